Source: an optimization exercise on an open RTL-to-GDS flow (aim: small area and a short achievable clock period). Production flows keep margins and buffers that such runs may drop. RTL that was checked went through simulation tests only; none was proved equivalent to the original. Runs are listed by start time; runs that overlapped did not see each other's results, and the first one shown may already differ from the original design. Some runs may be left out. An edit can pass the tests and still lose a function that they never use. No functional check of the RTL was part of runs 7, 11, 12, 20, 23, 26, 27 and 30. No activity file was given, so power comes from the tool's default toggle rates.

===== flow/constraint.sdc =====
create_clock -name core_clock -period 8.0 [get_ports {clock}]
set_input_delay 1.6000 -clock core_clock [delete_from_list [all_inputs] [get_ports {clock}]]
set_output_delay 1.6000 -clock core_clock [all_outputs]
set_load 0.01 [all_outputs]

===== flow/config.mk =====
export PLATFORM = sky130hd
export DESIGN_NAME = RegularFuzzification
export DESIGN_NICKNAME = RegularFuzzification
export VERILOG_FILES = /design/flow/design.v
export SDC_FILE = /design/flow/constraint.sdc
export NUM_CORES = 4
export LEC_CHECK = 0
export CAP_MARGIN = 20
export CORE_MARGIN = 2
export CORE_UTILIZATION = 40
export SLEW_MARGIN = 20

===== flow/design.v =====
module RegularFuzzification(
  input        clock,
  input        reset,
  input        io_start,
  input  [9:0] io_inputs_0,
  input  [9:0] io_inputs_1,
  output       io_outResultValid,
  output [6:0] io_outResult
);
  reg [9:0] xr;
  reg [7:0] yr;
  always @(posedge clock) if (io_start) begin
    xr <= io_inputs_0;
    yr <= io_inputs_1[7:0];
  end
  wire x50  = xr > 10'd50;
  wire x150 = xr > 10'd150;
  wire x200 = xr > 10'd200;
  wire x300 = xr > 10'd300;
  wire x350 = xr > 10'd350;
  wire x450 = xr > 10'd450;
  wire x500 = xr > 10'd500;
  wire x550 = xr > 10'd550;
  wire x600 = xr > 10'd600;
  wire [9:0] cx = !x150 ? 10'd50 : !x300 ? 10'd200 : !x450 ? 10'd350 : !x500 ? 10'd450 : 10'd500;
  wire [9:0] ud = xr - cx;
  wire [6:0] u  = ud[6:0];
  wire y20  = yr > 8'd20;
  wire y40  = yr > 8'd40;
  wire y60  = yr > 8'd60;
  wire y80  = yr > 8'd80;
  wire y100 = yr > 8'd100;
  wire y120 = yr > 8'd120;
  wire y140 = yr > 8'd140;
  wire y160 = yr > 8'd160;
  wire [7:0] cy = !y40 ? 8'd20 : !y80 ? 8'd60 : !y120 ? 8'd100 : 8'd140;
  wire [7:0] yd = yr - cy;
  wire [6:0] s5 = {yd[4:0], 2'b00} + {2'b00, yd[4:0]};
  wire slope = (y20 && !y40) || (y60 && !y80) || (y100 && !y120) || (y140 && !y160);
  wire [6:0] s  = y160 ? 7'd100 : slope ? s5 : 7'd0;
  wire [6:0] vC  = 7'd100;
  wire [6:0] vU  = u;
  wire [6:0] vNU = 7'd100 - u;
  wire [6:0] vFU = 7'd50 - u;
  wire [6:0] vS  = s;
  wire [6:0] vNS = 7'd100 - s;
  wire [7:0] us = {1'b0, u} + {1'b0, s};
  wire ugts     = u > s;
  wire ueqs     = u == s;
  wire u50ges   = ({1'b0, u} + 8'd50) >= {1'b0, s};
  wire uspgt100 = us > 8'd100;
  wire uspge50  = us >= 8'd50;
  wire ugt50    = u > 7'd50;
  wire ugt25    = u > 7'd25;
  wire sgt50    = s > 7'd50;
  wire a_C = 1'b0;
  wire a_FU = (x500 && !x550 && y80 && !ueqs && uspge50 && !ugt25) ||
      (x500 && !x550 && y120 && !ueqs && !ugt25) ||
      (x500 && !x600 && y120 && !u50ges) ||
      (x500 && !x600 && y120 && !ugts && !uspge50);
  wire a_NS = (x600 && y80 && !sgt50) ||
      (x550 && y120 && !y160 && uspgt100) ||
      (x450 && !x500 && y140 && !ugts && !sgt50) ||
      (x600 && y120 && !y160) ||
      (x550 && y80 && uspgt100 && !sgt50) ||
      (x350 && y140 && uspgt100 && !sgt50) ||
      (x500 && y120 && !y160 && u50ges && uspgt100);
  wire a_NU = (x450 && !x500 && y80 && !y160 && uspgt100) ||
      (x450 && !x500 && y120 && ugts && !uspge50) ||
      (x450 && !x500 && y160 && !u50ges) ||
      (x450 && !x500 && y140 && ugts);
  wire a_S = (x600 && y60 && !y80) ||
      (x450 && !x500 && y100 && !y120 && !uspgt100) ||
      (x350 && !x450 && y80 && ueqs) ||
      (x600 && y100 && !y120 && sgt50) ||
      (x500 && y60 && !y80 && ugts) ||
      (x350 && !x450 && y100 && !y120 && ugts) ||
      (x500 && !x550 && y40 && !y140 && ueqs) ||
      (x450 && !x500 && y140 && !uspgt100 && sgt50) ||
      (x500 && !x550 && y100 && ueqs && uspge50) ||
      (x500 && y60 && !y80 && ueqs) ||
      (x350 && !x500 && y120 && ugts && sgt50) ||
      (x500 && y40 && !y120 && ugts && sgt50) ||
      (x350 && !x600 && y80 && !y140 && ueqs) ||
      (x500 && !x550 && y80 && !y140 && !ugts && !uspge50);
  wire a_U = (x350 && !x450 && y100 && !ugts && !ueqs) ||
      (x500 && !x550 && y80 && !ueqs && !uspgt100 && ugt25) ||
      (x500 && !x600 && y40 && !y100 && !ugts && !ueqs) ||
      (x350 && !x450 && y120 && ugts && !uspgt100) ||
      (x550 && !x600 && y100 && !uspgt100) ||
      (x500 && !x600 && y80 && !y100) ||
      (x500 && !x550 && y80 && !y120 && uspgt100 && ugt25) ||
      (x450 && !x500 && y160 && u50ges) ||
      (x500 && !x550 && y100 && !y120 && ugts) ||
      (x350 && !x600 && y120 && !y140 && uspge50) ||
      (x550 && !x600 && y100 && !y120 && !ugts && !ueqs);
  wire n_C = 1'b0;
  wire n_FU = (x500 && !x600 && !y40 && !ueqs && !ugt25 && !sgt50) ||
      (x500 && !x600 && !y40 && !ugts && !uspge50) ||
      (x500 && !x600 && !y40 && u50ges && !ugt25 && sgt50);
  wire n_NS = (x600 && !y80 && !sgt50) ||
      (!x150 && !y120 && !ugts && !sgt50) ||
      (x500 && y40 && !y80 && uspgt100) ||
      (!x50 && !y120 && !sgt50) ||
      (x450 && !x500 && !y40 && !ugts) ||
      (x150 && !x200 && !y40) ||
      (x200 && !x300 && !y60 && !ugts && !uspgt100) ||
      (x150 && !x300 && y120 && !ugts && !sgt50) ||
      (x350 && !x500 && !y60 && uspgt100) ||
      (!x50 && y100 && !y120) ||
      (x150 && !x200 && y120 && !sgt50) ||
      (x600 && y40 && !y80) ||
      (!x150 && y100 && !y120 && !ugts && !uspgt100) ||
      (x200 && !x300 && !y140 && uspgt100 && !sgt50) ||
      (x50 && !x150 && !y80 && ueqs) ||
      (x50 && !x150 && !y60 && ugts && uspgt100) ||
      (x350 && !y40 && uspgt100 && !sgt50) ||
      (x50 && !x200 && y140 && uspgt100 && !sgt50) ||
      (x200 && !x300 && y140 && !y160 && ueqs) ||
      (x450 && !x600 && !y40 && !u50ges && !uspgt100) ||
      (x200 && !x300 && y80 && !y120 && ueqs && sgt50) ||
      (x150 && !x200 && y100 && u50ges && uspge50 && !ugt50) ||
      (x200 && !x300 && y80 && !y120 && ugts && sgt50);
  wire n_NU = (!x150 && !y100 && ugts && !uspge50) ||
      (!x150 && !y100 && uspgt100 && !ugt50) ||
      (x200 && !x300 && y140 && ugts) ||
      (x200 && !x300 && y100 && !u50ges && uspgt100) ||
      (x450 && !x500 && !y40 && ugts && !uspge50) ||
      (!x300 && y20 && !y40 && ugts && !ugt50) ||
      (x50 && !x150 && y60 && !y80 && ugts) ||
      (!x150 && y100 && !y120 && ugts && !ugt50) ||
      (x200 && !x300 && y120 && !ueqs && ugt50) ||
      (!x350 && !y20 && ugts && !uspge50) ||
      (x200 && !x350 && y120 && ugts && !uspge50) ||
      (x150 && !x350 && y80 && !y160 && uspgt100 && !ugt50) ||
      (x50 && !x150 && !y80 && !ugts && !ueqs && ugt50) ||
      (x50 && !x150 && y40 && !y60 && ugt50) ||
      (x50 && !x150 && y80 && !y100 && ugt50) ||
      (x450 && !x500 && y20 && !y40 && ugts) ||
      (x200 && !x300 && y100 && !ugts && !ueqs && ugt50) ||
      (x50 && !x150 && y100 && !y120 && !uspgt100 && ugt50);
  wire n_S = (x150 && !x200 && y80 && sgt50) ||
      (x600 && !y60 && sgt50) ||
      (x200 && !x300 && y80 && !y140 && !ugts && !uspgt100) ||
      (!x50 && !y80 && sgt50) ||
      (!x150 && !y80 && !uspgt100 && sgt50) ||
      (x50 && !x200 && y140 && ueqs) ||
      (x500 && !x550 && !y80 && ueqs && uspge50) ||
      (x200 && !x300 && y40 && !y80 && ueqs) ||
      (x150 && !x300 && y140 && !uspgt100 && sgt50) ||
      (x350 && !x450 && !y60 && ueqs && !uspgt100) ||
      (x150 && !x200 && y100 && !y120 && ugts) ||
      (x200 && !x300 && !y80 && ugts && sgt50) ||
      (x50 && !x150 && y100 && ugts && sgt50) ||
      (x450 && !y40 && ueqs && sgt50) ||
      (x450 && !y40 && ugts && sgt50) ||
      (x200 && !x300 && !y100 && ueqs && sgt50) ||
      (x150 && !x200 && y100 && !y120 && !uspge50) ||
      (x50 && !x150 && y80 && ueqs && uspgt100) ||
      (x500 && !x550 && y40 && !y80 && ueqs) ||
      (x50 && !x150 && y80 && !y140 && ugts && uspgt100);
  wire n_U = (x50 && !x150 && y120 && !ueqs && !ugt50) ||
      (x200 && !x300 && y40 && !y100 && !ueqs && !uspgt100) ||
      (x350 && !x450 && !y40 && !ueqs && !uspgt100) ||
      (x500 && !x600 && y40 && !y80 && !ueqs && !uspgt100) ||
      (x500 && !x550 && !y40 && !ueqs && ugt25) ||
      (x200 && !x300 && !y100 && !ugts && !ueqs && uspgt100) ||
      (x50 && !x150 && y100 && !ugts && !ueqs && uspgt100) ||
      (x200 && !x300 && y60 && !y120 && ugts && !uspgt100) ||
      (!x550 && !y20 && uspge50 && !ugt50) ||
      (x550 && !x600 && !y80 && !uspgt100) ||
      (x200 && !x300 && !y100 && !uspgt100 && ugt50) ||
      (x50 && !x150 && !y40 && !uspgt100 && ugt50) ||
      (x50 && !x150 && y120 && !y140) ||
      (!x350 && y160 && u50ges && !ugt50) ||
      (x500 && !x550 && !y60 && uspgt100) ||
      (!x200 && y80 && !y100 && uspge50 && !ugt50) ||
      (x50 && !x150 && y140 && !ueqs && !uspgt100) ||
      (!x300 && y40 && !y60 && uspge50 && !ugt50) ||
      (!x300 && y120 && !y140 && uspge50 && !ugt50) ||
      (x550 && !x600 && !y40 && !ugts && !ueqs);
  wire n_c0 = (x550) ||
      (y120 && !sgt50) ||
      (x150 && y80 && !y140 && !ugts) ||
      (x500 && ugt25) ||
      (x350 && y40) ||
      (x50 && !x200 && y80 && !y140 && uspgt100) ||
      (!x150 && y140 && !uspgt100) ||
      (x200 && !x300 && !y40 && ugt50 && !sgt50) ||
      (x500 && uspgt100) ||
      (x200 && y120 && ugts) ||
      (x200 && y140 && ueqs) ||
      (x150 && !x200 && y80 && !y120);
  wire n_c1 = (x350) ||
      (x200 && y40 && !y100) ||
      (y140 && !ugts && !ueqs && uspgt100) ||
      (!x200 && y120 && ugt50 && sgt50) ||
      (x200 && y60 && !y120 && ugts) ||
      (x200 && !y80 && uspgt100 && sgt50) ||
      (x150 && y120 && !u50ges) ||
      (x200 && y120 && !uspgt100 && sgt50);
  wire o_C = 1'b0;
  wire o_FU = (x500 && !x550 && !y80 && sgt50) ||
      (x500 && !x600 && y40 && !y120 && !uspge50) ||
      (x500 && !x550 && y100 && !y120 && !ueqs && u50ges) ||
      (x500 && !x550 && !y100 && !ugts && ugt25) ||
      (x500 && !x550 && y60 && !y80 && !ueqs) ||
      (x500 && !x550 && y20 && !y40 && !ueqs && uspge50) ||
      (x500 && !x550 && !y120 && ueqs && ugt25);
  wire o_NS = (x150 && !x200 && y40 && !y120 && !sgt50) ||
      (x450 && !x500 && y100 && !y120 && !ugts) ||
      (x200 && !x300 && y60 && !y140 && !ugts && !sgt50) ||
      (!x150 && y120 && !ugts && !sgt50) ||
      (x350 && !x450 && y80 && !y140 && uspgt100) ||
      (x450 && !x500 && y60 && !y120 && !ugts && !sgt50) ||
      (!x50 && y120 && !sgt50) ||
      (x150 && !x200 && y80 && !y120) ||
      (x500 && !x600 && y80 && !y120 && !u50ges) ||
      (x150 && !x300 && y80 && !y140 && !uspgt100 && sgt50) ||
      (x200 && !x300 && !y80 && ueqs && uspgt100) ||
      (x50 && !x200 && y100 && !y120 && ugts && uspgt100) ||
      (!x50 && y80 && uspge50 && !ugt50 && !sgt50) ||
      (x200 && !x300 && y140 && uspgt100 && !sgt50) ||
      (x50 && !x150 && y140 && !y160 && ueqs) ||
      (x50 && !x200 && y80 && !y140 && ueqs && sgt50) ||
      (x150 && !x200 && !y100 && u50ges && uspge50 && !ugt50) ||
      (x350 && !x500 && y60 && !y120 && uspgt100 && !sgt50) ||
      (x50 && !x200 && y40 && !y100 && uspgt100 && !sgt50);
  wire o_NU = (x200 && !x300 && !y80 && !ueqs && uspgt100) ||
      (x450 && !x500 && !y80 && uspgt100) ||
      (x50 && !x150 && y140 && ugts) ||
      (!x200 && y80 && !u50ges && uspgt100) ||
      (x200 && !x300 && y60 && !y80 && ugts) ||
      (x200 && !x300 && y100 && !y120 && ugts && !uspgt100) ||
      (x450 && !x500 && y100 && !y120 && ugts) ||
      (x50 && !x150 && y120 && !ueqs && ugt50) ||
      (x450 && !x500 && y60 && !y80 && ugts) ||
      (!x200 && y120 && ugts && !uspge50) ||
      (!x150 && y100 && !y160 && uspgt100 && !ugt50) ||
      (x200 && !x300 && y80 && !y100 && !uspge50) ||
      (x450 && !x500 && y80 && !y100 && !uspge50) ||
      (x450 && !x500 && y40 && !y60 && !uspge50) ||
      (x200 && !x300 && y40 && !y60 && !uspge50) ||
      (x200 && !x300 && y40 && !y60 && ugt50) ||
      (x200 && !x300 && y80 && !y100 && ugt50) ||
      (x50 && !x150 && y80 && !ugts && !ueqs && ugt50);
  wire o_S = (x200 && !x300 && y20 && !y40 && !uspgt100) ||
      (!x50 && y100 && sgt50) ||
      (x450 && !x500 && y20 && !y40 && !uspgt100) ||
      (x50 && !x200 && y20 && !y40 && ugts) ||
      (x350 && !x450 && !y120 && ueqs && !ugt50) ||
      (x50 && !x150 && !y120 && ueqs && !ugt50) ||
      (x150 && !x200 && !y80 && sgt50) ||
      (!x150 && y100 && !uspgt100 && sgt50) ||
      (x350 && !x500 && y20 && !y40 && ugts) ||
      (x200 && !x300 && y120 && ueqs) ||
      (x450 && !x600 && y20 && !y40 && !uspge50) ||
      (x450 && !x500 && !y100 && !uspgt100 && sgt50) ||
      (x200 && !x300 && !y100 && !uspgt100 && sgt50) ||
      (x50 && !x150 && y80 && !y120 && !ugts && !uspgt100) ||
      (x500 && !x600 && !y140 && ueqs && uspge50 && !ugt25) ||
      (x50 && !x150 && !y80 && ueqs) ||
      (x350 && !x450 && !y100 && ueqs) ||
      (!x50 && y100 && !y120 && ugt50) ||
      (x200 && !x300 && y80 && ugts && sgt50) ||
      (!x150 && y100 && !y120 && !ugts && !uspge50) ||
      (x50 && !x150 && !y100 && ugts && sgt50) ||
      (x350 && !x550 && !y80 && ugts && sgt50) ||
      (x150 && !x300 && y20 && !y40 && !uspge50) ||
      (x200 && !x300 && y80 && ueqs && uspgt100) ||
      (x200 && !x300 && y100 && !y120 && uspgt100 && !sgt50);
  wire o_U = (x350 && !x450 && y40 && !y120 && !ueqs && !uspgt100) ||
      (x50 && !x150 && !y80 && !ugts && !ueqs) ||
      (x200 && !x300 && y140 && !ueqs && !ugt50) ||
      (x350 && !x450 && !y100 && !ugts && !ueqs) ||
      (x50 && !x150 && y60 && !y120 && ugts && !uspgt100) ||
      (x200 && !x300 && y100 && !ugts && !ueqs && uspgt100) ||
      (x200 && !x300 && y120 && !ueqs && !uspgt100) ||
      (x50 && !x150 && y40 && !y60) ||
      (!x200 && y160 && u50ges && !ugt50) ||
      (!x300 && y80 && !y100 && uspge50 && !ugt50) ||
      (x350 && !x500 && y40 && !y60 && uspge50) ||
      (!x150 && y120 && !y140 && uspge50 && !ugt50) ||
      (x350 && !x500 && y80 && !y100 && uspge50) ||
      (!x300 && y40 && !y60 && uspge50 && !ugt50);
  wire o_c3 = (x350) ||
      (x200 && y120) ||
      (x200 && y80 && uspgt100);
  function [6:0] pick(input c, input uu, input nu, input fu, input ss, input ns,
                      input [6:0] a, input [6:0] b, input [6:0] d, input [6:0] e, input [6:0] f, input [6:0] g);
    pick = ({7{c}} & a) | ({7{uu}} & b) | ({7{nu}} & d) | ({7{fu}} & e) | ({7{ss}} & f) | ({7{ns}} & g);
  endfunction
  wire [6:0] ov = pick(o_C, o_U, o_NU, o_FU, o_S, o_NS, vC, vU, vNU, vFU, vS, vNS);
  wire [6:0] nv = pick(n_C, n_U, n_NU, n_FU, n_S, n_NS, vC, vU, vNU, vFU, vS, vNS);
  wire [6:0] av = pick(a_C, a_U, a_NU, a_FU, a_S, a_NS, vC, vU, vNU, vFU, vS, vNS);
  reg [6:0] rov, rnv, rav;
  reg       ro3;
  reg [1:0] rnk;
  always @(posedge clock) if (io_start) begin
    rov <= ov;
    ro3 <= o_c3;
    rnv <= nv;
    rnk <= {n_c1, n_c0};
    rav <= av;
  end
  reg [6:0] rov2;
  reg       ro32;
  always @(posedge clock) if (io_start) begin
    rov2 <= rov;
    ro32 <= ro3;
  end
  wire [1:0] ok = {ro32, 1'b1};
  wire       take_new = (rnv > rov2) || (rnv == rov2 && rnk < ok);
  reg  [6:0] bv;
  reg  [1:0] bk;
  always @(posedge clock) if (io_start) begin
    bv <= take_new ? rnv : rov2;
    bk <= take_new ? rnk : ok;
  end
  wire [9:0] tx = 10'd500 + bv;
  wire [7:0] ty = 8'd140 + bv / 7'd5;
  wire       keep = (bv == 7'd100) || (io_inputs_0 <= tx) || (io_inputs_1[7:0] <= ty);
  wire [2:0] fin = (bv >= rav && keep) ? ((bv == 7'd0) ? 3'd0 : {1'b0, bk}) : 3'd4;
  reg [2:0] f1, f2, f3, f4, f5;
  always @(posedge clock) if (io_start) begin
    f1 <= fin;
    f2 <= f1;
    f3 <= f2;
    f4 <= f3;
    f5 <= f4;
  end
  assign io_outResultValid = 1'b0;
  assign io_outResult = io_start ? {4'd0, f5} : 7'd0;
endmodule

===== flow/run.sh =====
#!/bin/bash
# synth_recipe.tcl (not shown) runs the flow's synth.tcl, then flattens the netlist and writes it again
# the make line also repeats each setting of config.mk as NAME=value (left out here)
make -C /OpenROAD-flow-scripts/flow DESIGN_CONFIG=/design/flow/config.mk WORK_HOME=/design/flow/orfs CLKGATE_MAP_FILE= SYNTH_SCRIPT=/design/flow/synth_recipe.tcl finish

==> results of run 1 <==
==> synthesized netlist by cell type (4+ instances only) <==
cell type | instances | share of area (%)
a211o_1 | 7 | 0.71
a211oi_1 | 14 | 1.2
a21o_1 | 22 | 1.9
a21oi_1 | 67 | 3.9
a221o_1 | 5 | 0.58
a221oi_1 | 13 | 1.3
a222oi_1 | 11 | 1.3
a22o_1 | 5 | 0.51
a22oi_1 | 17 | 1.5
a31oi_1 | 16 | 1.2
a32oi_1 | 5 | 0.51
and2_1 | 18 | 1.3
and3_1 | 5 | 0.36
buf_2 | 22 | 1.3
buf_4 | 7 | 0.61
clkbuf_1 | 32 | 1.4
edfxtp_1 | 74 | 26
fa_1 | 4 | 0.92
ha_1 | 75 | 11
inv_1 | 59 | 2.6
mux2_2 | 9 | 1.2
mux2i_1 | 5 | 0.58
nand2_1 | 69 | 3.0
nand2b_1 | 17 | 1.2
nand3_1 | 37 | 2.1
nand4_1 | 10 | 0.72
nor2_1 | 82 | 3.6
nor2b_1 | 14 | 1.0
nor3_1 | 28 | 1.6
nor3b_1 | 6 | 0.52
nor4_1 | 8 | 0.58
o211ai_1 | 12 | 1.0
o21a_1 | 7 | 0.61
o21ai_0 | 55 | 3.2
o21ai_1 | 19 | 1.1
o221ai_1 | 8 | 0.81
o22ai_1 | 20 | 1.4
o31ai_1 | 8 | 0.69
o32ai_1 | 6 | 0.61
or2_1 | 7 | 0.51
or3_1 | 9 | 0.65
xnor2_1 | 18 | 1.8
xor2_1 | 11 | 1.1
==> worst paths after layout <==
| check | slack [ns] | startpoint | endpoint | cells after the start |
|---|---|---|---|---|
| worst min-delay path | 0.42 | f3[0] | f4[0] | 0 |
| worst min register to register | 0.42 | f3[0] | f4[0] | 0 |
| worst max register to register | 0.42 | yr[0] | rnv[2] | 23 |
| worst max-delay path | 0.42 | yr[0] | rnv[2] | 23 |
==> through the flow <==
stage               setup WS (ns)  power (W)  instance area, um2
global placement           0.7169   0.003230                9250
finish                     0.4221   0.003811                9622
detailed placement         0.7194   0.003241                9250
CTS                        0.6706   0.003751                9617
global route               0.1106   0.004096                9622
floorplan                   1.891   0.002486                8673
==> final cells by class <==
class,instances,area share (%)
sequential,74,23.09
clock buffer,9,2.341
tap,275,3.576
multi-input combinational,839,61.35
clock inverter,7,1.469
timing repair buffer,65,5.748
inverter,62,2.419
==> logic make-up (layout without fill, tap and decap cells) <==
kind of cell,after synthesis,after routing
simple gates,327,327
xor+xnor,32,32
mux,15,15
buf+inv,127,143
compound gates,380,380
other cells,1,5
fa+ha+maj,80,80
flops,74,74
==> report_power, final <==
group	leakage, nW	switching (W)	internal [W]	total (W)
clock network	0.176	0.000156	0.000336	0.000492
logic	2.82	0.00160	0.00100	0.00260
registers	0.724	0.000112	0.000604	0.000716
==> flip-flops by register name, indices dropped and copies added, names as in the netlist <==
| signal | cells |
|---|---|
| rov2 | 7 |
| bv | 7 |
| f3 | 3 |
| xr | 10 |
| rav | 7 |
| f5 | 3 |
| yr | 8 |
| ro3 | 1 |
| f2 | 3 |
| rnk | 2 |
| rnv | 7 |
| ro32 | 1 |
| f1 | 3 |
| f4 | 3 |
| bk | 2 |
| rov | 7 |
==> per-layer routing <==
metal  wire, um  vias up  part of all wire [%]  global-route usage [%]
li1           -     4018                     -                       -
met1      12980     4193                    42                   37.35
met2      12840      648                    42                   39.41
met3       3562      119                    12                   6.416
met4       1445        0                   4.7                   13.13
met5          0        -                     0                       0
==> cells in the final DEF (no fill, tap or decap), drive strengths merged, types with 19 or more instances in the layout <==
cell,count
o22ai,20
and2,19
clkdlybuf4s50,21
a21oi,69
nand2,70
edfxtp,74
ha,75
inv,61
buf,44
nor3,28
nand3,37
a21o,22
nor2,83
o21ai,74
xnor2,19
==> reports/metrics.yaml, run 1 <==
run_status:
  status: "no timing/DRC/antenna violations"
grt:
  grtUsageTotal_pct: 27.00
  overflow: 0
  grt_max_degree: 60
  first_global_vias: 8200
  grt_pass1_wl_um: 47190
  antenna_found_initial: 0
placed_design:
  gp_congestion: 1.003
  post-dp-hpwl_um: 22490
  dp_cells: 1315
  io_buffers: 22
die:
  die_height_um: 151.1
  core_um2: 21150
  start_util_pct: 40.93
  rows: 53
  die_x_um: 151.1
  num_io_pins: 31
  die-area_um2: 22840
synthesis:
  synthMuxAreaShare_pct: 1.879
  synthArstFlopShare_pct: 0
  synth_warnings: 1
  synth_top_family_by_area: "compound AO/OA/AOI/OAI gates"
  yosys_register_bits: 74
  synth_flop_cell: "edfxtp_1"
  synth-xor-area-share_pct: 3.584
  yosysSeqAreaShare_pct: 25.66
  synth_compound_area_share_pct: 31.73
  synth-edff-count: 74
  syn_area_um2: 8658
  yosys.area_share.simple_pct: 18.83
  avgSynthCellArea_um2: 8.357
  yosys.cell_types.count: 102
  syn_inst: 1036
  synthAdderAreaFrac_pct: 11.88
clocking:
  path_clk_slew_ns: 0.06
  clkSinkCount: 74
  post_cts_resized: 0
  clockBufferDepth: 2
  cts_buffers: 9
  cts.htree.levels: 3
  ctsHoldBuffers: 0
  clk_root_buffer_cell: "clkbuf_16"
  cts_setup_buffers: 0
  clk-insertion-delay-late_ns: 0.34
  cts_tree: "done"
routing:
  wl_um: 30830
  ant_nets: 0
  vias: 8978
  drt_pass1_iterations: 9
  routed_via_density: 6.745
  wl_per_cell_um: 23.16
  dr.first_iter.drc_count: 1406
  drc: 0
setup_path:
  crit_family: "compound AO/OA/AOI/OAI gates"
  crit_path_cell_trace: "nor4_1 > nor2_1 > a21o_1 > and2_1 > fa_1 > xor2_1 > ha_1 > nor2b_1 > o21ai_0 > xor3_1 > o21ai_1 > ha_1 > and4bb_1 > and2_1 > a21o_1 > o21ai_0 > a22oi_1 > o221ai_1 > a2111oi_0 > buf_4 > nor3_1 > a221oi_1 > o21ai_1"
  path_max_fanout: 11
  cp.buffers_inverters: 1
  crit_required_ns: 8.06
  arrival_ns: 7.64
  critPathLaunchType: "register"
  slowest_stage: "edfxtp_1"
  criticalPathCategory: "reg -> reg"
  slowest_delay_ns: 0.60
  end_kind: "register"
job:
  drv_cap: 0
final_layout:
  area_growth_pct: 11.13
  multi_input_area_um2: 5903
  nNetsFinal: 1153
  antenna_cells: 0
  final_core_util_pct: 45.48
  layout.area.seq_um2: 2222
  n_fill_cell: 2070
  fin_cells: 1331
  layout-drive-gt1-share_pct: 9.375
pwr:
  leakage_nw: 3.719
  max-vdd-ir-drop_uv: 154.0
  p_per_area_nw_per_um2: 396.1
sta:
  max_freq_mhz: 132.0
  timing.final.crit_period_ns: 7.578
  worst_pin_slew_ns: 1.113
  setup_viol: 0
  hold_viol: 0
  finClkSkew_ns: 0.008962
  fin_tns_setup_ns: 0
  grt_setup_unrepaired: "false"
  whs_ns: 0.4162
  fin_crit_sh_pct: 94.72
  slew_viol_final: 0
  slew_headroom_pct: 25.54
worst_hold_path:
  min-delay-path-class: "reg -> reg"
==> run 2: changes to the inputs <==
--- a/flow/design.v
+++ b/flow/design.v
@@ -9,33 +9,42 @@
 );
-  reg [9:0] xr;
-  reg [7:0] yr;
+  wire [9:0] xi = io_inputs_0;
+  wire [7:0] yi = io_inputs_1[7:0];
+  wire [3:0] xseg = (xi <= 10'd50) ? 4'd0 : (xi <= 10'd150) ? 4'd1 : (xi <= 10'd200) ? 4'd2 :
+                    (xi <= 10'd300) ? 4'd3 : (xi <= 10'd350) ? 4'd4 : (xi <= 10'd450) ? 4'd5 :
+                    (xi <= 10'd500) ? 4'd6 : (xi <= 10'd550) ? 4'd7 : (xi <= 10'd600) ? 4'd8 : 4'd9;
+  wire [9:0] cxi = (xi <= 10'd150) ? 10'd50 : (xi <= 10'd300) ? 10'd200 : (xi <= 10'd450) ? 10'd350 :
+                   (xi <= 10'd500) ? 10'd450 : 10'd500;
+  wire [9:0] udi = xi - cxi;
+  wire [3:0] yseg = (yi <= 8'd20) ? 4'd0 : (yi <= 8'd40) ? 4'd1 : (yi <= 8'd60) ? 4'd2 :
+                    (yi <= 8'd80) ? 4'd3 : (yi <= 8'd100) ? 4'd4 : (yi <= 8'd120) ? 4'd5 :
+                    (yi <= 8'd140) ? 4'd6 : (yi <= 8'd160) ? 4'd7 : 4'd8;
+  wire [7:0] cyi = (yi <= 8'd40) ? 8'd20 : (yi <= 8'd80) ? 8'd60 : (yi <= 8'd120) ? 8'd100 : 8'd140;
+  wire [7:0] ydi = yi - cyi;
+  wire [6:0] s5i = {ydi[4:0], 2'b00} + {2'b00, ydi[4:0]};
+  wire [6:0] si  = (yseg == 4'd8) ? 7'd100 : yseg[0] ? s5i : 7'd0;
+  reg [3:0] xs, ys;
+  reg [6:0] u, s;
   always @(posedge clock) if (io_start) begin
-    xr <= io_inputs_0;
-    yr <= io_inputs_1[7:0];
+    xs <= xseg;
+    u  <= udi[6:0];
+    ys <= yseg;
+    s  <= si;
   end
-  wire x50  = xr > 10'd50;
-  wire x150 = xr > 10'd150;
-  wire x200 = xr > 10'd200;
-  wire x300 = xr > 10'd300;
-  wire x350 = xr > 10'd350;
-  wire x450 = xr > 10'd450;
-  wire x500 = xr > 10'd500;
-  wire x550 = xr > 10'd550;
-  wire x600 = xr > 10'd600;
-  wire [9:0] cx = !x150 ? 10'd50 : !x300 ? 10'd200 : !x450 ? 10'd350 : !x500 ? 10'd450 : 10'd500;
-  wire [9:0] ud = xr - cx;
-  wire [6:0] u  = ud[6:0];
-  wire y20  = yr > 8'd20;
-  wire y40  = yr > 8'd40;
-  wire y60  = yr > 8'd60;
-  wire y80  = yr > 8'd80;
-  wire y100 = yr > 8'd100;
-  wire y120 = yr > 8'd120;
-  wire y140 = yr > 8'd140;
-  wire y160 = yr > 8'd160;
-  wire [7:0] cy = !y40 ? 8'd20 : !y80 ? 8'd60 : !y120 ? 8'd100 : 8'd140;
-  wire [7:0] yd = yr - cy;
-  wire [6:0] s5 = {yd[4:0], 2'b00} + {2'b00, yd[4:0]};
-  wire slope = (y20 && !y40) || (y60 && !y80) || (y100 && !y120) || (y140 && !y160);
-  wire [6:0] s  = y160 ? 7'd100 : slope ? s5 : 7'd0;
+  wire x50  = xs > 4'd0;
+  wire x150 = xs > 4'd1;
+  wire x200 = xs > 4'd2;
+  wire x300 = xs > 4'd3;
+  wire x350 = xs > 4'd4;
+  wire x450 = xs > 4'd5;
+  wire x500 = xs > 4'd6;
+  wire x550 = xs > 4'd7;
+  wire x600 = xs > 4'd8;
+  wire y20  = ys > 4'd0;
+  wire y40  = ys > 4'd1;
+  wire y60  = ys > 4'd2;
+  wire y80  = ys > 4'd3;
+  wire y100 = ys > 4'd4;
+  wire y120 = ys > 4'd5;
+  wire y140 = ys > 4'd6;
+  wire y160 = ys > 4'd7;
   wire [6:0] vC  = 7'd100;
@@ -320,4 +329,6 @@
   wire [9:0] tx = 10'd500 + bv;
-  wire [7:0] ty = 8'd140 + bv / 7'd5;
-  wire       keep = (bv == 7'd100) || (io_inputs_0 <= tx) || (io_inputs_1[7:0] <= ty);
+  wire [4:0] t4 = yi[4:0] + 5'd20;                        
+  wire [6:0] b4 = {t4, 2'b00} + {2'b00, t4};
+  wire       keep = (bv == 7'd100) || (xi <= tx) || (yi <= 8'd140) ||
+                    (yi <= 8'd160 && b4 <= bv);
   wire [2:0] fin = (bv >= rav && keep) ? ((bv == 7'd0) ? 3'd0 : {1'b0, bk}) : 3'd4;
--- a/flow/config.mk
+++ b/flow/config.mk
@@ -10,2 +10,3 @@
 export CORE_UTILIZATION = 40
+export SETUP_SLACK_MARGIN = 3.0
 export SLEW_MARGIN = 20
==> run 2 against run 1 <==
Total power decreased by 37%; synthesized cell count fell by 1.5%; still clean on timing, DRC and antenna; critical endpoint is now rov[2]; cell count fell by 3.4%; design area shrank 3.3%; clock skew is essentially flat; hold slack got worse by 0.0014 ns; first-iteration DRC count decreased by 6.5%; sequential share of layout area is 2.1 points higher; sequential cell count is 4 higher; register-to-register slack improved by 2.8 ns.
==> reports/metrics.yaml, run 2 <==
die:
  core_um2: 21090  # -0.31%
  die-area_um2: 22740  # -0.44%
  die_x_um: 150.8  # -0.22%
  rows: 53  # unchanged
  start_util_pct: 40.87  # -0.055 points
  die_height_um: 150.8  # -0.22%
  num_io_pins: 31  # unchanged
synthesis:
  ys_top_cells_by_count: "edfxtp_1 (78), nor2_1 (78), ha_1 (77)"
  yosys.area.top_type_share_pct: 27.17  # +1.5 points
  synth_warnings: 1  # unchanged
  synthArstFlopShare_pct: 0  # unchanged
  syn_area_um2: 8620  # -0.45%
  yosys_register_bits: 78  # +5.4%
  ys_top_cells_by_area: "edfxtp_1 (27%), ha_1 (11%), a21oi_1 (3.9%)"
  synth-edff-count: 78  # +5.4%
  syn_inst: 1020  # -1.5%
  synth.largest_area_cell: "edfxtp_1"
  yosys.cell_types.count: 93  # -8.8%
  yosysSeqAreaShare_pct: 27.17  # +1.5 points
  synth_flop_cell: "edfxtp_1"
  avgSynthCellArea_um2: 8.451  # +1.1%
clocking:
  clkSinkCount: 78  # +5.4%
  cts.htree.levels: 3  # unchanged
  clk_root_buffer_cell: "clkbuf_16"
  cts_setup_buffers: 0  # unchanged
  path_clk_slew_ns: 0.06  # about the same
  ctsHoldBuffers: 0  # unchanged
  cts_tree: "done"
  clk-insertion-delay-late_ns: 0.34  # about the same
  cts_buffers: 9  # unchanged
  post_cts_resized: 0  # unchanged
  clockBufferDepth: 2  # unchanged
routing:
  drt_pass1_iterations: 6  # -3
  wl_per_cell_um: 21.85  # -5.7%
  wl_um: 28100  # -8.9%
  ant_nets: 0  # unchanged
  dr_wl_met3_um: 3117  # -12%
  dr.first_iter.drc_count: 1314  # -6.5%
  drt-met1-wl_um: 12010  # -7.5%
  top_layer: "met4"
  routed_via_density: 6.510  # -3.5%
  drc: 0  # unchanged
  routed-wl-met2_um: 11750  # -8.5%
  vias: 8372  # -6.7%
final_layout:
  final_cell_mix: "nor2_1 (78), edfxtp_1 (78), ha_1 (77)"
  layout-drive-gt1-share_pct: 8.614  # -0.76 points
  area_growth_pct: 7.984
  nNetsFinal: 1110  # -3.7%
  final_core_util_pct: 44.14  # -1.3 points
sta:
  timing.final.crit_period_ns: 4.762  # -2.816 ns
  fin_tns_setup_ns: 0  # unchanged
  worst_pin_slew_ns: 1.064  # -0.04873 ns
  setup_viol: 0  # unchanged
  fin_crit_sh_pct: 59.52  # -35 points
  max_freq_mhz: 210.0  # +59%
  hold_viol: 0  # unchanged
  grt_setup_unrepaired: "false"
  slew_viol_final: 0  # unchanged
  slew_headroom_pct: 28.80  # +3.3 points
  finClkSkew_ns: 0.009420  # +0.0004576 ns
run_status:
  status: "no timing/DRC/antenna violations"
setup_path:
  slowest_stage: "or3_2"
  startpoint: "s[6]"
  end_kind: "register"
  crit_family: "compound AO/OA/AOI/OAI gates"
  crit_path_cell_trace: "inv_1 > ha_1 > nand4_1 > or3_2 > o21ai_1 > buf_4 > o32ai_1 > a21oi_1 > nand3_1 > a2111oi_0 > o211ai_1"
  criticalPathCategory: "reg -> reg"
  ff2ff_path_depth: 11  # -52%
  cp.buffers_inverters: 2  # +1
  critPathLaunchType: "register"
  rr_startpoint: "s[6]"
  crit_required_ns: 8.05  # about the same
  arrival_ns: 4.81  # -2.83 ns
  slowest_delay_ns: 0.76  # +0.16 ns
  path_max_fanout: 23  # +12
  r2r_end: "rov[2]"
  rrSetupSlack_ns: 3.24  # +2.82 ns
grt:
  grtUsageTotal_pct: 24.87  # -2.1 points
  grt_pass1_wl_um: 43860  # -7.1%
  first_global_vias: 7778  # -5.1%
  overflow: 0  # unchanged
  grt_max_degree: 82  # +37%
  antenna_found_initial: 1  # +1
worst_hold_path:
  min-delay-path-class: "reg -> reg"
  whs_path_depth: 0  # unchanged
  min_from: "f1[2]"
  hold_end: "f2[2]"
placed_design:
  io_buffers: 22  # unchanged
  gp_congestion: 1.039  # +3.6%
  post-dp-hpwl_um: 20350  # -9.5%
pwr:
  p_per_area_nw_per_um2: 257.0  # -35%
  leakage_nw: 3.591  # -3.5%
  max-vdd-ir-drop_uv: 103.1  # -33%
job:
  drv_cap: 0  # unchanged
-- run 2: cells by family (layout without fill, tap and decap cells) --
family          count (synthesis)  after routing  share of synthesized area (%)
buf+inv                       134            120                          6.895
compound gates                338            338                          27.81
other cells                     1              6                        0.04351
simple gates                  333            333                          19.93
fa+ha+maj                      82             82                          12.34
mux                            13             13                          1.640
flops                          78             78                          27.17
xor+xnor                       41             41                          4.166
-- run 2: worst max-delay path by stage --
| stage | end | slack [ns] | cells after the start |
|---|---|---|---|
| after floorplan | f1[2] | 3.90 | 13 |
| after global placement | f1[0] | 2.80 | 14 |
| after detailed placement | f1[0] | 2.80 | 14 |
| after CTS | f1[0] | 3.14 | 14 |
| after global routing | s[6] | 3.00 | 14 |
| final | rov[2] | 3.24 | 11 |
-- run 2: layout make-up --
type                       instances  area (um2)
tap                              275       344.1
clock inverter                     7       78.83
antenna                            1       2.502
multi-input combinational        812        5725
fill                            2093       11780
timing repair buffer              39       345.3
inverter                          65       244.0
clock buffer                       9       225.2
sequential                        78        2342
-- run 2: power by group --
group | internal, W | switching [W]
Sequential | 0.000593 | 0.000123
Clock | 0.000245 | 0.000162
Combinational | 0.000496 | 0.000774
-- run 2: stage by stage --
step	hold WS (ns)	instances	power, W	instance area (um2)	setup WS, ns
floorplan	0.4003	1024	0.001593	8635	3.905
global placement	0.4009	1269	0.001943	8995	2.800
detailed placement	0.4045	1269	0.001948	8995	2.799
CTS	0.4182	1285	0.002364	9299	3.139
global route	0.4204	1285	0.002544	9305	3.003
finish	0.4148	1286	0.002392	9308	3.238
-- run 2: worst reg2reg max path, cell delays in order, from the launching register on --
cell       delay (ns)
edfxtp_1         0.68
inv_1            0.24
ha_1             0.50
nand4_1          0.21
or3_2            0.76
o21ai_1          0.18
buf_4            0.31
o32ai_1          0.15
a21oi_1          0.24
nand3_1          0.34
a2111oi_0        0.65
o211ai_1         0.22
-- run 2: layer usage --
metal	track usage (%)	vias up
met2	37.11	543
met4	10.23	0
met5	0	-
met3	5.151	107
li1	-	3831
met1	35.00	3891
==> run 3: changes to the inputs <==
--- a/flow/config.mk
+++ b/flow/config.mk
@@ -10,3 +10,2 @@
 export CORE_UTILIZATION = 40
-export SETUP_SLACK_MARGIN = 3.0
 export SLEW_MARGIN = 20
==> run 3 against run 2 <==
Combinational power hardly changed; first-iteration DRC count decreased by 17%; largest cell class unchanged; total power about the same; hold slack got worse by 0.00078 ns; global-route usage stayed put; area after synthesis did not move; clock power hardly changed; clock skew up 0.0014 ns; maximum frequency is 2.5% lower; non-clock buffer count stayed put; die area unchanged; largest power group unchanged.
==> reports/metrics.yaml, run 3 <==
run_status:
  status: "no timing/DRC/antenna violations"
die:
  rows: 53  # unchanged
  core_um2: 21090  # unchanged
  die-area_um2: 22740  # unchanged
  die_height_um: 150.8  # unchanged
  num_io_pins: 31  # unchanged
  die_x_um: 150.8  # unchanged
  start_util_pct: 40.87  # unchanged
pwr:
  p_per_area_nw_per_um2: 257.1  # about the same
  leakage_nw: 3.591  # about the same
  max-vdd-ir-drop_uv: 102.6  # -0.55%
sta:
  fin_crit_sh_pct: 61.06  # +1.5 points
  max_freq_mhz: 204.7  # -2.5%
  worst_pin_slew_ns: 1.030  # -0.03400 ns
  slew_viol_final: 0  # unchanged
  setup_viol: 0  # unchanged
  timing.final.crit_period_ns: 4.885  # +0.1228 ns
  layout_setup_ws_ns: 3.115  # -0.1228 ns
  finClkSkew_ns: 0.01083  # +0.001410 ns
  grt_setup_unrepaired: "false"
  slew_headroom_pct: 30.87  # +2.1 points
  hold_viol: 0  # unchanged
  whs_ns: 0.4140  # -0.0007810 ns
  fin_tns_setup_ns: 0  # unchanged
clocking:
  path_clk_slew_ns: 0.06  # about the same
  clk-insertion-delay-late_ns: 0.34  # about the same
  cts_setup_buffers: 0  # unchanged
  ctsHoldBuffers: 0  # unchanged
  clockBufferDepth: 2  # unchanged
  post_cts_resized: 0  # unchanged
  cts.htree.levels: 3  # unchanged
  cts_buffers: 9  # unchanged
  clkSinkCount: 78  # unchanged
  cts_tree: "done"
  clk_root_buffer_cell: "clkbuf_16"
synthesis:
  ys_top_cells_by_count: "edfxtp_1 (78), nor2_1 (78), ha_1 (77)"
  avgSynthCellArea_um2: 8.451  # unchanged
  synth_flop_cell: "edfxtp_1"
  synth_top_family_by_area: "compound AO/OA/AOI/OAI gates"
  synthMuxAreaShare_pct: 1.640  # unchanged
  synth_warnings: 1  # unchanged
  ys_top_cells_by_area: "edfxtp_1 (27%), ha_1 (11%), a21oi_1 (3.9%)"
  yosysSeqAreaShare_pct: 27.17  # unchanged
  synth.largest_area_cell: "edfxtp_1"
  yosys.cell_types.count: 93  # unchanged
  synth-xor-area-share_pct: 4.166  # unchanged
  syn_inst: 1020  # unchanged
  syn_area_um2: 8620  # unchanged
  yosys.area_share.simple_pct: 19.93  # unchanged
  synthAdderAreaFrac_pct: 12.34  # unchanged
  yosys.area.top_type_share_pct: 27.17  # unchanged
  synthArstFlopShare_pct: 0  # unchanged
  synth-edff-count: 78  # unchanged
  synth_compound_area_share_pct: 27.81  # unchanged
  yosys_register_bits: 78  # unchanged
setup_path:
  crit_end: "rav[1]"
  criticalPathCategory: "reg -> reg"
  end_kind: "register"
  crit_required_ns: 8.06  # about the same
  arrival_ns: 4.94  # +0.13 ns
  startpoint: "s[6]"
  ff2ff_path_depth: 12  # +1
  rr_startpoint: "s[6]"
  r2r_end: "rav[1]"
  rrSetupSlack_ns: 3.12  # -0.12 ns
  critPathLaunchType: "register"
  path_max_fanout: 23  # unchanged
final_layout:
  layout-drive-gt1-share_pct: 8.317  # -0.30 points
  nNetsFinal: 1110  # unchanged
  final_cell_mix: "nor2_1 (78), edfxtp_1 (78), ha_1 (77)"
  n_fill_cell: 2091  # -0.096%
  area_growth_pct: 7.911  # about the same
  fin_area_um2: 9301  # about the same
grt:
  overflow: 0  # unchanged
  first_global_vias: 7778  # unchanged
  grtUsageTotal_pct: 24.87  # unchanged
  grt_max_degree: 82  # unchanged
  antenna_found_initial: 1  # unchanged
  met1_usage_pct: 35.00  # unchanged
  use_met2_pct: 37.11  # unchanged
  met3_usage_pct: 5.151  # unchanged
  grt-busiest-layer: "met2"
  grt_pass1_wl_um: 43860  # unchanged
routing:
  ant_nets: 0  # unchanged
  drc: 0  # unchanged
  dr.first_iter.drc_count: 1092  # -17%
  drt_pass1_iterations: 6  # unchanged
  routed_via_density: 6.460  # -0.76%
  wl_per_cell_um: 21.86  # about the same
  vias: 8308  # -0.76%
  wl_um: 28110  # about the same
job:
  drv_cap: 0  # unchanged
placed_design:
  gp_congestion: 1.039  # unchanged
  dp_slack_ns: 2.799  # unchanged
  placed_area_um2: 8995  # unchanged
  post-dp-hpwl_um: 20350  # unchanged
  io_buffers: 22  # unchanged
worst_hold_path:
  min-delay-path-class: "reg -> reg"
## run 3: power by group
part           internal, W  switching, W
Clock             0.000245      0.000163
Sequential        0.000593      0.000122
Combinational     0.000495      0.000773
Total              0.00133       0.00106
## run 3: per-stage QoR
step                std cells  utilization (%)  total power (W)
finish                   1286            44.11         0.002391
global route             1285            44.10         0.002542
CTS                      1285            44.10         0.002364
detailed placement       1269            42.65         0.001948
global placement         1269            42.65         0.001943
floorplan                1024                -         0.001593
## run 3: worst max-delay path, stage by stage, from the launching register on
cell      delay, ns
edfxtp_1       0.69
inv_1          0.24
ha_1           0.50
nand4_1        0.21
or3_1          0.78
o21ai_1        0.22
buf_4          0.32
nor2_1         0.10
a222oi_1       0.32
mux2i_1        0.12
or4b_1         0.65
a222oi_1       0.28
o211ai_1       0.16
## run 3: cell families (layout without fill, tap and decap cells)
family | after synthesis | in the layout
compound gates | 338 | 338
simple gates | 333 | 333
buf+inv | 134 | 120
fa+ha+maj | 82 | 82
flops | 78 | 78
xor+xnor | 41 | 41
mux | 13 | 13
other cells | 1 | 6
## run 3: how the worst min path moves through the flow
stage / startpoint / endpoint / cells after the start
after floorplan: f1[0] / f2[0] / 0
after global placement: f1[0] / f2[0] / 0
after detailed placement: f4[0] / f5[0] / 0
after CTS: f1[2] / f2[2] / 0
after global routing: f1[2] / f2[2] / 0
final: f1[2] / f2[2] / 0
## run 3: area by class of cell
| type | count | area (um2) | share of cell area, % |
|---|---|---|---|
| diodes | 1 | 2.502 | 0.02690 |
| clock buffers | 9 | 225.2 | 2.421 |
| clock inverters | 7 | 78.83 | 0.8475 |
| inverters | 65 | 244.0 | 2.623 |
| multi-input cells | 812 | 5719 | 61.49 |
| flip-flops and latches | 78 | 2342 | 25.18 |
| well taps | 275 | 344.1 | 3.699 |
| repair buffers | 39 | 345.3 | 3.713 |
## run 3: routing by layer
layer	share of wire, %	up-vias
met5	0	-
met4	4.2	0
met3	11	106
met2	42	533
met1	43	3844
li1	-	3825
==> run 4: changes to the inputs <==
==> flow/design.v (replaced) <==
module RegularFuzzification(
  input        clock,
  input        reset,
  input        io_start,
  input  [9:0] io_inputs_0,
  input  [9:0] io_inputs_1,
  output       io_outResultValid,
  output [6:0] io_outResult
);
  function gt7(input [6:0] a, input [6:0] b);
    integer i;
    reg g;
    begin
      g = 1'b0;
      for (i = 0; i < 7; i = i + 1)
        g = (a[i] & ~b[i]) | (~(~a[i] & b[i]) & g);
      gt7 = g;
    end
  endfunction
  function gt10(input [9:0] a, input [9:0] b);
    integer i;
    reg g;
    begin
      g = 1'b0;
      for (i = 0; i < 10; i = i + 1)
        g = (a[i] & ~b[i]) | (~(~a[i] & b[i]) & g);
      gt10 = g;
    end
  endfunction
  wire [9:0] xi = io_inputs_0;
  wire [7:0] yi = io_inputs_1[7:0];
  wire [3:0] xseg = (xi <= 10'd50) ? 4'd0 : (xi <= 10'd150) ? 4'd1 : (xi <= 10'd200) ? 4'd2 :
                    (xi <= 10'd300) ? 4'd3 : (xi <= 10'd350) ? 4'd4 : (xi <= 10'd450) ? 4'd5 :
                    (xi <= 10'd500) ? 4'd6 : (xi <= 10'd550) ? 4'd7 : (xi <= 10'd600) ? 4'd8 : 4'd9;
  wire [9:0] cxi = (xi <= 10'd150) ? 10'd50 : (xi <= 10'd300) ? 10'd200 : (xi <= 10'd450) ? 10'd350 :
                   (xi <= 10'd500) ? 10'd450 : 10'd500;
  wire [9:0] udi = xi - cxi;
  wire [3:0] yseg = (yi <= 8'd20) ? 4'd0 : (yi <= 8'd40) ? 4'd1 : (yi <= 8'd60) ? 4'd2 :
                    (yi <= 8'd80) ? 4'd3 : (yi <= 8'd100) ? 4'd4 : (yi <= 8'd120) ? 4'd5 :
                    (yi <= 8'd140) ? 4'd6 : (yi <= 8'd160) ? 4'd7 : 4'd8;
  wire [7:0] cyi = (yi <= 8'd40) ? 8'd20 : (yi <= 8'd80) ? 8'd60 : (yi <= 8'd120) ? 8'd100 : 8'd140;
  wire [7:0] ydi = yi - cyi;
  wire [6:0] s5i = {ydi[4:0], 2'b00} + {2'b00, ydi[4:0]};
  wire [6:0] si  = (yseg == 4'd8) ? 7'd100 : yseg[0] ? s5i : 7'd0;
  reg [3:0] xs, ys;
  reg [6:0] u, s;
  always @(posedge clock) if (io_start) begin
    xs <= xseg;
    u  <= udi[6:0];
    ys <= yseg;
    s  <= si;
  end
  wire x50  = xs > 4'd0;
  wire x150 = xs > 4'd1;
  wire x200 = xs > 4'd2;
  wire x300 = xs > 4'd3;
  wire x350 = xs > 4'd4;
  wire x450 = xs > 4'd5;
  wire x500 = xs > 4'd6;
  wire x550 = xs > 4'd7;
  wire x600 = xs > 4'd8;
  wire y20  = ys > 4'd0;
  wire y40  = ys > 4'd1;
  wire y60  = ys > 4'd2;
  wire y80  = ys > 4'd3;
  wire y100 = ys > 4'd4;
  wire y120 = ys > 4'd5;
  wire y140 = ys > 4'd6;
  wire y160 = ys > 4'd7;
  wire [6:0] vC  = 7'd100;
  wire [6:0] vU  = u;
  wire [6:0] vNU = 7'd100 - u;
  wire [6:0] vFU = 7'd50 - u;
  wire [6:0] vS  = s;
  wire [6:0] vNS = 7'd100 - s;
  wire ugts     = gt7(u, s);
  wire ueqs     = u == s;
  wire u50ges   = !gt7(vFU, vNS);      
  wire uspgt100 = gt7(u, vNS);         
  wire uspge50  = !gt7(vFU, vS);       
  wire ugt50    = u > 7'd50;
  wire ugt25    = u > 7'd25;
  wire sgt50    = s > 7'd50;
  wire a_C = 1'b0;
  wire a_FU = (x500 && !x550 && y80 && !ueqs && uspge50 && !ugt25) ||
      (x500 && !x550 && y120 && !ueqs && !ugt25) ||
      (x500 && !x550 && y120 && !u50ges) ||
      (x500 && !x550 && y120 && ueqs && !uspge50);
  wire a_NS = (x600 && y80 && !sgt50) ||
      (x550 && y140 && !y160 && sgt50) ||
      (x450 && !x500 && y140 && !ugts && !sgt50) ||
      (x350 && y120 && uspgt100 && !sgt50) ||
      (x550 && y100 && uspgt100 && !sgt50) ||
      (x500 && y120 && !y160 && u50ges && uspgt100);
  wire a_NU = (x450 && !x500 && y80 && !y160 && uspgt100) ||
      (x450 && !x500 && y120 && ugts && !uspge50) ||
      (x450 && !x500 && y160 && !u50ges) ||
      (x450 && !x500 && y140 && ugts);
  wire a_S = (x600 && y60 && !y80) ||
      (x600 && y80 && !y120 && sgt50) ||
      (x450 && !x500 && y100 && !y120 && !uspgt100) ||
      (x350 && !x450 && y80 && ueqs) ||
      (x500 && !x600 && y40 && !y140 && ueqs) ||
      (x500 && y60 && !y80 && ugts) ||
      (x350 && !x450 && y100 && !y120 && ugts) ||
      (x450 && !x500 && y100 && !uspgt100 && sgt50) ||
      (x500 && !x550 && y40 && ueqs && uspge50) ||
      (x500 && y80 && !y140 && ugts && sgt50) ||
      (x350 && !x550 && y80 && ugts && sgt50) ||
      (x450 && !x550 && y80 && !y140 && !ugts && !uspge50);
  wire a_U = (x350 && !x450 && y100 && !ugts && !ueqs) ||
      (x500 && !x600 && y40 && !y140 && !ugts && !ueqs && ugt25) ||
      (x500 && !x600 && y120 && !ueqs && !uspgt100 && ugt25) ||
      (x350 && !x450 && y120 && !ueqs && !ugt50) ||
      (x500 && !x600 && y80 && !y100) ||
      (x500 && !x550 && y40 && !y100 && !ugts && !ueqs) ||
      (x500 && !x550 && y100 && !y120 && ugts) ||
      (x350 && !x450 && y120 && !y140) ||
      (x550 && !x600 && y100 && !uspgt100) ||
      (x350 && !x450 && y140 && !ueqs && !uspgt100) ||
      (x300 && !x500 && y160 && u50ges) ||
      (x350 && !x500 && y120 && !y140 && uspge50);
  wire n_C = 1'b0;
  wire n_FU = (x500 && !x600 && !y40 && !ueqs && !ugt25 && !sgt50) ||
      (x500 && !x550 && !y40 && !ugts && !uspge50) ||
      (x500 && !x600 && !y40 && u50ges && !ugt25 && sgt50);
  wire n_NS = (x600 && !y80 && !sgt50) ||
      (!x50 && !y120 && !sgt50) ||
      (x500 && y40 && !y80 && uspgt100) ||
      (!x150 && !y120 && !ugts && !sgt50) ||
      (x150 && !x200 && !y40) ||
      (x350 && !x500 && !y60 && uspgt100) ||
      (x450 && !x500 && !y40 && !ugts) ||
      (x150 && !x200 && y120 && !sgt50) ||
      (x200 && !x300 && !y60 && !ugts && !uspgt100) ||
      (!x50 && y100 && !y120) ||
      (x150 && !x300 && y140 && !ugts && !sgt50) ||
      (x200 && !x300 && !y120 && uspgt100 && !sgt50) ||
      (x50 && !x150 && !y80 && ueqs) ||
      (x50 && !x150 && !y60 && ugts && uspgt100) ||
      (x600 && y40 && !y80) ||
      (!x150 && y100 && !y120 && !ugts && !uspgt100) ||
      (x550 && !y60 && uspgt100 && !sgt50) ||
      (x200 && !x300 && y140 && !y160 && ueqs) ||
      (x50 && !x150 && y120 && uspgt100 && !sgt50) ||
      (x200 && !x300 && y100 && !y140 && ugts && sgt50) ||
      (x200 && !x300 && y100 && !y140 && ueqs && ugt50) ||
      (x500 && !x550 && !y60 && !u50ges && !uspgt100) ||
      (x150 && !x200 && y100 && uspge50 && !sgt50);
  wire n_NU = (!x200 && !y120 && ugts && !uspge50 && !ugt50) ||
      (x200 && !x300 && y120 && !ueqs && ugt50) ||
      (x50 && !x150 && !y80 && !ugts && !ueqs && uspgt100) ||
      (x50 && !x150 && y60 && !y80 && ugts) ||
      (x200 && !x350 && y100 && !u50ges && uspgt100 && !ugt50) ||
      (!x350 && y20 && !y40 && ugts && !ugt50) ||
      (x50 && !x150 && y80 && !y120 && !uspgt100 && ugt50) ||
      (x200 && !x300 && y140 && ugts) ||
      (x450 && !x500 && y20 && !y40 && ugts) ||
      (x450 && !x500 && !y20 && !uspge50) ||
      (!x300 && !y20 && !ueqs && !uspge50 && !ugt50) ||
      (x50 && !x150 && y40 && !y60 && !uspge50) ||
      (x200 && !x300 && y120 && !y140 && !uspge50) ||
      (x200 && !x300 && y80 && !ugts && !ueqs && ugt50) ||
      (x200 && !x300 && y100 && !y160 && uspgt100 && !ugt50) ||
      (!x150 && y100 && !y120 && ugts && !ugt50);
  wire n_S = (x150 && !x200 && y80 && sgt50) ||
      (!x50 && !y80 && sgt50) ||
      (x600 && !y60 && sgt50) ||
      (x200 && !x300 && y80 && !y140 && !ugts && !uspgt100) ||
      (!x150 && !y80 && !uspgt100 && sgt50) ||
      (x50 && !x200 && y140 && ueqs) ||
      (x150 && !x200 && y100 && !y120 && !uspge50) ||
      (x200 && !x300 && y40 && !y80 && ueqs) ||
      (x50 && !x200 && y100 && ugts && sgt50) ||
      (x200 && !x300 && !y80 && ugts && sgt50) ||
      (x500 && !x550 && !y100 && ueqs && uspge50) ||
      (x150 && !x300 && y140 && !uspgt100 && sgt50) ||
      (x350 && !x450 && !y60 && ueqs && !uspgt100) ||
      (x550 && !y40 && ueqs && uspgt100) ||
      (x450 && !y60 && ugts && sgt50) ||
      (x50 && !x200 && y100 && ueqs && !u50ges) ||
      (x200 && !x300 && !y80 && ueqs && ugt50) ||
      (x50 && !x150 && y80 && !y140 && uspgt100 && !sgt50) ||
      (x500 && !x550 && y40 && !y80 && ueqs);
  wire n_U = (x200 && !x300 && y40 && !y100 && !ueqs && !uspgt100) ||
      (x500 && !x600 && !y80 && !ueqs && !uspgt100 && ugt25) ||
      (x50 && !x150 && y120 && !ugts && !ueqs) ||
      (x350 && !x450 && !y40 && !ueqs && !uspgt100) ||
      (x50 && !x150 && y120 && !ueqs && !uspgt100) ||
      (x200 && !x350 && !y80 && uspgt100 && !ugt50) ||
      (x200 && !x300 && !y120 && !uspgt100 && ugt50) ||
      (x500 && !x600 && y40 && !y80 && !ueqs && !uspgt100) ||
      (x500 && !x600 && !y40 && !ugts && !ueqs && uspgt100) ||
      (x50 && !x150 && y100 && !ugts && !ueqs && uspgt100) ||
      (x50 && !x150 && !y40 && !uspgt100 && ugt50) ||
      (x200 && !x300 && !y100 && !ugts && !ueqs && ugt50) ||
      (!x500 && !y20 && uspge50) ||
      (x200 && !x300 && y80 && !y120 && ugts && !uspgt100) ||
      (!x300 && y160 && u50ges) ||
      (!x300 && y40 && !y60 && uspge50) ||
      (!x350 && y120 && !y140 && uspge50) ||
      (!x150 && y80 && !y100 && uspge50);
  wire n_c0 = (x550) ||
      (y120 && !sgt50) ||
      (x150 && y80 && !y140 && !ugts) ||
      (x500 && ugt25) ||
      (x50 && !x200 && y100 && !y120 && uspgt100) ||
      (x350 && y40) ||
      (x200 && !x300 && !y40 && ugt50 && !sgt50) ||
      (!x150 && y140 && !uspgt100) ||
      (x200 && y120 && ugts) ||
      (x200 && y140 && ueqs) ||
      (x150 && !x200 && y80 && !y120) ||
      (x500 && uspgt100);
  wire n_c1 = (x350) ||
      (x200 && y40 && !y100) ||
      (y140 && !ugts && !ueqs && uspgt100) ||
      (x200 && y100 && !y120 && ugts) ||
      (x200 && !y80 && uspgt100 && sgt50) ||
      (x150 && !x200 && y120 && sgt50) ||
      (!x200 && y120 && ueqs && uspgt100) ||
      (x150 && y120 && !ugt50 && sgt50) ||
      (!x200 && y140 && ugts && sgt50);
  wire o_C = 1'b0;
  wire o_FU = (x500 && !x550 && !y80 && sgt50) ||
      (x500 && !x550 && y40 && !y120 && !uspge50) ||
      (x500 && !x550 && y100 && !y120 && !ueqs && u50ges) ||
      (x500 && !x550 && !y100 && !ugts && ugt25) ||
      (x500 && !x550 && y60 && !y80 && !ueqs) ||
      (x500 && !x550 && !y120 && ueqs && ugt25) ||
      (x500 && !x550 && y20 && !y40 && ugts && uspge50) ||
      (x500 && !x600 && !y80 && !ueqs && uspge50 && !ugt25);
  wire o_NS = (x150 && !x300 && y40 && !y120 && !ugts && !sgt50) ||
      (x350 && !x500 && y80 && !y140 && uspgt100) ||
      (x150 && !x200 && y80 && !y120) ||
      (x450 && !x500 && y60 && !y140 && !ugts && !sgt50) ||
      (!x50 && y120 && !sgt50) ||
      (!x150 && y120 && !ugts && !sgt50) ||
      (x150 && !x200 && y40 && !y80 && !sgt50) ||
      (x200 && !x300 && !y80 && ueqs && !u50ges) ||
      (x450 && !x550 && y100 && !y120 && !u50ges) ||
      (x50 && !x150 && y40 && !y120 && uspgt100 && !sgt50) ||
      (x150 && !x300 && y100 && !y140 && !uspgt100 && sgt50) ||
      (x450 && !x500 && y100 && !y120 && !ugts) ||
      (x200 && !x300 && y140 && uspgt100 && !sgt50) ||
      (x50 && !x150 && y120 && !y160 && ueqs) ||
      (x50 && !x200 && y80 && !y140 && ugts && sgt50) ||
      (x50 && !x200 && y100 && !y120 && ueqs && ugt50) ||
      (x350 && !x550 && y40 && !y100 && uspgt100 && !sgt50) ||
      (!x50 && y80 && u50ges && uspge50) ||
      (x150 && !x200 && !y120 && uspge50 && !sgt50);
  wire o_NU = (x200 && !x300 && !y80 && !ueqs && uspgt100) ||
      (x50 && !x150 && y120 && !ueqs && ugt50) ||
      (x450 && !x500 && !y80 && uspgt100) ||
      (!x200 && y80 && !y160 && uspgt100 && !ugt50) ||
      (x150 && !x300 && y40 && !y100 && ugts && !uspge50 && !ugt50) ||
      (x200 && !x300 && y100 && !y120 && ugts && !uspgt100) ||
      (x50 && !x150 && y120 && ugts && !uspge50) ||
      (x200 && !x300 && y60 && !y80 && ugts) ||
      (x450 && !x500 && y100 && !y120 && ugts) ||
      (x450 && !x500 && y60 && !y80 && ugts) ||
      (x200 && !x300 && y40 && !y60 && ugt50) ||
      (x450 && !x500 && y80 && !y100 && !uspge50) ||
      (x450 && !x500 && y40 && !y60 && !uspge50) ||
      (x200 && !x300 && y80 && !y100 && ugt50) ||
      (!x150 && y80 && !u50ges && uspgt100 && !ugt50) ||
      (x50 && !x150 && y80 && !ugts && !ueqs && ugt50) ||
      (x50 && !x150 && y140 && ugts);
  wire o_S = (!x50 && y100 && sgt50) ||
      (x50 && !x200 && y20 && !y40 && ugts) ||
      (x200 && !x300 && y20 && !y40 && !uspgt100) ||
      (x150 && !x200 && !y80 && sgt50) ||
      (x450 && !x500 && y20 && !y40 && !uspgt100) ||
      (x50 && !x150 && !y80 && ueqs) ||
      (x350 && !x450 && !y100 && ueqs) ||
      (x350 && !x500 && y20 && !y40 && ugts) ||
      (x200 && !x300 && y120 && ueqs) ||
      (!x150 && y100 && !uspgt100 && sgt50) ||
      (x50 && !x150 && y100 && !y120 && !ugts && !sgt50) ||
      (!x50 && y100 && !y120 && !uspge50) ||
      (x450 && !x550 && y20 && !y40 && !uspge50) ||
      (x200 && !x300 && y100 && ugts && sgt50) ||
      (x450 && !x500 && !y100 && !uspgt100 && sgt50) ||
      (x200 && !x300 && !y100 && !uspgt100 && sgt50) ||
      (x350 && !x450 && !y140 && ueqs && !uspgt100) ||
      (x500 && !x550 && !y140 && ueqs && uspge50 && !ugt25) ||
      (x350 && !x550 && !y100 && ugts && sgt50) ||
      (x50 && !x200 && !y100 && ugts && sgt50) ||
      (x200 && !x300 && y80 && ueqs && uspgt100) ||
      (x200 && !x300 && y80 && !y140 && ugts && uspgt100) ||
      (x150 && !x200 && !y60 && !ueqs && !uspge50 && !ugt50);
  wire o_U = (x350 && !x450 && y60 && !y120 && !ueqs && !uspgt100) ||
      (x50 && !x150 && !y80 && !ugts && !ueqs) ||
      (x200 && !x300 && y120 && !ueqs && !uspgt100) ||
      (x350 && !x450 && !y100 && !ugts && !ueqs) ||
      (x200 && !x300 && y100 && !ugts && !ueqs && uspgt100) ||
      (x50 && !x150 && y60 && !y100 && !ueqs && !uspgt100) ||
      (x350 && !x450 && y40 && !y60) ||
      (x50 && !x150 && y40 && !y60) ||
      (!x200 && y60 && !y120 && ugts && !ugt50) ||
      (!x500 && y80 && !y100 && uspge50) ||
      (!x500 && y40 && !y60 && uspge50) ||
      (x50 && !x150 && y100 && !y120 && !uspgt100 && ugt50) ||
      (!x200 && y160 && u50ges) ||
      (!x350 && y120 && !y140 && uspge50);
  wire o_c3 = (x350) ||
      (x200 && y120) ||
      (x200 && y80 && uspgt100);
  function [6:0] pick(input c, input uu, input nu, input fu, input ss, input ns,
                      input [6:0] a, input [6:0] b, input [6:0] d, input [6:0] e, input [6:0] f, input [6:0] g);
    pick = ({7{c}} & a) | ({7{uu}} & b) | ({7{nu}} & d) | ({7{fu}} & e) | ({7{ss}} & f) | ({7{ns}} & g);
  endfunction
  wire [6:0] ov = pick(o_C, o_U, o_NU, o_FU, o_S, o_NS, vC, vU, vNU, vFU, vS, vNS);
  wire [6:0] nv = pick(n_C, n_U, n_NU, n_FU, n_S, n_NS, vC, vU, vNU, vFU, vS, vNS);
  wire [6:0] av = pick(a_C, a_U, a_NU, a_FU, a_S, a_NS, vC, vU, vNU, vFU, vS, vNS);
  reg [6:0] rov, rnv, rav;
  reg       ro3;
  reg [1:0] rnk;
  always @(posedge clock) if (io_start) begin
    rov <= ov;
    ro3 <= o_c3;
    rnv <= nv;
    rnk <= {n_c1, n_c0};
    rav <= av;
  end
  reg [6:0] rov2;
  reg       ro32;
  always @(posedge clock) if (io_start) begin
    rov2 <= rov;
    ro32 <= ro3;
  end
  wire [1:0] ok = {ro32, 1'b1};
  wire       take_new = gt7(rnv, rov2) || (rnv == rov2 && rnk < ok);
  reg  [6:0] bv;
  reg  [1:0] bk;
  always @(posedge clock) if (io_start) begin
    bv <= take_new ? rnv : rov2;
    bk <= take_new ? rnk : ok;
  end
  wire [9:0] tx = 10'd500 + bv;
  wire [4:0] t4 = yi[4:0] + 5'd20;                        
  wire [6:0] b4 = {t4, 2'b00} + {2'b00, t4};
  wire       keep = (bv == 7'd100) || (xi <= tx) || (yi <= 8'd140) ||
                    (yi <= 8'd160 && b4 <= bv);
  wire [2:0] fin = (!gt7(rav, bv) && keep) ? ((bv == 7'd0) ? 3'd0 : {1'b0, bk}) : 3'd4;
  reg [2:0] f1, f2, f3, f4, f5;
  always @(posedge clock) if (io_start) begin
    f1 <= fin;
    f2 <= f1;
    f3 <= f2;
    f4 <= f3;
    f5 <= f4;
  end
  assign io_outResultValid = 1'b0;
  assign io_outResult = io_start ? {4'd0, f5} : 7'd0;
endmodule
--- a/flow/config.mk
+++ b/flow/config.mk
@@ -10,2 +10,3 @@
 export CORE_UTILIZATION = 40
+export SETUP_SLACK_MARGIN = 4.0
 export SLEW_MARGIN = 20
==> run 4 against run 3 <==
Sequential share of layout area decreased by 1.6 points; via count up 6.2%; sequential cell count stayed put; hold slack worse by 0.0056 ns; total power grew 3.4%; area after synthesis is 0.39% lower; combinational power rose by 11%; sequential power down 4.3%; global-route usage rose by 1.3 points; core utilization up 3.2 points; synthesized cell count is 2.3% higher; cell count rose by 4.6%; critical path type is now in -> reg; largest power group unchanged.
==> reports/metrics.yaml, run 4 <==
run_status:
  status: "no timing/DRC/antenna violations"
pwr:
  power_w: 0.002473  # +3.4%
  p_per_area_nw_per_um2: 248.4  # -3.4%
  max-vdd-ir-drop_uv: 105.6  # +3.0%
  leakage_nw: 3.871  # +7.8%
die:
  die-area_um2: 22650  # -0.38%
  num_io_pins: 31  # unchanged
  core_um2: 21020  # -0.31%
  start_util_pct: 40.84  # about the same
  die_height_um: 150.5  # -0.19%
  rows: 53  # unchanged
  die_x_um: 150.5  # -0.19%
clocking:
  clk-insertion-delay-late_ns: 0.35  # about the same
  cts.htree.levels: 3  # unchanged
  clkSinkCount: 78  # unchanged
  cts_buffers: 9  # unchanged
  clockBufferDepth: 2  # unchanged
  path_clk_slew_ns: 0.06  # about the same
  cts_tree: "done"
  clk_root_buffer_cell: "clkbuf_16"
synthesis:
  synth_top_family_by_area: "compound AO/OA/AOI/OAI gates"
  yosysMostFrequentCell: "nand2_1"
  synth.largest_area_cell: "edfxtp_1"
  synthMuxAreaShare_pct: 1.428  # -0.21 points
  synthAdderAreaFrac_pct: 11.75  # -0.59 points
  synth_flop_cell: "edfxtp_1"
  synthArstFlopShare_pct: 0  # unchanged
  syn_area_um2: 8586  # -0.39%
  avgSynthCellArea_um2: 8.232  # -2.6%
  ys_top_cells_by_count: "nand2_1 (98), nor2_1 (79), edfxtp_1 (78)"
  synth_warnings: 1  # unchanged
  syn_inst: 1043  # +2.3%
  ys_top_cells_by_area: "edfxtp_1 (27%), ha_1 (9.6%), nand2_1 (4.3%)"
  yosys.area.top_type_share_pct: 27.28  # +0.11 points
  yosysSeqAreaShare_pct: 27.28  # +0.11 points
  yosys_register_bits: 78  # unchanged
  yosys.area_share.simple_pct: 20.77  # +0.84 points
  synth-edff-count: 78  # unchanged
  yosys.cell_types.count: 94  # +1.1%
  synth_compound_area_share_pct: 27.86  # +0.051 points
  synth-xor-area-share_pct: 3.556  # -0.61 points
grt:
  grtUsageTotal_pct: 26.14  # +1.3 points
  grt_max_degree: 41  # -50%
  grt_pass1_wl_um: 45640  # +4.1%
  overflow: 0  # unchanged
  antenna_found_initial: 0  # -1
  first_global_vias: 8015  # +3.0%
sta:
  slew_headroom_pct: 32.27  # +1.4 points
  hold_viol: 0  # unchanged
  worst_pin_slew_ns: 1.007  # -0.02275 ns
  timing.final.crit_period_ns: 3.943  # -0.9414 ns
  setup_viol: 0  # unchanged
  fin_crit_sh_pct: 49.29  # -12 points
  grt_setup_unrepaired: "true"
  finClkSkew_ns: 0.008813  # -0.002017 ns
  max_freq_mhz: 253.6  # +24%
  slew_viol_final: 0  # unchanged
  fin_tns_setup_ns: 0  # unchanged
  whs_ns: 0.4085  # -0.005559 ns
setup_path:
  criticalPathCategory: "in -> reg"
  critPathLaunchType: "input port"
  arrival_ns: 4.04  # -0.90 ns
  path_max_fanout: 5  # -78%
  end_kind: "register"
  crit_required_ns: 8.09  # +0.03 ns
final_layout:
  final_common_cell: "nand2_1"
  area_growth_pct: 15.93
  fin_area_um2: 9953  # +7.0%
  nNetsFinal: 1158  # +4.3%
  final_core_util_pct: 47.35  # +3.2 points
  final_cell_mix: "nand2_1 (97), edfxtp_1 (78), nor2_1 (77)"
  antenna_cells: 0  # -1
  layout-drive-gt1-share_pct: 16.36  # +8.0 points
placed_design:
  placed_area_um2: 8961  # -0.38%
  post-dp-hpwl_um: 20370  # +0.11%
  io_buffers: 22  # unchanged
  gp_congestion: 1.034  # -0.56%
routing:
  dr.first_iter.drc_count: 1252  # +15%
  wl_per_cell_um: 22.09  # +1.1%
  vias: 8823  # +6.2%
  wl_um: 29710  # +5.7%
  ant_nets: 0  # unchanged
  drt_pass1_iterations: 9  # +3
  routed_via_density: 6.560  # +1.5%
  drc: 0  # unchanged
worst_hold_path:
  min-delay-path-class: "reg -> reg"
job:
  drv_cap: 0  # unchanged
run 4: what timing repair did:
item,in CTS,in global routing
hold buffers,0,0
cloned,2,0
resized for setup,63,49
pin swaps,11,19
setup endpoints to repair,36,30
buffers inserted,27,14
run 4: metal layers:
metal  up-vias  part of all wire (%)  track usage (%)
li1       3990                     -                -
met1      4185                    42            36.54
met2       551                    44            39.70
met3        97                    11            5.727
met4         0                   3.6            9.198
met5         -                     0                0
run 4: final timing paths:
path / slack [ns] / start / end / depth (start not counted)
setup / recovery: 4.06 / io_inputs_1[3] / f1[1] / 14
hold / removal: 0.41 / rov[6] / rov2[6] / 0
setup reg to reg: 4.11 / u[1] / rov[6] / 13
hold reg to reg: 0.41 / rov[6] / rov2[6] / 0
run 4: cells by family (layout without fill, tap and decap cells):
family,count (synthesis),after routing
compound gates,336,336
other cells,1,5
buf+inv,145,168
fa+ha+maj,80,80
simple gates,357,357
flops,78,78
xor+xnor,34,34
mux,12,12
run 4: critical path, stage by stage:
cell	delay, ns
buf_4	0.14
inv_4	0.08
ha_4	0.22
buf_4	0.15
ha_1	0.28
a21o_1	0.19
a21oi_2	0.16
xnor2_2	0.08
ha_1	0.31
a21oi_2	0.06
nor2b_1	0.13
o22ai_2	0.13
a221oi_4	0.41
nor2_1	0.09
run 4: where the power goes:
| part | leakage, nW | internal (W) | switching [W] |
|---|---|---|---|
| sequential | 0.763 | 0.000600 | 0.0000838 |
| combinational | 2.97 | 0.000537 | 0.000868 |
| clock | 0.137 | 0.000212 | 0.000171 |
run 4: cell type report:
type / count / area, um2
Fill cell: 2006 / 11070
Tap cell: 275 / 344.1
Timing Repair Buffer: 85 / 763.2
Sequential cell: 78 / 2342
Clock buffer: 10 / 229.0
Multi-Input combinational cell: 824 / 5971
Inverter: 67 / 259.0
Clock inverter: 6 / 45.04
run 4: per-stage QoR:
step | instances | worst slack [ns]
after detailed placement | 1286 | 2.925
after CTS | 1331 | 3.975
after global routing | 1345 | 3.930
after global placement | 1286 | 2.904
final | 1345 | 4.057
after floorplan | 1047 | 3.974
==> run 5: changes to the inputs <==
--- a/flow/config.mk
+++ b/flow/config.mk
@@ -10,3 +10,3 @@
 export CORE_UTILIZATION = 40
-export SETUP_SLACK_MARGIN = 4.0
+export SETUP_SLACK_MARGIN = 3.5
 export SLEW_MARGIN = 20
==> run 5 against run 4 <==
Via count fell by 3.4%; count of clock-buffer cells in the layout fell by 1; design area fell by 5.8%; combinational power fell by 11%; register-to-register slack got worse by 0.44 ns; global-route usage fell by 0.76 points; routed wire length fell by 3.8%; critical path type is now in -> out; critical endpoint is now io_outResult[1]; highest routed layer unchanged.
==> reports/metrics.yaml, run 5 <==
final_layout:
  nNetsFinal: 1121  # -3.2%
  n_fill_cell: 2077  # +3.5%
  final_common_cell: "nand2_1"
  antenna_cells: 0  # unchanged
  area_growth_pct: 9.239
  final_cell_mix: "nand2_1 (98), nor2_1 (78), edfxtp_1 (78)"
  layout-drive-gt1-share_pct: 9.777  # -6.6 points
  layout.area.seq_um2: 2342  # unchanged
  multi_input_area_um2: 5725  # -4.1%
die:
  num_io_pins: 31  # unchanged
  start_util_pct: 40.84  # unchanged
  die_height_um: 150.5  # unchanged
  core_um2: 21020  # unchanged
  die-area_um2: 22650  # unchanged
  rows: 53  # unchanged
  die_x_um: 150.5  # unchanged
grt:
  first_global_vias: 7795  # -2.7%
  use_met2_pct: 37.84  # -1.9 points
  grt_max_degree: 82  # +100%
  overflow: 0  # unchanged
  met3_usage_pct: 4.545  # -1.2 points
  grtUsageTotal_pct: 25.37  # -0.76 points
  met1_usage_pct: 36.17  # -0.37 points
  antenna_found_initial: 0  # unchanged
  grt_pass1_wl_um: 44460  # -2.6%
  grt-busiest-layer: "met2"
routing:
  drc: 0  # unchanged
  wl_um: 28580  # -3.8%
  dr.first_iter.drc_count: 1167  # -6.8%
  ant_nets: 0  # unchanged
  wl_per_cell_um: 21.85  # -1.1%
  routed_via_density: 6.515  # -0.68%
  drt_pass1_iterations: 6  # -3
  vias: 8522  # -3.4%
synthesis:
  yosys.area.top_type_share_pct: 27.28  # unchanged
  yosys.cell_types.count: 94  # unchanged
  synthArstFlopShare_pct: 0  # unchanged
  yosys_register_bits: 78  # unchanged
  ys_top_cells_by_area: "edfxtp_1 (27%), ha_1 (9.6%), nand2_1 (4.3%)"
  yosysSeqAreaShare_pct: 27.28  # unchanged
  yosysMostFrequentCell: "nand2_1"
  synth.largest_area_cell: "edfxtp_1"
  syn_area_um2: 8586  # unchanged
  synth-edff-count: 78  # unchanged
  synth_warnings: 1  # unchanged
  avgSynthCellArea_um2: 8.232  # unchanged
  ys_top_cells_by_count: "nand2_1 (98), nor2_1 (79), edfxtp_1 (78)"
  syn_inst: 1043  # unchanged
  synth_flop_cell: "edfxtp_1"
pwr:
  max-vdd-ir-drop_uv: 109.1  # +3.3%
  p_per_area_nw_per_um2: 251.8  # +1.4%
  leakage_nw: 3.555  # -8.2%
placed_design:
  io_buffers: 22  # unchanged
  post-dp-hpwl_um: 20560  # +0.95%
  gp_congestion: 0.9757  # -5.6%
clocking:
  path_clk_slew_ns: 0.06  # about the same
  clk_root_buffer_cell: "clkbuf_16"
  cts.htree.levels: 3  # unchanged
  clockBufferDepth: 2  # unchanged
  clkSinkCount: 78  # unchanged
  cts_buffers: 9  # unchanged
  cts_tree: "done"
  clk-insertion-delay-late_ns: 0.35  # about the same
setup_path:
  path_max_fanout: 81  # +76
  critPathLaunchType: "input port"
  criticalPathCategory: "in -> out"
  end_kind: "primary output"
  arrival_ns: 2.77  # -1.27 ns
  crit_required_ns: 6.40  # -1.69 ns
sta:
  slew_viol_final: 0  # unchanged
  hold_viol: 0  # unchanged
  timing.final.crit_period_ns: 4.372  # +0.4290 ns
  setup_viol: 0  # unchanged
  whs_ns: 0.4184  # +0.009969 ns
  grt_setup_unrepaired: "false"
  fin_crit_sh_pct: 54.65  # +5.4 points
  worst_pin_slew_ns: 1.199  # +0.1917 ns
  finClkSkew_ns: 0.01100  # +0.002192 ns
  slew_headroom_pct: 19.39  # -13 points
  fin_tns_setup_ns: 0  # unchanged
  max_freq_mhz: 228.7  # -9.8%
worst_hold_path:
  min-delay-path-class: "reg -> reg"
run_status:
  status: "no timing/DRC/antenna violations"
job:
  drv_cap: 0  # unchanged
[run 5: cell count changes in the layout (fill, tap and decap cells not counted), moves of 3 or more]
cell             delta
buf_4              -34
clkdlybuf4s50_1    +16
dlygate4sd2_1       -9
xnor2_1             +6
inv_1               +5
a21oi_1             +4
inv_2               -4
xnor2_2             -4
a21oi_2             -3
ha_4                -3
o31ai_1             +3
o31ai_2             -3
[run 5: what timing repair did]
action,CTS,global route
endpoints found under the hold margin,0,0
hold buffers,0,0
pin swaps,1,1
buffers inserted,0,7
gates resized for setup,10,17
endpoints found under the setup margin,11,24
[run 5: power by group]
part / internal [W] / total (W) / switching, W
combinational: 0.000473 / 0.00126 / 0.000783
sequential: 0.000601 / 0.000715 / 0.000114
clock: 0.000214 / 0.000391 / 0.000177
total: 0.00129 / 0.00236 / 0.00107
[run 5: layout make-up]
class                   instances  share of cell area (%)
clock inverters                 7                  0.6137
well taps                     275                   3.669
flip-flops and latches         78                   24.97
inverters                      67                   2.748
repair buffers                 48                   4.549
multi-input cells             824                   61.05
clock buffers                   9                   2.401
[run 5: final timing paths]
check	start	to	slack, ns	cells past startpoint
setup reg to reg	u[0]	rov[3]	3.67	12
setup / recovery	io_start	io_outResult[1]	3.63	3
hold reg to reg	f4[0]	f5[0]	0.42	0
hold / removal	f4[0]	f5[0]	0.42	0
[run 5: per-stage QoR]
stage / area, um2 / std cells / worst slack [ns] / util (%) / power (W)
detailed placement: 8935 / 1285 / 2.818 / 42.50 / 0.001919
global route: 9379 / 1308 / 3.501 / 44.62 / 0.002512
floorplan: 8601 / 1047 / 3.858 / - / 0.001559
finish: 9379 / 1308 / 3.628 / 44.62 / 0.002361
global placement: 8927 / 1284 / 2.825 / 42.47 / 0.001912
CTS: 9260 / 1301 / 3.495 / 44.05 / 0.002323
[run 5: per-layer routing]
metal	vias to the layer above	wire length (um)
li1	3913	-
met4	0	1005
met5	-	0
met2	496	12350
met1	4031	12390
met3	82	2836
[run 5: logic make-up after synthesis]
group,Yosys count,synth area share [%]
AND/OR/NAND/NOR,357,20.77
flip-flops,78,27.28
adder cells (fa/ha/maj),80,11.75
AO/OA/AOI/OAI,336,27.86
buffers and inverters,145,7.316
XOR/XNOR,34,3.556
multiplexers,12,1.428
other,1,0.04368
[run 5: critical path, stage by stage]
cell             delay (ns)
buf_8                  0.42
and2_1                 0.21
clkdlybuf4s50_1        0.53
==> run 6: changes to the inputs <==
==> flow/design.v (replaced) <==
module RegularFuzzification(
  input        clock,
  input        reset,
  input        io_start,
  input  [9:0] io_inputs_0,
  input  [9:0] io_inputs_1,
  output       io_outResultValid,
  output [6:0] io_outResult
);
  function gt7(input [6:0] a, input [6:0] b);
    integer i;
    reg g;
    begin
      g = 1'b0;
      for (i = 0; i < 7; i = i + 1)
        g = (a[i] & ~b[i]) | (~(~a[i] & b[i]) & g);
      gt7 = g;
    end
  endfunction
  wire [9:0] xi = io_inputs_0;
  wire [7:0] yi = io_inputs_1[7:0];
  wire xa = xi > 10'd50,  xb = xi > 10'd150, xc = xi > 10'd200, xd = xi > 10'd300,
       xe = xi > 10'd350, xf = xi > 10'd450, xg = xi > 10'd500, xh = xi > 10'd550,
       xk = xi > 10'd600;
  wire a1 = xa && !xb, a2 = xb && !xc, a3 = xc && !xd, a5 = xe && !xf, a67 = xf && !xh,
       a78 = xg && !xk;
  wire [6:0] k2 = ({7{a1}} & 7'd78) | ({7{a3}} & 7'd56) | ({7{a78}} & 7'd12);
  wire [6:0] x2s = xi[6:0] + k2;                            
  wire [6:0] x2i = ({7{a1 || a3 || a78}} & x2s) | ({7{a2 || xk}} & 7'd100);
  wire       neg = !a5;                                     
  wire [6:0] k1 = ({7{a1}} & 7'd23) | ({7{a3}} & 7'd45) | ({7{a5}} & 7'd34) | ({7{a67}} & 7'd39);
  wire [6:0] x1s = (xi[6:0] ^ {7{neg}}) + k1;
  wire [6:0] x1i = ({7{a1 || a3 || a5 || a67}} & x1s) | ({7{!xa}} & 7'd100);
  wire [1:0] ii  = {xe, xc};
  wire hxgi = (xi < 10'd100) || (xc && xi < 10'd250) || (xe && xi < 10'd525);
  wire hxei = (xi == 10'd100) || (xi == 10'd250) || (xd && !xe) || (xi == 10'd525);
  wire ya = yi > 8'd20,  yb = yi > 8'd40,  yc = yi > 8'd60,  yd = yi > 8'd80,
       ye = yi > 8'd100, yf = yi > 8'd120, yg = yi > 8'd140, yh = yi > 8'd160;
  wire [1:0] ji  = {yd, yb} == 2'b11 ? {1'b1, yf} : {1'b0, yb};
  wire s1 = ya && !yb, s2 = yc && !yd, s3 = ye && !yf, s4 = yg && !yh;
  wire [6:0] y5  = {yi[4:0], 2'b00} + yi[6:0];               
  wire [6:0] ky2 = ({7{s1}} & 7'd28) | ({7{s2}} & 7'd84) | ({7{s3}} & 7'd12) | ({7{s4}} & 7'd68);
  wire [6:0] ky1 = ({7{s1}} & 7'd73) | ({7{s2}} & 7'd17) | ({7{s3}} & 7'd89) | ({7{s4}} & 7'd33);
  wire       ysl = s1 || s2 || s3 || s4;
  wire [6:0] y2s = y5 + ky2;                                
  wire [6:0] y1s = ~y5 + ky1;                               
  wire [6:0] y2i = ({7{ysl}} & y2s) | ({7{yh}} & 7'd100);
  wire [6:0] y1i = ({7{ysl}} & y1s) | ({7{!ysl && !yh}} & 7'd100);
  wire hyei = (yi == 8'd30) || (yi == 8'd70) || (yi == 8'd110) || (yi == 8'd150);
  wire hygi = !yh && !hyei && !(s1 && yi > 8'd30) && !(s2 && yi > 8'd70) &&
              !(s3 && yi > 8'd110) && !(s4 && yi > 8'd150);
  reg [6:0] X1, X2, Y1, Y2;
  reg       i1, i0, j1, j0, hxg, hxe, hyg, hye;
  always @(posedge clock) if (io_start) begin
    X1 <= x1i;  X2 <= x2i;  {i1, i0} <= ii;  hxg <= hxgi; hxe <= hxei;
    Y1 <= y1i;  Y2 <= y2i;  {j1, j0} <= ji;  hyg <= hygi; hye <= hyei;
  end
  wire g11 = gt7(X1, Y1);
  wire g12 = gt7(X1, Y2);
  wire g21 = gt7(X2, Y1);
  wire g22 = gt7(X2, Y2);
  wire a_X1 = (i1 && j1 && !g12 && hxg) ||
      (i1 && j1 && j0 && !g11 && hxg) ||
      (i1 && j1 && j0 && g11 && g21 && !hxe);
  wire a_X2 = (i1 && j1 && !g21 && !hxg) ||
      (i1 && !j1 && j0 && !g12 && !g22) ||
      (i1 && j1 && !j0 && !g22 && !hxg) ||
      (i1 && j1 && hxe) ||
      (i1 && !j1 && j0 && !g11 && !g22) ||
      (i1 && j1 && !j0 && g12 && g22);
  wire a_Y1 = (i1 && j1 && j0 && !g11 && g21 && !hye) ||
      (i1 && j1 && g21 && hyg) ||
      (i1 && j1 && j0 && g11 && hyg);
  wire a_Y2 = (i1 && !j1 && j0 && g22) ||
      (i1 && j1 && g12 && !hyg) ||
      (i1 && j1 && g22 && hye) ||
      (i1 && j1 && !j0 && g12 && !g22) ||
      (i1 && j1 && !j0 && g22 && !hyg);
  wire n_X1 = (!j1 && !j0 && !g11 && hxg) ||
      (!i0 && !j1 && j0 && !g11 && !hxe) ||
      (!i1 && i0 && j1 && j0 && !g11 && !hxe) ||
      (!i1 && i0 && j1 && g21 && !g22 && !hxe) ||
      (!i0 && !j1 && !g12 && hxg) ||
      (!i0 && j1 && !j0 && !g11 && !g21 && !hxe) ||
      (!i0 && !j1 && !g22 && !hxg && !hxe) ||
      (!i1 && i0 && j1 && !g12 && hxg);
  wire n_X2 = (i1 && !j1 && !g21 && !hxg) ||
      (!i0 && hxe) ||
      (!i0 && j1 && !g12 && !g22) ||
      (i0 && !j1 && !j0 && g21 && !g22) ||
      (!i0 && j1 && j0 && !g21) ||
      (i0 && !j1 && j0 && !g11 && hxg) ||
      (!i1 && i0 && !j1 && g11 && !g12) ||
      (!i1 && i0 && !j1 && j0 && g12) ||
      (!j1 && !j0 && !g21 && g22 && !hxg) ||
      (!i1 && hxe && hye) ||
      (!i1 && i0 && j1 && !j0 && !g11 && g12) ||
      (!i1 && g11 && hxe) ||
      (!i1 && g12 && hxe) ||
      (i0 && !j1 && !g21 && !hxg && !hxe) ||
      (i1 && !j1 && j0 && !g12 && !g21) ||
      (!i1 && i0 && !j1 && g21 && !g22) ||
      (!i1 && i0 && j1 && !j0 && !g21 && g22);
  wire n_Y1 = (i1 && !j1 && j0 && g21 && !hye) ||
      (i0 && !j1 && !j0 && g11 && g12 && !hye) ||
      (i0 && !j1 && g21 && hyg) ||
      (!i0 && !j0 && g11 && hyg) ||
      (!i1 && i0 && j1 && !j0 && g21 && g22 && !hye) ||
      (!i0 && !j1 && g11 && hyg) ||
      (!j1 && !j0 && g21 && hyg) ||
      (!i0 && j1 && j0 && g21 && hyg) ||
      (!i0 && j1 && !j0 && g12 && !hyg && !hye) ||
      (i1 && !j1 && !j0 && g11 && !g21 && !hye) ||
      (!i1 && i0 && j1 && j0 && g11 && hyg) ||
      (!i0 && !j1 && !j0 && g22 && !hyg && !hye);
  wire n_Y2 = (!i1 && !j0 && !hxe && hye) ||
      (!i0 && j1 && g22 && !hyg) ||
      (i0 && !j1 && g21 && hye) ||
      (!i0 && !j1 && g12 && !hyg) ||
      (!i1 && i0 && j1 && g12 && !hyg) ||
      (!i1 && i0 && !j1 && g22 && !hyg) ||
      (!j1 && !j0 && g11 && hye) ||
      (!i0 && j1 && !j0 && g21 && g22) ||
      (i0 && !j1 && !j0 && g22 && !hyg) ||
      (!i1 && i0 && j1 && !j0 && g11 && hyg);
  wire n_c0 = (i1 && j0) ||
      (j1 && j0 && hyg) ||
      (i1 && !hxg && !hxe) ||
      (i0 && j1 && !j0 && !g22) ||
      (!i0 && j1 && !j0 && g21) ||
      (j1 && j0 && hye) ||
      (i0 && !j1 && !j0 && !hxg && !hxe && hyg) ||
      (i1 && g21) ||
      (i0 && j1 && j0 && !g11) ||
      (!i0 && j1 && j0 && !g21) ||
      (i0 && !j1 && !j0 && g22 && hye);
  wire n_c1 = (i1) ||
      (i0 && !j1 && j0) ||
      (i0 && j1 && !j0 && g22) ||
      (j1 && j0 && g11 && g21) ||
      (i0 && !j1 && g21 && !g22) ||
      (i0 && j0 && !g21 && !hyg && !hye) ||
      (!i0 && j1 && j0 && g21 && !g22) ||
      (i0 && !j1 && !g11 && !hyg && !hye) ||
      (!i0 && j1 && j0 && g22 && !hyg && !hye);
  wire o_X1 = (i0 && !j1 && !g12 && !g22 && !hxe) ||
      (i0 && j1 && !j0 && !g11 && !g21 && !hxe) ||
      (!i0 && j1 && j0 && !g11 && !hxe) ||
      (!i1 && i0 && !j1 && !g12 && g22) ||
      (!i0 && j1 && !g12 && !g22 && !hxe) ||
      (i0 && !j1 && j0 && !g21 && g22 && !hxe) ||
      (i0 && !j1 && j0 && !g11 && hxg) ||
      (!j1 && !j0 && !g12 && !g21 && g22) ||
      (i1 && !j0 && !g11 && g21 && !g22);
  wire o_X2 = (!i0 && !j1 && !g22) ||
      (i1 && !j1 && !g12 && hxe) ||
      (!i1 && i0 && j1 && g21 && !g22) ||
      (!i1 && i0 && j1 && j0 && g12) ||
      (!i0 && j1 && hxe) ||
      (!i1 && hxe && hye) ||
      (!i0 && !j1 && j0 && !g21) ||
      (!i0 && j1 && !j0 && !g11 && !g21) ||
      (i1 && !j0 && !g11 && !g12 && hxe) ||
      (!j1 && g11 && hxe) ||
      (j1 && !j0 && g12 && hxe) ||
      (!j1 && j0 && g12 && hxe) ||
      (!i1 && i0 && j1 && !g12 && hxg) ||
      (!i1 && i0 && j1 && j0 && !g21 && g22) ||
      (!i1 && !j1 && !j0 && !g11 && g12 && !g22);
  wire o_Y1 = (i1 && j1 && !j0 && g11 && !hye) ||
      (i0 && !j1 && j0 && g11 && hyg) ||
      (i0 && j1 && !j0 && g11 && g12 && !hye) ||
      (!i0 && !j1 && j0 && g21 && hyg) ||
      (!i0 && j1 && j0 && g11 && hyg) ||
      (!i0 && j1 && !j0 && g21 && hyg) ||
      (!i0 && j1 && !j0 && g22 && !hyg && !hye) ||
      (!i1 && i0 && j1 && j0 && g21 && hyg);
  wire o_Y2 = (!j1 && !j0 && g12 && g22) ||
      (i0 && !j1 && g12 && !hyg) ||
      (!i0 && j1 && g12 && !hyg) ||
      (!i0 && !j1 && g22 && !hyg) ||
      (!i1 && i0 && j1 && g22 && !hyg) ||
      (i1 && !j1 && !j0 && g12) ||
      (i0 && !j0 && g11 && hye) ||
      (!i0 && !j0 && g22 && hye) ||
      (!i0 && j1 && !j0 && g11 && hyg) ||
      (i0 && !j1 && !j0 && g11 && hyg) ||
      (!i0 && !j1 && !j0 && g21 && g22) ||
      (!i1 && i0 && j1 && !j0 && g21 && g22);
  wire o_c3 = (i1) ||
      (i0 && j1 && j0) ||
      (i0 && j1 && g21);
  function [6:0] pick(input s1, input s2, input s3, input s4,
                      input [6:0] a, input [6:0] b, input [6:0] c, input [6:0] d);
    pick = ({7{s1}} & a) | ({7{s2}} & b) | ({7{s3}} & c) | ({7{s4}} & d);
  endfunction
  wire [6:0] ov = pick(o_X1, o_X2, o_Y1, o_Y2, X1, X2, Y1, Y2);
  wire [6:0] nv = pick(n_X1, n_X2, n_Y1, n_Y2, X1, X2, Y1, Y2);
  wire [6:0] av = pick(a_X1, a_X2, a_Y1, a_Y2, X1, X2, Y1, Y2);
  reg [6:0] rov, rnv, rav;
  reg       ro3;
  reg [1:0] rnk;
  always @(posedge clock) if (io_start) begin
    rov <= ov;
    ro3 <= o_c3;
    rnv <= nv;
    rnk <= {n_c1, n_c0};
    rav <= av;
  end
  reg [6:0] rov2;
  reg       ro32;
  always @(posedge clock) if (io_start) begin
    rov2 <= rov;
    ro32 <= ro3;
  end
  wire [1:0] ok = {ro32, 1'b1};
  wire       take_new = gt7(rnv, rov2) || (rnv == rov2 && rnk < ok);
  reg  [6:0] bv;
  reg  [1:0] bk;
  always @(posedge clock) if (io_start) begin
    bv <= take_new ? rnv : rov2;
    bk <= take_new ? rnk : ok;
  end
  wire [9:0] tx = 10'd500 + bv;
  wire [4:0] t4 = yi[4:0] + 5'd20;                        
  wire [6:0] b4 = {t4, 2'b00} + {2'b00, t4};
  wire       keep = (bv == 7'd100) || (xi <= tx) || (yi <= 8'd140) ||
                    (yi <= 8'd160 && b4 <= bv);
  wire [2:0] fin = (!gt7(rav, bv) && keep) ? ((bv == 7'd0) ? 3'd0 : {1'b0, bk}) : 3'd4;
  reg [2:0] f1, f2, f3, f4, f5;
  always @(posedge clock) if (io_start) begin
    f1 <= fin;
    f2 <= f1;
    f3 <= f2;
    f4 <= f3;
    f5 <= f4;
  end
  assign io_outResultValid = 1'b0;
  assign io_outResult = io_start ? {4'd0, f5} : 7'd0;
endmodule
--- a/flow/config.mk
+++ b/flow/config.mk
@@ -10,3 +10,3 @@
 export CORE_UTILIZATION = 40
-export SETUP_SLACK_MARGIN = 3.5
+export SETUP_SLACK_MARGIN = 4.0
 export SLEW_MARGIN = 20
==> run 6 against run 5 <==
Still clean on timing, DRC and antenna; first-iteration DRC count is 55% lower; sequential share of layout area grew 4.3 points; critical path type is now in -> reg; non-clock buffer count rose by 27; clock skew down 0.0020 ns; cell count is 11% lower; largest cell class unchanged; global-route usage shrank 2.9 points; design area shrank 0.39%; routed wire length down 22%.
==> reports/metrics.yaml, run 6 <==
synthesis:
  ys_top_cells_by_count: "edfxtp_1 (91), inv_1 (72), ha_1 (63)"
  synth_flop_cell: "edfxtp_1"
  ys_top_cells_by_area: "edfxtp_1 (35%), ha_1 (10%), o21ai_0 (3.5%)"
  syn_area_um2: 7776  # -9.4%
  yosys_register_bits: 91  # +17%
  synth_warnings: 1  # unchanged
  synthArstFlopShare_pct: 0  # unchanged
  yosys.cell_types.count: 83  # -12%
  synth.largest_area_cell: "edfxtp_1"
  yosysMostFrequentCell: "edfxtp_1"
  avgSynthCellArea_um2: 9.138  # +11%
  synth-edff-count: 91  # +17%
  yosys.area.top_type_share_pct: 35.14  # +7.9 points
  syn_inst: 851  # -18%
  yosysSeqAreaShare_pct: 35.14  # +7.9 points
grt:
  antenna_found_initial: 1  # +1
  overflow: 0  # unchanged
  grt_max_degree: 48  # -41%
  grt_pass1_wl_um: 35800  # -19%
  grtUsageTotal_pct: 22.49  # -2.9 points
  first_global_vias: 6664  # -15%
pwr:
  power_w: 0.001998  # -15%
  p_seq_share_pct: 36.3  # +6.0 points
  p_per_area_nw_per_um2: 213.9  # -15%
  clkPwrFrac_pct: 21.3  # +4.7 points
  p_switching_w: 0.0007855  # -27%
  p_sw_share_pct: 39.30  # -6.2 points
  leakage_nw: 3.662  # +3.0%
  max-vdd-ir-drop_uv: 101.3  # -7.1%
  p_comb_share_pct: 42.4  # -11 points
  internal_power_w: 0.001213  # -5.8%
sta:
  fin_tns_setup_ns: 0  # unchanged
  max_freq_mhz: 249.3  # +9.0%
  slew_viol_final: 0  # unchanged
  hold_viol: 0  # unchanged
  fin_crit_sh_pct: 50.13  # -4.5 points
  timing.final.crit_period_ns: 4.011  # -0.3616 ns
  setup_viol: 0  # unchanged
  slew_headroom_pct: 28.07  # +8.7 points
  finClkSkew_ns: 0.008970  # -0.002035 ns
  worst_pin_slew_ns: 1.079  # -0.1200 ns
  grt_setup_unrepaired: "true"
final_layout:
  area_growth_pct: 20.14
  final_common_cell: "edfxtp_1"
  layout-drive-gt1-share_pct: 19.58  # +9.8 points
  antenna_cells: 0  # unchanged
  nNetsFinal: 985  # -12%
  final_cell_mix: "edfxtp_1 (91), inv_1 (67), ha_1 (54)"
  fin_area_um2: 9343  # -0.39%
  n_fill_cell: 1816  # -13%
routing:
  wl_per_cell_um: 19.30  # -12%
  vias: 6947  # -18%
  dr.first_iter.drc_count: 520  # -55%
  routed_via_density: 5.994  # -8.0%
  drc: 0  # unchanged
  ant_nets: 0  # unchanged
  wl_um: 22370  # -22%
  drt_pass1_iterations: 5  # -1
setup_path:
  rr_startpoint: "i0"
  r2r_end: "rnv[6]"
  crit_required_ns: 8.09  # +1.69 ns
  arrival_ns: 4.10  # +1.33 ns
  ff2ff_path_depth: 8  # -4
  end_kind: "register"
  rrSetupSlack_ns: 4.38  # +0.71 ns
  critPathLaunchType: "input port"
  criticalPathCategory: "in -> reg"
  path_max_fanout: 4  # -95%
worst_hold_path:
  whs_path_depth: 0  # unchanged
  min_from: "rov[1]"
  hold_end: "rov2[1]"
  min-delay-path-class: "reg -> reg"
clocking:
  cts_tree: "done"
  cts_buffers: 9  # unchanged
  clk-insertion-delay-late_ns: 0.35  # about the same
  cts.htree.levels: 3  # unchanged
  clkSinkCount: 91  # +17%
  path_clk_slew_ns: 0.07  # about the same
  ctsHoldBuffers: 0  # unchanged
  clockBufferDepth: 2  # unchanged
  clk_root_buffer_cell: "clkbuf_16"
die:
  start_util_pct: 41.16  # +0.32 points
  core_um2: 18890  # -10%
  die_x_um: 143.4  # -4.7%
  num_io_pins: 31  # unchanged
  die-area_um2: 20570  # -9.2%
  die_height_um: 143.4  # -4.7%
  rows: 50  # -5.7%
placed_design:
  io_buffers: 22  # unchanged
  placed_area_um2: 8348  # -6.6%
  post-dp-hpwl_um: 15910  # -23%
  gp_congestion: 0.9710  # -0.48%
run_status:
  status: "no timing/DRC/antenna violations"
job:
  drv_cap: 0  # unchanged
==> run 6: metrics by stage <==
stage          hold WS [ns]  worst slack (ns)  std cells  utilization [%]
6_report             0.4209             3.989       1159            49.45
5_1_grt              0.4268             3.814       1159            49.45
4_1_cts              0.4225             3.920       1147            48.44
3_5_place_dp         0.4052             2.262       1095            44.19
3_3_place_gp         0.4008             2.301       1095            44.19
2_1_floorplan        0.4003             3.549        855                -
==> run 6: how the worst max path moves through the flow <==
| stage | startpoint | end | slack [ns] | depth (start not counted) |
|---|---|---|---|---|
| 2_1_floorplan | io_inputs_0[1] | X1[6] | 3.55 | 16 |
| 3_3_place_gp | io_inputs_1[3] | f1[0] | 2.30 | 13 |
| 6_report | io_inputs_0[0] | X1[6] | 3.99 | 16 |
| 4_1_cts | io_inputs_1[2] | f1[0] | 3.92 | 16 |
| 5_1_grt | io_inputs_0[0] | X1[6] | 3.81 | 16 |
| 3_5_place_dp | io_inputs_1[3] | f1[0] | 2.26 | 13 |
==> run 6: critical path, cell delays in order <==
cell and delay [ns]:
buf_8 0.10, and2_4 0.16, or4b_4 0.51, a21oi_4 0.16, a31oi_4 0.06, nor2_4 0.13
xnor2_1 0.09, ha_2 0.18, fa_2 0.35, a21oi_2 0.12, nor2_1 0.05, nor2_1 0.12
o21bai_1 0.08, a21oi_1 0.17, xnor2_1 0.13, o21ai_1 0.08
==> run 6: final cells by class <==
cell class / count / area, um2 / area share [%]
clock buffers: 9 / 225.2 / 2.411
clock inverters: 7 / 76.32 / 0.8169
inverters: 74 / 289.0 / 3.094
multi-input cells: 643 / 4989 / 53.39
flip-flops and latches: 91 / 2733 / 29.25
well taps: 260 / 325.3 / 3.482
repair buffers: 75 / 705.7 / 7.553
==> run 6: power by group through the flow <==
stage	Sequential, W	Combinational, W	Clock (W)
finish	0.000726	0.000848	0.000425
global route	0.000735	0.000940	0.000455
CTS	0.000724	0.000814	0.000436
detailed placement	0.000733	0.000756	0
global placement	0.000732	0.000750	0
floorplan	0.000689	0.000579	0
==> run 6: kinds of logic (layout without fill, tap and decap cells) <==
| group | Yosys count | in the layout | synth area share (%) |
|---|---|---|---|
| other cells | 1 | 5 | 0.04822 |
| fa+ha+maj | 75 | 75 | 12.37 |
| mux | 10 | 10 | 1.319 |
| buf+inv | 121 | 165 | 6.355 |
| xor+xnor | 37 | 37 | 4.167 |
| compound gates | 281 | 281 | 25.13 |
| simple gates | 235 | 235 | 15.46 |
| flops | 91 | 91 | 35.14 |
==> run 6: timing repair <==
item                                    4_1_cts  5_1_grt
gates cloned                                  2        0
endpoints found under the setup margin       31       12
pin swaps                                    27       33
buffers inserted                             34       12
gates resized for setup                     120       34
==> run 6: routing by layer <==
layer / GRT usage, % / share of wire, % / vias up
met5: 0 / 0 / -
met4: 6.347 / 1.7 / 0
met3: 3.032 / 6.4 / 31
met2: 36.22 / 47 / 286
met1: 31.73 / 45 / 3305
li1: - / - / 3325
==> run 7: changes to the inputs <==
--- a/flow/design.v
+++ b/flow/design.v
@@ -24,11 +24,15 @@
        xk = xi > 10'd600;
-  wire a1 = xa && !xb, a2 = xb && !xc, a3 = xc && !xd, a5 = xe && !xf, a67 = xf && !xh,
-       a78 = xg && !xk;
-  wire [6:0] k2 = ({7{a1}} & 7'd78) | ({7{a3}} & 7'd56) | ({7{a78}} & 7'd12);
-  wire [6:0] x2s = xi[6:0] + k2;                            
-  wire [6:0] x2i = ({7{a1 || a3 || a78}} & x2s) | ({7{a2 || xk}} & 7'd100);
-  wire       neg = !a5;                                     
-  wire [6:0] k1 = ({7{a1}} & 7'd23) | ({7{a3}} & 7'd45) | ({7{a5}} & 7'd34) | ({7{a67}} & 7'd39);
-  wire [6:0] x1s = (xi[6:0] ^ {7{neg}}) + k1;
-  wire [6:0] x1i = ({7{a1 || a3 || a5 || a67}} & x1s) | ({7{!xa}} & 7'd100);
+  wire [9:0] xm50  = xi - 10'd50;
+  wire [9:0] xm200 = xi - 10'd200;
+  wire [9:0] xm350 = xi - 10'd350;
+  wire [9:0] xm500 = xi - 10'd500;
+  wire [9:0] m150x = 10'd150 - xi;
+  wire [9:0] m300x = 10'd300 - xi;
+  wire [9:0] m550x = 10'd550 - xi;
+  wire [6:0] x1i = ({7{!xa}}       & 7'd100)      | ({7{xa && !xb}} & m150x[6:0]) |
+                   ({7{xc && !xd}} & m300x[6:0])  | ({7{xe && !xf}} & xm350[6:0]) |
+                   ({7{xf && !xh}} & m550x[6:0]);
+  wire [6:0] x2i = ({7{xa && !xb}} & xm50[6:0])   | ({7{xb && !xc}} & 7'd100) |
+                   ({7{xc && !xd}} & xm200[6:0])  | ({7{xg && !xk}} & xm500[6:0]) |
+                   ({7{xk}}        & 7'd100);
   wire [1:0] ii  = {xe, xc};
@@ -41,9 +45,7 @@
   wire [6:0] y5  = {yi[4:0], 2'b00} + yi[6:0];               
-  wire [6:0] ky2 = ({7{s1}} & 7'd28) | ({7{s2}} & 7'd84) | ({7{s3}} & 7'd12) | ({7{s4}} & 7'd68);
-  wire [6:0] ky1 = ({7{s1}} & 7'd73) | ({7{s2}} & 7'd17) | ({7{s3}} & 7'd89) | ({7{s4}} & 7'd33);
-  wire       ysl = s1 || s2 || s3 || s4;
-  wire [6:0] y2s = y5 + ky2;                                
-  wire [6:0] y1s = ~y5 + ky1;                               
-  wire [6:0] y2i = ({7{ysl}} & y2s) | ({7{yh}} & 7'd100);
-  wire [6:0] y1i = ({7{ysl}} & y1s) | ({7{!ysl && !yh}} & 7'd100);
+  wire [6:0] y2i = ({7{s1}} & (y5 - 7'd100)) | ({7{s2}} & (y5 - 7'd44)) |
+                   ({7{s3}} & (y5 - 7'd116)) | ({7{s4}} & (y5 - 7'd60)) | ({7{yh}} & 7'd100);
+  wire [6:0] y1i = ({7{s1}} & (7'd72 - y5)) | ({7{s2}} & (7'd16 - y5)) |
+                   ({7{s3}} & (7'd88 - y5)) | ({7{s4}} & (7'd32 - y5)) |
+                   ({7{!s1 && !s2 && !s3 && !s4 && !yh}} & 7'd100);
   wire hyei = (yi == 8'd30) || (yi == 8'd70) || (yi == 8'd110) || (yi == 8'd150);
==> run 7 against run 6 <==
Global-route usage is 0.18 points lower; register-to-register slack worse by 0.09 ns; highest routed layer unchanged; hold slack worse by 0.00052 ns; synthesized cell count is 11% higher; total power is 3.2% lower; combinational power is 6.7% lower; routed wire length is 9.7% higher; largest power group unchanged; sequential share of layout area is 0.19 points higher; core utilization is 3.9 points lower.
==> reports/metrics.yaml, run 7 <==
synthesis:
  synthAdderAreaFrac_pct: 11.65  # -0.72 points
  ys_top_cells_by_area: "edfxtp_1 (33%), ha_1 (10%), a21oi_1 (4.7%)"
  yosysSeqAreaShare_pct: 32.75  # -2.4 points
  yosys_register_bits: 91  # unchanged
  avgSynthCellArea_um2: 8.829  # -3.4%
  syn_inst: 945  # +11%
  synthMuxAreaShare_pct: 1.605  # +0.29 points
  synth.largest_area_cell: "edfxtp_1"
  ys_top_cells_by_count: "edfxtp_1 (91), inv_1 (82), a21oi_1 (78)"
  yosys.area.top_type_share_pct: 32.75  # -2.4 points
  synth_compound_area_share_pct: 28.09  # +3.0 points
  synth_flop_cell: "edfxtp_1"
  synth-edff-count: 91  # unchanged
  synth_warnings: 1  # unchanged
  yosys.area_share.simple_pct: 16.32  # +0.85 points
  yosys.cell_types.count: 89  # +7.2%
  synth_top_family_by_area: "compound AO/OA/AOI/OAI gates"
  synthArstFlopShare_pct: 0  # unchanged
  synth-xor-area-share_pct: 2.624  # -1.5 points
  yosysMostFrequentCell: "edfxtp_1"
  syn_area_um2: 8343  # +7.3%
setup_path:
  crit_path_cell_trace: "buf_2 > ha_1 > nor2b_1 > a31o_2 > o21ai_0 > a21oi_1 > or3_1 > o22ai_1 > a2111oi_0 > a31oi_1"
  criticalPathCategory: "in -> reg"
  crit_required_ns: 8.08  # about the same
  arrival_ns: 4.01  # -0.09 ns
  slowest_delay_ns: 0.52  # about the same
  end_kind: "register"
  critPathLaunchType: "input port"
  path_max_fanout: 12  # +8
  slowest_stage: "a2111oi_0"
die:
  die_x_um: 148.4  # +3.5%
  die-area_um2: 22030  # +7.1%
  rows: 52  # +4.0%
  die_height_um: 148.4  # +3.5%
  start_util_pct: 40.97  # -0.19 points
  core_um2: 20360  # +7.8%
  num_io_pins: 31  # unchanged
grt:
  grt_max_degree: 66  # +38%
  overflow: 0  # unchanged
  first_global_vias: 7041  # +5.7%
  antenna_found_initial: 0  # -1
  grtUsageTotal_pct: 22.31  # -0.18 points
  grt_pass1_wl_um: 38990  # +8.9%
sta:
  setup_viol: 0  # unchanged
  grt_setup_unrepaired: "true"
  slew_headroom_pct: 38.34  # +10 points
  worst_pin_slew_ns: 0.9187  # -0.1602 ns
  max_freq_mhz: 254.6  # +2.1%
  hold_viol: 0  # unchanged
  slew_viol_final: 0  # unchanged
  timing.final.crit_period_ns: 3.928  # -0.08255 ns
  fin_crit_sh_pct: 49.10  # -1.0 points
  fin_tns_setup_ns: 0  # unchanged
  finClkSkew_ns: 0.008868  # -0.0001023 ns
routing:
  wl_um: 24550  # +9.7%
  routed_via_density: 6.363  # +6.2%
  wl_per_cell_um: 20.24  # +4.9%
  drc: 0  # unchanged
  ant_nets: 0  # unchanged
  vias: 7718  # +11%
  dr.first_iter.drc_count: 790  # +52%
  drt_pass1_iterations: 6  # +1
final_layout:
  final_cell_mix: "edfxtp_1 (91), inv_1 (74), a21oi_1 (73)"
  final_common_cell: "edfxtp_1"
  fin_cells: 1213  # +4.7%
  layout-drive-gt1-share_pct: 10.50  # -9.1 points
  area_growth_pct: 11.26
  antenna_cells: 0  # unchanged
  nNetsFinal: 1031  # +4.7%
clocking:
  cts_tree: "done"
  clkSinkCount: 91  # unchanged
  clk-insertion-delay-late_ns: 0.35  # about the same
  cts.htree.levels: 3  # unchanged
  clk_root_buffer_cell: "clkbuf_16"
  clockBufferDepth: 2  # unchanged
  cts_buffers: 9  # unchanged
  path_clk_slew_ns: 0.07  # about the same
worst_hold_path:
  min-delay-path-class: "reg -> reg"
pwr:
  leakage_nw: 3.554  # -2.9%
  p_per_area_nw_per_um2: 208.4  # -2.6%
  max-vdd-ir-drop_uv: 110.7  # +9.3%
placed_design:
  dp_cells: 1193  # +8.9%
  gp_congestion: 0.9373  # -3.5%
  post-dp-hpwl_um: 17360  # +9.1%
  io_buffers: 22  # unchanged
run_status:
  status: "no timing/DRC/antenna violations"
job:
  drv_cap: 0  # unchanged
## run 7: cell types whose count changed after synthesis, moves of 7 or more
cell / previous run / this run
a21oi_1: 48 / 78
a221o_1: 1 / 16
o211ai_1: 24 / 13
inv_1: 72 / 82
o221ai_1: 0 / 10
nand2_1: 48 / 57
o32ai_1: 1 / 10
clkbuf_1: 26 / 34
nand3_1: 22 / 30
o22ai_1: 12 / 20
xnor2_1: 27 / 19
a32oi_1: 9 / 2
nor3_1: 19 / 26
## run 7: critical path: cells and delay by family
kind | cells | cell delay (ns)
buffers and inverters | 1 | 0.28
adders and majority gates | 1 | 0.33
and+or+nand+nor | 2 | 0.56
AOI/OAI and AO/OA | 6 | 1.24
## run 7: worst paths after layout
kind,start,depth (start not counted),endpoint,slack (ns)
min,f3[1],0,f4[1],0.42
min reg2reg,f3[1],0,f4[1],0.42
max,io_inputs_0[2],10,X1[4],4.07
max reg2reg,Y2[6],7,rnv[6],4.29
## run 7: logic make-up after synthesis
logic type | Yosys count
compound gates | 334
xor+xnor | 25
fa+ha+maj | 78
buf+inv | 139
flops | 91
mux | 13
other cells | 1
simple gates | 264
## run 7: layout make-up
cell class	instances	area, um2
clock buffer	9	225.2
multi-input combinational	719	5251
fill	1977	11080
clock inverter	7	76.32
timing repair buffer	30	309.0
inverter	87	350.3
sequential	91	2733
tap	270	337.8
## run 7: timing repair
item | in CTS | in global routing
resized for setup | 67 | 51
setup endpoints to repair | 36 | 19
hold buffers | 0 | 0
gates cloned | 1 | 0
setup buffers | 1 | 2
pin swaps | 0 | 6
## run 7: stage by stage
step	instance area [um2]	utilization, %	hold slack (ns)	setup WS [ns]	power [W]
after global routing	9283	45.58	0.4275	3.993	0.002051
after CTS	9154	44.95	0.4183	3.940	0.001913
after detailed placement	8708	42.76	0.4045	2.673	0.001478
after floorplan	8396	-	0.4003	3.910	0.001271
after global placement	8708	42.76	0.4004	2.635	0.001474
final	9283	45.58	0.4204	4.072	0.001935
## run 7: metal layers
metal  GRT usage [%]  up-vias  share of wire [%]
met1           32.31     3704                 44
met2           34.33      365                 45
li1                -     3607                  -
met4           6.762        0                2.1
met5               0        -                  0
met3           3.558       42                8.2
## run 7: power breakdown
group | total [W] | leakage (nW) | switching [W] | internal (W)
clock | 0.000418 | 0.149 | 0.000196 | 0.000222
sequential | 0.000726 | 0.889 | 0.0000898 | 0.000636
combinational | 0.000791 | 2.52 | 0.000481 | 0.000310
total | 0.00193 | 3.55 | 0.000767 | 0.00117
==> run 8: changes to the inputs <==
--- a/flow/design.v
+++ b/flow/design.v
@@ -24,15 +24,11 @@
        xk = xi > 10'd600;
-  wire [9:0] xm50  = xi - 10'd50;
-  wire [9:0] xm200 = xi - 10'd200;
-  wire [9:0] xm350 = xi - 10'd350;
-  wire [9:0] xm500 = xi - 10'd500;
-  wire [9:0] m150x = 10'd150 - xi;
-  wire [9:0] m300x = 10'd300 - xi;
-  wire [9:0] m550x = 10'd550 - xi;
-  wire [6:0] x1i = ({7{!xa}}       & 7'd100)      | ({7{xa && !xb}} & m150x[6:0]) |
-                   ({7{xc && !xd}} & m300x[6:0])  | ({7{xe && !xf}} & xm350[6:0]) |
-                   ({7{xf && !xh}} & m550x[6:0]);
-  wire [6:0] x2i = ({7{xa && !xb}} & xm50[6:0])   | ({7{xb && !xc}} & 7'd100) |
-                   ({7{xc && !xd}} & xm200[6:0])  | ({7{xg && !xk}} & xm500[6:0]) |
-                   ({7{xk}}        & 7'd100);
+  wire a1 = xa && !xb, a2 = xb && !xc, a3 = xc && !xd, a5 = xe && !xf, a67 = xf && !xh,
+       a78 = xg && !xk;
+  wire [6:0] k2 = ({7{a1}} & 7'd78) | ({7{a3}} & 7'd56) | ({7{a78}} & 7'd12);
+  wire [6:0] x2s = xi[6:0] + k2;                            
+  wire [6:0] x2i = ({7{a1 || a3 || a78}} & x2s) | ({7{a2 || xk}} & 7'd100);
+  wire       neg = !a5;                                     
+  wire [6:0] k1 = ({7{a1}} & 7'd23) | ({7{a3}} & 7'd45) | ({7{a5}} & 7'd34) | ({7{a67}} & 7'd39);
+  wire [6:0] x1s = (xi[6:0] ^ {7{neg}}) + k1;
+  wire [6:0] x1i = ({7{a1 || a3 || a5 || a67}} & x1s) | ({7{!xa}} & 7'd100);
   wire [1:0] ii  = {xe, xc};
@@ -45,7 +41,9 @@
   wire [6:0] y5  = {yi[4:0], 2'b00} + yi[6:0];               
-  wire [6:0] y2i = ({7{s1}} & (y5 - 7'd100)) | ({7{s2}} & (y5 - 7'd44)) |
-                   ({7{s3}} & (y5 - 7'd116)) | ({7{s4}} & (y5 - 7'd60)) | ({7{yh}} & 7'd100);
-  wire [6:0] y1i = ({7{s1}} & (7'd72 - y5)) | ({7{s2}} & (7'd16 - y5)) |
-                   ({7{s3}} & (7'd88 - y5)) | ({7{s4}} & (7'd32 - y5)) |
-                   ({7{!s1 && !s2 && !s3 && !s4 && !yh}} & 7'd100);
+  wire [6:0] ky2 = ({7{s1}} & 7'd28) | ({7{s2}} & 7'd84) | ({7{s3}} & 7'd12) | ({7{s4}} & 7'd68);
+  wire [6:0] ky1 = ({7{s1}} & 7'd73) | ({7{s2}} & 7'd17) | ({7{s3}} & 7'd89) | ({7{s4}} & 7'd33);
+  wire       ysl = s1 || s2 || s3 || s4;
+  wire [6:0] y2s = y5 + ky2;                                
+  wire [6:0] y1s = ~y5 + ky1;                               
+  wire [6:0] y2i = ({7{ysl}} & y2s) | ({7{yh}} & 7'd100);
+  wire [6:0] y1i = ({7{ysl}} & y1s) | ({7{!ysl && !yh}} & 7'd100);
   wire hyei = (yi == 8'd30) || (yi == 8'd70) || (yi == 8'd110) || (yi == 8'd150);
@@ -201,5 +199,4 @@
   wire [6:0] av = pick(a_X1, a_X2, a_Y1, a_Y2, X1, X2, Y1, Y2);
-  reg [6:0] rov, rnv, rav;
+  reg [6:0] rov;
   reg       ro3;
-  reg [1:0] rnk;
   always @(posedge clock) if (io_start) begin
@@ -207,14 +204,6 @@
     ro3 <= o_c3;
-    rnv <= nv;
-    rnk <= {n_c1, n_c0};
-    rav <= av;
-  end
-  reg [6:0] rov2;
-  reg       ro32;
-  always @(posedge clock) if (io_start) begin
-    rov2 <= rov;
-    ro32 <= ro3;
-  end
-  wire [1:0] ok = {ro32, 1'b1};
-  wire       take_new = gt7(rnv, rov2) || (rnv == rov2 && rnk < ok);
+  end
+  wire [1:0] ok = {ro3, 1'b1};
+  wire [1:0] nk = {n_c1, n_c0};
+  wire       take_new = gt7(nv, rov) || (nv == rov && nk < ok);
   reg  [6:0] bv;
@@ -222,11 +211,122 @@
   always @(posedge clock) if (io_start) begin
-    bv <= take_new ? rnv : rov2;
-    bk <= take_new ? rnk : ok;
-  end
-  wire [9:0] tx = 10'd500 + bv;
-  wire [4:0] t4 = yi[4:0] + 5'd20;                        
-  wire [6:0] b4 = {t4, 2'b00} + {2'b00, t4};
-  wire       keep = (bv == 7'd100) || (xi <= tx) || (yi <= 8'd140) ||
-                    (yi <= 8'd160 && b4 <= bv);
-  wire [2:0] fin = (!gt7(rav, bv) && keep) ? ((bv == 7'd0) ? 3'd0 : {1'b0, bk}) : 3'd4;
+    bv <= take_new ? nv : rov;
+    bk <= take_new ? nk : ok;
+  end
+  reg  [6:0] wv;
+  reg  [2:0] wi;
+  always @(posedge clock) if (io_start) begin
+    wv <= bv;
+    wi <= gt7(av, bv) ? 3'd4 : (bv == 7'd0) ? 3'd0 : {1'b0, bk};
+  end
+  reg [4:0] wv5;                           
+  always @* begin
+    case (wv)
+      7'd0: wv5 = 5'd0;
+      7'd1: wv5 = 5'd0;
+      7'd2: wv5 = 5'd0;
+      7'd3: wv5 = 5'd0;
+      7'd4: wv5 = 5'd0;
+      7'd5: wv5 = 5'd1;
+      7'd6: wv5 = 5'd1;
+      7'd7: wv5 = 5'd1;
+      7'd8: wv5 = 5'd1;
+      7'd9: wv5 = 5'd1;
+      7'd10: wv5 = 5'd2;
+      7'd11: wv5 = 5'd2;
+      7'd12: wv5 = 5'd2;
+      7'd13: wv5 = 5'd2;
+      7'd14: wv5 = 5'd2;
+      7'd15: wv5 = 5'd3;
+      7'd16: wv5 = 5'd3;
+      7'd17: wv5 = 5'd3;
+      7'd18: wv5 = 5'd3;
+      7'd19: wv5 = 5'd3;
+      7'd20: wv5 = 5'd4;
+      7'd21: wv5 = 5'd4;
+      7'd22: wv5 = 5'd4;
+      7'd23: wv5 = 5'd4;
+      7'd24: wv5 = 5'd4;
+      7'd25: wv5 = 5'd5;
+      7'd26: wv5 = 5'd5;
+      7'd27: wv5 = 5'd5;
+      7'd28: wv5 = 5'd5;
+      7'd29: wv5 = 5'd5;
+      7'd30: wv5 = 5'd6;
+      7'd31: wv5 = 5'd6;
+      7'd32: wv5 = 5'd6;
+      7'd33: wv5 = 5'd6;
+      7'd34: wv5 = 5'd6;
+      7'd35: wv5 = 5'd7;
+      7'd36: wv5 = 5'd7;
+      7'd37: wv5 = 5'd7;
+      7'd38: wv5 = 5'd7;
+      7'd39: wv5 = 5'd7;
+      7'd40: wv5 = 5'd8;
+      7'd41: wv5 = 5'd8;
+      7'd42: wv5 = 5'd8;
+      7'd43: wv5 = 5'd8;
+      7'd44: wv5 = 5'd8;
+      7'd45: wv5 = 5'd9;
+      7'd46: wv5 = 5'd9;
+      7'd47: wv5 = 5'd9;
+      7'd48: wv5 = 5'd9;
+      7'd49: wv5 = 5'd9;
+      7'd50: wv5 = 5'd10;
+      7'd51: wv5 = 5'd10;
+      7'd52: wv5 = 5'd10;
+      7'd53: wv5 = 5'd10;
+      7'd54: wv5 = 5'd10;
+      7'd55: wv5 = 5'd11;
+      7'd56: wv5 = 5'd11;
+      7'd57: wv5 = 5'd11;
+      7'd58: wv5 = 5'd11;
+      7'd59: wv5 = 5'd11;
+      7'd60: wv5 = 5'd12;
+      7'd61: wv5 = 5'd12;
+      7'd62: wv5 = 5'd12;
+      7'd63: wv5 = 5'd12;
+      7'd64: wv5 = 5'd12;
+      7'd65: wv5 = 5'd13;
+      7'd66: wv5 = 5'd13;
+      7'd67: wv5 = 5'd13;
+      7'd68: wv5 = 5'd13;
+      7'd69: wv5 = 5'd13;
+      7'd70: wv5 = 5'd14;
+      7'd71: wv5 = 5'd14;
+      7'd72: wv5 = 5'd14;
+      7'd73: wv5 = 5'd14;
+      7'd74: wv5 = 5'd14;
+      7'd75: wv5 = 5'd15;
+      7'd76: wv5 = 5'd15;
+      7'd77: wv5 = 5'd15;
+      7'd78: wv5 = 5'd15;
+      7'd79: wv5 = 5'd15;
+      7'd80: wv5 = 5'd16;
+      7'd81: wv5 = 5'd16;
+      7'd82: wv5 = 5'd16;
+      7'd83: wv5 = 5'd16;
+      7'd84: wv5 = 5'd16;
+      7'd85: wv5 = 5'd17;
+      7'd86: wv5 = 5'd17;
+      7'd87: wv5 = 5'd17;
+      7'd88: wv5 = 5'd17;
+      7'd89: wv5 = 5'd17;
+      7'd90: wv5 = 5'd18;
+      7'd91: wv5 = 5'd18;
+      7'd92: wv5 = 5'd18;
+      7'd93: wv5 = 5'd18;
+      7'd94: wv5 = 5'd18;
+      7'd95: wv5 = 5'd19;
+      7'd96: wv5 = 5'd19;
+      7'd97: wv5 = 5'd19;
+      7'd98: wv5 = 5'd19;
+      7'd99: wv5 = 5'd19;
+      7'd100: wv5 = 5'd20;
+      default: wv5 = 5'd20;
+    endcase
+  end
+  wire [9:0] tx = 10'd500 + wv;
+  wire [7:0] ty = 8'd140 + wv5;
+  wire       keep = (wv == 7'd100) || (xi <= tx) || (yi <= ty);
+  wire [2:0] fin = (wi[2] || !keep) ? 3'd4 : wi;
   reg [2:0] f1, f2, f3, f4, f5;
==> run 8 against run 7 <==
Routed wire length decreased by 7.4%; synthesized cell count decreased by 4.6%; design area increased by 3.7%; highest routed layer unchanged.
==> reports/metrics.yaml, run 8 <==
run_status:
  status: "no timing/DRC/antenna violations"
worst_hold_path:
  whs_path_depth: 0  # unchanged
  min-delay-path-class: "reg -> reg"
final_layout:
  layout-drive-gt1-share_pct: 25.36  # +15 points
  fin_area_um2: 9629  # +3.7%
  area_growth_pct: 26.56
  final_cell_mix: "nand2_1 (81), buf_4 (81), edfxtp_1 (77)"
  layout.area.seq_um2: 2412  # -12%
  nNetsFinal: 1058  # +2.6%
  multi_input_area_um2: 5374  # +2.3%
  antenna_cells: 0  # unchanged
  n_fill_cell: 1725  # -13%
clocking:
  path_clk_slew_ns: 0.06  # about the same
  clockBufferDepth: 2  # unchanged
  clkSinkCount: 82  # -9.9%
  ctsHoldBuffers: 0  # unchanged
  cts.htree.levels: 3  # unchanged
  clk_root_buffer_cell: "clkbuf_16"
  cts_buffers: 9  # unchanged
  cts_tree: "done"
  clk-insertion-delay-late_ns: 0.36  # about the same
routing:
  ant_nets: 0  # unchanged
  wl_per_cell_um: 18.70  # -7.6%
  routed_via_density: 6.024  # -5.3%
  drc: 0  # unchanged
  vias: 7325  # -5.1%
  wl_um: 22730  # -7.4%
  dr.first_iter.drc_count: 707  # -11%
  drt_pass1_iterations: 8  # +2
setup_path:
  cp.buffers_inverters: 3  # +2
  path_depth: 25  # +15
  critPathLaunchType: "register"
  slowest_stage: "edfxtp_1"
  crit_family: "compound AO/OA/AOI/OAI gates"
  slowest_delay_ns: 0.41  # -0.11 ns
  end_kind: "register"
  cpMostUsedCell: "nor2_2"
  criticalPathCategory: "reg -> reg"
  path_max_fanout: 5  # -7
  arrival_ns: 4.74  # +0.73 ns
  ff2ff_path_depth: 25  # +18
  crit_required_ns: 8.09  # about the same
sta:
  layout_setup_ws_ns: 3.351  # -0.7205 ns
  fin_crit_sh_pct: 58.11  # +9.0 points
  timing.final.crit_period_ns: 4.649  # +0.7205 ns
  slew_viol_final: 0  # unchanged
  grt_setup_unrepaired: "true"
  hold_viol: 0  # unchanged
  worst_pin_slew_ns: 0.7886  # -0.1301 ns
  setup_viol: 0  # unchanged
  slew_headroom_pct: 47.42  # +9.1 points
  finClkSkew_ns: 0.01776  # +0.008889 ns
  fin_tns_setup_ns: 0  # unchanged
  max_freq_mhz: 215.1  # -16%
die:
  num_io_pins: 31  # unchanged
  start_util_pct: 40.68  # -0.29 points
  core_um2: 18710  # -8.1%
  die_x_um: 141.9  # -4.4%
  die_height_um: 141.9  # -4.4%
  rows: 50  # -3.8%
  die-area_um2: 20140  # -8.6%
synthesis:
  synth.largest_area_cell: "edfxtp_1"
  yosys_register_bits: 82  # -9.9%
  yosysMostFrequentCell: "nand2_1"
  ys_top_cells_by_area: "edfxtp_1 (30%), ha_1 (8.9%), nand2_1 (4.4%)"
  yosys.cell_types.count: 77  # -13%
  avgSynthCellArea_um2: 8.435  # -4.5%
  synth-edff-count: 77  # -15%
  synthArstFlopShare_pct: 0  # unchanged
  ys_top_cells_by_count: "nand2_1 (90), edfxtp_1 (77), inv_1 (68)"
  yosys.area.top_type_share_pct: 30.39  # -2.4 points
  syn_inst: 902  # -4.6%
  synth_flop_cell: "edfxtp_1"
  synth_warnings: 1  # unchanged
  yosysSeqAreaShare_pct: 31.71  # -1.0 points
  syn_area_um2: 7609  # -8.8%
grt:
  first_global_vias: 6742  # -4.2%
  grt_pass1_wl_um: 35890  # -7.9%
  antenna_found_initial: 0  # unchanged
  overflow: 0  # unchanged
  grtUsageTotal_pct: 22.64  # +0.33 points
  grt_max_degree: 50  # -24%
pwr:
  power_w: 0.002336  # +21%
  p_per_area_nw_per_um2: 242.6  # +16%
  max-vdd-ir-drop_uv: 142.4  # +29%
  leakage_nw: 3.857  # +8.5%
placed_design:
  gp_congestion: 0.9283  # -0.96%
  io_buffers: 22  # unchanged
  placed_area_um2: 8183  # -6.0%
  post-dp-hpwl_um: 15020  # -13%
  dp_slack_ns: 2.564  # -0.1095 ns
job:
  drv_cap: 0  # unchanged
-- run 8: changes by cell type in the layout (fill, tap and decap cells not counted), sizes merged, moves of 9 or more --
| cell | previous run | this run |
|---|---|---|
| a21oi | 78 | 66 |
| nand2b | 8 | 21 |
| ha | 68 | 54 |
| nor3 | 28 | 17 |
| inv | 84 | 68 |
| a22oi | 10 | 23 |
| a221o | 16 | 2 |
| buf | 14 | 100 |
| edfxtp | 91 | 77 |
| nand3 | 30 | 20 |
| o2111ai | 12 | 3 |
| nand2 | 57 | 90 |
-- run 8: metal layers --
metal / routed length [um] / global-route usage, %
met1: 9844 / 30.32
met2: 10600 / 36.61
met3: 1655 / 4.286
met4: 633 / 8.211
met5: 0 / 0
-- run 8: cell families after synthesis --
group / share of synthesized area [%]
AOI/OAI and AO/OA: 26.79
adders and majority gates: 11.30
DFF: 31.71
xor gates and xnor gates: 3.568
other: 0.04929
muxes: 2.549
and+or+nand+nor: 17.88
buffers and inverters: 6.167
-- run 8: layout make-up --
class / count / share of cell area [%]
repair buffers: 110 / 10.10
flip-flops and latches: 82 / 25.05
clock inverters: 6 / 0.9485
inverters: 68 / 2.677
well taps: 234 / 3.041
multi-input cells: 706 / 55.81
clock buffers: 10 / 2.378
-- run 8: worst register-to-register path, cell delays in order (launching register included) --
cell,delay (ns)
edfxtp_1,0.41
nand2b_4,0.17
maj3_2,0.32
o211ai_1,0.20
buf_4,0.19
and2_4,0.17
nor2_4,0.05
a21oi_2,0.16
nor3_2,0.06
a221oi_1,0.22
o211ai_1,0.31
a22oi_2,0.33
nand2_2,0.11
inv_2,0.08
ha_4,0.12
inv_2,0.03
a21oi_2,0.11
nor2_2,0.05
nor2_2,0.12
nor2_1,0.05
o21bai_1,0.13
a21oi_1,0.09
nor2_1,0.12
nor2_2,0.06
or3_4,0.39
mux2_4,0.35
-- run 8: final timing paths --
| path | start | to | slack, ns |
|---|---|---|---|
| worst min register to register | f1[2] | f2[2] | 0.42 |
| worst min-delay path | f1[2] | f2[2] | 0.42 |
| worst max-delay path | Y1[0] | bv[3] | 3.35 |
| worst max register to register | Y1[0] | bv[3] | 3.35 |
-- run 8: power by group --
part	internal [W]	leakage [nW]	switching [W]	total, W
clock network	0.000274	0.145	0.000168	0.000442
registers	0.000591	0.790	0.000107	0.000698
logic	0.000537	2.92	0.000659	0.00120
total	0.00140	3.86	0.000934	0.00234
-- run 8: through the flow --
step | utilization, % | std cells | hold WS, ns
6_report | 51.48 | 1216 | 0.4193
5_1_grt | 51.48 | 1216 | 0.4271
4_1_cts | 49.09 | 1189 | 0.4187
3_5_place_dp | 43.75 | 1117 | 0.4045
3_3_place_gp | 43.75 | 1117 | 0.4003
2_1_floorplan | - | 906 | 0.4003
-- run 8: what timing repair did --
action                     CTS  global route
resized for setup          137            79
setup endpoints to repair   40            20
cloned                       2             0
buffers inserted            54            27
pin swaps                   36            49
==> run 9: changes to the inputs <==
--- a/flow/config.mk
+++ b/flow/config.mk
@@ -10,3 +10,3 @@
 export CORE_UTILIZATION = 40
-export SETUP_SLACK_MARGIN = 4.0
+export SETUP_SLACK_MARGIN = 4.3
 export SLEW_MARGIN = 20
==> run 9 against run 8 <==
Die area stayed put; area after synthesis stayed put; worst setup slack better by 0.13 ns; hold slack hardly changed; clock skew is 0.014 ns lower; synthesized cell count stayed put; count of clock-buffer cells in the layout is 1 lower; total power is 1.3% higher; critical path type unchanged.
==> reports/metrics.yaml, run 9 <==
grt:
  antenna_found_initial: 0  # unchanged
  overflow: 0  # unchanged
  grtUsageTotal_pct: 23.31  # +0.67 points
  grt_pass1_wl_um: 37210  # +3.7%
  first_global_vias: 7235  # +7.3%
  grt_max_degree: 62  # +24%
synthesis:
  synth-xor-area-share_pct: 3.568  # unchanged
  yosys_register_bits: 82  # unchanged
  synth_top_family_by_area: "compound AO/OA/AOI/OAI gates"
  synth-edff-count: 77  # unchanged
  yosysMostFrequentCell: "nand2_1"
  syn_area_um2: 7609  # unchanged
  synthAdderAreaFrac_pct: 11.30  # unchanged
  synth_flop_cell: "edfxtp_1"
  synthMuxAreaShare_pct: 2.549  # unchanged
  avgSynthCellArea_um2: 8.435  # unchanged
  synth.largest_area_cell: "edfxtp_1"
  yosysSeqAreaShare_pct: 31.71  # unchanged
  synthArstFlopShare_pct: 0  # unchanged
  syn_inst: 902  # unchanged
  yosys.area_share.simple_pct: 17.88  # unchanged
  ys_top_cells_by_area: "edfxtp_1 (30%), ha_1 (8.9%), nand2_1 (4.4%)"
  yosys.cell_types.count: 77  # unchanged
  ys_top_cells_by_count: "nand2_1 (90), edfxtp_1 (77), inv_1 (68)"
  yosys.area.top_type_share_pct: 30.39  # unchanged
  synth_compound_area_share_pct: 26.79  # unchanged
  synth_warnings: 1  # unchanged
sta:
  hold_viol: 0  # unchanged
  grt_setup_unrepaired: "true"
  max_freq_mhz: 221.2  # +2.8%
  timing.final.crit_period_ns: 4.520  # -0.1282 ns
  worst_pin_slew_ns: 0.8694  # +0.08075 ns
  setup_viol: 0  # unchanged
  finClkSkew_ns: 0.004165  # -0.01359 ns
  slew_viol_final: 0  # unchanged
  fin_tns_setup_ns: 0  # unchanged
  fin_crit_sh_pct: 56.50  # -1.6 points
  slew_headroom_pct: 42.04  # -5.4 points
routing:
  ant_nets: 0  # unchanged
  routed_via_density: 6.114  # +1.5%
  drt_pass1_iterations: 5  # -3
  vias: 7636  # +4.2%
  drc: 0  # unchanged
  wl_per_cell_um: 18.74  # +0.21%
  dr.first_iter.drc_count: 849  # +20%
  wl_um: 23400  # +2.9%
die:
  core_um2: 18710  # unchanged
  start_util_pct: 40.68  # unchanged
  die-area_um2: 20140  # unchanged
  die_height_um: 141.9  # unchanged
  num_io_pins: 31  # unchanged
  rows: 50  # unchanged
  die_x_um: 141.9  # unchanged
pwr:
  max-vdd-ir-drop_uv: 127.4  # -10%
  internal_power_w: 0.001406  # +0.33%
  power_w: 0.002366  # +1.3%
  leakage_nw: 4.065  # +5.4%
  clkPwrFrac_pct: 17.7  # -1.2 points
  p_sw_share_pct: 40.57  # +0.57 points
  p_comb_share_pct: 52.9  # +1.7 points
  p_per_area_nw_per_um2: 234.5  # -3.3%
  p_seq_share_pct: 29.4  # -0.5 points
  p_switching_w: 0.0009601  # +2.7%
setup_path:
  criticalPathCategory: "reg -> reg"
  arrival_ns: 4.61  # -0.13 ns
  rr_startpoint: "X1[1]"
  r2r_end: "bv[3]"
  rrSetupSlack_ns: 3.48  # +0.13 ns
  crit_required_ns: 8.09  # about the same
  path_max_fanout: 5  # unchanged
  critPathLaunchType: "register"
  ff2ff_path_depth: 25  # unchanged
  end_kind: "register"
final_layout:
  final_cell_mix: "buf_4 (112), nand2_1 (79), edfxtp_1 (77)"
  nNetsFinal: 1091  # +3.1%
  n_fill_cell: 1665  # -3.5%
  antenna_cells: 0  # unchanged
  final_core_util_pct: 53.94  # +2.5 points
  area_growth_pct: 32.61
  fin_cells: 1249  # +2.7%
  layout-drive-gt1-share_pct: 29.36  # +4.0 points
  final_common_cell: "buf_4"
clocking:
  cts_buffers: 9  # unchanged
  clk-insertion-delay-late_ns: 0.34  # -0.02 ns
  ctsHoldBuffers: 0  # unchanged
  cts_tree: "done"
  cts.htree.levels: 3  # unchanged
  clkSinkCount: 82  # unchanged
  path_clk_slew_ns: 0.06  # about the same
  clk_root_buffer_cell: "clkbuf_16"
  clockBufferDepth: 2  # unchanged
worst_hold_path:
  min_from: "f4[2]"
  hold_end: "f5[2]"
  min-delay-path-class: "reg -> reg"
  whs_path_depth: 0  # unchanged
job:
  drv_cap: 0  # unchanged
placed_design:
  post-dp-hpwl_um: 15100  # +0.53%
  dp_cells: 1117  # unchanged
  gp_congestion: 0.8955  # -3.5%
  io_buffers: 22  # unchanged
run_status:
  status: "no timing/DRC/antenna violations"
-- run 9: cell count changes in the layout (fill, tap and decap cells not counted), sizes merged --
cell	delta
clkbuf	-2
bufinv	-1
clkinv	+1
clkdlybuf4s15	+1
dlygate4sd2	-3
inv	+2
clkinvlp	-1
clkdlybuf4s18	+1
buf	+35
-- run 9: how the worst max path moves through the flow --
| stage | end | from | slack [ns] |
|---|---|---|---|
| after global routing | bv[3] | Y1[5] | 3.34 |
| after floorplan | Y1[6] | io_inputs_1[0] | 3.59 |
| final | bv[3] | X1[1] | 3.48 |
| after CTS | bv[3] | Y1[0] | 3.55 |
| after detailed placement | X1[6] | io_inputs_0[2] | 2.42 |
| after global placement | X1[6] | io_inputs_0[2] | 2.51 |
-- run 9: power groups by stage --
stage	combinational [W]	clock, W	sequential, W
2_1_floorplan	0.000764	0	0.000651
3_3_place_gp	0.000932	0	0.000705
3_5_place_dp	0.000939	0	0.000705
4_1_cts	0.00112	0.000430	0.000690
5_1_grt	0.00137	0.000444	0.000706
6_report	0.00125	0.000419	0.000695
-- run 9: kinds of logic after synthesis --
group           after synthesis
buf+inv                     119
other cells                   1
flops                        82
simple gates                284
compound gates              299
xor+xnor                     31
mux                          18
fa+ha+maj                    68
-- run 9: worst max-delay path: stages (launching register included) --
cell      delay (ns)
edfxtp_1        0.47
inv_1           0.09
maj3_2          0.32
o211ai_1        0.20
buf_4           0.19
and2_4          0.17
nor2_4          0.05
a21oi_1         0.15
nor3_1          0.07
a221oi_2        0.19
o211ai_1        0.27
a22oi_1         0.25
nand2_1         0.14
inv_1           0.08
ha_2            0.15
inv_1           0.04
a21oi_2         0.11
nor2_1          0.05
nor2_1          0.09
nor2_1          0.05
o21bai_1        0.13
a21oi_1         0.08
nor2_1          0.13
nor2_2          0.07
or3_4           0.38
mux2_4          0.34
-- run 9: layer usage --
| layer | routed length (um) | track usage, % | vias up |
|---|---|---|---|
| li1 | - | - | 3595 |
| met1 | 10030 | 30.82 | 3641 |
| met2 | 10880 | 37.30 | 325 |
| met3 | 1577 | 4.995 | 75 |
| met4 | 917 | 9.316 | 0 |
| met5 | 0 | 0 | - |
-- run 9: metrics by stage --
| stage | setup slack (ns) | area [um2] | hold slack, ns |
|---|---|---|---|
| after detailed placement | 2.417 | 8253 | 0.4045 |
| after global routing | 3.335 | 10090 | 0.4272 |
| after CTS | 3.551 | 9504 | 0.4197 |
| after floorplan | 3.588 | 8033 | 0.4003 |
| after global placement | 2.511 | 8253 | 0.4021 |
| final | 3.480 | 10090 | 0.4190 |
-- run 9: what timing repair did --
action | in CTS | in global routing
buffers inserted | 72 | 41
endpoints found under the setup margin | 46 | 30
pin swaps | 53 | 53
resized for setup | 181 | 61
cloned | 2 | 1
-- run 9: final cells by class --
type                            instances  area, um2  share of cell area, %
Inverter                               68      262.8                  2.604
Tap cell                              234      292.8                  2.902
Timing Repair Buffer                  143       1271                  12.60
Sequential cell                        82       2412                  23.91
Clock buffer                            9      225.2                  2.232
Multi-Input combinational cell        706       5549                  55.00
Clock inverter                          7      76.32                 0.7564
==> run 10: changes to the inputs <==
--- a/flow/design.v
+++ b/flow/design.v
@@ -199,4 +199,5 @@
   wire [6:0] av = pick(a_X1, a_X2, a_Y1, a_Y2, X1, X2, Y1, Y2);
-  reg [6:0] rov;
+  reg [6:0] rov, rnv;
   reg       ro3;
+  reg [1:0] rnk;
   always @(posedge clock) if (io_start) begin
@@ -204,12 +205,15 @@
     ro3 <= o_c3;
-  end
-  wire [1:0] ok = {ro3, 1'b1};
-  wire [1:0] nk = {n_c1, n_c0};
-  wire       take_new = gt7(nv, rov) || (nv == rov && nk < ok);
-  reg  [6:0] bv;
-  reg  [1:0] bk;
-  always @(posedge clock) if (io_start) begin
-    bv <= take_new ? nv : rov;
-    bk <= take_new ? nk : ok;
-  end
+    rnv <= nv;
+    rnk <= {n_c1, n_c0};
+  end
+  reg [6:0] rov2;
+  reg       ro32;
+  always @(posedge clock) if (io_start) begin
+    rov2 <= rov;
+    ro32 <= ro3;
+  end
+  wire [1:0] ok = {ro32, 1'b1};
+  wire       take_new = gt7(rnv, rov2) || (rnv == rov2 && rnk < ok);
+  wire [6:0] bv = take_new ? rnv : rov2;
+  wire [1:0] bk = take_new ? rnk : ok;
   reg  [6:0] wv;
@@ -220,114 +224,11 @@
   end
-  reg [4:0] wv5;                           
-  always @* begin
-    case (wv)
-      7'd0: wv5 = 5'd0;
-      7'd1: wv5 = 5'd0;
-      7'd2: wv5 = 5'd0;
-      7'd3: wv5 = 5'd0;
-      7'd4: wv5 = 5'd0;
-      7'd5: wv5 = 5'd1;
-      7'd6: wv5 = 5'd1;
-      7'd7: wv5 = 5'd1;
-      7'd8: wv5 = 5'd1;
-      7'd9: wv5 = 5'd1;
-      7'd10: wv5 = 5'd2;
-      7'd11: wv5 = 5'd2;
-      7'd12: wv5 = 5'd2;
-      7'd13: wv5 = 5'd2;
-      7'd14: wv5 = 5'd2;
-      7'd15: wv5 = 5'd3;
-      7'd16: wv5 = 5'd3;
-      7'd17: wv5 = 5'd3;
-      7'd18: wv5 = 5'd3;
-      7'd19: wv5 = 5'd3;
-      7'd20: wv5 = 5'd4;
-      7'd21: wv5 = 5'd4;
-      7'd22: wv5 = 5'd4;
-      7'd23: wv5 = 5'd4;
-      7'd24: wv5 = 5'd4;
-      7'd25: wv5 = 5'd5;
-      7'd26: wv5 = 5'd5;
-      7'd27: wv5 = 5'd5;
-      7'd28: wv5 = 5'd5;
-      7'd29: wv5 = 5'd5;
-      7'd30: wv5 = 5'd6;
-      7'd31: wv5 = 5'd6;
-      7'd32: wv5 = 5'd6;
-      7'd33: wv5 = 5'd6;
-      7'd34: wv5 = 5'd6;
-      7'd35: wv5 = 5'd7;
-      7'd36: wv5 = 5'd7;
-      7'd37: wv5 = 5'd7;
-      7'd38: wv5 = 5'd7;
-      7'd39: wv5 = 5'd7;
-      7'd40: wv5 = 5'd8;
-      7'd41: wv5 = 5'd8;
-      7'd42: wv5 = 5'd8;
-      7'd43: wv5 = 5'd8;
-      7'd44: wv5 = 5'd8;
-      7'd45: wv5 = 5'd9;
-      7'd46: wv5 = 5'd9;
-      7'd47: wv5 = 5'd9;
-      7'd48: wv5 = 5'd9;
-      7'd49: wv5 = 5'd9;
-      7'd50: wv5 = 5'd10;
-      7'd51: wv5 = 5'd10;
-      7'd52: wv5 = 5'd10;
-      7'd53: wv5 = 5'd10;
-      7'd54: wv5 = 5'd10;
-      7'd55: wv5 = 5'd11;
-      7'd56: wv5 = 5'd11;
-      7'd57: wv5 = 5'd11;
-      7'd58: wv5 = 5'd11;
-      7'd59: wv5 = 5'd11;
-      7'd60: wv5 = 5'd12;
-      7'd61: wv5 = 5'd12;
-      7'd62: wv5 = 5'd12;
-      7'd63: wv5 = 5'd12;
-      7'd64: wv5 = 5'd12;
-      7'd65: wv5 = 5'd13;
-      7'd66: wv5 = 5'd13;
-      7'd67: wv5 = 5'd13;
-      7'd68: wv5 = 5'd13;
-      7'd69: wv5 = 5'd13;
-      7'd70: wv5 = 5'd14;
-      7'd71: wv5 = 5'd14;
-      7'd72: wv5 = 5'd14;
-      7'd73: wv5 = 5'd14;
-      7'd74: wv5 = 5'd14;
-      7'd75: wv5 = 5'd15;
-      7'd76: wv5 = 5'd15;
-      7'd77: wv5 = 5'd15;
-      7'd78: wv5 = 5'd15;
-      7'd79: wv5 = 5'd15;
-      7'd80: wv5 = 5'd16;
-      7'd81: wv5 = 5'd16;
-      7'd82: wv5 = 5'd16;
-      7'd83: wv5 = 5'd16;
-      7'd84: wv5 = 5'd16;
-      7'd85: wv5 = 5'd17;
-      7'd86: wv5 = 5'd17;
-      7'd87: wv5 = 5'd17;
-      7'd88: wv5 = 5'd17;
-      7'd89: wv5 = 5'd17;
-      7'd90: wv5 = 5'd18;
-      7'd91: wv5 = 5'd18;
-      7'd92: wv5 = 5'd18;
-      7'd93: wv5 = 5'd18;
-      7'd94: wv5 = 5'd18;
-      7'd95: wv5 = 5'd19;
-      7'd96: wv5 = 5'd19;
-      7'd97: wv5 = 5'd19;
-      7'd98: wv5 = 5'd19;
-      7'd99: wv5 = 5'd19;
-      7'd100: wv5 = 5'd20;
-      default: wv5 = 5'd20;
-    endcase
-  end
-  wire [9:0] tx = 10'd500 + wv;
-  wire [7:0] ty = 8'd140 + wv5;
-  wire       keep = (wv == 7'd100) || (xi <= tx) || (yi <= ty);
-  wire [2:0] fin = (wi[2] || !keep) ? 3'd4 : wi;
-  reg [2:0] f1, f2, f3, f4, f5;
+  reg  [6:0] wv2;
+  reg  [2:0] wi2;
+  always @(posedge clock) if (io_start) begin
+    wv2 <= wv;
+    wi2 <= wi;
+  end
+  wire r24gt = i1 && i0 && j1 && j0 && gt7(X2, wv2) && gt7(Y2, wv2);
+  wire [2:0] fin = (wi2[2] || r24gt) ? 3'd4 : wi2;
+  reg [2:0] f1, f2, f3, f4;
   always @(posedge clock) if (io_start) begin
@@ -337,6 +238,5 @@
     f4 <= f3;
-    f5 <= f4;
   end
   assign io_outResultValid = 1'b0;
-  assign io_outResult = io_start ? {4'd0, f5} : 7'd0;
+  assign io_outResult = io_start ? {4'd0, f4} : 7'd0;
 endmodule
--- a/flow/config.mk
+++ b/flow/config.mk
@@ -10,3 +10,3 @@
 export CORE_UTILIZATION = 40
-export SETUP_SLACK_MARGIN = 4.3
+export SETUP_SLACK_MARGIN = 4.0
 export SLEW_MARGIN = 20
==> run 10 against run 9 <==
Highest routed layer unchanged; critical endpoint is now X1[5]; combinational power down 34%; synthesized cell count is 11% lower; largest cell class unchanged; register-to-register slack better by 0.68 ns; still clean on timing, DRC and antenna.
==> reports/metrics.yaml, run 10 <==
final_layout:
  multi_input_area_um2: 4392  # -21%
  final_cell_mix: "edfxtp_1 (92), nand2_1 (73), inv_1 (62)"
  antenna_cells: 0  # unchanged
  n_fill_cell: 1664  # -0.060%
  area_growth_pct: 19.08
  layout-drive-gt1-share_pct: 18.62  # -11 points
  nNetsFinal: 900  # -18%
  layout.area.seq_um2: 2763  # +15%
  fin_area_um2: 8606  # -15%
  final_common_cell: "edfxtp_1"
die:
  num_io_pins: 31  # unchanged
  rows: 49  # -2.0%
  start_util_pct: 40.51  # -0.17 points
  core_um2: 17840  # -4.6%
  die-area_um2: 19160  # -4.9%
  die_height_um: 138.4  # -2.5%
  die_x_um: 138.4  # -2.5%
worst_hold_path:
  whs_path_depth: 0  # unchanged
  min_from: "wi[2]"
  min-delay-path-class: "reg -> reg"
synthesis:
  synth.largest_area_cell: "edfxtp_1"
  synth_warnings: 1  # unchanged
  synthArstFlopShare_pct: 0  # unchanged
  yosys_register_bits: 92  # +12%
  syn_area_um2: 7227  # -5.0%
  ys_top_cells_by_area: "edfxtp_1 (38%), ha_1 (6.1%), nand2_1 (3.9%)"
  ys_top_cells_by_count: "edfxtp_1 (92), nand2_1 (76), nor2_1 (66)"
  synth-edff-count: 92  # +19%
  syn_inst: 801  # -11%
  yosysSeqAreaShare_pct: 38.23  # +6.5 points
  avgSynthCellArea_um2: 9.022  # +7.0%
  yosys.area.top_type_share_pct: 38.23  # +7.8 points
  synth_flop_cell: "edfxtp_1"
  yosysMostFrequentCell: "edfxtp_1"
  yosys.cell_types.count: 80  # +3.9%
clocking:
  ctsHoldBuffers: 0  # unchanged
  cts.htree.levels: 3  # unchanged
  clk_root_buffer_cell: "clkbuf_16"
  clockBufferDepth: 2  # unchanged
  cts_tree: "done"
  cts_buffers: 9  # unchanged
  path_clk_slew_ns: 0.07  # about the same
  clk-insertion-delay-late_ns: 0.35  # about the same
  clkSinkCount: 92  # +12%
setup_path:
  arrival_ns: 4.24  # -0.37 ns
  slowest_stage: "or3b_4"
  crit_required_ns: 8.09  # about the same
  crit_family: "compound AO/OA/AOI/OAI gates"
  path_max_fanout: 8  # +3
  criticalPathCategory: "in -> reg"
  cp.buffers_inverters: 3  # -1
  rr_startpoint: "Y2[0]"
  slowest_delay_ns: 0.43  # -0.04 ns
  end_kind: "register"
  startpoint: "io_inputs_0[1]"
  crit_path_cell_trace: "buf_6 > a211oi_4 > a21o_1 > or3b_4 > buf_6 > nor2b_2 > nand2_2 > buf_4 > ha_1 > a21o_1 > a21oi_2 > nor2_1 > o21ai_1 > nand2b_1 > xnor2_1 > o21ai_1"
  critPathLaunchType: "input port"
  path_depth: 16  # -36%
  ff2ff_path_depth: 12  # -52%
sta:
  timing.final.crit_period_ns: 4.149  # -0.3718 ns
  grt_setup_unrepaired: "true"
  finClkSkew_ns: 0.006494  # +0.002329 ns
  layout_setup_ws_ns: 3.851  # +0.3718 ns
  hold_viol: 0  # unchanged
  slew_headroom_pct: 37.81  # -4.2 points
  fin_tns_setup_ns: 0  # unchanged
  max_freq_mhz: 241.0  # +9.0%
  setup_viol: 0  # unchanged
  whs_ns: 0.4154  # -0.003611 ns
  worst_pin_slew_ns: 0.9329  # +0.06350 ns
  slew_viol_final: 0  # unchanged
  fin_crit_sh_pct: 51.86  # -4.6 points
grt:
  grtUsageTotal_pct: 20.14  # -3.2 points
  grt_pass1_wl_um: 31170  # -16%
  overflow: 0  # unchanged
  grt_max_degree: 52  # -16%
  first_global_vias: 5790  # -20%
  antenna_found_initial: 0  # unchanged
pwr:
  max-vdd-ir-drop_uv: 118.7  # -6.9%
  leakage_nw: 3.350  # -18%
  p_per_area_nw_per_um2: 228.8  # -2.5%
routing:
  wl_per_cell_um: 18.37  # -1.9%
  wl_um: 19700  # -16%
  routed_via_density: 5.893  # -3.6%
  ant_nets: 0  # unchanged
  dr.first_iter.drc_count: 683  # -20%
  vias: 6317  # -17%
  drt_pass1_iterations: 5  # unchanged
  drc: 0  # unchanged
placed_design:
  placed_area_um2: 7712  # -6.5%
  io_buffers: 22  # unchanged
  post-dp-hpwl_um: 13390  # -11%
  dp_slack_ns: 2.629  # +0.2122 ns
  gp_congestion: 0.8931  # -0.27%
run_status:
  status: "no timing/DRC/antenna violations"
job:
  drv_cap: 0  # unchanged
run 10: changes by cell type after synthesis, moves of 6 or more:
cell,before,now
ha_1,54,35
o21ai_0,61,43
edfxtp_1,77,92
nand2_1,90,76
a21oi_1,66,54
mux2_2,11,1
a22oi_1,23,14
o211ai_1,11,3
nor2b_1,21,14
a31oi_1,9,15
nand3_1,20,14
o22ai_1,14,20
run 10: final timing paths:
check / slack (ns) / to
min reg2reg: 0.42 / wi2[2]
max reg2reg: 4.16 / wi[2]
max: 3.85 / X1[5]
min: 0.42 / wi2[2]
run 10: cell type report:
cell class | count | area share, %
Clock buffer | 9 | 2.617
Clock inverter | 7 | 0.8723
Inverter | 64 | 2.792
Multi-Input combinational cell | 602 | 51.03
Sequential cell | 92 | 32.10
Tap cell | 229 | 3.329
Timing Repair Buffer | 69 | 7.255
run 10: per-stage QoR:
stage          util [%]  cells  power [W]
2_1_floorplan         -    805   0.001266
3_3_place_gp      43.23   1014   0.001460
3_5_place_dp      43.23   1014   0.001471
4_1_cts           46.61   1052   0.001930
5_1_grt           48.24   1072   0.002094
6_report          48.24   1072   0.001969
run 10: worst reg2reg max path, delay by kind of cell (launching register included):
kind	cells	cell delay, ns
fa+ha+maj	1	0.33
compound gates	5	1.43
simple gates	6	1.32
flops	1	0.50
run 10: logic make-up (layout without fill, tap and decap cells):
group / Yosys count / after routing / share of synthesized area, %
and+or+nand+nor: 249 / 250 / 16.72
adders and majority gates: 52 / 52 / 8.986
other: 1 / 5 / 0.05189
DFF: 92 / 92 / 38.23
AOI/OAI and AO/OA: 260 / 260 / 25.43
xor gates and xnor gates: 27 / 27 / 3.272
buffers and inverters: 112 / 149 / 6.181
muxes: 8 / 8 / 1.125
run 10: routing by layer:
layer	global-route usage (%)	up-vias	part of all wire [%]
met5	0	-	0
met4	6.552	0	1.1
met3	2.840	16	6.0
met2	31.34	205	47
met1	29.04	3016	46
li1	-	3080	-
run 10: power by group:
part,leakage (nW),switching [W],total (W),internal (W)
combinational,2.31,0.000484,0.000819,0.000335
clock,0.145,0.000200,0.000421,0.000221
sequential,0.895,0.0000762,0.000729,0.000652
total,3.35,0.000760,0.00197,0.00121
run 10: timing repair:
| item | CTS | global route |
|---|---|---|
| gates cloned | 2 | 0 |
| pin swaps | 26 | 28 |
| setup buffers | 20 | 20 |
| endpoints found under the setup margin | 23 | 17 |
| resized for setup | 118 | 55 |
==> run 11: changes to the inputs <==
--- a/flow/design.v
+++ b/flow/design.v
@@ -63,10 +63,8 @@
       (i1 && j1 && j0 && !g11 && hxg) ||
-      (i1 && j1 && j0 && g11 && g21 && !hxe);
-  wire a_X2 = (i1 && j1 && !g21 && !hxg) ||
-      (i1 && !j1 && j0 && !g12 && !g22) ||
+      (i1 && j1 && j0 && g11 && !g12);
+  wire a_X2 = (i1 && !j1 && j0 && !g22) ||
+      (i1 && j1 && !g21 && !hxg) ||
       (i1 && j1 && !j0 && !g22 && !hxg) ||
-      (i1 && j1 && hxe) ||
-      (i1 && !j1 && j0 && !g11 && !g22) ||
-      (i1 && j1 && !j0 && g12 && g22);
-  wire a_Y1 = (i1 && j1 && j0 && !g11 && g21 && !hye) ||
+      (i1 && j1 && !j0 && !g21 && g22);
+  wire a_Y1 = (i1 && j1 && j0 && !g11 && g21) ||
       (i1 && j1 && g21 && hyg) ||
@@ -74,53 +72,37 @@
   wire a_Y2 = (i1 && !j1 && j0 && g22) ||
+      (i1 && j1 && !j0 && g12 && !g22) ||
       (i1 && j1 && g12 && !hyg) ||
-      (i1 && j1 && g22 && hye) ||
-      (i1 && j1 && !j0 && g12 && !g22) ||
       (i1 && j1 && !j0 && g22 && !hyg);
   wire n_X1 = (!j1 && !j0 && !g11 && hxg) ||
-      (!i0 && !j1 && j0 && !g11 && !hxe) ||
-      (!i1 && i0 && j1 && j0 && !g11 && !hxe) ||
-      (!i1 && i0 && j1 && g21 && !g22 && !hxe) ||
-      (!i0 && !j1 && !g12 && hxg) ||
-      (!i0 && j1 && !j0 && !g11 && !g21 && !hxe) ||
-      (!i0 && !j1 && !g22 && !hxg && !hxe) ||
-      (!i1 && i0 && j1 && !g12 && hxg);
-  wire n_X2 = (i1 && !j1 && !g21 && !hxg) ||
-      (!i0 && hxe) ||
-      (!i0 && j1 && !g12 && !g22) ||
+      (!i0 && !j1 && j0 && !g11) ||
+      (!i1 && i0 && j1 && j0 && !g11) ||
+      (!i1 && i0 && j1 && !g12 && !g22) ||
+      (!i0 && !j1 && !g12 && !g22) ||
+      (!i0 && j1 && !j0 && !g11 && g12);
+  wire n_X2 = (i0 && !j1 && j0 && !g21) ||
+      (!j1 && !j0 && !g21 && !hxg) ||
+      (!i0 && j1 && j0 && !g21) ||
       (i0 && !j1 && !j0 && g21 && !g22) ||
-      (!i0 && j1 && j0 && !g21) ||
-      (i0 && !j1 && j0 && !g11 && hxg) ||
-      (!i1 && i0 && !j1 && g11 && !g12) ||
-      (!i1 && i0 && !j1 && j0 && g12) ||
-      (!j1 && !j0 && !g21 && g22 && !hxg) ||
-      (!i1 && hxe && hye) ||
-      (!i1 && i0 && j1 && !j0 && !g11 && g12) ||
-      (!i1 && g11 && hxe) ||
-      (!i1 && g12 && hxe) ||
-      (i0 && !j1 && !g21 && !hxg && !hxe) ||
-      (i1 && !j1 && j0 && !g12 && !g21) ||
-      (!i1 && i0 && !j1 && g21 && !g22) ||
-      (!i1 && i0 && j1 && !j0 && !g21 && g22);
-  wire n_Y1 = (i1 && !j1 && j0 && g21 && !hye) ||
-      (i0 && !j1 && !j0 && g11 && g12 && !hye) ||
+      (!i0 && j1 && g11 && g21) ||
+      (!i1 && i0 && !j1 && j0 && !g22) ||
+      (!i1 && i0 && j1 && !j0 && !g21 && g22) ||
+      (!i0 && j1 && !g12 && hxg) ||
+      (!i1 && i0 && !j1 && !g12 && !g21);
+  wire n_Y1 = (i1 && !j1 && j0 && g21) ||
+      (i0 && !j1 && !j0 && g11 && !g21) ||
       (i0 && !j1 && g21 && hyg) ||
-      (!i0 && !j0 && g11 && hyg) ||
-      (!i1 && i0 && j1 && !j0 && g21 && g22 && !hye) ||
-      (!i0 && !j1 && g11 && hyg) ||
-      (!j1 && !j0 && g21 && hyg) ||
+      (!i0 && !j0 && !g22 && hyg) ||
+      (!i0 && !j1 && !j0 && !g11 && !g12) ||
+      (!i1 && i0 && j1 && !j0 && !g11 && g21) ||
+      (!i0 && !j1 && !g22 && hyg) ||
       (!i0 && j1 && j0 && g21 && hyg) ||
-      (!i0 && j1 && !j0 && g12 && !hyg && !hye) ||
-      (i1 && !j1 && !j0 && g11 && !g21 && !hye) ||
-      (!i1 && i0 && j1 && j0 && g11 && hyg) ||
-      (!i0 && !j1 && !j0 && g22 && !hyg && !hye);
-  wire n_Y2 = (!i1 && !j0 && !hxe && hye) ||
-      (!i0 && j1 && g22 && !hyg) ||
-      (i0 && !j1 && g21 && hye) ||
+      (!i0 && j1 && !j0 && !g21 && !hyg) ||
+      (!i1 && i0 && j1 && j0 && g11 && hyg);
+  wire n_Y2 = (!i0 && j1 && !g11 && !hyg) ||
+      (!i1 && i0 && j1 && !g21 && hxg && !hyg) ||
+      (!i1 && i0 && !j1 && !g11 && g21 && !hyg) ||
       (!i0 && !j1 && g12 && !hyg) ||
-      (!i1 && i0 && j1 && g12 && !hyg) ||
-      (!i1 && i0 && !j1 && g22 && !hyg) ||
-      (!j1 && !j0 && g11 && hye) ||
-      (!i0 && j1 && !j0 && g21 && g22) ||
-      (i0 && !j1 && !j0 && g22 && !hyg) ||
-      (!i1 && i0 && j1 && !j0 && g11 && hyg);
+      (!i1 && i0 && j1 && !j0 && g12 && !g22) ||
+      (i1 && !j1 && !j0 && g22 && !hyg) ||
+      (!i0 && j1 && !j0 && !g11 && !g12);
   wire n_c0 = (i1 && j0) ||
@@ -135,3 +117,3 @@
       (!i0 && j1 && j0 && !g21) ||
-      (i0 && !j1 && !j0 && g22 && hye);
+      (i0 && !j1 && !j0 && g21 && hye);
   wire n_c1 = (i1) ||
@@ -145,46 +127,29 @@
       (!i0 && j1 && j0 && g22 && !hyg && !hye);
-  wire o_X1 = (i0 && !j1 && !g12 && !g22 && !hxe) ||
-      (i0 && j1 && !j0 && !g11 && !g21 && !hxe) ||
-      (!i0 && j1 && j0 && !g11 && !hxe) ||
-      (!i1 && i0 && !j1 && !g12 && g22) ||
-      (!i0 && j1 && !g12 && !g22 && !hxe) ||
-      (i0 && !j1 && j0 && !g21 && g22 && !hxe) ||
-      (i0 && !j1 && j0 && !g11 && hxg) ||
-      (!j1 && !j0 && !g12 && !g21 && g22) ||
-      (i1 && !j0 && !g11 && g21 && !g22);
+  wire o_X1 = (i0 && !j1 && !g12) ||
+      (i1 && j1 && !j0 && !g11) ||
+      (!i0 && j1 && j0 && !g11) ||
+      (i0 && !j1 && j0 && !g11) ||
+      (!i0 && j1 && !g12 && !g22) ||
+      (i0 && j1 && !j0 && !g21 && g22) ||
+      (i0 && j1 && !j0 && !g11 && g12);
   wire o_X2 = (!i0 && !j1 && !g22) ||
-      (i1 && !j1 && !g12 && hxe) ||
-      (!i1 && i0 && j1 && g21 && !g22) ||
-      (!i1 && i0 && j1 && j0 && g12) ||
-      (!i0 && j1 && hxe) ||
-      (!i1 && hxe && hye) ||
+      (!i1 && i0 && j1 && !g12 && !g22) ||
+      (!i1 && i0 && j1 && j0 && !g21) ||
       (!i0 && !j1 && j0 && !g21) ||
-      (!i0 && j1 && !j0 && !g11 && !g21) ||
-      (i1 && !j0 && !g11 && !g12 && hxe) ||
-      (!j1 && g11 && hxe) ||
-      (j1 && !j0 && g12 && hxe) ||
-      (!j1 && j0 && g12 && hxe) ||
-      (!i1 && i0 && j1 && !g12 && hxg) ||
-      (!i1 && i0 && j1 && j0 && !g21 && g22) ||
-      (!i1 && !j1 && !j0 && !g11 && g12 && !g22);
-  wire o_Y1 = (i1 && j1 && !j0 && g11 && !hye) ||
+      (!i0 && j1 && !j0 && !g21 && g22);
+  wire o_Y1 = (i1 && j1 && !j0 && g11) ||
       (i0 && !j1 && j0 && g11 && hyg) ||
-      (i0 && j1 && !j0 && g11 && g12 && !hye) ||
-      (!i0 && !j1 && j0 && g21 && hyg) ||
-      (!i0 && j1 && j0 && g11 && hyg) ||
-      (!i0 && j1 && !j0 && g21 && hyg) ||
-      (!i0 && j1 && !j0 && g22 && !hyg && !hye) ||
+      (!i0 && j1 && !j0 && g21 && g22) ||
+      (i0 && j1 && !j0 && g11 && !g21) ||
+      (!i0 && !j1 && j0 && !g12 && hyg) ||
+      (!i0 && j1 && j0 && !g22 && hyg) ||
       (!i1 && i0 && j1 && j0 && g21 && hyg);
-  wire o_Y2 = (!j1 && !j0 && g12 && g22) ||
+  wire o_Y2 = (i0 && !j1 && !j0 && g12) ||
+      (!i0 && !j1 && !j0 && g22) ||
+      (!i0 && j1 && g12 && !hyg) ||
       (i0 && !j1 && g12 && !hyg) ||
-      (!i0 && j1 && g12 && !hyg) ||
+      (!i1 && i0 && j1 && g22 && !hyg) ||
       (!i0 && !j1 && g22 && !hyg) ||
-      (!i1 && i0 && j1 && g22 && !hyg) ||
-      (i1 && !j1 && !j0 && g12) ||
-      (i0 && !j0 && g11 && hye) ||
-      (!i0 && !j0 && g22 && hye) ||
-      (!i0 && j1 && !j0 && g11 && hyg) ||
-      (i0 && !j1 && !j0 && g11 && hyg) ||
-      (!i0 && !j1 && !j0 && g21 && g22) ||
-      (!i1 && i0 && j1 && !j0 && g21 && g22);
+      (!i0 && j1 && !j0 && !g21 && !g22) ||
+      (!i1 && i0 && j1 && !j0 && !g12 && g22);
   wire o_c3 = (i1) ||
==> run 11 against run 10 <==
Critical path depth up 2; clock skew up 0.0061 ns; sequential power up 3.3%; sequential share of layout area up 1.2 points; worst setup slack worse by 0.018 ns; first-iteration DRC count down 37%; combinational power down 4.3%; core utilization down 0.51 points; global-route usage up 1.6 points; critical path type unchanged; critical endpoint is now X1[6]; largest power group unchanged.
==> reports/metrics.yaml, run 11 <==
run_status:
  status: "no timing/DRC/antenna violations"
sta:
  grt_setup_unrepaired: "true"
  worst_pin_slew_ns: 1.127  # +0.1939 ns
  hold_viol: 0  # unchanged
  fin_tns_setup_ns: 0  # unchanged
  fin_crit_sh_pct: 52.09  # +0.23 points
  finClkSkew_ns: 0.01257  # +0.006074 ns
  slew_headroom_pct: 24.88  # -13 points
  setup_viol: 0  # unchanged
  slew_viol_final: 0  # unchanged
  timing.final.crit_period_ns: 4.167  # +0.01833 ns
  max_freq_mhz: 240.0  # -0.44%
placed_design:
  placed_area_um2: 7508  # -2.6%
  post-dp-hpwl_um: 14150  # +5.7%
  gp_congestion: 0.9371  # +4.9%
  io_buffers: 22  # unchanged
final_layout:
  fin_area_um2: 8284  # -3.7%
  area_growth_pct: 16.44
  final_core_util_pct: 47.73  # -0.51 points
  nNetsFinal: 870  # -3.3%
  final_cell_mix: "edfxtp_1 (92), nand2_1 (78), inv_1 (60)"
  final_common_cell: "edfxtp_1"
  layout-drive-gt1-share_pct: 16.85  # -1.8 points
  antenna_cells: 0  # unchanged
  n_fill_cell: 1637  # -1.6%
synthesis:
  synthArstFlopShare_pct: 0  # unchanged
  avgSynthCellArea_um2: 9.156  # +1.5%
  synth_flop_cell: "edfxtp_1"
  synth_warnings: 1  # unchanged
  syn_inst: 777  # -3.0%
  yosys_register_bits: 92  # unchanged
  yosys.cell_types.count: 79  # -1.3%
  yosysMostFrequentCell: "edfxtp_1"
  ys_top_cells_by_area: "edfxtp_1 (39%), ha_1 (6.2%), nand2_1 (4.3%)"
  ys_top_cells_by_count: "edfxtp_1 (92), nand2_1 (81), inv_1 (61)"
  synth.largest_area_cell: "edfxtp_1"
  synth-edff-count: 92  # unchanged
  yosysSeqAreaShare_pct: 38.83  # +0.61 points
  syn_area_um2: 7114  # -1.6%
  yosys.area.top_type_share_pct: 38.83  # +0.61 points
setup_path:
  slowest_stage: "fa_2"
  path_max_fanout: 4  # -4
  crit_path_cell_trace: "buf_8 > and3_4 > a31o_4 > a211o_1 > o21ai_2 > or3_4 > xor2_2 > ha_2 > fa_2 > a21oi_2 > nor2_1 > nor2_1 > o21bai_1 > a21oi_1 > xnor2_1 > nand2_1 > o21ai_1 > nand2_1"
  arrival_ns: 4.28  # +0.04 ns
  criticalPathCategory: "in -> reg"
  slowest_delay_ns: 0.40  # -0.03 ns
  crit_required_ns: 8.11  # +0.02 ns
  crit_family: "simple AND/OR/NAND/NOR gates"
  cp.buffers_inverters: 1  # -2
  end_kind: "register"
  critPathLaunchType: "input port"
pwr:
  p_sw_share_pct: 38.64  # about the same
  internal_power_w: 0.001203  # -0.43%
  p_seq_share_pct: 38.4  # +1.4 points
  p_comb_share_pct: 40.0  # -1.6 points
  power_w: 0.001961  # -0.39%
  leakage_nw: 3.254  # -2.9%
  p_switching_w: 0.0007577  # -0.32%
  max-vdd-ir-drop_uv: 122.9  # +3.6%
  p_per_area_nw_per_um2: 236.7  # +3.5%
  clkPwrFrac_pct: 21.6  # +0.2 points
clocking:
  clkSinkCount: 92  # unchanged
  cts_tree: "done"
  clk-insertion-delay-late_ns: 0.36  # about the same
  clk_root_buffer_cell: "clkbuf_16"
  cts.htree.levels: 3  # unchanged
  ctsHoldBuffers: 0  # unchanged
  cts_buffers: 9  # unchanged
  clockBufferDepth: 2  # unchanged
  path_clk_slew_ns: 0.07  # about the same
grt:
  grt-busiest-layer: "met2"
  grt_pass1_wl_um: 31190  # about the same
  use_met2_pct: 36.12  # +4.8 points
  first_global_vias: 5891  # +1.7%
  grt_max_degree: 60  # +15%
  antenna_found_initial: 0  # unchanged
  grtUsageTotal_pct: 21.71  # +1.6 points
  met3_usage_pct: 4.194  # +1.4 points
  met1_usage_pct: 27.67  # -1.4 points
  overflow: 0  # unchanged
routing:
  routed_via_density: 5.947  # +0.92%
  drt_pass1_iterations: 6  # +1
  dr.first_iter.drc_count: 433  # -37%
  ant_nets: 0  # unchanged
  drc: 0  # unchanged
  wl_per_cell_um: 19.11  # +4.0%
  vias: 6173  # -2.3%
  wl_um: 19840  # +0.73%
die:
  rows: 48  # -2.0%
  die-area_um2: 18870  # -1.5%
  core_um2: 17360  # -2.7%
  die_height_um: 137.4  # -0.76%
  die_x_um: 137.4  # -0.76%
  start_util_pct: 40.99  # +0.48 points
  num_io_pins: 31  # unchanged
job:
  drv_cap: 0  # unchanged
worst_hold_path:
  min-delay-path-class: "reg -> reg"
[run 11: final timing paths]
check | start | to | slack (ns) | cells past startpoint
worst max-delay path | io_inputs_0[2] | X1[6] | 3.83 | 18
worst min-delay path | rov[6] | rov2[6] | 0.42 | 0
worst max register to register | Y2[6] | wi[1] | 4.22 | 10
worst min register to register | rov[6] | rov2[6] | 0.42 | 0
[run 11: logic make-up after synthesis]
| family | after synthesis | synth area share, % |
|---|---|---|
| and+or+nand+nor | 253 | 17.39 |
| DFF | 92 | 38.83 |
| xor gates and xnor gates | 26 | 3.201 |
| adders and majority gates | 53 | 9.304 |
| buffers and inverters | 110 | 6.261 |
| muxes | 8 | 1.143 |
| other | 1 | 0.05271 |
| AOI/OAI and AO/OA | 234 | 23.81 |
[run 11: layer usage]
| metal | up-vias | share of wire [%] |
|---|---|---|
| li1 | 2948 | - |
| met2 | 216 | 48 |
| met5 | - | 0 |
| met3 | 39 | 5.8 |
| met1 | 2970 | 43 |
| met4 | 0 | 3.0 |
[run 11: final cells by class]
cell class	count	area [um2]	area share, %
tap	225	281.5	3.398
timing repair buffer	61	590.6	7.129
inverter	65	244.0	2.945
clock buffer	9	225.2	2.719
clock inverter	7	75.07	0.9062
multi-input combinational	579	4105	49.55
sequential	92	2763	33.35
[run 11: timing repair]
item                                    4_1_cts  5_1_grt
endpoints found under the setup margin       25       11
cloned                                        1        0
pin swaps                                    25       24
buffers inserted                             27        8
gates resized for setup                     117       20
[run 11: metrics by stage]
stage,instances,hold slack [ns],worst slack [ns]
after CTS,1030,0.4155,3.850
after detailed placement,986,0.4045,2.486
after global placement,986,0.4016,2.482
final,1038,0.4190,3.833
after floorplan,781,0.4003,3.447
after global routing,1038,0.4184,3.659
[run 11: power by group through the flow]
stage          Clock [W]  Sequential, W  Combinational, W
2_1_floorplan          0       0.000712          0.000554
3_3_place_gp           0       0.000757          0.000707
3_5_place_dp           0       0.000762          0.000719
4_1_cts         0.000436       0.000752          0.000744
5_1_grt         0.000453       0.000762          0.000861
6_report        0.000425       0.000753          0.000784
==> run 12: changes to the inputs <==
--- a/flow/design.v
+++ b/flow/design.v
@@ -26,9 +26,8 @@
        a78 = xg && !xk;
-  wire [6:0] k2 = ({7{a1}} & 7'd78) | ({7{a3}} & 7'd56) | ({7{a78}} & 7'd12);
-  wire [6:0] x2s = xi[6:0] + k2;                            
-  wire [6:0] x2i = ({7{a1 || a3 || a78}} & x2s) | ({7{a2 || xk}} & 7'd100);
-  wire       neg = !a5;                                     
-  wire [6:0] k1 = ({7{a1}} & 7'd23) | ({7{a3}} & 7'd45) | ({7{a5}} & 7'd34) | ({7{a67}} & 7'd39);
-  wire [6:0] x1s = (xi[6:0] ^ {7{neg}}) + k1;
-  wire [6:0] x1i = ({7{a1 || a3 || a5 || a67}} & x1s) | ({7{!xa}} & 7'd100);
+  wire [6:0] x7 = xi[6:0];
+  wire [6:0] x1i = ({7{!xa}} & 7'd100)          | ({7{a1}}  & (7'd22 - x7)) |
+                   ({7{a3}}  & (7'd44 - x7))     | ({7{a5}}  & (x7 + 7'd34)) |
+                   ({7{a67}} & (7'd38 - x7));                    
+  wire [6:0] x2i = ({7{a1}}  & (x7 + 7'd78))     | ({7{a3}}  & (x7 + 7'd56)) |
+                   ({7{a78}} & (x7 + 7'd12))     | ({7{a2 || xk}} & 7'd100);   
   wire [1:0] ii  = {xe, xc};
==> run 12 against run 11 <==
Sequential share of layout area up 0.32 points; register-to-register slack worse by 0.12 ns; sequential cell count unchanged; worst setup slack better by 0.13 ns; clock skew down 0.0017 ns; critical path depth unchanged; cell count up 0.67%; count of clock-buffer cells in the layout unchanged; area after synthesis up 1.2%; via count down 0.18%.
==> reports/metrics.yaml, run 12 <==
run_status:
  status: "no timing/DRC/antenna violations"
placed_design:
  io_buffers: 22  # unchanged
  dp_slack_ns: 2.735  # +0.2493 ns
  gp_congestion: 0.9472  # +1.1%
  post-dp-hpwl_um: 12970  # -8.3%
sta:
  grt_setup_unrepaired: "true"
  setup_viol: 0  # unchanged
  slew_viol_final: 0  # unchanged
  layout_setup_ws_ns: 3.965  # +0.1321 ns
  hold_viol: 0  # unchanged
  fin_tns_setup_ns: 0  # unchanged
  max_freq_mhz: 247.8  # +3.3%
  whs_ns: 0.4118  # -0.007195 ns
  fin_crit_sh_pct: 50.43  # -1.7 points
  timing.final.crit_period_ns: 4.035  # -0.1321 ns
  finClkSkew_ns: 0.01089  # -0.001676 ns
  slew_headroom_pct: 20.80  # -4.1 points
  worst_pin_slew_ns: 1.169  # +0.04265 ns
synthesis:
  ys_top_cells_by_area: "edfxtp_1 (38%), ha_1 (7.3%), nand2_1 (4.9%)"
  yosys.area.top_type_share_pct: 38.39  # -0.45 points
  yosysMostFrequentCell: "nand2_1"
  syn_inst: 789  # +1.5%
  yosys_register_bits: 92  # unchanged
  synthArstFlopShare_pct: 0  # unchanged
  yosys.cell_types.count: 80  # +1.3%
  avgSynthCellArea_um2: 9.122  # -0.38%
  synth-edff-count: 92  # unchanged
  ys_top_cells_by_count: "nand2_1 (93), edfxtp_1 (92), inv_1 (58)"
  synth.largest_area_cell: "edfxtp_1"
  syn_area_um2: 7197  # +1.2%
  synth_flop_cell: "edfxtp_1"
  synth_warnings: 1  # unchanged
  yosysSeqAreaShare_pct: 38.39  # -0.45 points
grt:
  grt_max_degree: 43  # -28%
  grtUsageTotal_pct: 19.23  # -2.5 points
  overflow: 0  # unchanged
  antenna_found_initial: 0  # unchanged
  grt_pass1_wl_um: 29740  # -4.6%
  first_global_vias: 5664  # -3.9%
routing:
  ant_nets: 0  # unchanged
  vias: 6162  # -0.18%
  wl_per_cell_um: 17.75  # -7.1%
  drt_pass1_iterations: 8  # +2
  wl_um: 18550  # -6.5%
  dr.first_iter.drc_count: 546  # +26%
  routed_via_density: 5.897  # -0.85%
  drc: 0  # unchanged
setup_path:
  critPathLaunchType: "input port"
  slowest_delay_ns: 0.54  # +0.14 ns
  cpMostUsedCell: "a21oi_2"
  crit_family: "simple AND/OR/NAND/NOR gates"
  slowest_stage: "or4_4"
  rrSetupSlack_ns: 4.10  # -0.12 ns
  crit_path_cell_trace: "buf_12 > or4_4 > and2_4 > o21ai_1 > nand2_1 > a21o_1 > nand2b_1 > nor2_4 > nor2_2 > ha_2 > nor3b_4 > o21ai_2 > nand2b_1 > a21oi_2 > xnor2_2 > a21oi_2 > a21oi_2 > nand2_1"
  criticalPathCategory: "in -> reg"
  end_kind: "register"
  arrival_ns: 4.14  # -0.14 ns
  crit_required_ns: 8.11  # about the same
  path_max_fanout: 6  # +2
  cp.buffers_inverters: 1  # unchanged
clocking:
  clkSinkCount: 92  # unchanged
  cts.htree.levels: 3  # unchanged
  path_clk_slew_ns: 0.07  # about the same
  cts_buffers: 9  # unchanged
  clk-insertion-delay-late_ns: 0.36  # about the same
  clockBufferDepth: 2  # unchanged
  cts_tree: "done"
  clk_root_buffer_cell: "clkbuf_16"
pwr:
  leakage_nw: 3.175  # -2.4%
  p_comb_share_pct: 36.1  # -3.9 points
  p_switching_w: 0.0006522  # -14%
  clkPwrFrac_pct: 23.5  # +1.9 points
  p_per_area_nw_per_um2: 215.9  # -8.8%
  p_sw_share_pct: 36.81  # -1.8 points
  max-vdd-ir-drop_uv: 141.3  # +15%
  internal_power_w: 0.001119  # -7.0%
  p_seq_share_pct: 40.4  # +2.0 points
final_layout:
  final_common_cell: "edfxtp_1"
  layout-drive-gt1-share_pct: 14.71  # -2.1 points
  n_fill_cell: 1764  # +7.8%
  area_growth_pct: 14.01
  nNetsFinal: 878  # +0.92%
  layout.area.seq_um2: 2763  # unchanged
  final_cell_mix: "edfxtp_1 (92), nand2_1 (90), inv_1 (53)"
  antenna_cells: 0  # unchanged
  multi_input_area_um2: 4150  # +1.1%
die:
  start_util_pct: 40.48  # -0.51 points
  num_io_pins: 31  # unchanged
  core_um2: 17780  # +2.4%
  die_height_um: 138.1  # +0.56%
  die_x_um: 138.1  # +0.56%
  rows: 49  # +2.1%
  die-area_um2: 19080  # +1.1%
worst_hold_path:
  min-delay-path-class: "reg -> reg"
job:
  drv_cap: 0  # unchanged
run 12: metal layers:
metal  vias up  GRT usage (%)  routed length (um)
met2       252          30.64                8736
met4         0          6.552                 340
met5         -              0                   0
li1       2988              -                   -
met1      2894          26.90                8321
met3        28          2.910                1149
run 12: cell type report:
class / count / area share, %
tap: 229 / 3.492
inverter: 61 / 2.912
sequential: 92 / 33.67
clock inverter: 7 / 0.9149
timing repair buffer: 50 / 5.688
clock buffer: 9 / 2.745
multi-input combinational: 597 / 50.58
run 12: cells by family (layout without fill, tap and decap cells):
family | Yosys count | in the layout | synth area share [%]
simple gates | 256 | 256 | 17.19
compound gates | 242 | 242 | 23.77
buf+inv | 104 | 127 | 5.946
flops | 92 | 92 | 38.39
fa+ha+maj | 66 | 66 | 11.04
xor+xnor | 18 | 18 | 2.191
mux | 10 | 10 | 1.426
other cells | 1 | 5 | 0.05211
run 12: path summary, 6_finish.rpt:
| path | start | end | cells past startpoint |
|---|---|---|---|
| hold reg to reg | rov[6] | rov2[6] | 0 |
| setup / recovery | io_inputs_1[3] | Y1[6] | 18 |
| setup reg to reg | Y1[0] | wi[0] | 12 |
| hold / removal | rov[6] | rov2[6] | 0 |
run 12: metrics by stage:
step	utilization [%]	cell area (um2)	total power [W]	instances
detailed placement	42.48	7553	0.001321	1002
CTS	45.11	8020	0.001755	1032
floorplan	-	7261	0.001158	793
finish	46.15	8205	0.001772	1045
global route	46.15	8205	0.001882	1045
global placement	42.48	7553	0.001317	1002
run 12: power by group through the flow:
stage          registers [W]  clock network [W]  logic, W
2_1_floorplan       0.000685                  0  0.000472
3_3_place_gp        0.000725                  0  0.000592
3_5_place_dp        0.000726                  0  0.000595
4_1_cts             0.000717           0.000430  0.000609
5_1_grt             0.000726           0.000450  0.000707
6_report            0.000715           0.000416  0.000640
run 12: timing repair:
| action | 4_1_cts | 5_1_grt |
|---|---|---|
| endpoints found under the hold margin | 0 | 0 |
| setup buffers | 13 | 13 |
| gates resized for setup | 55 | 39 |
| endpoints found under the setup margin | 30 | 15 |
| pin swaps | 7 | 12 |
| gates cloned | 1 | 0 |
| hold buffers | 0 | 0 |
==> run 13: changes to the inputs <==
--- a/flow/design.v
+++ b/flow/design.v
@@ -40,18 +40,15 @@
   wire [6:0] y5  = {yi[4:0], 2'b00} + yi[6:0];               
-  wire [6:0] ky2 = ({7{s1}} & 7'd28) | ({7{s2}} & 7'd84) | ({7{s3}} & 7'd12) | ({7{s4}} & 7'd68);
-  wire [6:0] ky1 = ({7{s1}} & 7'd73) | ({7{s2}} & 7'd17) | ({7{s3}} & 7'd89) | ({7{s4}} & 7'd33);
-  wire       ysl = s1 || s2 || s3 || s4;
-  wire [6:0] y2s = y5 + ky2;                                
-  wire [6:0] y1s = ~y5 + ky1;                               
-  wire [6:0] y2i = ({7{ysl}} & y2s) | ({7{yh}} & 7'd100);
-  wire [6:0] y1i = ({7{ysl}} & y1s) | ({7{!ysl && !yh}} & 7'd100);
-  wire hyei = (yi == 8'd30) || (yi == 8'd70) || (yi == 8'd110) || (yi == 8'd150);
-  wire hygi = !yh && !hyei && !(s1 && yi > 8'd30) && !(s2 && yi > 8'd70) &&
-              !(s3 && yi > 8'd110) && !(s4 && yi > 8'd150);
-  reg [6:0] X1, X2, Y1, Y2;
-  reg       i1, i0, j1, j0, hxg, hxe, hyg, hye;
+  wire [6:0] y2i = ({7{s1}} & (y5 + 7'd28)) | ({7{s2}} & (y5 + 7'd84)) |
+                   ({7{s3}} & (y5 + 7'd12)) | ({7{s4}} & (y5 + 7'd68)) |
+                   ({7{yh}} & 7'd100);                      
+  wire       yp  = !(s1 || s2 || s3 || s4 || yh);           
+  reg [6:0] X1, X2, Y2;
+  reg       i1, i0, j1, j0, hxg, hxe;
   always @(posedge clock) if (io_start) begin
     X1 <= x1i;  X2 <= x2i;  {i1, i0} <= ii;  hxg <= hxgi; hxe <= hxei;
-    Y1 <= y1i;  Y2 <= y2i;  {j1, j0} <= ji;  hyg <= hygi; hye <= hyei;
-  end
+    Y2 <= y2i;  {j1, j0} <= ji;
+  end
+  wire [6:0] Y1  = 7'd100 - Y2;
+  wire       hyg = Y2 < 7'd50;
+  wire       hye = Y2 == 7'd50;
   wire g11 = gt7(X1, Y1);
==> run 13 against run 12 <==
Still clean on timing, DRC and antenna; sequential cell count down 8; cell count up 2.9%; count of clock-buffer cells in the layout unchanged; sequential power down 2.8%; area after synthesis down 1.6%; die area down 1.5%; core utilization up 1.4 points; hold slack better by 0.0078 ns; worst setup slack better by 0.11 ns; clock skew down 0.0031 ns; clock power about the same; via count up 7.6%; largest cell class unchanged.
==> reports/metrics.yaml, run 13 <==
setup_path:
  arrival_ns: 4.03  # -0.11 ns
  slowest_delay_ns: 0.42  # -0.12 ns
  path_max_fanout: 18  # +12
  crit_required_ns: 8.10  # about the same
  crit_path_cell_trace: "buf_2 > ha_2 > nand2_1 > o31ai_1 > nor2_1 > o21ai_0 > nor3_1 > buf_4 > a2111oi_1 > a31oi_1 > or2_2"
  end_kind: "register"
  rrSetupSlack_ns: 4.08  # -0.02 ns
  critPathLaunchType: "input port"
  slowest_stage: "a2111oi_1"
  criticalPathCategory: "in -> reg"
clocking:
  cts_tree: "done"
  cts.htree.levels: 3  # unchanged
  clk-insertion-delay-late_ns: 0.36  # about the same
  cts_buffers: 9  # unchanged
  ctsHoldBuffers: 0  # unchanged
  clk_root_buffer_cell: "clkbuf_16"
  clkSinkCount: 84  # -8.7%
  path_clk_slew_ns: 0.07  # about the same
  clockBufferDepth: 2  # unchanged
grt:
  grt_pass1_wl_um: 32050  # +7.8%
  grt_max_degree: 44  # +2.3%
  first_global_vias: 6018  # +6.3%
  grtUsageTotal_pct: 21.68  # +2.5 points
  overflow: 0  # unchanged
  antenna_found_initial: 0  # unchanged
run_status:
  status: "no timing/DRC/antenna violations"
sta:
  slew_viol_final: 0  # unchanged
  timing.final.crit_period_ns: 3.924  # -0.1107 ns
  fin_crit_sh_pct: 49.05  # -1.4 points
  max_freq_mhz: 254.8  # +2.8%
  worst_pin_slew_ns: 0.9375  # -0.2319 ns
  finClkSkew_ns: 0.007773  # -0.003118 ns
  fin_tns_setup_ns: 0  # unchanged
  whs_ns: 0.4196  # +0.007786 ns
  layout_setup_ws_ns: 4.076  # +0.1107 ns
  grt_setup_unrepaired: "false"
  hold_viol: 0  # unchanged
  slew_headroom_pct: 37.50  # +17 points
  setup_viol: 0  # unchanged
synthesis:
  avgSynthCellArea_um2: 8.627  # -5.4%
  yosys_register_bits: 84  # -8.7%
  syn_area_um2: 7083  # -1.6%
  ys_top_cells_by_count: "edfxtp_1 (84), nand2_1 (75), o21ai_0 (67)"
  yosysMostFrequentCell: "edfxtp_1"
  yosys.cell_types.count: 76  # -5.0%
  synth-edff-count: 84  # -8.7%
  synth_warnings: 1  # unchanged
  synth.largest_area_cell: "edfxtp_1"
  syn_inst: 821  # +4.1%
  yosysSeqAreaShare_pct: 35.61  # -2.8 points
  synth_flop_cell: "edfxtp_1"
  ys_top_cells_by_area: "edfxtp_1 (36%), ha_1 (7.1%), o21ai_0 (4.7%)"
  synthArstFlopShare_pct: 0  # unchanged
  yosys.area.top_type_share_pct: 35.61  # -2.8 points
die:
  die-area_um2: 18790  # -1.5%
  die_height_um: 137.1  # -0.77%
  die_x_um: 137.1  # -0.77%
  num_io_pins: 31  # unchanged
  core_um2: 17300  # -2.7%
  rows: 48  # -2.0%
  start_util_pct: 40.95  # +0.47 points
pwr:
  power_w: 0.001938  # +9.4%
  p_per_area_nw_per_um2: 235.6  # +9.1%
  leakage_nw: 3.093  # -2.6%
  max-vdd-ir-drop_uv: 133.7  # -5.3%
final_layout:
  multi_input_area_um2: 4335  # +4.5%
  layout-drive-gt1-share_pct: 14.59  # -0.12 points
  n_fill_cell: 1673  # -5.2%
  final_cell_mix: "edfxtp_1 (84), nand2_1 (73), o21ai_0 (66)"
  final_common_cell: "edfxtp_1"
  layout.area.seq_um2: 2522  # -8.7%
  area_growth_pct: 16.13
  antenna_cells: 0  # unchanged
  nNetsFinal: 909  # +3.5%
placed_design:
  io_buffers: 22  # unchanged
  dp_slack_ns: 2.746  # +0.01107 ns
  gp_congestion: 0.9636  # +1.7%
  post-dp-hpwl_um: 13730  # +5.8%
job:
  drv_cap: 0  # unchanged
routing:
  vias: 6630  # +7.6%
  wl_per_cell_um: 18.72  # +5.5%
  drt_pass1_iterations: 7  # -1
  routed_via_density: 6.167  # +4.6%
  wl_um: 20130  # +8.5%
  ant_nets: 0  # unchanged
  dr.first_iter.drc_count: 625  # +14%
  drc: 0  # unchanged
worst_hold_path:
  min-delay-path-class: "reg -> reg"
run 13: cell count changes after synthesis, sizes merged, moves of 7 or more:
cell | before | now
edfxtp | 92 | 84
nand2b | 22 | 15
nand2 | 93 | 75
a211oi | 7 | 14
nor2 | 46 | 61
o21ai | 54 | 84
mux2i | 8 | 1
run 13: kinds of logic after synthesis:
family / count (synthesis) / synth area share, %
buf+inv: 112 / 6.377
compound gates: 302 / 29.13
fa+ha+maj: 58 / 9.804
mux: 1 / 0.1413
flops: 84 / 35.61
xor+xnor: 13 / 1.820
simple gates: 250 / 17.06
other cells: 1 / 0.05294
run 13: worst max-delay path: cells and delay by family:
family | cells | cell delay [ns]
adder cells (fa/ha/maj) | 1 | 0.33
AO/OA/AOI/OAI | 4 | 1.02
AND/OR/NAND/NOR | 4 | 0.56
buffers and inverters | 2 | 0.51
run 13: area by class of cell:
type	instances	share of cell area [%]
multi-input cells	629	52.71
inverters	61	2.814
well taps	225	3.423
clock buffers	9	2.738
repair buffers	60	6.693
flip-flops and latches	84	30.67
clock inverters	7	0.9583
run 13: report_power, final:
part | internal (W) | leakage [nW] | switching [W] | total (W)
logic | 0.000323 | 2.12 | 0.000507 | 0.000831
registers | 0.000617 | 0.825 | 0.0000778 | 0.000695
clock network | 0.000221 | 0.148 | 0.000191 | 0.000413
total | 0.00116 | 3.09 | 0.000777 | 0.00194
run 13: metal layers:
metal  wire [um]  vias up  track usage (%)  share of wire (%)
met2        9295      290            35.07                 46
met4         552        0            7.159                2.7
met1        8917     3139            29.79                 44
met5           0        -                0                  0
met3        1363       48            3.111                6.8
li1            -     3153                -                  -
run 13: through the flow:
stage / cells / area (um2) / utilization [%]
after floorplan: 825 / 7108 / -
after global placement: 1023 / 7407 / 42.82
after detailed placement: 1023 / 7407 / 42.82
after CTS: 1053 / 7986 / 46.17
after global routing: 1075 / 8225 / 47.56
final: 1075 / 8225 / 47.56
run 13: what timing repair did:
item / in CTS / in global routing
setup endpoints to repair: 35 / 24
gates cloned: 2 / 0
pin swaps: 7 / 8
buffers inserted: 12 / 22
gates resized for setup: 57 / 27
hold endpoints to repair: 0 / 0
run 13: path summary, 6_finish.rpt:
| kind | endpoint | depth (start not counted) | start |
|---|---|---|---|
| setup reg to reg | wi[1] | 14 | Y2[1] |
| setup / recovery | X1[5] | 11 | io_inputs_0[4] |
| hold / removal | wi2[1] | 0 | wi[1] |
| hold reg to reg | wi2[1] | 0 | wi[1] |
==> run 14: changes to the inputs <==
--- a/flow/config.mk
+++ b/flow/config.mk
@@ -10,3 +10,3 @@
 export CORE_UTILIZATION = 40
-export SETUP_SLACK_MARGIN = 4.0
+export SETUP_SLACK_MARGIN = 4.3
 export SLEW_MARGIN = 20
==> run 14 against run 13 <==
Via count increased by 3.0%; sequential power fell by 1%; count of clock-buffer cells in the layout is the same; non-clock buffer count increased by 36; largest cell class unchanged.
==> reports/metrics.yaml, run 14 <==
sta:
  max_freq_mhz: 257.6  # +1.1%
  timing.final.crit_period_ns: 3.882  # -0.04232 ns
  hold_viol: 0  # unchanged
  slew_viol_final: 0  # unchanged
  slew_headroom_pct: 37.22  # -0.27 points
  worst_pin_slew_ns: 0.9416  # +0.004102 ns
  finClkSkew_ns: 0.009132  # +0.001358 ns
  setup_viol: 0  # unchanged
  fin_crit_sh_pct: 48.52  # -0.53 points
  grt_setup_unrepaired: "true"
  fin_tns_setup_ns: 0  # unchanged
grt:
  grt_max_degree: 44  # unchanged
  grt_pass1_wl_um: 33490  # +4.5%
  grtUsageTotal_pct: 22.67  # +0.99 points
  overflow: 0  # unchanged
  first_global_vias: 6312  # +4.9%
  antenna_found_initial: 0  # unchanged
synthesis:
  yosysMostFrequentCell: "edfxtp_1"
  yosys_register_bits: 84  # unchanged
  syn_area_um2: 7083  # unchanged
  yosysSeqAreaShare_pct: 35.61  # unchanged
  ys_top_cells_by_area: "edfxtp_1 (36%), ha_1 (7.1%), o21ai_0 (4.7%)"
  synth.largest_area_cell: "edfxtp_1"
  synth_warnings: 1  # unchanged
  yosys.area.top_type_share_pct: 35.61  # unchanged
  syn_inst: 821  # unchanged
  synthArstFlopShare_pct: 0  # unchanged
  avgSynthCellArea_um2: 8.627  # unchanged
  synth_flop_cell: "edfxtp_1"
  synth-edff-count: 84  # unchanged
  ys_top_cells_by_count: "edfxtp_1 (84), nand2_1 (75), o21ai_0 (67)"
  yosys.cell_types.count: 76  # unchanged
pwr:
  leakage_nw: 3.338  # +7.9%
  max-vdd-ir-drop_uv: 150.2  # +12%
  p_per_area_nw_per_um2: 233.8  # -0.78%
clocking:
  cts_buffers: 9  # unchanged
  clk-insertion-delay-late_ns: 0.35  # about the same
  clkSinkCount: 84  # unchanged
  clockBufferDepth: 2  # unchanged
  path_clk_slew_ns: 0.07  # about the same
  cts_tree: "done"
  clk_root_buffer_cell: "clkbuf_16"
  cts.htree.levels: 3  # unchanged
setup_path:
  critPathLaunchType: "register"
  criticalPathCategory: "reg -> reg"
  end_kind: "register"
  path_max_fanout: 7  # -11
  crit_required_ns: 8.11  # about the same
  arrival_ns: 3.99  # -0.04 ns
  rrSetupSlack_ns: 4.12  # +0.04 ns
die:
  die_x_um: 137.1  # unchanged
  rows: 48  # unchanged
  core_um2: 17300  # unchanged
  die_height_um: 137.1  # unchanged
  die-area_um2: 18790  # unchanged
  start_util_pct: 40.95  # unchanged
  num_io_pins: 31  # unchanged
run_status:
  status: "no timing/DRC/antenna violations"
routing:
  routed_via_density: 6.142  # -0.41%
  wl_per_cell_um: 19.15  # +2.3%
  dr.first_iter.drc_count: 679  # +8.6%
  wl_um: 21300  # +5.8%
  drt_pass1_iterations: 6  # -1
  drc: 0  # unchanged
  ant_nets: 0  # unchanged
  vias: 6830  # +3.0%
placed_design:
  io_buffers: 22  # unchanged
  post-dp-hpwl_um: 13630  # -0.73%
  gp_congestion: 0.9597  # -0.40%
final_layout:
  antenna_cells: 0  # unchanged
  nNetsFinal: 946  # +4.1%
  final_core_util_pct: 51.17  # +3.6 points
  layout-drive-gt1-share_pct: 23.34  # +8.7 points
  final_common_cell: "edfxtp_1"
  area_growth_pct: 24.96
  final_cell_mix: "edfxtp_1 (84), nand2_1 (72), buf_4 (67)"
job:
  drv_cap: 0  # unchanged
worst_hold_path:
  min-delay-path-class: "reg -> reg"
==> run 14: cell counts after synthesis <==
No cell type changed its count.
==> run 14: worst max-delay path, stage by stage (launching register included) <==
cell,delay [ns]
edfxtp_1,0.52
or3_4,0.45
o211a_4,0.29
a222oi_1,0.49
o21ai_4,0.18
buf_6,0.17
a211oi_4,0.19
buf_6,0.16
a222oi_1,0.08
buf_4,0.17
and3_4,0.16
maj3_2,0.31
a211o_1,0.26
and3_4,0.19
==> run 14: layout make-up <==
cell class                 instances  area, um2
clock buffer                       9      225.2
timing repair buffer              96      852.1
multi-input combinational        630       4643
tap                              225      281.5
clock inverter                     7      78.83
inverter                          61      247.7
fill                            1593       8446
sequential                        84       2522
==> run 14: where the power goes <==
| part | internal (W) | switching, W | total (W) |
|---|---|---|---|
| Sequential | 0.000616 | 0.0000700 | 0.000686 |
| Combinational | 0.000408 | 0.000563 | 0.000971 |
| Clock | 0.000221 | 0.000191 | 0.000412 |
==> run 14: final timing paths <==
kind,endpoint,depth (start not counted),from
worst min register to register,wi2[1],0,wi[1]
worst max-delay path,wi[0],13,Y2[5]
worst min-delay path,wi2[1],0,wi[1]
worst max register to register,wi[0],13,Y2[5]
==> run 14: repair_timing <==
action	CTS	global route
setup endpoints to repair	40	27
hold buffers	0	0
cloned	2	1
pin swaps	12	30
buffers inserted	36	32
gates resized for setup	104	78
==> run 14: cell families (layout without fill, tap and decap cells) <==
| kind of cell | after synthesis | count (layout) | share of synthesized area [%] |
|---|---|---|---|
| muxes | 1 | 1 | 0.1413 |
| and+or+nand+nor | 250 | 250 | 17.06 |
| xor gates and xnor gates | 13 | 14 | 1.820 |
| buffers and inverters | 112 | 173 | 6.377 |
| other | 1 | 5 | 0.05294 |
| DFF | 84 | 84 | 35.61 |
| adders and majority gates | 58 | 58 | 9.804 |
| AOI/OAI and AO/OA | 302 | 302 | 29.13 |
==> run 14: routing by layer <==
metal / GRT usage [%] / up-vias / part of all wire [%]
li1: - / 3226 / -
met1: 30.90 / 3258 / 43
met2: 36.29 / 303 / 48
met3: 3.000 / 43 / 6.6
met4: 9.278 / 0 / 2.6
met5: 0 / - / 0
==> run 14: per-stage QoR <==
step                      worst slack (ns)  std cells  instance area (um2)  hold slack (ns)  power [W]
after detailed placement             2.925       1025                 7456           0.4045   0.001443
final                                4.118       1112                 8851           0.4152   0.002069
after CTS                            4.273       1079                 8343           0.4179   0.001950
after global routing                 4.016       1112                 8851           0.4238   0.002186
after floorplan                      4.306        825                 7159           0.4003   0.001221
after global placement               2.839       1025                 7456           0.4008   0.001440
==> run 15: changes to the inputs <==
--- a/flow/config.mk
+++ b/flow/config.mk
@@ -9,4 +9,5 @@
 export CORE_MARGIN = 2
-export CORE_UTILIZATION = 40
-export SETUP_SLACK_MARGIN = 4.3
+export CORE_UTILIZATION = 65
+export PLACE_DENSITY = 0.75
+export SETUP_SLACK_MARGIN = 4.0
 export SLEW_MARGIN = 20
==> run 15 against run 14 <==
Hold slack better by 0.012 ns; non-clock buffer count is 48 lower; maximum frequency is 3.4% lower; combinational power is 7.2% lower; total power is 3.7% lower; critical path depth is 1 higher; sequential power is 2% higher; die area is 37% lower; highest routed layer unchanged; sequential share of layout area is 2.7 points higher; via count is 6.1% higher; worst setup slack worse by 0.14 ns.
==> reports/metrics.yaml, run 15 <==
run_status:
  status: "no timing/DRC/antenna violations"
clocking:
  clockBufferDepth: 2  # unchanged
  cts.htree.levels: 3  # unchanged
  cts_buffers: 9  # unchanged
  clk_root_buffer_cell: "clkbuf_8"
  clk-insertion-delay-late_ns: 0.37  # +0.02 ns
  clkSinkCount: 84  # unchanged
  cts_tree: "done"
  path_clk_slew_ns: 0.09  # +0.02 ns
synthesis:
  synth_warnings: 1  # unchanged
  yosys_register_bits: 84  # unchanged
  yosys.area.top_type_share_pct: 35.61  # unchanged
  yosysSeqAreaShare_pct: 35.61  # unchanged
  yosys.cell_types.count: 76  # unchanged
  synth.largest_area_cell: "edfxtp_1"
  synthArstFlopShare_pct: 0  # unchanged
  syn_area_um2: 7083  # unchanged
  avgSynthCellArea_um2: 8.627  # unchanged
  ys_top_cells_by_count: "edfxtp_1 (84), nand2_1 (75), o21ai_0 (67)"
  yosysMostFrequentCell: "edfxtp_1"
  ys_top_cells_by_area: "edfxtp_1 (36%), ha_1 (7.1%), o21ai_0 (4.7%)"
  syn_inst: 821  # unchanged
  synth-edff-count: 84  # unchanged
  synth_flop_cell: "edfxtp_1"
setup_path:
  crit_required_ns: 8.10  # about the same
  arrival_ns: 4.12  # +0.13 ns
  path_max_fanout: 8  # +1
  rrSetupSlack_ns: 3.98  # -0.14 ns
  criticalPathCategory: "reg -> reg"
  critPathLaunchType: "register"
  end_kind: "register"
sta:
  slew_headroom_pct: 31.27  # -5.9 points
  max_freq_mhz: 248.8  # -3.4%
  hold_viol: 0  # unchanged
  finClkSkew_ns: 0.01506  # +0.005926 ns
  setup_viol: 0  # unchanged
  worst_pin_slew_ns: 1.031  # +0.08925 ns
  slew_viol_final: 0  # unchanged
  timing.final.crit_period_ns: 4.019  # +0.1369 ns
  fin_tns_setup_ns: 0  # unchanged
  grt_setup_unrepaired: "true"
  fin_crit_sh_pct: 50.23  # +1.7 points
die:
  die_x_um: 108.4  # -21%
  die_height_um: 108.4  # -21%
  core_um2: 10750  # -38%
  start_util_pct: 65.92  # +25 points
  num_io_pins: 31  # unchanged
  die-area_um2: 11750  # -37%
  rows: 38  # -21%
grt:
  grt_pass1_wl_um: 34680  # +3.6%
  met3_usage_pct: 9.102  # +6.1 points
  grt_max_degree: 44  # unchanged
  grtUsageTotal_pct: 38.49  # +16 points
  overflow: 0  # unchanged
  antenna_found_initial: 0  # unchanged
  first_global_vias: 6428  # +1.8%
  use_met2_pct: 63.61  # +27 points
  grt-busiest-layer: "met2"
  met1_usage_pct: 47.77  # +17 points
routing:
  drc: 0  # unchanged
  dr.first_iter.drc_count: 1252  # +84%
  vias: 7248  # +6.1%
  ant_nets: 0  # unchanged
  wl_um: 22860  # +7.3%
  wl_per_cell_um: 23.35  # +22%
  drt_pass1_iterations: 11  # +5
  routed_via_density: 7.403  # +21%
final_layout:
  area_growth_pct: 14.04
  final_common_cell: "edfxtp_1"
  fin_area_um2: 8078  # -8.7%
  final_cell_mix: "edfxtp_1 (84), nand2_1 (73), o21ai_0 (63)"
  multi_input_area_um2: 4413  # -5.0%
  final_core_util_pct: 75.17  # +24 points
  layout-drive-gt1-share_pct: 14.30  # -9.0 points
  antenna_cells: 0  # unchanged
  nNetsFinal: 898  # -5.1%
  layout.area.seq_um2: 2522  # unchanged
  n_fill_cell: 745  # -53%
placed_design:
  post-dp-hpwl_um: 14970  # +9.9%
  gp_congestion: 0.9920  # +3.4%
  io_buffers: 22  # unchanged
  placed_area_um2: 7293  # -2.2%
job:
  drv_cap: 0  # unchanged
pwr:
  max-vdd-ir-drop_uv: 201.5  # +34%
  leakage_nw: 3.064  # -8.2%
  p_per_area_nw_per_um2: 246.8  # +5.6%
worst_hold_path:
  min-delay-path-class: "reg -> reg"
-- run 15: path summary, 6_finish.rpt --
check                            from     end  cells after the start
worst max-delay path            Y2[0]   wi[1]                     14
worst min-delay path            wv[0]  wv2[0]                      0
worst max register to register  Y2[0]   wi[1]                     14
worst min register to register  wv[0]  wv2[0]                      0
-- run 15: cell families after synthesis --
logic type	count (synthesis)	share of synthesized area, %
multiplexers	1	0.1413
flip-flops	84	35.61
AND/OR/NAND/NOR	250	17.06
AO/OA/AOI/OAI	302	29.13
buffers and inverters	112	6.377
other	1	0.05294
adder cells (fa/ha/maj)	58	9.804
XOR/XNOR	13	1.820
-- run 15: routing by layer --
layer | part of all wire (%) | up-vias
li1 | - | 3130
met3 | 11 | 103
met1 | 36 | 3404
met5 | 0 | -
met4 | 4.6 | 0
met2 | 48 | 611
-- run 15: cell type report --
type / instances / area share (%)
clock buffers: 9 / 1.533
inverters: 61 / 2.866
multi-input cells: 630 / 54.63
clock inverters: 7 / 1.580
well taps: 140 / 2.169
flip-flops and latches: 84 / 31.23
repair buffers: 48 / 5.994
-- run 15: stage by stage --
step / std cells / power [W] / hold WS (ns) / setup WS [ns]
global placement: 937 / 0.001407 / 0.4002 / 2.765
CTS: 965 / 0.001872 / 0.4251 / 4.016
detailed placement: 937 / 0.001454 / 0.4052 / 2.757
finish: 979 / 0.001994 / 0.4269 / 3.981
global route: 979 / 0.002064 / 0.4316 / 3.890
floorplan: 825 / 0.001219 / 0.4003 / 4.016
-- run 15: power by group --
group	leakage [nW]	switching, W	internal (W)	total [W]
combinational	2.11	0.000570	0.000331	0.000901
clock	0.127	0.000176	0.000213	0.000389
sequential	0.825	0.0000866	0.000617	0.000703
-- run 15: worst max-delay path, stage by stage, from the launching register on --
cell and delay, ns:
edfxtp_1 0.45, inv_2 0.10, ha_4 0.18, nand2b_4 0.19, a31oi_4 0.34, xnor2_4 0.16
a222oi_1 0.40, o21ai_2 0.22, a211oi_4 0.38, a22oi_1 0.17, o21ai_2 0.11, nor3_1 0.08
maj3_1 0.40, a211o_1 0.33, and3_1 0.24
-- run 15: repair_timing --
item                       4_1_cts  5_1_grt
hold buffers                     0        0
cloned                           2        1
pin swaps                        3       14
buffers inserted                10       13
setup endpoints to repair       34       25
gates resized for setup         61       41
==> run 16: changes to the inputs <==
--- a/flow/config.mk
+++ b/flow/config.mk
@@ -9,4 +9,5 @@
 export CORE_MARGIN = 2
-export CORE_UTILIZATION = 65
-export PLACE_DENSITY = 0.75
+export CORE_UTILIZATION = 40
+export CTS_BUF_LIST = sky130_fd_sc_hd__clkbuf_4 sky130_fd_sc_hd__clkbuf_8
+export CTS_CLUSTER_SIZE = 30
 export SETUP_SLACK_MARGIN = 4.0
==> run 16 against run 15 <==
Sequential cell count unchanged; die area up 60%; first-iteration DRC count down 53%; critical path depth up 1; design area up 0.53%; combinational power down 7.8%; worst setup slack better by 0.084 ns; clock skew up 0.0025 ns; register-to-register slack better by 0.08 ns; sequential share of layout area down 0.16 points; critical endpoint unchanged; largest cell class unchanged.
==> reports/metrics.yaml, run 16 <==
final_layout:
  layout-drive-gt1-share_pct: 14.24  # -0.067 points
  antenna_cells: 0  # unchanged
  final_common_cell: "edfxtp_1"
  area_growth_pct: 14.64
  final_cell_mix: "edfxtp_1 (84), nand2_1 (73), o21ai_0 (66)"
  nNetsFinal: 909  # +1.2%
synthesis:
  synth_warnings: 1  # unchanged
  synth_top_family_by_area: "compound AO/OA/AOI/OAI gates"
  synth_compound_area_share_pct: 29.13  # unchanged
  synth_flop_cell: "edfxtp_1"
  synth-edff-count: 84  # unchanged
  ys_top_cells_by_area: "edfxtp_1 (36%), ha_1 (7.1%), o21ai_0 (4.7%)"
  synthMuxAreaShare_pct: 0.1413  # unchanged
  avgSynthCellArea_um2: 8.627  # unchanged
  ys_top_cells_by_count: "edfxtp_1 (84), nand2_1 (75), o21ai_0 (67)"
  yosysSeqAreaShare_pct: 35.61  # unchanged
  synthArstFlopShare_pct: 0  # unchanged
  syn_inst: 821  # unchanged
  syn_area_um2: 7083  # unchanged
  yosys_register_bits: 84  # unchanged
  synth-xor-area-share_pct: 1.819  # unchanged
  synth.largest_area_cell: "edfxtp_1"
  yosysMostFrequentCell: "edfxtp_1"
  yosys.area.top_type_share_pct: 35.61  # unchanged
  synthAdderAreaFrac_pct: 9.804  # unchanged
  yosys.area_share.simple_pct: 17.06  # unchanged
  yosys.cell_types.count: 76  # unchanged
setup_path:
  rrSetupSlack_ns: 4.07  # +0.08 ns
  arrival_ns: 4.06  # -0.06 ns
  end_kind: "register"
  rr_startpoint: "Y2[1]"
  crit_required_ns: 8.12  # +0.02 ns
  criticalPathCategory: "reg -> reg"
  ff2ff_path_depth: 15  # +1
  path_max_fanout: 5  # -3
  r2r_end: "wi[1]"
  critPathLaunchType: "register"
routing:
  vias: 6616  # -8.7%
  drt_pass1_iterations: 8  # -3
  ant_nets: 0  # unchanged
  dr.first_iter.drc_count: 592  # -53%
  routed_via_density: 6.154  # -17%
  wl_per_cell_um: 18.62  # -20%
  drc: 0  # unchanged
  wl_um: 20020  # -12%
sta:
  slew_headroom_pct: 38.63  # +7.4 points
  fin_crit_sh_pct: 49.18  # -1.1 points
  setup_viol: 0  # unchanged
  finClkSkew_ns: 0.01751  # +0.002454 ns
  max_freq_mhz: 254.2  # +2.1%
  worst_pin_slew_ns: 0.9205  # -0.1104 ns
  whs_ns: 0.4224  # -0.004540 ns
  grt_setup_unrepaired: "false"
  timing.final.crit_period_ns: 3.934  # -0.08429 ns
  hold_viol: 0  # unchanged
  slew_viol_final: 0  # unchanged
  fin_tns_setup_ns: 0  # unchanged
die:
  start_util_pct: 40.95  # -25 points
  die-area_um2: 18790  # +60%
  num_io_pins: 31  # unchanged
  die_x_um: 137.1  # +26%
  core_um2: 17300  # +61%
  rows: 48  # +26%
  die_height_um: 137.1  # +26%
clocking:
  clockBufferDepth: 2  # unchanged
  cts_buffers: 9  # unchanged
  clk_root_buffer_cell: "clkbuf_8"
  clk-insertion-delay-late_ns: 0.38  # about the same
  cts_tree: "done"
  path_clk_slew_ns: 0.10  # about the same
  cts.htree.levels: 3  # unchanged
  ctsHoldBuffers: 0  # unchanged
  clkSinkCount: 84  # unchanged
grt:
  grtUsageTotal_pct: 21.64  # -17 points
  antenna_found_initial: 0  # unchanged
  grt_pass1_wl_um: 32010  # -7.7%
  grt_max_degree: 44  # unchanged
  first_global_vias: 5984  # -6.9%
  overflow: 0  # unchanged
pwr:
  p_comb_share_pct: 45.5  # +0.3 points
  leakage_nw: 3.055  # -0.31%
  clkPwrFrac_pct: 16.5  # -3.0 points
  p_sw_share_pct: 41.76  # about the same
  power_w: 0.001825  # -8.5%
  internal_power_w: 0.001063  # -8.4%
  p_switching_w: 0.0007621  # -8.5%
  p_per_area_nw_per_um2: 224.7  # -8.9%
  p_seq_share_pct: 38.0  # +2.7 points
  max-vdd-ir-drop_uv: 133.6  # -34%
job:
  drv_cap: 0  # unchanged
placed_design:
  io_buffers: 22  # unchanged
  gp_congestion: 0.9636  # -2.9%
  post-dp-hpwl_um: 13730  # -8.3%
worst_hold_path:
  min_from: "wi[1]"
  hold_end: "wi2[1]"
  min-delay-path-class: "reg -> reg"
  whs_path_depth: 0  # unchanged
run_status:
  status: "no timing/DRC/antenna violations"
[run 16: cell count changes in the layout (fill, tap and decap cells not counted), sizes merged]
cell and delta:
clkdlybuf4s50 +1, clkinv +3, xnor2 -1, buf +13, bufinv -3, clkdlybuf4s15 -1
dlygate4sd2 -1
[run 16: per-layer routing]
metal / share of wire [%] / up-vias / GRT usage, %
li1: - / 3160 / -
met1: 45 / 3108 / 30.10
met2: 46 / 309 / 35.05
met3: 6.7 / 39 / 2.852
met4: 2.6 / 0 / 6.529
met5: 0 / - / 0
[run 16: through the flow]
step | util, % | cells | area, um2 | setup WS (ns)
4_1_cts | 45.63 | 1053 | 7893 | 3.998
6_report | 46.95 | 1075 | 8120 | 4.066
2_1_floorplan | - | 825 | 7108 | 4.016
3_5_place_dp | 42.82 | 1023 | 7407 | 2.746
5_1_grt | 46.95 | 1075 | 8120 | 4.010
3_3_place_gp | 42.82 | 1023 | 7407 | 2.738
[run 16: logic make-up after synthesis]
kind of cell,after synthesis
XOR/XNOR,13
buffers and inverters,112
adder cells (fa/ha/maj),58
AND/OR/NAND/NOR,250
AO/OA/AOI/OAI,302
flip-flops,84
other,1
multiplexers,1
[run 16: power groups by stage]
stage | Clock (W) | Sequential (W) | Combinational, W
floorplan | 0 | 0.000658 | 0.000560
global placement | 0 | 0.000707 | 0.000727
detailed placement | 0 | 0.000710 | 0.000729
CTS | 0.000309 | 0.000700 | 0.000774
global route | 0.000325 | 0.000706 | 0.000908
finish | 0.000301 | 0.000693 | 0.000831
[run 16: repair_timing]
| action | in CTS | in global routing |
|---|---|---|
| cloned | 2 | 0 |
| hold endpoints to repair | 0 | 0 |
| gates resized for setup | 54 | 27 |
| setup endpoints to repair | 35 | 23 |
| setup buffers | 12 | 22 |
| pin swaps | 7 | 7 |
[run 16: worst max path at each step]
stage | slack (ns) | cells past startpoint | endpoint | startpoint
final | 4.07 | 15 | wi[1] | Y2[1]
after global routing | 4.01 | 13 | X1[6] | io_inputs_0[4]
after CTS | 4.00 | 11 | X1[5] | io_inputs_0[3]
after detailed placement | 2.75 | 12 | X1[5] | io_inputs_0[1]
after global placement | 2.74 | 12 | X1[5] | io_inputs_0[1]
after floorplan | 4.02 | 12 | X1[6] | io_inputs_0[1]
[run 16: cell type report]
| class | instances | area, um2 |
|---|---|---|
| Clock buffer | 9 | 123.9 |
| Clock inverter | 7 | 78.83 |
| Fill cell | 1680 | 9176 |
| Inverter | 61 | 231.5 |
| Multi-Input combinational cell | 629 | 4328 |
| Sequential cell | 84 | 2522 |
| Tap cell | 225 | 281.5 |
| Timing Repair Buffer | 60 | 554.3 |
[run 16: worst max-delay path, stage by stage, from the launching register on]
cell	delay, ns
edfxtp_1	0.51
inv_2	0.10
ha_4	0.30
inv_1	0.09
maj3_1	0.36
maj3_1	0.37
a21oi_2	0.15
o21ai_2	0.14
a211oi_4	0.38
buf_4	0.19
a222oi_1	0.08
buf_4	0.17
a21o_1	0.17
o211a_1	0.11
a211o_1	0.32
and3_1	0.22
==> run 17: changes to the inputs <==
--- a/flow/config.mk
+++ b/flow/config.mk
@@ -7,3 +7,3 @@
 export LEC_CHECK = 0
-export CAP_MARGIN = 20
+export CAP_MARGIN = 0
 export CORE_MARGIN = 2
@@ -13,2 +13,2 @@
 export SETUP_SLACK_MARGIN = 4.0
-export SLEW_MARGIN = 20
+export SLEW_MARGIN = 0
==> run 17 against run 16 <==
Worst setup slack is the same; largest cell class unchanged; via count is the same; critical path depth is the same; total power is the same; critical endpoint unchanged; still clean.
==> reports/metrics.yaml, run 17 <==
clocking:
  ctsHoldBuffers: 0  # unchanged
  cts_buffers: 9  # unchanged
  cts.htree.levels: 3  # unchanged
  path_clk_slew_ns: 0.10  # about the same
  clkSinkCount: 84  # unchanged
  clk-insertion-delay-late_ns: 0.38  # about the same
  clk_root_buffer_cell: "clkbuf_8"
  clockBufferDepth: 2  # unchanged
  cts_tree: "done"
sta:
  hold_viol: 0  # unchanged
  setup_viol: 0  # unchanged
  worst_pin_slew_ns: 0.9205  # unchanged
  fin_tns_setup_ns: 0  # unchanged
  grt_setup_unrepaired: "false"
  slew_viol_final: 0  # unchanged
  fin_crit_sh_pct: 49.18  # unchanged
  timing.final.crit_period_ns: 3.934  # unchanged
  layout_setup_ws_ns: 4.066  # unchanged
  slew_headroom_pct: 38.63  # unchanged
  max_freq_mhz: 254.2  # unchanged
  finClkSkew_ns: 0.01751  # unchanged
synthesis:
  synth_warnings: 1  # unchanged
  yosys_register_bits: 84  # unchanged
  synth_flop_cell: "edfxtp_1"
  avgSynthCellArea_um2: 8.627  # unchanged
  yosysSeqAreaShare_pct: 35.61  # unchanged
  yosys.area.top_type_share_pct: 35.61  # unchanged
  ys_top_cells_by_count: "edfxtp_1 (84), nand2_1 (75), o21ai_0 (67)"
  syn_inst: 821  # unchanged
  yosysMostFrequentCell: "edfxtp_1"
  ys_top_cells_by_area: "edfxtp_1 (36%), ha_1 (7.1%), o21ai_0 (4.7%)"
  syn_area_um2: 7083  # unchanged
  synth-edff-count: 84  # unchanged
  yosys.cell_types.count: 76  # unchanged
  synth.largest_area_cell: "edfxtp_1"
  synthArstFlopShare_pct: 0  # unchanged
die:
  num_io_pins: 31  # unchanged
  die_x_um: 137.1  # unchanged
  rows: 48  # unchanged
  start_util_pct: 40.95  # unchanged
  core_um2: 17300  # unchanged
  die_height_um: 137.1  # unchanged
  die-area_um2: 18790  # unchanged
routing:
  routed_via_density: 6.154  # unchanged
  wl_per_cell_um: 18.62  # unchanged
  drt_pass1_iterations: 8  # unchanged
  vias: 6616  # unchanged
  wl_um: 20020  # unchanged
  ant_nets: 0  # unchanged
  drc: 0  # unchanged
  dr.first_iter.drc_count: 592  # unchanged
grt:
  antenna_found_initial: 0  # unchanged
  overflow: 0  # unchanged
  grt_pass1_wl_um: 32010  # unchanged
  grtUsageTotal_pct: 21.64  # unchanged
  grt_max_degree: 44  # unchanged
  first_global_vias: 5984  # unchanged
setup_path:
  arrival_ns: 4.06  # about the same
  crit_required_ns: 8.12  # about the same
  cp.buffers_inverters: 4  # unchanged
  crit_family: "compound AO/OA/AOI/OAI gates"
  end_kind: "register"
  critPathLaunchType: "register"
  slowest_stage: "edfxtp_1"
  crit_path_cell_trace: "inv_2 > ha_4 > inv_1 > maj3_1 > maj3_1 > a21oi_2 > o21ai_2 > a211oi_4 > buf_4 > a222oi_1 > buf_4 > a21o_1 > o211a_1 > a211o_1 > and3_1"
  slowest_delay_ns: 0.51  # about the same
  criticalPathCategory: "reg -> reg"
  path_max_fanout: 5  # unchanged
placed_design:
  dp_cells: 1023  # unchanged
  gp_congestion: 0.9636  # unchanged
  dp_slack_ns: 2.746  # unchanged
  post-dp-hpwl_um: 13730  # unchanged
  io_buffers: 22  # unchanged
final_layout:
  final_core_util_pct: 46.95  # unchanged
  final_common_cell: "edfxtp_1"
  final_cell_mix: "edfxtp_1 (84), nand2_1 (73), o21ai_0 (66)"
  antenna_cells: 0  # unchanged
  fin_cells: 1075  # unchanged
  area_growth_pct: 14.64  # unchanged
  nNetsFinal: 909  # unchanged
  multi_input_area_um2: 4328  # unchanged
  layout.area.seq_um2: 2522  # unchanged
  n_fill_cell: 1680  # unchanged
  layout-drive-gt1-share_pct: 14.24  # unchanged
pwr:
  max-vdd-ir-drop_uv: 133.6  # unchanged
  leakage_nw: 3.055  # unchanged
  p_per_area_nw_per_um2: 224.7  # unchanged
worst_hold_path:
  min-delay-path-class: "reg -> reg"
job:
  drv_cap: 0  # unchanged
run_status:
  status: "no timing/DRC/antenna violations"
run 17: cell counts in the layout (fill, tap and decap cells not counted):
Identical to the previous run, type by type.
run 17: area by class of cell:
type / count / area share, %
Clock buffer: 9 / 1.525
Clock inverter: 7 / 0.9707
Inverter: 61 / 2.851
Multi-Input combinational cell: 629 / 53.30
Sequential cell: 84 / 31.06
Tap cell: 225 / 3.467
Timing Repair Buffer: 60 / 6.826
run 17: repair_timing:
item                                    in CTS  in global routing
gates cloned                                 2                  0
buffers inserted                            12                 22
endpoints found under the setup margin      35                 23
pin swaps                                    7                  7
resized for setup                           54                 27
run 17: cell families (layout without fill, tap and decap cells):
| family | after synthesis | in the layout | share of synthesized area, % |
|---|---|---|---|
| AO/OA/AOI/OAI | 302 | 302 | 29.13 |
| AND/OR/NAND/NOR | 250 | 250 | 17.06 |
| buffers and inverters | 112 | 137 | 6.377 |
| flip-flops | 84 | 84 | 35.61 |
| adder cells (fa/ha/maj) | 58 | 58 | 9.804 |
| XOR/XNOR | 13 | 13 | 1.820 |
| other | 1 | 5 | 0.05294 |
| multiplexers | 1 | 1 | 0.1413 |
run 17: stage by stage:
stage	cell area [um2]	total power, W	hold slack (ns)
floorplan	7108	0.001219	0.4003
global placement	7407	0.001435	0.4008
detailed placement	7407	0.001439	0.4045
CTS	7893	0.001783	0.4241
global route	8120	0.001939	0.4334
finish	8120	0.001825	0.4224
run 17: final timing paths:
check             start     end  slack (ns)  depth (start not counted)
hold / removal    wi[1]  wi2[1]        0.42                          0
setup reg to reg  Y2[1]   wi[1]        4.07                         15
hold reg to reg   wi[1]  wi2[1]        0.42                          0
setup / recovery  Y2[1]   wi[1]        4.07                         15
run 17: worst register-to-register path, stage by stage (launching register included):
cell	delay [ns]
edfxtp_1	0.51
inv_2	0.11
ha_4	0.30
inv_1	0.09
maj3_1	0.36
maj3_1	0.37
a21oi_2	0.15
o21ai_2	0.14
a211oi_4	0.39
buf_4	0.19
a222oi_1	0.08
buf_4	0.17
a21o_1	0.17
o211a_1	0.11
a211o_1	0.32
and3_1	0.22
run 17: routing by layer:
layer	share of wire, %	GRT usage [%]	vias up	wire, um
met2	46	35.05	309	9158
li1	-	-	3160	-
met1	45	30.10	3108	9001
met5	0	0	-	0
met3	6.7	2.852	39	1338
met4	2.6	6.529	0	518
run 17: report_power, final:
part,total [W],internal (W),switching [W]
Combinational,0.000831,0.000323,0.000508
Sequential,0.000693,0.000616,0.0000775
Clock,0.000301,0.000124,0.000177
==> run 18: changes to the inputs <==
--- a/flow/config.mk
+++ b/flow/config.mk
@@ -7,3 +7,3 @@
 export LEC_CHECK = 0
-export CAP_MARGIN = 0
+export CAP_MARGIN = 20
 export CORE_MARGIN = 2
@@ -12,3 +12,3 @@
 export CTS_CLUSTER_SIZE = 30
-export SETUP_SLACK_MARGIN = 4.0
-export SLEW_MARGIN = 0
+export SETUP_SLACK_MARGIN = 4.15
+export SLEW_MARGIN = 20
==> run 18 against run 17 <==
Still clean; non-clock buffer count increased by 11; sequential share of layout area down 1.0 points; register-to-register slack better by 0.09 ns; global-route usage is 0.11 points higher; highest routed layer unchanged.
==> reports/metrics.yaml, run 18 <==
worst_hold_path:
  hold_end: "wv2[2]"
  min_from: "wv[2]"
  min-delay-path-class: "reg -> reg"
  whs_path_depth: 0  # unchanged
job:
  drv_cap: 0  # unchanged
clocking:
  clkSinkCount: 84  # unchanged
  clk_root_buffer_cell: "clkbuf_8"
  clockBufferDepth: 2  # unchanged
  clk-insertion-delay-late_ns: 0.37  # about the same
  path_clk_slew_ns: 0.10  # about the same
  cts.htree.levels: 3  # unchanged
  cts_buffers: 9  # unchanged
  ctsHoldBuffers: 0  # unchanged
  cts_tree: "done"
sta:
  grt_setup_unrepaired: "true"
  finClkSkew_ns: 0.01204  # -0.005477 ns
  setup_viol: 0  # unchanged
  slew_viol_final: 0  # unchanged
  timing.final.crit_period_ns: 3.843  # -0.09116 ns
  fin_crit_sh_pct: 48.04  # -1.1 points
  max_freq_mhz: 260.2  # +2.4%
  hold_viol: 0  # unchanged
  worst_pin_slew_ns: 0.9204  # -0.00005871 ns
  slew_headroom_pct: 38.64  # about the same
  fin_tns_setup_ns: 0  # unchanged
final_layout:
  antenna_cells: 0  # unchanged
  layout-drive-gt1-share_pct: 18.93  # +4.7 points
  final_common_cell: "edfxtp_1"
  fin_cells: 1086  # +1.0%
  final_cell_mix: "edfxtp_1 (84), nand2_1 (73), o21ai_0 (62)"
  nNetsFinal: 920  # +1.2%
  n_fill_cell: 1624  # -3.3%
  area_growth_pct: 18.60
grt:
  overflow: 0  # unchanged
  antenna_found_initial: 0  # unchanged
  grt_pass1_wl_um: 31860  # -0.45%
  grtUsageTotal_pct: 21.76  # +0.11 points
  grt_max_degree: 44  # unchanged
  first_global_vias: 5968  # -0.27%
routing:
  vias: 6689  # +1.1%
  drt_pass1_iterations: 9  # +1
  routed_via_density: 6.159  # about the same
  ant_nets: 0  # unchanged
  wl_per_cell_um: 18.68  # +0.34%
  dr.first_iter.drc_count: 665  # +12%
  drc: 0  # unchanged
  wl_um: 20290  # +1.4%
pwr:
  power_w: 0.001912  # +4.8%
  p_per_area_nw_per_um2: 227.6  # +1.3%
  max-vdd-ir-drop_uv: 145.8  # +9.2%
  leakage_nw: 3.139  # +2.8%
setup_path:
  rrSetupSlack_ns: 4.16  # +0.09 ns
  r2r_end: "wi[0]"
  critPathLaunchType: "register"
  end_kind: "register"
  rr_startpoint: "Y2[0]"
  arrival_ns: 3.98  # -0.08 ns
  ff2ff_path_depth: 13  # -2
  crit_required_ns: 8.14  # +0.02 ns
  criticalPathCategory: "reg -> reg"
  path_max_fanout: 11  # +6
synthesis:
  yosysSeqAreaShare_pct: 35.61  # unchanged
  synth-edff-count: 84  # unchanged
  yosys.area.top_type_share_pct: 35.61  # unchanged
  synthArstFlopShare_pct: 0  # unchanged
  ys_top_cells_by_area: "edfxtp_1 (36%), ha_1 (7.1%), o21ai_0 (4.7%)"
  yosys_register_bits: 84  # unchanged
  synth_flop_cell: "edfxtp_1"
  synth.largest_area_cell: "edfxtp_1"
  syn_area_um2: 7083  # unchanged
  synth_warnings: 1  # unchanged
  yosysMostFrequentCell: "edfxtp_1"
  ys_top_cells_by_count: "edfxtp_1 (84), nand2_1 (75), o21ai_0 (67)"
  syn_inst: 821  # unchanged
  yosys.cell_types.count: 76  # unchanged
  avgSynthCellArea_um2: 8.627  # unchanged
die:
  core_um2: 17300  # unchanged
  num_io_pins: 31  # unchanged
  rows: 48  # unchanged
  die_x_um: 137.1  # unchanged
  die_height_um: 137.1  # unchanged
  die-area_um2: 18790  # unchanged
  start_util_pct: 40.95  # unchanged
placed_design:
  gp_congestion: 0.9551  # -0.88%
  io_buffers: 22  # unchanged
  dp_cells: 1023  # unchanged
  post-dp-hpwl_um: 13640  # -0.60%
run_status:
  status: "no timing/DRC/antenna violations"
==> run 18: cell families after synthesis <==
| family | after synthesis | synth area share (%) |
|---|---|---|
| mux | 1 | 0.1413 |
| compound gates | 302 | 29.13 |
| flops | 84 | 35.61 |
| xor+xnor | 13 | 1.820 |
| simple gates | 250 | 17.06 |
| other cells | 1 | 0.05294 |
| buf+inv | 112 | 6.377 |
| fa+ha+maj | 58 | 9.804 |
==> run 18: area by class of cell <==
cell class	instances	area, um2	share of cell area [%]
multi-input cells	629	4499	53.56
flip-flops and latches	84	2522	30.03
repair buffers	71	648.1	7.715
well taps	225	281.5	3.351
inverters	61	236.5	2.815
clock buffers	9	123.9	1.475
clock inverters	7	88.84	1.057
==> run 18: critical path, stage by stage (launching register included) <==
cell	delay, ns
edfxtp_1	0.47
buf_4	0.21
nor2b_1	0.08
a211oi_1	0.44
o21ai_1	0.22
a21o_1	0.36
o221a_2	0.31
a211oi_4	0.30
buf_4	0.16
a22o_1	0.14
a211oi_1	0.07
maj3_2	0.35
a211o_1	0.30
and3_4	0.19
==> run 18: metal layers <==
metal  wire length, um  up-vias  track usage [%]  share of wire (%)
met5                 0        -                0                  0
li1                  -     3193                -                  -
met4               693        0            7.847                3.4
met1              8729     3125            30.03                 43
met3              1426       54            3.185                7.0
met2              9441      317            34.63                 47
==> run 18: worst max-delay path by stage <==
stage	start	endpoint	slack, ns
floorplan	io_inputs_0[3]	X1[6]	4.17
global placement	io_inputs_0[1]	X1[5]	2.73
detailed placement	io_inputs_0[1]	X1[5]	2.80
CTS	io_inputs_0[2]	X1[6]	4.15
global route	Y2[0]	wi[0]	4.11
finish	Y2[0]	wi[0]	4.16
==> run 18: stage by stage <==
step           utilization [%]  instance area (um2)  hold slack (ns)  setup WS (ns)
2_1_floorplan                -                 7123           0.4003          4.171
3_3_place_gp             42.88                 7417           0.4018          2.734
3_5_place_dp             42.88                 7417           0.4045          2.797
4_1_cts                  46.30                 8009           0.4265          4.151
5_1_grt                  48.57                 8401           0.4342          4.112
6_report                 48.57                 8401           0.4242          4.157
==> run 18: report_power, final <==
part           leakage, nW  internal, W  total [W]  switching (W)
registers            0.825     0.000616   0.000690      0.0000741
clock network        0.106     0.000153   0.000322       0.000169
logic                 2.21     0.000364   0.000900       0.000536
==> run 18: what timing repair did <==
| item | CTS | global route |
|---|---|---|
| gates resized for setup | 68 | 67 |
| setup endpoints to repair | 36 | 24 |
| cloned | 2 | 0 |
| setup buffers | 23 | 22 |
| pin swaps | 8 | 24 |
==> run 19: changes to the inputs <==
--- a/flow/config.mk
+++ b/flow/config.mk
@@ -12,3 +12,3 @@
 export CTS_CLUSTER_SIZE = 30
-export SETUP_SLACK_MARGIN = 4.15
+export SETUP_SLACK_MARGIN = 3.8
 export SLEW_MARGIN = 20
==> run 19 against run 18 <==
Die area is the same; via count fell by 2.8%; critical endpoint is now io_outResult[1]; cell count shrank 2.8%; combinational power shrank 12%; synthesized cell count unchanged; sequential share of layout area grew 2.1 points.
==> reports/metrics.yaml, run 19 <==
run_status:
  status: "no timing/DRC/antenna violations"
placed_design:
  post-dp-hpwl_um: 13880  # +1.7%
  io_buffers: 22  # unchanged
  gp_congestion: 0.9697  # +1.5%
  dp_slack_ns: 2.621  # -0.1756 ns
  dp_cells: 1024  # +0.098%
synthesis:
  synth_warnings: 1  # unchanged
  syn_inst: 821  # unchanged
  yosys_register_bits: 84  # unchanged
  synth-edff-count: 84  # unchanged
  ys_top_cells_by_count: "edfxtp_1 (84), nand2_1 (75), o21ai_0 (67)"
  ys_top_cells_by_area: "edfxtp_1 (36%), ha_1 (7.1%), o21ai_0 (4.7%)"
  synth.largest_area_cell: "edfxtp_1"
  syn_area_um2: 7083  # unchanged
  synthArstFlopShare_pct: 0  # unchanged
  synth_flop_cell: "edfxtp_1"
  yosysSeqAreaShare_pct: 35.61  # unchanged
  yosys.cell_types.count: 76  # unchanged
  yosysMostFrequentCell: "edfxtp_1"
  yosys.area.top_type_share_pct: 35.61  # unchanged
  avgSynthCellArea_um2: 8.627  # unchanged
routing:
  drc: 0  # unchanged
  ant_nets: 0  # unchanged
  drt_pass1_iterations: 6  # -3
  wl_per_cell_um: 18.62  # -0.34%
  routed_via_density: 6.156  # about the same
  vias: 6501  # -2.8%
  wl_um: 19660  # -3.1%
  dr.first_iter.drc_count: 653  # -1.8%
clocking:
  clockBufferDepth: 2  # unchanged
  clkSinkCount: 84  # unchanged
  cts.htree.levels: 3  # unchanged
  clk_root_buffer_cell: "clkbuf_8"
  cts_buffers: 9  # unchanged
  cts_tree: "done"
  clk-insertion-delay-late_ns: 0.38  # about the same
  path_clk_slew_ns: 0.11  # about the same
die:
  die_height_um: 137.1  # unchanged
  die_x_um: 137.1  # unchanged
  start_util_pct: 40.95  # unchanged
  num_io_pins: 31  # unchanged
  die-area_um2: 18790  # unchanged
  rows: 48  # unchanged
  core_um2: 17300  # unchanged
sta:
  fin_crit_sh_pct: 51.22  # +3.2 points
  timing.final.crit_period_ns: 4.097  # +0.2540 ns
  slew_viol_final: 0  # unchanged
  grt_setup_unrepaired: "false"
  setup_viol: 0  # unchanged
  fin_tns_setup_ns: 0  # unchanged
  hold_viol: 0  # unchanged
  max_freq_mhz: 244.1  # -6.2%
  finClkSkew_ns: 0.01989  # +0.007855 ns
  worst_pin_slew_ns: 0.8944  # -0.02605 ns
  slew_headroom_pct: 40.38  # +1.7 points
  layout_setup_ws_ns: 3.903  # -0.2540 ns
  whs_ns: 0.4166  # -0.007602 ns
setup_path:
  end_kind: "primary output"
  rrSetupSlack_ns: 3.98  # -0.18 ns
  path_max_fanout: 35  # +24
  r2r_end: "wi[1]"
  criticalPathCategory: "in -> out"
  ff2ff_path_depth: 14  # +1
  crit_required_ns: 6.40  # -1.74 ns
  rr_startpoint: "Y2[1]"
  arrival_ns: 2.50  # -1.48 ns
  critPathLaunchType: "input port"
grt:
  overflow: 0  # unchanged
  first_global_vias: 5864  # -1.7%
  grtUsageTotal_pct: 21.18  # -0.58 points
  grt_max_degree: 54  # +23%
  grt_pass1_wl_um: 31230  # -2.0%
  antenna_found_initial: 0  # unchanged
worst_hold_path:
  hold_end: "wi2[1]"
  min-delay-path-class: "reg -> reg"
  min_from: "wi[1]"
  whs_path_depth: 0  # unchanged
final_layout:
  final_core_util_pct: 45.33  # -3.2 points
  area_growth_pct: 10.70
  antenna_cells: 0  # unchanged
  final_cell_mix: "edfxtp_1 (84), nand2_1 (73), o21ai_0 (67)"
  n_fill_cell: 1706  # +5.0%
  nNetsFinal: 890  # -3.3%
  layout-drive-gt1-share_pct: 10.47  # -8.5 points
  fin_cells: 1056  # -2.8%
  final_common_cell: "edfxtp_1"
pwr:
  leakage_nw: 2.915  # -7.2%
  max-vdd-ir-drop_uv: 141.1  # -3.3%
  p_per_area_nw_per_um2: 227.3  # -0.15%
job:
  drv_cap: 0  # unchanged
[run 19: cell counts after synthesis]
No cell type changed its count.
[run 19: timing repair]
item	in CTS	in global routing
endpoints found under the setup margin	34	17
buffers inserted	5	11
resized for setup	26	28
hold buffers	0	0
pin swaps	0	4
[run 19: cell type report]
class / count / area [um2] / area share, %
well taps: 225 / 281.5 / 3.590
clock buffers: 9 / 123.9 / 1.580
inverters: 61 / 235.2 / 3.000
repair buffers: 41 / 366.6 / 4.675
multi-input cells: 629 / 4235 / 54.01
flip-flops and latches: 84 / 2522 / 32.17
clock inverters: 7 / 76.32 / 0.9734
[run 19: worst max-delay path, cell delays in order]
cell	delay [ns]
buf_12	0.18
and2_1	0.16
clkdlybuf4s50_1	0.52
[run 19: report_power, final]
group	internal [W]	switching, W
Combinational	0.000295	0.000493
Clock	0.000124	0.000181
Sequential	0.000616	0.0000729
[run 19: how the worst max path moves through the flow]
stage | startpoint | to | slack, ns
2_1_floorplan | io_inputs_0[3] | X1[6] | 3.90
3_3_place_gp | io_inputs_0[1] | X1[5] | 2.57
3_5_place_dp | io_inputs_0[1] | X1[5] | 2.62
4_1_cts | io_inputs_0[4] | X1[6] | 3.80
5_1_grt | Y2[1] | wi[1] | 3.78
6_report | io_start | io_outResult[1] | 3.90
[run 19: per-layer routing]
| layer | track usage, % | vias up | wire length, um |
|---|---|---|---|
| li1 | - | 3112 | - |
| met4 | 6.357 | 0 | 483 |
| met2 | 34.60 | 300 | 9027 |
| met3 | 2.926 | 42 | 1301 |
| met1 | 29.10 | 3047 | 8851 |
| met5 | 0 | - | 0 |
[run 19: cell families (layout without fill, tap and decap cells)]
family | after synthesis | after routing | share of synthesized area [%]
DFF | 84 | 84 | 35.61
muxes | 1 | 1 | 0.1413
buffers and inverters | 112 | 118 | 6.377
adders and majority gates | 58 | 58 | 9.804
AOI/OAI and AO/OA | 302 | 302 | 29.13
and+or+nand+nor | 250 | 250 | 17.06
other | 1 | 5 | 0.05294
xor gates and xnor gates | 13 | 13 | 1.820
[run 19: per-stage QoR]
stage	power [W]	cell area (um2)
final	0.001782	7841
after floorplan	0.001218	7098
after global routing	0.001899	7841
after detailed placement	0.001438	7405
after global placement	0.001434	7405
after CTS	0.001755	7694
==> run 20: changes to the inputs <==
--- a/flow/design.v
+++ b/flow/design.v
@@ -39,16 +39,43 @@
   wire s1 = ya && !yb, s2 = yc && !yd, s3 = ye && !yf, s4 = yg && !yh;
-  wire [6:0] y5  = {yi[4:0], 2'b00} + yi[6:0];               
-  wire [6:0] y2i = ({7{s1}} & (y5 + 7'd28)) | ({7{s2}} & (y5 + 7'd84)) |
-                   ({7{s3}} & (y5 + 7'd12)) | ({7{s4}} & (y5 + 7'd68)) |
-                   ({7{yh}} & 7'd100);                      
-  wire       yp  = !(s1 || s2 || s3 || s4 || yh);           
-  reg [6:0] X1, X2, Y2;
-  reg       i1, i0, j1, j0, hxg, hxe;
+  wire       ysl = s1 || s2 || s3 || s4;
+  wire [4:0] ky  = ({5{s1}} & 5'd12) | ({5{s2}} & 5'd4) | ({5{s3}} & 5'd28) | ({5{s4}} & 5'd20);
+  wire [4:0] ti  = yi[4:0] + ky;
+  reg [6:0] X1, X2;
+  reg [4:0] t;
+  reg       i1, i0, j1, j0, hxg, hxe, sl, yhi;
   always @(posedge clock) if (io_start) begin
     X1 <= x1i;  X2 <= x2i;  {i1, i0} <= ii;  hxg <= hxgi; hxe <= hxei;
-    Y2 <= y2i;  {j1, j0} <= ji;
-  end
-  wire [6:0] Y1  = 7'd100 - Y2;
-  wire       hyg = Y2 < 7'd50;
-  wire       hye = Y2 == 7'd50;
+    t  <= ti;   sl <= ysl;  yhi <= yh;       {j1, j0} <= ji;
+  end
+  reg [6:0] t5, t5n;
+  always @* begin
+    case (t)
+      5'd0: begin t5 = 7'd0; t5n = 7'd100; end
+      5'd1: begin t5 = 7'd5; t5n = 7'd95; end
+      5'd2: begin t5 = 7'd10; t5n = 7'd90; end
+      5'd3: begin t5 = 7'd15; t5n = 7'd85; end
+      5'd4: begin t5 = 7'd20; t5n = 7'd80; end
+      5'd5: begin t5 = 7'd25; t5n = 7'd75; end
+      5'd6: begin t5 = 7'd30; t5n = 7'd70; end
+      5'd7: begin t5 = 7'd35; t5n = 7'd65; end
+      5'd8: begin t5 = 7'd40; t5n = 7'd60; end
+      5'd9: begin t5 = 7'd45; t5n = 7'd55; end
+      5'd10: begin t5 = 7'd50; t5n = 7'd50; end
+      5'd11: begin t5 = 7'd55; t5n = 7'd45; end
+      5'd12: begin t5 = 7'd60; t5n = 7'd40; end
+      5'd13: begin t5 = 7'd65; t5n = 7'd35; end
+      5'd14: begin t5 = 7'd70; t5n = 7'd30; end
+      5'd15: begin t5 = 7'd75; t5n = 7'd25; end
+      5'd16: begin t5 = 7'd80; t5n = 7'd20; end
+      5'd17: begin t5 = 7'd85; t5n = 7'd15; end
+      5'd18: begin t5 = 7'd90; t5n = 7'd10; end
+      5'd19: begin t5 = 7'd95; t5n = 7'd5; end
+      5'd20: begin t5 = 7'd100; t5n = 7'd0; end
+      default: begin t5 = 7'd0; t5n = 7'd0; end
+    endcase
+  end
+  wire [6:0] Y2  = sl ? t5  : yhi ? 7'd100 : 7'd0;
+  wire [6:0] Y1  = sl ? t5n : yhi ? 7'd0   : 7'd100;
+  wire       hyg = sl ? (t < 5'd10) : !yhi;
+  wire       hye = sl && (t == 5'd10);
   wire g11 = gt7(X1, Y1);
--- a/flow/config.mk
+++ b/flow/config.mk
@@ -12,3 +12,3 @@
 export CTS_CLUSTER_SIZE = 30
-export SETUP_SLACK_MARGIN = 3.8
+export SETUP_SLACK_MARGIN = 4.0
 export SLEW_MARGIN = 20
==> run 20 against run 19 <==
Via count grew 9.3%; routed wire length grew 17%; synthesized cell count rose by 6.0%; sequential share of layout area shrank 1.4 points; core utilization up 2.5 points; clock power up 6.6%; critical path depth rose by 13; register-to-register slack better by 0.22 ns; area after synthesis is 9.7% higher; global-route usage increased by 0.83 points; total power rose by 7.5%; sequential cell count rose by 13; highest routed layer unchanged.
==> reports/metrics.yaml, run 20 <==
run_status:
  status: "no timing/DRC/antenna violations"
synthesis:
  avgSynthCellArea_um2: 8.930  # +3.5%
  yosysMostFrequentCell: "edfxtp_1"
  yosys.cell_types.count: 99  # +30%
  syn_inst: 870  # +6.0%
  yosys.area.top_type_share_pct: 32.47  # -3.1 points
  yosysSeqAreaShare_pct: 35.82  # +0.21 points
  ys_top_cells_by_area: "edfxtp_1 (32%), ha_1 (6.8%), a21oi_1 (4.3%)"
  synth_warnings: 1  # unchanged
  synth-edff-count: 84  # unchanged
  syn_area_um2: 7769  # +9.7%
  synthArstFlopShare_pct: 0  # unchanged
  yosys_register_bits: 97  # +15%
  ys_top_cells_by_count: "edfxtp_1 (84), nand2_1 (71), nor2_1 (68)"
  synth.largest_area_cell: "edfxtp_1"
  synth_flop_cell: "edfxtp_1"
placed_design:
  post-dp-hpwl_um: 15620  # +13%
  io_buffers: 22  # unchanged
  dp_cells: 1102  # +7.6%
  gp_congestion: 0.9415  # -2.9%
routing:
  dr_wl_met3_um: 1680  # +29%
  vias: 7107  # +9.3%
  routed-wl-met2_um: 10570  # +17%
  routed_via_density: 6.090  # -1.1%
  ant_nets: 0  # unchanged
  drt-met1-wl_um: 10360  # +17%
  wl_per_cell_um: 19.76  # +6.1%
  wl_um: 23070  # +17%
  drc: 0  # unchanged
  dr.first_iter.drc_count: 776  # +19%
  drt_pass1_iterations: 9  # +3
  top_layer: "met4"
die:
  die_height_um: 143.4  # +4.6%
  num_io_pins: 31  # unchanged
  die-area_um2: 20550  # +9.4%
  die_x_um: 143.4  # +4.6%
  rows: 50  # +4.2%
  core_um2: 18890  # +9.2%
  start_util_pct: 41.12  # +0.17 points
sta:
  whs_ns: 0.4274  # +0.01078 ns
  hold_viol: 0  # unchanged
  worst_pin_slew_ns: 1.142  # +0.2473 ns
  max_freq_mhz: 248.8  # +1.9%
  slew_viol_final: 0  # unchanged
  slew_headroom_pct: 23.24  # -17 points
  timing.final.crit_period_ns: 4.019  # -0.07812 ns
  fin_tns_setup_ns: 0  # unchanged
  fin_crit_sh_pct: 50.24  # -0.98 points
  grt_setup_unrepaired: "true"
  finClkSkew_ns: 0.01239  # -0.007502 ns
  setup_viol: 0  # unchanged
pwr:
  max-vdd-ir-drop_uv: 99.97  # -29%
  p_switching_w: 0.0007948  # +6.4%
  internal_power_w: 0.001120  # +8.2%
  leakage_nw: 3.374  # +16%
  p_per_area_nw_per_um2: 212.0  # -6.7%
  p_sw_share_pct: 41.50  # -0.43 points
  p_seq_share_pct: 39.9  # +1.3 points
  p_comb_share_pct: 43.1  # -1.1 points
  clkPwrFrac_pct: 17.0  # about the same
setup_path:
  crit_required_ns: 8.31  # +1.91 ns
  end_kind: "register"
  r2r_end: "rnv[6]"
  startpoint: "io_inputs_1[0]"
  criticalPathCategory: "in -> reg"
  critPathLaunchType: "input port"
  ff2ff_path_depth: 12  # -2
  crit_end: "t5n[3]"
  rrSetupSlack_ns: 4.20  # +0.22 ns
  rr_startpoint: "sl"
  path_max_fanout: 7  # -80%
  arrival_ns: 4.33  # +1.83 ns
final_layout:
  area_growth_pct: 16.27
  fin_cells: 1167  # +11%
  n_fill_cell: 1828  # +7.2%
  multi_input_area_um2: 4795  # +13%
  antenna_cells: 0  # unchanged
  final_cell_mix: "edfxtp_1 (84), nand2_1 (65), nor2_1 (63)"
  final_core_util_pct: 47.81  # +2.5 points
  layout-drive-gt1-share_pct: 18.19  # +7.7 points
  layout.area.seq_um2: 2783  # +10%
  final_common_cell: "edfxtp_1"
  nNetsFinal: 968  # +8.8%
grt:
  grt_pass1_wl_um: 35530  # +14%
  first_global_vias: 6421  # +9.5%
  antenna_found_initial: 0  # unchanged
  grt_max_degree: 50  # -7.4%
  grtUsageTotal_pct: 22.01  # +0.83 points
  overflow: 0  # unchanged
clocking:
  ctsHoldBuffers: 0  # unchanged
  path_clk_slew_ns: 0.11  # about the same
  clk_root_buffer_cell: "clkbuf_8"
  cts_buffers: 9  # unchanged
  clockBufferDepth: 2  # unchanged
  cts_tree: "done"
  clkSinkCount: 97  # +15%
  clk-insertion-delay-late_ns: 0.39  # about the same
  cts.htree.levels: 3  # unchanged
worst_hold_path:
  whs_path_depth: 0  # unchanged
  min-delay-path-class: "reg -> reg"
job:
  drv_cap: 0  # unchanged
[run 20: cell count changes in the layout (fill, tap and decap cells not counted), moves of 8 or more]
cell	change
buf_4	+25
o21ai_0	-20
dfxtp_1	+13
a21oi_1	+9
a222oi_1	-8
buf_6	+8
mux2i_1	+8
nand2_1	-8
[run 20: logic make-up (layout without fill, tap and decap cells)]
kind of cell    Yosys count  in the layout  synth area share [%]
other cells               1              5               0.04827
compound gates          324            324                 30.18
fa+ha+maj                53             53                 8.311
xor+xnor                 12             12                 1.353
flops                    97             97                 35.82
buf+inv                 117            150                 6.442
mux                      14             14                 1.997
simple gates            252            252                 15.85
[run 20: per-stage QoR]
step	instance area, um2	total power (W)	setup WS [ns]
finish	9032	0.001915	3.981
CTS	8701	0.001850	4.001
detailed placement	8108	0.001492	2.951
global placement	8108	0.001488	2.952
global route	9032	0.002030	3.848
floorplan	7825	0.001290	3.984
[run 20: worst max-delay path, cell delays in order]
cell	delay [ns]
buf_8	0.10
nor3_4	0.24
nand2_2	0.11
a21oi_2	0.18
nand2_1	0.12
o21a_1	0.14
o21ai_2	0.14
ha_2	0.20
inv_2	0.04
fa_2	0.34
xnor2_2	0.15
xnor2_2	0.18
mux2_4	0.34
nor2_4	0.18
mux2i_1	0.09
o22ai_1	0.17
[run 20: worst min path at each step]
stage,startpoint,to
after floorplan,f1[0],f2[0]
after global placement,wv[6],wv2[6]
after detailed placement,f1[2],f2[2]
after CTS,ro3,ro32
after global routing,f2[2],f3[2]
final,f2[2],f3[2]
[run 20: per-layer routing]
| metal | vias to the layer above | track usage (%) |
|---|---|---|
| met3 | 43 | 3.432 |
| met4 | 0 | 5.573 |
| met2 | 290 | 34.29 |
| li1 | 3368 | - |
| met5 | - | 0 |
| met1 | 3406 | 31.98 |
[run 20: what timing repair did]
action | 4_1_cts | 5_1_grt
endpoints found under the setup margin | 48 | 34
setup buffers | 34 | 14
resized for setup | 79 | 57
gates cloned | 1 | 0
pin swaps | 15 | 18
endpoints found under the hold margin | 0 | 0
[run 20: layout make-up]
| type | instances | share of cell area, % |
|---|---|---|
| clock inverter | 7 | 0.8727 |
| sequential | 97 | 30.81 |
| clock buffer | 9 | 1.371 |
| tap | 260 | 3.602 |
| inverter | 59 | 2.535 |
| multi-input combinational | 660 | 53.08 |
| timing repair buffer | 75 | 7.730 |
[run 20: power groups by stage]
| stage | combinational (W) | sequential [W] | clock (W) |
|---|---|---|---|
| final | 0.000825 | 0.000764 | 0.000325 |
| after floorplan | 0.000572 | 0.000718 | 0 |
| after global routing | 0.000901 | 0.000774 | 0.000354 |
| after CTS | 0.000748 | 0.000765 | 0.000338 |
| after detailed placement | 0.000717 | 0.000775 | 0 |
| after global placement | 0.000714 | 0.000773 | 0 |
==> run 21: changes to the inputs <==
--- a/flow/design.v
+++ b/flow/design.v
@@ -39,43 +39,16 @@
   wire s1 = ya && !yb, s2 = yc && !yd, s3 = ye && !yf, s4 = yg && !yh;
-  wire       ysl = s1 || s2 || s3 || s4;
-  wire [4:0] ky  = ({5{s1}} & 5'd12) | ({5{s2}} & 5'd4) | ({5{s3}} & 5'd28) | ({5{s4}} & 5'd20);
-  wire [4:0] ti  = yi[4:0] + ky;
-  reg [6:0] X1, X2;
-  reg [4:0] t;
-  reg       i1, i0, j1, j0, hxg, hxe, sl, yhi;
+  wire [6:0] y5  = {yi[4:0], 2'b00} + yi[6:0];               
+  wire [6:0] y2i = ({7{s1}} & (y5 + 7'd28)) | ({7{s2}} & (y5 + 7'd84)) |
+                   ({7{s3}} & (y5 + 7'd12)) | ({7{s4}} & (y5 + 7'd68)) |
+                   ({7{yh}} & 7'd100);                      
+  wire       yp  = !(s1 || s2 || s3 || s4 || yh);           
+  reg [6:0] X1, X2, Y2;
+  reg       i1, i0, j1, j0, hxg, hxe;
   always @(posedge clock) if (io_start) begin
     X1 <= x1i;  X2 <= x2i;  {i1, i0} <= ii;  hxg <= hxgi; hxe <= hxei;
-    t  <= ti;   sl <= ysl;  yhi <= yh;       {j1, j0} <= ji;
-  end
-  reg [6:0] t5, t5n;
-  always @* begin
-    case (t)
-      5'd0: begin t5 = 7'd0; t5n = 7'd100; end
-      5'd1: begin t5 = 7'd5; t5n = 7'd95; end
-      5'd2: begin t5 = 7'd10; t5n = 7'd90; end
-      5'd3: begin t5 = 7'd15; t5n = 7'd85; end
-      5'd4: begin t5 = 7'd20; t5n = 7'd80; end
-      5'd5: begin t5 = 7'd25; t5n = 7'd75; end
-      5'd6: begin t5 = 7'd30; t5n = 7'd70; end
-      5'd7: begin t5 = 7'd35; t5n = 7'd65; end
-      5'd8: begin t5 = 7'd40; t5n = 7'd60; end
-      5'd9: begin t5 = 7'd45; t5n = 7'd55; end
-      5'd10: begin t5 = 7'd50; t5n = 7'd50; end
-      5'd11: begin t5 = 7'd55; t5n = 7'd45; end
-      5'd12: begin t5 = 7'd60; t5n = 7'd40; end
-      5'd13: begin t5 = 7'd65; t5n = 7'd35; end
-      5'd14: begin t5 = 7'd70; t5n = 7'd30; end
-      5'd15: begin t5 = 7'd75; t5n = 7'd25; end
-      5'd16: begin t5 = 7'd80; t5n = 7'd20; end
-      5'd17: begin t5 = 7'd85; t5n = 7'd15; end
-      5'd18: begin t5 = 7'd90; t5n = 7'd10; end
-      5'd19: begin t5 = 7'd95; t5n = 7'd5; end
-      5'd20: begin t5 = 7'd100; t5n = 7'd0; end
-      default: begin t5 = 7'd0; t5n = 7'd0; end
-    endcase
-  end
-  wire [6:0] Y2  = sl ? t5  : yhi ? 7'd100 : 7'd0;
-  wire [6:0] Y1  = sl ? t5n : yhi ? 7'd0   : 7'd100;
-  wire       hyg = sl ? (t < 5'd10) : !yhi;
-  wire       hye = sl && (t == 5'd10);
+    Y2 <= y2i;  {j1, j0} <= ji;
+  end
+  wire [6:0] Y1  = 7'd100 - Y2;
+  wire       hyg = Y2 < 7'd50;
+  wire       hye = Y2 == 7'd50;
   wire g11 = gt7(X1, Y1);
--- a/flow/config.mk
+++ b/flow/config.mk
@@ -7,2 +7,3 @@
 export LEC_CHECK = 0
+export ABC_AREA = 1
 export CAP_MARGIN = 20
==> run 21 against run 20 <==
Clock power decreased by 8.9%; non-clock buffer count decreased by 50; total power decreased by 9.7%; worst setup slack improved by 0.10 ns; sequential share of layout area increased by 1.6 points; maximum frequency increased by 2.6%; sequential cell count decreased by 13; routed wire length decreased by 17%; core utilization decreased by 2.9 points; largest power group unchanged.
==> reports/metrics.yaml, run 21 <==
setup_path:
  startpoint: "io_inputs_0[9]"
  cpMostUsedCell: "nor2_1"
  slowest_stage: "clkdlybuf4s50_1"
  crit_required_ns: 8.10  # -0.21 ns
  path_max_fanout: 7  # unchanged
  arrival_ns: 4.02  # -0.31 ns
  crit_family: "compound AO/OA/AOI/OAI gates"
  cp.buffers_inverters: 1  # -1
  rr_startpoint: "Y2[1]"
  critPathLaunchType: "input port"
  crit_path_cell_trace: "clkdlybuf4s50_1 > nor2_1 > nand2_1 > nor2_1 > nand4_1 > o22ai_1 > o21ai_0 > a31oi_1 > o221ai_1"
  slowest_delay_ns: 0.55  # +0.21 ns
  ff2ff_path_depth: 23  # +11
  criticalPathCategory: "in -> reg"
  path_depth: 9  # -7
  end_kind: "register"
clocking:
  clk-insertion-delay-late_ns: 0.37  # -0.02 ns
  clockBufferDepth: 2  # unchanged
  path_clk_slew_ns: 0.10  # about the same
  cts_tree: "done"
  clkSinkCount: 84  # -13%
  cts.htree.levels: 3  # unchanged
  clk_root_buffer_cell: "clkbuf_8"
  ctsHoldBuffers: 0  # unchanged
  cts_buffers: 9  # unchanged
pwr:
  p_per_area_nw_per_um2: 222.5  # +4.9%
  p_seq_share_pct: 39.8  # about the same
  internal_power_w: 0.0009840  # -12%
  clkPwrFrac_pct: 17.1  # about the same
  max-vdd-ir-drop_uv: 103.6  # +3.6%
  p_switching_w: 0.0007457  # -6.2%
  p_sw_share_pct: 43.11  # +1.6 points
  p_comb_share_pct: 43.1  # about the same
  leakage_nw: 3.549  # +5.2%
routing:
  vias: 6501  # -8.5%
  wl_per_cell_um: 16.32  # -17%
  drt_pass1_iterations: 6  # -3
  dr.first_iter.drc_count: 704  # -9.3%
  routed_via_density: 5.533  # -9.1%
  drc: 0  # unchanged
  ant_nets: 0  # unchanged
  wl_um: 19180  # -17%
synthesis:
  yosys_register_bits: 84  # -13%
  synth_flop_cell: "edfxtp_1"
  yosysSeqAreaShare_pct: 35.56  # -0.26 points
  yosys.cell_types.count: 59  # -40%
  avgSynthCellArea_um2: 7.635  # -14%
  yosys.area.top_type_share_pct: 35.56  # +3.1 points
  ys_top_cells_by_count: "nand2_1 (200), inv_1 (140), nor2_1 (93)"
  synth_warnings: 1  # unchanged
  syn_area_um2: 7093  # -8.7%
  synthArstFlopShare_pct: 0  # unchanged
  ys_top_cells_by_area: "edfxtp_1 (36%), nand2_1 (11%), inv_1 (7.4%)"
  synth.largest_area_cell: "edfxtp_1"
  syn_inst: 929  # +6.8%
  synth-edff-count: 84  # unchanged
  yosysMostFrequentCell: "nand2_1"
sta:
  grt_setup_unrepaired: "false"
  fin_tns_setup_ns: 0  # unchanged
  slew_headroom_pct: 24.61  # +1.4 points
  worst_pin_slew_ns: 1.121  # -0.02041 ns
  fin_crit_sh_pct: 48.97  # -1.3 points
  timing.final.crit_period_ns: 3.917  # -0.1017 ns
  slew_viol_final: 0  # unchanged
  max_freq_mhz: 255.3  # +2.6%
  hold_viol: 0  # unchanged
  finClkSkew_ns: 0.01051  # -0.001884 ns
  setup_viol: 0  # unchanged
die:
  die_x_um: 137.2  # -4.3%
  start_util_pct: 41.01  # -0.11 points
  die_height_um: 137.2  # -4.3%
  rows: 48  # -4.0%
  die-area_um2: 18810  # -8.5%
  num_io_pins: 31  # unchanged
  core_um2: 17300  # -8.5%
grt:
  grt_pass1_wl_um: 30860  # -13%
  first_global_vias: 5864  # -8.7%
  overflow: 0  # unchanged
  antenna_found_initial: 0  # unchanged
  grtUsageTotal_pct: 20.96  # -1.1 points
  grt_max_degree: 57  # +14%
worst_hold_path:
  min_from: "rov[3]"
  min-delay-path-class: "reg -> reg"
  whs_path_depth: 0  # unchanged
final_layout:
  final_common_cell: "nand2_1"
  antenna_cells: 0  # unchanged
  nNetsFinal: 1009  # +4.2%
  final_cell_mix: "nand2_1 (198), inv_1 (137), nor2_1 (93)"
  layout-drive-gt1-share_pct: 9.368  # -8.8 points
  n_fill_cell: 1786  # -2.3%
  final_core_util_pct: 44.95  # -2.9 points
  multi_input_area_um2: 3900  # -19%
  layout.area.seq_um2: 2522  # -9.4%
  area_growth_pct: 9.614
job:
  drv_cap: 0  # unchanged
placed_design:
  post-dp-hpwl_um: 14400  # -7.8%
  gp_congestion: 0.9667  # +2.7%
  io_buffers: 22  # unchanged
run_status:
  status: "no timing/DRC/antenna violations"
run 21: layer usage:
| layer | vias to the layer above | track usage (%) | share of wire (%) |
|---|---|---|---|
| met5 | - | 0 | 0 |
| met4 | 0 | 6.644 | 2.3 |
| met3 | 36 | 3.185 | 6.7 |
| met2 | 267 | 33.55 | 46 |
| met1 | 2999 | 29.07 | 45 |
| li1 | 3199 | - | - |
run 21: worst register-to-register path: cells and delay by family, from the launching register on:
family                     cells  cell delay, ns
adders and majority gates      1            0.42
DFF                            1            0.55
and+or+nand+nor               17            1.55
buffers and inverters          2            0.30
AOI/OAI and AO/OA              3            0.41
run 21: through the flow:
| stage | power (W) | hold slack, ns | setup slack, ns | cells | area [um2] |
|---|---|---|---|---|---|
| floorplan | 0.001205 | 0.4003 | 4.381 | 933 | 7108 |
| CTS | 0.001727 | 0.4231 | 3.934 | 1174 | 7756 |
| global route | 0.001858 | 0.4309 | 3.995 | 1175 | 7775 |
| detailed placement | 0.001423 | 0.4045 | 3.237 | 1157 | 7483 |
| global placement | 0.001423 | 0.4004 | 3.206 | 1157 | 7483 |
| finish | 0.001730 | 0.4205 | 4.083 | 1175 | 7775 |
run 21: worst paths after layout:
kind              to  slack [ns]
max            X2[6]        4.08
min          rov2[3]        0.42
max reg2reg    wi[0]        4.62
min reg2reg  rov2[3]        0.42
run 21: power by group through the flow:
stage	Combinational (W)	Clock, W	Sequential (W)
after floorplan	0.000546	0	0.000659
after global placement	0.000728	0	0.000695
after detailed placement	0.000726	0	0.000697
after CTS	0.000736	0.000303	0.000688
after global routing	0.000837	0.000321	0.000699
final	0.000745	0.000296	0.000688
run 21: cell type report:
class / instances / share of cell area (%)
clock inverter: 7 / 1.046
multi-input combinational: 672 / 50.16
timing repair buffer: 25 / 3.685
tap: 225 / 3.621
inverter: 153 / 7.451
sequential: 84 / 32.44
clock buffer: 9 / 1.593
run 21: cell families (layout without fill, tap and decap cells):
| family | after synthesis | in the layout | share of synthesized area, % |
|---|---|---|---|
| and+or+nand+nor | 419 | 419 | 26.79 |
| AOI/OAI and AO/OA | 183 | 183 | 17.15 |
| buffers and inverters | 177 | 194 | 10.02 |
| DFF | 84 | 84 | 35.56 |
| adders and majority gates | 41 | 41 | 7.338 |
| xor gates and xnor gates | 23 | 23 | 2.946 |
| other | 1 | 5 | 0.05287 |
| muxes | 1 | 1 | 0.1411 |
run 21: what timing repair did:
item	in CTS	in global routing
setup buffers	0	1
pin swaps	0	1
endpoints found under the setup margin	18	18
resized for setup	14	16
cloned	1	0
==> run 22: changes to the inputs <==
--- a/flow/design.v
+++ b/flow/design.v
@@ -39,7 +39,6 @@
   wire s1 = ya && !yb, s2 = yc && !yd, s3 = ye && !yf, s4 = yg && !yh;
-  wire [6:0] y5  = {yi[4:0], 2'b00} + yi[6:0];               
-  wire [6:0] y2i = ({7{s1}} & (y5 + 7'd28)) | ({7{s2}} & (y5 + 7'd84)) |
-                   ({7{s3}} & (y5 + 7'd12)) | ({7{s4}} & (y5 + 7'd68)) |
-                   ({7{yh}} & 7'd100);                      
-  wire       yp  = !(s1 || s2 || s3 || s4 || yh);           
+  wire [2:0] ty  = yi[4:2] + {s3 || s4, s1 || s3, 1'b1};
+  wire [4:0] ti  = {ty, yi[1:0]};
+  wire [6:0] t5i = {ti, 2'b00} + {2'b00, ti};
+  wire [6:0] y2i = ({7{s1 || s2 || s3 || s4}} & t5i) | ({7{yh}} & 7'd100);
   reg [6:0] X1, X2, Y2;
==> run 22 against run 21 <==
Synthesized cell count down 4.2%; area after synthesis down 4.0%; cell count down 2.7%; combinational power is 7.5% lower; register-to-register slack got worse by 0.13 ns; via count is 3.1% lower; sequential share of layout area grew 1.1 points; non-clock buffer count increased by 12; critical path type unchanged; largest power group unchanged; highest routed layer unchanged.
==> reports/metrics.yaml, run 22 <==
run_status:
  status: "no timing/DRC/antenna violations"
grt:
  grt_pass1_wl_um: 30880  # about the same
  first_global_vias: 5879  # +0.26%
  overflow: 0  # unchanged
  grt_max_degree: 85  # +49%
  grtUsageTotal_pct: 21.76  # +0.80 points
  antenna_found_initial: 0  # unchanged
sta:
  slew_viol_final: 0  # unchanged
  worst_pin_slew_ns: 0.9905  # -0.1307 ns
  finClkSkew_ns: 0.01264  # +0.002138 ns
  max_freq_mhz: 252.8  # -0.97%
  fin_tns_setup_ns: 0  # unchanged
  grt_setup_unrepaired: "true"
  timing.final.crit_period_ns: 3.956  # +0.03822 ns
  slew_headroom_pct: 33.97  # +9.4 points
  setup_viol: 0  # unchanged
  fin_crit_sh_pct: 49.45  # +0.48 points
  hold_viol: 0  # unchanged
  whs_ns: 0.4236  # +0.003134 ns
die:
  num_io_pins: 31  # unchanged
  core_um2: 16580  # -4.1%
  die-area_um2: 18080  # -3.9%
  rows: 47  # -2.1%
  start_util_pct: 41.04  # about the same
  die_height_um: 134.4  # -2.0%
  die_x_um: 134.4  # -2.0%
pwr:
  p_per_area_nw_per_um2: 221.7  # -0.35%
  p_sw_share_pct: 42.77  # -0.34 points
  p_seq_share_pct: 41.1  # +1.3 points
  leakage_nw: 3.313  # -6.6%
  max-vdd-ir-drop_uv: 98.98  # -4.5%
  internal_power_w: 0.0009553  # -2.9%
  p_switching_w: 0.0007139  # -4.3%
  p_comb_share_pct: 41.3  # -1.8 points
  clkPwrFrac_pct: 17.6  # +0.5 points
synthesis:
  syn_area_um2: 6807  # -4.0%
  synthArstFlopShare_pct: 0  # unchanged
  yosysSeqAreaShare_pct: 37.06  # +1.5 points
  yosys_register_bits: 84  # unchanged
  ys_top_cells_by_count: "nand2_1 (200), inv_1 (128), nor2_1 (102)"
  yosys.area_share.simple_pct: 26.56  # -0.23 points
  avgSynthCellArea_um2: 7.648  # +0.17%
  synth.largest_area_cell: "edfxtp_1"
  ys_top_cells_by_area: "edfxtp_1 (37%), nand2_1 (11%), inv_1 (7.1%)"
  yosysMostFrequentCell: "nand2_1"
  synth_warnings: 1  # unchanged
  synth-xor-area-share_pct: 2.426  # -0.52 points
  yosys.cell_types.count: 56  # -5.1%
  synth_compound_area_share_pct: 16.60  # -0.55 points
  yosys.area.top_type_share_pct: 37.06  # +1.5 points
  synth_top_family_by_area: "simple AND/OR/NAND/NOR gates"
  synth_flop_cell: "edfxtp_1"
  synth-edff-count: 84  # unchanged
  synthAdderAreaFrac_pct: 7.390  # +0.052 points
  syn_inst: 890  # -4.2%
  synthMuxAreaShare_pct: 0  # -0.14 points
routing:
  drc: 0  # unchanged
  routed_via_density: 5.509  # -0.43%
  drt_pass1_iterations: 5  # -1
  vias: 6297  # -3.1%
  wl_per_cell_um: 16.79  # +2.9%
  dr.first_iter.drc_count: 526  # -25%
  ant_nets: 0  # unchanged
  wl_um: 19200  # about the same
clocking:
  clockBufferDepth: 2  # unchanged
  clk-insertion-delay-late_ns: 0.37  # about the same
  cts_buffers: 9  # unchanged
  clkSinkCount: 84  # unchanged
  ctsHoldBuffers: 0  # unchanged
  cts.htree.levels: 3  # unchanged
  cts_tree: "done"
  path_clk_slew_ns: 0.09  # about the same
  clk_root_buffer_cell: "clkbuf_8"
final_layout:
  final_core_util_pct: 45.41  # +0.45 points
  area_growth_pct: 10.62
  layout-drive-gt1-share_pct: 11.92  # +2.5 points
  final_common_cell: "nand2_1"
  fin_cells: 1143  # -2.7%
  antenna_cells: 0  # unchanged
  final_cell_mix: "nand2_1 (200), inv_1 (122), nor2_1 (96)"
  nNetsFinal: 980  # -2.9%
  n_fill_cell: 1725  # -3.4%
setup_path:
  end_kind: "register"
  slowest_stage: "clkdlybuf4s50_1"
  slowest_delay_ns: 0.59  # +0.04 ns
  criticalPathCategory: "in -> reg"
  arrival_ns: 4.18  # +0.16 ns
  crit_required_ns: 8.22  # +0.12 ns
  critPathLaunchType: "input port"
  crit_path_cell_trace: "clkdlybuf4s50_1 > nor2_2 > inv_1 > nor3_1 > nand4_1 > o21ai_2 > nand2_1 > nand2_1 > inv_1 > o32ai_1 > a31oi_1 > o21ai_0"
  ff2ff_path_depth: 19  # -17%
  startpoint: "io_inputs_0[9]"
  rr_startpoint: "Y2[2]"
  path_max_fanout: 9  # +2
placed_design:
  dp_cells: 1114  # -3.7%
  io_buffers: 22  # unchanged
  post-dp-hpwl_um: 14160  # -1.6%
  gp_congestion: 0.9325  # -3.5%
worst_hold_path:
  min_from: "f2[0]"
  whs_path_depth: 0  # unchanged
  min-delay-path-class: "reg -> reg"
job:
  drv_cap: 0  # unchanged
==> run 22: cell count changes after synthesis, moves of 8 or more <==
cell,delta
nor3_1,-8
a22oi_1,-11
inv_1,-12
o2111ai_1,+10
nand3_1,-8
nor2_1,+9
==> run 22: stage by stage <==
| stage | setup WS [ns] | cell area (um2) | power [W] |
|---|---|---|---|
| floorplan | 3.908 | 6838 | 0.001153 |
| global placement | 3.040 | 7222 | 0.001361 |
| detailed placement | 3.089 | 7222 | 0.001365 |
| CTS | 4.033 | 7458 | 0.001663 |
| global route | 3.894 | 7530 | 0.001792 |
| finish | 4.044 | 7530 | 0.001669 |
==> run 22: layout make-up <==
| class | count | area [um2] | area share, % |
|---|---|---|---|
| multi-input combinational | 640 | 3672 | 48.77 |
| sequential | 84 | 2522 | 33.50 |
| inverter | 146 | 556.8 | 7.394 |
| timing repair buffer | 37 | 317.8 | 4.221 |
| tap | 220 | 275.3 | 3.656 |
| clock buffer | 9 | 123.9 | 1.645 |
| clock inverter | 7 | 61.31 | 0.8142 |
==> run 22: power by group through the flow <==
stage,logic (W),registers [W],clock network [W]
global route,0.000773,0.000697,0.000321
global placement,0.000667,0.000694,0
floorplan,0.000497,0.000656,0
detailed placement,0.000669,0.000696,0
finish,0.000689,0.000686,0.000294
CTS,0.000673,0.000687,0.000303
==> run 22: path summary, 6_finish.rpt <==
kind,slack [ns],endpoint
setup / recovery,4.04,X1[3]
hold reg to reg,0.42,f3[0]
setup reg to reg,4.49,wi[1]
hold / removal,0.42,f3[0]
==> run 22: worst max-delay path, delay by kind of cell <==
kind / cells / cell delay [ns]
buffers and inverters: 3 / 0.81
AO/OA/AOI/OAI: 4 / 0.66
AND/OR/NAND/NOR: 5 / 1.09
==> run 22: repair_timing <==
action | 4_1_cts | 5_1_grt
setup endpoints to repair | 16 | 14
pin swaps | 10 | 13
cloned | 0 | 0
gates resized for setup | 32 | 30
buffers inserted | 8 | 4
==> run 22: layer usage <==
layer  vias up  part of all wire (%)  global-route usage (%)
met4         0                   2.5                   6.959
met5         -                     0                       0
met3        42                   6.0                   3.628
li1       3078                     -                       -
met2       262                    45                   34.04
met1      2915                    46                   30.77
==> run 22: cell families after synthesis <==
kind of cell,Yosys count
AOI/OAI and AO/OA,173
xor gates and xnor gates,18
DFF,84
adders and majority gates,39
other,1
buffers and inverters,170
and+or+nand+nor,405
==> run 23: changes to the inputs <==
--- a/flow/design.v
+++ b/flow/design.v
@@ -26,8 +26,9 @@
        a78 = xg && !xk;
-  wire [6:0] x7 = xi[6:0];
-  wire [6:0] x1i = ({7{!xa}} & 7'd100)          | ({7{a1}}  & (7'd22 - x7)) |
-                   ({7{a3}}  & (7'd44 - x7))     | ({7{a5}}  & (x7 + 7'd34)) |
-                   ({7{a67}} & (7'd38 - x7));                    
-  wire [6:0] x2i = ({7{a1}}  & (x7 + 7'd78))     | ({7{a3}}  & (x7 + 7'd56)) |
-                   ({7{a78}} & (x7 + 7'd12))     | ({7{a2 || xk}} & 7'd100);   
+  wire [6:0] k2 = ({7{a1}} & 7'd78) | ({7{a3}} & 7'd56) | ({7{a78}} & 7'd12);
+  wire [6:0] x2s = xi[6:0] + k2;                            
+  wire [6:0] x2i = ({7{a1 || a3 || a78}} & x2s) | ({7{a2 || xk}} & 7'd100);
+  wire       neg = !a5;                                     
+  wire [6:0] k1 = ({7{a1}} & 7'd23) | ({7{a3}} & 7'd45) | ({7{a5}} & 7'd34) | ({7{a67}} & 7'd39);
+  wire [6:0] x1s = (xi[6:0] ^ {7{neg}}) + k1;
+  wire [6:0] x1i = ({7{a1 || a3 || a5 || a67}} & x1s) | ({7{!xa}} & 7'd100);
   wire [1:0] ii  = {xe, xc};
==> run 23 against run 22 <==
Still clean on timing, DRC and antenna; synthesized cell count is 1.7% lower; global-route usage shrank 0.28 points; total power grew 15%; sequential cell count did not move; worst setup slack got worse by 0.027 ns; maximum frequency fell by 0.67%; highest routed layer unchanged.
==> reports/metrics.yaml, run 23 <==
run_status:
  status: "no timing/DRC/antenna violations"
final_layout:
  antenna_cells: 0  # unchanged
  area_growth_pct: 20.72
  final_core_util_pct: 48.97  # +3.6 points
  nNetsFinal: 1001  # +2.1%
  final_common_cell: "nand2_1"
  layout-drive-gt1-share_pct: 23.08  # +11 points
  final_cell_mix: "nand2_1 (186), inv_1 (125), edfxtp_1 (84)"
job:
  drv_cap: 0  # unchanged
grt:
  grt-busiest-layer: "met2"
  met3_usage_pct: 4.528  # +0.90 points
  grtUsageTotal_pct: 21.48  # -0.28 points
  grt_pass1_wl_um: 30100  # -2.5%
  antenna_found_initial: 0  # unchanged
  grt_max_degree: 56  # -34%
  first_global_vias: 5972  # +1.6%
  met1_usage_pct: 28.68  # -2.1 points
  overflow: 0  # unchanged
  use_met2_pct: 34.54  # +0.50 points
die:
  rows: 47  # unchanged
  num_io_pins: 31  # unchanged
  core_um2: 16470  # -0.71%
  die_x_um: 133.2  # -0.90%
  die-area_um2: 17750  # -1.8%
  die_height_um: 133.2  # -0.90%
  start_util_pct: 40.57  # -0.47 points
sta:
  hold_viol: 0  # unchanged
  max_freq_mhz: 251.1  # -0.67%
  setup_viol: 0  # unchanged
  slew_headroom_pct: 30.03  # -3.9 points
  fin_crit_sh_pct: 49.78  # +0.33 points
  grt_setup_unrepaired: "true"
  finClkSkew_ns: 0.008357  # -0.004286 ns
  timing.final.crit_period_ns: 3.982  # +0.02665 ns
  whs_ns: 0.4176  # -0.005974 ns
  fin_tns_setup_ns: 0  # unchanged
  slew_viol_final: 0  # unchanged
  worst_pin_slew_ns: 1.049  # +0.05800 ns
synthesis:
  synth_flop_cell: "edfxtp_1"
  yosys_register_bits: 84  # unchanged
  avgSynthCellArea_um2: 7.634  # -0.17%
  yosysMostFrequentCell: "nand2_1"
  synth.largest_area_cell: "edfxtp_1"
  yosysSeqAreaShare_pct: 37.76  # +0.70 points
  synth-edff-count: 84  # unchanged
  synth_warnings: 1  # unchanged
  yosys.cell_types.count: 57  # +1.8%
  ys_top_cells_by_area: "edfxtp_1 (38%), nand2_1 (11%), inv_1 (8.0%)"
  yosys.area.top_type_share_pct: 37.76  # +0.70 points
  syn_inst: 875  # -1.7%
  syn_area_um2: 6680  # -1.9%
  synthArstFlopShare_pct: 0  # unchanged
  ys_top_cells_by_count: "nand2_1 (196), inv_1 (142), nor2_1 (100)"
setup_path:
  arrival_ns: 4.10  # -0.08 ns
  criticalPathCategory: "in -> reg"
  rr_startpoint: "Y2[1]"
  critPathLaunchType: "input port"
  slowest_stage: "nor3_1"
  path_max_fanout: 8  # -1
  r2r_end: "rnv[6]"
  crit_path_cell_trace: "buf_6 > clkinvlp_4 > buf_4 > nor3_1 > nor4_4 > nor2_4 > nor2_4 > inv_1 > nor2_4 > inv_2 > ha_4 > a21oi_2 > inv_1 > a31oi_2 > nor2_1 > nor2_1 > inv_1 > a21oi_2 > xor2_1 > o21ai_1"
  end_kind: "register"
  ff2ff_path_depth: 17  # -2
  slowest_delay_ns: 0.35  # -0.24 ns
  rrSetupSlack_ns: 4.39  # -0.10 ns
  crit_required_ns: 8.12  # -0.10 ns
routing:
  vias: 6300  # +0.048%
  drc: 0  # unchanged
  wl_um: 18590  # -3.1%
  drt_pass1_iterations: 5  # unchanged
  wl_per_cell_um: 15.90  # -5.3%
  dr.first_iter.drc_count: 447  # -15%
  routed_via_density: 5.389  # -2.2%
  ant_nets: 0  # unchanged
clocking:
  ctsHoldBuffers: 0  # unchanged
  cts_tree: "done"
  clockBufferDepth: 2  # unchanged
  clk_root_buffer_cell: "clkbuf_8"
  clk-insertion-delay-late_ns: 0.38  # about the same
  path_clk_slew_ns: 0.09  # about the same
  clkSinkCount: 84  # unchanged
  cts_buffers: 9  # unchanged
  cts.htree.levels: 3  # unchanged
placed_design:
  post-dp-hpwl_um: 13010  # -8.2%
  io_buffers: 22  # unchanged
  gp_congestion: 0.9500  # +1.9%
pwr:
  max-vdd-ir-drop_uv: 112.3  # +13%
  p_per_area_nw_per_um2: 238.3  # +7.5%
  leakage_nw: 3.642  # +9.9%
worst_hold_path:
  hold_end: "rov2[5]"
  min-delay-path-class: "reg -> reg"
  min_from: "rov[5]"
  whs_path_depth: 0  # unchanged
==> run 23: cell count changes in the layout (fill, tap and decap cells not counted), sizes merged, moves of 6 or more <==
| cell | previous run | this run |
|---|---|---|
| clkinv | 9 | 3 |
| o221ai | 18 | 10 |
| buf | 18 | 68 |
| inv | 142 | 156 |
| nor3 | 14 | 22 |
| o21ai | 56 | 50 |
| ha | 37 | 30 |
| a21oi | 32 | 22 |
==> run 23: final cells by class <==
type / instances / area, um2
multi-input combinational: 617 / 3814
fill: 1600 / 8402
sequential: 84 / 2522
clock buffer: 10 / 131.4
tap: 220 / 275.3
timing repair buffer: 77 / 681.9
clock inverter: 6 / 47.55
inverter: 155 / 591.8
==> run 23: metrics by stage <==
step | total power (W) | cell area, um2 | setup WS, ns | std cells
final | 0.001922 | 8064 | 4.018 | 1169
after CTS | 0.001886 | 7767 | 3.974 | 1153
after global routing | 0.002073 | 8064 | 3.798 | 1169
after global placement | 0.001560 | 7182 | 2.732 | 1100
after floorplan | 0.001330 | 6880 | 3.864 | 879
after detailed placement | 0.001566 | 7182 | 2.727 | 1100
==> run 23: worst max-delay path, delay by kind of cell <==
family	cells	cell delay, ns
AO/OA/AOI/OAI	4	0.47
XOR/XNOR	1	0.15
adder cells (fa/ha/maj)	1	0.23
buffers and inverters	7	0.76
AND/OR/NAND/NOR	7	0.87
==> run 23: cell families (layout without fill, tap and decap cells) <==
family | count (synthesis) | after routing | share of synthesized area, %
AOI/OAI and AO/OA | 153 | 153 | 15.15
buffers and inverters | 178 | 248 | 10.86
xor gates and xnor gates | 16 | 16 | 2.210
and+or+nand+nor | 409 | 409 | 27.14
other | 1 | 5 | 0.05614
DFF | 84 | 84 | 37.76
adders and majority gates | 34 | 34 | 6.818
==> run 23: layer usage <==
| metal | routed length, um | vias to the layer above |
|---|---|---|
| li1 | - | 3090 |
| met4 | 465 | 0 |
| met2 | 8561 | 235 |
| met3 | 1178 | 41 |
| met1 | 8386 | 2934 |
| met5 | 0 | - |
==> run 23: power breakdown <==
part	internal [W]	switching, W
Clock	0.000120	0.000165
Combinational	0.000310	0.000606
Sequential	0.000640	0.0000810
Total	0.00107	0.000852
==> run 23: how the worst max path moves through the flow <==
stage,start,to,slack (ns),cells after the start
after floorplan,io_inputs_1[4],Y2[6],3.86,18
after global placement,io_inputs_0[4],X1[6],2.73,22
after detailed placement,io_inputs_0[4],X1[6],2.73,22
after CTS,io_inputs_0[5],X1[6],3.97,21
after global routing,io_inputs_0[1],X1[6],3.80,21
final,io_inputs_0[1],X2[6],4.02,20
==> run 23: what timing repair did <==
item | in CTS | in global routing
setup buffers | 36 | 16
pin swaps | 11 | 33
gates resized for setup | 101 | 77
endpoints found under the setup margin | 17 | 11
cloned | 1 | 0
==> run 24: changes to the inputs <==
--- a/flow/design.v
+++ b/flow/design.v
@@ -26,9 +26,8 @@
        a78 = xg && !xk;
-  wire [6:0] k2 = ({7{a1}} & 7'd78) | ({7{a3}} & 7'd56) | ({7{a78}} & 7'd12);
-  wire [6:0] x2s = xi[6:0] + k2;                            
-  wire [6:0] x2i = ({7{a1 || a3 || a78}} & x2s) | ({7{a2 || xk}} & 7'd100);
-  wire       neg = !a5;                                     
-  wire [6:0] k1 = ({7{a1}} & 7'd23) | ({7{a3}} & 7'd45) | ({7{a5}} & 7'd34) | ({7{a67}} & 7'd39);
-  wire [6:0] x1s = (xi[6:0] ^ {7{neg}}) + k1;
-  wire [6:0] x1i = ({7{a1 || a3 || a5 || a67}} & x1s) | ({7{!xa}} & 7'd100);
+  wire [6:0] x7 = xi[6:0];
+  wire [6:0] x1i = ({7{!xa}} & 7'd100)          | ({7{a1}}  & (7'd22 - x7)) |
+                   ({7{a3}}  & (7'd44 - x7))     | ({7{a5}}  & (x7 + 7'd34)) |
+                   ({7{a67}} & (7'd38 - x7));                    
+  wire [6:0] x2i = ({7{a1}}  & (x7 + 7'd78))     | ({7{a3}}  & (x7 + 7'd56)) |
+                   ({7{a78}} & (x7 + 7'd12))     | ({7{a2 || xk}} & 7'd100);   
   wire [1:0] ii  = {xe, xc};
--- a/flow/config.mk
+++ b/flow/config.mk
@@ -13,3 +13,3 @@
 export CTS_CLUSTER_SIZE = 30
-export SETUP_SLACK_MARGIN = 4.0
+export SETUP_SLACK_MARGIN = 3.9
 export SLEW_MARGIN = 20
==> run 24 against run 23 <==
Highest routed layer unchanged; critical path depth fell by 2; critical endpoint is now Y2[6]; largest power group unchanged; non-clock buffer count decreased by 41; maximum frequency fell by 1.5%; count of clock-buffer cells in the layout fell by 1; largest cell class unchanged; combinational power shrank 25%.
==> reports/metrics.yaml, run 24 <==
sta:
  max_freq_mhz: 247.5  # -1.5%
  grt_setup_unrepaired: "true"
  timing.final.crit_period_ns: 4.041  # +0.05862 ns
  fin_tns_setup_ns: 0  # unchanged
  slew_viol_final: 0  # unchanged
  finClkSkew_ns: 0.01236  # +0.004005 ns
  fin_crit_sh_pct: 50.51  # +0.73 points
  worst_pin_slew_ns: 0.9987  # -0.04978 ns
  slew_headroom_pct: 33.35  # +3.3 points
  setup_viol: 0  # unchanged
  hold_viol: 0  # unchanged
die:
  num_io_pins: 31  # unchanged
  rows: 47  # unchanged
  die-area_um2: 18080  # +1.8%
  die_x_um: 134.4  # +0.91%
  die_height_um: 134.4  # +0.91%
  core_um2: 16580  # +0.71%
  start_util_pct: 41.04  # +0.47 points
routing:
  routed_via_density: 5.480  # +1.7%
  drc: 0  # unchanged
  ant_nets: 0  # unchanged
  vias: 6258  # -0.67%
  wl_um: 18960  # +2.0%
  wl_per_cell_um: 16.60  # +4.4%
  dr.first_iter.drc_count: 551  # +23%
  drt_pass1_iterations: 5  # unchanged
final_layout:
  layout.area.seq_um2: 2522  # unchanged
  n_fill_cell: 1712  # +7.0%
  final_common_cell: "nand2_1"
  fin_area_um2: 7581  # -6.0%
  antenna_cells: 0  # unchanged
  nNetsFinal: 979  # -2.2%
  final_cell_mix: "nand2_1 (200), inv_1 (122), nor2_1 (96)"
  area_growth_pct: 11.38
  multi_input_area_um2: 3685  # -3.4%
  layout-drive-gt1-share_pct: 11.61  # -11 points
clocking:
  cts_tree: "done"
  path_clk_slew_ns: 0.10  # about the same
  clk-insertion-delay-late_ns: 0.38  # about the same
  cts_buffers: 9  # unchanged
  clkSinkCount: 84  # unchanged
  ctsHoldBuffers: 0  # unchanged
  clockBufferDepth: 2  # unchanged
  cts.htree.levels: 3  # unchanged
  clk_root_buffer_cell: "clkbuf_8"
synthesis:
  synth-edff-count: 84  # unchanged
  synth.largest_area_cell: "edfxtp_1"
  syn_inst: 890  # +1.7%
  yosysMostFrequentCell: "nand2_1"
  syn_area_um2: 6807  # +1.9%
  yosysSeqAreaShare_pct: 37.06  # -0.70 points
  ys_top_cells_by_count: "nand2_1 (200), inv_1 (128), nor2_1 (102)"
  ys_top_cells_by_area: "edfxtp_1 (37%), nand2_1 (11%), inv_1 (7.1%)"
  synthArstFlopShare_pct: 0  # unchanged
  yosys_register_bits: 84  # unchanged
  yosys.area.top_type_share_pct: 37.06  # -0.70 points
  synth_flop_cell: "edfxtp_1"
  yosys.cell_types.count: 56  # -1.8%
  avgSynthCellArea_um2: 7.648  # +0.17%
  synth_warnings: 1  # unchanged
pwr:
  p_per_area_nw_per_um2: 222.0  # -6.9%
  leakage_nw: 3.366  # -7.6%
  max-vdd-ir-drop_uv: 90.97  # -19%
setup_path:
  arrival_ns: 4.19  # +0.09 ns
  criticalPathCategory: "in -> reg"
  crit_required_ns: 8.14  # +0.02 ns
  path_max_fanout: 3  # -5
  rr_startpoint: "Y2[1]"
  critPathLaunchType: "input port"
  end_kind: "register"
  startpoint: "io_inputs_1[2]"
grt:
  antenna_found_initial: 0  # unchanged
  grt_max_degree: 78  # +39%
  first_global_vias: 5764  # -3.5%
  grt_pass1_wl_um: 30830  # +2.4%
  overflow: 0  # unchanged
  grtUsageTotal_pct: 21.78  # +0.30 points
job:
  drv_cap: 0  # unchanged
worst_hold_path:
  min_from: "wi[0]"
  min-delay-path-class: "reg -> reg"
placed_design:
  placed_area_um2: 7219  # +0.52%
  io_buffers: 22  # unchanged
  post-dp-hpwl_um: 14050  # +8.0%
  gp_congestion: 0.9624  # +1.3%
run_status:
  status: "no timing/DRC/antenna violations"
==> run 24: changes by cell type after synthesis, moves of 3 or more <==
cell,change
a22o_1,-3
a221o_1,+3
a21oi_1,+10
o21ai_0,+3
inv_1,-14
buf_6,-3
nor3_1,-9
a22oi_1,+4
clkbuf_1,+3
clkinv_1,+5
o221ai_1,+8
o21ai_1,+4
ha_1,+7
nand2_1,+4
==> run 24: critical path, stage by stage <==
cell	delay, ns
dlygate4sd2_1	0.27
nor2_4	0.11
inv_2	0.06
nor2_2	0.12
nand4_1	0.12
o21ai_2	0.21
a21oi_2	0.09
fa_2	0.36
xor2_1	0.15
xor2_1	0.20
ha_1	0.31
inv_2	0.04
nor2_1	0.09
inv_1	0.07
a21oi_2	0.18
a21oi_2	0.07
o21ai_1	0.07
nand2_1	0.06
==> run 24: logic make-up (layout without fill, tap and decap cells) <==
logic type      count (synthesis)  count (layout)  synth area share, %
other cells                     1               5              0.05509
buf+inv                       170             198                9.908
compound gates                173             173                16.60
xor+xnor                       18              18                2.427
fa+ha+maj                      39              39                7.390
simple gates                  405             405                26.56
flops                          84              84                37.06
==> run 24: cell type report <==
type / count / share of cell area, %
Timing Repair Buffer: 36 / 4.440
Clock inverter: 7 / 1.040
Multi-Input combinational cell: 640 / 48.61
Clock buffer: 9 / 1.634
Tap cell: 220 / 3.631
Sequential cell: 84 / 33.27
Inverter: 146 / 7.377
==> run 24: worst paths after layout <==
| check | endpoint | slack [ns] | cells past startpoint |
|---|---|---|---|
| min reg2reg | wi2[0] | 0.42 | 0 |
| max reg2reg | rnv[5] | 4.36 | 18 |
| max | Y2[6] | 3.96 | 18 |
| min | wi2[0] | 0.42 | 0 |
==> run 24: metrics by stage <==
step                      utilization, %  hold slack, ns  instances  power, W  worst slack [ns]
after CTS                          45.22          0.4183       1139  0.001677             3.859
final                              45.71          0.4163       1142  0.001683             3.959
after global placement             43.50          0.4005       1113  0.001363             3.076
after global routing               45.71          0.4315       1142  0.001810             3.765
after floorplan                        -          0.4003        894  0.001153             3.908
after detailed placement           43.53          0.4045       1113  0.001364             3.119
==> run 24: timing repair <==
action	in CTS	in global routing
pin swaps	4	12
buffers inserted	10	3
setup endpoints to repair	13	14
resized for setup	17	36
==> run 24: metal layers <==
metal  track usage [%]  wire [um]  vias to the layer above
met5                 0          0                        -
met2             33.56       8457                      265
met4             7.602        505                        0
met1             31.25       8675                     2870
met3             3.212       1318                       35
li1                  -          -                     3088
==> run 24: power by group <==
part	switching [W]	total (W)	internal [W]	leakage [nW]
combinational	0.000471	0.000691	0.000220	2.44
clock	0.000181	0.000305	0.000124	0.102
sequential	0.0000701	0.000686	0.000616	0.824
==> run 25: changes to the inputs <==
--- a/flow/config.mk
+++ b/flow/config.mk
@@ -13,3 +13,3 @@
 export CTS_CLUSTER_SIZE = 30
-export SETUP_SLACK_MARGIN = 3.9
+export SETUP_SLACK_MARGIN = 4.1
 export SLEW_MARGIN = 20
==> run 25 against run 24 <==
Critical endpoint unchanged; die area unchanged; sequential power about the same; first-iteration DRC count down 5.4%; synthesized cell count unchanged; non-clock buffer count down 3; clock skew about the same; still clean; count of clock-buffer cells in the layout unchanged; clock power up 17%; global-route usage up 0.59 points; maximum frequency up 2.8%.
==> reports/metrics.yaml, run 25 <==
run_status:
  status: "no timing/DRC/antenna violations"
routing:
  wl_per_cell_um: 16.92  # +2.0%
  drc: 0  # unchanged
  drt_pass1_iterations: 5  # unchanged
  routed_via_density: 5.488  # +0.15%
  ant_nets: 0  # unchanged
  vias: 6251  # -0.11%
  wl_um: 19280  # +1.7%
  dr.first_iter.drc_count: 521  # -5.4%
die:
  num_io_pins: 31  # unchanged
  die_height_um: 134.4  # unchanged
  rows: 47  # unchanged
  core_um2: 16580  # unchanged
  die-area_um2: 18080  # unchanged
  die_x_um: 134.4  # unchanged
  start_util_pct: 41.04  # unchanged
final_layout:
  final_common_cell: "nand2_1"
  area_growth_pct: 12.10
  layout.area.seq_um2: 2522  # unchanged
  fin_area_um2: 7630  # +0.64%
  antenna_cells: 0  # unchanged
  layout-drive-gt1-share_pct: 12.19  # +0.58 points
  multi_input_area_um2: 3699  # +0.37%
  n_fill_cell: 1693  # -1.1%
  nNetsFinal: 976  # -0.31%
  final_cell_mix: "nand2_1 (200), inv_1 (121), nor2_1 (96)"
grt:
  overflow: 0  # unchanged
  grtUsageTotal_pct: 22.38  # +0.59 points
  first_global_vias: 5774  # +0.17%
  grt_max_degree: 44  # -44%
  antenna_found_initial: 0  # unchanged
  grt_pass1_wl_um: 31280  # +1.5%
setup_path:
  ff2ff_path_depth: 19  # +1
  path_max_fanout: 3  # unchanged
  end_kind: "register"
  rr_startpoint: "Y2[1]"
  arrival_ns: 4.08  # -0.11 ns
  criticalPathCategory: "in -> reg"
  critPathLaunchType: "input port"
  rrSetupSlack_ns: 4.36  # about the same
  crit_required_ns: 8.15  # about the same
  r2r_end: "rnv[0]"
clocking:
  clk_root_buffer_cell: "clkbuf_8"
  clk-insertion-delay-late_ns: 0.39  # about the same
  clkSinkCount: 84  # unchanged
  path_clk_slew_ns: 0.10  # about the same
  clockBufferDepth: 2  # unchanged
  cts.htree.levels: 3  # unchanged
  cts_buffers: 9  # unchanged
  cts_tree: "done"
placed_design:
  io_buffers: 22  # unchanged
  post-dp-hpwl_um: 13860  # -1.4%
  placed_area_um2: 7224  # about the same
  gp_congestion: 0.9554  # -0.73%
synthesis:
  avgSynthCellArea_um2: 7.648  # unchanged
  ys_top_cells_by_count: "nand2_1 (200), inv_1 (128), nor2_1 (102)"
  synth.largest_area_cell: "edfxtp_1"
  ys_top_cells_by_area: "edfxtp_1 (37%), nand2_1 (11%), inv_1 (7.1%)"
  synth_flop_cell: "edfxtp_1"
  synth_warnings: 1  # unchanged
  synth-edff-count: 84  # unchanged
  syn_inst: 890  # unchanged
  yosys.cell_types.count: 56  # unchanged
  synthArstFlopShare_pct: 0  # unchanged
  yosysMostFrequentCell: "nand2_1"
  syn_area_um2: 6807  # unchanged
  yosys_register_bits: 84  # unchanged
  yosys.area.top_type_share_pct: 37.06  # unchanged
  yosysSeqAreaShare_pct: 37.06  # unchanged
sta:
  hold_viol: 0  # unchanged
  max_freq_mhz: 254.5  # +2.8%
  fin_tns_setup_ns: 0  # unchanged
  slew_viol_final: 0  # unchanged
  fin_crit_sh_pct: 49.12  # -1.4 points
  whs_ns: 0.4200  # +0.003642 ns
  setup_viol: 0  # unchanged
  grt_setup_unrepaired: "true"
  finClkSkew_ns: 0.01238  # +0.00001320 ns
  timing.final.crit_period_ns: 3.930  # -0.1113 ns
  slew_headroom_pct: 37.82  # +4.5 points
  worst_pin_slew_ns: 0.9326  # -0.06610 ns
pwr:
  max-vdd-ir-drop_uv: 85.40  # -6.1%
  p_per_area_nw_per_um2: 228.0  # +2.7%
  leakage_nw: 3.365  # about the same
job:
  drv_cap: 0  # unchanged
worst_hold_path:
  min-delay-path-class: "reg -> reg"
  hold_end: "f2[1]"
  min_from: "f1[1]"
  whs_path_depth: 0  # unchanged
## run 25: worst max path at each step
stage	start	end	slack, ns	cells past startpoint
after floorplan	io_inputs_1[1]	Y2[6]	3.92	19
final	io_inputs_1[2]	Y2[6]	4.07	18
after detailed placement	io_inputs_0[4]	X2[5]	3.11	11
after global routing	io_inputs_1[4]	Y2[6]	3.92	18
after global placement	io_inputs_0[4]	X2[5]	3.08	11
after CTS	io_inputs_0[3]	X1[3]	4.10	12
## run 25: layout make-up
cell class,instances,share of cell area (%)
sequential,84,33.06
inverter,146,7.314
clock buffer,9,1.623
timing repair buffer,33,4.559
clock inverter,7,1.361
multi-input combinational,640,48.47
tap,220,3.608
## run 25: timing repair
item                       4_1_cts  5_1_grt
buffers inserted                 3        6
pin swaps                        7       12
gates resized for setup         41       29
setup endpoints to repair       21       13
gates cloned                     2        0
hold buffers                     0        0
## run 25: routing by layer
metal	vias to the layer above	part of all wire (%)	track usage [%]
met4	0	2.0	6.199
li1	3075	-	-
met3	32	7.5	5.140
met2	263	45	34.07
met5	-	0	0
met1	2881	46	31.93
## run 25: through the flow
stage	power, W	util, %	setup WS [ns]	cells
floorplan	0.001156	-	3.916	894
global placement	0.001361	43.53	3.081	1112
detailed placement	0.001363	43.56	3.105	1112
CTS	0.001727	45.53	4.103	1133
global route	0.001861	46.01	3.915	1139
finish	0.001740	46.01	4.070	1139
## run 25: worst max-delay path, cell delays in order
cell and delay, ns:
dlygate4sd2_1 0.27, nor2_4 0.11, inv_2 0.06, nor2_4 0.10, nand4_1 0.11, o21ai_2 0.21, a21oi_2 0.09, fa_2 0.35
xor2_1 0.15, xor2_1 0.18, ha_1 0.30, inv_2 0.04, nor2_1 0.09, inv_1 0.06, a21oi_2 0.14, a21oi_1 0.07
o21ai_1 0.07, nand2_1 0.06
## run 25: report_power, final
group          switching (W)  internal, W  total, W
combinational       0.000471     0.000225  0.000696
clock               0.000177     0.000180  0.000357
sequential         0.0000714     0.000616  0.000687
## run 25: logic make-up after synthesis
group | synth area share [%]
AO/OA/AOI/OAI | 16.60
AND/OR/NAND/NOR | 26.56
buffers and inverters | 9.908
adder cells (fa/ha/maj) | 7.390
XOR/XNOR | 2.427
flip-flops | 37.06
other | 0.05509
==> run 26: changes to the inputs <==
--- a/flow/design.v
+++ b/flow/design.v
@@ -178,16 +178,19 @@
   wire [1:0] bk = take_new ? rnk : ok;
+  wire       a_wins = gt7(av, bv);
   reg  [6:0] wv;
-  reg  [2:0] wi;
-  always @(posedge clock) if (io_start) begin
-    wv <= bv;
-    wi <= gt7(av, bv) ? 3'd4 : (bv == 7'd0) ? 3'd0 : {1'b0, bk};
+  reg  [1:0] wk;
+  always @(posedge clock) if (io_start) begin
+    wv <= a_wins ? 7'd0 : bv;
+    wk <= a_wins ? 2'd1 : (bv == 7'd0) ? 2'd0 : bk;
   end
   reg  [6:0] wv2;
-  reg  [2:0] wi2;
+  reg  [1:0] wk2;
   always @(posedge clock) if (io_start) begin
     wv2 <= wv;
-    wi2 <= wi;
-  end
-  wire r24gt = i1 && i0 && j1 && j0 && gt7(X2, wv2) && gt7(Y2, wv2);
-  wire [2:0] fin = (wi2[2] || r24gt) ? 3'd4 : wi2;
+    wk2 <= wk;
+  end
+  wire [6:0] m22 = g22 ? Y2 : X2;                  
+  wire r24gt = i1 && i0 && j1 && j0 && gt7(m22, wv2);
+  wire a_won = (wv2 == 7'd0) && (wk2 != 2'd0);
+  wire [2:0] fin = (a_won || r24gt) ? 3'd4 : {1'b0, wk2};
   reg [2:0] f1, f2, f3, f4;
==> run 26 against run 25 <==
Routed wire length shrank 1.7%; core utilization increased by 0.45 points; combinational power grew 12%; area after synthesis is 0.61% higher; hold slack got worse by 0.0036 ns; design area is 1.3% higher; sequential share of layout area decreased by 1.2 points; total power grew 1.4%; die area increased by 0.59%; critical path depth is 2 higher; critical endpoint unchanged; largest cell class unchanged.
==> reports/metrics.yaml, run 26 <==
clocking:
  clk_root_buffer_cell: "clkbuf_8"
  clk-insertion-delay-late_ns: 0.37  # -0.02 ns
  clkSinkCount: 82  # -2.4%
  ctsHoldBuffers: 0  # unchanged
  clockBufferDepth: 2  # unchanged
  cts.htree.levels: 3  # unchanged
  cts_tree: "done"
  cts_buffers: 9  # unchanged
  path_clk_slew_ns: 0.09  # about the same
sta:
  max_freq_mhz: 259.1  # +1.8%
  fin_tns_setup_ns: 0  # unchanged
  hold_viol: 0  # unchanged
  whs_ns: 0.4164  # -0.003570 ns
  slew_viol_final: 0  # unchanged
  timing.final.crit_period_ns: 3.860  # -0.06982 ns
  worst_pin_slew_ns: 0.8032  # -0.1295 ns
  fin_crit_sh_pct: 48.25  # -0.87 points
  slew_headroom_pct: 46.46  # +8.6 points
  setup_viol: 0  # unchanged
  finClkSkew_ns: 0.01101  # -0.001364 ns
  grt_setup_unrepaired: "true"
final_layout:
  final_common_cell: "nand2_1"
  area_growth_pct: 12.90
  fin_area_um2: 7731  # +1.3%
  nNetsFinal: 1008  # +3.3%
  layout-drive-gt1-share_pct: 13.88  # +1.7 points
  final_cell_mix: "nand2_1 (218), inv_1 (127), nor2_1 (85)"
  antenna_cells: 0  # unchanged
synthesis:
  syn_inst: 911  # +2.4%
  synthArstFlopShare_pct: 0  # unchanged
  ys_top_cells_by_area: "edfxtp_1 (36%), nand2_1 (12%), inv_1 (7.4%)"
  syn_area_um2: 6848  # +0.61%
  yosys.cell_types.count: 50  # -11%
  yosys.area.top_type_share_pct: 35.96  # -1.1 points
  synth_warnings: 1  # unchanged
  ys_top_cells_by_count: "nand2_1 (219), inv_1 (135), nor2_1 (88)"
  synth_flop_cell: "edfxtp_1"
  yosysMostFrequentCell: "nand2_1"
  yosysSeqAreaShare_pct: 35.96  # -1.1 points
  synth-edff-count: 82  # -2.4%
  yosys_register_bits: 82  # -2.4%
  synth.largest_area_cell: "edfxtp_1"
  avgSynthCellArea_um2: 7.517  # -1.7%
setup_path:
  criticalPathCategory: "in -> reg"
  critPathLaunchType: "input port"
  path_max_fanout: 4  # +1
  crit_required_ns: 8.14  # about the same
  end_kind: "register"
  crit_path_cell_trace: "buf_8 > nor2_4 > inv_2 > nor2_4 > inv_2 > a21oi_2 > nand4_1 > inv_1 > a21oi_2 > fa_2 > xor2_2 > xor2_1 > ha_1 > inv_2 > nor2_2 > inv_1 > a21oi_2 > a21oi_1 > o21ai_1 > nand2_1"
  slowest_delay_ns: 0.35  # about the same
  arrival_ns: 4.00  # -0.08 ns
  slowest_stage: "fa_2"
die:
  num_io_pins: 31  # unchanged
  die_x_um: 134.8  # +0.29%
  die_height_um: 134.8  # +0.29%
  rows: 47  # unchanged
  start_util_pct: 41.15  # +0.10 points
  die-area_um2: 18180  # +0.59%
  core_um2: 16640  # +0.35%
pwr:
  leakage_nw: 3.517  # +4.5%
  power_w: 0.001764  # +1.4%
  max-vdd-ir-drop_uv: 88.44  # +3.6%
  p_per_area_nw_per_um2: 228.1  # about the same
routing:
  wl_um: 18940  # -1.7%
  vias: 6281  # +0.48%
  dr.first_iter.drc_count: 539  # +3.5%
  drc: 0  # unchanged
  drt_pass1_iterations: 5  # unchanged
  ant_nets: 0  # unchanged
  wl_per_cell_um: 16.17  # -4.4%
  routed_via_density: 5.364  # -2.3%
grt:
  grt_pass1_wl_um: 30760  # -1.7%
  grt_max_degree: 43  # -2.3%
  first_global_vias: 5882  # +1.9%
  antenna_found_initial: 0  # unchanged
  grtUsageTotal_pct: 21.67  # -0.71 points
  overflow: 0  # unchanged
job:
  drv_cap: 0  # unchanged
placed_design:
  io_buffers: 22  # unchanged
  placed_area_um2: 7238  # +0.19%
  gp_congestion: 0.9422  # -1.4%
  post-dp-hpwl_um: 13930  # +0.54%
run_status:
  status: "no timing/DRC/antenna violations"
worst_hold_path:
  min-delay-path-class: "reg -> reg"
-- run 26: cell type report --
class | count | area, um2
sequential | 82 | 2462
tap | 220 | 275.3
timing repair buffer | 47 | 456.7
fill | 1701 | 8911
clock inverter | 7 | 80.08
inverter | 150 | 574.3
multi-input combinational | 656 | 3759
clock buffer | 9 | 123.9
-- run 26: final timing paths --
path / start / endpoint / slack, ns / cells past startpoint
setup reg to reg: Y2[1] / wv[3] / 4.46 / 25
hold / removal: wv[4] / wv2[4] / 0.42 / 0
setup / recovery: io_inputs_1[1] / Y2[6] / 4.14 / 20
hold reg to reg: wv[4] / wv2[4] / 0.42 / 0
-- run 26: worst max-delay path, delay by kind of cell --
kind            cells  cell delay, ns
simple gates        5            0.54
buf+inv             6            0.43
compound gates      5            0.45
fa+ha+maj           2            0.64
xor+xnor            2            0.33
-- run 26: power by group --
part | internal (W) | total (W) | switching (W)
clock network | 0.000149 | 0.000309 | 0.000160
registers | 0.000609 | 0.000678 | 0.0000683
logic | 0.000256 | 0.000777 | 0.000522
total | 0.00101 | 0.00176 | 0.000750
-- run 26: per-stage QoR --
step | worst slack, ns | util, % | std cells
after floorplan | 4.038 | - | 915
after global placement | 3.099 | 43.49 | 1130
after detailed placement | 3.167 | 43.49 | 1130
after CTS | 4.107 | 45.82 | 1160
after global routing | 4.016 | 46.46 | 1171
final | 4.140 | 46.46 | 1171
-- run 26: layer usage --
layer	vias to the layer above	global-route usage (%)	part of all wire, %
li1	3131	-	-
met1	2906	28.59	44
met2	209	35.36	48
met3	35	3.829	5.1
met4	0	8.655	2.9
met5	-	0	0
-- run 26: logic make-up after synthesis --
logic type               share of synthesized area [%]
flip-flops                                       35.96
buffers and inverters                            10.29
AND/OR/NAND/NOR                                  27.85
XOR/XNOR                                         2.668
other                                          0.05476
adder cells (fa/ha/maj)                          7.491
AO/OA/AOI/OAI                                    15.70
-- run 26: what timing repair did --
action,4_1_cts,5_1_grt
resized for setup,38,28
gates cloned,2,0
pin swaps,8,11
setup buffers,12,11
hold endpoints to repair,0,0
setup endpoints to repair,20,21
==> run 27: changes to the inputs <==
--- a/flow/config.mk
+++ b/flow/config.mk
@@ -13,3 +13,3 @@
 export CTS_CLUSTER_SIZE = 30
-export SETUP_SLACK_MARGIN = 4.1
+export SETUP_SLACK_MARGIN = 4.2
 export SLEW_MARGIN = 20
==> run 27 against run 26 <==
Still clean on timing, DRC and antenna; first-iteration DRC count is 19% lower; core utilization is 0.17 points higher; sequential cell count stayed put; clock power hardly changed.
==> reports/metrics.yaml, run 27 <==
run_status:
  status: "no timing/DRC/antenna violations"
grt:
  antenna_found_initial: 0  # unchanged
  met3_usage_pct: 2.252  # -1.6 points
  first_global_vias: 5712  # -2.9%
  overflow: 0  # unchanged
  met1_usage_pct: 27.82  # -0.77 points
  grt_max_degree: 43  # unchanged
  grt_pass1_wl_um: 29800  # -3.1%
  use_met2_pct: 35.28  # -0.085 points
  grtUsageTotal_pct: 20.90  # -0.77 points
  grt-busiest-layer: "met2"
setup_path:
  cp.buffers_inverters: 6  # unchanged
  critPathLaunchType: "input port"
  crit_family: "adder cells"
  slowest_stage: "fa_2"
  cpMostUsedCell: "inv_2"
  slowest_delay_ns: 0.35  # about the same
  crit_path_cell_trace: "buf_8 > nor2_4 > inv_2 > nor2_4 > inv_2 > a21oi_2 > nand4_1 > inv_2 > a21oi_2 > fa_2 > xor2_2 > xor2_1 > ha_1 > inv_2 > nor2_1 > inv_1 > a21oi_2 > a21oi_1 > o21ai_1 > nand2_1"
  arrival_ns: 3.98  # -0.02 ns
  crit_required_ns: 8.13  # about the same
  path_max_fanout: 3  # -1
  criticalPathCategory: "in -> reg"
  end_kind: "register"
pwr:
  internal_power_w: 0.001020  # +0.56%
  leakage_nw: 3.495  # -0.61%
  p_per_area_nw_per_um2: 227.6  # -0.23%
  p_comb_share_pct: 44.2  # about the same
  clkPwrFrac_pct: 17.5  # about the same
  p_switching_w: 0.0007466  # -0.42%
  p_sw_share_pct: 42.27  # -0.24 points
  max-vdd-ir-drop_uv: 80.06  # -9.5%
  power_w: 0.001766  # +0.15%
  p_seq_share_pct: 38.3  # about the same
synthesis:
  avgSynthCellArea_um2: 7.517  # unchanged
  yosys_register_bits: 82  # unchanged
  synth_warnings: 1  # unchanged
  syn_area_um2: 6848  # unchanged
  yosys.area.top_type_share_pct: 35.96  # unchanged
  synth.largest_area_cell: "edfxtp_1"
  synthArstFlopShare_pct: 0  # unchanged
  yosysSeqAreaShare_pct: 35.96  # unchanged
  ys_top_cells_by_area: "edfxtp_1 (36%), nand2_1 (12%), inv_1 (7.4%)"
  syn_inst: 911  # unchanged
  synth-edff-count: 82  # unchanged
  yosysMostFrequentCell: "nand2_1"
  synth_flop_cell: "edfxtp_1"
  yosys.cell_types.count: 50  # unchanged
  ys_top_cells_by_count: "nand2_1 (219), inv_1 (135), nor2_1 (88)"
placed_design:
  dp_cells: 1130  # unchanged
  gp_congestion: 0.9406  # -0.17%
  post-dp-hpwl_um: 13970  # +0.26%
  io_buffers: 22  # unchanged
final_layout:
  multi_input_area_um2: 3780  # +0.57%
  final_common_cell: "nand2_1"
  area_growth_pct: 13.32
  layout-drive-gt1-share_pct: 14.63  # +0.75 points
  final_cell_mix: "nand2_1 (216), inv_1 (124), nor2_1 (84)"
  n_fill_cell: 1681  # -1.2%
  fin_cells: 1170  # -0.085%
  layout.area.seq_um2: 2462  # unchanged
  nNetsFinal: 1007  # -0.099%
  antenna_cells: 0  # unchanged
sta:
  fin_crit_sh_pct: 48.15  # -0.096 points
  slew_viol_final: 0  # unchanged
  setup_viol: 0  # unchanged
  grt_setup_unrepaired: "true"
  hold_viol: 0  # unchanged
  worst_pin_slew_ns: 0.8499  # +0.04673 ns
  finClkSkew_ns: 0.01831  # +0.007294 ns
  fin_tns_setup_ns: 0  # unchanged
  max_freq_mhz: 259.6  # +0.20%
  timing.final.crit_period_ns: 3.852  # -0.007710 ns
  slew_headroom_pct: 43.34  # -3.1 points
clocking:
  clockBufferDepth: 2  # unchanged
  cts.htree.levels: 3  # unchanged
  clk_root_buffer_cell: "clkbuf_8"
  cts_buffers: 9  # unchanged
  path_clk_slew_ns: 0.09  # about the same
  clk-insertion-delay-late_ns: 0.38  # about the same
  clkSinkCount: 82  # unchanged
  ctsHoldBuffers: 0  # unchanged
  cts_tree: "done"
job:
  drv_cap: 0  # unchanged
die:
  rows: 47  # unchanged
  die-area_um2: 18180  # unchanged
  core_um2: 16640  # unchanged
  die_x_um: 134.8  # unchanged
  start_util_pct: 41.15  # unchanged
  num_io_pins: 31  # unchanged
  die_height_um: 134.8  # unchanged
routing:
  wl_per_cell_um: 15.90  # -1.7%
  ant_nets: 0  # unchanged
  wl_um: 18600  # -1.8%
  vias: 6190  # -1.4%
  routed_via_density: 5.291  # -1.4%
  dr.first_iter.drc_count: 434  # -19%
  drt_pass1_iterations: 5  # unchanged
  drc: 0  # unchanged
worst_hold_path:
  min-delay-path-class: "reg -> reg"
==> run 27: changes by cell type in the layout (fill, tap and decap cells not counted), moves of 2 or more <==
cell,previous run,this run
clkbuf_2,5,2
clkdlybuf4s15_2,0,3
inv_1,127,124
inv_2,19,22
buf_4,23,21
dlygate4sd2_1,6,8
dlymetal6s2s_1,3,1
nand2_1,218,216
nand2_4,6,8
o21ai_0,47,45
==> run 27: power by group through the flow <==
stage | clock, W | combinational (W) | sequential [W]
after floorplan | 0 | 0.000566 | 0.000648
after global placement | 0 | 0.000746 | 0.000688
after detailed placement | 0 | 0.000744 | 0.000689
after CTS | 0.000318 | 0.000758 | 0.000680
after global routing | 0.000332 | 0.000878 | 0.000689
final | 0.000309 | 0.000780 | 0.000677
==> run 27: final cells by class <==
type / instances / area share, %
Clock buffer: 10 / 1.693
Clock inverter: 6 / 0.9352
Inverter: 150 / 7.417
Multi-Input combinational cell: 656 / 48.71
Sequential cell: 82 / 31.73
Tap cell: 220 / 3.547
Timing Repair Buffer: 46 / 5.966
==> run 27: worst paths after layout <==
path | start | to | slack [ns] | cells past startpoint
min reg2reg | f1[1] | f2[1] | 0.42 | 0
max reg2reg | Y2[1] | wv[3] | 4.59 | 25
max | io_inputs_1[1] | Y2[6] | 4.15 | 20
min | f1[1] | f2[1] | 0.42 | 0
==> run 27: what timing repair did <==
action | in CTS | in global routing
buffers inserted | 10 | 12
gates cloned | 2 | 0
setup endpoints to repair | 21 | 23
pin swaps | 12 | 13
resized for setup | 53 | 20
endpoints found under the hold margin | 0 | 0
==> run 27: metal layers <==
layer,share of wire [%],routed length (um)
met5,0,0
met3,4.3,796
met2,48,8998
met4,2.5,468
met1,45,8336
==> run 27: cell families (layout without fill, tap and decap cells) <==
| kind of cell | Yosys count | in the layout | share of synthesized area (%) |
|---|---|---|---|
| flops | 82 | 82 | 35.96 |
| xor+xnor | 20 | 20 | 2.668 |
| buf+inv | 177 | 212 | 10.29 |
| other cells | 1 | 5 | 0.05476 |
| simple gates | 423 | 423 | 27.85 |
| fa+ha+maj | 40 | 40 | 7.491 |
| compound gates | 168 | 168 | 15.70 |
==> run 27: per-stage QoR <==
step           utilization, %  worst slack [ns]  area [um2]  hold slack (ns)
4_1_cts                 45.93             4.166        7644           0.4245
5_1_grt                 46.63             4.042        7760           0.4278
6_report                46.63             4.148        7760           0.4206
3_3_place_gp            43.60             3.167        7256           0.4005
2_1_floorplan               -             4.039        6900           0.4003
3_5_place_dp            43.60             3.191        7256           0.4045
==> run 28: changes to the inputs <==
--- a/flow/design.v
+++ b/flow/design.v
@@ -178,19 +178,16 @@
   wire [1:0] bk = take_new ? rnk : ok;
-  wire       a_wins = gt7(av, bv);
   reg  [6:0] wv;
-  reg  [1:0] wk;
-  always @(posedge clock) if (io_start) begin
-    wv <= a_wins ? 7'd0 : bv;
-    wk <= a_wins ? 2'd1 : (bv == 7'd0) ? 2'd0 : bk;
+  reg  [2:0] wi;
+  always @(posedge clock) if (io_start) begin
+    wv <= bv;
+    wi <= gt7(av, bv) ? 3'd4 : (bv == 7'd0) ? 3'd0 : {1'b0, bk};
   end
   reg  [6:0] wv2;
-  reg  [1:0] wk2;
+  reg  [2:0] wi2;
   always @(posedge clock) if (io_start) begin
     wv2 <= wv;
-    wk2 <= wk;
-  end
-  wire [6:0] m22 = g22 ? Y2 : X2;                  
-  wire r24gt = i1 && i0 && j1 && j0 && gt7(m22, wv2);
-  wire a_won = (wv2 == 7'd0) && (wk2 != 2'd0);
-  wire [2:0] fin = (a_won || r24gt) ? 3'd4 : {1'b0, wk2};
+    wi2 <= wi;
+  end
+  wire r24gt = i1 && i0 && j1 && j0 && gt7(X2, wv2) && gt7(Y2, wv2);
+  wire [2:0] fin = (wi2[2] || r24gt) ? 3'd4 : wi2;
   reg [2:0] f1, f2, f3, f4;
--- a/flow/config.mk
+++ b/flow/config.mk
@@ -12,3 +12,3 @@
 export CTS_BUF_LIST = sky130_fd_sc_hd__clkbuf_4 sky130_fd_sc_hd__clkbuf_8
-export CTS_CLUSTER_SIZE = 30
+export CTS_CLUSTER_SIZE = 40
 export SETUP_SLACK_MARGIN = 4.2
==> run 28 against run 27 <==
Still clean on timing, DRC and antenna; non-clock buffer count decreased by 9; total power grew 0.65%; synthesized cell count fell by 2.3%; area after synthesis shrank 0.60%; critical path depth stayed put; core utilization is 0.32 points lower; routed wire length is 3.7% higher; worst setup slack worse by 0.033 ns; critical endpoint unchanged; largest power group unchanged.
==> reports/metrics.yaml, run 28 <==
clocking:
  clk-insertion-delay-late_ns: 0.38  # about the same
  cts_buffers: 9  # unchanged
  clk_root_buffer_cell: "clkbuf_8"
  cts.htree.levels: 3  # unchanged
  cts_tree: "done"
  clkSinkCount: 84  # +2.4%
  path_clk_slew_ns: 0.09  # about the same
  clockBufferDepth: 2  # unchanged
die:
  die_x_um: 134.4  # -0.29%
  core_um2: 16580  # -0.35%
  die-area_um2: 18080  # -0.58%
  start_util_pct: 41.04  # -0.10 points
  die_height_um: 134.4  # -0.29%
  num_io_pins: 31  # unchanged
  rows: 47  # unchanged
worst_hold_path:
  whs_path_depth: 0  # unchanged
  min-delay-path-class: "reg -> reg"
  min_from: "f1[0]"
  hold_end: "f2[0]"
routing:
  dr.first_iter.drc_count: 494  # +14%
  ant_nets: 0  # unchanged
  routed_via_density: 5.484  # +3.7%
  wl_um: 19280  # +3.7%
  vias: 6268  # +1.3%
  drt_pass1_iterations: 5  # unchanged
  drc: 0  # unchanged
  wl_per_cell_um: 16.87  # +6.1%
synthesis:
  yosysMostFrequentCell: "nand2_1"
  ys_top_cells_by_count: "nand2_1 (200), inv_1 (128), nor2_1 (102)"
  synth_flop_cell: "edfxtp_1"
  synth.largest_area_cell: "edfxtp_1"
  yosys.area.top_type_share_pct: 37.06  # +1.1 points
  syn_inst: 890  # -2.3%
  yosys_register_bits: 84  # +2.4%
  yosys.cell_types.count: 56  # +12%
  avgSynthCellArea_um2: 7.648  # +1.7%
  syn_area_um2: 6807  # -0.60%
  yosysSeqAreaShare_pct: 37.06  # +1.1 points
  ys_top_cells_by_area: "edfxtp_1 (37%), nand2_1 (11%), inv_1 (7.1%)"
  synth_warnings: 1  # unchanged
  synth-edff-count: 84  # +2.4%
  synthArstFlopShare_pct: 0  # unchanged
final_layout:
  n_fill_cell: 1674  # -0.42%
  layout.area.seq_um2: 2522  # +2.4%
  antenna_cells: 0  # unchanged
  multi_input_area_um2: 3717  # -1.7%
  layout-drive-gt1-share_pct: 13.33  # -1.3 points
  area_growth_pct: 12.83
  final_cell_mix: "nand2_1 (198), inv_1 (119), nor2_1 (96)"
  final_common_cell: "nand2_1"
  nNetsFinal: 980  # -2.7%
setup_path:
  criticalPathCategory: "in -> reg"
  end_kind: "register"
  arrival_ns: 4.03  # +0.05 ns
  critPathLaunchType: "input port"
  rrSetupSlack_ns: 4.49  # -0.10 ns
  rr_startpoint: "Y2[1]"
  crit_required_ns: 8.14  # about the same
  ff2ff_path_depth: 19  # -24%
  path_max_fanout: 2  # -1
  r2r_end: "rnv[5]"
job:
  drv_cap: 0  # unchanged
sta:
  slew_headroom_pct: 23.62  # -20 points
  fin_crit_sh_pct: 48.57  # +0.42 points
  slew_viol_final: 0  # unchanged
  layout_setup_ws_ns: 4.115  # -0.03322 ns
  fin_tns_setup_ns: 0  # unchanged
  finClkSkew_ns: 0.01126  # -0.007041 ns
  grt_setup_unrepaired: "true"
  hold_viol: 0  # unchanged
  setup_viol: 0  # unchanged
  worst_pin_slew_ns: 1.145  # +0.2947 ns
  timing.final.crit_period_ns: 3.885  # +0.03322 ns
  max_freq_mhz: 257.4  # -0.85%
pwr:
  leakage_nw: 3.386  # -3.1%
  p_per_area_nw_per_um2: 231.5  # +1.7%
  max-vdd-ir-drop_uv: 111.7  # +39%
run_status:
  status: "no timing/DRC/antenna violations"
placed_design:
  post-dp-hpwl_um: 14180  # +1.5%
  gp_congestion: 0.9615  # +2.2%
  dp_slack_ns: 3.092  # -0.09943 ns
  io_buffers: 22  # unchanged
grt:
  grt_pass1_wl_um: 30680  # +2.9%
  grtUsageTotal_pct: 21.82  # +0.92 points
  first_global_vias: 5796  # +1.5%
  overflow: 0  # unchanged
  antenna_found_initial: 0  # unchanged
  grt_max_degree: 52  # +21%
## run 28: cell types whose count changed in the layout (fill, tap and decap cells not counted), sizes merged, moves of 4 or more
cell / before / now
buf: 26 / 17
nand3: 57 / 48
clkinv: 1 / 5
inv: 151 / 144
o221ai: 10 / 18
nor2: 93 / 103
nand2: 239 / 217
## run 28: worst max path at each step
stage / start / end / cells past startpoint
finish: io_inputs_1[0] / Y2[6] / 20
global placement: io_inputs_0[4] / X2[5] / 11
global route: io_inputs_1[0] / Y2[6] / 20
detailed placement: io_inputs_0[4] / X2[5] / 11
CTS: io_inputs_1[0] / Y2[6] / 20
floorplan: io_inputs_1[1] / Y2[6] / 19
## run 28: per-stage QoR
stage | hold slack [ns] | total power, W | instances | util, % | area [um2]
finish | 0.4238 | 0.001778 | 1143 | 46.31 | 7680
global placement | 0.4002 | 0.001362 | 1113 | 43.58 | 7227
floorplan | 0.4003 | 0.001156 | 894 | - | 6850
detailed placement | 0.4045 | 0.001364 | 1113 | 43.58 | 7227
global route | 0.4298 | 0.001897 | 1143 | 46.31 | 7680
CTS | 0.4256 | 0.001766 | 1139 | 45.99 | 7627
## run 28: layout make-up
cell class	instances	area share, %
multi-input cells	640	48.40
clock buffers	9	1.613
clock inverters	7	1.662
inverters	146	7.250
well taps	220	3.584
repair buffers	37	4.643
flip-flops and latches	84	32.84
## run 28: cells by family (layout without fill, tap and decap cells)
| family | Yosys count | after routing | share of synthesized area, % |
|---|---|---|---|
| AND/OR/NAND/NOR | 405 | 405 | 26.56 |
| adder cells (fa/ha/maj) | 39 | 39 | 7.390 |
| flip-flops | 84 | 84 | 37.06 |
| other | 1 | 5 | 0.05509 |
| buffers and inverters | 170 | 199 | 9.908 |
| XOR/XNOR | 18 | 18 | 2.427 |
| AO/OA/AOI/OAI | 173 | 173 | 16.60 |
## run 28: layer usage
layer / routed length [um] / share of wire [%] / vias to the layer above / global-route usage (%)
met3: 1179 / 6.1 / 33 / 4.119
met4: 437 / 2.3 / 0 / 6.667
li1: - / - / 3075 / -
met1: 8968 / 47 / 2903 / 30.74
met2: 8693 / 45 / 257 / 34.04
met5: 0 / 0 / - / 0
## run 28: report_power, final
part | internal [W] | total, W | switching (W)
clock | 0.000212 | 0.000387 | 0.000175
combinational | 0.000228 | 0.000705 | 0.000477
sequential | 0.000616 | 0.000685 | 0.0000696
## run 28: repair_timing
item / 4_1_cts / 5_1_grt
pin swaps: 13 / 6
buffers inserted: 9 / 4
hold buffers: 0 / 0
gates cloned: 1 / 0
setup endpoints to repair: 21 / 21
resized for setup: 59 / 22
## run 28: critical path, cell delays in order
cell,delay [ns]
buf_8,0.10
nor2_4,0.11
inv_2,0.05
nor2_4,0.09
inv_2,0.07
nor2_4,0.09
nand4_1,0.11
o21ai_2,0.19
a21oi_2,0.08
fa_2,0.33
xor2_1,0.15
xor2_1,0.18
ha_1,0.31
inv_2,0.04
nor2_1,0.09
inv_1,0.07
a21oi_2,0.14
a21oi_1,0.07
o21ai_1,0.08
nand2_1,0.06
==> run 29: changes to the inputs <==
--- a/flow/config.mk
+++ b/flow/config.mk
@@ -12,3 +12,3 @@
 export CTS_BUF_LIST = sky130_fd_sc_hd__clkbuf_4 sky130_fd_sc_hd__clkbuf_8
-export CTS_CLUSTER_SIZE = 40
+export CTS_CLUSTER_SIZE = 30
 export SETUP_SLACK_MARGIN = 4.2
==> run 29 against run 28 <==
Still clean; non-clock buffer count unchanged; first-iteration DRC count unchanged; hold slack unchanged; register-to-register slack about the same; clock power about the same; critical path type unchanged; critical endpoint unchanged; largest power group unchanged.
==> reports/metrics.yaml, run 29 <==
final_layout:
  antenna_cells: 0  # unchanged
  final_core_util_pct: 46.31  # unchanged
  layout-drive-gt1-share_pct: 13.33  # unchanged
  area_growth_pct: 12.83  # unchanged
  final_common_cell: "nand2_1"
  n_fill_cell: 1674  # unchanged
  nNetsFinal: 980  # unchanged
  final_cell_mix: "nand2_1 (198), inv_1 (119), nor2_1 (96)"
clocking:
  clkSinkCount: 84  # unchanged
  cts.htree.levels: 3  # unchanged
  path_clk_slew_ns: 0.09  # about the same
  cts_buffers: 9  # unchanged
  cts_tree: "done"
  clockBufferDepth: 2  # unchanged
  ctsHoldBuffers: 0  # unchanged
  clk_root_buffer_cell: "clkbuf_8"
  clk-insertion-delay-late_ns: 0.38  # about the same
synthesis:
  synth_warnings: 1  # unchanged
  synth.largest_area_cell: "edfxtp_1"
  avgSynthCellArea_um2: 7.648  # unchanged
  yosysMostFrequentCell: "nand2_1"
  ys_top_cells_by_area: "edfxtp_1 (37%), nand2_1 (11%), inv_1 (7.1%)"
  ys_top_cells_by_count: "nand2_1 (200), inv_1 (128), nor2_1 (102)"
  synth_flop_cell: "edfxtp_1"
  synthArstFlopShare_pct: 0  # unchanged
  yosysSeqAreaShare_pct: 37.06  # unchanged
  syn_area_um2: 6807  # unchanged
  yosys_register_bits: 84  # unchanged
  yosys.area.top_type_share_pct: 37.06  # unchanged
  synth-edff-count: 84  # unchanged
  yosys.cell_types.count: 56  # unchanged
  syn_inst: 890  # unchanged
pwr:
  max-vdd-ir-drop_uv: 111.7  # unchanged
  leakage_nw: 3.386  # unchanged
  p_per_area_nw_per_um2: 231.5  # unchanged
sta:
  fin_tns_setup_ns: 0  # unchanged
  max_freq_mhz: 257.4  # unchanged
  hold_viol: 0  # unchanged
  finClkSkew_ns: 0.01126  # unchanged
  grt_setup_unrepaired: "true"
  fin_crit_sh_pct: 48.57  # unchanged
  setup_viol: 0  # unchanged
  timing.final.crit_period_ns: 3.885  # unchanged
  slew_viol_final: 0  # unchanged
  worst_pin_slew_ns: 1.145  # unchanged
  layout_setup_ws_ns: 4.115  # unchanged
  slew_headroom_pct: 23.62  # unchanged
grt:
  overflow: 0  # unchanged
  grt_pass1_wl_um: 30680  # unchanged
  grtUsageTotal_pct: 21.82  # unchanged
  antenna_found_initial: 0  # unchanged
  first_global_vias: 5796  # unchanged
  grt_max_degree: 52  # unchanged
placed_design:
  post-dp-hpwl_um: 14180  # unchanged
  io_buffers: 22  # unchanged
  gp_congestion: 0.9615  # unchanged
  dp_slack_ns: 3.092  # unchanged
die:
  die-area_um2: 18080  # unchanged
  num_io_pins: 31  # unchanged
  die_x_um: 134.4  # unchanged
  die_height_um: 134.4  # unchanged
  rows: 47  # unchanged
  start_util_pct: 41.04  # unchanged
  core_um2: 16580  # unchanged
routing:
  wl_per_cell_um: 16.87  # unchanged
  ant_nets: 0  # unchanged
  vias: 6268  # unchanged
  drc: 0  # unchanged
  wl_um: 19280  # unchanged
  routed_via_density: 5.484  # unchanged
  dr.first_iter.drc_count: 494  # unchanged
  drt_pass1_iterations: 5  # unchanged
job:
  drv_cap: 0  # unchanged
setup_path:
  crit_required_ns: 8.14  # about the same
  arrival_ns: 4.03  # about the same
  path_max_fanout: 2  # unchanged
  criticalPathCategory: "in -> reg"
  crit_path_cell_trace: "buf_8 > nor2_4 > inv_2 > nor2_4 > inv_2 > nor2_4 > nand4_1 > o21ai_2 > a21oi_2 > fa_2 > xor2_1 > xor2_1 > ha_1 > inv_2 > nor2_1 > inv_1 > a21oi_2 > a21oi_1 > o21ai_1 > nand2_1"
  critPathLaunchType: "input port"
  end_kind: "register"
  slowest_stage: "fa_2"
  slowest_delay_ns: 0.33  # about the same
run_status:
  status: "no timing/DRC/antenna violations"
worst_hold_path:
  min-delay-path-class: "reg -> reg"
## run 29: cell counts after synthesis
Identical to the previous run, type by type.
## run 29: cells by family after synthesis
kind of cell | after synthesis | synth area share [%]
AOI/OAI and AO/OA | 173 | 16.60
xor gates and xnor gates | 18 | 2.427
buffers and inverters | 170 | 9.908
other | 1 | 0.05509
DFF | 84 | 37.06
adders and majority gates | 39 | 7.390
and+or+nand+nor | 405 | 26.56
## run 29: repair_timing
item / 4_1_cts / 5_1_grt
resized for setup: 59 / 22
cloned: 1 / 0
endpoints found under the setup margin: 21 / 21
pin swaps: 13 / 6
buffers inserted: 9 / 4
## run 29: report_power, final
| group | internal (W) | leakage [nW] | switching [W] |
|---|---|---|---|
| clock network | 0.000212 | 0.126 | 0.000175 |
| registers | 0.000616 | 0.824 | 0.0000696 |
| logic | 0.000228 | 2.44 | 0.000477 |
## run 29: worst paths after layout
path | from | to | slack, ns | depth (start not counted)
setup / recovery | io_inputs_1[0] | Y2[6] | 4.11 | 20
hold / removal | f1[0] | f2[0] | 0.42 | 0
setup reg to reg | Y2[1] | rnv[5] | 4.49 | 19
hold reg to reg | f1[0] | f2[0] | 0.42 | 0
## run 29: layout make-up
cell class,instances,area [um2],area share [%]
clock buffers,9,123.9,1.613
clock inverters,7,127.6,1.662
inverters,146,556.8,7.250
multi-input cells,640,3717,48.40
flip-flops and latches,84,2522,32.84
well taps,220,275.3,3.584
repair buffers,37,356.6,4.643
## run 29: per-stage QoR
step,instance area (um2),instances,hold slack (ns),power (W)
2_1_floorplan,6850,894,0.4003,0.001156
3_3_place_gp,7227,1113,0.4002,0.001362
3_5_place_dp,7227,1113,0.4045,0.001364
4_1_cts,7627,1139,0.4256,0.001766
5_1_grt,7680,1143,0.4298,0.001897
6_report,7680,1143,0.4238,0.001778
## run 29: critical path, delay by kind of cell
kind,cells,cell delay [ns]
buffers and inverters,5,0.33
AOI/OAI and AO/OA,5,0.56
adders and majority gates,2,0.64
xor gates and xnor gates,2,0.33
and+or+nand+nor,6,0.55
## run 29: per-layer routing
metal	vias to the layer above	track usage [%]	part of all wire, %
met5	-	0	0
met4	0	6.667	2.3
li1	3075	-	-
met3	33	4.119	6.1
met2	257	34.04	45
met1	2903	30.74	47
==> run 30: changes to the inputs <==
--- a/flow/design.v
+++ b/flow/design.v
@@ -19,7 +19,42 @@
   endfunction
+  function gtc10(input [9:0] x, input [9:0] c);
+    integer k;
+    reg g, e;
+    begin
+      g = 1'b0; e = 1'b1;
+      for (k = 9; k >= 0; k = k - 1) begin
+        if (!c[k]) g = g | (e & x[k]);
+        e = e & (x[k] == c[k]);
+      end
+      gtc10 = g;
+    end
+  endfunction
+  function gtc8(input [7:0] x, input [7:0] c);
+    integer k;
+    reg g, e;
+    begin
+      g = 1'b0; e = 1'b1;
+      for (k = 7; k >= 0; k = k - 1) begin
+        if (!c[k]) g = g | (e & x[k]);
+        e = e & (x[k] == c[k]);
+      end
+      gtc8 = g;
+    end
+  endfunction
+  function [6:0] add7(input [6:0] a, input [6:0] b);
+    integer k;
+    reg c;
+    begin
+      c = 1'b0;
+      for (k = 0; k < 7; k = k + 1) begin
+        add7[k] = a[k] ^ b[k] ^ c;
+        c = (a[k] & b[k]) | (a[k] & c) | (b[k] & c);
+      end
+    end
+  endfunction
   wire [9:0] xi = io_inputs_0;
   wire [7:0] yi = io_inputs_1[7:0];
-  wire xa = xi > 10'd50,  xb = xi > 10'd150, xc = xi > 10'd200, xd = xi > 10'd300,
-       xe = xi > 10'd350, xf = xi > 10'd450, xg = xi > 10'd500, xh = xi > 10'd550,
-       xk = xi > 10'd600;
+  wire xa = gtc10(xi, 10'd50),  xb = gtc10(xi, 10'd150), xc = gtc10(xi, 10'd200), xd = gtc10(xi, 10'd300),
+       xe = gtc10(xi, 10'd350), xf = gtc10(xi, 10'd450), xg = gtc10(xi, 10'd500), xh = gtc10(xi, 10'd550),
+       xk = gtc10(xi, 10'd600);
   wire a1 = xa && !xb, a2 = xb && !xc, a3 = xc && !xd, a5 = xe && !xf, a67 = xf && !xh,
@@ -27,12 +62,12 @@
   wire [6:0] x7 = xi[6:0];
-  wire [6:0] x1i = ({7{!xa}} & 7'd100)          | ({7{a1}}  & (7'd22 - x7)) |
-                   ({7{a3}}  & (7'd44 - x7))     | ({7{a5}}  & (x7 + 7'd34)) |
-                   ({7{a67}} & (7'd38 - x7));                    
-  wire [6:0] x2i = ({7{a1}}  & (x7 + 7'd78))     | ({7{a3}}  & (x7 + 7'd56)) |
-                   ({7{a78}} & (x7 + 7'd12))     | ({7{a2 || xk}} & 7'd100);   
+  wire [6:0] x1i = ({7{!xa}} & 7'd100)          | ({7{a1}}  & add7(~x7, 7'd23)) |
+                   ({7{a3}}  & add7(~x7, 7'd45))     | ({7{a5}}  & add7(x7, 7'd34)) |
+                   ({7{a67}} & add7(~x7, 7'd39));                    
+  wire [6:0] x2i = ({7{a1}}  & add7(x7, 7'd78))     | ({7{a3}}  & add7(x7, 7'd56)) |
+                   ({7{a78}} & add7(x7, 7'd12))     | ({7{a2 || xk}} & 7'd100);   
   wire [1:0] ii  = {xe, xc};
-  wire hxgi = (xi < 10'd100) || (xc && xi < 10'd250) || (xe && xi < 10'd525);
+  wire hxgi = (!gtc10(xi, 10'd99)) || (xc && !gtc10(xi, 10'd249)) || (xe && !gtc10(xi, 10'd524));
   wire hxei = (xi == 10'd100) || (xi == 10'd250) || (xd && !xe) || (xi == 10'd525);
-  wire ya = yi > 8'd20,  yb = yi > 8'd40,  yc = yi > 8'd60,  yd = yi > 8'd80,
-       ye = yi > 8'd100, yf = yi > 8'd120, yg = yi > 8'd140, yh = yi > 8'd160;
+  wire ya = gtc8(yi, 8'd20),  yb = gtc8(yi, 8'd40),  yc = gtc8(yi, 8'd60),  yd = gtc8(yi, 8'd80),
+       ye = gtc8(yi, 8'd100), yf = gtc8(yi, 8'd120), yg = gtc8(yi, 8'd140), yh = gtc8(yi, 8'd160);
   wire [1:0] ji  = {yd, yb} == 2'b11 ? {1'b1, yf} : {1'b0, yb};
@@ -41,3 +76,3 @@
   wire [4:0] ti  = {ty, yi[1:0]};
-  wire [6:0] t5i = {ti, 2'b00} + {2'b00, ti};
+  wire [6:0] t5i = add7({ti, 2'b00}, {2'b00, ti});
   wire [6:0] y2i = ({7{s1 || s2 || s3 || s4}} & t5i) | ({7{yh}} & 7'd100);
@@ -49,3 +84,3 @@
   end
-  wire [6:0] Y1  = 7'd100 - Y2;
+  wire [6:0] Y1  = add7(~Y2, 7'd101);
   wire       hyg = Y2 < 7'd50;
==> run 30 against run 29 <==
Cell count down 0.17%; sequential power is 2% higher; total power rose by 6.7%; count of clock-buffer cells in the layout is the same; maximum frequency up 0.98%; global-route usage decreased by 1.9 points; still clean; highest routed layer unchanged; register-to-register slack got worse by 0.13 ns; first-iteration DRC count is 18% lower.
==> reports/metrics.yaml, run 30 <==
setup_path:
  slowest_stage: "fa_1"
  end_kind: "register"
  crit_required_ns: 8.14  # about the same
  criticalPathCategory: "in -> reg"
  startpoint: "io_inputs_1[1]"
  crit_path_cell_trace: "buf_12 > inv_16 > nand2_8 > nor2_4 > inv_2 > a21oi_4 > o311ai_4 > nand2_1 > inv_2 > fa_1 > fa_2 > fa_2 > inv_2 > ha_4 > nand2_2 > nand2_1"
  arrival_ns: 3.99  # -0.04 ns
  rrSetupSlack_ns: 4.36  # -0.13 ns
  path_max_fanout: 2  # unchanged
  critPathLaunchType: "input port"
  crit_end: "Y2[5]"
  slowest_delay_ns: 0.49  # +0.16 ns
  ff2ff_path_depth: 34  # +15
  r2r_end: "wi[1]"
  rr_startpoint: "Y2[1]"
  cpMostUsedCell: "inv_2"
clocking:
  clk_root_buffer_cell: "clkbuf_8"
  clkSinkCount: 84  # unchanged
  path_clk_slew_ns: 0.09  # about the same
  clk-insertion-delay-late_ns: 0.38  # about the same
  clockBufferDepth: 2  # unchanged
  cts_buffers: 9  # unchanged
  cts_tree: "done"
  ctsHoldBuffers: 0  # unchanged
  cts.htree.levels: 3  # unchanged
pwr:
  max-vdd-ir-drop_uv: 98.02  # -12%
  p_seq_share_pct: 36.8  # -1.8 points
  p_sw_share_pct: 42.78  # +2.2 points
  p_per_area_nw_per_um2: 241.2  # +4.2%
  leakage_nw: 3.605  # +6.5%
  p_comb_share_pct: 46.2  # +6.5 points
  internal_power_w: 0.001085  # +2.8%
  p_switching_w: 0.0008115  # +12%
  clkPwrFrac_pct: 17.0  # -4.8 points
final_layout:
  n_fill_cell: 1621  # -3.2%
  area_growth_pct: 17.28
  nNetsFinal: 994  # +1.4%
  fin_cells: 1141  # -0.17%
  final_cell_mix: "nand2_1 (210), inv_1 (140), edfxtp_1 (84)"
  layout-drive-gt1-share_pct: 15.96  # +2.6 points
  antenna_cells: 0  # unchanged
  fin_area_um2: 7864  # +2.4%
  final_common_cell: "nand2_1"
worst_hold_path:
  min_from: "rov[5]"
  min-delay-path-class: "reg -> reg"
grt:
  grtUsageTotal_pct: 19.91  # -1.9 points
  grt_pass1_wl_um: 28100  # -8.4%
  grt_max_degree: 77  # +48%
  overflow: 0  # unchanged
  antenna_found_initial: 0  # unchanged
  first_global_vias: 5593  # -3.5%
sta:
  grt_setup_unrepaired: "true"
  fin_crit_sh_pct: 48.09  # -0.47 points
  hold_viol: 0  # unchanged
  slew_headroom_pct: 38.89  # +15 points
  finClkSkew_ns: 0.01122  # -0.00004510 ns
  max_freq_mhz: 259.9  # +0.98%
  timing.final.crit_period_ns: 3.847  # -0.03787 ns
  fin_tns_setup_ns: 0  # unchanged
  slew_viol_final: 0  # unchanged
  setup_viol: 0  # unchanged
  worst_pin_slew_ns: 0.9166  # -0.2280 ns
routing:
  vias: 5998  # -4.3%
  wl_per_cell_um: 15.45  # -8.4%
  ant_nets: 0  # unchanged
  wl_um: 17620  # -8.6%
  routed-wl-met2_um: 8601  # -1.1%
  drt_pass1_iterations: 7  # +2
  dr_wl_met3_um: 724  # -39%
  drc: 0  # unchanged
  routed_via_density: 5.257  # -4.1%
  drt-met1-wl_um: 7827  # -13%
  top_layer: "met4"
  dr.first_iter.drc_count: 407  # -18%
die:
  die_x_um: 133.5  # -0.73%
  rows: 47  # unchanged
  die_height_um: 133.5  # -0.73%
  core_um2: 16470  # -0.71%
  die-area_um2: 17810  # -1.4%
  num_io_pins: 31  # unchanged
  start_util_pct: 40.72  # -0.32 points
placed_design:
  io_buffers: 22  # unchanged
  post-dp-hpwl_um: 13020  # -8.2%
  placed_area_um2: 7161  # -0.92%
  dp_cells: 1095  # -1.6%
  gp_congestion: 0.9276  # -3.5%
synthesis:
  synthArstFlopShare_pct: 0  # unchanged
  yosys.cell_types.count: 52  # -7.1%
  yosysSeqAreaShare_pct: 37.62  # +0.56 points
  yosys_register_bits: 84  # unchanged
  avgSynthCellArea_um2: 7.725  # +1.0%
  syn_inst: 868  # -2.5%
  yosysMostFrequentCell: "nand2_1"
  synth.largest_area_cell: "edfxtp_1"
  ys_top_cells_by_count: "nand2_1 (219), inv_1 (155), edfxtp_1 (84)"
  synth_warnings: 1  # unchanged
  synth_flop_cell: "edfxtp_1"
  yosys.area.top_type_share_pct: 37.62  # +0.56 points
  syn_area_um2: 6705  # -1.5%
  ys_top_cells_by_area: "edfxtp_1 (38%), nand2_1 (12%), ha_1 (9.7%)"
  synth-edff-count: 84  # unchanged
job:
  drv_cap: 0  # unchanged
run_status:
  status: "no timing/DRC/antenna violations"
==> run 30: worst min path at each step <==
stage	cells past startpoint	slack [ns]	to
after floorplan	0	0.40	f2[0]
after global placement	0	0.40	rov2[5]
after detailed placement	0	0.40	f2[0]
after CTS	0	0.42	rov2[5]
after global routing	0	0.43	wi2[0]
final	0	0.42	rov2[5]
==> run 30: repair_timing <==
item / in CTS / in global routing
endpoints found under the setup margin: 25 / 32
setup buffers: 21 / 9
resized for setup: 70 / 55
pin swaps: 10 / 22
==> run 30: routing by layer <==
| layer | track usage (%) | up-vias |
|---|---|---|
| li1 | - | 2997 |
| met4 | 7.920 | 0 |
| met1 | 25.65 | 2795 |
| met3 | 2.740 | 29 |
| met2 | 33.91 | 177 |
| met5 | 0 | - |
==> run 30: worst max-delay path: cells and delay by family <==
family,cells,cell delay [ns]
adders and majority gates,4,1.39
and+or+nand+nor,5,0.36
buffers and inverters,5,0.35
AOI/OAI and AO/OA,2,0.28
==> run 30: through the flow <==
stage | hold slack (ns) | util [%] | setup slack [ns] | power, W
after detailed placement | 0.4045 | 43.49 | 3.147 | 0.001479
after global placement | 0.4006 | 43.49 | 3.158 | 0.001477
after CTS | 0.4243 | 46.13 | 4.149 | 0.001827
after floorplan | 0.4003 | - | 3.991 | 0.001253
final | 0.4237 | 47.76 | 4.153 | 0.001897
after global routing | 0.4329 | 47.76 | 4.052 | 0.002038
==> run 30: logic make-up (layout without fill, tap and decap cells) <==
kind of cell / count (synthesis) / after routing / share of synthesized area, %
simple gates: 383 / 383 / 24.37
buf+inv: 193 / 242 / 11.51
compound gates: 145 / 145 / 14.93
flops: 84 / 84 / 37.62
fa+ha+maj: 55 / 55 / 10.60
xor+xnor: 7 / 7 / 0.9144
other cells: 1 / 5 / 0.05593
==> run 30: area by class of cell <==
type,count,area (um2),area share (%)
clock inverters,7,87.58,1.114
well taps,220,275.3,3.500
multi-input cells,595,3657,46.51
inverters,173,698.2,8.878
clock buffers,9,123.9,1.575
repair buffers,53,499.2,6.348
flip-flops and latches,84,2522,32.08
==> run 30: power groups by stage <==
stage	combinational [W]	clock (W)	sequential [W]
after global routing	0.000980	0.000349	0.000710
after detailed placement	0.000770	0	0.000709
after CTS	0.000797	0.000333	0.000697
final	0.000876	0.000323	0.000698
after floorplan	0.000582	0	0.000671
after global placement	0.000771	0	0.000706
==> run 31: changes to the inputs <==
==> flow/design.v: back to that of run 22 <==
--- a/flow/config.mk
+++ b/flow/config.mk
@@ -13,2 +13,4 @@
 export CTS_CLUSTER_SIZE = 30
+export GPL_ROUTABILITY_DRIVEN = 0
+export GPL_TIMING_DRIVEN = 0
 export SETUP_SLACK_MARGIN = 4.2
==> run 31 against run 30 <==
Still clean; clock power grew 6.8%; first-iteration DRC count grew 11%; via count rose by 6.3%; sequential power down 3.9%; clock skew grew 0.0064 ns; area after synthesis grew 1.5%; non-clock buffer count up 12; sequential cell count is the same; critical path type unchanged; highest routed layer unchanged.
==> reports/metrics.yaml, run 31 <==
run_status:
  status: "no timing/DRC/antenna violations"
final_layout:
  final_common_cell: "nand2_1"
  layout-drive-gt1-share_pct: 15.56  # -0.40 points
  area_growth_pct: 15.79
  final_cell_mix: "nand2_1 (198), inv_1 (120), nor2_1 (95)"
  n_fill_cell: 1663  # +2.6%
  final_core_util_pct: 47.53  # -0.23 points
  antenna_cells: 0  # unchanged
  nNetsFinal: 1008  # +1.4%
setup_path:
  startpoint: "io_inputs_1[0]"
  end_kind: "register"
  crit_required_ns: 8.12  # -0.02 ns
  crit_end: "Y2[6]"
  rrSetupSlack_ns: 4.55  # +0.19 ns
  critPathLaunchType: "input port"
  criticalPathCategory: "in -> reg"
  ff2ff_path_depth: 17  # -50%
  arrival_ns: 4.00  # about the same
  rr_startpoint: "Y2[1]"
  path_max_fanout: 2  # unchanged
  r2r_end: "rnv[5]"
routing:
  drt_pass1_iterations: 5  # -2
  vias: 6377  # +6.3%
  wl_per_cell_um: 16.48  # +6.7%
  dr.first_iter.drc_count: 452  # +11%
  ant_nets: 0  # unchanged
  wl_um: 19300  # +9.5%
  routed_via_density: 5.446  # +3.6%
  drc: 0  # unchanged
pwr:
  internal_power_w: 0.001038  # -4.3%
  max-vdd-ir-drop_uv: 88.21  # -10%
  p_switching_w: 0.0007055  # -13%
  p_per_area_nw_per_um2: 221.2  # -8.3%
  p_comb_share_pct: 41.7  # -4.5 points
  p_sw_share_pct: 40.46  # -2.3 points
  clkPwrFrac_pct: 19.8  # +2.8 points
  p_seq_share_pct: 38.5  # +1.7 points
  leakage_nw: 3.491  # -3.1%
sta:
  worst_pin_slew_ns: 0.9105  # -0.006110 ns
  timing.final.crit_period_ns: 3.877  # +0.02944 ns
  finClkSkew_ns: 0.01759  # +0.006373 ns
  slew_viol_final: 0  # unchanged
  fin_tns_setup_ns: 0  # unchanged
  grt_setup_unrepaired: "true"
  setup_viol: 0  # unchanged
  slew_headroom_pct: 38.83  # -0.060 points
  fin_crit_sh_pct: 48.46  # +0.37 points
  hold_viol: 0  # unchanged
  max_freq_mhz: 257.9  # -0.76%
synthesis:
  yosys.area.top_type_share_pct: 37.06  # -0.56 points
  synth.largest_area_cell: "edfxtp_1"
  syn_inst: 890  # +2.5%
  yosysMostFrequentCell: "nand2_1"
  yosysSeqAreaShare_pct: 37.06  # -0.56 points
  synth_warnings: 1  # unchanged
  avgSynthCellArea_um2: 7.648  # -1.0%
  yosys_register_bits: 84  # unchanged
  synth_flop_cell: "edfxtp_1"
  ys_top_cells_by_area: "edfxtp_1 (37%), nand2_1 (11%), inv_1 (7.1%)"
  synth-edff-count: 84  # unchanged
  syn_area_um2: 6807  # +1.5%
  synthArstFlopShare_pct: 0  # unchanged
  ys_top_cells_by_count: "nand2_1 (200), inv_1 (128), nor2_1 (102)"
  yosys.cell_types.count: 56  # +7.7%
clocking:
  clockBufferDepth: 2  # unchanged
  path_clk_slew_ns: 0.09  # about the same
  cts_tree: "done"
  clk_root_buffer_cell: "clkbuf_8"
  clk-insertion-delay-late_ns: 0.38  # about the same
  clkSinkCount: 84  # unchanged
  cts_buffers: 9  # unchanged
  cts.htree.levels: 3  # unchanged
die:
  start_util_pct: 41.04  # +0.32 points
  die_x_um: 134.4  # +0.73%
  core_um2: 16580  # +0.71%
  num_io_pins: 31  # unchanged
  die_height_um: 134.4  # +0.73%
  rows: 47  # unchanged
  die-area_um2: 18080  # +1.5%
placed_design:
  io_buffers: 20  # -9.1%
  post-dp-hpwl_um: 14440  # +11%
grt:
  grt_pass1_wl_um: 31070  # +11%
  met1_usage_pct: 28.50  # +2.9 points
  grt-busiest-layer: "met2"
  antenna_found_initial: 0  # unchanged
  grtUsageTotal_pct: 21.97  # +2.1 points
  first_global_vias: 5984  # +7.0%
  met3_usage_pct: 4.195  # +1.5 points
  grt_max_degree: 28  # -64%
  use_met2_pct: 35.32  # +1.4 points
  overflow: 0  # unchanged
job:
  drv_cap: 0  # unchanged
worst_hold_path:
  min-delay-path-class: "reg -> reg"
  min_from: "f1[2]"
==> run 31: cell count changes after synthesis, moves of 6 or more <==
cell	before	now
a21oi_1	21	31
o2111ai_1	8	14
nor2_1	74	102
nor3_1	7	13
nand3_2	4	10
inv_1	155	128
o21ai_0	36	49
xor2_1	6	14
nand2_1	219	200
clkbuf_1	6	12
o311ai_0	6	0
ha_1	52	37
==> run 31: routing by layer <==
metal | up-vias | share of wire [%]
met5 | - | 0
met4 | 0 | 4.1
met3 | 54 | 6.3
met2 | 259 | 46
met1 | 2920 | 44
li1 | 3144 | -
==> run 31: cell families (layout without fill, tap and decap cells) <==
logic type,after synthesis,count (layout),synth area share [%]
xor+xnor,18,18,2.427
compound gates,173,173,16.60
flops,84,84,37.06
simple gates,405,405,26.56
buf+inv,170,227,9.908
fa+ha+maj,39,39,7.390
other cells,1,5,0.05509
==> run 31: worst max-delay path, stage by stage <==
cell	delay, ns
buf_8	0.10
nor2_4	0.10
inv_2	0.05
nor2_4	0.09
inv_2	0.06
nor2_4	0.08
nand4_1	0.11
o21ai_2	0.19
a21oi_2	0.08
fa_2	0.33
xor2_1	0.15
xor2_1	0.19
ha_1	0.31
inv_2	0.04
nor2_1	0.09
inv_1	0.06
a21oi_2	0.13
a21oi_1	0.08
o21ai_1	0.08
nand2_1	0.08
==> run 31: layout make-up <==
type	count	area, um2	share of cell area [%]
Tap cell	220	275.3	3.493
Sequential cell	84	2522	32.01
Clock buffer	9	123.9	1.572
Buffer	24	140.1	1.778
Clock inverter	7	102.6	1.302
Inverter	146	558.0	7.080
Timing Repair Buffer	41	444.2	5.636
Multi-Input combinational cell	640	3715	47.13
==> run 31: worst min path at each step <==
stage	slack (ns)	depth (start not counted)	to
3_5_place_dp	0.41	0	rov2[0]
2_1_floorplan	0.40	0	f2[0]
4_1_cts	0.41	0	rov2[6]
3_3_place_gp	0.40	0	wv2[0]
6_report	0.41	0	f2[2]
5_1_grt	0.41	0	f2[2]
==> run 31: metrics by stage <==
step	hold WS [ns]	power (W)	instance area [um2]	setup slack (ns)	instances
floorplan	0.4003	0.001156	6850	3.916	894
global placement	0.4002	0.001368	7326	0.8588	1134
detailed placement	0.4056	0.001374	7351	2.996	1135
CTS	0.4111	0.001743	7859	4.115	1168
global route	0.4140	0.001863	7881	3.949	1171
finish	0.4140	0.001744	7881	4.123	1171
==> run 31: timing repair <==
item / in CTS / in global routing
buffers inserted: 14 / 3
hold buffers: 0 / 0
gates resized for setup: 64 / 25
setup endpoints to repair: 22 / 10
pin swaps: 12 / 11
gates cloned: 3 / 0
==> run 31: power by group through the flow <==
stage	Sequential [W]	Clock [W]	Combinational (W)
after global placement	0.000680	0	0.000688
after global routing	0.000682	0.000371	0.000810
after detailed placement	0.000682	0	0.000692
after floorplan	0.000656	0	0.000500
after CTS	0.000671	0.000356	0.000715
final	0.000671	0.000345	0.000727
==> run 32: changes to the inputs <==
--- a/flow/config.mk
+++ b/flow/config.mk
@@ -13,4 +13,3 @@
 export CTS_CLUSTER_SIZE = 30
-export GPL_ROUTABILITY_DRIVEN = 0
-export GPL_TIMING_DRIVEN = 0
+export PLACE_DENSITY = 0.7
 export SETUP_SLACK_MARGIN = 4.2
==> run 32 against run 31 <==
Maximum frequency shrank 1.4%; worst setup slack lost 0.056 ns; sequential share of layout area increased by 0.75 points; combinational power decreased by 3.0%; highest routed layer unchanged.
==> reports/metrics.yaml, run 32 <==
clocking:
  cts_buffers: 9  # unchanged
  ctsHoldBuffers: 0  # unchanged
  clockBufferDepth: 2  # unchanged
  path_clk_slew_ns: 0.10  # about the same
  clk_root_buffer_cell: "clkbuf_8"
  clk-insertion-delay-late_ns: 0.38  # about the same
  clkSinkCount: 84  # unchanged
  cts_tree: "done"
  cts.htree.levels: 3  # unchanged
setup_path:
  crit_required_ns: 8.15  # +0.03 ns
  critPathLaunchType: "input port"
  path_max_fanout: 5  # +3
  criticalPathCategory: "in -> reg"
  rrSetupSlack_ns: 4.55  # about the same
  arrival_ns: 4.08  # +0.08 ns
  end_kind: "register"
die:
  core_um2: 16580  # unchanged
  die_x_um: 134.4  # unchanged
  die_height_um: 134.4  # unchanged
  num_io_pins: 31  # unchanged
  die-area_um2: 18080  # unchanged
  rows: 47  # unchanged
  start_util_pct: 41.04  # unchanged
final_layout:
  final_cell_mix: "nand2_1 (199), inv_1 (122), nor2_1 (96)"
  fin_cells: 1151  # -1.7%
  layout-drive-gt1-share_pct: 13.86  # -1.7 points
  layout.area.seq_um2: 2522  # unchanged
  area_growth_pct: 13.12
  antenna_cells: 0  # unchanged
  n_fill_cell: 1664  # +0.060%
  nNetsFinal: 988  # -2.0%
  multi_input_area_um2: 3697  # -0.47%
  fin_area_um2: 7700  # -2.3%
  final_common_cell: "nand2_1"
placed_design:
  post-dp-hpwl_um: 13310  # -7.8%
  placed_area_um2: 7227  # -1.7%
  io_buffers: 22  # +10%
  dp_cells: 1113  # -1.9%
  gp_congestion: 0.9353
sta:
  slew_viol_final: 0  # unchanged
  max_freq_mhz: 254.3  # -1.4%
  hold_viol: 0  # unchanged
  slew_headroom_pct: 34.54  # -4.3 points
  setup_viol: 0  # unchanged
  grt_setup_unrepaired: "true"
  finClkSkew_ns: 0.01832  # +0.0007254 ns
  fin_crit_sh_pct: 49.16  # +0.70 points
  worst_pin_slew_ns: 0.9809  # +0.07043 ns
  timing.final.crit_period_ns: 3.933  # +0.05571 ns
  fin_tns_setup_ns: 0  # unchanged
routing:
  wl_um: 19140  # -0.85%
  drt_pass1_iterations: 5  # unchanged
  routed_via_density: 5.527  # +1.5%
  vias: 6362  # -0.24%
  wl_per_cell_um: 16.63  # +0.87%
  drc: 0  # unchanged
  ant_nets: 0  # unchanged
  dr.first_iter.drc_count: 649  # +44%
pwr:
  p_switching_w: 0.0007140  # +1.2%
  p_comb_share_pct: 41.2  # -0.5 points
  max-vdd-ir-drop_uv: 113.2  # +28%
  p_per_area_nw_per_um2: 222.4  # +0.52%
  clkPwrFrac_pct: 18.9  # -0.9 points
  internal_power_w: 0.0009983  # -3.8%
  leakage_nw: 3.409  # -2.4%
  p_sw_share_pct: 41.70  # +1.2 points
  p_seq_share_pct: 39.9  # +1.4 points
synthesis:
  yosys_register_bits: 84  # unchanged
  yosysSeqAreaShare_pct: 37.06  # unchanged
  synth.largest_area_cell: "edfxtp_1"
  ys_top_cells_by_count: "nand2_1 (200), inv_1 (128), nor2_1 (102)"
  synth_warnings: 1  # unchanged
  synthArstFlopShare_pct: 0  # unchanged
  synth-edff-count: 84  # unchanged
  yosys.area.top_type_share_pct: 37.06  # unchanged
  ys_top_cells_by_area: "edfxtp_1 (37%), nand2_1 (11%), inv_1 (7.1%)"
  yosys.cell_types.count: 56  # unchanged
  syn_area_um2: 6807  # unchanged
  synth_flop_cell: "edfxtp_1"
  avgSynthCellArea_um2: 7.648  # unchanged
  yosysMostFrequentCell: "nand2_1"
  syn_inst: 890  # unchanged
grt:
  grt_max_degree: 44  # +57%
  grtUsageTotal_pct: 21.56  # -0.41 points
  grt_pass1_wl_um: 30530  # -1.8%
  overflow: 0  # unchanged
  first_global_vias: 5913  # -1.2%
  antenna_found_initial: 0  # unchanged
job:
  drv_cap: 0  # unchanged
worst_hold_path:
  min-delay-path-class: "reg -> reg"
run_status:
  status: "no timing/DRC/antenna violations"
run 32: cell count changes in the layout (fill, tap and decap cells not counted), moves of 3 or more:
cell and delta:
buf_2 -7, clkbuf_1 -8, buf_4 -3, dlygate4sd2_1 +4
clkdlybuf4s50_1 -3
run 32: timing repair:
item                                    in CTS  in global routing
pin swaps                                   15                 10
gates resized for setup                     58                 21
endpoints found under the setup margin      21                 21
hold endpoints to repair                     0                  0
gates cloned                                 2                  0
buffers inserted                            12                  8
run 32: critical path, cell delays in order:
cell,delay (ns)
dlygate4sd2_1,0.32
inv_1,0.12
nor3_2,0.22
a21oi_2,0.10
nand4_1,0.08
inv_1,0.06
a21oi_2,0.12
fa_2,0.49
fa_1,0.43
nor2_1,0.11
inv_1,0.07
buf_4,0.13
buf_4,0.12
nand2_1,0.06
a21oi_1,0.05
run 32: per-stage QoR:
stage	utilization, %	setup WS (ns)	hold slack, ns	total power, W
after floorplan	-	3.916	0.4003	0.001156
after global placement	43.58	3.066	0.4006	0.001352
after detailed placement	43.58	3.118	0.4045	0.001356
after CTS	45.97	4.112	0.4126	0.001694
after global routing	46.43	3.993	0.4232	0.001834
final	46.43	4.067	0.4127	0.001712
run 32: kinds of logic after synthesis:
| kind of cell | after synthesis | share of synthesized area, % |
|---|---|---|
| adders and majority gates | 39 | 7.390 |
| and+or+nand+nor | 405 | 26.56 |
| DFF | 84 | 37.06 |
| buffers and inverters | 170 | 9.908 |
| xor gates and xnor gates | 18 | 2.427 |
| other | 1 | 0.05509 |
| AOI/OAI and AO/OA | 173 | 16.60 |
run 32: path summary, 6_finish.rpt:
path / end / startpoint / cells past startpoint
max reg2reg: rnv[0] / Y2[0] / 19
max: Y2[4] / io_inputs_1[6] / 15
min: f3[0] / f2[0] / 0
min reg2reg: f3[0] / f2[0] / 0
run 32: final cells by class:
cell class	count	area share (%)
multi-input combinational	640	48.02
sequential	84	32.76
inverter	146	7.231
timing repair buffer	45	5.736
tap	220	3.575
clock buffer	9	1.609
clock inverter	7	1.072
run 32: power groups by stage:
stage / Clock (W) / Sequential, W / Combinational, W
final: 0.000323 / 0.000684 / 0.000705
after detailed placement: 0 / 0.000693 / 0.000663
after global placement: 0 / 0.000691 / 0.000661
after CTS: 0.000331 / 0.000684 / 0.000679
after floorplan: 0 / 0.000656 / 0.000500
after global routing: 0.000348 / 0.000694 / 0.000792
run 32: per-layer routing:
layer	track usage, %	wire (um)	part of all wire, %	vias to the layer above
met5	0	0	0	-
met3	4.951	1586	8.3	61
met2	32.48	8309	43	305
met4	8.713	737	3.9	0
met1	29.95	8503	44	2891
li1	-	-	-	3105

re-timing with driven ports:
The flow's constraints put no driver on any port. The routed layouts listed below were extracted and timed again, unchanged, in two steps. Step 1: set_driving_cell puts a clkbuf_16 on clock and a buf_2 on each other input, an assumption about the parent block. Step 2 times the ports against the registers' clock, not the clock port: input delays grow and output delays shrink by t, the midpoint of the rising clock arrivals with the driver on. Slacks: ideal ports / drivers / drivers and shift; pairs: ideal ports / drivers.
| run | t (ns) | slack for setup (ns) | hold WS [ns] | slew at the worst register clock pin (ns) | worst data-port slew with drivers (ns) |
|---|---|---|---|---|---|
| run 1 | 0.375 | 0.422 / 0.422 / 0.422 | 0.416 / 0.416 / 0.416 | 0.06 / 0.06 | 0.04 |
| run 2 | 0.371 | 3.238 / 3.238 / 2.918 | 0.415 / 0.415 / 0.415 | 0.06 / 0.06 | 0.04 |
| run 3 | 0.369 | 3.115 / 3.115 / 2.786 | 0.414 / 0.414 / 0.414 | 0.06 / 0.06 | 0.04 |
| run 4 | 0.384 | 4.057 / 4.042 / 3.659 | 0.408 / 0.408 / 0.408 | 0.06 / 0.06 | 0.17 |
| run 5 | 0.383 | 3.628 / 3.580 / 3.338 | 0.418 / 0.418 / 0.418 | 0.07 / 0.07 | 0.05 |
| run 6 | 0.391 | 3.989 / 3.993 / 3.602 | 0.421 / 0.421 / 0.421 | 0.07 / 0.07 | 0.12 |
| run 7 | 0.394 | 4.072 / 4.076 / 3.683 | 0.420 / 0.420 / 0.420 | 0.07 / 0.07 | 0.13 |
| run 8 | 0.397 | 3.351 / 3.351 / 3.351 | 0.419 / 0.419 / 0.419 | 0.07 / 0.07 | 0.15 |
| run 9 | 0.388 | 3.480 / 3.480 / 3.480 | 0.419 / 0.419 / 0.419 | 0.06 / 0.06 | 0.19 |
| run 10 | 0.387 | 3.851 / 3.852 / 3.466 | 0.415 / 0.415 / 0.415 | 0.07 / 0.07 | 0.16 |
| run 11 | 0.398 | 3.833 / 3.821 / 3.423 | 0.419 / 0.419 / 0.419 | 0.07 / 0.07 | 0.20 |
| run 12 | 0.393 | 3.965 / 3.962 / 3.570 | 0.412 / 0.412 / 0.412 | 0.07 / 0.07 | 0.14 |
| run 13 | 0.392 | 4.076 / 4.078 / 3.704 | 0.420 / 0.420 / 0.420 | 0.07 / 0.07 | 0.17 |
| run 14 | 0.390 | 4.118 / 4.118 / 3.978 | 0.415 / 0.415 / 0.415 | 0.07 / 0.07 | 0.15 |
| run 15 | 0.403 | 3.981 / 3.981 / 3.703 | 0.427 / 0.427 / 0.427 | 0.10 / 0.10 | 0.21 |
| run 16 | 0.408 | 4.066 / 4.066 / 3.689 | 0.422 / 0.422 / 0.422 | 0.10 / 0.10 | 0.18 |
| run 17 | 0.408 | 4.066 / 4.066 / 3.689 | 0.422 / 0.422 / 0.422 | 0.10 / 0.10 | 0.18 |
| run 18 | 0.404 | 4.157 / 4.056 / 3.854 | 0.424 / 0.424 / 0.424 | 0.10 / 0.10 | 0.20 |
| run 19 | 0.410 | 3.903 / 3.839 / 3.544 | 0.417 / 0.417 / 0.417 | 0.11 / 0.11 | 0.06 |
| run 20 | 0.426 | 3.981 / 3.978 / 3.551 | 0.427 / 0.427 / 0.427 | 0.11 / 0.11 | 0.11 |
| run 21 | 0.401 | 4.083 / 4.096 / 3.696 | 0.420 / 0.420 / 0.420 | 0.10 / 0.10 | 0.16 |
| run 22 | 0.397 | 4.044 / 4.035 / 3.648 | 0.424 / 0.424 / 0.424 | 0.10 / 0.10 | 0.06 |
| run 23 | 0.407 | 4.018 / 3.901 / 3.608 | 0.418 / 0.418 / 0.418 | 0.09 / 0.09 | 0.13 |
| run 24 | 0.407 | 3.959 / 3.939 / 3.556 | 0.416 / 0.416 / 0.416 | 0.10 / 0.10 | 0.06 |
| run 25 | 0.415 | 4.070 / 4.079 / 3.663 | 0.420 / 0.420 / 0.420 | 0.10 / 0.10 | 0.18 |
| run 26 | 0.402 | 4.140 / 4.103 / 3.733 | 0.416 / 0.416 / 0.416 | 0.09 / 0.09 | 0.19 |
| run 27 | 0.402 | 4.148 / 4.123 / 3.741 | 0.421 / 0.421 / 0.421 | 0.09 / 0.09 | 0.17 |
| run 28 | 0.405 | 4.115 / 4.108 / 3.702 | 0.424 / 0.424 / 0.424 | 0.10 / 0.10 | 0.13 |
| run 29 | 0.405 | 4.115 / 4.108 / 3.702 | 0.424 / 0.424 / 0.424 | 0.10 / 0.10 | 0.13 |
| run 30 | 0.410 | 4.153 / 4.143 / 3.733 | 0.424 / 0.424 / 0.424 | 0.10 / 0.10 | 0.06 |
| run 31 | 0.410 | 4.123 / 4.120 / 3.710 | 0.414 / 0.414 / 0.414 | 0.10 / 0.10 | 0.16 |
| run 32 | 0.415 | 4.067 / 4.055 / 3.639 | 0.413 / 0.413 / 0.413 | 0.10 / 0.10 | 0.17 |
After both steps setup and hold are still met in every run listed. For run 20, which loses most, drivers alone change the setup slack by -0.003 ns; drivers and shift together by -0.430 ns.
